This is an optimization exercise on Yosys and OpenROAD, whose aim is small area, a short achievable clock period and few clock cycles per item, not a production implementation.
RTL that was checked went through simulation tests only; none was proved equivalent to the original.
Runs are listed by start time; runs that overlapped did not see each other's results, and the first one shown may already differ from the original design.
Not every run is shown, and edits may drop behaviour that the tests do not exercise.
The RTL of runs 2, 3, 5, 6, 8 to 12, 14, 15 and 22 was laid out without a check of its function.
No activity file was given, so power comes from the tool's default toggle rates.

==> flow/config.mk <==
export PLATFORM = sky130hd
export DESIGN_NAME = systolic_array_top
export DESIGN_NICKNAME = systolic_array_top
export VERILOG_FILES = /design/flow/design.v
export SDC_FILE = /design/flow/constraint.sdc
export NUM_CORES = 4
export LEC_CHECK = 0
export CAP_MARGIN = 20
export CORE_MARGIN = 2
export CORE_UTILIZATION = 40
export SLEW_MARGIN = 20
==> flow/constraint.sdc <==
create_clock -name core_clock -period 10.0 [get_ports {clk}]
set_input_delay 2.0000 -clock core_clock [delete_from_list [all_inputs] [get_ports {clk}]]
set_output_delay 2.0000 -clock core_clock [all_outputs]
set_load 0.01 [all_outputs]
==> flow/run.sh <==
#!/bin/bash
# synth_recipe.tcl (not shown) runs the flow's synth.tcl, then flattens the netlist and writes it again
# the make line also repeats each setting of config.mk as NAME=value (left out here)
make -C /OpenROAD-flow-scripts/flow DESIGN_CONFIG=/design/flow/config.mk WORK_HOME=/design/flow/orfs CLKGATE_MAP_FILE= SYNTH_SCRIPT=/design/flow/synth_recipe.tcl finish
==> flow/design.v <==
module PE (
    input  logic [15:0] a,
    input  logic [15:0] b,
    input  logic [31:0] s_in,
    input  logic [31:0] c_in,
    output logic [31:0] s_out,
    output logic [31:0] c_out
);
    logic [255:0] pp;
    genvar gi, gj;
    generate
        for (gi = 0; gi < 16; gi++) begin : g_row
            for (gj = 0; gj < 16; gj++) begin : g_col
                assign pp[gi*16+gj] = b[gi] & a[gj];
            end
        end
    endgenerate
    logic hs1, hc2, fs3, fc4, hs5, hc6, fs7, fc8, fs9, fc10, hs11, hc12, fs13, fc14, fs15, fc16, fs17, fc18, hs19, hc20, fs21, fc22, fs23, fc24, fs25, fc26, fs27, fc28, hs29, hc30, fs31, fc32, fs33, fc34, fs35, fc36, fs37, fc38, hs39, hc40, fs41, fc42, fs43, fc44, fs45, fc46, fs47, fc48, fs49, fc50, fs51, fc52, fs53, fc54, fs55, fc56, fs57, fc58, fs59, fc60, hs61, hc62, fs63, fc64, hs65, hc66, fs67, fc68, fs69, fc70, hs71, hc72, fs73, fc74, fs75, fc76, fs77, fc78, hs79, hc80, fs81, fc82, fs83, fc84, fs85, fc86, fs87, fc88, fs89, fc90, fs91, fc92, fs93, fc94, fs95, fc96, fs97, fc98, fs99, fc100, fs101, fc102, fs103, fc104, fs105, fc106, fs107, fc108, fs109, fc110, fs111, fc112, fs113, fc114, fs115, fc116, fs117, fc118, fs119, fc120, fs121, fc122, fs123, fc124, fs125, fc126, fs127, fc128, fs129, fc130, fs131, fc132, fs133, fc134, fs135, fc136, fs137, fc138, fs139, fc140, fs141, fc142, fs143, fc144, fs145, fc146, fs147, fc148, fs149, fc150, fs151, fc152, fs153, fc154, fs155, fc156, fs157, fc158, fs159, fc160, fs161, fc162, fs163, fc164, fs165, fc166, fs167, fc168, fs169, fc170, fs171, fc172, fs173, fc174, fs175, fc176, fs177, fc178, fs179, fc180, hs181, hc182, fs183, fc184, hs185, hc186, fs187, fc188, fs189, fc190, hs191, hc192, fs193, fc194, fs195, fc196, fs197, fc198, fs199, fc200, fs201, fc202, fs203, fc204, fs205, fc206, fs207, fc208, fs209, fc210, fs211, fc212, fs213, fc214, fs215, fc216, fs217, fc218, fs219, fc220, fs221, fc222, fs223, fc224, fs225, fc226, fs227, fc228, fs229, fc230, fs231, fc232, fs233, fc234, fs235, fc236, fs237, fc238, fs239, fc240, fs241, fc242, fs243, fc244, fs245, fc246, fs247, fc248, fs249, fc250, fs251, fc252, fs253, fc254, fs255, fc256, fs257, fc258, fs259, fc260, fs261, fc262, fs263, fc264, fs265, fc266, fs267, fc268, fs269, fc270, fs271, fc272, fs273, fc274, fs275, fc276, fs277, fc278, fs279, fc280, fs281, fc282, fs283, fc284, fs285, fc286, fs287, fc288, fs289, fc290, fs291, fc292, fs293, fc294, fs295, fc296, fs297, fc298, fs299, fc300, fs301, fc302, fs303, fc304, fs305, fc306, fs307, fc308, fs309, fc310, fs311, fc312, hs313, hc314, fs315, fc316, hs317, hc318, fs319, fc320, fs321, fc322, fs323, fc324, fs325, fc326, fs327, fc328, fs329, fc330, fs331, fc332, fs333, fc334, fs335, fc336, fs337, fc338, fs339, fc340, fs341, fc342, fs343, fc344, fs345, fc346, fs347, fc348, fs349, fc350, fs351, fc352, fs353, fc354, fs355, fc356, fs357, fc358, fs359, fc360, fs361, fc362, fs363, fc364, fs365, fc366, fs367, fc368, fs369, fc370, fs371, fc372, fs373, fc374, fs375, fc376, fs377, fc378, fs379, fc380, fs381, fc382, fs383, fc384, fs385, fc386, fs387, fc388, fs389, fc390, fs391, fc392, fs393, fc394, fs395, fc396, fs397, fc398, fs399, fc400, fs401, fc402, fs403, fc404, fs405, fc406, fs407, fc408, fs409, fc410, fs411, fc412, fs413, fc414, fs415, fc416, fs417, fc418, fs419, fc420, hs421, hc422, fs423, fc424, fs425, fc426, fs427, fc428, fs429, fc430, fs431, fc432, fs433, fc434, fs435, fc436, fs437, fc438, fs439, fc440, fs441, fc442, fs443, fc444, fs445, fc446, fs447, fc448, fs449, fc450, fs451, fc452, fs453, fc454, fs455, fc456, fs457, fc458, fs459, fc460, fs461, fc462, fs463, fc464, fs465, fc466, fs467, fc468, fs469, fc470, fs471, fc472, fs473, fc474, fs475, fc476, fs477, fc478, fs479, fc480, hs481, hc482, fs483, fc484, fs485, fc486, fs487, fc488, fs489, fc490, fs491, fc492, fs493, fc494, fs495, fc496, fs497, fc498, fs499, fc500, fs501, fc502, fs503, fc504, fs505, fc506, fs507, fc508, fs509, fc510, fs511, fc512, fs513, fc514, fs515, fc516, fs517, fc518, fs519, fc520, fs521, fc522, fs523, fc524, fs525, fc526, fs527, fc528, fs529, fc530, fs531, fc532, fs533, fc534, fs535, fc536, fs537, fc538, fs539, fc540, fs541, fc542, fs543, fc544;
    assign hs1 = pp[11] ^ pp[26];
    assign hc2 = pp[11] & pp[26];
    assign fs3 = pp[12] ^ pp[27] ^ pp[42];
    assign fc4 = (pp[12] & pp[27]) | (pp[12] & pp[42]) | (pp[27] & pp[42]);
    assign hs5 = pp[57] ^ pp[72];
    assign hc6 = pp[57] & pp[72];
    assign fs7 = pp[13] ^ pp[28] ^ pp[43];
    assign fc8 = (pp[13] & pp[28]) | (pp[13] & pp[43]) | (pp[28] & pp[43]);
    assign fs9 = pp[58] ^ pp[73] ^ pp[88];
    assign fc10 = (pp[58] & pp[73]) | (pp[58] & pp[88]) | (pp[73] & pp[88]);
    assign hs11 = pp[103] ^ pp[118];
    assign hc12 = pp[103] & pp[118];
    assign fs13 = pp[14] ^ pp[29] ^ pp[44];
    assign fc14 = (pp[14] & pp[29]) | (pp[14] & pp[44]) | (pp[29] & pp[44]);
    assign fs15 = pp[59] ^ pp[74] ^ pp[89];
    assign fc16 = (pp[59] & pp[74]) | (pp[59] & pp[89]) | (pp[74] & pp[89]);
    assign fs17 = pp[104] ^ pp[119] ^ pp[134];
    assign fc18 = (pp[104] & pp[119]) | (pp[104] & pp[134]) | (pp[119] & pp[134]);
    assign hs19 = pp[149] ^ pp[164];
    assign hc20 = pp[149] & pp[164];
    assign fs21 = pp[15] ^ pp[30] ^ pp[45];
    assign fc22 = (pp[15] & pp[30]) | (pp[15] & pp[45]) | (pp[30] & pp[45]);
    assign fs23 = pp[60] ^ pp[75] ^ pp[90];
    assign fc24 = (pp[60] & pp[75]) | (pp[60] & pp[90]) | (pp[75] & pp[90]);
    assign fs25 = pp[105] ^ pp[120] ^ pp[135];
    assign fc26 = (pp[105] & pp[120]) | (pp[105] & pp[135]) | (pp[120] & pp[135]);
    assign fs27 = pp[150] ^ pp[165] ^ pp[180];
    assign fc28 = (pp[150] & pp[165]) | (pp[150] & pp[180]) | (pp[165] & pp[180]);
    assign hs29 = pp[195] ^ pp[210];
    assign hc30 = pp[195] & pp[210];
    assign fs31 = pp[31] ^ pp[46] ^ pp[61];
    assign fc32 = (pp[31] & pp[46]) | (pp[31] & pp[61]) | (pp[46] & pp[61]);
    assign fs33 = pp[76] ^ pp[91] ^ pp[106];
    assign fc34 = (pp[76] & pp[91]) | (pp[76] & pp[106]) | (pp[91] & pp[106]);
    assign fs35 = pp[121] ^ pp[136] ^ pp[151];
    assign fc36 = (pp[121] & pp[136]) | (pp[121] & pp[151]) | (pp[136] & pp[151]);
    assign fs37 = pp[166] ^ pp[181] ^ pp[196];
    assign fc38 = (pp[166] & pp[181]) | (pp[166] & pp[196]) | (pp[181] & pp[196]);
    assign hs39 = pp[211] ^ pp[226];
    assign hc40 = pp[211] & pp[226];
    assign fs41 = pp[47] ^ pp[62] ^ pp[77];
    assign fc42 = (pp[47] & pp[62]) | (pp[47] & pp[77]) | (pp[62] & pp[77]);
    assign fs43 = pp[92] ^ pp[107] ^ pp[122];
    assign fc44 = (pp[92] & pp[107]) | (pp[92] & pp[122]) | (pp[107] & pp[122]);
    assign fs45 = pp[137] ^ pp[152] ^ pp[167];
    assign fc46 = (pp[137] & pp[152]) | (pp[137] & pp[167]) | (pp[152] & pp[167]);
    assign fs47 = pp[182] ^ pp[197] ^ pp[212];
    assign fc48 = (pp[182] & pp[197]) | (pp[182] & pp[212]) | (pp[197] & pp[212]);
    assign fs49 = pp[63] ^ pp[78] ^ pp[93];
    assign fc50 = (pp[63] & pp[78]) | (pp[63] & pp[93]) | (pp[78] & pp[93]);
    assign fs51 = pp[108] ^ pp[123] ^ pp[138];
    assign fc52 = (pp[108] & pp[123]) | (pp[108] & pp[138]) | (pp[123] & pp[138]);
    assign fs53 = pp[153] ^ pp[168] ^ pp[183];
    assign fc54 = (pp[153] & pp[168]) | (pp[153] & pp[183]) | (pp[168] & pp[183]);
    assign fs55 = pp[79] ^ pp[94] ^ pp[109];
    assign fc56 = (pp[79] & pp[94]) | (pp[79] & pp[109]) | (pp[94] & pp[109]);
    assign fs57 = pp[124] ^ pp[139] ^ pp[154];
    assign fc58 = (pp[124] & pp[139]) | (pp[124] & pp[154]) | (pp[139] & pp[154]);
    assign fs59 = pp[95] ^ pp[110] ^ pp[125];
    assign fc60 = (pp[95] & pp[110]) | (pp[95] & pp[125]) | (pp[110] & pp[125]);
    assign hs61 = pp[7] ^ pp[22];
    assign hc62 = pp[7] & pp[22];
    assign fs63 = pp[8] ^ pp[23] ^ pp[38];
    assign fc64 = (pp[8] & pp[23]) | (pp[8] & pp[38]) | (pp[23] & pp[38]);
    assign hs65 = pp[53] ^ pp[68];
    assign hc66 = pp[53] & pp[68];
    assign fs67 = pp[9] ^ pp[24] ^ pp[39];
    assign fc68 = (pp[9] & pp[24]) | (pp[9] & pp[39]) | (pp[24] & pp[39]);
    assign fs69 = pp[54] ^ pp[69] ^ pp[84];
    assign fc70 = (pp[54] & pp[69]) | (pp[54] & pp[84]) | (pp[69] & pp[84]);
    assign hs71 = pp[99] ^ pp[114];
    assign hc72 = pp[99] & pp[114];
    assign fs73 = pp[10] ^ pp[25] ^ pp[40];
    assign fc74 = (pp[10] & pp[25]) | (pp[10] & pp[40]) | (pp[25] & pp[40]);
    assign fs75 = pp[55] ^ pp[70] ^ pp[85];
    assign fc76 = (pp[55] & pp[70]) | (pp[55] & pp[85]) | (pp[70] & pp[85]);
    assign fs77 = pp[100] ^ pp[115] ^ pp[130];
    assign fc78 = (pp[100] & pp[115]) | (pp[100] & pp[130]) | (pp[115] & pp[130]);
    assign hs79 = pp[145] ^ pp[160];
    assign hc80 = pp[145] & pp[160];
    assign fs81 = hs1 ^ pp[41] ^ pp[56];
    assign fc82 = (hs1 & pp[41]) | (hs1 & pp[56]) | (pp[41] & pp[56]);
    assign fs83 = pp[71] ^ pp[86] ^ pp[101];
    assign fc84 = (pp[71] & pp[86]) | (pp[71] & pp[101]) | (pp[86] & pp[101]);
    assign fs85 = pp[116] ^ pp[131] ^ pp[146];
    assign fc86 = (pp[116] & pp[131]) | (pp[116] & pp[146]) | (pp[131] & pp[146]);
    assign fs87 = pp[161] ^ pp[176] ^ s_in[11];
    assign fc88 = (pp[161] & pp[176]) | (pp[161] & s_in[11]) | (pp[176] & s_in[11]);
    assign fs89 = fs3 ^ hs5 ^ pp[87];
    assign fc90 = (fs3 & hs5) | (fs3 & pp[87]) | (hs5 & pp[87]);
    assign fs91 = pp[102] ^ pp[117] ^ pp[132];
    assign fc92 = (pp[102] & pp[117]) | (pp[102] & pp[132]) | (pp[117] & pp[132]);
    assign fs93 = pp[147] ^ pp[162] ^ pp[177];
    assign fc94 = (pp[147] & pp[162]) | (pp[147] & pp[177]) | (pp[162] & pp[177]);
    assign fs95 = pp[192] ^ s_in[12] ^ c_in[12];
    assign fc96 = (pp[192] & s_in[12]) | (pp[192] & c_in[12]) | (s_in[12] & c_in[12]);
    assign fs97 = fs7 ^ fs9 ^ hs11;
    assign fc98 = (fs7 & fs9) | (fs7 & hs11) | (fs9 & hs11);
    assign fs99 = pp[133] ^ pp[148] ^ pp[163];
    assign fc100 = (pp[133] & pp[148]) | (pp[133] & pp[163]) | (pp[148] & pp[163]);
    assign fs101 = pp[178] ^ pp[193] ^ pp[208];
    assign fc102 = (pp[178] & pp[193]) | (pp[178] & pp[208]) | (pp[193] & pp[208]);
    assign fs103 = s_in[13] ^ c_in[13] ^ fc4;
    assign fc104 = (s_in[13] & c_in[13]) | (s_in[13] & fc4) | (c_in[13] & fc4);
    assign fs105 = fs13 ^ fs15 ^ fs17;
    assign fc106 = (fs13 & fs15) | (fs13 & fs17) | (fs15 & fs17);
    assign fs107 = hs19 ^ pp[179] ^ pp[194];
    assign fc108 = (hs19 & pp[179]) | (hs19 & pp[194]) | (pp[179] & pp[194]);
    assign fs109 = pp[209] ^ pp[224] ^ s_in[14];
    assign fc110 = (pp[209] & pp[224]) | (pp[209] & s_in[14]) | (pp[224] & s_in[14]);
    assign fs111 = c_in[14] ^ fc8 ^ fc10;
    assign fc112 = (c_in[14] & fc8) | (c_in[14] & fc10) | (fc8 & fc10);
    assign fs113 = fs21 ^ fs23 ^ fs25;
    assign fc114 = (fs21 & fs23) | (fs21 & fs25) | (fs23 & fs25);
    assign fs115 = fs27 ^ hs29 ^ pp[225];
    assign fc116 = (fs27 & hs29) | (fs27 & pp[225]) | (hs29 & pp[225]);
    assign fs117 = pp[240] ^ s_in[15] ^ c_in[15];
    assign fc118 = (pp[240] & s_in[15]) | (pp[240] & c_in[15]) | (s_in[15] & c_in[15]);
    assign fs119 = fc14 ^ fc16 ^ fc18;
    assign fc120 = (fc14 & fc16) | (fc14 & fc18) | (fc16 & fc18);
    assign fs121 = fs31 ^ fs33 ^ fs35;
    assign fc122 = (fs31 & fs33) | (fs31 & fs35) | (fs33 & fs35);
    assign fs123 = fs37 ^ hs39 ^ pp[241];
    assign fc124 = (fs37 & hs39) | (fs37 & pp[241]) | (hs39 & pp[241]);
    assign fs125 = s_in[16] ^ c_in[16] ^ fc22;
    assign fc126 = (s_in[16] & c_in[16]) | (s_in[16] & fc22) | (c_in[16] & fc22);
    assign fs127 = fc24 ^ fc26 ^ fc28;
    assign fc128 = (fc24 & fc26) | (fc24 & fc28) | (fc26 & fc28);
    assign fs129 = fs41 ^ fs43 ^ fs45;
    assign fc130 = (fs41 & fs43) | (fs41 & fs45) | (fs43 & fs45);
    assign fs131 = fs47 ^ pp[227] ^ pp[242];
    assign fc132 = (fs47 & pp[227]) | (fs47 & pp[242]) | (pp[227] & pp[242]);
    assign fs133 = s_in[17] ^ c_in[17] ^ fc32;
    assign fc134 = (s_in[17] & c_in[17]) | (s_in[17] & fc32) | (c_in[17] & fc32);
    assign fs135 = fc34 ^ fc36 ^ fc38;
    assign fc136 = (fc34 & fc36) | (fc34 & fc38) | (fc36 & fc38);
    assign fs137 = fs49 ^ fs51 ^ fs53;
    assign fc138 = (fs49 & fs51) | (fs49 & fs53) | (fs51 & fs53);
    assign fs139 = pp[198] ^ pp[213] ^ pp[228];
    assign fc140 = (pp[198] & pp[213]) | (pp[198] & pp[228]) | (pp[213] & pp[228]);
    assign fs141 = pp[243] ^ s_in[18] ^ c_in[18];
    assign fc142 = (pp[243] & s_in[18]) | (pp[243] & c_in[18]) | (s_in[18] & c_in[18]);
    assign fs143 = fc42 ^ fc44 ^ fc46;
    assign fc144 = (fc42 & fc44) | (fc42 & fc46) | (fc44 & fc46);
    assign fs145 = fs55 ^ fs57 ^ pp[169];
    assign fc146 = (fs55 & fs57) | (fs55 & pp[169]) | (fs57 & pp[169]);
    assign fs147 = pp[184] ^ pp[199] ^ pp[214];
    assign fc148 = (pp[184] & pp[199]) | (pp[184] & pp[214]) | (pp[199] & pp[214]);
    assign fs149 = pp[229] ^ pp[244] ^ s_in[19];
    assign fc150 = (pp[229] & pp[244]) | (pp[229] & s_in[19]) | (pp[244] & s_in[19]);
    assign fs151 = c_in[19] ^ fc50 ^ fc52;
    assign fc152 = (c_in[19] & fc50) | (c_in[19] & fc52) | (fc50 & fc52);
    assign fs153 = fs59 ^ pp[140] ^ pp[155];
    assign fc154 = (fs59 & pp[140]) | (fs59 & pp[155]) | (pp[140] & pp[155]);
    assign fs155 = pp[170] ^ pp[185] ^ pp[200];
    assign fc156 = (pp[170] & pp[185]) | (pp[170] & pp[200]) | (pp[185] & pp[200]);
    assign fs157 = pp[215] ^ pp[230] ^ pp[245];
    assign fc158 = (pp[215] & pp[230]) | (pp[215] & pp[245]) | (pp[230] & pp[245]);
    assign fs159 = s_in[20] ^ c_in[20] ^ fc56;
    assign fc160 = (s_in[20] & c_in[20]) | (s_in[20] & fc56) | (c_in[20] & fc56);
    assign fs161 = pp[111] ^ pp[126] ^ pp[141];
    assign fc162 = (pp[111] & pp[126]) | (pp[111] & pp[141]) | (pp[126] & pp[141]);
    assign fs163 = pp[156] ^ pp[171] ^ pp[186];
    assign fc164 = (pp[156] & pp[171]) | (pp[156] & pp[186]) | (pp[171] & pp[186]);
    assign fs165 = pp[201] ^ pp[216] ^ pp[231];
    assign fc166 = (pp[201] & pp[216]) | (pp[201] & pp[231]) | (pp[216] & pp[231]);
    assign fs167 = pp[246] ^ s_in[21] ^ c_in[21];
    assign fc168 = (pp[246] & s_in[21]) | (pp[246] & c_in[21]) | (s_in[21] & c_in[21]);
    assign fs169 = pp[127] ^ pp[142] ^ pp[157];
    assign fc170 = (pp[127] & pp[142]) | (pp[127] & pp[157]) | (pp[142] & pp[157]);
    assign fs171 = pp[172] ^ pp[187] ^ pp[202];
    assign fc172 = (pp[172] & pp[187]) | (pp[172] & pp[202]) | (pp[187] & pp[202]);
    assign fs173 = pp[217] ^ pp[232] ^ pp[247];
    assign fc174 = (pp[217] & pp[232]) | (pp[217] & pp[247]) | (pp[232] & pp[247]);
    assign fs175 = pp[143] ^ pp[158] ^ pp[173];
    assign fc176 = (pp[143] & pp[158]) | (pp[143] & pp[173]) | (pp[158] & pp[173]);
    assign fs177 = pp[188] ^ pp[203] ^ pp[218];
    assign fc178 = (pp[188] & pp[203]) | (pp[188] & pp[218]) | (pp[203] & pp[218]);
    assign fs179 = pp[159] ^ pp[174] ^ pp[189];
    assign fc180 = (pp[159] & pp[174]) | (pp[159] & pp[189]) | (pp[174] & pp[189]);
    assign hs181 = pp[4] ^ pp[19];
    assign hc182 = pp[4] & pp[19];
    assign fs183 = pp[5] ^ pp[20] ^ pp[35];
    assign fc184 = (pp[5] & pp[20]) | (pp[5] & pp[35]) | (pp[20] & pp[35]);
    assign hs185 = pp[50] ^ pp[65];
    assign hc186 = pp[50] & pp[65];
    assign fs187 = pp[6] ^ pp[21] ^ pp[36];
    assign fc188 = (pp[6] & pp[21]) | (pp[6] & pp[36]) | (pp[21] & pp[36]);
    assign fs189 = pp[51] ^ pp[66] ^ pp[81];
    assign fc190 = (pp[51] & pp[66]) | (pp[51] & pp[81]) | (pp[66] & pp[81]);
    assign hs191 = pp[96] ^ s_in[6];
    assign hc192 = pp[96] & s_in[6];
    assign fs193 = hs61 ^ pp[37] ^ pp[52];
    assign fc194 = (hs61 & pp[37]) | (hs61 & pp[52]) | (pp[37] & pp[52]);
    assign fs195 = pp[67] ^ pp[82] ^ pp[97];
    assign fc196 = (pp[67] & pp[82]) | (pp[67] & pp[97]) | (pp[82] & pp[97]);
    assign fs197 = pp[112] ^ s_in[7] ^ c_in[7];
    assign fc198 = (pp[112] & s_in[7]) | (pp[112] & c_in[7]) | (s_in[7] & c_in[7]);
    assign fs199 = fs63 ^ hs65 ^ pp[83];
    assign fc200 = (fs63 & hs65) | (fs63 & pp[83]) | (hs65 & pp[83]);
    assign fs201 = pp[98] ^ pp[113] ^ pp[128];
    assign fc202 = (pp[98] & pp[113]) | (pp[98] & pp[128]) | (pp[113] & pp[128]);
    assign fs203 = s_in[8] ^ c_in[8] ^ hc62;
    assign fc204 = (s_in[8] & c_in[8]) | (s_in[8] & hc62) | (c_in[8] & hc62);
    assign fs205 = fs67 ^ fs69 ^ hs71;
    assign fc206 = (fs67 & fs69) | (fs67 & hs71) | (fs69 & hs71);
    assign fs207 = pp[129] ^ pp[144] ^ s_in[9];
    assign fc208 = (pp[129] & pp[144]) | (pp[129] & s_in[9]) | (pp[144] & s_in[9]);
    assign fs209 = c_in[9] ^ fc64 ^ hc66;
    assign fc210 = (c_in[9] & fc64) | (c_in[9] & hc66) | (fc64 & hc66);
    assign fs211 = fs73 ^ fs75 ^ fs77;
    assign fc212 = (fs73 & fs75) | (fs73 & fs77) | (fs75 & fs77);
    assign fs213 = hs79 ^ s_in[10] ^ c_in[10];
    assign fc214 = (hs79 & s_in[10]) | (hs79 & c_in[10]) | (s_in[10] & c_in[10]);
    assign fs215 = fc68 ^ fc70 ^ hc72;
    assign fc216 = (fc68 & fc70) | (fc68 & hc72) | (fc70 & hc72);
    assign fs217 = fs81 ^ fs83 ^ fs85;
    assign fc218 = (fs81 & fs83) | (fs81 & fs85) | (fs83 & fs85);
    assign fs219 = fs87 ^ c_in[11] ^ fc74;
    assign fc220 = (fs87 & c_in[11]) | (fs87 & fc74) | (c_in[11] & fc74);
    assign fs221 = fc76 ^ fc78 ^ hc80;
    assign fc222 = (fc76 & fc78) | (fc76 & hc80) | (fc78 & hc80);
    assign fs223 = fs89 ^ fs91 ^ fs93;
    assign fc224 = (fs89 & fs91) | (fs89 & fs93) | (fs91 & fs93);
    assign fs225 = fs95 ^ hc2 ^ fc82;
    assign fc226 = (fs95 & hc2) | (fs95 & fc82) | (hc2 & fc82);
    assign fs227 = fc84 ^ fc86 ^ fc88;
    assign fc228 = (fc84 & fc86) | (fc84 & fc88) | (fc86 & fc88);
    assign fs229 = fs97 ^ fs99 ^ fs101;
    assign fc230 = (fs97 & fs99) | (fs97 & fs101) | (fs99 & fs101);
    assign fs231 = fs103 ^ hc6 ^ fc90;
    assign fc232 = (fs103 & hc6) | (fs103 & fc90) | (hc6 & fc90);
    assign fs233 = fc92 ^ fc94 ^ fc96;
    assign fc234 = (fc92 & fc94) | (fc92 & fc96) | (fc94 & fc96);
    assign fs235 = fs105 ^ fs107 ^ fs109;
    assign fc236 = (fs105 & fs107) | (fs105 & fs109) | (fs107 & fs109);
    assign fs237 = fs111 ^ hc12 ^ fc98;
    assign fc238 = (fs111 & hc12) | (fs111 & fc98) | (hc12 & fc98);
    assign fs239 = fc100 ^ fc102 ^ fc104;
    assign fc240 = (fc100 & fc102) | (fc100 & fc104) | (fc102 & fc104);
    assign fs241 = fs113 ^ fs115 ^ fs117;
    assign fc242 = (fs113 & fs115) | (fs113 & fs117) | (fs115 & fs117);
    assign fs243 = fs119 ^ hc20 ^ fc106;
    assign fc244 = (fs119 & hc20) | (fs119 & fc106) | (hc20 & fc106);
    assign fs245 = fc108 ^ fc110 ^ fc112;
    assign fc246 = (fc108 & fc110) | (fc108 & fc112) | (fc110 & fc112);
    assign fs247 = fs121 ^ fs123 ^ fs125;
    assign fc248 = (fs121 & fs123) | (fs121 & fs125) | (fs123 & fs125);
    assign fs249 = fs127 ^ hc30 ^ fc114;
    assign fc250 = (fs127 & hc30) | (fs127 & fc114) | (hc30 & fc114);
    assign fs251 = fc116 ^ fc118 ^ fc120;
    assign fc252 = (fc116 & fc118) | (fc116 & fc120) | (fc118 & fc120);
    assign fs253 = fs129 ^ fs131 ^ fs133;
    assign fc254 = (fs129 & fs131) | (fs129 & fs133) | (fs131 & fs133);
    assign fs255 = fs135 ^ hc40 ^ fc122;
    assign fc256 = (fs135 & hc40) | (fs135 & fc122) | (hc40 & fc122);
    assign fs257 = fc124 ^ fc126 ^ fc128;
    assign fc258 = (fc124 & fc126) | (fc124 & fc128) | (fc126 & fc128);
    assign fs259 = fs137 ^ fs139 ^ fs141;
    assign fc260 = (fs137 & fs139) | (fs137 & fs141) | (fs139 & fs141);
    assign fs261 = fs143 ^ fc48 ^ fc130;
    assign fc262 = (fs143 & fc48) | (fs143 & fc130) | (fc48 & fc130);
    assign fs263 = fc132 ^ fc134 ^ fc136;
    assign fc264 = (fc132 & fc134) | (fc132 & fc136) | (fc134 & fc136);
    assign fs265 = fs145 ^ fs147 ^ fs149;
    assign fc266 = (fs145 & fs147) | (fs145 & fs149) | (fs147 & fs149);
    assign fs267 = fs151 ^ fc54 ^ fc138;
    assign fc268 = (fs151 & fc54) | (fs151 & fc138) | (fc54 & fc138);
    assign fs269 = fc140 ^ fc142 ^ fc144;
    assign fc270 = (fc140 & fc142) | (fc140 & fc144) | (fc142 & fc144);
    assign fs271 = fs153 ^ fs155 ^ fs157;
    assign fc272 = (fs153 & fs155) | (fs153 & fs157) | (fs155 & fs157);
    assign fs273 = fs159 ^ fc58 ^ fc146;
    assign fc274 = (fs159 & fc58) | (fs159 & fc146) | (fc58 & fc146);
    assign fs275 = fc148 ^ fc150 ^ fc152;
    assign fc276 = (fc148 & fc150) | (fc148 & fc152) | (fc150 & fc152);
    assign fs277 = fs161 ^ fs163 ^ fs165;
    assign fc278 = (fs161 & fs163) | (fs161 & fs165) | (fs163 & fs165);
    assign fs279 = fs167 ^ fc60 ^ fc154;
    assign fc280 = (fs167 & fc60) | (fs167 & fc154) | (fc60 & fc154);
    assign fs281 = fc156 ^ fc158 ^ fc160;
    assign fc282 = (fc156 & fc158) | (fc156 & fc160) | (fc158 & fc160);
    assign fs283 = fs169 ^ fs171 ^ fs173;
    assign fc284 = (fs169 & fs171) | (fs169 & fs173) | (fs171 & fs173);
    assign fs285 = s_in[22] ^ c_in[22] ^ fc162;
    assign fc286 = (s_in[22] & c_in[22]) | (s_in[22] & fc162) | (c_in[22] & fc162);
    assign fs287 = fc164 ^ fc166 ^ fc168;
    assign fc288 = (fc164 & fc166) | (fc164 & fc168) | (fc166 & fc168);
    assign fs289 = fs175 ^ fs177 ^ pp[233];
    assign fc290 = (fs175 & fs177) | (fs175 & pp[233]) | (fs177 & pp[233]);
    assign fs291 = pp[248] ^ s_in[23] ^ c_in[23];
    assign fc292 = (pp[248] & s_in[23]) | (pp[248] & c_in[23]) | (s_in[23] & c_in[23]);
    assign fs293 = fc170 ^ fc172 ^ fc174;
    assign fc294 = (fc170 & fc172) | (fc170 & fc174) | (fc172 & fc174);
    assign fs295 = fs179 ^ pp[204] ^ pp[219];
    assign fc296 = (fs179 & pp[204]) | (fs179 & pp[219]) | (pp[204] & pp[219]);
    assign fs297 = pp[234] ^ pp[249] ^ s_in[24];
    assign fc298 = (pp[234] & pp[249]) | (pp[234] & s_in[24]) | (pp[249] & s_in[24]);
    assign fs299 = c_in[24] ^ fc176 ^ fc178;
    assign fc300 = (c_in[24] & fc176) | (c_in[24] & fc178) | (fc176 & fc178);
    assign fs301 = pp[175] ^ pp[190] ^ pp[205];
    assign fc302 = (pp[175] & pp[190]) | (pp[175] & pp[205]) | (pp[190] & pp[205]);
    assign fs303 = pp[220] ^ pp[235] ^ pp[250];
    assign fc304 = (pp[220] & pp[235]) | (pp[220] & pp[250]) | (pp[235] & pp[250]);
    assign fs305 = s_in[25] ^ c_in[25] ^ fc180;
    assign fc306 = (s_in[25] & c_in[25]) | (s_in[25] & fc180) | (c_in[25] & fc180);
    assign fs307 = pp[191] ^ pp[206] ^ pp[221];
    assign fc308 = (pp[191] & pp[206]) | (pp[191] & pp[221]) | (pp[206] & pp[221]);
    assign fs309 = pp[236] ^ pp[251] ^ s_in[26];
    assign fc310 = (pp[236] & pp[251]) | (pp[236] & s_in[26]) | (pp[251] & s_in[26]);
    assign fs311 = pp[207] ^ pp[222] ^ pp[237];
    assign fc312 = (pp[207] & pp[222]) | (pp[207] & pp[237]) | (pp[222] & pp[237]);
    assign hs313 = pp[2] ^ pp[17];
    assign hc314 = pp[2] & pp[17];
    assign fs315 = pp[3] ^ pp[18] ^ pp[33];
    assign fc316 = (pp[3] & pp[18]) | (pp[3] & pp[33]) | (pp[18] & pp[33]);
    assign hs317 = pp[48] ^ s_in[3];
    assign hc318 = pp[48] & s_in[3];
    assign fs319 = hs181 ^ pp[34] ^ pp[49];
    assign fc320 = (hs181 & pp[34]) | (hs181 & pp[49]) | (pp[34] & pp[49]);
    assign fs321 = pp[64] ^ s_in[4] ^ c_in[4];
    assign fc322 = (pp[64] & s_in[4]) | (pp[64] & c_in[4]) | (s_in[4] & c_in[4]);
    assign fs323 = fs183 ^ hs185 ^ pp[80];
    assign fc324 = (fs183 & hs185) | (fs183 & pp[80]) | (hs185 & pp[80]);
    assign fs325 = s_in[5] ^ c_in[5] ^ hc182;
    assign fc326 = (s_in[5] & c_in[5]) | (s_in[5] & hc182) | (c_in[5] & hc182);
    assign fs327 = fs187 ^ fs189 ^ hs191;
    assign fc328 = (fs187 & fs189) | (fs187 & hs191) | (fs189 & hs191);
    assign fs329 = c_in[6] ^ fc184 ^ hc186;
    assign fc330 = (c_in[6] & fc184) | (c_in[6] & hc186) | (fc184 & hc186);
    assign fs331 = fs193 ^ fs195 ^ fs197;
    assign fc332 = (fs193 & fs195) | (fs193 & fs197) | (fs195 & fs197);
    assign fs333 = fc188 ^ fc190 ^ hc192;
    assign fc334 = (fc188 & fc190) | (fc188 & hc192) | (fc190 & hc192);
    assign fs335 = fs199 ^ fs201 ^ fs203;
    assign fc336 = (fs199 & fs201) | (fs199 & fs203) | (fs201 & fs203);
    assign fs337 = fc194 ^ fc196 ^ fc198;
    assign fc338 = (fc194 & fc196) | (fc194 & fc198) | (fc196 & fc198);
    assign fs339 = fs205 ^ fs207 ^ fs209;
    assign fc340 = (fs205 & fs207) | (fs205 & fs209) | (fs207 & fs209);
    assign fs341 = fc200 ^ fc202 ^ fc204;
    assign fc342 = (fc200 & fc202) | (fc200 & fc204) | (fc202 & fc204);
    assign fs343 = fs211 ^ fs213 ^ fs215;
    assign fc344 = (fs211 & fs213) | (fs211 & fs215) | (fs213 & fs215);
    assign fs345 = fc206 ^ fc208 ^ fc210;
    assign fc346 = (fc206 & fc208) | (fc206 & fc210) | (fc208 & fc210);
    assign fs347 = fs217 ^ fs219 ^ fs221;
    assign fc348 = (fs217 & fs219) | (fs217 & fs221) | (fs219 & fs221);
    assign fs349 = fc212 ^ fc214 ^ fc216;
    assign fc350 = (fc212 & fc214) | (fc212 & fc216) | (fc214 & fc216);
    assign fs351 = fs223 ^ fs225 ^ fs227;
    assign fc352 = (fs223 & fs225) | (fs223 & fs227) | (fs225 & fs227);
    assign fs353 = fc218 ^ fc220 ^ fc222;
    assign fc354 = (fc218 & fc220) | (fc218 & fc222) | (fc220 & fc222);
    assign fs355 = fs229 ^ fs231 ^ fs233;
    assign fc356 = (fs229 & fs231) | (fs229 & fs233) | (fs231 & fs233);
    assign fs357 = fc224 ^ fc226 ^ fc228;
    assign fc358 = (fc224 & fc226) | (fc224 & fc228) | (fc226 & fc228);
    assign fs359 = fs235 ^ fs237 ^ fs239;
    assign fc360 = (fs235 & fs237) | (fs235 & fs239) | (fs237 & fs239);
    assign fs361 = fc230 ^ fc232 ^ fc234;
    assign fc362 = (fc230 & fc232) | (fc230 & fc234) | (fc232 & fc234);
    assign fs363 = fs241 ^ fs243 ^ fs245;
    assign fc364 = (fs241 & fs243) | (fs241 & fs245) | (fs243 & fs245);
    assign fs365 = fc236 ^ fc238 ^ fc240;
    assign fc366 = (fc236 & fc238) | (fc236 & fc240) | (fc238 & fc240);
    assign fs367 = fs247 ^ fs249 ^ fs251;
    assign fc368 = (fs247 & fs249) | (fs247 & fs251) | (fs249 & fs251);
    assign fs369 = fc242 ^ fc244 ^ fc246;
    assign fc370 = (fc242 & fc244) | (fc242 & fc246) | (fc244 & fc246);
    assign fs371 = fs253 ^ fs255 ^ fs257;
    assign fc372 = (fs253 & fs255) | (fs253 & fs257) | (fs255 & fs257);
    assign fs373 = fc248 ^ fc250 ^ fc252;
    assign fc374 = (fc248 & fc250) | (fc248 & fc252) | (fc250 & fc252);
    assign fs375 = fs259 ^ fs261 ^ fs263;
    assign fc376 = (fs259 & fs261) | (fs259 & fs263) | (fs261 & fs263);
    assign fs377 = fc254 ^ fc256 ^ fc258;
    assign fc378 = (fc254 & fc256) | (fc254 & fc258) | (fc256 & fc258);
    assign fs379 = fs265 ^ fs267 ^ fs269;
    assign fc380 = (fs265 & fs267) | (fs265 & fs269) | (fs267 & fs269);
    assign fs381 = fc260 ^ fc262 ^ fc264;
    assign fc382 = (fc260 & fc262) | (fc260 & fc264) | (fc262 & fc264);
    assign fs383 = fs271 ^ fs273 ^ fs275;
    assign fc384 = (fs271 & fs273) | (fs271 & fs275) | (fs273 & fs275);
    assign fs385 = fc266 ^ fc268 ^ fc270;
    assign fc386 = (fc266 & fc268) | (fc266 & fc270) | (fc268 & fc270);
    assign fs387 = fs277 ^ fs279 ^ fs281;
    assign fc388 = (fs277 & fs279) | (fs277 & fs281) | (fs279 & fs281);
    assign fs389 = fc272 ^ fc274 ^ fc276;
    assign fc390 = (fc272 & fc274) | (fc272 & fc276) | (fc274 & fc276);
    assign fs391 = fs283 ^ fs285 ^ fs287;
    assign fc392 = (fs283 & fs285) | (fs283 & fs287) | (fs285 & fs287);
    assign fs393 = fc278 ^ fc280 ^ fc282;
    assign fc394 = (fc278 & fc280) | (fc278 & fc282) | (fc280 & fc282);
    assign fs395 = fs289 ^ fs291 ^ fs293;
    assign fc396 = (fs289 & fs291) | (fs289 & fs293) | (fs291 & fs293);
    assign fs397 = fc284 ^ fc286 ^ fc288;
    assign fc398 = (fc284 & fc286) | (fc284 & fc288) | (fc286 & fc288);
    assign fs399 = fs295 ^ fs297 ^ fs299;
    assign fc400 = (fs295 & fs297) | (fs295 & fs299) | (fs297 & fs299);
    assign fs401 = fc290 ^ fc292 ^ fc294;
    assign fc402 = (fc290 & fc292) | (fc290 & fc294) | (fc292 & fc294);
    assign fs403 = fs301 ^ fs303 ^ fs305;
    assign fc404 = (fs301 & fs303) | (fs301 & fs305) | (fs303 & fs305);
    assign fs405 = fc296 ^ fc298 ^ fc300;
    assign fc406 = (fc296 & fc298) | (fc296 & fc300) | (fc298 & fc300);
    assign fs407 = fs307 ^ fs309 ^ c_in[26];
    assign fc408 = (fs307 & fs309) | (fs307 & c_in[26]) | (fs309 & c_in[26]);
    assign fs409 = fc302 ^ fc304 ^ fc306;
    assign fc410 = (fc302 & fc304) | (fc302 & fc306) | (fc304 & fc306);
    assign fs411 = fs311 ^ pp[252] ^ s_in[27];
    assign fc412 = (fs311 & pp[252]) | (fs311 & s_in[27]) | (pp[252] & s_in[27]);
    assign fs413 = c_in[27] ^ fc308 ^ fc310;
    assign fc414 = (c_in[27] & fc308) | (c_in[27] & fc310) | (fc308 & fc310);
    assign fs415 = pp[223] ^ pp[238] ^ pp[253];
    assign fc416 = (pp[223] & pp[238]) | (pp[223] & pp[253]) | (pp[238] & pp[253]);
    assign fs417 = s_in[28] ^ c_in[28] ^ fc312;
    assign fc418 = (s_in[28] & c_in[28]) | (s_in[28] & fc312) | (c_in[28] & fc312);
    assign fs419 = pp[239] ^ pp[254] ^ s_in[29];
    assign fc420 = (pp[239] & pp[254]) | (pp[239] & s_in[29]) | (pp[254] & s_in[29]);
    assign hs421 = pp[1] ^ pp[16];
    assign hc422 = pp[1] & pp[16];
    assign fs423 = hs313 ^ pp[32] ^ s_in[2];
    assign fc424 = (hs313 & pp[32]) | (hs313 & s_in[2]) | (pp[32] & s_in[2]);
    assign fs425 = fs315 ^ hs317 ^ c_in[3];
    assign fc426 = (fs315 & hs317) | (fs315 & c_in[3]) | (hs317 & c_in[3]);
    assign fs427 = fs319 ^ fs321 ^ fc316;
    assign fc428 = (fs319 & fs321) | (fs319 & fc316) | (fs321 & fc316);
    assign fs429 = fs323 ^ fs325 ^ fc320;
    assign fc430 = (fs323 & fs325) | (fs323 & fc320) | (fs325 & fc320);
    assign fs431 = fs327 ^ fs329 ^ fc324;
    assign fc432 = (fs327 & fs329) | (fs327 & fc324) | (fs329 & fc324);
    assign fs433 = fs331 ^ fs333 ^ fc328;
    assign fc434 = (fs331 & fs333) | (fs331 & fc328) | (fs333 & fc328);
    assign fs435 = fs335 ^ fs337 ^ fc332;
    assign fc436 = (fs335 & fs337) | (fs335 & fc332) | (fs337 & fc332);
    assign fs437 = fs339 ^ fs341 ^ fc336;
    assign fc438 = (fs339 & fs341) | (fs339 & fc336) | (fs341 & fc336);
    assign fs439 = fs343 ^ fs345 ^ fc340;
    assign fc440 = (fs343 & fs345) | (fs343 & fc340) | (fs345 & fc340);
    assign fs441 = fs347 ^ fs349 ^ fc344;
    assign fc442 = (fs347 & fs349) | (fs347 & fc344) | (fs349 & fc344);
    assign fs443 = fs351 ^ fs353 ^ fc348;
    assign fc444 = (fs351 & fs353) | (fs351 & fc348) | (fs353 & fc348);
    assign fs445 = fs355 ^ fs357 ^ fc352;
    assign fc446 = (fs355 & fs357) | (fs355 & fc352) | (fs357 & fc352);
    assign fs447 = fs359 ^ fs361 ^ fc356;
    assign fc448 = (fs359 & fs361) | (fs359 & fc356) | (fs361 & fc356);
    assign fs449 = fs363 ^ fs365 ^ fc360;
    assign fc450 = (fs363 & fs365) | (fs363 & fc360) | (fs365 & fc360);
    assign fs451 = fs367 ^ fs369 ^ fc364;
    assign fc452 = (fs367 & fs369) | (fs367 & fc364) | (fs369 & fc364);
    assign fs453 = fs371 ^ fs373 ^ fc368;
    assign fc454 = (fs371 & fs373) | (fs371 & fc368) | (fs373 & fc368);
    assign fs455 = fs375 ^ fs377 ^ fc372;
    assign fc456 = (fs375 & fs377) | (fs375 & fc372) | (fs377 & fc372);
    assign fs457 = fs379 ^ fs381 ^ fc376;
    assign fc458 = (fs379 & fs381) | (fs379 & fc376) | (fs381 & fc376);
    assign fs459 = fs383 ^ fs385 ^ fc380;
    assign fc460 = (fs383 & fs385) | (fs383 & fc380) | (fs385 & fc380);
    assign fs461 = fs387 ^ fs389 ^ fc384;
    assign fc462 = (fs387 & fs389) | (fs387 & fc384) | (fs389 & fc384);
    assign fs463 = fs391 ^ fs393 ^ fc388;
    assign fc464 = (fs391 & fs393) | (fs391 & fc388) | (fs393 & fc388);
    assign fs465 = fs395 ^ fs397 ^ fc392;
    assign fc466 = (fs395 & fs397) | (fs395 & fc392) | (fs397 & fc392);
    assign fs467 = fs399 ^ fs401 ^ fc396;
    assign fc468 = (fs399 & fs401) | (fs399 & fc396) | (fs401 & fc396);
    assign fs469 = fs403 ^ fs405 ^ fc400;
    assign fc470 = (fs403 & fs405) | (fs403 & fc400) | (fs405 & fc400);
    assign fs471 = fs407 ^ fs409 ^ fc404;
    assign fc472 = (fs407 & fs409) | (fs407 & fc404) | (fs409 & fc404);
    assign fs473 = fs411 ^ fs413 ^ fc408;
    assign fc474 = (fs411 & fs413) | (fs411 & fc408) | (fs413 & fc408);
    assign fs475 = fs415 ^ fs417 ^ fc412;
    assign fc476 = (fs415 & fs417) | (fs415 & fc412) | (fs417 & fc412);
    assign fs477 = fs419 ^ c_in[29] ^ fc416;
    assign fc478 = (fs419 & c_in[29]) | (fs419 & fc416) | (c_in[29] & fc416);
    assign fs479 = pp[255] ^ s_in[30] ^ c_in[30];
    assign fc480 = (pp[255] & s_in[30]) | (pp[255] & c_in[30]) | (s_in[30] & c_in[30]);
    assign hs481 = pp[0] ^ s_in[0];
    assign hc482 = pp[0] & s_in[0];
    assign fs483 = hs421 ^ s_in[1] ^ c_in[1];
    assign fc484 = (hs421 & s_in[1]) | (hs421 & c_in[1]) | (s_in[1] & c_in[1]);
    assign fs485 = fs423 ^ c_in[2] ^ hc422;
    assign fc486 = (fs423 & c_in[2]) | (fs423 & hc422) | (c_in[2] & hc422);
    assign fs487 = fs425 ^ hc314 ^ fc424;
    assign fc488 = (fs425 & hc314) | (fs425 & fc424) | (hc314 & fc424);
    assign fs489 = fs427 ^ hc318 ^ fc426;
    assign fc490 = (fs427 & hc318) | (fs427 & fc426) | (hc318 & fc426);
    assign fs491 = fs429 ^ fc322 ^ fc428;
    assign fc492 = (fs429 & fc322) | (fs429 & fc428) | (fc322 & fc428);
    assign fs493 = fs431 ^ fc326 ^ fc430;
    assign fc494 = (fs431 & fc326) | (fs431 & fc430) | (fc326 & fc430);
    assign fs495 = fs433 ^ fc330 ^ fc432;
    assign fc496 = (fs433 & fc330) | (fs433 & fc432) | (fc330 & fc432);
    assign fs497 = fs435 ^ fc334 ^ fc434;
    assign fc498 = (fs435 & fc334) | (fs435 & fc434) | (fc334 & fc434);
    assign fs499 = fs437 ^ fc338 ^ fc436;
    assign fc500 = (fs437 & fc338) | (fs437 & fc436) | (fc338 & fc436);
    assign fs501 = fs439 ^ fc342 ^ fc438;
    assign fc502 = (fs439 & fc342) | (fs439 & fc438) | (fc342 & fc438);
    assign fs503 = fs441 ^ fc346 ^ fc440;
    assign fc504 = (fs441 & fc346) | (fs441 & fc440) | (fc346 & fc440);
    assign fs505 = fs443 ^ fc350 ^ fc442;
    assign fc506 = (fs443 & fc350) | (fs443 & fc442) | (fc350 & fc442);
    assign fs507 = fs445 ^ fc354 ^ fc444;
    assign fc508 = (fs445 & fc354) | (fs445 & fc444) | (fc354 & fc444);
    assign fs509 = fs447 ^ fc358 ^ fc446;
    assign fc510 = (fs447 & fc358) | (fs447 & fc446) | (fc358 & fc446);
    assign fs511 = fs449 ^ fc362 ^ fc448;
    assign fc512 = (fs449 & fc362) | (fs449 & fc448) | (fc362 & fc448);
    assign fs513 = fs451 ^ fc366 ^ fc450;
    assign fc514 = (fs451 & fc366) | (fs451 & fc450) | (fc366 & fc450);
    assign fs515 = fs453 ^ fc370 ^ fc452;
    assign fc516 = (fs453 & fc370) | (fs453 & fc452) | (fc370 & fc452);
    assign fs517 = fs455 ^ fc374 ^ fc454;
    assign fc518 = (fs455 & fc374) | (fs455 & fc454) | (fc374 & fc454);
    assign fs519 = fs457 ^ fc378 ^ fc456;
    assign fc520 = (fs457 & fc378) | (fs457 & fc456) | (fc378 & fc456);
    assign fs521 = fs459 ^ fc382 ^ fc458;
    assign fc522 = (fs459 & fc382) | (fs459 & fc458) | (fc382 & fc458);
    assign fs523 = fs461 ^ fc386 ^ fc460;
    assign fc524 = (fs461 & fc386) | (fs461 & fc460) | (fc386 & fc460);
    assign fs525 = fs463 ^ fc390 ^ fc462;
    assign fc526 = (fs463 & fc390) | (fs463 & fc462) | (fc390 & fc462);
    assign fs527 = fs465 ^ fc394 ^ fc464;
    assign fc528 = (fs465 & fc394) | (fs465 & fc464) | (fc394 & fc464);
    assign fs529 = fs467 ^ fc398 ^ fc466;
    assign fc530 = (fs467 & fc398) | (fs467 & fc466) | (fc398 & fc466);
    assign fs531 = fs469 ^ fc402 ^ fc468;
    assign fc532 = (fs469 & fc402) | (fs469 & fc468) | (fc402 & fc468);
    assign fs533 = fs471 ^ fc406 ^ fc470;
    assign fc534 = (fs471 & fc406) | (fs471 & fc470) | (fc406 & fc470);
    assign fs535 = fs473 ^ fc410 ^ fc472;
    assign fc536 = (fs473 & fc410) | (fs473 & fc472) | (fc410 & fc472);
    assign fs537 = fs475 ^ fc414 ^ fc474;
    assign fc538 = (fs475 & fc414) | (fs475 & fc474) | (fc414 & fc474);
    assign fs539 = fs477 ^ fc418 ^ fc476;
    assign fc540 = (fs477 & fc418) | (fs477 & fc476) | (fc418 & fc476);
    assign fs541 = fs479 ^ fc420 ^ fc478;
    assign fc542 = (fs479 & fc420) | (fs479 & fc478) | (fc420 & fc478);
    assign fs543 = s_in[31] ^ c_in[31] ^ fc480;
    assign fc544 = (s_in[31] & c_in[31]) | (s_in[31] & fc480) | (c_in[31] & fc480);
    assign s_out = {fs543, fs541, fs539, fs537, fs535, fs533, fs531, fs529, fs527, fs525, fs523, fs521, fs519, fs517, fs515, fs513, fs511, fs509, fs507, fs505, fs503, fs501, fs499, fs497, fs495, fs493, fs491, fs489, fs487, fs485, fs483, hs481};
    assign c_out = {fc542, fc540, fc538, fc536, fc534, fc532, fc530, fc528, fc526, fc524, fc522, fc520, fc518, fc516, fc514, fc512, fc510, fc508, fc506, fc504, fc502, fc500, fc498, fc496, fc494, fc492, fc490, fc488, fc486, fc484, hc482, c_in[0]};
endmodule
module systolic_array (
    input  logic        clk,
    input  logic        first,
    input  logic [15:0] a,
    input  logic [47:0] b,
    output logic [95:0] sum
);
    logic [2:0][31:0] s_q, c_q, s_d, c_d;
    genvar j;
    generate
        for (j = 0; j < 3; j++) begin : g_col
            PE pe (
                .a    (a),
                .b    (b[16*j +: 16]),
                .s_in (first ? 32'd0 : s_q[j]),
                .c_in (first ? 32'd0 : c_q[j]),
                .s_out(s_d[j]),
                .c_out(c_d[j])
            );
            assign sum[32*j +: 32] = s_q[j] + c_q[j];
        end
    endgenerate
    always_ff @(posedge clk) begin
        s_q <= s_d;
        c_q <= c_d;
    end
endmodule
module systolic_array_top #(
    parameter DATAWIDTH = 16,
    parameter N_SIZE = 3
) (
    input  logic clk,
    input  logic rst_n,
    input  logic valid_in,
    input  logic [N_SIZE*DATAWIDTH-1:0] matrix_a_in,    
    input  logic [N_SIZE*DATAWIDTH-1:0] matrix_b_in,    
    output logic valid_out,
    output logic [N_SIZE*DATAWIDTH*2-1:0] matrix_c_out
);
    logic [3:0] cnt;
    logic       first;      
    always_ff @(posedge clk, negedge rst_n) begin
        if (!rst_n) begin
            cnt       <= 4'd0;
            first     <= 1'b0;
            valid_out <= 1'b0;
        end else begin
            if (cnt == 4'd0) begin
                if (valid_in) cnt <= 4'd1;
            end else if (cnt != 4'd11) begin
                cnt <= cnt + 4'd1;
            end
            first     <= (cnt == 4'd0 && valid_in) || cnt == 4'd3 || cnt == 4'd6;
            valid_out <= cnt == 4'd3 || cnt == 4'd6 || cnt == 4'd9;
        end
    end
    logic [15:0]      a_op;
    logic [2:0][15:0] a1, a2;
    logic [2:0][47:0] b;
    always_ff @(posedge clk) begin
        a_op  <= valid_in ? matrix_a_in[15:0] : a1[2];
        a1[0] <= valid_in ? matrix_a_in[31:16] : a2[2];
        a1[1] <= a1[0];
        a1[2] <= a1[1];
        a2[0] <= matrix_a_in[47:32];
        a2[1] <= a2[0];
        a2[2] <= a2[1];
        b[0]  <= valid_in ? matrix_b_in : b[2];
        b[1]  <= b[0];
        b[2]  <= b[1];
    end
    systolic_array u_array (
        .clk  (clk),
        .first(first),
        .a    (a_op),
        .b    (b[0]),
        .sum  (matrix_c_out)
    );
endmodule
==> flow_summary.ini, run 1 <==
[outcome]
outcome = timing/DRC/antenna clean

[timing]
worst_pin_slew_ns = 1.044
fin_tns_setup_ns = 0
slew_viol_final = 0
slew_headroom_pct = 30.30
fin_crit_sh_pct = 62.41
max_freq_mhz = 160.2
fin_skew_ns = 0.06081
period_minus_slack_ns = 6.241
hold_viol_final = 0
setup_violations = 0
rsz0062_at_grt = no

[clocking]
numCtsBuffers = 54
htree_num_levels = 2
clk_pin_slew_worst_paths_ns = 0.07
cts_buffer_depth = 3
cts_hold_buf = 0
insertion_delay_ns = 0.69
cts_tree = built
cts_sinks = 451
cts_resized = 0
clock-root-buffer = clkbuf_16
postCtsSetupRepairBufs = 0

[global_route]
antenna_found_initial = 4
grt_pass1_vias = 28284
grt_max_degree = 90
track_usage_pct = 21.17
grt_overflow = 0
grt_pass1_wl_mm = 162.4

[finish]
nFillCells = 9122
antennaDiodeCount = 0
fin_nets = 4939
finish.utilization_pct = 45.75
areaGrowthSynthToFinish_pct = 13.52
drive_above_1_share_pct = 6.591

[die]
initial_core_util_pct = 40.30
die_y_um = 315.9
core-area_mm2 = 0.09657
pin_count = 196
rows = 114
dieArea_mm2 = 0.09980
die_w_um = 315.9

[routing]
routed_wl_mm = 100.9
dr.pass1.iters = 5
drc_errors = 0
dr.first_iter.drc_count = 1362
postRouteAntennaNets = 0
via_count = 25766
detail_route.wl_per_cell_um = 19.22
avgViaCountPerCell = 4.907

[place]
port-buffer-count = 195
post-dp-hpwl_mm = 69.65
place.gp.congestion = 0.8337

[synthesis]
synth_fp_nets = 4825
ys_seq_area_share_pct = 23.28
synth.distinct_cells = 68
synthAdderAreaFrac_pct = 44.02
synthCells = 3816
synth_xor_area_share_pct = 1.981
muxShareOfSynthArea_pct = 2.370
synth-compound-area-share_pct = 4.923
async_flop_share_pct = 1.330
synth_edf_count = 0
synth_warnings = 2
synth_top_family_by_area = adder cells
ys.flop_type = dfxtp_1
yosys_register_bits = 451
synth-simple-area-share_pct = 15.21
netlist_area_mm2 = 0.03891
synth.avg_cell_area_um2 = 10.20

[worst_setup_path]
cp-end-kind = primary output
criticalPathCategory = reg -> out
critPathArrivalTime_ns = 4.24
path_max_fanout = 5
cp.required_ns = 8.00
cp-start-kind = flop

[worst_hold_path]
min_path_type = reg -> reg

[run]
cap_violations = 0
-- layout make-up --
cell class	instances	area, µm²	share of cell area (%)
inverters	662	2485	5.625
flip-flops and latches	451	9085	20.57
well taps	1276	1597	3.614
repair buffers	245	2325	5.262
multi-input cells	2516	26660	60.34
clock buffers	68	1505	3.407
clock inverters	33	523.0	1.184
-- critical path: stages, from the launching register on --
cell and delay (ns):
dfxtp_1 0.33, ha_1 0.19, inv_1 0.07, fa_1 0.46, nand2b_1 0.18, a21oi_1 0.24, o221a_2 0.31, a21o_1 0.15
nand3_1 0.13, o31ai_1 0.50, a211oi_1 0.17, a311oi_2 0.27, clkdlybuf4s50_1 0.57
-- path summary, 6_finish.rpt --
check	from	slack (ns)	cells after the start	endpoint
min in group asynchronous	rst_n	1.58	1	valid_out
max in group asynchronous	rst_n	8.16	1	first
min reg2reg	b[89]	0.30	0	b[137]
max	u_array.c_q[1]	3.76	12	matrix_c_out[31]
min	b[89]	0.30	0	b[137]
max reg2reg	a_op[8]	5.22	12	u_array.s_q[13]
-- cell usage after synthesis, drive strengths merged (4+ instances only) --
cell type / number / area share, %
fa: 765 / 39
inv: 662 / 6.4
dfxtp: 445 / 23
nand2: 424 / 4.1
and2: 393 / 6.3
clkbuf: 183 / 1.8
ha: 145 / 4.7
nand2b: 110 / 1.8
nor2b: 92 / 1.5
a21oi: 84 / 1.1
mux2: 81 / 2.3
nor2: 65 / 0.63
xnor2: 64 / 1.4
o21ai: 52 / 0.67
a21o: 48 / 0.93
nand3: 27 / 0.35
xor2: 24 / 0.54
o21a: 16 / 0.31
a31oi: 11 / 0.18
o211ai: 11 / 0.21
o21bai: 11 / 0.21
a211oi: 9 / 0.17
nand4: 7 / 0.11
nor3: 7 / 0.090
dfrtp: 6 / 0.39
o31ai: 5 / 0.12
or3: 5 / 0.080
a211o: 4 / 0.090
a311oi: 4 / 0.11
a41oi: 4 / 0.11
buf: 4 / 0.071
o2111ai: 4 / 0.090
o22ai: 4 / 0.064
or2: 4 / 0.064
-- state kept, by name (all words and copies together), names as in the netlist, 4 cells and up --
register	cells
u_array.c_q	93
u_array.s_q	96
a_op	16
b	144
cnt	4
a2	48
a1	48
-- layer usage --
layer	up-vias	global-route usage, %	routed length [µm]
met2	790	34.52	47490
met4	2	4.998	2248
met5	-	0	13
li1	11633	-	-
met1	13177	29.22	44660
met3	164	4.021	6526
-- layout by cell type, fill, tap and decap left out, types with 8 or more instances in the layout --
master	count
xor2_1	24
dfxtp_2	15
a31oi_1	11
o21a_1	16
o21ai_0	50
fa_1	765
ha_1	145
nand3_1	27
clkbuf_8	8
clkinv_2	11
xnor2_1	64
a21oi_1	83
clkdlybuf4s50_1	194
nand2_1	424
inv_1	662
a211oi_1	9
mux2_2	81
bufinv_16	10
o211ai_1	11
o21bai_1	11
nand2b_1	110
dfxtp_1	429
buf_4	51
nor2_1	65
and2_1	392
clkbuf_16	55
a21o_1	48
nor2b_1	92
-- kinds of logic (layout without fill, tap and decap cells) --
kind of cell / count (synthesis) / count (layout)
flip-flops: 451 / 451
buffers and inverters: 849 / 1008
XOR/XNOR: 88 / 88
AND/OR/NAND/NOR: 1146 / 1146
AO/OA/AOI/OAI: 290 / 290
multiplexers: 82 / 82
adder cells (fa/ha/maj): 910 / 910
-- metrics by stage --
| stage | worst slack, ns | hold WS [ns] | area (µm²) | instances |
|---|---|---|---|---|
| global placement | 4.446 | 0.3096 | 42150 | 5150 |
| global route | 3.462 | 0.3134 | 44180 | 5251 |
| detailed placement | 4.382 | 0.3121 | 42150 | 5150 |
| finish | 3.759 | 0.3046 | 44180 | 5251 |
| floorplan | 5.399 | 0.3096 | 38910 | 3816 |
| CTS | 3.632 | 0.3070 | 44180 | 5251 |
Testbench counts, summed over its fixed seeds: cycles 3,520, items 320.
Power of run 1 is not shown: the default activity estimate is doubtful for this run.
==> run 2: changes to the inputs <==
==> flow/design.v (replaced) <==
module PE (
    input  logic [8:0]  one,
    input  logic [7:0]  two,
    input  logic [7:0]  neg,
    input  logic [15:0] b,
    input  logic        first,
    input  logic [31:0] s_q,
    input  logic [31:0] c_q,
    output logic [31:0] s_out,
    output logic [31:0] c_out
);
    localparam logic [31:0] START = 32'h00020000;
    logic [31:0] s_in, c_in;
    assign s_in = first ? START : s_q;
    assign c_in = first ? 32'd0 : c_q;
    logic y1, y2, y3, y4, y5, y6, y7, y8, y9, y10, y11, y12, y13, y14, y15, y16, y17, nn18, y19, y20, y21, y22, y23, y24, y25, y26, y27, y28, y29, y30, y31, y32, y33, y34, y35, nn36, y37, y38, y39, y40, y41, y42, y43, y44, y45, y46, y47, y48, y49, y50, y51, y52, y53, nn54, y55, y56, y57, y58, y59, y60, y61, y62, y63, y64, y65, y66, y67, y68, y69, y70, y71, nn72, y73, y74, y75, y76, y77, y78, y79, y80, y81, y82, y83, y84, y85, y86, y87, y88, y89, nn90, y91, y92, y93, y94, y95, y96, y97, y98, y99, y100, y101, y102, y103, y104, y105, y106, y107, nn108, y109, y110, y111, y112, y113, y114, y115, y116, y117, y118, y119, y120, y121, y122, y123, y124, y125, nn126, y127, y128, y129, y130, y131, y132, y133, y134, y135, y136, y137, y138, y139, y140, y141, y142, y143, nn144, y145, y146, y147, y148, y149, y150, y151, y152, y153, y154, y155, y156, y157, y158, y159, y160, hs161, hc162, hs163, hc164, fs165, fc166, hs167, hc168, fs169, fc170, hs171, hc172, fs173, fc174, fs175, fc176, fs177, fc178, fs179, fc180, fs181, fc182, hs183, hc184, fs185, fc186, hs187, hc188, fs189, fc190, hs191, hc192, hs193, hc194, hs195, hc196, fs197, fc198, hs199, hc200, fs201, fc202, hs203, hc204, fs205, fc206, fs207, fc208, hs209, hc210, fs211, fc212, fs213, fc214, hs215, hc216, fs217, fc218, fs219, fc220, fs221, fc222, fs223, fc224, fs225, fc226, fs227, fc228, fs229, fc230, fs231, fc232, fs233, fc234, fs235, fc236, fs237, fc238, fs239, fc240, fs241, fc242, fs243, fc244, fs245, fc246, fs247, fc248, fs249, fc250, fs251, fc252, fs253, fc254, fs255, fc256, fs257, fc258, fs259, fc260, fs261, fc262, fs263, fc264, fs265, fc266, fs267, fc268, fs269, fc270, fs271, fc272, fs273, fc274, fs275, fc276, fs277, fc278, fs279, fc280, fs281, fc282, fs283, fc284, fs285, fc286, hs287, hc288, fs289, fc290, fs291, fc292, fs293, fc294, hs295, hc296, fs297, fc298, hs299, hc300, hs301, hc302, hs303, hc304, fs305, fc306, hs307, hc308, fs309, fc310, hs311, hc312, fs313, fc314, fs315, fc316, fs317, fc318, fs319, fc320, fs321, fc322, fs323, fc324, fs325, fc326, fs327, fc328, fs329, fc330, fs331, fc332, fs333, fc334, fs335, fc336, fs337, fc338, fs339, fc340, fs341, fc342, fs343, fc344, fs345, fc346, fs347, fc348, fs349, fc350, fs351, fc352, fs353, fc354, fs355, fc356, fs357, fc358, fs359, fc360, fs361, fc362, fs363, fc364, fs365, fc366, fs367, fc368, fs369, fc370, fs371, fc372, fs373, fc374, fs375, fc376, fs377, fc378, fs379, fc380, fs381, fc382, fs383, fc384, fs385, fc386, fs387, fc388, fs389, fc390, fs391, fc392, fs393, fc394, fs395, fc396, fs397, fc398, fs399, fc400, fs401, fc402, fs403, fc404, fs405, fc406, hs407, hc408, fs409, fc410, hs411, hc412, hs413, hc414, hs415, hc416, fs417, fc418, fs419, fc420, fs421, fc422, fs423, fc424, fs425, fc426, fs427, fc428, fs429, fc430, fs431, fc432, fs433, fc434, fs435, fc436, fs437, fc438, fs439, fc440, fs441, fc442, fs443, fc444, fs445, fc446, fs447, fc448, fs449, fc450, fs451, fc452, fs453, fc454, fs455, fc456, fs457, fc458, fs459, fc460, fs461, fc462, fs463, fc464, fs465, fc466, fs467, fc468, fs469, fc470, fs471, fc472, fs473, fc474, fs475, fc476, hs477, hc478, fs479, fc480, fs481, fc482, fs483, fc484, fs485, fc486, fs487, fc488, fs489, fc490, fs491, fc492, fs493, fc494, fs495, fc496, fs497, fc498, fs499, fc500, fs501, fc502, fs503, fc504, fs505, fc506, fs507, fc508, fs509, fc510, fs511, fc512, fs513, fc514, fs515, fc516, fs517, fc518, fs519, fc520, fs521, fc522, fs523, fc524, fs525, fc526, fs527, fc528, fs529, fc530, fs531, fc532, fs533, fc534, fs535, fc536, fs537, fc538, fs539, fc540;
    assign y1 = (one[0] & b[0]) ^ neg[0];
    assign y2 = ((one[0] & b[1]) | (two[0] & b[0])) ^ neg[0];
    assign y3 = ((one[0] & b[2]) | (two[0] & b[1])) ^ neg[0];
    assign y4 = ((one[0] & b[3]) | (two[0] & b[2])) ^ neg[0];
    assign y5 = ((one[0] & b[4]) | (two[0] & b[3])) ^ neg[0];
    assign y6 = ((one[0] & b[5]) | (two[0] & b[4])) ^ neg[0];
    assign y7 = ((one[0] & b[6]) | (two[0] & b[5])) ^ neg[0];
    assign y8 = ((one[0] & b[7]) | (two[0] & b[6])) ^ neg[0];
    assign y9 = ((one[0] & b[8]) | (two[0] & b[7])) ^ neg[0];
    assign y10 = ((one[0] & b[9]) | (two[0] & b[8])) ^ neg[0];
    assign y11 = ((one[0] & b[10]) | (two[0] & b[9])) ^ neg[0];
    assign y12 = ((one[0] & b[11]) | (two[0] & b[10])) ^ neg[0];
    assign y13 = ((one[0] & b[12]) | (two[0] & b[11])) ^ neg[0];
    assign y14 = ((one[0] & b[13]) | (two[0] & b[12])) ^ neg[0];
    assign y15 = ((one[0] & b[14]) | (two[0] & b[13])) ^ neg[0];
    assign y16 = ((one[0] & b[15]) | (two[0] & b[14])) ^ neg[0];
    assign y17 = (two[0] & b[15]) ^ neg[0];
    assign nn18 = ~neg[0];
    assign y19 = (one[1] & b[0]) ^ neg[1];
    assign y20 = ((one[1] & b[1]) | (two[1] & b[0])) ^ neg[1];
    assign y21 = ((one[1] & b[2]) | (two[1] & b[1])) ^ neg[1];
    assign y22 = ((one[1] & b[3]) | (two[1] & b[2])) ^ neg[1];
    assign y23 = ((one[1] & b[4]) | (two[1] & b[3])) ^ neg[1];
    assign y24 = ((one[1] & b[5]) | (two[1] & b[4])) ^ neg[1];
    assign y25 = ((one[1] & b[6]) | (two[1] & b[5])) ^ neg[1];
    assign y26 = ((one[1] & b[7]) | (two[1] & b[6])) ^ neg[1];
    assign y27 = ((one[1] & b[8]) | (two[1] & b[7])) ^ neg[1];
    assign y28 = ((one[1] & b[9]) | (two[1] & b[8])) ^ neg[1];
    assign y29 = ((one[1] & b[10]) | (two[1] & b[9])) ^ neg[1];
    assign y30 = ((one[1] & b[11]) | (two[1] & b[10])) ^ neg[1];
    assign y31 = ((one[1] & b[12]) | (two[1] & b[11])) ^ neg[1];
    assign y32 = ((one[1] & b[13]) | (two[1] & b[12])) ^ neg[1];
    assign y33 = ((one[1] & b[14]) | (two[1] & b[13])) ^ neg[1];
    assign y34 = ((one[1] & b[15]) | (two[1] & b[14])) ^ neg[1];
    assign y35 = (two[1] & b[15]) ^ neg[1];
    assign nn36 = ~neg[1];
    assign y37 = (one[2] & b[0]) ^ neg[2];
    assign y38 = ((one[2] & b[1]) | (two[2] & b[0])) ^ neg[2];
    assign y39 = ((one[2] & b[2]) | (two[2] & b[1])) ^ neg[2];
    assign y40 = ((one[2] & b[3]) | (two[2] & b[2])) ^ neg[2];
    assign y41 = ((one[2] & b[4]) | (two[2] & b[3])) ^ neg[2];
    assign y42 = ((one[2] & b[5]) | (two[2] & b[4])) ^ neg[2];
    assign y43 = ((one[2] & b[6]) | (two[2] & b[5])) ^ neg[2];
    assign y44 = ((one[2] & b[7]) | (two[2] & b[6])) ^ neg[2];
    assign y45 = ((one[2] & b[8]) | (two[2] & b[7])) ^ neg[2];
    assign y46 = ((one[2] & b[9]) | (two[2] & b[8])) ^ neg[2];
    assign y47 = ((one[2] & b[10]) | (two[2] & b[9])) ^ neg[2];
    assign y48 = ((one[2] & b[11]) | (two[2] & b[10])) ^ neg[2];
    assign y49 = ((one[2] & b[12]) | (two[2] & b[11])) ^ neg[2];
    assign y50 = ((one[2] & b[13]) | (two[2] & b[12])) ^ neg[2];
    assign y51 = ((one[2] & b[14]) | (two[2] & b[13])) ^ neg[2];
    assign y52 = ((one[2] & b[15]) | (two[2] & b[14])) ^ neg[2];
    assign y53 = (two[2] & b[15]) ^ neg[2];
    assign nn54 = ~neg[2];
    assign y55 = (one[3] & b[0]) ^ neg[3];
    assign y56 = ((one[3] & b[1]) | (two[3] & b[0])) ^ neg[3];
    assign y57 = ((one[3] & b[2]) | (two[3] & b[1])) ^ neg[3];
    assign y58 = ((one[3] & b[3]) | (two[3] & b[2])) ^ neg[3];
    assign y59 = ((one[3] & b[4]) | (two[3] & b[3])) ^ neg[3];
    assign y60 = ((one[3] & b[5]) | (two[3] & b[4])) ^ neg[3];
    assign y61 = ((one[3] & b[6]) | (two[3] & b[5])) ^ neg[3];
    assign y62 = ((one[3] & b[7]) | (two[3] & b[6])) ^ neg[3];
    assign y63 = ((one[3] & b[8]) | (two[3] & b[7])) ^ neg[3];
    assign y64 = ((one[3] & b[9]) | (two[3] & b[8])) ^ neg[3];
    assign y65 = ((one[3] & b[10]) | (two[3] & b[9])) ^ neg[3];
    assign y66 = ((one[3] & b[11]) | (two[3] & b[10])) ^ neg[3];
    assign y67 = ((one[3] & b[12]) | (two[3] & b[11])) ^ neg[3];
    assign y68 = ((one[3] & b[13]) | (two[3] & b[12])) ^ neg[3];
    assign y69 = ((one[3] & b[14]) | (two[3] & b[13])) ^ neg[3];
    assign y70 = ((one[3] & b[15]) | (two[3] & b[14])) ^ neg[3];
    assign y71 = (two[3] & b[15]) ^ neg[3];
    assign nn72 = ~neg[3];
    assign y73 = (one[4] & b[0]) ^ neg[4];
    assign y74 = ((one[4] & b[1]) | (two[4] & b[0])) ^ neg[4];
    assign y75 = ((one[4] & b[2]) | (two[4] & b[1])) ^ neg[4];
    assign y76 = ((one[4] & b[3]) | (two[4] & b[2])) ^ neg[4];
    assign y77 = ((one[4] & b[4]) | (two[4] & b[3])) ^ neg[4];
    assign y78 = ((one[4] & b[5]) | (two[4] & b[4])) ^ neg[4];
    assign y79 = ((one[4] & b[6]) | (two[4] & b[5])) ^ neg[4];
    assign y80 = ((one[4] & b[7]) | (two[4] & b[6])) ^ neg[4];
    assign y81 = ((one[4] & b[8]) | (two[4] & b[7])) ^ neg[4];
    assign y82 = ((one[4] & b[9]) | (two[4] & b[8])) ^ neg[4];
    assign y83 = ((one[4] & b[10]) | (two[4] & b[9])) ^ neg[4];
    assign y84 = ((one[4] & b[11]) | (two[4] & b[10])) ^ neg[4];
    assign y85 = ((one[4] & b[12]) | (two[4] & b[11])) ^ neg[4];
    assign y86 = ((one[4] & b[13]) | (two[4] & b[12])) ^ neg[4];
    assign y87 = ((one[4] & b[14]) | (two[4] & b[13])) ^ neg[4];
    assign y88 = ((one[4] & b[15]) | (two[4] & b[14])) ^ neg[4];
    assign y89 = (two[4] & b[15]) ^ neg[4];
    assign nn90 = ~neg[4];
    assign y91 = (one[5] & b[0]) ^ neg[5];
    assign y92 = ((one[5] & b[1]) | (two[5] & b[0])) ^ neg[5];
    assign y93 = ((one[5] & b[2]) | (two[5] & b[1])) ^ neg[5];
    assign y94 = ((one[5] & b[3]) | (two[5] & b[2])) ^ neg[5];
    assign y95 = ((one[5] & b[4]) | (two[5] & b[3])) ^ neg[5];
    assign y96 = ((one[5] & b[5]) | (two[5] & b[4])) ^ neg[5];
    assign y97 = ((one[5] & b[6]) | (two[5] & b[5])) ^ neg[5];
    assign y98 = ((one[5] & b[7]) | (two[5] & b[6])) ^ neg[5];
    assign y99 = ((one[5] & b[8]) | (two[5] & b[7])) ^ neg[5];
    assign y100 = ((one[5] & b[9]) | (two[5] & b[8])) ^ neg[5];
    assign y101 = ((one[5] & b[10]) | (two[5] & b[9])) ^ neg[5];
    assign y102 = ((one[5] & b[11]) | (two[5] & b[10])) ^ neg[5];
    assign y103 = ((one[5] & b[12]) | (two[5] & b[11])) ^ neg[5];
    assign y104 = ((one[5] & b[13]) | (two[5] & b[12])) ^ neg[5];
    assign y105 = ((one[5] & b[14]) | (two[5] & b[13])) ^ neg[5];
    assign y106 = ((one[5] & b[15]) | (two[5] & b[14])) ^ neg[5];
    assign y107 = (two[5] & b[15]) ^ neg[5];
    assign nn108 = ~neg[5];
    assign y109 = (one[6] & b[0]) ^ neg[6];
    assign y110 = ((one[6] & b[1]) | (two[6] & b[0])) ^ neg[6];
    assign y111 = ((one[6] & b[2]) | (two[6] & b[1])) ^ neg[6];
    assign y112 = ((one[6] & b[3]) | (two[6] & b[2])) ^ neg[6];
    assign y113 = ((one[6] & b[4]) | (two[6] & b[3])) ^ neg[6];
    assign y114 = ((one[6] & b[5]) | (two[6] & b[4])) ^ neg[6];
    assign y115 = ((one[6] & b[6]) | (two[6] & b[5])) ^ neg[6];
    assign y116 = ((one[6] & b[7]) | (two[6] & b[6])) ^ neg[6];
    assign y117 = ((one[6] & b[8]) | (two[6] & b[7])) ^ neg[6];
    assign y118 = ((one[6] & b[9]) | (two[6] & b[8])) ^ neg[6];
    assign y119 = ((one[6] & b[10]) | (two[6] & b[9])) ^ neg[6];
    assign y120 = ((one[6] & b[11]) | (two[6] & b[10])) ^ neg[6];
    assign y121 = ((one[6] & b[12]) | (two[6] & b[11])) ^ neg[6];
    assign y122 = ((one[6] & b[13]) | (two[6] & b[12])) ^ neg[6];
    assign y123 = ((one[6] & b[14]) | (two[6] & b[13])) ^ neg[6];
    assign y124 = ((one[6] & b[15]) | (two[6] & b[14])) ^ neg[6];
    assign y125 = (two[6] & b[15]) ^ neg[6];
    assign nn126 = ~neg[6];
    assign y127 = (one[7] & b[0]) ^ neg[7];
    assign y128 = ((one[7] & b[1]) | (two[7] & b[0])) ^ neg[7];
    assign y129 = ((one[7] & b[2]) | (two[7] & b[1])) ^ neg[7];
    assign y130 = ((one[7] & b[3]) | (two[7] & b[2])) ^ neg[7];
    assign y131 = ((one[7] & b[4]) | (two[7] & b[3])) ^ neg[7];
    assign y132 = ((one[7] & b[5]) | (two[7] & b[4])) ^ neg[7];
    assign y133 = ((one[7] & b[6]) | (two[7] & b[5])) ^ neg[7];
    assign y134 = ((one[7] & b[7]) | (two[7] & b[6])) ^ neg[7];
    assign y135 = ((one[7] & b[8]) | (two[7] & b[7])) ^ neg[7];
    assign y136 = ((one[7] & b[9]) | (two[7] & b[8])) ^ neg[7];
    assign y137 = ((one[7] & b[10]) | (two[7] & b[9])) ^ neg[7];
    assign y138 = ((one[7] & b[11]) | (two[7] & b[10])) ^ neg[7];
    assign y139 = ((one[7] & b[12]) | (two[7] & b[11])) ^ neg[7];
    assign y140 = ((one[7] & b[13]) | (two[7] & b[12])) ^ neg[7];
    assign y141 = ((one[7] & b[14]) | (two[7] & b[13])) ^ neg[7];
    assign y142 = ((one[7] & b[15]) | (two[7] & b[14])) ^ neg[7];
    assign y143 = (two[7] & b[15]) ^ neg[7];
    assign nn144 = ~neg[7];
    assign y145 = one[8] & b[0];
    assign y146 = one[8] & b[1];
    assign y147 = one[8] & b[2];
    assign y148 = one[8] & b[3];
    assign y149 = one[8] & b[4];
    assign y150 = one[8] & b[5];
    assign y151 = one[8] & b[6];
    assign y152 = one[8] & b[7];
    assign y153 = one[8] & b[8];
    assign y154 = one[8] & b[9];
    assign y155 = one[8] & b[10];
    assign y156 = one[8] & b[11];
    assign y157 = one[8] & b[12];
    assign y158 = one[8] & b[13];
    assign y159 = one[8] & b[14];
    assign y160 = one[8] & b[15];
    assign hs161 = y13 ^ y29;
    assign hc162 = y13 & y29;
    assign hs163 = y14 ^ y30;
    assign hc164 = y14 & y30;
    assign fs165 = y15 ^ y31 ^ y47;
    assign fc166 = (y15 & y31) | (y15 & y47) | (y31 & y47);
    assign hs167 = y63 ^ y79;
    assign hc168 = y63 & y79;
    assign fs169 = y16 ^ y32 ^ y48;
    assign fc170 = (y16 & y32) | (y16 & y48) | (y32 & y48);
    assign hs171 = y64 ^ y80;
    assign hc172 = y64 & y80;
    assign fs173 = y17 ^ y33 ^ y49;
    assign fc174 = (y17 & y33) | (y17 & y49) | (y33 & y49);
    assign fs175 = y65 ^ y81 ^ y97;
    assign fc176 = (y65 & y81) | (y65 & y97) | (y81 & y97);
    assign fs177 = nn18 ^ y34 ^ y50;
    assign fc178 = (nn18 & y34) | (nn18 & y50) | (y34 & y50);
    assign fs179 = y66 ^ y82 ^ y98;
    assign fc180 = (y66 & y82) | (y66 & y98) | (y82 & y98);
    assign fs181 = y35 ^ y51 ^ y67;
    assign fc182 = (y35 & y51) | (y35 & y67) | (y51 & y67);
    assign hs183 = y83 ^ y99;
    assign hc184 = y83 & y99;
    assign fs185 = nn36 ^ y52 ^ y68;
    assign fc186 = (nn36 & y52) | (nn36 & y68) | (y52 & y68);
    assign hs187 = y84 ^ y100;
    assign hc188 = y84 & y100;
    assign fs189 = y53 ^ y69 ^ y85;
    assign fc190 = (y53 & y69) | (y53 & y85) | (y69 & y85);
    assign hs191 = nn54 ^ y70;
    assign hc192 = nn54 & y70;
    assign hs193 = y7 ^ y23;
    assign hc194 = y7 & y23;
    assign hs195 = y8 ^ y24;
    assign hc196 = y8 & y24;
    assign fs197 = y9 ^ y25 ^ y41;
    assign fc198 = (y9 & y25) | (y9 & y41) | (y25 & y41);
    assign hs199 = y57 ^ y73;
    assign hc200 = y57 & y73;
    assign fs201 = y10 ^ y26 ^ y42;
    assign fc202 = (y10 & y26) | (y10 & y42) | (y26 & y42);
    assign hs203 = y58 ^ y74;
    assign hc204 = y58 & y74;
    assign fs205 = y11 ^ y27 ^ y43;
    assign fc206 = (y11 & y27) | (y11 & y43) | (y27 & y43);
    assign fs207 = y59 ^ y75 ^ y91;
    assign fc208 = (y59 & y75) | (y59 & y91) | (y75 & y91);
    assign hs209 = neg[5] ^ s_in[10];
    assign hc210 = neg[5] & s_in[10];
    assign fs211 = y12 ^ y28 ^ y44;
    assign fc212 = (y12 & y28) | (y12 & y44) | (y28 & y44);
    assign fs213 = y60 ^ y76 ^ y92;
    assign fc214 = (y60 & y76) | (y60 & y92) | (y76 & y92);
    assign hs215 = s_in[11] ^ c_in[11];
    assign hc216 = s_in[11] & c_in[11];
    assign fs217 = hs161 ^ y45 ^ y61;
    assign fc218 = (hs161 & y45) | (hs161 & y61) | (y45 & y61);
    assign fs219 = y77 ^ y93 ^ y109;
    assign fc220 = (y77 & y93) | (y77 & y109) | (y93 & y109);
    assign fs221 = neg[6] ^ s_in[12] ^ c_in[12];
    assign fc222 = (neg[6] & s_in[12]) | (neg[6] & c_in[12]) | (s_in[12] & c_in[12]);
    assign fs223 = hs163 ^ y46 ^ y62;
    assign fc224 = (hs163 & y46) | (hs163 & y62) | (y46 & y62);
    assign fs225 = y78 ^ y94 ^ y110;
    assign fc226 = (y78 & y94) | (y78 & y110) | (y94 & y110);
    assign fs227 = s_in[13] ^ c_in[13] ^ hc162;
    assign fc228 = (s_in[13] & c_in[13]) | (s_in[13] & hc162) | (c_in[13] & hc162);
    assign fs229 = fs165 ^ hs167 ^ y95;
    assign fc230 = (fs165 & hs167) | (fs165 & y95) | (hs167 & y95);
    assign fs231 = y111 ^ y127 ^ neg[7];
    assign fc232 = (y111 & y127) | (y111 & neg[7]) | (y127 & neg[7]);
    assign fs233 = s_in[14] ^ c_in[14] ^ hc164;
    assign fc234 = (s_in[14] & c_in[14]) | (s_in[14] & hc164) | (c_in[14] & hc164);
    assign fs235 = fs169 ^ hs171 ^ y96;
    assign fc236 = (fs169 & hs171) | (fs169 & y96) | (hs171 & y96);
    assign fs237 = y112 ^ y128 ^ s_in[15];
    assign fc238 = (y112 & y128) | (y112 & s_in[15]) | (y128 & s_in[15]);
    assign fs239 = c_in[15] ^ fc166 ^ hc168;
    assign fc240 = (c_in[15] & fc166) | (c_in[15] & hc168) | (fc166 & hc168);
    assign fs241 = fs173 ^ fs175 ^ y113;
    assign fc242 = (fs173 & fs175) | (fs173 & y113) | (fs175 & y113);
    assign fs243 = y129 ^ y145 ^ s_in[16];
    assign fc244 = (y129 & y145) | (y129 & s_in[16]) | (y145 & s_in[16]);
    assign fs245 = c_in[16] ^ fc170 ^ hc172;
    assign fc246 = (c_in[16] & fc170) | (c_in[16] & hc172) | (fc170 & hc172);
    assign fs247 = fs177 ^ fs179 ^ y114;
    assign fc248 = (fs177 & fs179) | (fs177 & y114) | (fs179 & y114);
    assign fs249 = y130 ^ y146 ^ s_in[17];
    assign fc250 = (y130 & y146) | (y130 & s_in[17]) | (y146 & s_in[17]);
    assign fs251 = c_in[17] ^ fc174 ^ fc176;
    assign fc252 = (c_in[17] & fc174) | (c_in[17] & fc176) | (fc174 & fc176);
    assign fs253 = fs181 ^ hs183 ^ y115;
    assign fc254 = (fs181 & hs183) | (fs181 & y115) | (hs183 & y115);
    assign fs255 = y131 ^ y147 ^ s_in[18];
    assign fc256 = (y131 & y147) | (y131 & s_in[18]) | (y147 & s_in[18]);
    assign fs257 = c_in[18] ^ fc178 ^ fc180;
    assign fc258 = (c_in[18] & fc178) | (c_in[18] & fc180) | (fc178 & fc180);
    assign fs259 = fs185 ^ hs187 ^ y116;
    assign fc260 = (fs185 & hs187) | (fs185 & y116) | (hs187 & y116);
    assign fs261 = y132 ^ y148 ^ s_in[19];
    assign fc262 = (y132 & y148) | (y132 & s_in[19]) | (y148 & s_in[19]);
    assign fs263 = c_in[19] ^ fc182 ^ hc184;
    assign fc264 = (c_in[19] & fc182) | (c_in[19] & hc184) | (fc182 & hc184);
    assign fs265 = fs189 ^ y101 ^ y117;
    assign fc266 = (fs189 & y101) | (fs189 & y117) | (y101 & y117);
    assign fs267 = y133 ^ y149 ^ s_in[20];
    assign fc268 = (y133 & y149) | (y133 & s_in[20]) | (y149 & s_in[20]);
    assign fs269 = c_in[20] ^ fc186 ^ hc188;
    assign fc270 = (c_in[20] & fc186) | (c_in[20] & hc188) | (fc186 & hc188);
    assign fs271 = hs191 ^ y86 ^ y102;
    assign fc272 = (hs191 & y86) | (hs191 & y102) | (y86 & y102);
    assign fs273 = y118 ^ y134 ^ y150;
    assign fc274 = (y118 & y134) | (y118 & y150) | (y134 & y150);
    assign fs275 = s_in[21] ^ c_in[21] ^ fc190;
    assign fc276 = (s_in[21] & c_in[21]) | (s_in[21] & fc190) | (c_in[21] & fc190);
    assign fs277 = y71 ^ y87 ^ y103;
    assign fc278 = (y71 & y87) | (y71 & y103) | (y87 & y103);
    assign fs279 = y119 ^ y135 ^ y151;
    assign fc280 = (y119 & y135) | (y119 & y151) | (y135 & y151);
    assign fs281 = s_in[22] ^ c_in[22] ^ hc192;
    assign fc282 = (s_in[22] & c_in[22]) | (s_in[22] & hc192) | (c_in[22] & hc192);
    assign fs283 = nn72 ^ y88 ^ y104;
    assign fc284 = (nn72 & y88) | (nn72 & y104) | (y88 & y104);
    assign fs285 = y120 ^ y136 ^ y152;
    assign fc286 = (y120 & y136) | (y120 & y152) | (y136 & y152);
    assign hs287 = s_in[23] ^ c_in[23];
    assign hc288 = s_in[23] & c_in[23];
    assign fs289 = y89 ^ y105 ^ y121;
    assign fc290 = (y89 & y105) | (y89 & y121) | (y105 & y121);
    assign fs291 = y137 ^ y153 ^ s_in[24];
    assign fc292 = (y137 & y153) | (y137 & s_in[24]) | (y153 & s_in[24]);
    assign fs293 = nn90 ^ y106 ^ y122;
    assign fc294 = (nn90 & y106) | (nn90 & y122) | (y106 & y122);
    assign hs295 = y138 ^ y154;
    assign hc296 = y138 & y154;
    assign fs297 = y107 ^ y123 ^ y139;
    assign fc298 = (y107 & y123) | (y107 & y139) | (y123 & y139);
    assign hs299 = nn108 ^ y124;
    assign hc300 = nn108 & y124;
    assign hs301 = y3 ^ y19;
    assign hc302 = y3 & y19;
    assign hs303 = y4 ^ y20;
    assign hc304 = y4 & y20;
    assign fs305 = y5 ^ y21 ^ y37;
    assign fc306 = (y5 & y21) | (y5 & y37) | (y21 & y37);
    assign hs307 = neg[2] ^ s_in[4];
    assign hc308 = neg[2] & s_in[4];
    assign fs309 = y6 ^ y22 ^ y38;
    assign fc310 = (y6 & y22) | (y6 & y38) | (y22 & y38);
    assign hs311 = s_in[5] ^ c_in[5];
    assign hc312 = s_in[5] & c_in[5];
    assign fs313 = hs193 ^ y39 ^ y55;
    assign fc314 = (hs193 & y39) | (hs193 & y55) | (y39 & y55);
    assign fs315 = neg[3] ^ s_in[6] ^ c_in[6];
    assign fc316 = (neg[3] & s_in[6]) | (neg[3] & c_in[6]) | (s_in[6] & c_in[6]);
    assign fs317 = hs195 ^ y40 ^ y56;
    assign fc318 = (hs195 & y40) | (hs195 & y56) | (y40 & y56);
    assign fs319 = s_in[7] ^ c_in[7] ^ hc194;
    assign fc320 = (s_in[7] & c_in[7]) | (s_in[7] & hc194) | (c_in[7] & hc194);
    assign fs321 = fs197 ^ hs199 ^ neg[4];
    assign fc322 = (fs197 & hs199) | (fs197 & neg[4]) | (hs199 & neg[4]);
    assign fs323 = s_in[8] ^ c_in[8] ^ hc196;
    assign fc324 = (s_in[8] & c_in[8]) | (s_in[8] & hc196) | (c_in[8] & hc196);
    assign fs325 = fs201 ^ hs203 ^ s_in[9];
    assign fc326 = (fs201 & hs203) | (fs201 & s_in[9]) | (hs203 & s_in[9]);
    assign fs327 = c_in[9] ^ fc198 ^ hc200;
    assign fc328 = (c_in[9] & fc198) | (c_in[9] & hc200) | (fc198 & hc200);
    assign fs329 = fs205 ^ fs207 ^ hs209;
    assign fc330 = (fs205 & fs207) | (fs205 & hs209) | (fs207 & hs209);
    assign fs331 = c_in[10] ^ fc202 ^ hc204;
    assign fc332 = (c_in[10] & fc202) | (c_in[10] & hc204) | (fc202 & hc204);
    assign fs333 = fs211 ^ fs213 ^ hs215;
    assign fc334 = (fs211 & fs213) | (fs211 & hs215) | (fs213 & hs215);
    assign fs335 = fc206 ^ fc208 ^ hc210;
    assign fc336 = (fc206 & fc208) | (fc206 & hc210) | (fc208 & hc210);
    assign fs337 = fs217 ^ fs219 ^ fs221;
    assign fc338 = (fs217 & fs219) | (fs217 & fs221) | (fs219 & fs221);
    assign fs339 = fc212 ^ fc214 ^ hc216;
    assign fc340 = (fc212 & fc214) | (fc212 & hc216) | (fc214 & hc216);
    assign fs341 = fs223 ^ fs225 ^ fs227;
    assign fc342 = (fs223 & fs225) | (fs223 & fs227) | (fs225 & fs227);
    assign fs343 = fc218 ^ fc220 ^ fc222;
    assign fc344 = (fc218 & fc220) | (fc218 & fc222) | (fc220 & fc222);
    assign fs345 = fs229 ^ fs231 ^ fs233;
    assign fc346 = (fs229 & fs231) | (fs229 & fs233) | (fs231 & fs233);
    assign fs347 = fc224 ^ fc226 ^ fc228;
    assign fc348 = (fc224 & fc226) | (fc224 & fc228) | (fc226 & fc228);
    assign fs349 = fs235 ^ fs237 ^ fs239;
    assign fc350 = (fs235 & fs237) | (fs235 & fs239) | (fs237 & fs239);
    assign fs351 = fc230 ^ fc232 ^ fc234;
    assign fc352 = (fc230 & fc232) | (fc230 & fc234) | (fc232 & fc234);
    assign fs353 = fs241 ^ fs243 ^ fs245;
    assign fc354 = (fs241 & fs243) | (fs241 & fs245) | (fs243 & fs245);
    assign fs355 = fc236 ^ fc238 ^ fc240;
    assign fc356 = (fc236 & fc238) | (fc236 & fc240) | (fc238 & fc240);
    assign fs357 = fs247 ^ fs249 ^ fs251;
    assign fc358 = (fs247 & fs249) | (fs247 & fs251) | (fs249 & fs251);
    assign fs359 = fc242 ^ fc244 ^ fc246;
    assign fc360 = (fc242 & fc244) | (fc242 & fc246) | (fc244 & fc246);
    assign fs361 = fs253 ^ fs255 ^ fs257;
    assign fc362 = (fs253 & fs255) | (fs253 & fs257) | (fs255 & fs257);
    assign fs363 = fc248 ^ fc250 ^ fc252;
    assign fc364 = (fc248 & fc250) | (fc248 & fc252) | (fc250 & fc252);
    assign fs365 = fs259 ^ fs261 ^ fs263;
    assign fc366 = (fs259 & fs261) | (fs259 & fs263) | (fs261 & fs263);
    assign fs367 = fc254 ^ fc256 ^ fc258;
    assign fc368 = (fc254 & fc256) | (fc254 & fc258) | (fc256 & fc258);
    assign fs369 = fs265 ^ fs267 ^ fs269;
    assign fc370 = (fs265 & fs267) | (fs265 & fs269) | (fs267 & fs269);
    assign fs371 = fc260 ^ fc262 ^ fc264;
    assign fc372 = (fc260 & fc262) | (fc260 & fc264) | (fc262 & fc264);
    assign fs373 = fs271 ^ fs273 ^ fs275;
    assign fc374 = (fs271 & fs273) | (fs271 & fs275) | (fs273 & fs275);
    assign fs375 = fc266 ^ fc268 ^ fc270;
    assign fc376 = (fc266 & fc268) | (fc266 & fc270) | (fc268 & fc270);
    assign fs377 = fs277 ^ fs279 ^ fs281;
    assign fc378 = (fs277 & fs279) | (fs277 & fs281) | (fs279 & fs281);
    assign fs379 = fc272 ^ fc274 ^ fc276;
    assign fc380 = (fc272 & fc274) | (fc272 & fc276) | (fc274 & fc276);
    assign fs381 = fs283 ^ fs285 ^ hs287;
    assign fc382 = (fs283 & fs285) | (fs283 & hs287) | (fs285 & hs287);
    assign fs383 = fc278 ^ fc280 ^ fc282;
    assign fc384 = (fc278 & fc280) | (fc278 & fc282) | (fc280 & fc282);
    assign fs385 = fs289 ^ fs291 ^ c_in[24];
    assign fc386 = (fs289 & fs291) | (fs289 & c_in[24]) | (fs291 & c_in[24]);
    assign fs387 = fc284 ^ fc286 ^ hc288;
    assign fc388 = (fc284 & fc286) | (fc284 & hc288) | (fc286 & hc288);
    assign fs389 = fs293 ^ hs295 ^ s_in[25];
    assign fc390 = (fs293 & hs295) | (fs293 & s_in[25]) | (hs295 & s_in[25]);
    assign fs391 = c_in[25] ^ fc290 ^ fc292;
    assign fc392 = (c_in[25] & fc290) | (c_in[25] & fc292) | (fc290 & fc292);
    assign fs393 = fs297 ^ y155 ^ s_in[26];
    assign fc394 = (fs297 & y155) | (fs297 & s_in[26]) | (y155 & s_in[26]);
    assign fs395 = c_in[26] ^ fc294 ^ hc296;
    assign fc396 = (c_in[26] & fc294) | (c_in[26] & hc296) | (fc294 & hc296);
    assign fs397 = hs299 ^ y140 ^ y156;
    assign fc398 = (hs299 & y140) | (hs299 & y156) | (y140 & y156);
    assign fs399 = s_in[27] ^ c_in[27] ^ fc298;
    assign fc400 = (s_in[27] & c_in[27]) | (s_in[27] & fc298) | (c_in[27] & fc298);
    assign fs401 = y125 ^ y141 ^ y157;
    assign fc402 = (y125 & y141) | (y125 & y157) | (y141 & y157);
    assign fs403 = s_in[28] ^ c_in[28] ^ hc300;
    assign fc404 = (s_in[28] & c_in[28]) | (s_in[28] & hc300) | (c_in[28] & hc300);
    assign fs405 = nn126 ^ y142 ^ y158;
    assign fc406 = (nn126 & y142) | (nn126 & y158) | (y142 & y158);
    assign hs407 = s_in[29] ^ c_in[29];
    assign hc408 = s_in[29] & c_in[29];
    assign fs409 = y143 ^ y159 ^ s_in[30];
    assign fc410 = (y143 & y159) | (y143 & s_in[30]) | (y159 & s_in[30]);
    assign hs411 = nn144 ^ y160;
    assign hc412 = nn144 & y160;
    assign hs413 = y1 ^ neg[0];
    assign hc414 = y1 & neg[0];
    assign hs415 = y2 ^ s_in[1];
    assign hc416 = y2 & s_in[1];
    assign fs417 = hs301 ^ neg[1] ^ s_in[2];
    assign fc418 = (hs301 & neg[1]) | (hs301 & s_in[2]) | (neg[1] & s_in[2]);
    assign fs419 = hs303 ^ s_in[3] ^ c_in[3];
    assign fc420 = (hs303 & s_in[3]) | (hs303 & c_in[3]) | (s_in[3] & c_in[3]);
    assign fs421 = fs305 ^ hs307 ^ c_in[4];
    assign fc422 = (fs305 & hs307) | (fs305 & c_in[4]) | (hs307 & c_in[4]);
    assign fs423 = fs309 ^ hs311 ^ fc306;
    assign fc424 = (fs309 & hs311) | (fs309 & fc306) | (hs311 & fc306);
    assign fs425 = fs313 ^ fs315 ^ fc310;
    assign fc426 = (fs313 & fs315) | (fs313 & fc310) | (fs315 & fc310);
    assign fs427 = fs317 ^ fs319 ^ fc314;
    assign fc428 = (fs317 & fs319) | (fs317 & fc314) | (fs319 & fc314);
    assign fs429 = fs321 ^ fs323 ^ fc318;
    assign fc430 = (fs321 & fs323) | (fs321 & fc318) | (fs323 & fc318);
    assign fs431 = fs325 ^ fs327 ^ fc322;
    assign fc432 = (fs325 & fs327) | (fs325 & fc322) | (fs327 & fc322);
    assign fs433 = fs329 ^ fs331 ^ fc326;
    assign fc434 = (fs329 & fs331) | (fs329 & fc326) | (fs331 & fc326);
    assign fs435 = fs333 ^ fs335 ^ fc330;
    assign fc436 = (fs333 & fs335) | (fs333 & fc330) | (fs335 & fc330);
    assign fs437 = fs337 ^ fs339 ^ fc334;
    assign fc438 = (fs337 & fs339) | (fs337 & fc334) | (fs339 & fc334);
    assign fs439 = fs341 ^ fs343 ^ fc338;
    assign fc440 = (fs341 & fs343) | (fs341 & fc338) | (fs343 & fc338);
    assign fs441 = fs345 ^ fs347 ^ fc342;
    assign fc442 = (fs345 & fs347) | (fs345 & fc342) | (fs347 & fc342);
    assign fs443 = fs349 ^ fs351 ^ fc346;
    assign fc444 = (fs349 & fs351) | (fs349 & fc346) | (fs351 & fc346);
    assign fs445 = fs353 ^ fs355 ^ fc350;
    assign fc446 = (fs353 & fs355) | (fs353 & fc350) | (fs355 & fc350);
    assign fs447 = fs357 ^ fs359 ^ fc354;
    assign fc448 = (fs357 & fs359) | (fs357 & fc354) | (fs359 & fc354);
    assign fs449 = fs361 ^ fs363 ^ fc358;
    assign fc450 = (fs361 & fs363) | (fs361 & fc358) | (fs363 & fc358);
    assign fs451 = fs365 ^ fs367 ^ fc362;
    assign fc452 = (fs365 & fs367) | (fs365 & fc362) | (fs367 & fc362);
    assign fs453 = fs369 ^ fs371 ^ fc366;
    assign fc454 = (fs369 & fs371) | (fs369 & fc366) | (fs371 & fc366);
    assign fs455 = fs373 ^ fs375 ^ fc370;
    assign fc456 = (fs373 & fs375) | (fs373 & fc370) | (fs375 & fc370);
    assign fs457 = fs377 ^ fs379 ^ fc374;
    assign fc458 = (fs377 & fs379) | (fs377 & fc374) | (fs379 & fc374);
    assign fs459 = fs381 ^ fs383 ^ fc378;
    assign fc460 = (fs381 & fs383) | (fs381 & fc378) | (fs383 & fc378);
    assign fs461 = fs385 ^ fs387 ^ fc382;
    assign fc462 = (fs385 & fs387) | (fs385 & fc382) | (fs387 & fc382);
    assign fs463 = fs389 ^ fs391 ^ fc386;
    assign fc464 = (fs389 & fs391) | (fs389 & fc386) | (fs391 & fc386);
    assign fs465 = fs393 ^ fs395 ^ fc390;
    assign fc466 = (fs393 & fs395) | (fs393 & fc390) | (fs395 & fc390);
    assign fs467 = fs397 ^ fs399 ^ fc394;
    assign fc468 = (fs397 & fs399) | (fs397 & fc394) | (fs399 & fc394);
    assign fs469 = fs401 ^ fs403 ^ fc398;
    assign fc470 = (fs401 & fs403) | (fs401 & fc398) | (fs403 & fc398);
    assign fs471 = fs405 ^ hs407 ^ fc402;
    assign fc472 = (fs405 & hs407) | (fs405 & fc402) | (hs407 & fc402);
    assign fs473 = fs409 ^ c_in[30] ^ fc406;
    assign fc474 = (fs409 & c_in[30]) | (fs409 & fc406) | (c_in[30] & fc406);
    assign fs475 = hs411 ^ s_in[31] ^ c_in[31];
    assign fc476 = (hs411 & s_in[31]) | (hs411 & c_in[31]) | (s_in[31] & c_in[31]);
    assign hs477 = hs413 ^ s_in[0];
    assign hc478 = hs413 & s_in[0];
    assign fs479 = hs415 ^ c_in[1] ^ hc414;
    assign fc480 = (hs415 & c_in[1]) | (hs415 & hc414) | (c_in[1] & hc414);
    assign fs481 = fs417 ^ c_in[2] ^ hc416;
    assign fc482 = (fs417 & c_in[2]) | (fs417 & hc416) | (c_in[2] & hc416);
    assign fs483 = fs419 ^ hc302 ^ fc418;
    assign fc484 = (fs419 & hc302) | (fs419 & fc418) | (hc302 & fc418);
    assign fs485 = fs421 ^ hc304 ^ fc420;
    assign fc486 = (fs421 & hc304) | (fs421 & fc420) | (hc304 & fc420);
    assign fs487 = fs423 ^ hc308 ^ fc422;
    assign fc488 = (fs423 & hc308) | (fs423 & fc422) | (hc308 & fc422);
    assign fs489 = fs425 ^ hc312 ^ fc424;
    assign fc490 = (fs425 & hc312) | (fs425 & fc424) | (hc312 & fc424);
    assign fs491 = fs427 ^ fc316 ^ fc426;
    assign fc492 = (fs427 & fc316) | (fs427 & fc426) | (fc316 & fc426);
    assign fs493 = fs429 ^ fc320 ^ fc428;
    assign fc494 = (fs429 & fc320) | (fs429 & fc428) | (fc320 & fc428);
    assign fs495 = fs431 ^ fc324 ^ fc430;
    assign fc496 = (fs431 & fc324) | (fs431 & fc430) | (fc324 & fc430);
    assign fs497 = fs433 ^ fc328 ^ fc432;
    assign fc498 = (fs433 & fc328) | (fs433 & fc432) | (fc328 & fc432);
    assign fs499 = fs435 ^ fc332 ^ fc434;
    assign fc500 = (fs435 & fc332) | (fs435 & fc434) | (fc332 & fc434);
    assign fs501 = fs437 ^ fc336 ^ fc436;
    assign fc502 = (fs437 & fc336) | (fs437 & fc436) | (fc336 & fc436);
    assign fs503 = fs439 ^ fc340 ^ fc438;
    assign fc504 = (fs439 & fc340) | (fs439 & fc438) | (fc340 & fc438);
    assign fs505 = fs441 ^ fc344 ^ fc440;
    assign fc506 = (fs441 & fc344) | (fs441 & fc440) | (fc344 & fc440);
    assign fs507 = fs443 ^ fc348 ^ fc442;
    assign fc508 = (fs443 & fc348) | (fs443 & fc442) | (fc348 & fc442);
    assign fs509 = fs445 ^ fc352 ^ fc444;
    assign fc510 = (fs445 & fc352) | (fs445 & fc444) | (fc352 & fc444);
    assign fs511 = fs447 ^ fc356 ^ fc446;
    assign fc512 = (fs447 & fc356) | (fs447 & fc446) | (fc356 & fc446);
    assign fs513 = fs449 ^ fc360 ^ fc448;
    assign fc514 = (fs449 & fc360) | (fs449 & fc448) | (fc360 & fc448);
    assign fs515 = fs451 ^ fc364 ^ fc450;
    assign fc516 = (fs451 & fc364) | (fs451 & fc450) | (fc364 & fc450);
    assign fs517 = fs453 ^ fc368 ^ fc452;
    assign fc518 = (fs453 & fc368) | (fs453 & fc452) | (fc368 & fc452);
    assign fs519 = fs455 ^ fc372 ^ fc454;
    assign fc520 = (fs455 & fc372) | (fs455 & fc454) | (fc372 & fc454);
    assign fs521 = fs457 ^ fc376 ^ fc456;
    assign fc522 = (fs457 & fc376) | (fs457 & fc456) | (fc376 & fc456);
    assign fs523 = fs459 ^ fc380 ^ fc458;
    assign fc524 = (fs459 & fc380) | (fs459 & fc458) | (fc380 & fc458);
    assign fs525 = fs461 ^ fc384 ^ fc460;
    assign fc526 = (fs461 & fc384) | (fs461 & fc460) | (fc384 & fc460);
    assign fs527 = fs463 ^ fc388 ^ fc462;
    assign fc528 = (fs463 & fc388) | (fs463 & fc462) | (fc388 & fc462);
    assign fs529 = fs465 ^ fc392 ^ fc464;
    assign fc530 = (fs465 & fc392) | (fs465 & fc464) | (fc392 & fc464);
    assign fs531 = fs467 ^ fc396 ^ fc466;
    assign fc532 = (fs467 & fc396) | (fs467 & fc466) | (fc396 & fc466);
    assign fs533 = fs469 ^ fc400 ^ fc468;
    assign fc534 = (fs469 & fc400) | (fs469 & fc468) | (fc400 & fc468);
    assign fs535 = fs471 ^ fc404 ^ fc470;
    assign fc536 = (fs471 & fc404) | (fs471 & fc470) | (fc404 & fc470);
    assign fs537 = fs473 ^ hc408 ^ fc472;
    assign fc538 = (fs473 & hc408) | (fs473 & fc472) | (hc408 & fc472);
    assign fs539 = fs475 ^ fc410 ^ fc474;
    assign fc540 = (fs475 & fc410) | (fs475 & fc474) | (fc410 & fc474);
    assign s_out = {fs539, fs537, fs535, fs533, fs531, fs529, fs527, fs525, fs523, fs521, fs519, fs517, fs515, fs513, fs511, fs509, fs507, fs505, fs503, fs501, fs499, fs497, fs495, fs493, fs491, fs489, fs487, fs485, fs483, fs481, fs479, hs477};
    assign c_out = {fc538, fc536, fc534, fc532, fc530, fc528, fc526, fc524, fc522, fc520, fc518, fc516, fc514, fc512, fc510, fc508, fc506, fc504, fc502, fc500, fc498, fc496, fc494, fc492, fc490, fc488, fc486, fc484, fc482, fc480, hc478, c_in[0]};
endmodule
module systolic_array (
    input  logic        clk,
    input  logic        first,
    input  logic [8:0]  one,
    input  logic [7:0]  two,
    input  logic [7:0]  neg,
    input  logic [47:0] b,
    output logic [95:0] sum
);
    logic [2:0][31:0] s_q, c_q, s_d, c_d;
    genvar j;
    generate
        for (j = 0; j < 3; j++) begin : g_col
            PE pe (
                .one  (one),
                .two  (two),
                .neg  (neg),
                .b    (b[16*j +: 16]),
                .first(first),
                .s_q  (s_q[j]),
                .c_q  (c_q[j]),
                .s_out(s_d[j]),
                .c_out(c_d[j])
            );
            assign sum[32*j +: 32] = s_q[j] + c_q[j];
        end
    endgenerate
    always_ff @(posedge clk) begin
        s_q <= s_d;
        c_q <= c_d;
    end
endmodule
module systolic_array_top #(
    parameter DATAWIDTH = 16,
    parameter N_SIZE = 3
) (
    input  logic clk,
    input  logic rst_n,
    input  logic valid_in,
    input  logic [N_SIZE*DATAWIDTH-1:0] matrix_a_in,    
    input  logic [N_SIZE*DATAWIDTH-1:0] matrix_b_in,    
    output logic valid_out,
    output logic [N_SIZE*DATAWIDTH*2-1:0] matrix_c_out
);
    logic [3:0] cnt;
    logic       first;      
    always_ff @(posedge clk, negedge rst_n) begin
        if (!rst_n) begin
            cnt       <= 4'd0;
            first     <= 1'b0;
            valid_out <= 1'b0;
        end else begin
            if (cnt == 4'd0) begin
                if (valid_in) cnt <= 4'd1;
            end else if (cnt != 4'd11) begin
                cnt <= cnt + 4'd1;
            end
            first     <= (cnt == 4'd0 && valid_in) || cnt == 4'd3 || cnt == 4'd6;
            valid_out <= cnt == 4'd3 || cnt == 4'd6 || cnt == 4'd9;
        end
    end
    logic [15:0]      a_next;
    logic [16:0]      a_pad;
    logic [2:0][15:0] a1, a2;
    logic [2:0][47:0] b;
    logic [8:0]       one;
    logic [7:0]       two, neg;
    assign a_next = valid_in ? matrix_a_in[15:0] : a1[2];
    assign a_pad  = {a_next, 1'b0};
    always_ff @(posedge clk) begin
        for (int i = 0; i < 8; i++) begin
            one[i] <= a_pad[2*i+1] ^ a_pad[2*i];
            two[i] <= (a_pad[2*i+2] & ~a_pad[2*i+1] & ~a_pad[2*i])
                    | (~a_pad[2*i+2] & a_pad[2*i+1] & a_pad[2*i]);
            neg[i] <= a_pad[2*i+2];
        end
        one[8] <= a_next[15];
        a1[0] <= valid_in ? matrix_a_in[31:16] : a2[2];
        a1[1] <= a1[0];
        a1[2] <= a1[1];
        a2[0] <= matrix_a_in[47:32];
        a2[1] <= a2[0];
        a2[2] <= a2[1];
        b[0]  <= valid_in ? matrix_b_in : b[2];
        b[1]  <= b[0];
        b[2]  <= b[1];
    end
    systolic_array u_array (
        .clk  (clk),
        .first(first),
        .one  (one),
        .two  (two),
        .neg  (neg),
        .b    (b[0]),
        .sum  (matrix_c_out)
    );
endmodule
--- a/flow/config.mk
+++ b/flow/config.mk
@@ -7,2 +7,3 @@
 export LEC_CHECK = 0
+export ABC_CLOCK_PERIOD_IN_PS = 4000
 export CAP_MARGIN = 20
@@ -10,2 +11,3 @@
 export CORE_UTILIZATION = 40
+export SETUP_SLACK_MARGIN = 5
 export SLEW_MARGIN = 20
==> flow_summary.ini, run 2 <==
[die]
rows = 110
dieArea_mm2 = 0.09343
initial_core_util_pct = 40.38
die_y_um = 305.7
core-area_mm2 = 0.09015
pin_count = 196
die_w_um = 305.7

[synthesis]
netlist_area_mm2 = 0.03640
synth_fp_nets = 4353
synth_warnings = 2
ys.flop_type = dfxtp_1
synthCells = 3600
synth_edf_count = 0
synth_commonest_cells = fa_1 (489), inv_1 (474), dfxtp_1 (453), xnor2_1 (443), a22oi_1 (361)
synth_top_area_cell = fa_1
yosys_register_bits = 459
ys_seq_area_share_pct = 25.33
async_flop_share_pct = 1.307
synth_top_area_share_pct = 26.89
synth.avg_cell_area_um2 = 10.11
yosysMostFrequentCell = fa_1
synth.distinct_cells = 69
synth_area_leaders = fa_1 (27%), dfxtp_1 (25%), xnor2_1 (11%)

[global_route]
track_usage_pct = 21.65
grt_pass1_vias = 27411
grt_overflow = 0
grt_max_degree = 86
antenna_found_initial = 13
grt_pass1_wl_mm = 158.3

[finish]
fin_nets = 4420
regMostFlops = b
nFillCells = 8401
drive_above_1_share_pct = 13.18
top_regs = b (144), u_array.s_q (96), u_array.c_q (93)
finish.utilization_pct = 46.87
largest_reg_flops = 144
layout_common_cells = fa_1 (486), inv_1 (471), xnor2_1 (438)
finalInstanceArea_mm2 = 0.04225
areaGrowthSynthToFinish_pct = 16.09
mostFrequentLayoutCell = fa_1

[timing]
rsz0062_at_grt = yes
fin_skew_ns = 0.04007
slew_headroom_pct = 30.52
period_minus_slack_ns = 5.146
slew_viol_final = 0
fin_tns_setup_ns = 0
fin_crit_sh_pct = 51.46
max_freq_mhz = 194.3
setup_violations = 0
worst_pin_slew_ns = 1.041
hold_viol_final = 0

[routing]
dr.pass1.iters = 6
avgViaCountPerCell = 5.275
routed_wl_mm = 100.2
dr.first_iter.drc_count = 1761
detail_route.wl_per_cell_um = 20.50
drc_errors = 0
via_count = 25790
postRouteAntennaNets = 0

[clocking]
htree_num_levels = 2
clk_pin_slew_worst_paths_ns = 0.06
cts_hold_buf = 0
cts_buffer_depth = 3
clock-root-buffer = clkbuf_16
cts_sinks = 459
numCtsBuffers = 54
insertion_delay_ns = 0.64
cts_tree = built

[worst_setup_path]
reg2regPathDepth = 8
criticalPathCategory = reg -> out
critPathArrivalTime_ns = 3.15
cp-start-kind = flop
cp.required_ns = 8.00
cp-end-kind = primary output
path_max_fanout = 3

[outcome]
outcome = timing/DRC/antenna clean

[place]
place.gp.congestion = 0.8402
post-dp-hpwl_mm = 66.82
place_area_mm2 = 0.03917
port-buffer-count = 195

[worst_hold_path]
hold_depth = 0
min_path_type = reg -> reg

[run]
cap_violations = 0
==> run 2: worst max-delay path, stage by stage, from the launching register on <==
cell,delay (ns)
dfxtp_2,0.33
ha_4,0.16
inv_2,0.05
fa_2,0.20
nor2b_2,0.05
o21ai_2,0.19
a21boi_4,0.11
buf_4,0.14
o31a_1,0.28
buf_4,0.15
o21ai_4,0.21
o31ai_2,0.08
buf_4,0.16
a31oi_2,0.15
xnor2_1,0.13
buf_2,0.15
==> run 2: kinds of logic after synthesis <==
logic type,count (synthesis),share of synthesized area [%]
compound gates,649,12.47
fa+ha+maj,654,32.57
buf+inv,759,7.896
simple gates,484,6.878
mux,88,2.664
xor+xnor,507,12.20
flops,459,25.33
==> run 2: final timing paths <==
path / slack, ns / from / endpoint
max: 4.85 / u_array.s_q[65] / matrix_c_out[89]
min reg2reg: 0.32 / b[67] / b[115]
max reg2reg: 5.35 / neg[0] / u_array.s_q[17]
min: 0.32 / b[67] / b[115]
min in group asynchronous: 1.61 / rst_n / valid_out
max in group asynchronous: 8.13 / rst_n / first
==> run 2: cell type report <==
type | count | area [µm²] | share of cell area (%)
repair buffers | 290 | 2489 | 5.890
clock buffers | 71 | 1536 | 3.636
flip-flops and latches | 459 | 9280 | 21.96
clock inverters | 28 | 440.4 | 1.042
well taps | 1176 | 1471 | 3.482
diodes | 3 | 7.507 | 0.01777
inverters | 480 | 1802 | 4.264
multi-input cells | 2382 | 25230 | 59.70
==> run 2: through the flow <==
stage | worst slack, ns | hold WS, ns | instances
floorplan | 5.578 | 0.3096 | 3600
finish | 4.854 | 0.3179 | 4889
global route | 4.681 | 0.3269 | 4886
detailed placement | 4.539 | 0.3121 | 4743
CTS | 4.721 | 0.3218 | 4874
global placement | 4.573 | 0.3095 | 4743
==> run 2: repair_timing <==
item | in CTS | in global routing
pin swaps | 73 | 50
setup endpoints to repair | 71 | 56
setup buffers | 32 | 12
gates resized for setup | 266 | 99
==> run 2: layer usage <==
layer	global-route usage (%)	wire (µm)	vias to the layer above
li1	-	-	11694
met1	28.02	42020	12963
met2	35.79	47460	926
met3	5.297	7938	185
met4	6.392	2675	22
met5	0	131	-
Power of run 2 is not shown: default switching activity piles up to over one toggle a cycle in this logic, so the estimate is an artifact.
==> run 3: changes to the inputs <==
--- a/flow/config.mk
+++ b/flow/config.mk
@@ -7,3 +7,2 @@
 export LEC_CHECK = 0
-export ABC_CLOCK_PERIOD_IN_PS = 4000
 export CAP_MARGIN = 20
==> flow_summary.ini, run 3 <==
[timing]
rsz0062_at_grt = yes
max_freq_mhz = 194.3
hold_viol_final = 0
fin_crit_sh_pct = 51.46
fin_skew_ns = 0.04007
fin_tns_setup_ns = 0
setup_violations = 0
slew_viol_final = 0
worst_pin_slew_ns = 1.041
period_minus_slack_ns = 5.146
slew_headroom_pct = 30.52

[die]
die_y_um = 305.7
die_w_um = 305.7
dieArea_mm2 = 0.09343
pin_count = 196
core-area_mm2 = 0.09015
initial_core_util_pct = 40.38
rows = 110

[finish]
fin_cells = 4889
seq_area_mm2 = 0.009280
mostFrequentLayoutCell = fa_1
multi_input_area_mm2 = 0.02523
areaGrowthSynthToFinish_pct = 16.09
largest_reg_flops = 144
drive_above_1_share_pct = 13.18
finish.utilization_pct = 46.87
layout_common_cells = fa_1 (486), inv_1 (471), xnor2_1 (438)
top_regs = b (144), u_array.s_q (96), u_array.c_q (93)
nFillCells = 8401
fin_nets = 4420
regMostFlops = b

[place]
port-buffer-count = 195
post-dp-hpwl_mm = 66.82
place.gp.congestion = 0.8402
placed_cells = 4743

[clocking]
clk_pin_slew_worst_paths_ns = 0.06
clock-root-buffer = clkbuf_16
cts_buffer_depth = 3
cts_tree = built
numCtsBuffers = 54
cts_sinks = 459
htree_num_levels = 2
insertion_delay_ns = 0.64

[synthesis]
async_flop_share_pct = 1.307
synth.avg_cell_area_um2 = 10.11
synth_area_leaders = fa_1 (27%), dfxtp_1 (25%), xnor2_1 (11%)
synthCells = 3600
synth_top_area_share_pct = 26.89
ys_seq_area_share_pct = 25.33
yosysMostFrequentCell = fa_1
netlist_area_mm2 = 0.03640
synth_edf_count = 0
yosys_register_bits = 459
synth_top_area_cell = fa_1
synth_commonest_cells = fa_1 (489), inv_1 (474), dfxtp_1 (453), xnor2_1 (443), a22oi_1 (361)
synth.distinct_cells = 69
ys.flop_type = dfxtp_1
synth_warnings = 2
synth_fp_nets = 4353

[worst_setup_path]
cp-end-kind = primary output
criticalPathCategory = reg -> out
path_max_fanout = 3
r2r_end = u_array.s_q[17]
reg2regPathDepth = 8
rrSetupSlack_ns = 5.35
cp.required_ns = 8.00
reg2reg_from = neg[0]
cp-start-kind = flop
critPathArrivalTime_ns = 3.15

[routing]
drc_errors = 0
postRouteAntennaNets = 0
detail_route.wl_per_cell_um = 20.50
via_count = 25790
routed_wl_mm = 100.2
dr.first_iter.drc_count = 1761
dr.pass1.iters = 6
avgViaCountPerCell = 5.275

[global_route]
grt_pass1_wl_mm = 158.3
grt_pass1_vias = 27411
grt_max_degree = 86
antenna_found_initial = 13
grt_overflow = 0
track_usage_pct = 21.65

[worst_hold_path]
min-delay-start = b[67]
min_path_type = reg -> reg
hold_depth = 0
holdPathEnd = b[115]

[run]
cap_violations = 0

[outcome]
outcome = timing/DRC/antenna clean
run 3: how the worst max path moves through the flow:
stage                     from          endpoint  slack [ns]  cells after the start
6_report       u_array.s_q[65]  matrix_c_out[89]        4.85                     15
5_1_grt        u_array.s_q[65]  matrix_c_out[93]        4.68                     13
4_1_cts        u_array.c_q[65]  matrix_c_out[93]        4.72                     13
3_5_place_dp   u_array.s_q[65]  matrix_c_out[93]        4.54                     12
3_3_place_gp   u_array.s_q[65]  matrix_c_out[93]        4.57                     12
2_1_floorplan  u_array.s_q[33]  matrix_c_out[61]        5.58                     11
run 3: logic make-up (layout without fill, tap and decap cells):
| logic type | Yosys count | count (layout) | synth area share (%) |
|---|---|---|---|
| buffers and inverters | 759 | 869 | 7.896 |
| other | 0 | 3 | 0 |
| AO/OA/AOI/OAI | 649 | 649 | 12.47 |
| multiplexers | 88 | 88 | 2.664 |
| adder cells (fa/ha/maj) | 654 | 654 | 32.57 |
| flip-flops | 459 | 459 | 25.33 |
| XOR/XNOR | 507 | 507 | 12.20 |
| AND/OR/NAND/NOR | 484 | 484 | 6.878 |
run 3: metrics by stage:
step / hold WS [ns] / instance area [µm²] / setup slack (ns)
floorplan: 0.3096 / 36400 / 5.578
global placement: 0.3095 / 39170 / 4.573
detailed placement: 0.3121 / 39170 / 4.539
CTS: 0.3218 / 41930 / 4.721
global route: 0.3269 / 42250 / 4.681
finish: 0.3179 / 42250 / 4.854
run 3: per-layer routing:
layer	vias up	share of wire, %	track usage, %
met5	-	0.13	0
met2	926	47	35.79
met4	22	2.7	6.392
met3	185	7.9	5.297
li1	11694	-	-
met1	12963	42	28.02
run 3: critical path, stage by stage (launching register included):
cell and delay (ns):
dfxtp_2 0.33, ha_4 0.16, inv_2 0.05, fa_2 0.20
nor2b_2 0.05, o21ai_2 0.19, a21boi_4 0.11, buf_4 0.14
o31a_1 0.28, buf_4 0.15, o21ai_4 0.21, o31ai_2 0.08
buf_4 0.16, a31oi_2 0.15, xnor2_1 0.13, buf_2 0.15
run 3: area by class of cell:
type                    instances  area share (%)
well taps                    1176           3.482
clock inverters                28           1.042
clock buffers                  71           3.636
diodes                          3         0.01777
inverters                     480           4.264
flip-flops and latches        459           21.96
multi-input cells            2382           59.70
repair buffers                290           5.890
run 3: timing repair:
item	in CTS	in global routing
hold buffers	0	0
gates resized for setup	266	99
endpoints found under the setup margin	71	56
pin swaps	73	50
setup buffers	32	12
Power of run 3 is left out for the same reason.
==> run 4: changes to the inputs <==
--- a/flow/design.v
+++ b/flow/design.v
@@ -1,5 +1,7 @@
-module PE (
-    input  logic [8:0]  one,
-    input  logic [7:0]  two,
-    input  logic [7:0]  neg,
+module PE #(
+    parameter logic [8:0] INV = 9'd0
+) (
+    input  logic [8:0]  one_in,
+    input  logic [7:0]  two_in,
+    input  logic [7:0]  neg_in,
     input  logic [15:0] b,
@@ -12,2 +14,7 @@
     localparam logic [31:0] START = 32'h00020000;
+    logic [8:0]  one;
+    logic [7:0]  two, neg;
+    assign one = one_in ^ INV;
+    assign two = two_in ^ INV[7:0];
+    assign neg = neg_in ^ INV[7:0];
     logic [31:0] s_in, c_in;
@@ -562,5 +569,5 @@
     input  logic        first,
-    input  logic [8:0]  one,
-    input  logic [7:0]  two,
-    input  logic [7:0]  neg,
+    input  logic [8:0]  one_p, one_n,
+    input  logic [7:0]  two_p, two_n,
+    input  logic [7:0]  neg_p, neg_n,
     input  logic [47:0] b,
@@ -569,19 +576,17 @@
     logic [2:0][31:0] s_q, c_q, s_d, c_d;
-    genvar j;
-    generate
-        for (j = 0; j < 3; j++) begin : g_col
-            PE pe (
-                .one  (one),
-                .two  (two),
-                .neg  (neg),
-                .b    (b[16*j +: 16]),
-                .first(first),
-                .s_q  (s_q[j]),
-                .c_q  (c_q[j]),
-                .s_out(s_d[j]),
-                .c_out(c_d[j])
-            );
-            assign sum[32*j +: 32] = s_q[j] + c_q[j];
-        end
-    endgenerate
+    PE #(.INV(9'b000000000)) pe0 (
+        .one_in(one_p), .two_in(two_p), .neg_in(neg_p), .b(b[15:0]),
+        .first(first), .s_q(s_q[0]), .c_q(c_q[0]), .s_out(s_d[0]), .c_out(c_d[0])
+    );
+    PE #(.INV(9'b111111111)) pe1 (
+        .one_in(one_n), .two_in(two_n), .neg_in(neg_n), .b(b[31:16]),
+        .first(first), .s_q(s_q[1]), .c_q(c_q[1]), .s_out(s_d[1]), .c_out(c_d[1])
+    );
+    PE #(.INV(9'b010101010)) pe2 (
+        .one_in((one_p & 9'b101010101) | (one_n & 9'b010101010)),
+        .two_in((two_p & 8'b01010101) | (two_n & 8'b10101010)),
+        .neg_in((neg_p & 8'b01010101) | (neg_n & 8'b10101010)),
+        .b(b[47:32]),
+        .first(first), .s_q(s_q[2]), .c_q(c_q[2]), .s_out(s_d[2]), .c_out(c_d[2])
+    );
     always_ff @(posedge clk) begin
@@ -589,2 +594,3 @@
         c_q <= c_d;
+        for (int j = 0; j < 3; j++) sum[32*j +: 32] <= s_q[j] + c_q[j];
     end
@@ -617,3 +623,3 @@
             first     <= (cnt == 4'd0 && valid_in) || cnt == 4'd3 || cnt == 4'd6;
-            valid_out <= cnt == 4'd3 || cnt == 4'd6 || cnt == 4'd9;
+            valid_out <= cnt == 4'd4 || cnt == 4'd7 || cnt == 4'd10;
         end
@@ -624,4 +630,4 @@
     logic [2:0][47:0] b;
-    logic [8:0]       one;
-    logic [7:0]       two, neg;
+    logic [8:0]       one, one_n;
+    logic [7:0]       two, neg, two_n, neg_n;
     assign a_next = valid_in ? matrix_a_in[15:0] : a1[2];
@@ -636,2 +642,9 @@
         one[8] <= a_next[15];
+        for (int i = 0; i < 8; i++) begin
+            one_n[i] <= ~(a_pad[2*i+1] ^ a_pad[2*i]);
+            two_n[i] <= ~((a_pad[2*i+2] & ~a_pad[2*i+1] & ~a_pad[2*i])
+                        | (~a_pad[2*i+2] & a_pad[2*i+1] & a_pad[2*i]));
+            neg_n[i] <= ~a_pad[2*i+2];
+        end
+        one_n[8] <= ~a_next[15];
         a1[0] <= valid_in ? matrix_a_in[31:16] : a2[2];
@@ -649,5 +662,8 @@
         .first(first),
-        .one  (one),
-        .two  (two),
-        .neg  (neg),
+        .one_p(one),
+        .one_n(one_n),
+        .two_p(two),
+        .two_n(two_n),
+        .neg_p(neg),
+        .neg_n(neg_n),
         .b    (b[0]),
==> flow_summary.ini, run 4 <==
[worst_setup_path]
cp.required_ns = 10.53
critPathArrivalTime_ns = 5.07
path_max_fanout = 91
crit_start = first
reg2reg_from = first
endpoint = u_array.s_q[12]
cp-start-kind = flop
cp-end-kind = flop
r2r_end = u_array.s_q[12]
reg2regPathDepth = 9
criticalPathCategory = reg -> reg
rrSetupSlack_ns = 5.46

[synthesis]
synth_warnings = 2
yosysMostFrequentCell = dfxtp_1
synth.avg_cell_area_um2 = 10.34
synth.distinct_cells = 70
synth_commonest_cells = dfxtp_1 (573), inv_1 (526), fa_1 (489), xnor2_1 (435), clkbuf_1 (209)
synth_top_area_share_pct = 29.66
synth_area_leaders = dfxtp_1 (30%), fa_1 (25%), xnor2_1 (9.9%)
yosys_register_bits = 579
synth_top_area_cell = dfxtp_1
synth_edf_count = 0
synth_fp_nets = 4494
netlist_area_mm2 = 0.03868
async_flop_share_pct = 1.036
ys_seq_area_share_pct = 30.05
synthCells = 3742
ys.flop_type = dfxtp_1

[finish]
drive_above_1_share_pct = 6.501
largest_reg_flops = 144
areaGrowthSynthToFinish_pct = 13.60
regMostFlops = b
antennaDiodeCount = 0
top_regs = b (144), u_array.s_q (96), u_array.sum (96)
mostFrequentLayoutCell = dfxtp_1
nFillCells = 9054
fin_nets = 4556
seq_area_mm2 = 0.01164
layout_common_cells = dfxtp_1 (562), inv_1 (526), fa_1 (489)
multi_input_area_mm2 = 0.02411
finish.utilization_pct = 45.63

[die]
die_y_um = 315.0
dieArea_mm2 = 0.09920
initial_core_util_pct = 40.17
pin_count = 196
core-area_mm2 = 0.09628
die_w_um = 315.0
rows = 114

[timing]
period_minus_slack_ns = 4.544
max_freq_mhz = 220.1
fin_hold_ws_ns = 0.3024
slew_headroom_pct = 27.10
slew_viol_final = 0
fin_skew_ns = 0.03987
fin_crit_sh_pct = 45.44
worst_pin_slew_ns = 1.093
hold_viol_final = 0
fin_tns_setup_ns = 0
rsz0062_at_grt = no
setup_violations = 0

[place]
port-buffer-count = 195
place.gp.congestion = 0.8775
post-dp-hpwl_mm = 76.72

[routing]
avgViaCountPerCell = 5.142
via_count = 26413
routed_wl_mm = 104.3
dr.pass1.iters = 6
dr.first_iter.drc_count = 1901
postRouteAntennaNets = 0
detail_route.wl_per_cell_um = 20.31
drc_errors = 0

[clocking]
clk_pin_slew_worst_paths_ns = 0.06
cts_hold_buf = 0
cts_tree = built
postCtsSetupRepairBufs = 0
htree_num_levels = 3
cts_resized = 0
insertion_delay_ns = 0.65
clock-root-buffer = clkbuf_16
numCtsBuffers = 70
cts_sinks = 579
cts_buffer_depth = 3

[global_route]
grt_pass1_wl_mm = 163.8
track_usage_pct = 21.42
grt_max_degree = 92
grt_overflow = 0
antenna_found_initial = 2
grt_pass1_vias = 27913

[outcome]
outcome = timing/DRC/antenna clean

[run]
cap_violations = 0

[worst_hold_path]
min_path_type = reg -> reg
==> run 4: cell types whose count changed after synthesis, sizes merged, moves of 8 or more <==
| cell | delta |
|---|---|
| a22oi | -178 |
| buf | -29 |
| clkbuf | -12 |
| dfxtp | +120 |
| inv | +59 |
| nand2 | -34 |
| nand2b | +18 |
| nand3 | +14 |
| nor2 | +28 |
| nor2b | -15 |
| o21ai | -14 |
| o22ai | +176 |
| xnor2 | -8 |
==> run 4: worst max-delay path, stage by stage, from the launching register on <==
cell	delay, ns
dfrtp_4	1.03
buf_4	0.54
buf_4	0.54
nor2b_1	0.13
fa_1	0.49
fa_1	0.49
inv_1	0.06
fa_1	0.53
inv_1	0.05
fa_1	0.45
==> run 4: logic make-up after synthesis <==
| logic type | Yosys count | synth area share, % |
|---|---|---|
| compound gates | 640 | 11.12 |
| fa+ha+maj | 653 | 30.62 |
| mux | 85 | 2.429 |
| flops | 579 | 30.05 |
| simple gates | 503 | 6.780 |
| xor+xnor | 503 | 11.39 |
| buf+inv | 779 | 7.618 |
==> run 4: layout make-up <==
type / instances / share of cell area, %
multi-input combinational: 2384 / 54.87
sequential: 579 / 26.49
timing repair buffer: 228 / 5.001
inverter: 541 / 4.622
clock buffer: 93 / 4.437
tap: 1276 / 3.634
clock inverter: 36 / 0.9426
==> run 4: worst min path at each step <==
stage            from  endpoint  slack (ns)  cells past startpoint
2_1_floorplan   a1[0]    a1[16]        0.31                      0
3_3_place_gp    b[60]    b[108]        0.31                      0
3_5_place_dp    b[68]    b[116]        0.31                      0
4_1_cts        a1[20]    a1[36]        0.31                      0
5_1_grt         b[57]    b[105]        0.32                      0
6_report       a1[20]    a1[36]        0.30                      0
==> run 4: per-layer routing <==
layer	vias to the layer above	GRT usage (%)	routed length (µm)
li1	12149	-	-
met1	13140	28.39	44460
met2	926	35.40	49500
met3	198	3.999	7228
met4	0	6.710	3129
met5	-	0	0
==> run 4: metrics by stage <==
| stage | setup WS, ns | cell area (µm²) | std cells |
|---|---|---|---|
| 2_1_floorplan | 5.864 | 38680 | 3742 |
| 3_3_place_gp | 5.422 | 41570 | 5008 |
| 3_5_place_dp | 5.384 | 41570 | 5008 |
| 4_1_cts | 5.418 | 43940 | 5137 |
| 5_1_grt | 5.180 | 43940 | 5137 |
| 6_report | 5.456 | 43940 | 5137 |
Testbench counts for the RTL of run 4, summed over its fixed seeds: cycles 3,840, items 320.
Power of run 4 is not shown: the default activity estimate is doubtful for this run.
--- run 5: outline of the changes from run 4 ---
flow/design.v: 672 -> 680 lines; modules unchanged: 0
  PE: edited, 566 -> 569 lines, shown in part
  systolic_array: edited, 31 -> 31 lines
  systolic_array_top: edited, 75 -> 80 lines
==> module PE, changes in run 5, first 53 of 647 lines <==
@@ -1,3 +1,4 @@
 module PE #(
-    parameter logic [8:0] INV = 9'd0
+    parameter logic [8:0] INV = 9'd0,
+    parameter logic       FIRST_INV = 1'b0
 ) (
@@ -7,3 +8,3 @@
     input  logic [15:0] b,
-    input  logic        first,
+    input  logic        first_in,
     input  logic [31:0] s_q,
@@ -19,2 +20,4 @@
     assign neg = neg_in ^ INV[7:0];
+    logic        first;
+    assign first = first_in ^ FIRST_INV;
     logic [31:0] s_in, c_in;
@@ -183,10 +186,10 @@
     assign y160 = one[8] & b[15];
-    assign hs161 = y13 ^ y29;
-    assign hc162 = y13 & y29;
+    assign hs161 = neg[6] ^ y13;
+    assign hc162 = neg[6] & y13;
     assign hs163 = y14 ^ y30;
     assign hc164 = y14 & y30;
-    assign fs165 = y15 ^ y31 ^ y47;
-    assign fc166 = (y15 & y31) | (y15 & y47) | (y31 & y47);
-    assign hs167 = y63 ^ y79;
-    assign hc168 = y63 & y79;
+    assign fs165 = neg[7] ^ y15 ^ y31;
+    assign fc166 = (neg[7] & y15) | (neg[7] & y31) | (y15 & y31);
+    assign hs167 = y47 ^ y63;
+    assign hc168 = y47 & y63;
     assign fs169 = y16 ^ y32 ^ y48;
@@ -215,10 +218,10 @@
     assign hc192 = nn54 & y70;
-    assign hs193 = y7 ^ y23;
-    assign hc194 = y7 & y23;
+    assign hs193 = neg[3] ^ y7;
+    assign hc194 = neg[3] & y7;
     assign hs195 = y8 ^ y24;
     assign hc196 = y8 & y24;
-    assign fs197 = y9 ^ y25 ^ y41;
-    assign fc198 = (y9 & y25) | (y9 & y41) | (y25 & y41);
-    assign hs199 = y57 ^ y73;
-    assign hc200 = y57 & y73;
+    assign fs197 = neg[4] ^ y9 ^ y25;
+    assign fc198 = (neg[4] & y9) | (neg[4] & y25) | (y9 & y25);
+    assign hs199 = y41 ^ y57;
+    assign hc200 = y41 & y57;
     assign fs201 = y10 ^ y26 ^ y42;
@@ -227,8 +230,8 @@
     assign hc204 = y58 & y74;
-    assign fs205 = y11 ^ y27 ^ y43;
==> module systolic_array as of run 5 <==
module systolic_array (
    input  logic        clk,
    input  logic [2:0]  first,     
    input  logic [8:0]  one_p, one_n,
    input  logic [7:0]  two_p, two_n,
    input  logic [7:0]  neg_p, neg_n,
    input  logic [47:0] b,
    output logic [95:0] sum
);
    logic [2:0][31:0] s_q, c_q, s_d, c_d;
    PE #(.INV(9'b000000000), .FIRST_INV(1'b0)) pe0 (
        .one_in(one_p), .two_in(two_p), .neg_in(neg_p), .b(b[15:0]),
        .first_in(first[0]), .s_q(s_q[0]), .c_q(c_q[0]), .s_out(s_d[0]), .c_out(c_d[0])
    );
    PE #(.INV(9'b111111111), .FIRST_INV(1'b1)) pe1 (
        .one_in(one_n), .two_in(two_n), .neg_in(neg_n), .b(b[31:16]),
        .first_in(first[1]), .s_q(s_q[1]), .c_q(c_q[1]), .s_out(s_d[1]), .c_out(c_d[1])
    );
    PE #(.INV(9'b010101010), .FIRST_INV(1'b0)) pe2 (
        .one_in((one_p & 9'b101010101) | (one_n & 9'b010101010)),
        .two_in((two_p & 8'b01010101) | (two_n & 8'b10101010)),
        .neg_in((neg_p & 8'b01010101) | (neg_n & 8'b10101010)),
        .b(b[47:32]),
        .first_in(first[2]), .s_q(s_q[2]), .c_q(c_q[2]), .s_out(s_d[2]), .c_out(c_d[2])
    );
    always_ff @(posedge clk) begin
        s_q <= s_d;
        c_q <= c_d;
        for (int j = 0; j < 3; j++) sum[32*j +: 32] <= s_q[j] + c_q[j];
    end
endmodule
==> module systolic_array_top, changes in run 5 <==
@@ -13,3 +13,10 @@
     logic [3:0] cnt;
-    logic       first;      
+    logic       first_c, first_n, first_k;
+    logic [2:0] k;
+    always_ff @(posedge clk) begin
+        first_c <= (cnt == 4'd0 && valid_in) || cnt == 4'd3 || cnt == 4'd6;
+        first_n <= !((cnt == 4'd0 && valid_in) || cnt == 4'd3 || cnt == 4'd6);
+        k       <= cnt == 4'd0 ? 3'b001 : {k[1:0], k[2]};
+    end
+    assign first_k = k[0];
     always_ff @(posedge clk, negedge rst_n) begin
@@ -17,3 +24,2 @@
             cnt       <= 4'd0;
-            first     <= 1'b0;
             valid_out <= 1'b0;
@@ -25,3 +31,2 @@
             end
-            first     <= (cnt == 4'd0 && valid_in) || cnt == 4'd3 || cnt == 4'd6;
             valid_out <= cnt == 4'd4 || cnt == 4'd7 || cnt == 4'd10;
@@ -64,3 +69,3 @@
         .clk  (clk),
-        .first(first),
+        .first({first_k, first_n, first_c}),
         .one_p(one),
==> flow_summary.ini, run 5 <==
[worst_setup_path]
slowest_delay_ns = 0.60
cp-start-kind = flop
r2r_end = u_array.s_q[19]
crit_slowest_cell = clkinv_1
path_max_fanout = 22
crit_path_cell_trace = buf_4 > clkinv_1 > buf_4 > xnor2_1 > fa_1 > inv_1 > fa_1 > inv_1 > fa_1 > fa_1 > inv_1 > fa_1
rrSetupSlack_ns = 5.41
cp-end-kind = flop
cp.required_ns = 10.51
reg2regPathDepth = 12
reg2reg_from = neg[2]
critPathArrivalTime_ns = 5.10
crit_path_frequent_cell = fa_1
criticalPathCategory = reg -> reg

[timing]
worst_pin_slew_ns = 0.9911
fin_skew_ns = 0.02946
fin_crit_sh_pct = 45.88
slew_headroom_pct = 33.86
hold_viol_final = 0
worst_slack_ns = 5.412
period_minus_slack_ns = 4.588
max_freq_mhz = 218.0
rsz0062_at_grt = no
fin_tns_setup_ns = 0
slew_viol_final = 0
setup_violations = 0

[clocking]
cts_buffer_depth = 3
insertion_delay_ns = 0.65
cts_resized = 0
postCtsSetupRepairBufs = 0
cts_sinks = 583
numCtsBuffers = 68
cts_tree = built
cts_hold_buf = 0
htree_num_levels = 3
clock-root-buffer = clkbuf_16
clk_pin_slew_worst_paths_ns = 0.06

[die]
core-area_mm2 = 0.09828
initial_core_util_pct = 40.29
die_w_um = 318.6
die_y_um = 318.6
pin_count = 196
rows = 115
dieArea_mm2 = 0.1015

[global_route]
antenna_found_initial = 1
grt_max_degree = 63
grt_pass1_wl_mm = 167.3
track_usage_pct = 20.98
grt_overflow = 0
grt_pass1_vias = 29331

[synthesis]
yosys_register_bits = 583
netlist_area_mm2 = 0.03959
synth_fp_nets = 4691
ys.flop_type = dfxtp_1
synth_area_leaders = dfxtp_1 (29%), fa_1 (25%), xnor2_1 (9.7%)
synth_commonest_cells = inv_1 (642), dfxtp_1 (578), fa_1 (492), xnor2_1 (440), clkbuf_1 (224)
synth.avg_cell_area_um2 = 10.06
synth_edf_count = 0
synth_warnings = 2
synthCells = 3936
yosysMostFrequentCell = inv_1
synth_top_area_cell = dfxtp_1
synth.distinct_cells = 69
synth_top_area_share_pct = 29.23
async_flop_share_pct = 0.8576
ys_seq_area_share_pct = 29.54

[worst_hold_path]
hold_depth = 0
min-delay-start = b[49]
holdPathEnd = b[97]
min_path_type = reg -> reg

[place]
place.gp.congestion = 0.9033
post-dp-hpwl_mm = 78.56
port-buffer-count = 195
post-place-ws_ns = 5.490

[outcome]
outcome = timing/DRC/antenna clean

[routing]
drc_errors = 0
postRouteAntennaNets = 0
dr.pass1.iters = 6
avgViaCountPerCell = 5.169
dr.first_iter.drc_count = 2024
detail_route.wl_per_cell_um = 19.65
routed_wl_mm = 104.6
via_count = 27521

[finish]
top_regs = b (144), u_array.s_q (96), u_array.sum (96)
fin_nets = 4740
layout_common_cells = inv_1 (642), dfxtp_1 (571), fa_1 (492)
drive_above_1_share_pct = 6.095
regMostFlops = b
mostFrequentLayoutCell = inv_1
areaGrowthSynthToFinish_pct = 13.05
largest_reg_flops = 144
nFillCells = 9258

[run]
cap_violations = 0
## run 5: changes by cell type in the layout (fill, tap and decap cells not counted), moves of 19 or more
cell,previous run,this run
and2_1,15,59
inv_1,526,642
nor2b_1,113,82
nand2b_1,94,69
o21ai_1,26,7
a21oi_1,95,72
nand2_1,110,129
## run 5: worst max-delay path by stage
stage	slack, ns	endpoint	cells after the start	startpoint
global placement	5.57	u_array.s_q[19]	12	neg[2]
detailed placement	5.49	u_array.s_q[19]	12	neg[2]
floorplan	6.16	u_array.s_q[19]	12	neg[2]
global route	5.26	u_array.s_q[19]	12	neg[2]
CTS	5.48	u_array.s_q[19]	12	neg[2]
finish	5.41	u_array.s_q[19]	12	neg[2]
## run 5: logic make-up after synthesis
kind of cell	after synthesis	synth area share, %
adders and majority gates	656	30.06
xor gates and xnor gates	503	11.13
AOI/OAI and AO/OA	658	11.32
and+or+nand+nor	537	6.918
DFF	583	29.54
muxes	83	2.310
buffers and inverters	916	8.723
## run 5: cell type report
type | instances | area (µm²) | area share, %
timing repair buffer | 236 | 2257 | 5.043
multi-input combinational | 2437 | 24440 | 54.61
clock buffer | 84 | 1883 | 4.207
sequential | 583 | 11710 | 26.16
tap | 1287 | 1610 | 3.598
inverter | 659 | 2474 | 5.527
clock inverter | 37 | 382.9 | 0.8554
antenna | 1 | 2.502 | 0.005591
## run 5: layer usage
metal	GRT usage, %	wire length, µm
met4	8.552	4086
met2	35.15	50640
met1	26.65	42850
met5	0	0
met3	3.905	7057
## run 5: worst max-delay path, delay by kind of cell, from the launching register on
family / cells / cell delay (ns)
DFF: 1 / 0.31
buffers and inverters: 6 / 1.57
adders and majority gates: 5 / 2.39
xor gates and xnor gates: 1 / 0.18
## run 5: through the flow
stage	util (%)	cell area, µm²	hold slack (ns)	instances
floorplan	-	39590	0.3096	3936
global placement	43.23	42490	0.3096	5202
detailed placement	43.23	42490	0.3121	5202
CTS	45.54	44750	0.3227	5323
global route	45.54	44760	0.3283	5324
finish	45.54	44760	0.3184	5324
Power of run 5 is not shown: the default activity estimate is doubtful for this run.
==> run 6: changes to the inputs <==
==> flow/flow/run.sh (new file) <==
#!/bin/bash
# The standard layout, with timing repair aiming at a 3.5 ns period (setup
# margin 6.5 ns on the 10 ns clock) instead of the 10 ns period itself.
set -euo pipefail
bash standard.sh finish SETUP_SLACK_MARGIN=6.5 > flow.log 2>&1
==> flow/standard.sh (new file) <==
#!/bin/bash
# synth_recipe.tcl (not shown) runs the flow's synth.tcl, then flattens the netlist and writes it again
# the make line also repeats each setting of config.mk as NAME=value (left out here)
make -C /OpenROAD-flow-scripts/flow DESIGN_CONFIG=/design/flow/config.mk WORK_HOME=/design/flow/orfs CLKGATE_MAP_FILE= SYNTH_SCRIPT=/design/flow/synth_recipe.tcl "${@:-finish}"
--- a/flow/config.mk
+++ b/flow/config.mk
@@ -10,3 +10,2 @@
 export CORE_UTILIZATION = 40
-export SETUP_SLACK_MARGIN = 5
 export SLEW_MARGIN = 20
removed: flow/run.sh
==> flow_summary.ini, run 6 <==
[worst_setup_path]
crit_path_frequent_cell = fa_1
cp-end-kind = flop
cp-start-kind = flop
crit_slowest_cell = fa_1
path_max_fanout = 5
path_buf_inv = 6
cp.required_ns = 10.52
slowest_delay_ns = 0.58
crit_family = adder cells
critPathArrivalTime_ns = 4.13
criticalPathCategory = reg -> reg
crit_path_cell_trace = buf_6 > clkinvlp_4 > o22ai_2 > xnor2_2 > fa_1 > inv_2 > fa_1 > inv_1 > fa_2 > inv_2 > fa_1 > inv_1 > fa_1

[die]
core-area_mm2 = 0.09828
rows = 115
initial_core_util_pct = 40.29
die_y_um = 318.6
die_w_um = 318.6
pin_count = 196
dieArea_mm2 = 0.1015

[clocking]
insertion_delay_ns = 0.66
clock-root-buffer = clkbuf_16
numCtsBuffers = 69
clk_pin_slew_worst_paths_ns = 0.06
htree_num_levels = 3
cts_buffer_depth = 3
cts_hold_buf = 0
cts_sinks = 583
cts_tree = built

[timing]
fin_skew_ns = 0.03460
max_freq_mhz = 276.3
hold_viol_final = 0
period_minus_slack_ns = 3.619
worst_slack_ns = 6.381
worst_pin_slew_ns = 0.7329
slew_headroom_pct = 49.74
fin_hold_ws_ns = 0.3079
fin_tns_setup_ns = 0
slew_viol_final = 0
fin_crit_sh_pct = 36.19
rsz0062_at_grt = yes
setup_violations = 0

[synthesis]
yosys_register_bits = 583
synth_fp_nets = 4691
synth_edf_count = 0
async_flop_share_pct = 0.8576
netlist_area_mm2 = 0.03959
synth_warnings = 2
synth_area_leaders = dfxtp_1 (29%), fa_1 (25%), xnor2_1 (9.7%)
yosysMostFrequentCell = inv_1
synth_commonest_cells = inv_1 (642), dfxtp_1 (578), fa_1 (492), xnor2_1 (440), clkbuf_1 (224)
synth.distinct_cells = 69
synth_top_area_cell = dfxtp_1
synth.avg_cell_area_um2 = 10.06
ys.flop_type = dfxtp_1
ys_seq_area_share_pct = 29.54
synth_top_area_share_pct = 29.23
synthCells = 3936

[global_route]
grt.busiest_layer = met2
track_usage_pct = 22.09
met2_usage_pct = 36.63
grt_overflow = 0
grt_use_met3_pct = 5.062
grt_max_degree = 63
grt_util_met1_pct = 27.71
grt_pass1_wl_mm = 174.4
antenna_found_initial = 0
grt_pass1_vias = 30170

[finish]
finalInstanceArea_mm2 = 0.04851
largest_reg_flops = 144
antennaDiodeCount = 0
fin_nets = 4945
nFillCells = 8910
layout_common_cells = inv_1 (590), dfxtp_1 (493), fa_1 (448)
regMostFlops = b
areaGrowthSynthToFinish_pct = 22.52
mostFrequentLayoutCell = inv_1
top_regs = b (144), u_array.s_q (96), u_array.sum (96)
drive_above_1_share_pct = 17.42

[place]
post-place-ws_ns = 5.654
place_area_mm2 = 0.04247
post-dp-hpwl_mm = 77.90
place.gp.congestion = 0.8953
port-buffer-count = 195

[routing]
dr.first_iter.drc_count = 2649
routed_wl_mm = 114.1
dr.pass1.iters = 6
via_count = 29241
postRouteAntennaNets = 0
avgViaCountPerCell = 5.289
drc_errors = 0
detail_route.wl_per_cell_um = 20.64

[run]
cap_violations = 0

[outcome]
outcome = timing/DRC/antenna clean

[worst_hold_path]
min_path_type = reg -> reg
## run 6: logic make-up after synthesis
kind of cell	Yosys count	share of synthesized area, %
buf+inv	916	8.723
fa+ha+maj	656	30.06
simple gates	537	6.918
flops	583	29.54
xor+xnor	503	11.13
mux	83	2.310
compound gates	658	11.32
## run 6: final cells by class
class                           instances  area (µm²)  area share (%)
Tap cell                             1287        1610           3.320
Multi-Input combinational cell       2437       25340           52.25
Sequential cell                       583       11920           24.56
Timing Repair inverter                  1       7.507         0.01548
Clock buffer                           88        1908           3.934
Timing Repair Buffer                  439        4597           9.477
Inverter                              659        2661           5.486
Clock inverter                         35       464.2          0.9569
## run 6: worst reg2reg max path, delay by kind of cell (launching register included)
kind            cells  cell delay [ns]
buf+inv             6             0.61
flops               1             0.32
compound gates      1             0.22
fa+ha+maj           5             2.24
xor+xnor            1             0.12
## run 6: repair_timing
action	4_1_cts	5_1_grt
cloned	14	7
setup buffers	89	97
pin swaps	33	81
setup endpoints to repair	216	66
resized for setup	373	188
## run 6: through the flow
stage | instances | util (%)
after floorplan | 3936 | -
after global placement | 5199 | 43.21
after detailed placement | 5199 | 43.21
after CTS | 5425 | 47.66
after global routing | 5529 | 49.36
final | 5529 | 49.36
## run 6: path summary, 6_finish.rpt
path	startpoint	to	slack, ns	cells past startpoint
setup / recovery	b[43]	u_array.s_q[82]	6.38	13
hold / removal	a1[18]	a1[34]	0.31	0
setup reg to reg	b[43]	u_array.s_q[82]	6.38	13
hold reg to reg	a1[18]	a1[34]	0.31	0
max in group asynchronous	rst_n	cnt[2]	8.19	1
min in group asynchronous	rst_n	valid_out	1.58	1
## run 6: layer usage
layer  vias up  routed length [µm]
met2      1316               54280
met5         -                   0
met4         0                5316
met3       328                9213
met1     14534               45310
li1      13063                   -
Power of run 6 is not shown: the default activity estimate is doubtful for this run.
==> run 7: changes to the inputs <==
==> flow/design.v: back to that of run 4 <==
==> flow_summary.ini, run 7 <==
[synthesis]
synth_top_area_share_pct = 29.66
netlist_area_mm2 = 0.03868
synthCells = 3742
ys.flop_type = dfxtp_1
synth_top_area_cell = dfxtp_1
synth_warnings = 2
synth_commonest_cells = dfxtp_1 (573), inv_1 (526), fa_1 (489), xnor2_1 (435), clkbuf_1 (209)
ys_seq_area_share_pct = 30.05
synth.distinct_cells = 70
synth_edf_count = 0
async_flop_share_pct = 1.036
synth.avg_cell_area_um2 = 10.34
yosysMostFrequentCell = dfxtp_1
synth_area_leaders = dfxtp_1 (30%), fa_1 (25%), xnor2_1 (9.9%)
yosys_register_bits = 579
synth_fp_nets = 4494

[routing]
avgViaCountPerCell = 5.318
detail_route.wl_per_cell_um = 22.46
drc_errors = 0
dr.first_iter.drc_count = 2485
routed_wl_mm = 120.5
dr.pass1.iters = 7
postRouteAntennaNets = 0
via_count = 28544

[outcome]
outcome = timing/DRC/antenna clean

[worst_hold_path]
min_path_type = reg -> reg

[global_route]
track_usage_pct = 23.50
grt_pass1_wl_mm = 177.4
grt_overflow = 0
grt_max_degree = 52
antenna_found_initial = 4
grt_pass1_vias = 29233

[die]
dieArea_mm2 = 0.09920
initial_core_util_pct = 40.17
die_y_um = 315.0
pin_count = 196
die_w_um = 315.0
rows = 114
core-area_mm2 = 0.09628

[clocking]
clk_pin_slew_worst_paths_ns = 0.07
htree_num_levels = 3
cts_hold_buf = 0
numCtsBuffers = 69
insertion_delay_ns = 0.66
clock-root-buffer = clkbuf_16
cts_tree = built
cts_buffer_depth = 3
cts_sinks = 579

[timing]
slew_headroom_pct = 56.85
fin_skew_ns = 0.03505
max_freq_mhz = 265.0
slew_viol_final = 0
fin_tns_setup_ns = 0
setup_violations = 0
worst_pin_slew_ns = 0.6292
rsz0062_at_grt = yes
hold_viol_final = 0
fin_crit_sh_pct = 37.74
period_minus_slack_ns = 3.774

[finish]
layout_common_cells = dfxtp_1 (485), inv_1 (464), fa_1 (430)
areaGrowthSynthToFinish_pct = 25.73
finish.utilization_pct = 50.51
regMostFlops = b
top_regs = b (144), u_array.s_q (96), u_array.sum (96)
mostFrequentLayoutCell = dfxtp_1
drive_above_1_share_pct = 20.47
largest_reg_flops = 144
fin_cells = 5367
fin_nets = 4786
finalInstanceArea_mm2 = 0.04863

[run]
cap_violations = 0

[worst_setup_path]
crit_slowest_cell = fa_2
path_buf_inv = 3
cp-start-kind = flop
crit_path_frequent_cell = fa_2
crit_path_cell_trace = buf_12 > buf_16 > buf_6 > a22oi_2 > xnor2_2 > fa_2 > fa_2 > fa_1 > fa_2 > fa_2
path_max_fanout = 6
slowest_delay_ns = 0.56
critPathArrivalTime_ns = 4.31
cp-end-kind = flop
crit_family = adder cells
criticalPathCategory = reg -> reg
cp.required_ns = 10.54

[place]
placed_cells = 5009
place.gp.congestion = 0.8697
post-dp-hpwl_mm = 76.17
port-buffer-count = 195
place_area_mm2 = 0.04163
==> run 7: cell count changes after synthesis, sizes merged, moves of 15 or more <==
| cell | change |
|---|---|
| a21oi | +23 |
| and2 | -44 |
| clkbuf | -16 |
| inv | -110 |
| nand2 | -19 |
| nand2b | +25 |
| nor2 | -15 |
| nor2b | +31 |
==> run 7: kinds of logic (layout without fill, tap and decap cells) <==
kind of cell | after synthesis | in the layout | synth area share, %
buffers and inverters | 779 | 1126 | 7.618
and+or+nand+nor | 503 | 503 | 6.780
AOI/OAI and AO/OA | 640 | 640 | 11.12
muxes | 85 | 85 | 2.429
other | 0 | 2 | 0
adders and majority gates | 653 | 653 | 30.62
xor gates and xnor gates | 503 | 503 | 11.39
DFF | 579 | 579 | 30.05
==> run 7: metrics by stage <==
stage          hold slack (ns)  setup WS [ns]
2_1_floorplan           0.3096          6.451
3_3_place_gp            0.3096          5.471
3_5_place_dp            0.3121          5.359
4_1_cts                 0.3178          6.356
5_1_grt                 0.3167          6.181
6_report                0.3137          6.226
==> run 7: layer usage <==
metal  up-vias  GRT usage, %  routed length, µm
met5         -             0                 23
met4         4         8.939               5322
met3       374         5.618              12090
met2      1445         37.47              54600
met1     14075         30.87              48490
li1      12646             -                  -
==> run 7: worst paths after layout <==
kind | cells after the start | start | endpoint | slack (ns)
max | 10 | two[2] | u_array.s_q[17] | 6.23
min | 0 | a1[21] | a1[37] | 0.31
max reg2reg | 10 | two[2] | u_array.s_q[17] | 6.23
min reg2reg | 0 | a1[21] | a1[37] | 0.31
max in group asynchronous | 1 | rst_n | first | 8.09
min in group asynchronous | 1 | rst_n | cnt[3] | 1.63
==> run 7: area by class of cell <==
type,instances,area [µm²]
inverter,541,2165
sequential,579,11880
multi-input combinational,2384,25340
clock buffer,86,1903
timing repair inverter,3,21.27
fill,8503,47650
antenna,2,5.005
clock inverter,40,586.8
timing repair buffer,456,5136
tap,1276,1597
==> run 7: timing repair <==
action                     4_1_cts  5_1_grt
resized for setup              396      261
setup endpoints to repair      263      117
setup buffers                  137       68
pin swaps                      140      213
gates cloned                    19        6
==> run 7: worst reg2reg max path: cells and delay by family, from the launching register on <==
family                     cells  cell delay, ns
buffers and inverters          3            0.38
xor gates and xnor gates       1            0.18
AOI/OAI and AO/OA              1            0.24
adders and majority gates      5            2.49
DFF                            1            0.37
Testbench counts for the RTL of run 7, summed over its fixed seeds: cycles 3,840, items 320.
Power of run 7 is not shown: the default activity estimate is doubtful for this run.
==> run 8: changes to the inputs <==
==> flow/design.v (replaced) <==
module PE (
    input  logic [8:0]  one,
    input  logic [7:0]  two,
    input  logic [7:0]  neg,
    input  logic [15:0] b,
    input  logic        first_s,    
    input  logic        first_c,    
    input  logic [31:0] s_q,
    input  logic [31:0] c_q,
    output logic [31:0] s_out,
    output logic [31:0] c_out
);
    localparam logic [31:0] START = 32'h00020000;
    logic [31:0] s_in, c_in;
    assign s_in = first_s ? START : s_q;
    assign c_in = first_c ? 32'd0 : c_q;
    logic y1, y2, y3, y4, y5, y6, y7, y8, y9, y10, y11, y12, y13, y14, y15, y16, y17, nn18, y19, y20, y21, y22, y23, y24, y25, y26, y27, y28, y29, y30, y31, y32, y33, y34, y35, nn36, y37, y38, y39, y40, y41, y42, y43, y44, y45, y46, y47, y48, y49, y50, y51, y52, y53, nn54, y55, y56, y57, y58, y59, y60, y61, y62, y63, y64, y65, y66, y67, y68, y69, y70, y71, nn72, y73, y74, y75, y76, y77, y78, y79, y80, y81, y82, y83, y84, y85, y86, y87, y88, y89, nn90, y91, y92, y93, y94, y95, y96, y97, y98, y99, y100, y101, y102, y103, y104, y105, y106, y107, nn108, y109, y110, y111, y112, y113, y114, y115, y116, y117, y118, y119, y120, y121, y122, y123, y124, y125, nn126, y127, y128, y129, y130, y131, y132, y133, y134, y135, y136, y137, y138, y139, y140, y141, y142, y143, nn144, y145, y146, y147, y148, y149, y150, y151, y152, y153, y154, y155, y156, y157, y158, y159, y160, hs161, hc162, hs163, hc164, fs165, fc166, hs167, hc168, fs169, fc170, hs171, hc172, fs173, fc174, fs175, fc176, fs177, fc178, fs179, fc180, fs181, fc182, hs183, hc184, fs185, fc186, hs187, hc188, fs189, fc190, hs191, hc192, hs193, hc194, hs195, hc196, fs197, fc198, hs199, hc200, fs201, fc202, hs203, hc204, fs205, fc206, fs207, fc208, hs209, hc210, fs211, fc212, fs213, fc214, hs215, hc216, fs217, fc218, fs219, fc220, fs221, fc222, fs223, fc224, fs225, fc226, fs227, fc228, fs229, fc230, fs231, fc232, fs233, fc234, fs235, fc236, fs237, fc238, fs239, fc240, fs241, fc242, fs243, fc244, fs245, fc246, fs247, fc248, fs249, fc250, fs251, fc252, fs253, fc254, fs255, fc256, fs257, fc258, fs259, fc260, fs261, fc262, fs263, fc264, fs265, fc266, fs267, fc268, fs269, fc270, fs271, fc272, fs273, fc274, fs275, fc276, fs277, fc278, fs279, fc280, fs281, fc282, fs283, fc284, fs285, fc286, hs287, hc288, fs289, fc290, fs291, fc292, fs293, fc294, hs295, hc296, fs297, fc298, hs299, hc300, hs301, hc302, hs303, hc304, fs305, fc306, hs307, hc308, fs309, fc310, hs311, hc312, fs313, fc314, fs315, fc316, fs317, fc318, fs319, fc320, fs321, fc322, fs323, fc324, fs325, fc326, fs327, fc328, fs329, fc330, fs331, fc332, fs333, fc334, fs335, fc336, fs337, fc338, fs339, fc340, fs341, fc342, fs343, fc344, fs345, fc346, fs347, fc348, fs349, fc350, fs351, fc352, fs353, fc354, fs355, fc356, fs357, fc358, fs359, fc360, fs361, fc362, fs363, fc364, fs365, fc366, fs367, fc368, fs369, fc370, fs371, fc372, fs373, fc374, fs375, fc376, fs377, fc378, fs379, fc380, fs381, fc382, fs383, fc384, fs385, fc386, fs387, fc388, fs389, fc390, fs391, fc392, fs393, fc394, fs395, fc396, fs397, fc398, fs399, fc400, fs401, fc402, fs403, fc404, fs405, fc406, hs407, hc408, fs409, fc410, hs411, hc412, hs413, hc414, hs415, hc416, fs417, fc418, fs419, fc420, fs421, fc422, fs423, fc424, fs425, fc426, fs427, fc428, fs429, fc430, fs431, fc432, fs433, fc434, fs435, fc436, fs437, fc438, fs439, fc440, fs441, fc442, fs443, fc444, fs445, fc446, fs447, fc448, fs449, fc450, fs451, fc452, fs453, fc454, fs455, fc456, fs457, fc458, fs459, fc460, fs461, fc462, fs463, fc464, fs465, fc466, fs467, fc468, fs469, fc470, fs471, fc472, fs473, fc474, fs475, fc476, hs477, hc478, fs479, fc480, fs481, fc482, fs483, fc484, fs485, fc486, fs487, fc488, fs489, fc490, fs491, fc492, fs493, fc494, fs495, fc496, fs497, fc498, fs499, fc500, fs501, fc502, fs503, fc504, fs505, fc506, fs507, fc508, fs509, fc510, fs511, fc512, fs513, fc514, fs515, fc516, fs517, fc518, fs519, fc520, fs521, fc522, fs523, fc524, fs525, fc526, fs527, fc528, fs529, fc530, fs531, fc532, fs533, fc534, fs535, fc536, fs537, fc538, fs539, fc540;
    assign y1 = (one[0] & b[0]) ^ neg[0];
    assign y2 = ((one[0] & b[1]) | (two[0] & b[0])) ^ neg[0];
    assign y3 = ((one[0] & b[2]) | (two[0] & b[1])) ^ neg[0];
    assign y4 = ((one[0] & b[3]) | (two[0] & b[2])) ^ neg[0];
    assign y5 = ((one[0] & b[4]) | (two[0] & b[3])) ^ neg[0];
    assign y6 = ((one[0] & b[5]) | (two[0] & b[4])) ^ neg[0];
    assign y7 = ((one[0] & b[6]) | (two[0] & b[5])) ^ neg[0];
    assign y8 = ((one[0] & b[7]) | (two[0] & b[6])) ^ neg[0];
    assign y9 = ((one[0] & b[8]) | (two[0] & b[7])) ^ neg[0];
    assign y10 = ((one[0] & b[9]) | (two[0] & b[8])) ^ neg[0];
    assign y11 = ((one[0] & b[10]) | (two[0] & b[9])) ^ neg[0];
    assign y12 = ((one[0] & b[11]) | (two[0] & b[10])) ^ neg[0];
    assign y13 = ((one[0] & b[12]) | (two[0] & b[11])) ^ neg[0];
    assign y14 = ((one[0] & b[13]) | (two[0] & b[12])) ^ neg[0];
    assign y15 = ((one[0] & b[14]) | (two[0] & b[13])) ^ neg[0];
    assign y16 = ((one[0] & b[15]) | (two[0] & b[14])) ^ neg[0];
    assign y17 = (two[0] & b[15]) ^ neg[0];
    assign nn18 = ~neg[0];
    assign y19 = (one[1] & b[0]) ^ neg[1];
    assign y20 = ((one[1] & b[1]) | (two[1] & b[0])) ^ neg[1];
    assign y21 = ((one[1] & b[2]) | (two[1] & b[1])) ^ neg[1];
    assign y22 = ((one[1] & b[3]) | (two[1] & b[2])) ^ neg[1];
    assign y23 = ((one[1] & b[4]) | (two[1] & b[3])) ^ neg[1];
    assign y24 = ((one[1] & b[5]) | (two[1] & b[4])) ^ neg[1];
    assign y25 = ((one[1] & b[6]) | (two[1] & b[5])) ^ neg[1];
    assign y26 = ((one[1] & b[7]) | (two[1] & b[6])) ^ neg[1];
    assign y27 = ((one[1] & b[8]) | (two[1] & b[7])) ^ neg[1];
    assign y28 = ((one[1] & b[9]) | (two[1] & b[8])) ^ neg[1];
    assign y29 = ((one[1] & b[10]) | (two[1] & b[9])) ^ neg[1];
    assign y30 = ((one[1] & b[11]) | (two[1] & b[10])) ^ neg[1];
    assign y31 = ((one[1] & b[12]) | (two[1] & b[11])) ^ neg[1];
    assign y32 = ((one[1] & b[13]) | (two[1] & b[12])) ^ neg[1];
    assign y33 = ((one[1] & b[14]) | (two[1] & b[13])) ^ neg[1];
    assign y34 = ((one[1] & b[15]) | (two[1] & b[14])) ^ neg[1];
    assign y35 = (two[1] & b[15]) ^ neg[1];
    assign nn36 = ~neg[1];
    assign y37 = (one[2] & b[0]) ^ neg[2];
    assign y38 = ((one[2] & b[1]) | (two[2] & b[0])) ^ neg[2];
    assign y39 = ((one[2] & b[2]) | (two[2] & b[1])) ^ neg[2];
    assign y40 = ((one[2] & b[3]) | (two[2] & b[2])) ^ neg[2];
    assign y41 = ((one[2] & b[4]) | (two[2] & b[3])) ^ neg[2];
    assign y42 = ((one[2] & b[5]) | (two[2] & b[4])) ^ neg[2];
    assign y43 = ((one[2] & b[6]) | (two[2] & b[5])) ^ neg[2];
    assign y44 = ((one[2] & b[7]) | (two[2] & b[6])) ^ neg[2];
    assign y45 = ((one[2] & b[8]) | (two[2] & b[7])) ^ neg[2];
    assign y46 = ((one[2] & b[9]) | (two[2] & b[8])) ^ neg[2];
    assign y47 = ((one[2] & b[10]) | (two[2] & b[9])) ^ neg[2];
    assign y48 = ((one[2] & b[11]) | (two[2] & b[10])) ^ neg[2];
    assign y49 = ((one[2] & b[12]) | (two[2] & b[11])) ^ neg[2];
    assign y50 = ((one[2] & b[13]) | (two[2] & b[12])) ^ neg[2];
    assign y51 = ((one[2] & b[14]) | (two[2] & b[13])) ^ neg[2];
    assign y52 = ((one[2] & b[15]) | (two[2] & b[14])) ^ neg[2];
    assign y53 = (two[2] & b[15]) ^ neg[2];
    assign nn54 = ~neg[2];
    assign y55 = (one[3] & b[0]) ^ neg[3];
    assign y56 = ((one[3] & b[1]) | (two[3] & b[0])) ^ neg[3];
    assign y57 = ((one[3] & b[2]) | (two[3] & b[1])) ^ neg[3];
    assign y58 = ((one[3] & b[3]) | (two[3] & b[2])) ^ neg[3];
    assign y59 = ((one[3] & b[4]) | (two[3] & b[3])) ^ neg[3];
    assign y60 = ((one[3] & b[5]) | (two[3] & b[4])) ^ neg[3];
    assign y61 = ((one[3] & b[6]) | (two[3] & b[5])) ^ neg[3];
    assign y62 = ((one[3] & b[7]) | (two[3] & b[6])) ^ neg[3];
    assign y63 = ((one[3] & b[8]) | (two[3] & b[7])) ^ neg[3];
    assign y64 = ((one[3] & b[9]) | (two[3] & b[8])) ^ neg[3];
    assign y65 = ((one[3] & b[10]) | (two[3] & b[9])) ^ neg[3];
    assign y66 = ((one[3] & b[11]) | (two[3] & b[10])) ^ neg[3];
    assign y67 = ((one[3] & b[12]) | (two[3] & b[11])) ^ neg[3];
    assign y68 = ((one[3] & b[13]) | (two[3] & b[12])) ^ neg[3];
    assign y69 = ((one[3] & b[14]) | (two[3] & b[13])) ^ neg[3];
    assign y70 = ((one[3] & b[15]) | (two[3] & b[14])) ^ neg[3];
    assign y71 = (two[3] & b[15]) ^ neg[3];
    assign nn72 = ~neg[3];
    assign y73 = (one[4] & b[0]) ^ neg[4];
    assign y74 = ((one[4] & b[1]) | (two[4] & b[0])) ^ neg[4];
    assign y75 = ((one[4] & b[2]) | (two[4] & b[1])) ^ neg[4];
    assign y76 = ((one[4] & b[3]) | (two[4] & b[2])) ^ neg[4];
    assign y77 = ((one[4] & b[4]) | (two[4] & b[3])) ^ neg[4];
    assign y78 = ((one[4] & b[5]) | (two[4] & b[4])) ^ neg[4];
    assign y79 = ((one[4] & b[6]) | (two[4] & b[5])) ^ neg[4];
    assign y80 = ((one[4] & b[7]) | (two[4] & b[6])) ^ neg[4];
    assign y81 = ((one[4] & b[8]) | (two[4] & b[7])) ^ neg[4];
    assign y82 = ((one[4] & b[9]) | (two[4] & b[8])) ^ neg[4];
    assign y83 = ((one[4] & b[10]) | (two[4] & b[9])) ^ neg[4];
    assign y84 = ((one[4] & b[11]) | (two[4] & b[10])) ^ neg[4];
    assign y85 = ((one[4] & b[12]) | (two[4] & b[11])) ^ neg[4];
    assign y86 = ((one[4] & b[13]) | (two[4] & b[12])) ^ neg[4];
    assign y87 = ((one[4] & b[14]) | (two[4] & b[13])) ^ neg[4];
    assign y88 = ((one[4] & b[15]) | (two[4] & b[14])) ^ neg[4];
    assign y89 = (two[4] & b[15]) ^ neg[4];
    assign nn90 = ~neg[4];
    assign y91 = (one[5] & b[0]) ^ neg[5];
    assign y92 = ((one[5] & b[1]) | (two[5] & b[0])) ^ neg[5];
    assign y93 = ((one[5] & b[2]) | (two[5] & b[1])) ^ neg[5];
    assign y94 = ((one[5] & b[3]) | (two[5] & b[2])) ^ neg[5];
    assign y95 = ((one[5] & b[4]) | (two[5] & b[3])) ^ neg[5];
    assign y96 = ((one[5] & b[5]) | (two[5] & b[4])) ^ neg[5];
    assign y97 = ((one[5] & b[6]) | (two[5] & b[5])) ^ neg[5];
    assign y98 = ((one[5] & b[7]) | (two[5] & b[6])) ^ neg[5];
    assign y99 = ((one[5] & b[8]) | (two[5] & b[7])) ^ neg[5];
    assign y100 = ((one[5] & b[9]) | (two[5] & b[8])) ^ neg[5];
    assign y101 = ((one[5] & b[10]) | (two[5] & b[9])) ^ neg[5];
    assign y102 = ((one[5] & b[11]) | (two[5] & b[10])) ^ neg[5];
    assign y103 = ((one[5] & b[12]) | (two[5] & b[11])) ^ neg[5];
    assign y104 = ((one[5] & b[13]) | (two[5] & b[12])) ^ neg[5];
    assign y105 = ((one[5] & b[14]) | (two[5] & b[13])) ^ neg[5];
    assign y106 = ((one[5] & b[15]) | (two[5] & b[14])) ^ neg[5];
    assign y107 = (two[5] & b[15]) ^ neg[5];
    assign nn108 = ~neg[5];
    assign y109 = (one[6] & b[0]) ^ neg[6];
    assign y110 = ((one[6] & b[1]) | (two[6] & b[0])) ^ neg[6];
    assign y111 = ((one[6] & b[2]) | (two[6] & b[1])) ^ neg[6];
    assign y112 = ((one[6] & b[3]) | (two[6] & b[2])) ^ neg[6];
    assign y113 = ((one[6] & b[4]) | (two[6] & b[3])) ^ neg[6];
    assign y114 = ((one[6] & b[5]) | (two[6] & b[4])) ^ neg[6];
    assign y115 = ((one[6] & b[6]) | (two[6] & b[5])) ^ neg[6];
    assign y116 = ((one[6] & b[7]) | (two[6] & b[6])) ^ neg[6];
    assign y117 = ((one[6] & b[8]) | (two[6] & b[7])) ^ neg[6];
    assign y118 = ((one[6] & b[9]) | (two[6] & b[8])) ^ neg[6];
    assign y119 = ((one[6] & b[10]) | (two[6] & b[9])) ^ neg[6];
    assign y120 = ((one[6] & b[11]) | (two[6] & b[10])) ^ neg[6];
    assign y121 = ((one[6] & b[12]) | (two[6] & b[11])) ^ neg[6];
    assign y122 = ((one[6] & b[13]) | (two[6] & b[12])) ^ neg[6];
    assign y123 = ((one[6] & b[14]) | (two[6] & b[13])) ^ neg[6];
    assign y124 = ((one[6] & b[15]) | (two[6] & b[14])) ^ neg[6];
    assign y125 = (two[6] & b[15]) ^ neg[6];
    assign nn126 = ~neg[6];
    assign y127 = (one[7] & b[0]) ^ neg[7];
    assign y128 = ((one[7] & b[1]) | (two[7] & b[0])) ^ neg[7];
    assign y129 = ((one[7] & b[2]) | (two[7] & b[1])) ^ neg[7];
    assign y130 = ((one[7] & b[3]) | (two[7] & b[2])) ^ neg[7];
    assign y131 = ((one[7] & b[4]) | (two[7] & b[3])) ^ neg[7];
    assign y132 = ((one[7] & b[5]) | (two[7] & b[4])) ^ neg[7];
    assign y133 = ((one[7] & b[6]) | (two[7] & b[5])) ^ neg[7];
    assign y134 = ((one[7] & b[7]) | (two[7] & b[6])) ^ neg[7];
    assign y135 = ((one[7] & b[8]) | (two[7] & b[7])) ^ neg[7];
    assign y136 = ((one[7] & b[9]) | (two[7] & b[8])) ^ neg[7];
    assign y137 = ((one[7] & b[10]) | (two[7] & b[9])) ^ neg[7];
    assign y138 = ((one[7] & b[11]) | (two[7] & b[10])) ^ neg[7];
    assign y139 = ((one[7] & b[12]) | (two[7] & b[11])) ^ neg[7];
    assign y140 = ((one[7] & b[13]) | (two[7] & b[12])) ^ neg[7];
    assign y141 = ((one[7] & b[14]) | (two[7] & b[13])) ^ neg[7];
    assign y142 = ((one[7] & b[15]) | (two[7] & b[14])) ^ neg[7];
    assign y143 = (two[7] & b[15]) ^ neg[7];
    assign nn144 = ~neg[7];
    assign y145 = one[8] & b[0];
    assign y146 = one[8] & b[1];
    assign y147 = one[8] & b[2];
    assign y148 = one[8] & b[3];
    assign y149 = one[8] & b[4];
    assign y150 = one[8] & b[5];
    assign y151 = one[8] & b[6];
    assign y152 = one[8] & b[7];
    assign y153 = one[8] & b[8];
    assign y154 = one[8] & b[9];
    assign y155 = one[8] & b[10];
    assign y156 = one[8] & b[11];
    assign y157 = one[8] & b[12];
    assign y158 = one[8] & b[13];
    assign y159 = one[8] & b[14];
    assign y160 = one[8] & b[15];
    assign hs161 = neg[6] ^ y13;
    assign hc162 = neg[6] & y13;
    assign hs163 = y14 ^ y30;
    assign hc164 = y14 & y30;
    assign fs165 = neg[7] ^ y15 ^ y31;
    assign fc166 = (neg[7] & y15) | (neg[7] & y31) | (y15 & y31);
    assign hs167 = y47 ^ y63;
    assign hc168 = y47 & y63;
    assign fs169 = y16 ^ y32 ^ y48;
    assign fc170 = (y16 & y32) | (y16 & y48) | (y32 & y48);
    assign hs171 = y64 ^ y80;
    assign hc172 = y64 & y80;
    assign fs173 = y17 ^ y33 ^ y49;
    assign fc174 = (y17 & y33) | (y17 & y49) | (y33 & y49);
    assign fs175 = y65 ^ y81 ^ y97;
    assign fc176 = (y65 & y81) | (y65 & y97) | (y81 & y97);
    assign fs177 = nn18 ^ y34 ^ y50;
    assign fc178 = (nn18 & y34) | (nn18 & y50) | (y34 & y50);
    assign fs179 = y66 ^ y82 ^ y98;
    assign fc180 = (y66 & y82) | (y66 & y98) | (y82 & y98);
    assign fs181 = y35 ^ y51 ^ y67;
    assign fc182 = (y35 & y51) | (y35 & y67) | (y51 & y67);
    assign hs183 = y83 ^ y99;
    assign hc184 = y83 & y99;
    assign fs185 = nn36 ^ y52 ^ y68;
    assign fc186 = (nn36 & y52) | (nn36 & y68) | (y52 & y68);
    assign hs187 = y84 ^ y100;
    assign hc188 = y84 & y100;
    assign fs189 = y53 ^ y69 ^ y85;
    assign fc190 = (y53 & y69) | (y53 & y85) | (y69 & y85);
    assign hs191 = nn54 ^ y70;
    assign hc192 = nn54 & y70;
    assign hs193 = neg[3] ^ y7;
    assign hc194 = neg[3] & y7;
    assign hs195 = y8 ^ y24;
    assign hc196 = y8 & y24;
    assign fs197 = neg[4] ^ y9 ^ y25;
    assign fc198 = (neg[4] & y9) | (neg[4] & y25) | (y9 & y25);
    assign hs199 = y41 ^ y57;
    assign hc200 = y41 & y57;
    assign fs201 = y10 ^ y26 ^ y42;
    assign fc202 = (y10 & y26) | (y10 & y42) | (y26 & y42);
    assign hs203 = y58 ^ y74;
    assign hc204 = y58 & y74;
    assign fs205 = neg[5] ^ y11 ^ y27;
    assign fc206 = (neg[5] & y11) | (neg[5] & y27) | (y11 & y27);
    assign fs207 = y43 ^ y59 ^ y75;
    assign fc208 = (y43 & y59) | (y43 & y75) | (y59 & y75);
    assign hs209 = y91 ^ s_in[10];
    assign hc210 = y91 & s_in[10];
    assign fs211 = y12 ^ y28 ^ y44;
    assign fc212 = (y12 & y28) | (y12 & y44) | (y28 & y44);
    assign fs213 = y60 ^ y76 ^ y92;
    assign fc214 = (y60 & y76) | (y60 & y92) | (y76 & y92);
    assign hs215 = s_in[11] ^ c_in[11];
    assign hc216 = s_in[11] & c_in[11];
    assign fs217 = y29 ^ y45 ^ y61;
    assign fc218 = (y29 & y45) | (y29 & y61) | (y45 & y61);
    assign fs219 = y77 ^ y93 ^ y109;
    assign fc220 = (y77 & y93) | (y77 & y109) | (y93 & y109);
    assign fs221 = hs161 ^ s_in[12] ^ c_in[12];
    assign fc222 = (hs161 & s_in[12]) | (hs161 & c_in[12]) | (s_in[12] & c_in[12]);
    assign fs223 = y46 ^ y62 ^ y78;
    assign fc224 = (y46 & y62) | (y46 & y78) | (y62 & y78);
    assign fs225 = y94 ^ y110 ^ hc162;
    assign fc226 = (y94 & y110) | (y94 & hc162) | (y110 & hc162);
    assign fs227 = hs163 ^ s_in[13] ^ c_in[13];
    assign fc228 = (hs163 & s_in[13]) | (hs163 & c_in[13]) | (s_in[13] & c_in[13]);
    assign fs229 = y79 ^ y95 ^ y111;
    assign fc230 = (y79 & y95) | (y79 & y111) | (y95 & y111);
    assign fs231 = y127 ^ hc164 ^ hs167;
    assign fc232 = (y127 & hc164) | (y127 & hs167) | (hc164 & hs167);
    assign fs233 = fs165 ^ s_in[14] ^ c_in[14];
    assign fc234 = (fs165 & s_in[14]) | (fs165 & c_in[14]) | (s_in[14] & c_in[14]);
    assign fs235 = y96 ^ y112 ^ y128;
    assign fc236 = (y96 & y112) | (y96 & y128) | (y112 & y128);
    assign fs237 = hc168 ^ hs171 ^ fc166;
    assign fc238 = (hc168 & hs171) | (hc168 & fc166) | (hs171 & fc166);
    assign fs239 = fs169 ^ s_in[15] ^ c_in[15];
    assign fc240 = (fs169 & s_in[15]) | (fs169 & c_in[15]) | (s_in[15] & c_in[15]);
    assign fs241 = y113 ^ y129 ^ y145;
    assign fc242 = (y113 & y129) | (y113 & y145) | (y129 & y145);
    assign fs243 = hc172 ^ fc170 ^ fs173;
    assign fc244 = (hc172 & fc170) | (hc172 & fs173) | (fc170 & fs173);
    assign fs245 = fs175 ^ s_in[16] ^ c_in[16];
    assign fc246 = (fs175 & s_in[16]) | (fs175 & c_in[16]) | (s_in[16] & c_in[16]);
    assign fs247 = y114 ^ y130 ^ y146;
    assign fc248 = (y114 & y130) | (y114 & y146) | (y130 & y146);
    assign fs249 = fc174 ^ fc176 ^ fs177;
    assign fc250 = (fc174 & fc176) | (fc174 & fs177) | (fc176 & fs177);
    assign fs251 = fs179 ^ s_in[17] ^ c_in[17];
    assign fc252 = (fs179 & s_in[17]) | (fs179 & c_in[17]) | (s_in[17] & c_in[17]);
    assign fs253 = y115 ^ y131 ^ y147;
    assign fc254 = (y115 & y131) | (y115 & y147) | (y131 & y147);
    assign fs255 = hs183 ^ fc178 ^ fc180;
    assign fc256 = (hs183 & fc178) | (hs183 & fc180) | (fc178 & fc180);
    assign fs257 = fs181 ^ s_in[18] ^ c_in[18];
    assign fc258 = (fs181 & s_in[18]) | (fs181 & c_in[18]) | (s_in[18] & c_in[18]);
    assign fs259 = y116 ^ y132 ^ y148;
    assign fc260 = (y116 & y132) | (y116 & y148) | (y132 & y148);
    assign fs261 = hc184 ^ hs187 ^ fc182;
    assign fc262 = (hc184 & hs187) | (hc184 & fc182) | (hs187 & fc182);
    assign fs263 = fs185 ^ s_in[19] ^ c_in[19];
    assign fc264 = (fs185 & s_in[19]) | (fs185 & c_in[19]) | (s_in[19] & c_in[19]);
    assign fs265 = y101 ^ y117 ^ y133;
    assign fc266 = (y101 & y117) | (y101 & y133) | (y117 & y133);
    assign fs267 = y149 ^ hc188 ^ fc186;
    assign fc268 = (y149 & hc188) | (y149 & fc186) | (hc188 & fc186);
    assign fs269 = fs189 ^ s_in[20] ^ c_in[20];
    assign fc270 = (fs189 & s_in[20]) | (fs189 & c_in[20]) | (s_in[20] & c_in[20]);
    assign fs271 = y86 ^ y102 ^ y118;
    assign fc272 = (y86 & y102) | (y86 & y118) | (y102 & y118);
    assign fs273 = y134 ^ y150 ^ hs191;
    assign fc274 = (y134 & y150) | (y134 & hs191) | (y150 & hs191);
    assign fs275 = fc190 ^ s_in[21] ^ c_in[21];
    assign fc276 = (fc190 & s_in[21]) | (fc190 & c_in[21]) | (s_in[21] & c_in[21]);
    assign fs277 = y71 ^ y87 ^ y103;
    assign fc278 = (y71 & y87) | (y71 & y103) | (y87 & y103);
    assign fs279 = y119 ^ y135 ^ y151;
    assign fc280 = (y119 & y135) | (y119 & y151) | (y135 & y151);
    assign fs281 = hc192 ^ s_in[22] ^ c_in[22];
    assign fc282 = (hc192 & s_in[22]) | (hc192 & c_in[22]) | (s_in[22] & c_in[22]);
    assign fs283 = nn72 ^ y88 ^ y104;
    assign fc284 = (nn72 & y88) | (nn72 & y104) | (y88 & y104);
    assign fs285 = y120 ^ y136 ^ y152;
    assign fc286 = (y120 & y136) | (y120 & y152) | (y136 & y152);
    assign hs287 = s_in[23] ^ c_in[23];
    assign hc288 = s_in[23] & c_in[23];
    assign fs289 = y89 ^ y105 ^ y121;
    assign fc290 = (y89 & y105) | (y89 & y121) | (y105 & y121);
    assign fs291 = y137 ^ y153 ^ s_in[24];
    assign fc292 = (y137 & y153) | (y137 & s_in[24]) | (y153 & s_in[24]);
    assign fs293 = nn90 ^ y106 ^ y122;
    assign fc294 = (nn90 & y106) | (nn90 & y122) | (y106 & y122);
    assign hs295 = y138 ^ y154;
    assign hc296 = y138 & y154;
    assign fs297 = y107 ^ y123 ^ y139;
    assign fc298 = (y107 & y123) | (y107 & y139) | (y123 & y139);
    assign hs299 = nn108 ^ y124;
    assign hc300 = nn108 & y124;
    assign hs301 = neg[1] ^ y3;
    assign hc302 = neg[1] & y3;
    assign hs303 = y4 ^ y20;
    assign hc304 = y4 & y20;
    assign fs305 = neg[2] ^ y5 ^ y21;
    assign fc306 = (neg[2] & y5) | (neg[2] & y21) | (y5 & y21);
    assign hs307 = y37 ^ s_in[4];
    assign hc308 = y37 & s_in[4];
    assign fs309 = y6 ^ y22 ^ y38;
    assign fc310 = (y6 & y22) | (y6 & y38) | (y22 & y38);
    assign hs311 = s_in[5] ^ c_in[5];
    assign hc312 = s_in[5] & c_in[5];
    assign fs313 = y23 ^ y39 ^ y55;
    assign fc314 = (y23 & y39) | (y23 & y55) | (y39 & y55);
    assign fs315 = hs193 ^ s_in[6] ^ c_in[6];
    assign fc316 = (hs193 & s_in[6]) | (hs193 & c_in[6]) | (s_in[6] & c_in[6]);
    assign fs317 = y40 ^ y56 ^ hc194;
    assign fc318 = (y40 & y56) | (y40 & hc194) | (y56 & hc194);
    assign fs319 = hs195 ^ s_in[7] ^ c_in[7];
    assign fc320 = (hs195 & s_in[7]) | (hs195 & c_in[7]) | (s_in[7] & c_in[7]);
    assign fs321 = y73 ^ hc196 ^ hs199;
    assign fc322 = (y73 & hc196) | (y73 & hs199) | (hc196 & hs199);
    assign fs323 = fs197 ^ s_in[8] ^ c_in[8];
    assign fc324 = (fs197 & s_in[8]) | (fs197 & c_in[8]) | (s_in[8] & c_in[8]);
    assign fs325 = hc200 ^ hs203 ^ fc198;
    assign fc326 = (hc200 & hs203) | (hc200 & fc198) | (hs203 & fc198);
    assign fs327 = fs201 ^ s_in[9] ^ c_in[9];
    assign fc328 = (fs201 & s_in[9]) | (fs201 & c_in[9]) | (s_in[9] & c_in[9]);
    assign fs329 = hc204 ^ fc202 ^ fs205;
    assign fc330 = (hc204 & fc202) | (hc204 & fs205) | (fc202 & fs205);
    assign fs331 = fs207 ^ c_in[10] ^ hs209;
    assign fc332 = (fs207 & c_in[10]) | (fs207 & hs209) | (c_in[10] & hs209);
    assign fs333 = fc206 ^ fc208 ^ fs211;
    assign fc334 = (fc206 & fc208) | (fc206 & fs211) | (fc208 & fs211);
    assign fs335 = fs213 ^ hc210 ^ hs215;
    assign fc336 = (fs213 & hc210) | (fs213 & hs215) | (hc210 & hs215);
    assign fs337 = fc212 ^ fc214 ^ fs217;
    assign fc338 = (fc212 & fc214) | (fc212 & fs217) | (fc214 & fs217);
    assign fs339 = fs219 ^ hc216 ^ fs221;
    assign fc340 = (fs219 & hc216) | (fs219 & fs221) | (hc216 & fs221);
    assign fs341 = fc218 ^ fc220 ^ fs223;
    assign fc342 = (fc218 & fc220) | (fc218 & fs223) | (fc220 & fs223);
    assign fs343 = fs225 ^ fc222 ^ fs227;
    assign fc344 = (fs225 & fc222) | (fs225 & fs227) | (fc222 & fs227);
    assign fs345 = fc224 ^ fs229 ^ fc226;
    assign fc346 = (fc224 & fs229) | (fc224 & fc226) | (fs229 & fc226);
    assign fs347 = fs231 ^ fc228 ^ fs233;
    assign fc348 = (fs231 & fc228) | (fs231 & fs233) | (fc228 & fs233);
    assign fs349 = fc230 ^ fs235 ^ fc232;
    assign fc350 = (fc230 & fs235) | (fc230 & fc232) | (fs235 & fc232);
    assign fs351 = fs237 ^ fc234 ^ fs239;
    assign fc352 = (fs237 & fc234) | (fs237 & fs239) | (fc234 & fs239);
    assign fs353 = fc236 ^ fs241 ^ fc238;
    assign fc354 = (fc236 & fs241) | (fc236 & fc238) | (fs241 & fc238);
    assign fs355 = fs243 ^ fc240 ^ fs245;
    assign fc356 = (fs243 & fc240) | (fs243 & fs245) | (fc240 & fs245);
    assign fs357 = fc242 ^ fs247 ^ fc244;
    assign fc358 = (fc242 & fs247) | (fc242 & fc244) | (fs247 & fc244);
    assign fs359 = fs249 ^ fc246 ^ fs251;
    assign fc360 = (fs249 & fc246) | (fs249 & fs251) | (fc246 & fs251);
    assign fs361 = fc248 ^ fs253 ^ fs255;
    assign fc362 = (fc248 & fs253) | (fc248 & fs255) | (fs253 & fs255);
    assign fs363 = fc250 ^ fc252 ^ fs257;
    assign fc364 = (fc250 & fc252) | (fc250 & fs257) | (fc252 & fs257);
    assign fs365 = fc254 ^ fs259 ^ fc256;
    assign fc366 = (fc254 & fs259) | (fc254 & fc256) | (fs259 & fc256);
    assign fs367 = fs261 ^ fc258 ^ fs263;
    assign fc368 = (fs261 & fc258) | (fs261 & fs263) | (fc258 & fs263);
    assign fs369 = fc260 ^ fs265 ^ fc262;
    assign fc370 = (fc260 & fs265) | (fc260 & fc262) | (fs265 & fc262);
    assign fs371 = fs267 ^ fc264 ^ fs269;
    assign fc372 = (fs267 & fc264) | (fs267 & fs269) | (fc264 & fs269);
    assign fs373 = fc266 ^ fs271 ^ fs273;
    assign fc374 = (fc266 & fs271) | (fc266 & fs273) | (fs271 & fs273);
    assign fs375 = fc268 ^ fc270 ^ fs275;
    assign fc376 = (fc268 & fc270) | (fc268 & fs275) | (fc270 & fs275);
    assign fs377 = fc272 ^ fs277 ^ fs279;
    assign fc378 = (fc272 & fs277) | (fc272 & fs279) | (fs277 & fs279);
    assign fs379 = fc274 ^ fc276 ^ fs281;
    assign fc380 = (fc274 & fc276) | (fc274 & fs281) | (fc276 & fs281);
    assign fs381 = fc278 ^ fc280 ^ fs283;
    assign fc382 = (fc278 & fc280) | (fc278 & fs283) | (fc280 & fs283);
    assign fs383 = fs285 ^ hs287 ^ fc282;
    assign fc384 = (fs285 & hs287) | (fs285 & fc282) | (hs287 & fc282);
    assign fs385 = fc284 ^ fc286 ^ fs289;
    assign fc386 = (fc284 & fc286) | (fc284 & fs289) | (fc286 & fs289);
    assign fs387 = c_in[24] ^ hc288 ^ fs291;
    assign fc388 = (c_in[24] & hc288) | (c_in[24] & fs291) | (hc288 & fs291);
    assign fs389 = hs295 ^ fc290 ^ fs293;
    assign fc390 = (hs295 & fc290) | (hs295 & fs293) | (fc290 & fs293);
    assign fs391 = s_in[25] ^ c_in[25] ^ fc292;
    assign fc392 = (s_in[25] & c_in[25]) | (s_in[25] & fc292) | (c_in[25] & fc292);
    assign fs393 = y155 ^ hc296 ^ fc294;
    assign fc394 = (y155 & hc296) | (y155 & fc294) | (hc296 & fc294);
    assign fs395 = fs297 ^ s_in[26] ^ c_in[26];
    assign fc396 = (fs297 & s_in[26]) | (fs297 & c_in[26]) | (s_in[26] & c_in[26]);
    assign fs397 = y140 ^ y156 ^ hs299;
    assign fc398 = (y140 & y156) | (y140 & hs299) | (y156 & hs299);
    assign fs399 = fc298 ^ s_in[27] ^ c_in[27];
    assign fc400 = (fc298 & s_in[27]) | (fc298 & c_in[27]) | (s_in[27] & c_in[27]);
    assign fs401 = y125 ^ y141 ^ y157;
    assign fc402 = (y125 & y141) | (y125 & y157) | (y141 & y157);
    assign fs403 = hc300 ^ s_in[28] ^ c_in[28];
    assign fc404 = (hc300 & s_in[28]) | (hc300 & c_in[28]) | (s_in[28] & c_in[28]);
    assign fs405 = nn126 ^ y142 ^ y158;
    assign fc406 = (nn126 & y142) | (nn126 & y158) | (y142 & y158);
    assign hs407 = s_in[29] ^ c_in[29];
    assign hc408 = s_in[29] & c_in[29];
    assign fs409 = y143 ^ y159 ^ s_in[30];
    assign fc410 = (y143 & y159) | (y143 & s_in[30]) | (y159 & s_in[30]);
    assign hs411 = nn144 ^ y160;
    assign hc412 = nn144 & y160;
    assign hs413 = neg[0] ^ y1;
    assign hc414 = neg[0] & y1;
    assign hs415 = y2 ^ s_in[1];
    assign hc416 = y2 & s_in[1];
    assign fs417 = y19 ^ hs301 ^ s_in[2];
    assign fc418 = (y19 & hs301) | (y19 & s_in[2]) | (hs301 & s_in[2]);
    assign fs419 = hc302 ^ hs303 ^ s_in[3];
    assign fc420 = (hc302 & hs303) | (hc302 & s_in[3]) | (hs303 & s_in[3]);
    assign fs421 = hc304 ^ fs305 ^ c_in[4];
    assign fc422 = (hc304 & fs305) | (hc304 & c_in[4]) | (fs305 & c_in[4]);
    assign fs423 = fc306 ^ fs309 ^ hc308;
    assign fc424 = (fc306 & fs309) | (fc306 & hc308) | (fs309 & hc308);
    assign fs425 = fc310 ^ fs313 ^ hc312;
    assign fc426 = (fc310 & fs313) | (fc310 & hc312) | (fs313 & hc312);
    assign fs427 = fc314 ^ fs317 ^ fc316;
    assign fc428 = (fc314 & fs317) | (fc314 & fc316) | (fs317 & fc316);
    assign fs429 = fc318 ^ fs321 ^ fc320;
    assign fc430 = (fc318 & fs321) | (fc318 & fc320) | (fs321 & fc320);
    assign fs431 = fc322 ^ fs325 ^ fc324;
    assign fc432 = (fc322 & fs325) | (fc322 & fc324) | (fs325 & fc324);
    assign fs433 = fc326 ^ fs329 ^ fc328;
    assign fc434 = (fc326 & fs329) | (fc326 & fc328) | (fs329 & fc328);
    assign fs435 = fc330 ^ fs333 ^ fc332;
    assign fc436 = (fc330 & fs333) | (fc330 & fc332) | (fs333 & fc332);
    assign fs437 = fc334 ^ fs337 ^ fc336;
    assign fc438 = (fc334 & fs337) | (fc334 & fc336) | (fs337 & fc336);
    assign fs439 = fc338 ^ fs341 ^ fc340;
    assign fc440 = (fc338 & fs341) | (fc338 & fc340) | (fs341 & fc340);
    assign fs441 = fc342 ^ fs345 ^ fc344;
    assign fc442 = (fc342 & fs345) | (fc342 & fc344) | (fs345 & fc344);
    assign fs443 = fc346 ^ fs349 ^ fc348;
    assign fc444 = (fc346 & fs349) | (fc346 & fc348) | (fs349 & fc348);
    assign fs445 = fc350 ^ fs353 ^ fc352;
    assign fc446 = (fc350 & fs353) | (fc350 & fc352) | (fs353 & fc352);
    assign fs447 = fc354 ^ fs357 ^ fc356;
    assign fc448 = (fc354 & fs357) | (fc354 & fc356) | (fs357 & fc356);
    assign fs449 = fc358 ^ fs361 ^ fc360;
    assign fc450 = (fc358 & fs361) | (fc358 & fc360) | (fs361 & fc360);
    assign fs451 = fs365 ^ fc362 ^ fc364;
    assign fc452 = (fs365 & fc362) | (fs365 & fc364) | (fc362 & fc364);
    assign fs453 = fc366 ^ fs369 ^ fc368;
    assign fc454 = (fc366 & fs369) | (fc366 & fc368) | (fs369 & fc368);
    assign fs455 = fc370 ^ fs373 ^ fc372;
    assign fc456 = (fc370 & fs373) | (fc370 & fc372) | (fs373 & fc372);
    assign fs457 = fs377 ^ fc374 ^ fc376;
    assign fc458 = (fs377 & fc374) | (fs377 & fc376) | (fc374 & fc376);
    assign fs459 = fc378 ^ fs381 ^ fs383;
    assign fc460 = (fc378 & fs381) | (fc378 & fs383) | (fs381 & fs383);
    assign fs461 = fc382 ^ fs385 ^ fc384;
    assign fc462 = (fc382 & fs385) | (fc382 & fc384) | (fs385 & fc384);
    assign fs463 = fc386 ^ fs389 ^ fs391;
    assign fc464 = (fc386 & fs389) | (fc386 & fs391) | (fs389 & fs391);
    assign fs465 = fs393 ^ fc390 ^ fs395;
    assign fc466 = (fs393 & fc390) | (fs393 & fs395) | (fc390 & fs395);
    assign fs467 = fs397 ^ fc394 ^ fc396;
    assign fc468 = (fs397 & fc394) | (fs397 & fc396) | (fc394 & fc396);
    assign fs469 = fs401 ^ fc398 ^ fc400;
    assign fc470 = (fs401 & fc398) | (fs401 & fc400) | (fc398 & fc400);
    assign fs471 = fc402 ^ fs405 ^ hs407;
    assign fc472 = (fc402 & fs405) | (fc402 & hs407) | (fs405 & hs407);
    assign fs473 = fc406 ^ c_in[30] ^ hc408;
    assign fc474 = (fc406 & c_in[30]) | (fc406 & hc408) | (c_in[30] & hc408);
    assign fs475 = hs411 ^ s_in[31] ^ c_in[31];
    assign fc476 = (hs411 & s_in[31]) | (hs411 & c_in[31]) | (s_in[31] & c_in[31]);
    assign hs477 = hs413 ^ s_in[0];
    assign hc478 = hs413 & s_in[0];
    assign fs479 = hc414 ^ c_in[1] ^ hs415;
    assign fc480 = (hc414 & c_in[1]) | (hc414 & hs415) | (c_in[1] & hs415);
    assign fs481 = c_in[2] ^ hc416 ^ fs417;
    assign fc482 = (c_in[2] & hc416) | (c_in[2] & fs417) | (hc416 & fs417);
    assign fs483 = c_in[3] ^ fc418 ^ fs419;
    assign fc484 = (c_in[3] & fc418) | (c_in[3] & fs419) | (fc418 & fs419);
    assign fs485 = hs307 ^ fc420 ^ fs421;
    assign fc486 = (hs307 & fc420) | (hs307 & fs421) | (fc420 & fs421);
    assign fs487 = hs311 ^ fc422 ^ fs423;
    assign fc488 = (hs311 & fc422) | (hs311 & fs423) | (fc422 & fs423);
    assign fs489 = fs315 ^ fc424 ^ fs425;
    assign fc490 = (fs315 & fc424) | (fs315 & fs425) | (fc424 & fs425);
    assign fs491 = fs319 ^ fc426 ^ fs427;
    assign fc492 = (fs319 & fc426) | (fs319 & fs427) | (fc426 & fs427);
    assign fs493 = fs323 ^ fc428 ^ fs429;
    assign fc494 = (fs323 & fc428) | (fs323 & fs429) | (fc428 & fs429);
    assign fs495 = fs327 ^ fc430 ^ fs431;
    assign fc496 = (fs327 & fc430) | (fs327 & fs431) | (fc430 & fs431);
    assign fs497 = fs331 ^ fc432 ^ fs433;
    assign fc498 = (fs331 & fc432) | (fs331 & fs433) | (fc432 & fs433);
    assign fs499 = fs335 ^ fc434 ^ fs435;
    assign fc500 = (fs335 & fc434) | (fs335 & fs435) | (fc434 & fs435);
    assign fs501 = fs339 ^ fc436 ^ fs437;
    assign fc502 = (fs339 & fc436) | (fs339 & fs437) | (fc436 & fs437);
    assign fs503 = fs343 ^ fc438 ^ fs439;
    assign fc504 = (fs343 & fc438) | (fs343 & fs439) | (fc438 & fs439);
    assign fs505 = fs347 ^ fc440 ^ fs441;
    assign fc506 = (fs347 & fc440) | (fs347 & fs441) | (fc440 & fs441);
    assign fs507 = fs351 ^ fc442 ^ fs443;
    assign fc508 = (fs351 & fc442) | (fs351 & fs443) | (fc442 & fs443);
    assign fs509 = fs355 ^ fc444 ^ fs445;
    assign fc510 = (fs355 & fc444) | (fs355 & fs445) | (fc444 & fs445);
    assign fs511 = fs359 ^ fc446 ^ fs447;
    assign fc512 = (fs359 & fc446) | (fs359 & fs447) | (fc446 & fs447);
    assign fs513 = fs363 ^ fc448 ^ fs449;
    assign fc514 = (fs363 & fc448) | (fs363 & fs449) | (fc448 & fs449);
    assign fs515 = fs367 ^ fc450 ^ fs451;
    assign fc516 = (fs367 & fc450) | (fs367 & fs451) | (fc450 & fs451);
    assign fs517 = fs371 ^ fc452 ^ fs453;
    assign fc518 = (fs371 & fc452) | (fs371 & fs453) | (fc452 & fs453);
    assign fs519 = fs375 ^ fc454 ^ fs455;
    assign fc520 = (fs375 & fc454) | (fs375 & fs455) | (fc454 & fs455);
    assign fs521 = fs379 ^ fc456 ^ fs457;
    assign fc522 = (fs379 & fc456) | (fs379 & fs457) | (fc456 & fs457);
    assign fs523 = fc380 ^ fc458 ^ fs459;
    assign fc524 = (fc380 & fc458) | (fc380 & fs459) | (fc458 & fs459);
    assign fs525 = fs387 ^ fs461 ^ fc460;
    assign fc526 = (fs387 & fs461) | (fs387 & fc460) | (fs461 & fc460);
    assign fs527 = fc388 ^ fc462 ^ fs463;
    assign fc528 = (fc388 & fc462) | (fc388 & fs463) | (fc462 & fs463);
    assign fs529 = fc392 ^ fs465 ^ fc464;
    assign fc530 = (fc392 & fs465) | (fc392 & fc464) | (fs465 & fc464);
    assign fs531 = fs399 ^ fs467 ^ fc466;
    assign fc532 = (fs399 & fs467) | (fs399 & fc466) | (fs467 & fc466);
    assign fs533 = fs403 ^ fc468 ^ fs469;
    assign fc534 = (fs403 & fc468) | (fs403 & fs469) | (fc468 & fs469);
    assign fs535 = fc404 ^ fs471 ^ fc470;
    assign fc536 = (fc404 & fs471) | (fc404 & fc470) | (fs471 & fc470);
    assign fs537 = fs409 ^ fs473 ^ fc472;
    assign fc538 = (fs409 & fs473) | (fs409 & fc472) | (fs473 & fc472);
    assign fs539 = fc410 ^ fs475 ^ fc474;
    assign fc540 = (fc410 & fs475) | (fc410 & fc474) | (fs475 & fc474);
    assign s_out = {fs539, fs537, fs535, fs533, fs531, fs529, fs527, fs525, fs523, fs521, fs519, fs517, fs515, fs513, fs511, fs509, fs507, fs505, fs503, fs501, fs499, fs497, fs495, fs493, fs491, fs489, fs487, fs485, fs483, fs481, fs479, hs477};
    assign c_out = {fc538, fc536, fc534, fc532, fc530, fc528, fc526, fc524, fc522, fc520, fc518, fc516, fc514, fc512, fc510, fc508, fc506, fc504, fc502, fc500, fc498, fc496, fc494, fc492, fc490, fc488, fc486, fc484, fc482, fc480, hc478, c_in[0]};
endmodule
module systolic_array (
    input  logic        clk,
    input  logic [1:0]  first,     
    input  logic [8:0]  one,
    input  logic [7:0]  two,
    input  logic [7:0]  neg,
    input  logic [47:0] b,
    output logic [95:0] sum
);
    logic [2:0][31:0] s_q, c_q, s_d, c_d;
    PE pe0 (
        .one(one), .two(two), .neg(neg), .b(b[15:0]),
        .first_s(first[0]), .first_c(first[0]),
        .s_q(s_q[0]), .c_q(c_q[0]), .s_out(s_d[0]), .c_out(c_d[0])
    );
    PE pe1 (
        .one(one), .two(two), .neg(neg), .b(b[31:16]),
        .first_s(first[1]), .first_c(first[1]),
        .s_q(s_q[1]), .c_q(c_q[1]), .s_out(s_d[1]), .c_out(c_d[1])
    );
    PE pe2 (
        .one(one), .two(two), .neg(neg), .b(b[47:32]),
        .first_s(first[0]), .first_c(first[1]),
        .s_q(s_q[2]), .c_q(c_q[2]), .s_out(s_d[2]), .c_out(c_d[2])
    );
    always_ff @(posedge clk) begin
        s_q <= s_d;
        c_q <= c_d;
        for (int j = 0; j < 3; j++) sum[32*j +: 32] <= s_q[j] + c_q[j];
    end
endmodule
module systolic_array_top #(
    parameter DATAWIDTH = 16,
    parameter N_SIZE = 3
) (
    input  logic clk,
    input  logic rst_n,
    input  logic valid_in,
    input  logic [N_SIZE*DATAWIDTH-1:0] matrix_a_in,    
    input  logic [N_SIZE*DATAWIDTH-1:0] matrix_b_in,    
    output logic valid_out,
    output logic [N_SIZE*DATAWIDTH*2-1:0] matrix_c_out
);
    logic [3:0] cnt;
    logic       first_c, first_k;
    logic [2:0] k;
    always_ff @(posedge clk) begin
        first_c <= (cnt == 4'd0 && valid_in) || cnt == 4'd3 || cnt == 4'd6;
        k       <= cnt == 4'd0 ? 3'b001 : {k[1:0], k[2]};
    end
    assign first_k = k[0];
    always_ff @(posedge clk, negedge rst_n) begin
        if (!rst_n) begin
            cnt       <= 4'd0;
            valid_out <= 1'b0;
        end else begin
            if (cnt == 4'd0) begin
                if (valid_in) cnt <= 4'd1;
            end else if (cnt != 4'd11) begin
                cnt <= cnt + 4'd1;
            end
            valid_out <= cnt == 4'd4 || cnt == 4'd7 || cnt == 4'd10;
        end
    end
    logic [15:0]      a_next;
    logic [16:0]      a_pad;
    logic [2:0][15:0] a1, a2;
    logic [2:0][47:0] b;
    logic [8:0]       one;
    logic [7:0]       two, neg;
    assign a_next = valid_in ? matrix_a_in[15:0] : a1[2];
    assign a_pad  = {a_next, 1'b0};
    always_ff @(posedge clk) begin
        for (int i = 0; i < 8; i++) begin
            one[i] <= a_pad[2*i+1] ^ a_pad[2*i];
            two[i] <= (a_pad[2*i+2] & ~a_pad[2*i+1] & ~a_pad[2*i])
                    | (~a_pad[2*i+2] & a_pad[2*i+1] & a_pad[2*i]);
            neg[i] <= a_pad[2*i+2];
        end
        one[8] <= a_next[15];
        a1[0] <= valid_in ? matrix_a_in[31:16] : a2[2];
        a1[1] <= a1[0];
        a1[2] <= a1[1];
        a2[0] <= matrix_a_in[47:32];
        a2[1] <= a2[0];
        a2[2] <= a2[1];
        b[0]  <= valid_in ? matrix_b_in : b[2];
        b[1]  <= b[0];
        b[2]  <= b[1];
    end
    systolic_array u_array (
        .clk  (clk),
        .first({first_k, first_c}),
        .one  (one),
        .two  (two),
        .neg  (neg),
        .b    (b[0]),
        .sum  (matrix_c_out)
    );
endmodule
==> flow_summary.ini, run 8 <==
[global_route]
antenna_found_initial = 7
grt_overflow = 0
grt_max_degree = 91
grt_pass1_wl_mm = 173.9
grt_pass1_vias = 29069
track_usage_pct = 23.13

[clocking]
cts_tree = built
clock-root-buffer = clkbuf_16
clk_pin_slew_worst_paths_ns = 0.07
htree_num_levels = 3
cts_hold_buf = 0
numCtsBuffers = 69
cts_buffer_depth = 3
cts_sinks = 558
insertion_delay_ns = 0.66

[routing]
wl_met1_mm = 46.13
detail_route.wl_per_cell_um = 22.05
via_count = 27801
dr.pass1.iters = 6
drc_errors = 0
top_layer_used = met5
postRouteAntennaNets = 0
dr.first_iter.drc_count = 2391
dr_wl_met3_mm = 12.46
routed_wl_mm = 116.1
avgViaCountPerCell = 5.280
wl_met2_mm = 50.91

[outcome]
outcome = timing/DRC/antenna clean

[place]
place.gp.congestion = 0.8110
port-buffer-count = 195
post-dp-hpwl_mm = 66.74
place_area_mm2 = 0.04140

[synthesis]
synth_warnings = 2
synth_top_area_share_pct = 28.77
yosysMostFrequentCell = inv_1
ys_seq_area_share_pct = 29.10
netlist_area_mm2 = 0.03848
async_flop_share_pct = 0.8961
synthCells = 3734
synth_edf_count = 0
synth_top_area_cell = dfxtp_1
ys.flop_type = dfxtp_1
synth_commonest_cells = inv_1 (603), dfxtp_1 (553), fa_1 (492), xnor2_1 (435), a22oi_1 (360)
synth.avg_cell_area_um2 = 10.30
synth.distinct_cells = 67
yosys_register_bits = 558
synth_fp_nets = 4489
synth_area_leaders = dfxtp_1 (29%), fa_1 (26%), xnor2_1 (9.9%)

[finish]
top_regs = b (144), u_array.s_q (96), u_array.sum (96)
largest_reg_flops = 144
drive_above_1_share_pct = 15.73
layout_common_cells = inv_1 (578), dfxtp_1 (499), fa_1 (456)
fin_nets = 4702
mostFrequentLayoutCell = inv_1
finalInstanceArea_mm2 = 0.04720
regMostFlops = b
areaGrowthSynthToFinish_pct = 22.67

[die]
die_y_um = 314.2
die_w_um = 314.2
rows = 113
dieArea_mm2 = 0.09869
core-area_mm2 = 0.09515
initial_core_util_pct = 40.44
pin_count = 196

[timing]
max_freq_mhz = 270.0
slew_viol_final = 0
period_minus_slack_ns = 3.704
setup_violations = 0
fin_crit_sh_pct = 37.04
hold_viol_final = 0
worst_pin_slew_ns = 0.7924
fin_skew_ns = 0.04034
fin_tns_setup_ns = 0
rsz0062_at_grt = yes
slew_headroom_pct = 47.18

[worst_hold_path]
min_path_type = reg -> reg

[worst_setup_path]
cp-end-kind = flop
critPathArrivalTime_ns = 4.23
path_max_fanout = 13
criticalPathCategory = reg -> reg
cp-start-kind = flop
cp.required_ns = 10.53

[run]
cap_violations = 0
## run 8: repair_timing
item,4_1_cts,5_1_grt
cloned,31,7
hold endpoints to repair,0,0
buffers inserted,61,62
resized for setup,291,159
endpoints found under the setup margin,234,58
pin swaps,15,90
## run 8: critical path, stage by stage, from the launching register on
cell	delay (ns)
dfxtp_4	0.42
buf_4	0.17
a22oi_1	0.28
xor2_1	0.17
fa_1	0.54
inv_1	0.06
fa_1	0.50
fa_1	0.40
inv_1	0.08
fa_1	0.42
inv_1	0.09
fa_1	0.44
## run 8: kinds of logic (layout without fill, tap and decap cells)
family                     after synthesis  count (layout)  synth area share [%]
other                                    0               1                     0
DFF                                    558             558                 29.10
AOI/OAI and AO/OA                      599             599                 11.15
muxes                                   83              83                 2.380
xor gates and xnor gates               508             508                 11.56
buffers and inverters                  868            1133                 8.477
adders and majority gates              656             656                 30.93
and+or+nand+nor                        462             462                 6.400
## run 8: final timing paths
| kind | startpoint | end | slack (ns) | cells past startpoint |
|---|---|---|---|---|
| worst max register to register | b[29] | u_array.s_q[48] | 6.30 | 11 |
| min in group asynchronous | rst_n | cnt[1] | 1.59 | 1 |
| worst min-delay path | b[67] | b[115] | 0.31 | 0 |
| worst min register to register | b[67] | b[115] | 0.31 | 0 |
| max in group asynchronous | rst_n | cnt[2] | 8.21 | 1 |
| worst max-delay path | b[29] | u_array.s_q[48] | 6.30 | 11 |
## run 8: area by class of cell
type	count	area (µm²)
antenna	1	2.502
clock buffer	94	2003
clock inverter	29	412.9
fill	8584	47950
inverter	608	2352
multi-input combinational	2308	24650
sequential	558	11360
tap	1265	1583
timing repair buffer	401	4827
timing repair inverter	1	11.26
## run 8: layer usage
layer / GRT usage [%] / up-vias
met5: 0.04836 / -
li1: - / 12289
met3: 7.154 / 410
met4: 11.44 / 10
met2: 35.82 / 1357
met1: 29.23 / 13735
## run 8: through the flow
stage          hold WS (ns)  std cells  setup WS [ns]  utilization (%)
2_1_floorplan        0.3096       3734          6.423                -
3_3_place_gp         0.3096       4980          4.945            43.51
3_5_place_dp         0.3121       4980          4.836            43.51
4_1_cts              0.3150       5195          6.440            48.31
5_1_grt              0.3203       5264          6.242            49.60
6_report             0.3133       5265          6.296            49.60
Power of run 8 is not shown: the default activity estimate is doubtful for this run.
==> run 9: changes to the inputs <==
==> flow/flow/run.sh (replaced) <==
#!/bin/bash
# The standard layout, with timing repair aiming at a 3.5 ns period (setup
# margin 6.5 ns on the 10 ns clock) and denser placement.
set -euo pipefail
bash standard.sh finish SETUP_SLACK_MARGIN=6.5 PLACE_DENSITY=0.75 CORE_UTILIZATION=55 > flow.log 2>&1
==> flow_summary.ini, run 9 <==
[synthesis]
synth.distinct_cells = 67
synthCells = 3734
synth.avg_cell_area_um2 = 10.30
yosys_register_bits = 558
synth_top_area_share_pct = 28.77
synth_warnings = 2
synth_edf_count = 0
synth_fp_nets = 4489
async_flop_share_pct = 0.8961
ys.flop_type = dfxtp_1
synth_commonest_cells = inv_1 (603), dfxtp_1 (553), fa_1 (492), xnor2_1 (435), a22oi_1 (360)
netlist_area_mm2 = 0.03848
yosysMostFrequentCell = inv_1
ys_seq_area_share_pct = 29.10
synth_top_area_cell = dfxtp_1
synth_area_leaders = dfxtp_1 (29%), fa_1 (26%), xnor2_1 (9.9%)

[die]
pin_count = 196
die_w_um = 268.5
rows = 96
initial_core_util_pct = 55.81
core-area_mm2 = 0.06895
die_y_um = 268.5
dieArea_mm2 = 0.07209

[routing]
dr.pass1.iters = 14
dr.first_iter.drc_count = 3669
postRouteAntennaNets = 0
routed_wl_mm = 114.8
detail_route.wl_per_cell_um = 23.50
avgViaCountPerCell = 5.894
via_count = 28786
drc_errors = 0

[finish]
antennaDiodeCount = 0
largest_reg_flops = 144
layout_common_cells = inv_1 (569), dfxtp_1 (493), fa_1 (434)
nFillCells = 4949
areaGrowthSynthToFinish_pct = 20.62
drive_above_1_share_pct = 16.04
fin_nets = 4658
top_regs = b (144), u_array.s_q (96), u_array.sum (96)
regMostFlops = b
mostFrequentLayoutCell = inv_1

[worst_hold_path]
min_path_type = reg -> reg
min-delay-start = a1[8]

[clocking]
cts_hold_buf = 0
clk_pin_slew_worst_paths_ns = 0.06
clock-root-buffer = clkbuf_16
cts_tree = built
cts_buffer_depth = 3
htree_num_levels = 2
numCtsBuffers = 58
cts_sinks = 558
insertion_delay_ns = 0.69

[worst_setup_path]
cp-end-kind = flop
path_max_fanout = 12
crit_start = one[5]
cp-start-kind = flop
cp.required_ns = 10.52
reg2reg_from = one[5]
criticalPathCategory = reg -> reg
critPathArrivalTime_ns = 4.49

[global_route]
grt_pass1_vias = 29649
antenna_found_initial = 8
grt_max_degree = 64
track_usage_pct = 30.37
grt_overflow = 0
grt_pass1_wl_mm = 167.1

[timing]
period_minus_slack_ns = 3.970
worst_pin_slew_ns = 0.8457
max_freq_mhz = 251.9
rsz0062_at_grt = yes
fin_skew_ns = 0.05030
setup_violations = 0
fin_crit_sh_pct = 39.70
slew_headroom_pct = 43.22
fin_tns_setup_ns = 0
hold_viol_final = 0
slew_viol_final = 0

[place]
port-buffer-count = 195
post-dp-hpwl_mm = 63.21
place.gp.congestion = 0.8441

[outcome]
outcome = timing/DRC/antenna clean

[run]
cap_violations = 0
[run 9: final cells by class]
type	instances	area, µm²	share of cell area [%]
Multi-Input combinational cell	2308	24770	53.37
Timing Repair Buffer	369	4674	10.07
Tap cell	931	1165	2.510
Clock buffer	69	1583	3.410
Inverter	608	2347	5.058
Clock inverter	41	493.0	1.062
Sequential cell	558	11380	24.52
[run 9: cell families (layout without fill, tap and decap cells)]
group           Yosys count  in the layout  share of synthesized area (%)
flops                   558            558                          29.10
compound gates          599            599                          11.15
mux                      83             83                          2.380
xor+xnor                508            508                          11.56
fa+ha+maj               656            656                          30.93
simple gates            462            462                          6.400
buf+inv                 868           1087                          8.477
[run 9: per-stage QoR]
step / cell area [µm²] / setup slack [ns] / utilization [%] / hold slack [ns] / instances
finish: 46410 / 6.030 / 67.31 / 0.3243 / 4884
global placement: 40930 / 5.373 / 59.37 / 0.3097 / 4640
global route: 46410 / 6.007 / 67.31 / 0.3268 / 4884
detailed placement: 40930 / 5.252 / 59.37 / 0.3121 / 4640
CTS: 44910 / 6.420 / 65.14 / 0.3226 / 4808
floorplan: 38670 / 6.423 / - / 0.3096 / 3734
[run 9: per-layer routing]
metal | part of all wire, % | track usage (%)
met1 | 36 | 37.14
met2 | 42 | 46.38
met3 | 14 | 11.50
met4 | 8.1 | 16.43
met5 | 0.26 | 1.419
[run 9: final timing paths]
kind	to	slack [ns]	depth (start not counted)
max in group asynchronous	cnt[2]	8.27	1
max reg2reg	u_array.s_q[47]	6.03	9
min in group asynchronous	cnt[3]	1.54	1
max	u_array.s_q[47]	6.03	9
min	a1[24]	0.32	0
min reg2reg	a1[24]	0.32	0
[run 9: what timing repair did]
action                     CTS  global route
resized for setup          268           234
cloned                      33             4
pin swaps                   15            84
setup buffers               25            72
setup endpoints to repair  198            99
[run 9: worst max-delay path: stages, from the launching register on]
cell and delay (ns):
dfxtp_4 0.45, bufbuf_16 0.36, a22oi_1 0.12, xnor2_1 0.72, fa_1 0.59, fa_1 0.52
inv_1 0.05, fa_1 0.41, inv_1 0.14, fa_2 0.46
Power of run 9 is not shown: the default activity estimate is doubtful for this run.
==> run 10: changes to the inputs <==
==> flow/flow/run.sh (replaced) <==
#!/bin/bash
# The standard layout, with timing repair aiming at a 3.0 ns period (setup
# margin 7 ns on the 10 ns clock) instead of the 10 ns period itself.
set -euo pipefail
bash standard.sh finish SETUP_SLACK_MARGIN=7 > flow.log 2>&1
==> flow_summary.ini, run 10 <==
[synthesis]
synth_warnings = 2
netlist_area_mm2 = 0.03848
ys.flop_type = dfxtp_1
synth_commonest_cells = inv_1 (603), dfxtp_1 (553), fa_1 (492), xnor2_1 (435), a22oi_1 (360)
async_flop_share_pct = 0.8961
ys_seq_area_share_pct = 29.10
synth_top_area_cell = dfxtp_1
synth.distinct_cells = 67
yosys_register_bits = 558
synth_fp_nets = 4489
synth_edf_count = 0
synth_top_area_share_pct = 28.77
synthCells = 3734
synth.avg_cell_area_um2 = 10.30
synth_area_leaders = dfxtp_1 (29%), fa_1 (26%), xnor2_1 (9.9%)
yosysMostFrequentCell = inv_1

[clocking]
cts_sinks = 558
cts_tree = built
numCtsBuffers = 67
insertion_delay_ns = 0.64
cts_hold_buf = 0
htree_num_levels = 3
clk_pin_slew_worst_paths_ns = 0.06
cts_buffer_depth = 3
clock-root-buffer = clkbuf_16

[routing]
detail_route.wl_per_cell_um = 23.99
postRouteAntennaNets = 0
dr.pass1.iters = 8
avgViaCountPerCell = 5.431
routed_wl_mm = 127.6
drc_errors = 0
dr.first_iter.drc_count = 2809
via_count = 28885

[timing]
setup_violations = 0
slew_headroom_pct = 54.49
rsz0062_at_grt = yes
fin_crit_sh_pct = 38.89
slew_viol_final = 0
fin_tns_setup_ns = 0
fin_skew_ns = 0.03109
max_freq_mhz = 257.2
hold_viol_final = 0
worst_pin_slew_ns = 0.6826
period_minus_slack_ns = 3.889

[finish]
largest_reg_flops = 144
fin_cells = 5319
layout_common_cells = inv_1 (498), dfxtp_1 (436), xnor2_1 (373)
regMostFlops = b
finish.utilization_pct = 52.40
fin_nets = 4751
drive_above_1_share_pct = 30.38
top_regs = b (144), u_array.s_q (96), u_array.sum (96)
mostFrequentLayoutCell = inv_1
nFillCells = 8209
seq_area_mm2 = 0.01143
multi_input_area_mm2 = 0.02608
areaGrowthSynthToFinish_pct = 29.58

[outcome]
outcome = timing/DRC/antenna clean

[worst_setup_path]
cp-start-kind = flop
path_max_fanout = 12
cp.required_ns = 10.50
critPathArrivalTime_ns = 4.39
criticalPathCategory = reg -> reg
cp-end-kind = flop

[die]
core-area_mm2 = 0.09515
die_w_um = 314.2
die_y_um = 314.2
initial_core_util_pct = 40.44
rows = 113
dieArea_mm2 = 0.09869
pin_count = 196

[worst_hold_path]
min_path_type = reg -> reg

[global_route]
grt_pass1_wl_mm = 185.7
grt_max_degree = 63
grt_pass1_vias = 29694
antenna_found_initial = 13
track_usage_pct = 25.11
grt_overflow = 0

[place]
place.gp.congestion = 0.7901
post-dp-hpwl_mm = 67.15
placed_cells = 4984
port-buffer-count = 195

[run]
cap_violations = 0
## run 10: cell counts after synthesis
No cell type changed its count.
## run 10: cells by family after synthesis
family                   count (synthesis)  share of synthesized area [%]
adder cells (fa/ha/maj)                656                          30.93
multiplexers                            83                          2.380
XOR/XNOR                               508                          11.56
buffers and inverters                  868                          8.477
AND/OR/NAND/NOR                        462                          6.400
AO/OA/AOI/OAI                          599                          11.15
flip-flops                             558                          29.10
## run 10: timing repair
| item | 4_1_cts | 5_1_grt |
|---|---|---|
| gates cloned | 59 | 9 |
| buffers inserted | 88 | 52 |
| pin swaps | 158 | 251 |
| endpoints found under the hold margin | 0 | 0 |
| gates resized for setup | 888 | 357 |
| setup endpoints to repair | 330 | 257 |
## run 10: stage by stage
step | setup slack, ns | cell area [µm²] | hold slack [ns]
2_1_floorplan | 6.621 | 40420 | 0.3096
3_3_place_gp | 5.656 | 41980 | 0.3099
3_5_place_dp | 5.594 | 41980 | 0.3121
4_1_cts | 6.508 | 48140 | 0.3225
5_1_grt | 6.080 | 49840 | 0.3238
6_report | 6.111 | 49860 | 0.3204
## run 10: worst paths after layout
path	from	end	slack, ns	depth (start not counted)
worst min-delay path	a1[3]	a1[19]	0.32	0
worst max-delay path	two[0]	u_array.s_q[48]	6.11	11
max in group asynchronous	rst_n	cnt[0]	8.22	1
worst min register to register	a1[3]	a1[19]	0.32	0
min in group asynchronous	rst_n	cnt[2]	1.58	1
worst max register to register	two[0]	u_array.s_q[48]	6.11	11
## run 10: per-layer routing
layer	global-route usage, %	wire length, µm	up-vias
li1	-	-	12396
met1	31.43	48470	14168
met2	37.40	53650	1663
met3	10.26	16590	646
met4	12.24	8761	12
met5	0.5319	152	-
## run 10: cell type report
class / count / area share, %
Clock inverter: 30 / 0.9085
Tap cell: 1265 / 3.175
Timing Repair inverter: 2 / 0.09285
Multi-Input combinational cell: 2308 / 52.32
Antenna cell: 8 / 0.04015
Sequential cell: 558 / 22.93
Inverter: 608 / 4.723
Clock buffer: 89 / 3.769
Timing Repair Buffer: 451 / 12.04
## run 10: worst max-delay path, stage by stage, from the launching register on
cell and delay [ns]:
dfxtp_4 0.36, buf_12 0.16, a22oi_2 0.26, xor2_2 0.43
fa_2 0.56, inv_1 0.12, fa_1 0.45, fa_2 0.35
inv_2 0.07, fa_1 0.42, inv_2 0.10, fa_2 0.46
Power of run 10 is not shown: the default activity estimate is doubtful for this run.
==> run 11: changes to the inputs <==
==> flow/flow/run.sh (replaced) <==
#!/bin/bash
# The standard layout, with timing repair aiming at a 3.5 ns period (setup
# margin 6.5 ns on the 10 ns clock) instead of the 10 ns period itself, and
# the port buffers made with buf_2 cells.
set -euo pipefail
bash standard.sh finish SETUP_SLACK_MARGIN=6.5 "BUFFER_PORTS_ARGS=-buffer_cell sky130_fd_sc_hd__buf_2" > flow.log 2>&1
==> flow_summary.ini, run 11 <==
[worst_setup_path]
crit_family = adder cells
crit_slowest_cell = fa_2
crit_start = two[0]
critPathArrivalTime_ns = 4.29
crit_path_frequent_cell = fa_2
slowest_delay_ns = 0.56
reg2reg_from = two[0]
cp-end-kind = flop
r2r_end = u_array.s_q[48]
cp-start-kind = flop
path_buf_inv = 4
cp.required_ns = 10.55
crit_path_cell_trace = buf_12 > a22oi_2 > xor2_2 > fa_2 > inv_2 > fa_2 > fa_2 > inv_2 > fa_1 > inv_1 > fa_1
reg2regPathDepth = 11
path_max_fanout = 12
rrSetupSlack_ns = 6.26
criticalPathCategory = reg -> reg

[die]
core-area_mm2 = 0.09515
initial_core_util_pct = 40.44
die_w_um = 314.2
die_y_um = 314.2
rows = 113
dieArea_mm2 = 0.09869
pin_count = 196

[clocking]
cts_tree = built
cts_sinks = 558
cts_buffer_depth = 3
clock-root-buffer = clkbuf_16
numCtsBuffers = 61
insertion_delay_ns = 0.68
cts_hold_buf = 0
clk_pin_slew_worst_paths_ns = 0.06
htree_num_levels = 2

[synthesis]
synth_area_leaders = dfxtp_1 (29%), fa_1 (26%), xnor2_1 (9.9%)
synth_xor_area_share_pct = 11.56
synth_commonest_cells = inv_1 (603), dfxtp_1 (553), fa_1 (492), xnor2_1 (435), a22oi_1 (360)
synth_top_family_by_area = adder cells
synthCells = 3734
synth_warnings = 2
synthAdderAreaFrac_pct = 30.93
ys.flop_type = dfxtp_1
async_flop_share_pct = 0.8961
synth_top_area_share_pct = 28.77
synth.distinct_cells = 67
muxShareOfSynthArea_pct = 2.380
synth-compound-area-share_pct = 11.15
ys_seq_area_share_pct = 29.10
synth-simple-area-share_pct = 6.400
netlist_area_mm2 = 0.03848
synth.avg_cell_area_um2 = 10.30
synth_top_area_cell = dfxtp_1
synth_fp_nets = 4489
yosysMostFrequentCell = inv_1
synth_edf_count = 0
yosys_register_bits = 558

[finish]
fin_nets = 4648
regMostFlops = b
largest_reg_flops = 144
top_regs = b (144), u_array.s_q (96), u_array.sum (96)
drive_above_1_share_pct = 19.88
layout_common_cells = inv_1 (582), dfxtp_1 (499), fa_1 (441)
mostFrequentLayoutCell = inv_1
areaGrowthSynthToFinish_pct = 19.17

[routing]
via_count = 27542
postRouteAntennaNets = 0
detail_route.wl_per_cell_um = 21.94
routed_wl_mm = 114.4
dr.pass1.iters = 6
drc_errors = 0
avgViaCountPerCell = 5.283
dr.first_iter.drc_count = 2201

[global_route]
grt_max_degree = 63
track_usage_pct = 23.06
grt_pass1_wl_mm = 173.6
antenna_found_initial = 9
grt_overflow = 0
grt_pass1_vias = 29019

[timing]
rsz0062_at_grt = yes
fin_tns_setup_ns = 0
slew_headroom_pct = 49.69
period_minus_slack_ns = 3.738
worst_pin_slew_ns = 0.7453
fin_crit_sh_pct = 37.38
fin_skew_ns = 0.02314
max_freq_mhz = 267.5
slew_viol_final = 0
hold_viol_final = 0
setup_violations = 0

[worst_hold_path]
holdPathEnd = b[106]
hold_depth = 0
min_path_type = reg -> reg
min-delay-start = b[58]

[place]
place.gp.congestion = 0.8047
port-buffer-count = 195
post-dp-hpwl_mm = 67.50

[outcome]
outcome = timing/DRC/antenna clean

[run]
cap_violations = 0
## run 11: cell counts after synthesis
Identical to the previous run, type by type.
## run 11: cell type report
class	instances	area (µm²)
fillers	8685	49300
multi-input cells	2308	24720
flip-flops and latches	558	11360
repair buffers	355	3575
inverters	608	2345
clock buffers	83	1739
well taps	1265	1583
clock inverters	30	504.2
diodes	5	12.51
repair inverters	1	11.26
## run 11: cell families after synthesis
logic type / Yosys count
flip-flops: 558
multiplexers: 83
XOR/XNOR: 508
buffers and inverters: 868
adder cells (fa/ha/maj): 656
AND/OR/NAND/NOR: 462
AO/OA/AOI/OAI: 599
## run 11: how the worst max path moves through the flow
stage,endpoint,cells past startpoint
2_1_floorplan,a1[0],4
3_3_place_gp,u_array.s_q[19],12
3_5_place_dp,u_array.s_q[19],12
4_1_cts,u_array.s_q[17],11
5_1_grt,u_array.s_q[48],11
6_report,u_array.s_q[48],11
## run 11: stage by stage
| step | util [%] | worst slack, ns | hold slack [ns] | cells | instance area (µm²) |
|---|---|---|---|---|---|
| after floorplan | - | 6.423 | 0.3096 | 3734 | 38670 |
| after global placement | 42.50 | 5.141 | 0.3098 | 4981 | 40440 |
| after detailed placement | 42.50 | 5.103 | 0.3121 | 4981 | 40440 |
| after CTS | 47.19 | 6.460 | 0.3199 | 5180 | 44900 |
| after global routing | 48.18 | 6.205 | 0.3309 | 5209 | 45840 |
| final | 48.19 | 6.262 | 0.3191 | 5213 | 45850 |
## run 11: routing by layer
metal / up-vias / routed length [µm] / global-route usage, %
met4: 10 / 7321 / 12.57
met1: 13596 / 46000 / 29.65
met5: - / 56 / 0
met3: 448 / 11560 / 6.495
li1: 12168 / - / -
met2: 1320 / 49450 / 35.08
## run 11: worst register-to-register path: cells and delay by family (launching register included)
kind	cells	cell delay, ns
fa+ha+maj	5	2.14
flops	1	0.35
xor+xnor	1	0.45
compound gates	1	0.28
buf+inv	4	0.39
## run 11: repair_timing
item                                    CTS  global route
endpoints found under the setup margin  139            74
pin swaps                                20            93
setup buffers                            52            23
gates resized for setup                 198           180
gates cloned                             34             5
Power of run 11 is not shown: the default activity estimate is doubtful for this run.
==> run 12: changes to the inputs <==
--- a/flow/design.v
+++ b/flow/design.v
@@ -16,3 +16,3 @@
     assign c_in = first_c ? 32'd0 : c_q;
-    logic y1, y2, y3, y4, y5, y6, y7, y8, y9, y10, y11, y12, y13, y14, y15, y16, y17, nn18, y19, y20, y21, y22, y23, y24, y25, y26, y27, y28, y29, y30, y31, y32, y33, y34, y35, nn36, y37, y38, y39, y40, y41, y42, y43, y44, y45, y46, y47, y48, y49, y50, y51, y52, y53, nn54, y55, y56, y57, y58, y59, y60, y61, y62, y63, y64, y65, y66, y67, y68, y69, y70, y71, nn72, y73, y74, y75, y76, y77, y78, y79, y80, y81, y82, y83, y84, y85, y86, y87, y88, y89, nn90, y91, y92, y93, y94, y95, y96, y97, y98, y99, y100, y101, y102, y103, y104, y105, y106, y107, nn108, y109, y110, y111, y112, y113, y114, y115, y116, y117, y118, y119, y120, y121, y122, y123, y124, y125, nn126, y127, y128, y129, y130, y131, y132, y133, y134, y135, y136, y137, y138, y139, y140, y141, y142, y143, nn144, y145, y146, y147, y148, y149, y150, y151, y152, y153, y154, y155, y156, y157, y158, y159, y160, hs161, hc162, hs163, hc164, fs165, fc166, hs167, hc168, fs169, fc170, hs171, hc172, fs173, fc174, fs175, fc176, fs177, fc178, fs179, fc180, fs181, fc182, hs183, hc184, fs185, fc186, hs187, hc188, fs189, fc190, hs191, hc192, hs193, hc194, hs195, hc196, fs197, fc198, hs199, hc200, fs201, fc202, hs203, hc204, fs205, fc206, fs207, fc208, hs209, hc210, fs211, fc212, fs213, fc214, hs215, hc216, fs217, fc218, fs219, fc220, fs221, fc222, fs223, fc224, fs225, fc226, fs227, fc228, fs229, fc230, fs231, fc232, fs233, fc234, fs235, fc236, fs237, fc238, fs239, fc240, fs241, fc242, fs243, fc244, fs245, fc246, fs247, fc248, fs249, fc250, fs251, fc252, fs253, fc254, fs255, fc256, fs257, fc258, fs259, fc260, fs261, fc262, fs263, fc264, fs265, fc266, fs267, fc268, fs269, fc270, fs271, fc272, fs273, fc274, fs275, fc276, fs277, fc278, fs279, fc280, fs281, fc282, fs283, fc284, fs285, fc286, hs287, hc288, fs289, fc290, fs291, fc292, fs293, fc294, hs295, hc296, fs297, fc298, hs299, hc300, hs301, hc302, hs303, hc304, fs305, fc306, hs307, hc308, fs309, fc310, hs311, hc312, fs313, fc314, fs315, fc316, fs317, fc318, fs319, fc320, fs321, fc322, fs323, fc324, fs325, fc326, fs327, fc328, fs329, fc330, fs331, fc332, fs333, fc334, fs335, fc336, fs337, fc338, fs339, fc340, fs341, fc342, fs343, fc344, fs345, fc346, fs347, fc348, fs349, fc350, fs351, fc352, fs353, fc354, fs355, fc356, fs357, fc358, fs359, fc360, fs361, fc362, fs363, fc364, fs365, fc366, fs367, fc368, fs369, fc370, fs371, fc372, fs373, fc374, fs375, fc376, fs377, fc378, fs379, fc380, fs381, fc382, fs383, fc384, fs385, fc386, fs387, fc388, fs389, fc390, fs391, fc392, fs393, fc394, fs395, fc396, fs397, fc398, fs399, fc400, fs401, fc402, fs403, fc404, fs405, fc406, hs407, hc408, fs409, fc410, hs411, hc412, hs413, hc414, hs415, hc416, fs417, fc418, fs419, fc420, fs421, fc422, fs423, fc424, fs425, fc426, fs427, fc428, fs429, fc430, fs431, fc432, fs433, fc434, fs435, fc436, fs437, fc438, fs439, fc440, fs441, fc442, fs443, fc444, fs445, fc446, fs447, fc448, fs449, fc450, fs451, fc452, fs453, fc454, fs455, fc456, fs457, fc458, fs459, fc460, fs461, fc462, fs463, fc464, fs465, fc466, fs467, fc468, fs469, fc470, fs471, fc472, fs473, fc474, fs475, fc476, hs477, hc478, fs479, fc480, fs481, fc482, fs483, fc484, fs485, fc486, fs487, fc488, fs489, fc490, fs491, fc492, fs493, fc494, fs495, fc496, fs497, fc498, fs499, fc500, fs501, fc502, fs503, fc504, fs505, fc506, fs507, fc508, fs509, fc510, fs511, fc512, fs513, fc514, fs515, fc516, fs517, fc518, fs519, fc520, fs521, fc522, fs523, fc524, fs525, fc526, fs527, fc528, fs529, fc530, fs531, fc532, fs533, fc534, fs535, fc536, fs537, fc538, fs539, fc540;
+    logic y1, y2, y3, y4, y5, y6, y7, y8, y9, y10, y11, y12, y13, y14, y15, y16, y17, nn18, y19, y20, y21, y22, y23, y24, y25, y26, y27, y28, y29, y30, y31, y32, y33, y34, y35, nn36, y37, y38, y39, y40, y41, y42, y43, y44, y45, y46, y47, y48, y49, y50, y51, y52, y53, nn54, y55, y56, y57, y58, y59, y60, y61, y62, y63, y64, y65, y66, y67, y68, y69, y70, y71, nn72, y73, y74, y75, y76, y77, y78, y79, y80, y81, y82, y83, y84, y85, y86, y87, y88, y89, nn90, y91, y92, y93, y94, y95, y96, y97, y98, y99, y100, y101, y102, y103, y104, y105, y106, y107, nn108, y109, y110, y111, y112, y113, y114, y115, y116, y117, y118, y119, y120, y121, y122, y123, y124, y125, nn126, y127, y128, y129, y130, y131, y132, y133, y134, y135, y136, y137, y138, y139, y140, y141, y142, y143, nn144, y145, y146, y147, y148, y149, y150, y151, y152, y153, y154, y155, y156, y157, y158, y159, y160, hs161, hc162, hs163, hc164, fs165, fc166, hs167, hc168, fs169, fc170, hs171, hc172, fs173, fc174, fs175, fc176, fs177, fc178, fs179, fc180, fs181, fc182, hs183, hc184, fs185, fc186, hs187, hc188, fs189, fc190, hs191, hc192, hs193, hc194, hs195, hc196, fs197, fc198, hs199, hc200, fs201, fc202, hs203, hc204, fs205, fc206, fs207, fc208, hs209, hc210, fs211, fc212, fs213, fc214, hs215, hc216, fs217, fc218, fs219, fc220, fs221, fc222, fs223, fc224, fs225, fc226, fs227, fc228, fs229, fc230, fs231, fc232, fs233, fc234, fs235, fc236, fs237, fc238, fs239, fc240, fs241, fc242, fs243, fc244, fs245, fc246, fs247, fc248, fs249, fc250, fs251, fc252, fs253, fc254, fs255, fc256, fs257, fc258, fs259, fc260, fs261, fc262, fs263, fc264, fs265, fc266, fs267, fc268, fs269, fc270, fs271, fc272, fs273, fc274, fs275, fc276, fs277, fc278, fs279, fc280, fs281, fc282, fs283, fc284, fs285, fc286, hs287, hc288, fs289, fc290, fs291, fc292, fs293, fc294, hs295, hc296, fs297, fc298, hs299, hc300, hs301, hc302, hs303, hc304, fs305, fc306, fx307, hs308, hc309, fs310, fc311, fx312, hs313, hc314, fs315, fc316, fx317, fs318, fc319, fx320, fs321, fc322, fx323, fs324, fc325, fx326, fs327, fc328, fx329, fs330, fc331, fx332, fs333, fc334, fx335, fs336, fc337, fx338, fs339, fc340, fx341, fs342, fc343, fx344, fs345, fc346, fx347, fs348, fc349, fx350, fs351, fc352, fx353, fs354, fc355, fx356, fs357, fc358, fx359, fs360, fc361, fx362, fs363, fc364, fx365, fs366, fc367, fx368, fs369, fc370, fx371, fs372, fc373, fx374, fs375, fc376, fx377, fs378, fc379, fx380, fs381, fc382, fx383, fs384, fc385, fx386, fs387, fc388, fx389, fs390, fc391, fx392, fs393, fc394, fx395, fs396, fc397, fx398, fs399, fc400, fx401, fs402, fc403, fx404, fs405, fc406, fx407, fs408, fc409, fx410, fs411, fc412, fx413, fs414, fc415, fx416, fs417, fc418, fx419, fs420, fc421, fx422, fs423, fc424, fx425, fs426, fc427, fx428, fs429, fc430, fx431, fs432, fc433, fx434, fs435, fc436, fx437, fs438, fc439, fx440, fs441, fc442, fx443, fs444, fc445, fx446, fs447, fc448, fx449, fs450, fc451, fx452, fs453, fc454, fx455, hs456, hc457, fs458, fc459, fx460, hs461, hc462, hs463, hc464, hs465, hc466, fs467, fc468, fx469, fs470, fc471, fx472, fs473, fc474, fx475, fs476, fc477, fx478, fs479, fc480, fx481, fs482, fc483, fx484, fs485, fc486, fx487, fs488, fc489, fx490, fs491, fc492, fx493, fs494, fc495, fx496, fs497, fc498, fx499, fs500, fc501, fx502, fs503, fc504, fx505, fs506, fc507, fx508, fs509, fc510, fx511, fs512, fc513, fx514, fs515, fc516, fx517, fs518, fc519, fx520, fs521, fc522, fx523, fs524, fc525, fx526, fs527, fc528, fx529, fs530, fc531, fx532, fs533, fc534, fx535, fs536, fc537, fx538, fs539, fc540, fx541, fs542, fc543, fx544, fs545, fc546, fx547, fs548, fc549, fx550, fs551, fc552, fx553, fs554, fc555, fx556, hs557, hc558, fs559, fc560, fx561, fs562, fc563, fx564, fs565, fc566, fx567, fs568, fc569, fx570, fs571, fc572, fx573, fs574, fc575, fx576, fs577, fc578, fx579, fs580, fc581, fx582, fs583, fc584, fx585, fs586, fc587, fx588, fs589, fc590, fx591, fs592, fc593, fx594, fs595, fc596, fx597, fs598, fc599, fx600, fs601, fc602, fx603, fs604, fc605, fx606, fs607, fc608, fx609, fs610, fc611, fx612, fs613, fc614, fx615, fs616, fc617, fx618, fs619, fc620, fx621, fs622, fc623, fx624, fs625, fc626, fx627, fs628, fc629, fx630, fs631, fc632, fx633, fs634, fc635, fx636, fs637, fc638, fx639, fs640, fc641, fx642, fs643, fc644, fx645, fs646, fc647, fx648, fs649, fc650, fx651;
     assign y1 = (one[0] & b[0]) ^ neg[0];
@@ -321,240 +321,351 @@
     assign hc304 = y4 & y20;
-    assign fs305 = neg[2] ^ y5 ^ y21;
-    assign fc306 = (neg[2] & y5) | (neg[2] & y21) | (y5 & y21);
-    assign hs307 = y37 ^ s_in[4];
-    assign hc308 = y37 & s_in[4];
-    assign fs309 = y6 ^ y22 ^ y38;
-    assign fc310 = (y6 & y22) | (y6 & y38) | (y22 & y38);
-    assign hs311 = s_in[5] ^ c_in[5];
-    assign hc312 = s_in[5] & c_in[5];
-    assign fs313 = y23 ^ y39 ^ y55;
-    assign fc314 = (y23 & y39) | (y23 & y55) | (y39 & y55);
-    assign fs315 = hs193 ^ s_in[6] ^ c_in[6];
-    assign fc316 = (hs193 & s_in[6]) | (hs193 & c_in[6]) | (s_in[6] & c_in[6]);
-    assign fs317 = y40 ^ y56 ^ hc194;
-    assign fc318 = (y40 & y56) | (y40 & hc194) | (y56 & hc194);
-    assign fs319 = hs195 ^ s_in[7] ^ c_in[7];
-    assign fc320 = (hs195 & s_in[7]) | (hs195 & c_in[7]) | (s_in[7] & c_in[7]);
-    assign fs321 = y73 ^ hc196 ^ hs199;
-    assign fc322 = (y73 & hc196) | (y73 & hs199) | (hc196 & hs199);
-    assign fs323 = fs197 ^ s_in[8] ^ c_in[8];
-    assign fc324 = (fs197 & s_in[8]) | (fs197 & c_in[8]) | (s_in[8] & c_in[8]);
-    assign fs325 = hc200 ^ hs203 ^ fc198;
-    assign fc326 = (hc200 & hs203) | (hc200 & fc198) | (hs203 & fc198);
-    assign fs327 = fs201 ^ s_in[9] ^ c_in[9];
-    assign fc328 = (fs201 & s_in[9]) | (fs201 & c_in[9]) | (s_in[9] & c_in[9]);
-    assign fs329 = hc204 ^ fc202 ^ fs205;
-    assign fc330 = (hc204 & fc202) | (hc204 & fs205) | (fc202 & fs205);
-    assign fs331 = fs207 ^ c_in[10] ^ hs209;
-    assign fc332 = (fs207 & c_in[10]) | (fs207 & hs209) | (c_in[10] & hs209);
-    assign fs333 = fc206 ^ fc208 ^ fs211;
-    assign fc334 = (fc206 & fc208) | (fc206 & fs211) | (fc208 & fs211);
-    assign fs335 = fs213 ^ hc210 ^ hs215;
-    assign fc336 = (fs213 & hc210) | (fs213 & hs215) | (hc210 & hs215);
-    assign fs337 = fc212 ^ fc214 ^ fs217;
-    assign fc338 = (fc212 & fc214) | (fc212 & fs217) | (fc214 & fs217);
-    assign fs339 = fs219 ^ hc216 ^ fs221;
-    assign fc340 = (fs219 & hc216) | (fs219 & fs221) | (hc216 & fs221);
-    assign fs341 = fc218 ^ fc220 ^ fs223;
-    assign fc342 = (fc218 & fc220) | (fc218 & fs223) | (fc220 & fs223);
-    assign fs343 = fs225 ^ fc222 ^ fs227;
-    assign fc344 = (fs225 & fc222) | (fs225 & fs227) | (fc222 & fs227);
-    assign fs345 = fc224 ^ fs229 ^ fc226;
-    assign fc346 = (fc224 & fs229) | (fc224 & fc226) | (fs229 & fc226);
-    assign fs347 = fs231 ^ fc228 ^ fs233;
-    assign fc348 = (fs231 & fc228) | (fs231 & fs233) | (fc228 & fs233);
-    assign fs349 = fc230 ^ fs235 ^ fc232;
-    assign fc350 = (fc230 & fs235) | (fc230 & fc232) | (fs235 & fc232);
-    assign fs351 = fs237 ^ fc234 ^ fs239;
-    assign fc352 = (fs237 & fc234) | (fs237 & fs239) | (fc234 & fs239);
-    assign fs353 = fc236 ^ fs241 ^ fc238;
-    assign fc354 = (fc236 & fs241) | (fc236 & fc238) | (fs241 & fc238);
-    assign fs355 = fs243 ^ fc240 ^ fs245;
-    assign fc356 = (fs243 & fc240) | (fs243 & fs245) | (fc240 & fs245);
-    assign fs357 = fc242 ^ fs247 ^ fc244;
-    assign fc358 = (fc242 & fs247) | (fc242 & fc244) | (fs247 & fc244);
-    assign fs359 = fs249 ^ fc246 ^ fs251;
-    assign fc360 = (fs249 & fc246) | (fs249 & fs251) | (fc246 & fs251);
-    assign fs361 = fc248 ^ fs253 ^ fs255;
-    assign fc362 = (fc248 & fs253) | (fc248 & fs255) | (fs253 & fs255);
-    assign fs363 = fc250 ^ fc252 ^ fs257;
-    assign fc364 = (fc250 & fc252) | (fc250 & fs257) | (fc252 & fs257);
-    assign fs365 = fc254 ^ fs259 ^ fc256;
-    assign fc366 = (fc254 & fs259) | (fc254 & fc256) | (fs259 & fc256);
-    assign fs367 = fs261 ^ fc258 ^ fs263;
-    assign fc368 = (fs261 & fc258) | (fs261 & fs263) | (fc258 & fs263);
-    assign fs369 = fc260 ^ fs265 ^ fc262;
-    assign fc370 = (fc260 & fs265) | (fc260 & fc262) | (fs265 & fc262);
-    assign fs371 = fs267 ^ fc264 ^ fs269;
-    assign fc372 = (fs267 & fc264) | (fs267 & fs269) | (fc264 & fs269);
-    assign fs373 = fc266 ^ fs271 ^ fs273;
-    assign fc374 = (fc266 & fs271) | (fc266 & fs273) | (fs271 & fs273);
-    assign fs375 = fc268 ^ fc270 ^ fs275;
-    assign fc376 = (fc268 & fc270) | (fc268 & fs275) | (fc270 & fs275);
-    assign fs377 = fc272 ^ fs277 ^ fs279;
-    assign fc378 = (fc272 & fs277) | (fc272 & fs279) | (fs277 & fs279);
-    assign fs379 = fc274 ^ fc276 ^ fs281;
-    assign fc380 = (fc274 & fc276) | (fc274 & fs281) | (fc276 & fs281);
-    assign fs381 = fc278 ^ fc280 ^ fs283;
-    assign fc382 = (fc278 & fc280) | (fc278 & fs283) | (fc280 & fs283);
-    assign fs383 = fs285 ^ hs287 ^ fc282;
-    assign fc384 = (fs285 & hs287) | (fs285 & fc282) | (hs287 & fc282);
-    assign fs385 = fc284 ^ fc286 ^ fs289;
-    assign fc386 = (fc284 & fc286) | (fc284 & fs289) | (fc286 & fs289);
-    assign fs387 = c_in[24] ^ hc288 ^ fs291;
-    assign fc388 = (c_in[24] & hc288) | (c_in[24] & fs291) | (hc288 & fs291);
-    assign fs389 = hs295 ^ fc290 ^ fs293;
-    assign fc390 = (hs295 & fc290) | (hs295 & fs293) | (fc290 & fs293);
-    assign fs391 = s_in[25] ^ c_in[25] ^ fc292;
-    assign fc392 = (s_in[25] & c_in[25]) | (s_in[25] & fc292) | (c_in[25] & fc292);
-    assign fs393 = y155 ^ hc296 ^ fc294;
-    assign fc394 = (y155 & hc296) | (y155 & fc294) | (hc296 & fc294);
-    assign fs395 = fs297 ^ s_in[26] ^ c_in[26];
-    assign fc396 = (fs297 & s_in[26]) | (fs297 & c_in[26]) | (s_in[26] & c_in[26]);
-    assign fs397 = y140 ^ y156 ^ hs299;
-    assign fc398 = (y140 & y156) | (y140 & hs299) | (y156 & hs299);
-    assign fs399 = fc298 ^ s_in[27] ^ c_in[27];
-    assign fc400 = (fc298 & s_in[27]) | (fc298 & c_in[27]) | (s_in[27] & c_in[27]);
-    assign fs401 = y125 ^ y141 ^ y157;
-    assign fc402 = (y125 & y141) | (y125 & y157) | (y141 & y157);
-    assign fs403 = hc300 ^ s_in[28] ^ c_in[28];
-    assign fc404 = (hc300 & s_in[28]) | (hc300 & c_in[28]) | (s_in[28] & c_in[28]);
-    assign fs405 = nn126 ^ y142 ^ y158;
-    assign fc406 = (nn126 & y142) | (nn126 & y158) | (y142 & y158);
-    assign hs407 = s_in[29] ^ c_in[29];
-    assign hc408 = s_in[29] & c_in[29];
-    assign fs409 = y143 ^ y159 ^ s_in[30];
-    assign fc410 = (y143 & y159) | (y143 & s_in[30]) | (y159 & s_in[30]);
-    assign hs411 = nn144 ^ y160;
-    assign hc412 = nn144 & y160;
-    assign hs413 = neg[0] ^ y1;
-    assign hc414 = neg[0] & y1;
-    assign hs415 = y2 ^ s_in[1];
-    assign hc416 = y2 & s_in[1];
-    assign fs417 = y19 ^ hs301 ^ s_in[2];
-    assign fc418 = (y19 & hs301) | (y19 & s_in[2]) | (hs301 & s_in[2]);
-    assign fs419 = hc302 ^ hs303 ^ s_in[3];
-    assign fc420 = (hc302 & hs303) | (hc302 & s_in[3]) | (hs303 & s_in[3]);
-    assign fs421 = hc304 ^ fs305 ^ c_in[4];
-    assign fc422 = (hc304 & fs305) | (hc304 & c_in[4]) | (fs305 & c_in[4]);
-    assign fs423 = fc306 ^ fs309 ^ hc308;
-    assign fc424 = (fc306 & fs309) | (fc306 & hc308) | (fs309 & hc308);
-    assign fs425 = fc310 ^ fs313 ^ hc312;
-    assign fc426 = (fc310 & fs313) | (fc310 & hc312) | (fs313 & hc312);
-    assign fs427 = fc314 ^ fs317 ^ fc316;
-    assign fc428 = (fc314 & fs317) | (fc314 & fc316) | (fs317 & fc316);
-    assign fs429 = fc318 ^ fs321 ^ fc320;
-    assign fc430 = (fc318 & fs321) | (fc318 & fc320) | (fs321 & fc320);
-    assign fs431 = fc322 ^ fs325 ^ fc324;
-    assign fc432 = (fc322 & fs325) | (fc322 & fc324) | (fs325 & fc324);
-    assign fs433 = fc326 ^ fs329 ^ fc328;
-    assign fc434 = (fc326 & fs329) | (fc326 & fc328) | (fs329 & fc328);
-    assign fs435 = fc330 ^ fs333 ^ fc332;
-    assign fc436 = (fc330 & fs333) | (fc330 & fc332) | (fs333 & fc332);
-    assign fs437 = fc334 ^ fs337 ^ fc336;
-    assign fc438 = (fc334 & fs337) | (fc334 & fc336) | (fs337 & fc336);
-    assign fs439 = fc338 ^ fs341 ^ fc340;
-    assign fc440 = (fc338 & fs341) | (fc338 & fc340) | (fs341 & fc340);
-    assign fs441 = fc342 ^ fs345 ^ fc344;
-    assign fc442 = (fc342 & fs345) | (fc342 & fc344) | (fs345 & fc344);
-    assign fs443 = fc346 ^ fs349 ^ fc348;
-    assign fc444 = (fc346 & fs349) | (fc346 & fc348) | (fs349 & fc348);
-    assign fs445 = fc350 ^ fs353 ^ fc352;
-    assign fc446 = (fc350 & fs353) | (fc350 & fc352) | (fs353 & fc352);
-    assign fs447 = fc354 ^ fs357 ^ fc356;
-    assign fc448 = (fc354 & fs357) | (fc354 & fc356) | (fs357 & fc356);
-    assign fs449 = fc358 ^ fs361 ^ fc360;
-    assign fc450 = (fc358 & fs361) | (fc358 & fc360) | (fs361 & fc360);
-    assign fs451 = fs365 ^ fc362 ^ fc364;
-    assign fc452 = (fs365 & fc362) | (fs365 & fc364) | (fc362 & fc364);
-    assign fs453 = fc366 ^ fs369 ^ fc368;
-    assign fc454 = (fc366 & fs369) | (fc366 & fc368) | (fs369 & fc368);
-    assign fs455 = fc370 ^ fs373 ^ fc372;
-    assign fc456 = (fc370 & fs373) | (fc370 & fc372) | (fs373 & fc372);
-    assign fs457 = fs377 ^ fc374 ^ fc376;
-    assign fc458 = (fs377 & fc374) | (fs377 & fc376) | (fc374 & fc376);
-    assign fs459 = fc378 ^ fs381 ^ fs383;
-    assign fc460 = (fc378 & fs381) | (fc378 & fs383) | (fs381 & fs383);
-    assign fs461 = fc382 ^ fs385 ^ fc384;
-    assign fc462 = (fc382 & fs385) | (fc382 & fc384) | (fs385 & fc384);
-    assign fs463 = fc386 ^ fs389 ^ fs391;
-    assign fc464 = (fc386 & fs389) | (fc386 & fs391) | (fs389 & fs391);
-    assign fs465 = fs393 ^ fc390 ^ fs395;
-    assign fc466 = (fs393 & fc390) | (fs393 & fs395) | (fc390 & fs395);
-    assign fs467 = fs397 ^ fc394 ^ fc396;
-    assign fc468 = (fs397 & fc394) | (fs397 & fc396) | (fc394 & fc396);
-    assign fs469 = fs401 ^ fc398 ^ fc400;
-    assign fc470 = (fs401 & fc398) | (fs401 & fc400) | (fc398 & fc400);
-    assign fs471 = fc402 ^ fs405 ^ hs407;
-    assign fc472 = (fc402 & fs405) | (fc402 & hs407) | (fs405 & hs407);
-    assign fs473 = fc406 ^ c_in[30] ^ hc408;
-    assign fc474 = (fc406 & c_in[30]) | (fc406 & hc408) | (c_in[30] & hc408);
-    assign fs475 = hs411 ^ s_in[31] ^ c_in[31];
-    assign fc476 = (hs411 & s_in[31]) | (hs411 & c_in[31]) | (s_in[31] & c_in[31]);
-    assign hs477 = hs413 ^ s_in[0];
-    assign hc478 = hs413 & s_in[0];
-    assign fs479 = hc414 ^ c_in[1] ^ hs415;
-    assign fc480 = (hc414 & c_in[1]) | (hc414 & hs415) | (c_in[1] & hs415);
-    assign fs481 = c_in[2] ^ hc416 ^ fs417;
-    assign fc482 = (c_in[2] & hc416) | (c_in[2] & fs417) | (hc416 & fs417);
-    assign fs483 = c_in[3] ^ fc418 ^ fs419;
-    assign fc484 = (c_in[3] & fc418) | (c_in[3] & fs419) | (fc418 & fs419);
-    assign fs485 = hs307 ^ fc420 ^ fs421;
-    assign fc486 = (hs307 & fc420) | (hs307 & fs421) | (fc420 & fs421);
-    assign fs487 = hs311 ^ fc422 ^ fs423;
-    assign fc488 = (hs311 & fc422) | (hs311 & fs423) | (fc422 & fs423);
-    assign fs489 = fs315 ^ fc424 ^ fs425;
-    assign fc490 = (fs315 & fc424) | (fs315 & fs425) | (fc424 & fs425);
-    assign fs491 = fs319 ^ fc426 ^ fs427;
-    assign fc492 = (fs319 & fc426) | (fs319 & fs427) | (fc426 & fs427);
-    assign fs493 = fs323 ^ fc428 ^ fs429;
-    assign fc494 = (fs323 & fc428) | (fs323 & fs429) | (fc428 & fs429);
-    assign fs495 = fs327 ^ fc430 ^ fs431;
-    assign fc496 = (fs327 & fc430) | (fs327 & fs431) | (fc430 & fs431);
-    assign fs497 = fs331 ^ fc432 ^ fs433;
-    assign fc498 = (fs331 & fc432) | (fs331 & fs433) | (fc432 & fs433);
-    assign fs499 = fs335 ^ fc434 ^ fs435;
-    assign fc500 = (fs335 & fc434) | (fs335 & fs435) | (fc434 & fs435);
-    assign fs501 = fs339 ^ fc436 ^ fs437;
-    assign fc502 = (fs339 & fc436) | (fs339 & fs437) | (fc436 & fs437);
-    assign fs503 = fs343 ^ fc438 ^ fs439;
-    assign fc504 = (fs343 & fc438) | (fs343 & fs439) | (fc438 & fs439);
-    assign fs505 = fs347 ^ fc440 ^ fs441;
-    assign fc506 = (fs347 & fc440) | (fs347 & fs441) | (fc440 & fs441);
-    assign fs507 = fs351 ^ fc442 ^ fs443;
-    assign fc508 = (fs351 & fc442) | (fs351 & fs443) | (fc442 & fs443);
-    assign fs509 = fs355 ^ fc444 ^ fs445;
-    assign fc510 = (fs355 & fc444) | (fs355 & fs445) | (fc444 & fs445);
-    assign fs511 = fs359 ^ fc446 ^ fs447;
-    assign fc512 = (fs359 & fc446) | (fs359 & fs447) | (fc446 & fs447);
-    assign fs513 = fs363 ^ fc448 ^ fs449;
-    assign fc514 = (fs363 & fc448) | (fs363 & fs449) | (fc448 & fs449);
-    assign fs515 = fs367 ^ fc450 ^ fs451;
-    assign fc516 = (fs367 & fc450) | (fs367 & fs451) | (fc450 & fs451);
-    assign fs517 = fs371 ^ fc452 ^ fs453;
-    assign fc518 = (fs371 & fc452) | (fs371 & fs453) | (fc452 & fs453);
-    assign fs519 = fs375 ^ fc454 ^ fs455;
-    assign fc520 = (fs375 & fc454) | (fs375 & fs455) | (fc454 & fs455);
-    assign fs521 = fs379 ^ fc456 ^ fs457;
-    assign fc522 = (fs379 & fc456) | (fs379 & fs457) | (fc456 & fs457);
-    assign fs523 = fc380 ^ fc458 ^ fs459;
-    assign fc524 = (fc380 & fc458) | (fc380 & fs459) | (fc458 & fs459);
-    assign fs525 = fs387 ^ fs461 ^ fc460;
-    assign fc526 = (fs387 & fs461) | (fs387 & fc460) | (fs461 & fc460);
-    assign fs527 = fc388 ^ fc462 ^ fs463;
-    assign fc528 = (fc388 & fc462) | (fc388 & fs463) | (fc462 & fs463);
-    assign fs529 = fc392 ^ fs465 ^ fc464;
-    assign fc530 = (fc392 & fs465) | (fc392 & fc464) | (fs465 & fc464);
-    assign fs531 = fs399 ^ fs467 ^ fc466;
-    assign fc532 = (fs399 & fs467) | (fs399 & fc466) | (fs467 & fc466);
-    assign fs533 = fs403 ^ fc468 ^ fs469;
-    assign fc534 = (fs403 & fc468) | (fs403 & fs469) | (fc468 & fs469);
-    assign fs535 = fc404 ^ fs471 ^ fc470;
-    assign fc536 = (fc404 & fs471) | (fc404 & fc470) | (fs471 & fc470);
-    assign fs537 = fs409 ^ fs473 ^ fc472;
-    assign fc538 = (fs409 & fs473) | (fs409 & fc472) | (fs473 & fc472);
-    assign fs539 = fc410 ^ fs475 ^ fc474;
-    assign fc540 = (fc410 & fs475) | (fc410 & fc474) | (fs475 & fc474);
-    assign s_out = {fs539, fs537, fs535, fs533, fs531, fs529, fs527, fs525, fs523, fs521, fs519, fs517, fs515, fs513, fs511, fs509, fs507, fs505, fs503, fs501, fs499, fs497, fs495, fs493, fs491, fs489, fs487, fs485, fs483, fs481, fs479, hs477};
-    assign c_out = {fc538, fc536, fc534, fc532, fc530, fc528, fc526, fc524, fc522, fc520, fc518, fc516, fc514, fc512, fc510, fc508, fc506, fc504, fc502, fc500, fc498, fc496, fc494, fc492, fc490, fc488, fc486, fc484, fc482, fc480, hc478, c_in[0]};
+    assign fx307 = neg[2] ^ y5;
+    assign fs305 = fx307 ^ y21;
+    assign fc306 = fx307 ? y21 : neg[2];
+    assign hs308 = y37 ^ s_in[4];
+    assign hc309 = y37 & s_in[4];
+    assign fx312 = y6 ^ y22;
+    assign fs310 = fx312 ^ y38;
+    assign fc311 = fx312 ? y38 : y6;
+    assign hs313 = s_in[5] ^ c_in[5];
+    assign hc314 = s_in[5] & c_in[5];
+    assign fx317 = y23 ^ y39;
+    assign fs315 = fx317 ^ y55;
+    assign fc316 = fx317 ? y55 : y23;
+    assign fx320 = hs193 ^ s_in[6];
+    assign fs318 = fx320 ^ c_in[6];
+    assign fc319 = fx320 ? c_in[6] : hs193;
+    assign fx323 = y40 ^ y56;
+    assign fs321 = fx323 ^ hc194;
+    assign fc322 = fx323 ? hc194 : y40;
+    assign fx326 = hs195 ^ s_in[7];
+    assign fs324 = fx326 ^ c_in[7];
+    assign fc325 = fx326 ? c_in[7] : hs195;
+    assign fx329 = y73 ^ hc196;
+    assign fs327 = fx329 ^ hs199;
+    assign fc328 = fx329 ? hs199 : y73;
+    assign fx332 = fs197 ^ s_in[8];
+    assign fs330 = fx332 ^ c_in[8];
+    assign fc331 = fx332 ? c_in[8] : fs197;
+    assign fx335 = hc200 ^ hs203;
+    assign fs333 = fx335 ^ fc198;
+    assign fc334 = fx335 ? fc198 : hc200;
+    assign fx338 = fs201 ^ s_in[9];
+    assign fs336 = fx338 ^ c_in[9];
+    assign fc337 = fx338 ? c_in[9] : fs201;
+    assign fx341 = hc204 ^ fc202;
+    assign fs339 = fx341 ^ fs205;
+    assign fc340 = fx341 ? fs205 : hc204;
+    assign fx344 = fs207 ^ c_in[10];
+    assign fs342 = fx344 ^ hs209;
+    assign fc343 = fx344 ? hs209 : fs207;
+    assign fx347 = fc206 ^ fc208;
+    assign fs345 = fx347 ^ fs211;
+    assign fc346 = fx347 ? fs211 : fc206;
+    assign fx350 = fs213 ^ hc210;
+    assign fs348 = fx350 ^ hs215;
+    assign fc349 = fx350 ? hs215 : fs213;
+    assign fx353 = fc212 ^ fc214;
+    assign fs351 = fx353 ^ fs217;
+    assign fc352 = fx353 ? fs217 : fc212;
+    assign fx356 = fs219 ^ hc216;
+    assign fs354 = fx356 ^ fs221;
+    assign fc355 = fx356 ? fs221 : fs219;
+    assign fx359 = fc218 ^ fc220;
+    assign fs357 = fx359 ^ fs223;
+    assign fc358 = fx359 ? fs223 : fc218;
+    assign fx362 = fs225 ^ fc222;
+    assign fs360 = fx362 ^ fs227;
+    assign fc361 = fx362 ? fs227 : fs225;
+    assign fx365 = fc224 ^ fs229;
+    assign fs363 = fx365 ^ fc226;
+    assign fc364 = fx365 ? fc226 : fc224;
+    assign fx368 = fs231 ^ fc228;
+    assign fs366 = fx368 ^ fs233;
+    assign fc367 = fx368 ? fs233 : fs231;
+    assign fx371 = fc230 ^ fs235;
+    assign fs369 = fx371 ^ fc232;
+    assign fc370 = fx371 ? fc232 : fc230;
+    assign fx374 = fs237 ^ fc234;
+    assign fs372 = fx374 ^ fs239;
+    assign fc373 = fx374 ? fs239 : fs237;
+    assign fx377 = fc236 ^ fs241;
+    assign fs375 = fx377 ^ fc238;
+    assign fc376 = fx377 ? fc238 : fc236;
+    assign fx380 = fs243 ^ fc240;
+    assign fs378 = fx380 ^ fs245;
+    assign fc379 = fx380 ? fs245 : fs243;
+    assign fx383 = fc242 ^ fs247;
+    assign fs381 = fx383 ^ fc244;
+    assign fc382 = fx383 ? fc244 : fc242;
+    assign fx386 = fs249 ^ fc246;
+    assign fs384 = fx386 ^ fs251;
+    assign fc385 = fx386 ? fs251 : fs249;
+    assign fx389 = fc248 ^ fs253;
+    assign fs387 = fx389 ^ fs255;
+    assign fc388 = fx389 ? fs255 : fc248;
+    assign fx392 = fc250 ^ fc252;
+    assign fs390 = fx392 ^ fs257;
+    assign fc391 = fx392 ? fs257 : fc250;
+    assign fx395 = fc254 ^ fs259;
+    assign fs393 = fx395 ^ fc256;
+    assign fc394 = fx395 ? fc256 : fc254;
+    assign fx398 = fs261 ^ fc258;
+    assign fs396 = fx398 ^ fs263;
+    assign fc397 = fx398 ? fs263 : fs261;
+    assign fx401 = fc260 ^ fs265;
+    assign fs399 = fx401 ^ fc262;
+    assign fc400 = fx401 ? fc262 : fc260;
+    assign fx404 = fs267 ^ fc264;
+    assign fs402 = fx404 ^ fs269;
+    assign fc403 = fx404 ? fs269 : fs267;
+    assign fx407 = fc266 ^ fs271;
+    assign fs405 = fx407 ^ fs273;
+    assign fc406 = fx407 ? fs273 : fc266;
+    assign fx410 = fc268 ^ fc270;
+    assign fs408 = fx410 ^ fs275;
+    assign fc409 = fx410 ? fs275 : fc268;
+    assign fx413 = fc272 ^ fs277;
+    assign fs411 = fx413 ^ fs279;
+    assign fc412 = fx413 ? fs279 : fc272;
+    assign fx416 = fc274 ^ fc276;
+    assign fs414 = fx416 ^ fs281;
+    assign fc415 = fx416 ? fs281 : fc274;
+    assign fx419 = fc278 ^ fc280;
+    assign fs417 = fx419 ^ fs283;
+    assign fc418 = fx419 ? fs283 : fc278;
+    assign fx422 = fs285 ^ hs287;
+    assign fs420 = fx422 ^ fc282;
+    assign fc421 = fx422 ? fc282 : fs285;
+    assign fx425 = fc284 ^ fc286;
+    assign fs423 = fx425 ^ fs289;
+    assign fc424 = fx425 ? fs289 : fc284;
+    assign fx428 = c_in[24] ^ hc288;
+    assign fs426 = fx428 ^ fs291;
+    assign fc427 = fx428 ? fs291 : c_in[24];
+    assign fx431 = hs295 ^ fc290;
+    assign fs429 = fx431 ^ fs293;
+    assign fc430 = fx431 ? fs293 : hs295;
+    assign fx434 = s_in[25] ^ c_in[25];
+    assign fs432 = fx434 ^ fc292;
+    assign fc433 = fx434 ? fc292 : s_in[25];
+    assign fx437 = y155 ^ hc296;
+    assign fs435 = fx437 ^ fc294;
+    assign fc436 = fx437 ? fc294 : y155;
+    assign fx440 = fs297 ^ s_in[26];
+    assign fs438 = fx440 ^ c_in[26];
+    assign fc439 = fx440 ? c_in[26] : fs297;
+    assign fx443 = y140 ^ y156;
+    assign fs441 = fx443 ^ hs299;
+    assign fc442 = fx443 ? hs299 : y140;
+    assign fx446 = fc298 ^ s_in[27];
+    assign fs444 = fx446 ^ c_in[27];
+    assign fc445 = fx446 ? c_in[27] : fc298;
+    assign fx449 = y125 ^ y141;
+    assign fs447 = fx449 ^ y157;
+    assign fc448 = fx449 ? y157 : y125;
+    assign fx452 = hc300 ^ s_in[28];
+    assign fs450 = fx452 ^ c_in[28];
+    assign fc451 = fx452 ? c_in[28] : hc300;
+    assign fx455 = nn126 ^ y142;
+    assign fs453 = fx455 ^ y158;
+    assign fc454 = fx455 ? y158 : nn126;
+    assign hs456 = s_in[29] ^ c_in[29];
+    assign hc457 = s_in[29] & c_in[29];
+    assign fx460 = y143 ^ y159;
+    assign fs458 = fx460 ^ s_in[30];
+    assign fc459 = fx460 ? s_in[30] : y143;
+    assign hs461 = nn144 ^ y160;
+    assign hc462 = nn144 & y160;
+    assign hs463 = neg[0] ^ y1;
+    assign hc464 = neg[0] & y1;
+    assign hs465 = y2 ^ s_in[1];
+    assign hc466 = y2 & s_in[1];
+    assign fx469 = y19 ^ hs301;
+    assign fs467 = fx469 ^ s_in[2];
+    assign fc468 = fx469 ? s_in[2] : y19;
+    assign fx472 = hc302 ^ hs303;
+    assign fs470 = fx472 ^ s_in[3];
+    assign fc471 = fx472 ? s_in[3] : hc302;
+    assign fx475 = hc304 ^ fs305;
+    assign fs473 = fx475 ^ c_in[4];
+    assign fc474 = fx475 ? c_in[4] : hc304;
+    assign fx478 = fc306 ^ fs310;
+    assign fs476 = fx478 ^ hc309;
+    assign fc477 = fx478 ? hc309 : fc306;
+    assign fx481 = fc311 ^ fs315;
+    assign fs479 = fx481 ^ hc314;
+    assign fc480 = fx481 ? hc314 : fc311;
+    assign fx484 = fc316 ^ fs321;
+    assign fs482 = fx484 ^ fc319;
+    assign fc483 = fx484 ? fc319 : fc316;
+    assign fx487 = fc322 ^ fs327;
+    assign fs485 = fx487 ^ fc325;
+    assign fc486 = fx487 ? fc325 : fc322;
+    assign fx490 = fc328 ^ fs333;
+    assign fs488 = fx490 ^ fc331;
+    assign fc489 = fx490 ? fc331 : fc328;
+    assign fx493 = fc334 ^ fs339;
+    assign fs491 = fx493 ^ fc337;
+    assign fc492 = fx493 ? fc337 : fc334;
+    assign fx496 = fc340 ^ fs345;
+    assign fs494 = fx496 ^ fc343;
+    assign fc495 = fx496 ? fc343 : fc340;
+    assign fx499 = fc346 ^ fs351;
+    assign fs497 = fx499 ^ fc349;
+    assign fc498 = fx499 ? fc349 : fc346;
+    assign fx502 = fc352 ^ fs357;
+    assign fs500 = fx502 ^ fc355;
+    assign fc501 = fx502 ? fc355 : fc352;
+    assign fx505 = fc358 ^ fs363;
+    assign fs503 = fx505 ^ fc361;
+    assign fc504 = fx505 ? fc361 : fc358;
+    assign fx508 = fc364 ^ fs369;
+    assign fs506 = fx508 ^ fc367;
+    assign fc507 = fx508 ? fc367 : fc364;
+    assign fx511 = fc370 ^ fs375;
+    assign fs509 = fx511 ^ fc373;
+    assign fc510 = fx511 ? fc373 : fc370;
+    assign fx514 = fc376 ^ fs381;
+    assign fs512 = fx514 ^ fc379;
+    assign fc513 = fx514 ? fc379 : fc376;
+    assign fx517 = fc382 ^ fs387;
+    assign fs515 = fx517 ^ fc385;
+    assign fc516 = fx517 ? fc385 : fc382;
+    assign fx520 = fs393 ^ fc388;
+    assign fs518 = fx520 ^ fc391;
+    assign fc519 = fx520 ? fc391 : fs393;
+    assign fx523 = fc394 ^ fs399;
+    assign fs521 = fx523 ^ fc397;
+    assign fc522 = fx523 ? fc397 : fc394;
+    assign fx526 = fc400 ^ fs405;
+    assign fs524 = fx526 ^ fc403;
+    assign fc525 = fx526 ? fc403 : fc400;
+    assign fx529 = fs411 ^ fc406;
+    assign fs527 = fx529 ^ fc409;
+    assign fc528 = fx529 ? fc409 : fs411;
+    assign fx532 = fc412 ^ fs417;
+    assign fs530 = fx532 ^ fs420;
+    assign fc531 = fx532 ? fs420 : fc412;
+    assign fx535 = fc418 ^ fs423;
+    assign fs533 = fx535 ^ fc421;
+    assign fc534 = fx535 ? fc421 : fc418;
+    assign fx538 = fc424 ^ fs429;
+    assign fs536 = fx538 ^ fs432;
+    assign fc537 = fx538 ? fs432 : fc424;
+    assign fx541 = fs435 ^ fc430;
+    assign fs539 = fx541 ^ fs438;
+    assign fc540 = fx541 ? fs438 : fs435;
+    assign fx544 = fs441 ^ fc436;
+    assign fs542 = fx544 ^ fc439;
+    assign fc543 = fx544 ? fc439 : fs441;
+    assign fx547 = fs447 ^ fc442;
+    assign fs545 = fx547 ^ fc445;
+    assign fc546 = fx547 ? fc445 : fs447;
+    assign fx550 = fc448 ^ fs453;
+    assign fs548 = fx550 ^ hs456;
+    assign fc549 = fx550 ? hs456 : fc448;
+    assign fx553 = fc454 ^ c_in[30];
+    assign fs551 = fx553 ^ hc457;
+    assign fc552 = fx553 ? hc457 : fc454;
+    assign fx556 = hs461 ^ s_in[31];
+    assign fs554 = fx556 ^ c_in[31];
+    assign fc555 = fx556 ? c_in[31] : hs461;
+    assign hs557 = hs463 ^ s_in[0];
+    assign hc558 = hs463 & s_in[0];
+    assign fx561 = hc464 ^ c_in[1];
+    assign fs559 = fx561 ^ hs465;
+    assign fc560 = fx561 ? hs465 : hc464;
+    assign fx564 = c_in[2] ^ hc466;
+    assign fs562 = fx564 ^ fs467;
+    assign fc563 = fx564 ? fs467 : c_in[2];
+    assign fx567 = c_in[3] ^ fc468;
+    assign fs565 = fx567 ^ fs470;
+    assign fc566 = fx567 ? fs470 : c_in[3];
+    assign fx570 = hs308 ^ fc471;
+    assign fs568 = fx570 ^ fs473;
+    assign fc569 = fx570 ? fs473 : hs308;
+    assign fx573 = hs313 ^ fc474;
+    assign fs571 = fx573 ^ fs476;
+    assign fc572 = fx573 ? fs476 : hs313;
+    assign fx576 = fs318 ^ fc477;
+    assign fs574 = fx576 ^ fs479;
+    assign fc575 = fx576 ? fs479 : fs318;
+    assign fx579 = fs324 ^ fc480;
+    assign fs577 = fx579 ^ fs482;
+    assign fc578 = fx579 ? fs482 : fs324;
+    assign fx582 = fs330 ^ fc483;
+    assign fs580 = fx582 ^ fs485;
+    assign fc581 = fx582 ? fs485 : fs330;
+    assign fx585 = fs336 ^ fc486;
+    assign fs583 = fx585 ^ fs488;
+    assign fc584 = fx585 ? fs488 : fs336;
+    assign fx588 = fs342 ^ fc489;
+    assign fs586 = fx588 ^ fs491;
+    assign fc587 = fx588 ? fs491 : fs342;
+    assign fx591 = fs348 ^ fc492;
+    assign fs589 = fx591 ^ fs494;
+    assign fc590 = fx591 ? fs494 : fs348;
+    assign fx594 = fs354 ^ fc495;
+    assign fs592 = fx594 ^ fs497;
+    assign fc593 = fx594 ? fs497 : fs354;
+    assign fx597 = fs360 ^ fc498;
+    assign fs595 = fx597 ^ fs500;
+    assign fc596 = fx597 ? fs500 : fs360;
+    assign fx600 = fs366 ^ fc501;
+    assign fs598 = fx600 ^ fs503;
+    assign fc599 = fx600 ? fs503 : fs366;
+    assign fx603 = fs372 ^ fc504;
+    assign fs601 = fx603 ^ fs506;
+    assign fc602 = fx603 ? fs506 : fs372;
+    assign fx606 = fs378 ^ fc507;
+    assign fs604 = fx606 ^ fs509;
+    assign fc605 = fx606 ? fs509 : fs378;
+    assign fx609 = fs384 ^ fc510;
+    assign fs607 = fx609 ^ fs512;
+    assign fc608 = fx609 ? fs512 : fs384;
+    assign fx612 = fs390 ^ fc513;
+    assign fs610 = fx612 ^ fs515;
+    assign fc611 = fx612 ? fs515 : fs390;
+    assign fx615 = fs396 ^ fc516;
+    assign fs613 = fx615 ^ fs518;
+    assign fc614 = fx615 ? fs518 : fs396;
+    assign fx618 = fs402 ^ fc519;
+    assign fs616 = fx618 ^ fs521;
+    assign fc617 = fx618 ? fs521 : fs402;
+    assign fx621 = fs408 ^ fc522;
+    assign fs619 = fx621 ^ fs524;
+    assign fc620 = fx621 ? fs524 : fs408;
+    assign fx624 = fs414 ^ fc525;
+    assign fs622 = fx624 ^ fs527;
+    assign fc623 = fx624 ? fs527 : fs414;
+    assign fx627 = fc415 ^ fc528;
+    assign fs625 = fx627 ^ fs530;
+    assign fc626 = fx627 ? fs530 : fc415;
+    assign fx630 = fs426 ^ fs533;
+    assign fs628 = fx630 ^ fc531;
+    assign fc629 = fx630 ? fc531 : fs426;
+    assign fx633 = fc427 ^ fc534;
+    assign fs631 = fx633 ^ fs536;
+    assign fc632 = fx633 ? fs536 : fc427;
+    assign fx636 = fc433 ^ fs539;
+    assign fs634 = fx636 ^ fc537;
+    assign fc635 = fx636 ? fc537 : fc433;
+    assign fx639 = fs444 ^ fs542;
+    assign fs637 = fx639 ^ fc540;
+    assign fc638 = fx639 ? fc540 : fs444;
+    assign fx642 = fs450 ^ fc543;
+    assign fs640 = fx642 ^ fs545;
+    assign fc641 = fx642 ? fs545 : fs450;
+    assign fx645 = fc451 ^ fs548;
+    assign fs643 = fx645 ^ fc546;
+    assign fc644 = fx645 ? fc546 : fc451;
+    assign fx648 = fs458 ^ fs551;
+    assign fs646 = fx648 ^ fc549;
+    assign fc647 = fx648 ? fc549 : fs458;
+    assign fx651 = fc459 ^ fs554;
+    assign fs649 = fx651 ^ fc552;
+    assign fc650 = fx651 ? fc552 : fc459;
+    assign s_out = {fs649, fs646, fs643, fs640, fs637, fs634, fs631, fs628, fs625, fs622, fs619, fs616, fs613, fs610, fs607, fs604, fs601, fs598, fs595, fs592, fs589, fs586, fs583, fs580, fs577, fs574, fs571, fs568, fs565, fs562, fs559, hs557};
+    assign c_out = {fc647, fc644, fc641, fc638, fc635, fc632, fc629, fc626, fc623, fc620, fc617, fc614, fc611, fc608, fc605, fc602, fc599, fc596, fc593, fc590, fc587, fc584, fc581, fc578, fc575, fc572, fc569, fc566, fc563, fc560, hc558, c_in[0]};
 endmodule
==> flow/flow/run.sh (replaced) <==
#!/bin/bash
# The standard layout, with timing repair aiming at a 3.5 ns period (setup
# margin 6.5 ns on the 10 ns clock) instead of the 10 ns period itself.
set -euo pipefail
bash standard.sh finish SETUP_SLACK_MARGIN=6.5 > flow.log 2>&1
==> flow_summary.ini, run 12 <==
[synthesis]
synth.avg_cell_area_um2 = 9.562
synth.distinct_cells = 78
synth_top_area_cell = dfxtp_1
synth_fp_nets = 4591
synth_area_leaders = dfxtp_1 (28%), xnor2_1 (19%), fa_1 (8.9%)
ys_seq_area_share_pct = 28.21
async_flop_share_pct = 0.8961
synth_warnings = 2
ys.flop_type = dfxtp_1
netlist_area_mm2 = 0.03969
synth_top_area_share_pct = 27.89
synthCells = 4151
yosysMostFrequentCell = xnor2_1
synth_edf_count = 0
synth_commonest_cells = xnor2_1 (869), dfxtp_1 (553), a22oi_1 (359), xor2_1 (236), nand2_1 (219)
yosys_register_bits = 558

[run]
cap_violations = 0

[worst_setup_path]
path_max_fanout = 14
crit_slowest_cell = fa_1
crit_path_cell_trace = buf_12 > inv_2 > buf_12 > xnor2_1 > fa_1 > inv_1 > fa_1 > maj3_1 > xor2_2 > xnor2_1 > maj3_1
crit_family = adder cells
slowest_delay_ns = 0.52
cp.required_ns = 10.54
cp-start-kind = flop
path_buf_inv = 4
cp-end-kind = flop
critPathArrivalTime_ns = 3.94
criticalPathCategory = reg -> reg

[clocking]
numCtsBuffers = 60
clk_pin_slew_worst_paths_ns = 0.06
cts_buffer_depth = 3
insertion_delay_ns = 0.67
cts_tree = built
cts_sinks = 558
cts_hold_buf = 0
clock-root-buffer = clkbuf_16
htree_num_levels = 2

[global_route]
grt_overflow = 0
grt_pass1_wl_mm = 166.0
antenna_found_initial = 16
track_usage_pct = 20.45
grt_use_met3_pct = 4.947
grt_util_met1_pct = 27.76
grt_pass1_vias = 29459
grt.busiest_layer = met2
grt_max_degree = 66
met2_usage_pct = 32.23

[routing]
postRouteAntennaNets = 0
detail_route.wl_per_cell_um = 19.50
dr.first_iter.drc_count = 2153
routed_wl_mm = 108.3
via_count = 29717
drc_errors = 0
avgViaCountPerCell = 5.350
dr.pass1.iters = 5

[place]
port-buffer-count = 195
post-dp-hpwl_mm = 72.00
place.gp.congestion = 0.8245

[finish]
nFillCells = 9481
regMostFlops = b
areaGrowthSynthToFinish_pct = 14.21
fin_nets = 4657
layout_common_cells = xnor2_1 (865), dfxtp_1 (511), a22oi_1 (358)
mostFrequentLayoutCell = xnor2_1
top_regs = b (144), u_array.s_q (96), u_array.sum (96)
drive_above_1_share_pct = 8.015
largest_reg_flops = 144

[die]
die_y_um = 319.0
pin_count = 196
dieArea_mm2 = 0.1018
core-area_mm2 = 0.09842
initial_core_util_pct = 40.33
rows = 115
die_w_um = 319.0

[timing]
hold_viol_final = 0
slew_headroom_pct = 37.05
fin_tns_setup_ns = 0
slew_viol_final = 0
rsz0062_at_grt = no
fin_crit_sh_pct = 34.00
setup_violations = 0
worst_pin_slew_ns = 0.9429
fin_skew_ns = 0.03143
period_minus_slack_ns = 3.399
max_freq_mhz = 294.2

[worst_hold_path]
min_path_type = reg -> reg

[outcome]
outcome = timing/DRC/antenna clean
run 12: changes by cell type after synthesis, moves of 105 or more:
cell     before  now
xor2_1       73  236
nand2_1     114  219
inv_1       603  144
maj3_1        0  197
xnor2_1     435  869
fa_1        492  177
run 12: through the flow:
| stage | util, % | cell area, µm² | worst slack [ns] | hold WS, ns | std cells |
|---|---|---|---|---|---|
| 2_1_floorplan | - | 39780 | 6.495 | 0.3096 | 4151 |
| 3_3_place_gp | 43.23 | 42550 | 5.904 | 0.3101 | 5406 |
| 3_5_place_dp | 43.23 | 42550 | 5.900 | 0.3121 | 5406 |
| 4_1_cts | 45.51 | 44790 | 6.499 | 0.3202 | 5526 |
| 5_1_grt | 46.06 | 45330 | 6.495 | 0.3260 | 5555 |
| 6_report | 46.06 | 45330 | 6.601 | 0.3152 | 5555 |
run 12: worst paths after layout:
kind / from / cells after the start / to / slack, ns
setup / recovery: neg[5] / 11 / u_array.c_q[18] / 6.60
hold / removal: b[60] / 0 / b[108] / 0.32
setup reg to reg: neg[5] / 11 / u_array.c_q[18] / 6.60
hold reg to reg: b[60] / 0 / b[108] / 0.32
max in group asynchronous: rst_n / 1 / cnt[3] / 8.23
min in group asynchronous: rst_n / 1 / valid_out / 1.58
run 12: per-layer routing:
| metal | routed length [µm] | share of wire, % |
|---|---|---|
| met3 | 9449 | 8.7 |
| met1 | 47940 | 44 |
| met2 | 47740 | 44 |
| met4 | 3037 | 2.8 |
| met5 | 161 | 0.15 |
run 12: what timing repair did:
action / in CTS / in global routing
pin swaps: 0 / 2
setup buffers: 8 / 21
setup endpoints to repair: 178 / 63
gates cloned: 0 / 7
resized for setup: 157 / 64
run 12: cells by family (layout without fill, tap and decap cells):
group	after synthesis	count (layout)	share of synthesized area [%]
xor+xnor	1107	1107	24.50
compound gates	792	792	13.72
simple gates	646	646	7.849
flops	558	558	28.21
fa+ha+maj	546	546	19.29
buf+inv	418	534	4.101
mux	84	84	2.333
other cells	0	1	0
run 12: area by class of cell:
| class | count | area [µm²] | area share [%] |
|---|---|---|---|
| Multi-Input combinational cell | 3175 | 26910 | 59.37 |
| Sequential cell | 558 | 11310 | 24.95 |
| Timing Repair Buffer | 276 | 2849 | 6.285 |
| Clock buffer | 83 | 1750 | 3.861 |
| Tap cell | 1287 | 1610 | 3.552 |
| Inverter | 146 | 554.3 | 1.223 |
| Clock inverter | 29 | 339.1 | 0.7480 |
| Antenna cell | 1 | 2.502 | 0.005520 |
Power of run 12 is not shown: the default activity estimate is doubtful for this run.
==> run 13: changes to the inputs <==
--- a/flow/design.v
+++ b/flow/design.v
@@ -16,3 +16,3 @@
     assign c_in = first_c ? 32'd0 : c_q;
-    logic y1, y2, y3, y4, y5, y6, y7, y8, y9, y10, y11, y12, y13, y14, y15, y16, y17, nn18, y19, y20, y21, y22, y23, y24, y25, y26, y27, y28, y29, y30, y31, y32, y33, y34, y35, nn36, y37, y38, y39, y40, y41, y42, y43, y44, y45, y46, y47, y48, y49, y50, y51, y52, y53, nn54, y55, y56, y57, y58, y59, y60, y61, y62, y63, y64, y65, y66, y67, y68, y69, y70, y71, nn72, y73, y74, y75, y76, y77, y78, y79, y80, y81, y82, y83, y84, y85, y86, y87, y88, y89, nn90, y91, y92, y93, y94, y95, y96, y97, y98, y99, y100, y101, y102, y103, y104, y105, y106, y107, nn108, y109, y110, y111, y112, y113, y114, y115, y116, y117, y118, y119, y120, y121, y122, y123, y124, y125, nn126, y127, y128, y129, y130, y131, y132, y133, y134, y135, y136, y137, y138, y139, y140, y141, y142, y143, nn144, y145, y146, y147, y148, y149, y150, y151, y152, y153, y154, y155, y156, y157, y158, y159, y160, hs161, hc162, hs163, hc164, fs165, fc166, hs167, hc168, fs169, fc170, hs171, hc172, fs173, fc174, fs175, fc176, fs177, fc178, fs179, fc180, fs181, fc182, hs183, hc184, fs185, fc186, hs187, hc188, fs189, fc190, hs191, hc192, hs193, hc194, hs195, hc196, fs197, fc198, hs199, hc200, fs201, fc202, hs203, hc204, fs205, fc206, fs207, fc208, hs209, hc210, fs211, fc212, fs213, fc214, hs215, hc216, fs217, fc218, fs219, fc220, fs221, fc222, fs223, fc224, fs225, fc226, fs227, fc228, fs229, fc230, fs231, fc232, fs233, fc234, fs235, fc236, fs237, fc238, fs239, fc240, fs241, fc242, fs243, fc244, fs245, fc246, fs247, fc248, fs249, fc250, fs251, fc252, fs253, fc254, fs255, fc256, fs257, fc258, fs259, fc260, fs261, fc262, fs263, fc264, fs265, fc266, fs267, fc268, fs269, fc270, fs271, fc272, fs273, fc274, fs275, fc276, fs277, fc278, fs279, fc280, fs281, fc282, fs283, fc284, fs285, fc286, hs287, hc288, fs289, fc290, fs291, fc292, fs293, fc294, hs295, hc296, fs297, fc298, hs299, hc300, hs301, hc302, hs303, hc304, fs305, fc306, fx307, hs308, hc309, fs310, fc311, fx312, hs313, hc314, fs315, fc316, fx317, fs318, fc319, fx320, fs321, fc322, fx323, fs324, fc325, fx326, fs327, fc328, fx329, fs330, fc331, fx332, fs333, fc334, fx335, fs336, fc337, fx338, fs339, fc340, fx341, fs342, fc343, fx344, fs345, fc346, fx347, fs348, fc349, fx350, fs351, fc352, fx353, fs354, fc355, fx356, fs357, fc358, fx359, fs360, fc361, fx362, fs363, fc364, fx365, fs366, fc367, fx368, fs369, fc370, fx371, fs372, fc373, fx374, fs375, fc376, fx377, fs378, fc379, fx380, fs381, fc382, fx383, fs384, fc385, fx386, fs387, fc388, fx389, fs390, fc391, fx392, fs393, fc394, fx395, fs396, fc397, fx398, fs399, fc400, fx401, fs402, fc403, fx404, fs405, fc406, fx407, fs408, fc409, fx410, fs411, fc412, fx413, fs414, fc415, fx416, fs417, fc418, fx419, fs420, fc421, fx422, fs423, fc424, fx425, fs426, fc427, fx428, fs429, fc430, fx431, fs432, fc433, fx434, fs435, fc436, fx437, fs438, fc439, fx440, fs441, fc442, fx443, fs444, fc445, fx446, fs447, fc448, fx449, fs450, fc451, fx452, fs453, fc454, fx455, hs456, hc457, fs458, fc459, fx460, hs461, hc462, hs463, hc464, hs465, hc466, fs467, fc468, fx469, fs470, fc471, fx472, fs473, fc474, fx475, fs476, fc477, fx478, fs479, fc480, fx481, fs482, fc483, fx484, fs485, fc486, fx487, fs488, fc489, fx490, fs491, fc492, fx493, fs494, fc495, fx496, fs497, fc498, fx499, fs500, fc501, fx502, fs503, fc504, fx505, fs506, fc507, fx508, fs509, fc510, fx511, fs512, fc513, fx514, fs515, fc516, fx517, fs518, fc519, fx520, fs521, fc522, fx523, fs524, fc525, fx526, fs527, fc528, fx529, fs530, fc531, fx532, fs533, fc534, fx535, fs536, fc537, fx538, fs539, fc540, fx541, fs542, fc543, fx544, fs545, fc546, fx547, fs548, fc549, fx550, fs551, fc552, fx553, fs554, fc555, fx556, hs557, hc558, fs559, fc560, fx561, fs562, fc563, fx564, fs565, fc566, fx567, fs568, fc569, fx570, fs571, fc572, fx573, fs574, fc575, fx576, fs577, fc578, fx579, fs580, fc581, fx582, fs583, fc584, fx585, fs586, fc587, fx588, fs589, fc590, fx591, fs592, fc593, fx594, fs595, fc596, fx597, fs598, fc599, fx600, fs601, fc602, fx603, fs604, fc605, fx606, fs607, fc608, fx609, fs610, fc611, fx612, fs613, fc614, fx615, fs616, fc617, fx618, fs619, fc620, fx621, fs622, fc623, fx624, fs625, fc626, fx627, fs628, fc629, fx630, fs631, fc632, fx633, fs634, fc635, fx636, fs637, fc638, fx639, fs640, fc641, fx642, fs643, fc644, fx645, fs646, fc647, fx648, fs649, fc650, fx651;
+    logic y1, y2, y3, y4, y5, y6, y7, y8, y9, y10, y11, y12, y13, y14, y15, y16, y17, nn18, y19, y20, y21, y22, y23, y24, y25, y26, y27, y28, y29, y30, y31, y32, y33, y34, y35, nn36, y37, y38, y39, y40, y41, y42, y43, y44, y45, y46, y47, y48, y49, y50, y51, y52, y53, nn54, y55, y56, y57, y58, y59, y60, y61, y62, y63, y64, y65, y66, y67, y68, y69, y70, y71, nn72, y73, y74, y75, y76, y77, y78, y79, y80, y81, y82, y83, y84, y85, y86, y87, y88, y89, nn90, y91, y92, y93, y94, y95, y96, y97, y98, y99, y100, y101, y102, y103, y104, y105, y106, y107, nn108, y109, y110, y111, y112, y113, y114, y115, y116, y117, y118, y119, y120, y121, y122, y123, y124, y125, nn126, y127, y128, y129, y130, y131, y132, y133, y134, y135, y136, y137, y138, y139, y140, y141, y142, y143, nn144, y145, y146, y147, y148, y149, y150, y151, y152, y153, y154, y155, y156, y157, y158, y159, y160, hs161, hc162, hs163, hc164, fs165, fc166, hs167, hc168, fs169, fc170, hs171, hc172, fs173, fc174, fs175, fc176, fs177, fc178, fs179, fc180, fs181, fc182, hs183, hc184, fs185, fc186, hs187, hc188, fs189, fc190, hs191, hc192, hs193, hc194, hs195, hc196, fs197, fc198, hs199, hc200, fs201, fc202, hs203, hc204, fs205, fc206, fs207, fc208, hs209, hc210, fs211, fc212, fs213, fc214, hs215, hc216, fs217, fc218, fs219, fc220, fs221, fc222, fs223, fc224, fs225, fc226, fs227, fc228, fs229, fc230, fs231, fc232, fs233, fc234, fs235, fc236, fs237, fc238, fs239, fc240, fs241, fc242, fs243, fc244, fs245, fc246, fs247, fc248, fs249, fc250, fs251, fc252, fs253, fc254, fs255, fc256, fs257, fc258, fs259, fc260, fs261, fc262, fs263, fc264, fs265, fc266, fs267, fc268, fs269, fc270, fs271, fc272, fs273, fc274, fs275, fc276, fs277, fc278, fs279, fc280, fs281, fc282, fs283, fc284, fs285, fc286, hs287, hc288, fs289, fc290, fs291, fc292, fs293, fc294, hs295, hc296, fs297, fc298, hs299, hc300, hs301, hc302, hs303, hc304, fs305, fc306, hs307, hc308, fs309, fc310, hs311, hc312, fs313, fc314, fs315, fc316, fs317, fc318, fs319, fc320, fs321, fc322, fs323, fc324, fs325, fc326, fs327, fc328, fs329, fc330, fs331, fc332, fs333, fc334, fs335, fc336, fs337, fc338, fs339, fc340, fs341, fc342, fs343, fc344, fs345, fc346, fs347, fc348, fs349, fc350, fs351, fc352, fs353, fc354, fs355, fc356, fs357, fc358, fs359, fc360, fs361, fc362, fs363, fc364, fs365, fc366, fs367, fc368, fs369, fc370, fs371, fc372, fs373, fc374, fs375, fc376, fs377, fc378, fs379, fc380, fs381, fc382, fs383, fc384, fs385, fc386, fs387, fc388, fs389, fc390, fs391, fc392, fs393, fc394, fs395, fc396, fs397, fc398, fs399, fc400, fs401, fc402, fs403, fc404, fs405, fc406, hs407, hc408, fs409, fc410, hs411, hc412, hs413, hc414, hs415, hc416, fs417, fc418, fx419, fs420, fc421, fx422, fs423, fc424, fx425, fs426, fc427, fx428, fs429, fc430, fx431, fs432, fc433, fx434, fs435, fc436, fx437, fs438, fc439, fx440, fs441, fc442, fx443, fs444, fc445, fx446, fs447, fc448, fx449, fs450, fc451, fx452, fs453, fc454, fx455, fs456, fc457, fx458, fs459, fc460, fx461, fs462, fc463, fx464, fs465, fc466, fx467, fs468, fc469, fx470, fs471, fc472, fx473, fs474, fc475, fx476, fs477, fc478, fx479, fs480, fc481, fx482, fs483, fc484, fx485, fs486, fc487, fx488, fs489, fc490, fx491, fs492, fc493, fx494, fs495, fc496, fx497, fs498, fc499, fx500, fs501, fc502, fx503, fs504, fc505, fx506, hs507, hc508, fs509, fc510, fx511, fs512, fc513, fx514, fs515, fc516, fx517, fs518, fc519, fx520, fs521, fc522, fx523, fs524, fc525, fx526, fs527, fc528, fx529, fs530, fc531, fx532, fs533, fc534, fx535, fs536, fc537, fx538, fs539, fc540, fx541, fs542, fc543, fx544, fs545, fc546, fx547, fs548, fc549, fx550, fs551, fc552, fx553, fs554, fc555, fx556, fs557, fc558, fx559, fs560, fc561, fx562, fs563, fc564, fx565, fs566, fc567, fx568, fs569, fc570, fx571, fs572, fc573, fx574, fs575, fc576, fx577, fs578, fc579, fx580, fs581, fc582, fx583, fs584, fc585, fx586, fs587, fc588, fx589, fs590, fc591, fx592, fs593, fc594, fx595, fs596, fc597, fx598, fs599, fc600, fx601;
     assign y1 = (one[0] & b[0]) ^ neg[0];
@@ -321,351 +321,301 @@
     assign hc304 = y4 & y20;
-    assign fx307 = neg[2] ^ y5;
-    assign fs305 = fx307 ^ y21;
-    assign fc306 = fx307 ? y21 : neg[2];
-    assign hs308 = y37 ^ s_in[4];
-    assign hc309 = y37 & s_in[4];
-    assign fx312 = y6 ^ y22;
-    assign fs310 = fx312 ^ y38;
-    assign fc311 = fx312 ? y38 : y6;
-    assign hs313 = s_in[5] ^ c_in[5];
-    assign hc314 = s_in[5] & c_in[5];
-    assign fx317 = y23 ^ y39;
-    assign fs315 = fx317 ^ y55;
-    assign fc316 = fx317 ? y55 : y23;
-    assign fx320 = hs193 ^ s_in[6];
-    assign fs318 = fx320 ^ c_in[6];
-    assign fc319 = fx320 ? c_in[6] : hs193;
-    assign fx323 = y40 ^ y56;
-    assign fs321 = fx323 ^ hc194;
-    assign fc322 = fx323 ? hc194 : y40;
-    assign fx326 = hs195 ^ s_in[7];
-    assign fs324 = fx326 ^ c_in[7];
-    assign fc325 = fx326 ? c_in[7] : hs195;
-    assign fx329 = y73 ^ hc196;
-    assign fs327 = fx329 ^ hs199;
-    assign fc328 = fx329 ? hs199 : y73;
-    assign fx332 = fs197 ^ s_in[8];
-    assign fs330 = fx332 ^ c_in[8];
-    assign fc331 = fx332 ? c_in[8] : fs197;
-    assign fx335 = hc200 ^ hs203;
-    assign fs333 = fx335 ^ fc198;
-    assign fc334 = fx335 ? fc198 : hc200;
-    assign fx338 = fs201 ^ s_in[9];
-    assign fs336 = fx338 ^ c_in[9];
-    assign fc337 = fx338 ? c_in[9] : fs201;
-    assign fx341 = hc204 ^ fc202;
-    assign fs339 = fx341 ^ fs205;
-    assign fc340 = fx341 ? fs205 : hc204;
-    assign fx344 = fs207 ^ c_in[10];
-    assign fs342 = fx344 ^ hs209;
-    assign fc343 = fx344 ? hs209 : fs207;
-    assign fx347 = fc206 ^ fc208;
-    assign fs345 = fx347 ^ fs211;
-    assign fc346 = fx347 ? fs211 : fc206;
-    assign fx350 = fs213 ^ hc210;
-    assign fs348 = fx350 ^ hs215;
-    assign fc349 = fx350 ? hs215 : fs213;
-    assign fx353 = fc212 ^ fc214;
-    assign fs351 = fx353 ^ fs217;
-    assign fc352 = fx353 ? fs217 : fc212;
-    assign fx356 = fs219 ^ hc216;
-    assign fs354 = fx356 ^ fs221;
-    assign fc355 = fx356 ? fs221 : fs219;
-    assign fx359 = fc218 ^ fc220;
-    assign fs357 = fx359 ^ fs223;
-    assign fc358 = fx359 ? fs223 : fc218;
-    assign fx362 = fs225 ^ fc222;
-    assign fs360 = fx362 ^ fs227;
-    assign fc361 = fx362 ? fs227 : fs225;
-    assign fx365 = fc224 ^ fs229;
-    assign fs363 = fx365 ^ fc226;
-    assign fc364 = fx365 ? fc226 : fc224;
-    assign fx368 = fs231 ^ fc228;
-    assign fs366 = fx368 ^ fs233;
-    assign fc367 = fx368 ? fs233 : fs231;
-    assign fx371 = fc230 ^ fs235;
-    assign fs369 = fx371 ^ fc232;
-    assign fc370 = fx371 ? fc232 : fc230;
-    assign fx374 = fs237 ^ fc234;
-    assign fs372 = fx374 ^ fs239;
-    assign fc373 = fx374 ? fs239 : fs237;
-    assign fx377 = fc236 ^ fs241;
-    assign fs375 = fx377 ^ fc238;
-    assign fc376 = fx377 ? fc238 : fc236;
-    assign fx380 = fs243 ^ fc240;
-    assign fs378 = fx380 ^ fs245;
-    assign fc379 = fx380 ? fs245 : fs243;
-    assign fx383 = fc242 ^ fs247;
-    assign fs381 = fx383 ^ fc244;
-    assign fc382 = fx383 ? fc244 : fc242;
-    assign fx386 = fs249 ^ fc246;
-    assign fs384 = fx386 ^ fs251;
-    assign fc385 = fx386 ? fs251 : fs249;
-    assign fx389 = fc248 ^ fs253;
-    assign fs387 = fx389 ^ fs255;
-    assign fc388 = fx389 ? fs255 : fc248;
-    assign fx392 = fc250 ^ fc252;
-    assign fs390 = fx392 ^ fs257;
-    assign fc391 = fx392 ? fs257 : fc250;
-    assign fx395 = fc254 ^ fs259;
-    assign fs393 = fx395 ^ fc256;
-    assign fc394 = fx395 ? fc256 : fc254;
-    assign fx398 = fs261 ^ fc258;
-    assign fs396 = fx398 ^ fs263;
-    assign fc397 = fx398 ? fs263 : fs261;
-    assign fx401 = fc260 ^ fs265;
-    assign fs399 = fx401 ^ fc262;
-    assign fc400 = fx401 ? fc262 : fc260;
-    assign fx404 = fs267 ^ fc264;
-    assign fs402 = fx404 ^ fs269;
-    assign fc403 = fx404 ? fs269 : fs267;
-    assign fx407 = fc266 ^ fs271;
-    assign fs405 = fx407 ^ fs273;
-    assign fc406 = fx407 ? fs273 : fc266;
-    assign fx410 = fc268 ^ fc270;
-    assign fs408 = fx410 ^ fs275;
-    assign fc409 = fx410 ? fs275 : fc268;
-    assign fx413 = fc272 ^ fs277;
-    assign fs411 = fx413 ^ fs279;
-    assign fc412 = fx413 ? fs279 : fc272;
-    assign fx416 = fc274 ^ fc276;
-    assign fs414 = fx416 ^ fs281;
-    assign fc415 = fx416 ? fs281 : fc274;
-    assign fx419 = fc278 ^ fc280;
-    assign fs417 = fx419 ^ fs283;
-    assign fc418 = fx419 ? fs283 : fc278;
-    assign fx422 = fs285 ^ hs287;
-    assign fs420 = fx422 ^ fc282;
-    assign fc421 = fx422 ? fc282 : fs285;
-    assign fx425 = fc284 ^ fc286;
-    assign fs423 = fx425 ^ fs289;
-    assign fc424 = fx425 ? fs289 : fc284;
-    assign fx428 = c_in[24] ^ hc288;
-    assign fs426 = fx428 ^ fs291;
-    assign fc427 = fx428 ? fs291 : c_in[24];
-    assign fx431 = hs295 ^ fc290;
-    assign fs429 = fx431 ^ fs293;
-    assign fc430 = fx431 ? fs293 : hs295;
-    assign fx434 = s_in[25] ^ c_in[25];
-    assign fs432 = fx434 ^ fc292;
-    assign fc433 = fx434 ? fc292 : s_in[25];
-    assign fx437 = y155 ^ hc296;
-    assign fs435 = fx437 ^ fc294;
-    assign fc436 = fx437 ? fc294 : y155;
-    assign fx440 = fs297 ^ s_in[26];
-    assign fs438 = fx440 ^ c_in[26];
-    assign fc439 = fx440 ? c_in[26] : fs297;
-    assign fx443 = y140 ^ y156;
-    assign fs441 = fx443 ^ hs299;
-    assign fc442 = fx443 ? hs299 : y140;
-    assign fx446 = fc298 ^ s_in[27];
-    assign fs444 = fx446 ^ c_in[27];
-    assign fc445 = fx446 ? c_in[27] : fc298;
-    assign fx449 = y125 ^ y141;
-    assign fs447 = fx449 ^ y157;
-    assign fc448 = fx449 ? y157 : y125;
-    assign fx452 = hc300 ^ s_in[28];
-    assign fs450 = fx452 ^ c_in[28];
-    assign fc451 = fx452 ? c_in[28] : hc300;
-    assign fx455 = nn126 ^ y142;
-    assign fs453 = fx455 ^ y158;
-    assign fc454 = fx455 ? y158 : nn126;
-    assign hs456 = s_in[29] ^ c_in[29];
-    assign hc457 = s_in[29] & c_in[29];
-    assign fx460 = y143 ^ y159;
-    assign fs458 = fx460 ^ s_in[30];
-    assign fc459 = fx460 ? s_in[30] : y143;
-    assign hs461 = nn144 ^ y160;
-    assign hc462 = nn144 & y160;
-    assign hs463 = neg[0] ^ y1;
-    assign hc464 = neg[0] & y1;
-    assign hs465 = y2 ^ s_in[1];
-    assign hc466 = y2 & s_in[1];
-    assign fx469 = y19 ^ hs301;
-    assign fs467 = fx469 ^ s_in[2];
-    assign fc468 = fx469 ? s_in[2] : y19;
-    assign fx472 = hc302 ^ hs303;
-    assign fs470 = fx472 ^ s_in[3];
-    assign fc471 = fx472 ? s_in[3] : hc302;
-    assign fx475 = hc304 ^ fs305;
-    assign fs473 = fx475 ^ c_in[4];
-    assign fc474 = fx475 ? c_in[4] : hc304;
-    assign fx478 = fc306 ^ fs310;
-    assign fs476 = fx478 ^ hc309;
-    assign fc477 = fx478 ? hc309 : fc306;
-    assign fx481 = fc311 ^ fs315;
-    assign fs479 = fx481 ^ hc314;
-    assign fc480 = fx481 ? hc314 : fc311;
-    assign fx484 = fc316 ^ fs321;
-    assign fs482 = fx484 ^ fc319;
-    assign fc483 = fx484 ? fc319 : fc316;
-    assign fx487 = fc322 ^ fs327;
-    assign fs485 = fx487 ^ fc325;
-    assign fc486 = fx487 ? fc325 : fc322;
-    assign fx490 = fc328 ^ fs333;
-    assign fs488 = fx490 ^ fc331;
-    assign fc489 = fx490 ? fc331 : fc328;
-    assign fx493 = fc334 ^ fs339;
-    assign fs491 = fx493 ^ fc337;
-    assign fc492 = fx493 ? fc337 : fc334;
-    assign fx496 = fc340 ^ fs345;
-    assign fs494 = fx496 ^ fc343;
-    assign fc495 = fx496 ? fc343 : fc340;
-    assign fx499 = fc346 ^ fs351;
-    assign fs497 = fx499 ^ fc349;
-    assign fc498 = fx499 ? fc349 : fc346;
-    assign fx502 = fc352 ^ fs357;
-    assign fs500 = fx502 ^ fc355;
-    assign fc501 = fx502 ? fc355 : fc352;
-    assign fx505 = fc358 ^ fs363;
-    assign fs503 = fx505 ^ fc361;
-    assign fc504 = fx505 ? fc361 : fc358;
-    assign fx508 = fc364 ^ fs369;
-    assign fs506 = fx508 ^ fc367;
-    assign fc507 = fx508 ? fc367 : fc364;
-    assign fx511 = fc370 ^ fs375;
-    assign fs509 = fx511 ^ fc373;
-    assign fc510 = fx511 ? fc373 : fc370;
-    assign fx514 = fc376 ^ fs381;
-    assign fs512 = fx514 ^ fc379;
-    assign fc513 = fx514 ? fc379 : fc376;
-    assign fx517 = fc382 ^ fs387;
-    assign fs515 = fx517 ^ fc385;
-    assign fc516 = fx517 ? fc385 : fc382;
-    assign fx520 = fs393 ^ fc388;
-    assign fs518 = fx520 ^ fc391;
-    assign fc519 = fx520 ? fc391 : fs393;
-    assign fx523 = fc394 ^ fs399;
-    assign fs521 = fx523 ^ fc397;
-    assign fc522 = fx523 ? fc397 : fc394;
-    assign fx526 = fc400 ^ fs405;
-    assign fs524 = fx526 ^ fc403;
-    assign fc525 = fx526 ? fc403 : fc400;
-    assign fx529 = fs411 ^ fc406;
-    assign fs527 = fx529 ^ fc409;
-    assign fc528 = fx529 ? fc409 : fs411;
-    assign fx532 = fc412 ^ fs417;
-    assign fs530 = fx532 ^ fs420;
-    assign fc531 = fx532 ? fs420 : fc412;
-    assign fx535 = fc418 ^ fs423;
-    assign fs533 = fx535 ^ fc421;
-    assign fc534 = fx535 ? fc421 : fc418;
-    assign fx538 = fc424 ^ fs429;
-    assign fs536 = fx538 ^ fs432;
-    assign fc537 = fx538 ? fs432 : fc424;
-    assign fx541 = fs435 ^ fc430;
-    assign fs539 = fx541 ^ fs438;
-    assign fc540 = fx541 ? fs438 : fs435;
-    assign fx544 = fs441 ^ fc436;
-    assign fs542 = fx544 ^ fc439;
-    assign fc543 = fx544 ? fc439 : fs441;
-    assign fx547 = fs447 ^ fc442;
-    assign fs545 = fx547 ^ fc445;
-    assign fc546 = fx547 ? fc445 : fs447;
-    assign fx550 = fc448 ^ fs453;
-    assign fs548 = fx550 ^ hs456;
-    assign fc549 = fx550 ? hs456 : fc448;
-    assign fx553 = fc454 ^ c_in[30];
-    assign fs551 = fx553 ^ hc457;
-    assign fc552 = fx553 ? hc457 : fc454;
-    assign fx556 = hs461 ^ s_in[31];
-    assign fs554 = fx556 ^ c_in[31];
-    assign fc555 = fx556 ? c_in[31] : hs461;
-    assign hs557 = hs463 ^ s_in[0];
-    assign hc558 = hs463 & s_in[0];
-    assign fx561 = hc464 ^ c_in[1];
-    assign fs559 = fx561 ^ hs465;
-    assign fc560 = fx561 ? hs465 : hc464;
-    assign fx564 = c_in[2] ^ hc466;
-    assign fs562 = fx564 ^ fs467;
-    assign fc563 = fx564 ? fs467 : c_in[2];
-    assign fx567 = c_in[3] ^ fc468;
-    assign fs565 = fx567 ^ fs470;
-    assign fc566 = fx567 ? fs470 : c_in[3];
-    assign fx570 = hs308 ^ fc471;
-    assign fs568 = fx570 ^ fs473;
-    assign fc569 = fx570 ? fs473 : hs308;
-    assign fx573 = hs313 ^ fc474;
-    assign fs571 = fx573 ^ fs476;
-    assign fc572 = fx573 ? fs476 : hs313;
-    assign fx576 = fs318 ^ fc477;
-    assign fs574 = fx576 ^ fs479;
-    assign fc575 = fx576 ? fs479 : fs318;
-    assign fx579 = fs324 ^ fc480;
-    assign fs577 = fx579 ^ fs482;
-    assign fc578 = fx579 ? fs482 : fs324;
-    assign fx582 = fs330 ^ fc483;
-    assign fs580 = fx582 ^ fs485;
-    assign fc581 = fx582 ? fs485 : fs330;
-    assign fx585 = fs336 ^ fc486;
-    assign fs583 = fx585 ^ fs488;
-    assign fc584 = fx585 ? fs488 : fs336;
-    assign fx588 = fs342 ^ fc489;
-    assign fs586 = fx588 ^ fs491;
-    assign fc587 = fx588 ? fs491 : fs342;
-    assign fx591 = fs348 ^ fc492;
-    assign fs589 = fx591 ^ fs494;
-    assign fc590 = fx591 ? fs494 : fs348;
-    assign fx594 = fs354 ^ fc495;
-    assign fs592 = fx594 ^ fs497;
-    assign fc593 = fx594 ? fs497 : fs354;
-    assign fx597 = fs360 ^ fc498;
-    assign fs595 = fx597 ^ fs500;
-    assign fc596 = fx597 ? fs500 : fs360;
-    assign fx600 = fs366 ^ fc501;
-    assign fs598 = fx600 ^ fs503;
-    assign fc599 = fx600 ? fs503 : fs366;
-    assign fx603 = fs372 ^ fc504;
-    assign fs601 = fx603 ^ fs506;
-    assign fc602 = fx603 ? fs506 : fs372;
-    assign fx606 = fs378 ^ fc507;
-    assign fs604 = fx606 ^ fs509;
-    assign fc605 = fx606 ? fs509 : fs378;
-    assign fx609 = fs384 ^ fc510;
-    assign fs607 = fx609 ^ fs512;
-    assign fc608 = fx609 ? fs512 : fs384;
-    assign fx612 = fs390 ^ fc513;
-    assign fs610 = fx612 ^ fs515;
-    assign fc611 = fx612 ? fs515 : fs390;
-    assign fx615 = fs396 ^ fc516;
-    assign fs613 = fx615 ^ fs518;
-    assign fc614 = fx615 ? fs518 : fs396;
-    assign fx618 = fs402 ^ fc519;
-    assign fs616 = fx618 ^ fs521;
-    assign fc617 = fx618 ? fs521 : fs402;
-    assign fx621 = fs408 ^ fc522;
-    assign fs619 = fx621 ^ fs524;
-    assign fc620 = fx621 ? fs524 : fs408;
-    assign fx624 = fs414 ^ fc525;
-    assign fs622 = fx624 ^ fs527;
-    assign fc623 = fx624 ? fs527 : fs414;
-    assign fx627 = fc415 ^ fc528;
-    assign fs625 = fx627 ^ fs530;
-    assign fc626 = fx627 ? fs530 : fc415;
-    assign fx630 = fs426 ^ fs533;
-    assign fs628 = fx630 ^ fc531;
-    assign fc629 = fx630 ? fc531 : fs426;
-    assign fx633 = fc427 ^ fc534;
-    assign fs631 = fx633 ^ fs536;
-    assign fc632 = fx633 ? fs536 : fc427;
-    assign fx636 = fc433 ^ fs539;
-    assign fs634 = fx636 ^ fc537;
-    assign fc635 = fx636 ? fc537 : fc433;
-    assign fx639 = fs444 ^ fs542;
-    assign fs637 = fx639 ^ fc540;
-    assign fc638 = fx639 ? fc540 : fs444;
-    assign fx642 = fs450 ^ fc543;
-    assign fs640 = fx642 ^ fs545;
-    assign fc641 = fx642 ? fs545 : fs450;
-    assign fx645 = fc451 ^ fs548;
-    assign fs643 = fx645 ^ fc546;
-    assign fc644 = fx645 ? fc546 : fc451;
-    assign fx648 = fs458 ^ fs551;
-    assign fs646 = fx648 ^ fc549;
-    assign fc647 = fx648 ? fc549 : fs458;
-    assign fx651 = fc459 ^ fs554;
-    assign fs649 = fx651 ^ fc552;
-    assign fc650 = fx651 ? fc552 : fc459;
-    assign s_out = {fs649, fs646, fs643, fs640, fs637, fs634, fs631, fs628, fs625, fs622, fs619, fs616, fs613, fs610, fs607, fs604, fs601, fs598, fs595, fs592, fs589, fs586, fs583, fs580, fs577, fs574, fs571, fs568, fs565, fs562, fs559, hs557};
-    assign c_out = {fc647, fc644, fc641, fc638, fc635, fc632, fc629, fc626, fc623, fc620, fc617, fc614, fc611, fc608, fc605, fc602, fc599, fc596, fc593, fc590, fc587, fc584, fc581, fc578, fc575, fc572, fc569, fc566, fc563, fc560, hc558, c_in[0]};
+    assign fs305 = neg[2] ^ y5 ^ y21;
+    assign fc306 = (neg[2] & y5) | (neg[2] & y21) | (y5 & y21);
+    assign hs307 = y37 ^ s_in[4];
+    assign hc308 = y37 & s_in[4];
+    assign fs309 = y6 ^ y22 ^ y38;
+    assign fc310 = (y6 & y22) | (y6 & y38) | (y22 & y38);
+    assign hs311 = s_in[5] ^ c_in[5];
+    assign hc312 = s_in[5] & c_in[5];
+    assign fs313 = y23 ^ y39 ^ y55;
+    assign fc314 = (y23 & y39) | (y23 & y55) | (y39 & y55);
+    assign fs315 = hs193 ^ s_in[6] ^ c_in[6];
+    assign fc316 = (hs193 & s_in[6]) | (hs193 & c_in[6]) | (s_in[6] & c_in[6]);
+    assign fs317 = y40 ^ y56 ^ hc194;
+    assign fc318 = (y40 & y56) | (y40 & hc194) | (y56 & hc194);
+    assign fs319 = hs195 ^ s_in[7] ^ c_in[7];
+    assign fc320 = (hs195 & s_in[7]) | (hs195 & c_in[7]) | (s_in[7] & c_in[7]);
+    assign fs321 = y73 ^ hc196 ^ hs199;
+    assign fc322 = (y73 & hc196) | (y73 & hs199) | (hc196 & hs199);
+    assign fs323 = fs197 ^ s_in[8] ^ c_in[8];
+    assign fc324 = (fs197 & s_in[8]) | (fs197 & c_in[8]) | (s_in[8] & c_in[8]);
+    assign fs325 = hc200 ^ hs203 ^ fc198;
+    assign fc326 = (hc200 & hs203) | (hc200 & fc198) | (hs203 & fc198);
+    assign fs327 = fs201 ^ s_in[9] ^ c_in[9];
+    assign fc328 = (fs201 & s_in[9]) | (fs201 & c_in[9]) | (s_in[9] & c_in[9]);
+    assign fs329 = hc204 ^ fc202 ^ fs205;
+    assign fc330 = (hc204 & fc202) | (hc204 & fs205) | (fc202 & fs205);
+    assign fs331 = fs207 ^ c_in[10] ^ hs209;
+    assign fc332 = (fs207 & c_in[10]) | (fs207 & hs209) | (c_in[10] & hs209);
+    assign fs333 = fc206 ^ fc208 ^ fs211;
+    assign fc334 = (fc206 & fc208) | (fc206 & fs211) | (fc208 & fs211);
+    assign fs335 = fs213 ^ hc210 ^ hs215;
+    assign fc336 = (fs213 & hc210) | (fs213 & hs215) | (hc210 & hs215);
+    assign fs337 = fc212 ^ fc214 ^ fs217;
+    assign fc338 = (fc212 & fc214) | (fc212 & fs217) | (fc214 & fs217);
+    assign fs339 = fs219 ^ hc216 ^ fs221;
+    assign fc340 = (fs219 & hc216) | (fs219 & fs221) | (hc216 & fs221);
+    assign fs341 = fc218 ^ fc220 ^ fs223;
+    assign fc342 = (fc218 & fc220) | (fc218 & fs223) | (fc220 & fs223);
+    assign fs343 = fs225 ^ fc222 ^ fs227;
+    assign fc344 = (fs225 & fc222) | (fs225 & fs227) | (fc222 & fs227);
+    assign fs345 = fc224 ^ fs229 ^ fc226;
+    assign fc346 = (fc224 & fs229) | (fc224 & fc226) | (fs229 & fc226);
+    assign fs347 = fs231 ^ fc228 ^ fs233;
+    assign fc348 = (fs231 & fc228) | (fs231 & fs233) | (fc228 & fs233);
+    assign fs349 = fc230 ^ fs235 ^ fc232;
+    assign fc350 = (fc230 & fs235) | (fc230 & fc232) | (fs235 & fc232);
+    assign fs351 = fs237 ^ fc234 ^ fs239;
+    assign fc352 = (fs237 & fc234) | (fs237 & fs239) | (fc234 & fs239);
+    assign fs353 = fc236 ^ fs241 ^ fc238;
+    assign fc354 = (fc236 & fs241) | (fc236 & fc238) | (fs241 & fc238);
+    assign fs355 = fs243 ^ fc240 ^ fs245;
+    assign fc356 = (fs243 & fc240) | (fs243 & fs245) | (fc240 & fs245);
+    assign fs357 = fc242 ^ fs247 ^ fc244;
+    assign fc358 = (fc242 & fs247) | (fc242 & fc244) | (fs247 & fc244);
+    assign fs359 = fs249 ^ fc246 ^ fs251;
+    assign fc360 = (fs249 & fc246) | (fs249 & fs251) | (fc246 & fs251);
+    assign fs361 = fc248 ^ fs253 ^ fs255;
+    assign fc362 = (fc248 & fs253) | (fc248 & fs255) | (fs253 & fs255);
+    assign fs363 = fc250 ^ fc252 ^ fs257;
+    assign fc364 = (fc250 & fc252) | (fc250 & fs257) | (fc252 & fs257);
+    assign fs365 = fc254 ^ fs259 ^ fc256;
+    assign fc366 = (fc254 & fs259) | (fc254 & fc256) | (fs259 & fc256);
+    assign fs367 = fs261 ^ fc258 ^ fs263;
+    assign fc368 = (fs261 & fc258) | (fs261 & fs263) | (fc258 & fs263);
+    assign fs369 = fc260 ^ fs265 ^ fc262;
+    assign fc370 = (fc260 & fs265) | (fc260 & fc262) | (fs265 & fc262);
+    assign fs371 = fs267 ^ fc264 ^ fs269;
+    assign fc372 = (fs267 & fc264) | (fs267 & fs269) | (fc264 & fs269);
+    assign fs373 = fc266 ^ fs271 ^ fs273;
+    assign fc374 = (fc266 & fs271) | (fc266 & fs273) | (fs271 & fs273);
+    assign fs375 = fc268 ^ fc270 ^ fs275;
+    assign fc376 = (fc268 & fc270) | (fc268 & fs275) | (fc270 & fs275);
+    assign fs377 = fc272 ^ fs277 ^ fs279;
+    assign fc378 = (fc272 & fs277) | (fc272 & fs279) | (fs277 & fs279);
+    assign fs379 = fc274 ^ fc276 ^ fs281;
+    assign fc380 = (fc274 & fc276) | (fc274 & fs281) | (fc276 & fs281);
+    assign fs381 = fc278 ^ fc280 ^ fs283;
+    assign fc382 = (fc278 & fc280) | (fc278 & fs283) | (fc280 & fs283);
+    assign fs383 = fs285 ^ hs287 ^ fc282;
+    assign fc384 = (fs285 & hs287) | (fs285 & fc282) | (hs287 & fc282);
+    assign fs385 = fc284 ^ fc286 ^ fs289;
+    assign fc386 = (fc284 & fc286) | (fc284 & fs289) | (fc286 & fs289);
+    assign fs387 = c_in[24] ^ hc288 ^ fs291;
+    assign fc388 = (c_in[24] & hc288) | (c_in[24] & fs291) | (hc288 & fs291);
+    assign fs389 = hs295 ^ fc290 ^ fs293;
+    assign fc390 = (hs295 & fc290) | (hs295 & fs293) | (fc290 & fs293);
+    assign fs391 = s_in[25] ^ c_in[25] ^ fc292;
+    assign fc392 = (s_in[25] & c_in[25]) | (s_in[25] & fc292) | (c_in[25] & fc292);
+    assign fs393 = y155 ^ hc296 ^ fc294;
+    assign fc394 = (y155 & hc296) | (y155 & fc294) | (hc296 & fc294);
+    assign fs395 = fs297 ^ s_in[26] ^ c_in[26];
+    assign fc396 = (fs297 & s_in[26]) | (fs297 & c_in[26]) | (s_in[26] & c_in[26]);
+    assign fs397 = y140 ^ y156 ^ hs299;
+    assign fc398 = (y140 & y156) | (y140 & hs299) | (y156 & hs299);
+    assign fs399 = fc298 ^ s_in[27] ^ c_in[27];
+    assign fc400 = (fc298 & s_in[27]) | (fc298 & c_in[27]) | (s_in[27] & c_in[27]);
+    assign fs401 = y125 ^ y141 ^ y157;
+    assign fc402 = (y125 & y141) | (y125 & y157) | (y141 & y157);
+    assign fs403 = hc300 ^ s_in[28] ^ c_in[28];
+    assign fc404 = (hc300 & s_in[28]) | (hc300 & c_in[28]) | (s_in[28] & c_in[28]);
+    assign fs405 = nn126 ^ y142 ^ y158;
+    assign fc406 = (nn126 & y142) | (nn126 & y158) | (y142 & y158);
+    assign hs407 = s_in[29] ^ c_in[29];
+    assign hc408 = s_in[29] & c_in[29];
+    assign fs409 = y143 ^ y159 ^ s_in[30];
+    assign fc410 = (y143 & y159) | (y143 & s_in[30]) | (y159 & s_in[30]);
+    assign hs411 = nn144 ^ y160;
+    assign hc412 = nn144 & y160;
+    assign hs413 = neg[0] ^ y1;
+    assign hc414 = neg[0] & y1;
+    assign hs415 = y2 ^ s_in[1];
+    assign hc416 = y2 & s_in[1];
+    assign fx419 = y19 ^ hs301;
+    assign fs417 = fx419 ^ s_in[2];
+    assign fc418 = fx419 ? s_in[2] : y19;
+    assign fx422 = hc302 ^ hs303;
+    assign fs420 = fx422 ^ s_in[3];
+    assign fc421 = fx422 ? s_in[3] : hc302;
+    assign fx425 = hc304 ^ fs305;
+    assign fs423 = fx425 ^ c_in[4];
+    assign fc424 = fx425 ? c_in[4] : hc304;
+    assign fx428 = fc306 ^ fs309;
+    assign fs426 = fx428 ^ hc308;
+    assign fc427 = fx428 ? hc308 : fc306;
+    assign fx431 = fc310 ^ fs313;
+    assign fs429 = fx431 ^ hc312;
+    assign fc430 = fx431 ? hc312 : fc310;
+    assign fx434 = fc314 ^ fs317;
+    assign fs432 = fx434 ^ fc316;
+    assign fc433 = fx434 ? fc316 : fc314;
+    assign fx437 = fc318 ^ fs321;
+    assign fs435 = fx437 ^ fc320;
+    assign fc436 = fx437 ? fc320 : fc318;
+    assign fx440 = fc322 ^ fs325;
+    assign fs438 = fx440 ^ fc324;
+    assign fc439 = fx440 ? fc324 : fc322;
+    assign fx443 = fc326 ^ fs329;
+    assign fs441 = fx443 ^ fc328;
+    assign fc442 = fx443 ? fc328 : fc326;
+    assign fx446 = fc330 ^ fs333;
+    assign fs444 = fx446 ^ fc332;
+    assign fc445 = fx446 ? fc332 : fc330;
+    assign fx449 = fc334 ^ fs337;
+    assign fs447 = fx449 ^ fc336;
+    assign fc448 = fx449 ? fc336 : fc334;
+    assign fx452 = fc338 ^ fs341;
+    assign fs450 = fx452 ^ fc340;
+    assign fc451 = fx452 ? fc340 : fc338;
+    assign fx455 = fc342 ^ fs345;
+    assign fs453 = fx455 ^ fc344;
+    assign fc454 = fx455 ? fc344 : fc342;
+    assign fx458 = fc346 ^ fs349;
+    assign fs456 = fx458 ^ fc348;
+    assign fc457 = fx458 ? fc348 : fc346;
+    assign fx461 = fc350 ^ fs353;
+    assign fs459 = fx461 ^ fc352;
+    assign fc460 = fx461 ? fc352 : fc350;
+    assign fx464 = fc354 ^ fs357;
+    assign fs462 = fx464 ^ fc356;
+    assign fc463 = fx464 ? fc356 : fc354;
+    assign fx467 = fc358 ^ fs361;
+    assign fs465 = fx467 ^ fc360;
+    assign fc466 = fx467 ? fc360 : fc358;
+    assign fx470 = fs365 ^ fc362;
+    assign fs468 = fx470 ^ fc364;
+    assign fc469 = fx470 ? fc364 : fs365;
+    assign fx473 = fc366 ^ fs369;
+    assign fs471 = fx473 ^ fc368;
+    assign fc472 = fx473 ? fc368 : fc366;
+    assign fx476 = fc370 ^ fs373;
+    assign fs474 = fx476 ^ fc372;
+    assign fc475 = fx476 ? fc372 : fc370;
+    assign fx479 = fs377 ^ fc374;
+    assign fs477 = fx479 ^ fc376;
+    assign fc478 = fx479 ? fc376 : fs377;
+    assign fx482 = fc378 ^ fs381;
+    assign fs480 = fx482 ^ fs383;
+    assign fc481 = fx482 ? fs383 : fc378;
+    assign fx485 = fc382 ^ fs385;
+    assign fs483 = fx485 ^ fc384;
+    assign fc484 = fx485 ? fc384 : fc382;
+    assign fx488 = fc386 ^ fs389;
+    assign fs486 = fx488 ^ fs391;
+    assign fc487 = fx488 ? fs391 : fc386;
+    assign fx491 = fs393 ^ fc390;
+    assign fs489 = fx491 ^ fs395;
+    assign fc490 = fx491 ? fs395 : fs393;
+    assign fx494 = fs397 ^ fc394;
+    assign fs492 = fx494 ^ fc396;
+    assign fc493 = fx494 ? fc396 : fs397;
+    assign fx497 = fs401 ^ fc398;
+    assign fs495 = fx497 ^ fc400;
+    assign fc496 = fx497 ? fc400 : fs401;
+    assign fx500 = fc402 ^ fs405;
+    assign fs498 = fx500 ^ hs407;
+    assign fc499 = fx500 ? hs407 : fc402;
+    assign fx503 = fc406 ^ c_in[30];
+    assign fs501 = fx503 ^ hc408;
+    assign fc502 = fx503 ? hc408 : fc406;
+    assign fx506 = hs411 ^ s_in[31];
+    assign fs504 = fx506 ^ c_in[31];
+    assign fc505 = fx506 ? c_in[31] : hs411;
+    assign hs507 = hs413 ^ s_in[0];
+    assign hc508 = hs413 & s_in[0];
+    assign fx511 = hc414 ^ c_in[1];
+    assign fs509 = fx511 ^ hs415;
+    assign fc510 = fx511 ? hs415 : hc414;
+    assign fx514 = c_in[2] ^ hc416;
+    assign fs512 = fx514 ^ fs417;
+    assign fc513 = fx514 ? fs417 : c_in[2];
+    assign fx517 = c_in[3] ^ fc418;
+    assign fs515 = fx517 ^ fs420;
+    assign fc516 = fx517 ? fs420 : c_in[3];
+    assign fx520 = hs307 ^ fc421;
+    assign fs518 = fx520 ^ fs423;
+    assign fc519 = fx520 ? fs423 : hs307;
+    assign fx523 = hs311 ^ fc424;
+    assign fs521 = fx523 ^ fs426;
+    assign fc522 = fx523 ? fs426 : hs311;
+    assign fx526 = fs315 ^ fc427;
+    assign fs524 = fx526 ^ fs429;
+    assign fc525 = fx526 ? fs429 : fs315;
+    assign fx529 = fs319 ^ fc430;
+    assign fs527 = fx529 ^ fs432;
+    assign fc528 = fx529 ? fs432 : fs319;
+    assign fx532 = fs323 ^ fc433;
+    assign fs530 = fx532 ^ fs435;
+    assign fc531 = fx532 ? fs435 : fs323;
+    assign fx535 = fs327 ^ fc436;
+    assign fs533 = fx535 ^ fs438;
+    assign fc534 = fx535 ? fs438 : fs327;
+    assign fx538 = fs331 ^ fc439;
+    assign fs536 = fx538 ^ fs441;
+    assign fc537 = fx538 ? fs441 : fs331;
+    assign fx541 = fs335 ^ fc442;
+    assign fs539 = fx541 ^ fs444;
+    assign fc540 = fx541 ? fs444 : fs335;
+    assign fx544 = fs339 ^ fc445;
+    assign fs542 = fx544 ^ fs447;
+    assign fc543 = fx544 ? fs447 : fs339;
+    assign fx547 = fs343 ^ fc448;
+    assign fs545 = fx547 ^ fs450;
+    assign fc546 = fx547 ? fs450 : fs343;
+    assign fx550 = fs347 ^ fc451;
+    assign fs548 = fx550 ^ fs453;
+    assign fc549 = fx550 ? fs453 : fs347;
+    assign fx553 = fs351 ^ fc454;
+    assign fs551 = fx553 ^ fs456;
+    assign fc552 = fx553 ? fs456 : fs351;
+    assign fx556 = fs355 ^ fc457;
+    assign fs554 = fx556 ^ fs459;
+    assign fc555 = fx556 ? fs459 : fs355;
+    assign fx559 = fs359 ^ fc460;
+    assign fs557 = fx559 ^ fs462;
+    assign fc558 = fx559 ? fs462 : fs359;
+    assign fx562 = fs363 ^ fc463;
+    assign fs560 = fx562 ^ fs465;
+    assign fc561 = fx562 ? fs465 : fs363;
+    assign fx565 = fs367 ^ fc466;
+    assign fs563 = fx565 ^ fs468;
+    assign fc564 = fx565 ? fs468 : fs367;
+    assign fx568 = fs371 ^ fc469;
+    assign fs566 = fx568 ^ fs471;
+    assign fc567 = fx568 ? fs471 : fs371;
+    assign fx571 = fs375 ^ fc472;
+    assign fs569 = fx571 ^ fs474;
+    assign fc570 = fx571 ? fs474 : fs375;
+    assign fx574 = fs379 ^ fc475;
+    assign fs572 = fx574 ^ fs477;
+    assign fc573 = fx574 ? fs477 : fs379;
+    assign fx577 = fc380 ^ fc478;
+    assign fs575 = fx577 ^ fs480;
+    assign fc576 = fx577 ? fs480 : fc380;
+    assign fx580 = fs387 ^ fs483;
+    assign fs578 = fx580 ^ fc481;
+    assign fc579 = fx580 ? fc481 : fs387;
+    assign fx583 = fc388 ^ fc484;
+    assign fs581 = fx583 ^ fs486;
+    assign fc582 = fx583 ? fs486 : fc388;
+    assign fx586 = fc392 ^ fs489;
+    assign fs584 = fx586 ^ fc487;
+    assign fc585 = fx586 ? fc487 : fc392;
+    assign fx589 = fs399 ^ fs492;
+    assign fs587 = fx589 ^ fc490;
+    assign fc588 = fx589 ? fc490 : fs399;
+    assign fx592 = fs403 ^ fc493;
+    assign fs590 = fx592 ^ fs495;
+    assign fc591 = fx592 ? fs495 : fs403;
+    assign fx595 = fc404 ^ fs498;
+    assign fs593 = fx595 ^ fc496;
+    assign fc594 = fx595 ? fc496 : fc404;
+    assign fx598 = fs409 ^ fs501;
+    assign fs596 = fx598 ^ fc499;
+    assign fc597 = fx598 ? fc499 : fs409;
+    assign fx601 = fc410 ^ fs504;
+    assign fs599 = fx601 ^ fc502;
+    assign fc600 = fx601 ? fc502 : fc410;
+    assign s_out = {fs599, fs596, fs593, fs590, fs587, fs584, fs581, fs578, fs575, fs572, fs569, fs566, fs563, fs560, fs557, fs554, fs551, fs548, fs545, fs542, fs539, fs536, fs533, fs530, fs527, fs524, fs521, fs518, fs515, fs512, fs509, hs507};
+    assign c_out = {fc597, fc594, fc591, fc588, fc585, fc582, fc579, fc576, fc573, fc570, fc567, fc564, fc561, fc558, fc555, fc552, fc549, fc546, fc543, fc540, fc537, fc534, fc531, fc528, fc525, fc522, fc519, fc516, fc513, fc510, hc508, c_in[0]};
 endmodule
==> flow_summary.ini, run 13 <==
[outcome]
outcome = timing/DRC/antenna clean

[timing]
max_freq_mhz = 288.6
fin_tns_setup_ns = 0
hold_viol_final = 0
fin_crit_sh_pct = 34.65
slew_viol_final = 0
setup_violations = 0
slew_headroom_pct = 30.14
period_minus_slack_ns = 3.465
fin_skew_ns = 0.06863
worst_pin_slew_ns = 1.046
rsz0062_at_grt = yes

[worst_setup_path]
criticalPathCategory = reg -> reg
slowest_delay_ns = 0.51
crit_path_cell_trace = clkbuf_8 > xnor2_1 > fa_1 > inv_1 > fa_1 > fa_1 > maj3_1 > maj3_1 > inv_1
cp.required_ns = 10.59
path_max_fanout = 30
crit_path_frequent_cell = fa_1
crit_slowest_cell = fa_1
cp-end-kind = flop
critPathArrivalTime_ns = 4.06
cp-start-kind = flop

[finish]
regMostFlops = b
mostFrequentLayoutCell = xnor2_1
areaGrowthSynthToFinish_pct = 15.41
fin_nets = 4571
largest_reg_flops = 144
drive_above_1_share_pct = 7.862
nFillCells = 9078
layout_common_cells = xnor2_1 (674), dfxtp_1 (519), a22oi_1 (360)
top_regs = b (144), u_array.s_q (96), u_array.sum (96)

[clocking]
clock-root-buffer = clkbuf_16
cts_tree = built
cts_sinks = 558
htree_num_levels = 3
cts_buffer_depth = 3
clk_pin_slew_worst_paths_ns = 0.07
insertion_delay_ns = 0.68
numCtsBuffers = 66

[synthesis]
synth_commonest_cells = xnor2_1 (675), dfxtp_1 (553), a22oi_1 (361), fa_1 (315), inv_1 (253)
yosys_register_bits = 558
synth_fp_nets = 4498
synth_warnings = 2
synth_edf_count = 0
yosysMostFrequentCell = xnor2_1
synth.avg_cell_area_um2 = 9.945
ys.flop_type = dfxtp_1
netlist_area_mm2 = 0.03899
ys_seq_area_share_pct = 28.72
synthCells = 3920
synth_area_leaders = dfxtp_1 (28%), fa_1 (16%), xnor2_1 (15%)
synth_top_area_share_pct = 28.40
synth.distinct_cells = 74
async_flop_share_pct = 0.8961
synth_top_area_cell = dfxtp_1

[global_route]
grt_overflow = 0
track_usage_pct = 20.87
antenna_found_initial = 4
grt_pass1_wl_mm = 163.6
grt_pass1_vias = 28652
grt_max_degree = 67

[routing]
dr.pass1.iters = 8
avgViaCountPerCell = 5.193
routed_wl_mm = 104.0
dr_wl_met3_mm = 6.447
detail_route.wl_per_cell_um = 19.53
wl_met2_mm = 49.67
via_count = 27641
wl_met1_mm = 44.44
dr.first_iter.drc_count = 1879
postRouteAntennaNets = 0
drc_errors = 0
top_layer_used = met4

[run]
cap_violations = 0

[die]
rows = 114
die_y_um = 316.2
core-area_mm2 = 0.09671
initial_core_util_pct = 40.31
die_w_um = 316.2
dieArea_mm2 = 0.09998
pin_count = 196

[worst_hold_path]
min_path_type = reg -> reg

[place]
port-buffer-count = 195
place.gp.congestion = 0.8114
post-dp-hpwl_mm = 69.38
[run 13: cell types whose count changed after synthesis, sizes merged, moves of 35 or more]
cell,change
nor2,-40
maj3,-93
clkbuf,+79
xor2,-55
nand2,-35
inv,+110
nand2b,+56
xnor2,-194
a21oi,-51
fa,+138
buf,-77
[run 13: cells by family (layout without fill, tap and decap cells)]
kind of cell               after synthesis  in the layout  share of synthesized area (%)
muxes                                   82             82                          2.320
buffers and inverters                  530            655                          5.112
and+or+nand+nor                        579            579                          7.436
other                                    0              2                              0
DFF                                    558            558                          28.72
adders and majority gates              591            591                          24.31
xor gates and xnor gates               856            856                          19.23
AOI/OAI and AO/OA                      724            724                          12.87
[run 13: path summary, 6_finish.rpt]
path | slack [ns] | start | endpoint | depth (start not counted)
min reg2reg | 0.31 | b[73] | b[121] | 0
max in group asynchronous | 8.24 | rst_n | cnt[2] | 1
max reg2reg | 6.53 | neg[5] | u_array.c_q[84] | 9
max | 6.53 | neg[5] | u_array.c_q[84] | 9
min | 0.31 | b[73] | b[121] | 0
min in group asynchronous | 1.57 | rst_n | cnt[0] | 1
[run 13: area by class of cell]
type / instances / area, µm² / area share, %
Antenna cell: 2 / 5.005 / 0.01112
Inverter: 256 / 978.4 / 2.175
Multi-Input combinational cell: 2832 / 25810 / 57.37
Tap cell: 1276 / 1597 / 3.548
Sequential cell: 558 / 11280 / 25.06
Clock inverter: 29 / 467.9 / 1.040
Timing Repair Buffer: 279 / 2999 / 6.666
Clock buffer: 91 / 1856 / 4.124
[run 13: routing by layer]
layer	global-route usage, %	up-vias
met4	8.158	0
met2	35.49	884
met1	26.58	13403
li1	-	13147
met3	3.257	207
met5	0	-
[run 13: through the flow]
step	setup slack [ns]	utilization [%]	area [µm²]	instances	hold WS [ns]
floorplan	6.484	-	39030	3920	0.3096
global placement	5.475	43.35	41920	5169	0.3098
detailed placement	5.499	43.35	41920	5169	0.3121
CTS	6.451	46.17	44650	5305	0.3156
global route	6.433	46.52	44990	5322	0.3205
finish	6.535	46.52	44990	5323	0.3141
[run 13: repair_timing]
item / CTS / global route
pin swaps: 0 / 1
endpoints found under the setup margin: 198 / 63
hold buffers: 0 / 0
setup buffers: 12 / 11
cloned: 4 / 5
gates resized for setup: 166 / 41
[run 13: critical path, delay by kind of cell, from the launching register on]
kind	cells	cell delay, ns
xor+xnor	1	0.16
flops	1	0.41
buf+inv	3	0.58
fa+ha+maj	5	2.20
Testbench counts for the RTL of run 13, summed over its fixed seeds: cycles 3,840, items 320.
Power of run 13 is not shown: the default activity estimate is doubtful for this run.
==> run 14: changes to the inputs <==
--- a/flow/design.v
+++ b/flow/design.v
@@ -631,2 +631,9 @@
     logic [2:0][31:0] s_q, c_q, s_d, c_d;
+    logic [95:0]      sum_d;
+    genvar j;
+    generate
+        for (j = 0; j < 3; j++) begin : g_add
+            adder32 add (.a(s_q[j]), .b(c_q[j]), .y(sum_d[32*j +: 32]));
+        end
+    endgenerate
     PE pe0 (
@@ -649,5 +656,217 @@
         c_q <= c_d;
-        for (int j = 0; j < 3; j++) sum[32*j +: 32] <= s_q[j] + c_q[j];
+        sum <= sum_d;
     end
 endmodule
+module adder32 (
+    input  logic [31:0] a,
+    input  logic [31:0] b,
+    output logic [31:0] y
+);
+    logic [31:0] g0, p0;
+    assign g0 = a & b;
+    assign p0 = a ^ b;
+    logic g1, p1;
+    assign g1 = g0[1] | (p0[1] & g0[0]);
+    assign p1 = p0[1] & p0[0];
+    logic g2, p2;
+    assign g2 = g0[3] | (p0[3] & g0[2]);
+    assign p2 = p0[3] & p0[2];
+    logic g3, p3;
+    assign g3 = g0[5] | (p0[5] & g0[4]);
+    assign p3 = p0[5] & p0[4];
+    logic g4, p4;
+    assign g4 = g0[7] | (p0[7] & g0[6]);
+    assign p4 = p0[7] & p0[6];
+    logic g5, p5;
+    assign g5 = g0[9] | (p0[9] & g0[8]);
+    assign p5 = p0[9] & p0[8];
+    logic g6, p6;
+    assign g6 = g0[11] | (p0[11] & g0[10]);
+    assign p6 = p0[11] & p0[10];
+    logic g7, p7;
+    assign g7 = g0[13] | (p0[13] & g0[12]);
+    assign p7 = p0[13] & p0[12];
+    logic g8, p8;
+    assign g8 = g0[15] | (p0[15] & g0[14]);
+    assign p8 = p0[15] & p0[14];
+    logic g9, p9;
+    assign g9 = g0[17] | (p0[17] & g0[16]);
+    assign p9 = p0[17] & p0[16];
+    logic g10, p10;
+    assign g10 = g0[19] | (p0[19] & g0[18]);
+    assign p10 = p0[19] & p0[18];
+    logic g11, p11;
+    assign g11 = g0[21] | (p0[21] & g0[20]);
+    assign p11 = p0[21] & p0[20];
+    logic g12, p12;
+    assign g12 = g0[23] | (p0[23] & g0[22]);
+    assign p12 = p0[23] & p0[22];
+    logic g13, p13;
+    assign g13 = g0[25] | (p0[25] & g0[24]);
+    assign p13 = p0[25] & p0[24];
+    logic g14, p14;
+    assign g14 = g0[27] | (p0[27] & g0[26]);
+    assign p14 = p0[27] & p0[26];
+    logic g15, p15;
+    assign g15 = g0[29] | (p0[29] & g0[28]);
+    assign p15 = p0[29] & p0[28];
+    logic g16, p16;
+    assign g16 = g0[31] | (p0[31] & g0[30]);
+    assign p16 = p0[31] & p0[30];
+    logic g17, p17;
+    assign g17 = g2 | (p2 & g1);
+    assign p17 = p2 & p1;
+    logic g18, p18;
+    assign g18 = g4 | (p4 & g3);
+    assign p18 = p4 & p3;
+    logic g19, p19;
+    assign g19 = g6 | (p6 & g5);
+    assign p19 = p6 & p5;
+    logic g20, p20;
+    assign g20 = g8 | (p8 & g7);
+    assign p20 = p8 & p7;
+    logic g21, p21;
+    assign g21 = g10 | (p10 & g9);
+    assign p21 = p10 & p9;
+    logic g22, p22;
+    assign g22 = g12 | (p12 & g11);
+    assign p22 = p12 & p11;
+    logic g23, p23;
+    assign g23 = g14 | (p14 & g13);
+    assign p23 = p14 & p13;
+    logic g24, p24;
+    assign g24 = g16 | (p16 & g15);
+    assign p24 = p16 & p15;
+    logic g25, p25;
+    assign g25 = g18 | (p18 & g17);
+    assign p25 = p18 & p17;
+    logic g26, p26;
+    assign g26 = g20 | (p20 & g19);
+    assign p26 = p20 & p19;
+    logic g27, p27;
+    assign g27 = g22 | (p22 & g21);
+    assign p27 = p22 & p21;
+    logic g28, p28;
+    assign g28 = g24 | (p24 & g23);
+    assign p28 = p24 & p23;
+    logic g29, p29;
+    assign g29 = g26 | (p26 & g25);
+    assign p29 = p26 & p25;
+    logic g30, p30;
+    assign g30 = g28 | (p28 & g27);
+    assign p30 = p28 & p27;
+    logic g31, p31;
+    assign g31 = g30 | (p30 & g29);
+    assign p31 = p30 & p29;
+    logic g32, p32;
+    assign g32 = g27 | (p27 & g29);
+    assign p32 = p27 & p29;
+    logic g33, p33;
+    assign g33 = g19 | (p19 & g25);
+    assign p33 = p19 & p25;
+    logic g34, p34;
+    assign g34 = g21 | (p21 & g29);
+    assign p34 = p21 & p29;
+    logic g35, p35;
+    assign g35 = g23 | (p23 & g32);
+    assign p35 = p23 & p32;
+    logic g36, p36;
+    assign g36 = g3 | (p3 & g17);
+    assign p36 = p3 & p17;
+    logic g37, p37;
+    assign g37 = g5 | (p5 & g25);
+    assign p37 = p5 & p25;
+    logic g38, p38;
+    assign g38 = g7 | (p7 & g33);
+    assign p38 = p7 & p33;
+    logic g39, p39;
+    assign g39 = g9 | (p9 & g29);
+    assign p39 = p9 & p29;
+    logic g40, p40;
+    assign g40 = g11 | (p11 & g34);
+    assign p40 = p11 & p34;
+    logic g41, p41;
+    assign g41 = g13 | (p13 & g32);
+    assign p41 = p13 & p32;
+    logic g42, p42;
+    assign g42 = g15 | (p15 & g35);
+    assign p42 = p15 & p35;
+    logic g43, p43;
+    assign g43 = g0[2] | (p0[2] & g1);
+    assign p43 = p0[2] & p1;
+    logic g44, p44;
+    assign g44 = g0[4] | (p0[4] & g17);
+    assign p44 = p0[4] & p17;
+    logic g45, p45;
+    assign g45 = g0[6] | (p0[6] & g36);
+    assign p45 = p0[6] & p36;
+    logic g46, p46;
+    assign g46 = g0[8] | (p0[8] & g25);
+    assign p46 = p0[8] & p25;
+    logic g47, p47;
+    assign g47 = g0[10] | (p0[10] & g37);
+    assign p47 = p0[10] & p37;
+    logic g48, p48;
+    assign g48 = g0[12] | (p0[12] & g33);
+    assign p48 = p0[12] & p33;
+    logic g49, p49;
+    assign g49 = g0[14] | (p0[14] & g38);
+    assign p49 = p0[14] & p38;
+    logic g50, p50;
+    assign g50 = g0[16] | (p0[16] & g29);
+    assign p50 = p0[16] & p29;
+    logic g51, p51;
+    assign g51 = g0[18] | (p0[18] & g39);
+    assign p51 = p0[18] & p39;
+    logic g52, p52;
+    assign g52 = g0[20] | (p0[20] & g34);
+    assign p52 = p0[20] & p34;
+    logic g53, p53;
+    assign g53 = g0[22] | (p0[22] & g40);
+    assign p53 = p0[22] & p40;
+    logic g54, p54;
+    assign g54 = g0[24] | (p0[24] & g32);
+    assign p54 = p0[24] & p32;
+    logic g55, p55;
+    assign g55 = g0[26] | (p0[26] & g41);
+    assign p55 = p0[26] & p41;
+    logic g56, p56;
+    assign g56 = g0[28] | (p0[28] & g35);
+    assign p56 = p0[28] & p35;
+    logic g57, p57;
+    assign g57 = g0[30] | (p0[30] & g42);
+    assign p57 = p0[30] & p42;
+    assign y[0] = p0[0];
+    assign y[1] = p0[1] ^ g0[0];
+    assign y[2] = p0[2] ^ g1;
+    assign y[3] = p0[3] ^ g43;
+    assign y[4] = p0[4] ^ g17;
+    assign y[5] = p0[5] ^ g44;
+    assign y[6] = p0[6] ^ g36;
+    assign y[7] = p0[7] ^ g45;
+    assign y[8] = p0[8] ^ g25;
+    assign y[9] = p0[9] ^ g46;
+    assign y[10] = p0[10] ^ g37;
+    assign y[11] = p0[11] ^ g47;
+    assign y[12] = p0[12] ^ g33;
+    assign y[13] = p0[13] ^ g48;
+    assign y[14] = p0[14] ^ g38;
+    assign y[15] = p0[15] ^ g49;
+    assign y[16] = p0[16] ^ g29;
+    assign y[17] = p0[17] ^ g50;
+    assign y[18] = p0[18] ^ g39;
+    assign y[19] = p0[19] ^ g51;
+    assign y[20] = p0[20] ^ g34;
+    assign y[21] = p0[21] ^ g52;
+    assign y[22] = p0[22] ^ g40;
+    assign y[23] = p0[23] ^ g53;
+    assign y[24] = p0[24] ^ g32;
+    assign y[25] = p0[25] ^ g54;
+    assign y[26] = p0[26] ^ g41;
+    assign y[27] = p0[27] ^ g55;
+    assign y[28] = p0[28] ^ g35;
+    assign y[29] = p0[29] ^ g56;
+    assign y[30] = p0[30] ^ g42;
+    assign y[31] = p0[31] ^ g57;
+endmodule
 module systolic_array_top #(
==> flow/flow/run.sh (replaced) <==
#!/bin/bash
# The standard layout, with timing repair aiming at a 3.5 ns period (setup
# margin 6.5 ns on the 10 ns clock) instead of the 10 ns period itself, and
# the port buffers made with buf_2 cells.
set -euo pipefail
bash standard.sh finish SETUP_SLACK_MARGIN=6.5 "BUFFER_PORTS_ARGS=-buffer_cell sky130_fd_sc_hd__buf_2" > flow.log 2>&1
==> flow_summary.ini, run 14 <==
[synthesis]
synth_top_area_cell = dfxtp_1
ys.flop_type = dfxtp_1
netlist_area_mm2 = 0.03822
yosys_register_bits = 558
synth_warnings = 2
synth.avg_cell_area_um2 = 10.28
synth_fp_nets = 4334
synth_edf_count = 0
synthCells = 3717
synth_area_leaders = dfxtp_1 (29%), fa_1 (19%), xnor2_1 (15%)
synth_top_area_share_pct = 28.97
yosysMostFrequentCell = xnor2_1
ys_seq_area_share_pct = 29.30
synth_commonest_cells = xnor2_1 (640), dfxtp_1 (553), a22oi_1 (361), fa_1 (357), inv_1 (300)
synth.distinct_cells = 60
async_flop_share_pct = 0.8961

[finish]
areaGrowthSynthToFinish_pct = 13.53
drive_above_1_share_pct = 13.62
mostFrequentLayoutCell = xnor2_1
top_regs = b (144), u_array.s_q (96), u_array.sum (96)
layout_common_cells = xnor2_1 (636), dfxtp_1 (505), a22oi_1 (361)
regMostFlops = b
fin_nets = 4422
largest_reg_flops = 144
finish.utilization_pct = 45.73

[worst_setup_path]
path_max_fanout = 18
path_buf_inv = 2
r2r_end = u_array.c_q[20]
crit_path_frequent_cell = fa_1
slowest_delay_ns = 0.65
cp-end-kind = flop
cp.required_ns = 10.58
cp-start-kind = flop
crit_family = adder cells
critPathArrivalTime_ns = 4.02
reg2reg_from = b[9]
crit_slowest_cell = dfxtp_2
crit_path_cell_trace = a22oi_1 > xnor2_1 > fa_1 > inv_1 > fa_1 > fa_1 > maj3_1 > maj3_1 > inv_1
rrSetupSlack_ns = 6.56
reg2regPathDepth = 9
criticalPathCategory = reg -> reg

[timing]
worst_pin_slew_ns = 1.028
fin_tns_setup_ns = 0
setup_violations = 0
slew_headroom_pct = 31.50
rsz0062_at_grt = yes
fin_hold_ws_ns = 0.3170
hold_viol_final = 0
period_minus_slack_ns = 3.441
fin_crit_sh_pct = 34.41
max_freq_mhz = 290.6
slew_viol_final = 0
worst_slack_ns = 6.559
fin_skew_ns = 0.02695

[global_route]
grt_pass1_wl_mm = 154.0
grt_util_met1_pct = 25.47
grt_max_degree = 95
grt_use_met3_pct = 2.971
antenna_found_initial = 1
grt_pass1_vias = 27333
track_usage_pct = 20.01
grt.busiest_layer = met2
grt_overflow = 0
met2_usage_pct = 34.60

[clocking]
numCtsBuffers = 66
insertion_delay_ns = 0.64
cts_tree = built
cts_buffer_depth = 3
clock-root-buffer = clkbuf_16
cts_sinks = 558
htree_num_levels = 3
clk_pin_slew_worst_paths_ns = 0.06

[routing]
routed_wl_mm = 98.89
dr.first_iter.drc_count = 1791
avgViaCountPerCell = 5.132
dr.pass1.iters = 6
drc_errors = 0
via_count = 26274
postRouteAntennaNets = 0
detail_route.wl_per_cell_um = 19.32

[worst_hold_path]
min-delay-start = a1[18]
holdPathEnd = a1[34]
hold_depth = 0
min_path_type = reg -> reg

[die]
die_w_um = 313.1
rows = 113
initial_core_util_pct = 40.28
pin_count = 196
dieArea_mm2 = 0.09803
core-area_mm2 = 0.09487
die_y_um = 313.1

[run]
cap_violations = 0

[outcome]
outcome = timing/DRC/antenna clean

[place]
place.gp.congestion = 0.8023
port-buffer-count = 195
post-dp-hpwl_mm = 67.17
post-place-ws_ns = 5.924
[run 14: cell count changes in the layout (fill, tap and decap cells not counted), sizes merged, moves of 41 or more]
cell / before / now
dlygate4sd2: 95 / 0
o21ai: 112 / 71
fa: 315 / 357
buf: 74 / 272
clkdlybuf4s50: 98 / 0
inv: 260 / 308
[run 14: what timing repair did]
item                       CTS  global route
hold buffers                 0             0
buffers inserted             2            30
cloned                       0             6
setup endpoints to repair   94            61
resized for setup           69            50
[run 14: kinds of logic after synthesis]
logic type | synth area share, %
xor+xnor | 18.93
fa+ha+maj | 27.01
compound gates | 10.68
buf+inv | 5.563
flops | 29.30
simple gates | 6.185
mux | 2.338
[run 14: area by class of cell]
class	count	area [µm²]
Multi-Input combinational cell	2598	24930
Inverter	303	1144
Fill cell	8959	51480
Clock buffer	77	1753
Clock inverter	40	584.3
Sequential cell	558	11300
Timing Repair Buffer	278	2085
Tap cell	1265	1583
Antenna cell	1	2.502
[run 14: metrics by stage]
stage	cell area, µm²	std cells
6_report	43390	5120
2_1_floorplan	38260	3717
4_1_cts	42750	5083
3_5_place_dp	40170	4964
3_3_place_gp	40170	4964
5_1_grt	43380	5119
[run 14: how the worst max path moves through the flow]
stage / endpoint / depth (start not counted) / slack (ns) / startpoint
floorplan: u_array.c_q[52] / 12 / 6.49 / one[1]
global route: u_array.s_q[23] / 10 / 6.46 / one[4]
finish: u_array.c_q[20] / 9 / 6.56 / b[9]
CTS: u_array.c_q[52] / 10 / 6.48 / two[3]
detailed placement: two[6] / 6 / 5.92 / valid_in
global placement: two[5] / 6 / 5.95 / valid_in
[run 14: per-layer routing]
metal,part of all wire [%],wire length [µm]
met4,3.4,3402
met3,5.7,5643
met1,42,41740
met5,0.013,13
met2,49,48090
Power of run 14 is not shown: the default activity estimate is doubtful for this run.
## Run 15: large edit since run 14, in outline
flow/design.v: 940 -> 1050 lines; modules unchanged: 3
  PE: edited, 621 -> 731 lines, shown in part
==> module PE as of run 15, first 16 of 731 lines <==
module PE (
    input  logic [8:0]  one,
    input  logic [7:0]  two,
    input  logic [7:0]  neg,
    input  logic [15:0] b,
    input  logic        first_s,    
    input  logic        first_c,    
    input  logic [31:0] s_q,
    input  logic [31:0] c_q,
    output logic [31:0] s_out,
    output logic [31:0] c_out
);
    localparam logic [31:0] START = 32'h00020000;
    logic [31:0] s_in, c_in;
    assign s_in = first_s ? START : s_q;
    assign c_in = first_c ? 32'd0 : c_q;
==> flow_summary.ini, run 15 <==
[synthesis]
yosysMostFrequentCell = xnor2_1
synth_warnings = 2
synth.avg_cell_area_um2 = 9.205
synth_commonest_cells = xnor2_1 (1059), dfxtp_1 (553), a22oi_1 (358), nand2_1 (289), nor2_1 (264)
ys_seq_area_share_pct = 26.27
ys.flop_type = dfxtp_1
synth.distinct_cells = 86
synth_top_area_cell = dfxtp_1
synth_area_leaders = dfxtp_1 (26%), xnor2_1 (22%), a22oi_1 (6.3%)
yosys_register_bits = 558
synth_edf_count = 0
synth_top_area_share_pct = 25.97
netlist_area_mm2 = 0.04262
async_flop_share_pct = 0.8961
synth_fp_nets = 4900
synthCells = 4630

[finish]
drive_above_1_share_pct = 14.16
largest_reg_flops = 144
layout_common_cells = xnor2_1 (1047), dfxtp_1 (505), a22oi_1 (357)
top_regs = b (144), u_array.s_q (96), u_array.sum (96)
areaGrowthSynthToFinish_pct = 12.33
mostFrequentLayoutCell = xnor2_1
fin_nets = 4976
regMostFlops = b

[timing]
slew_headroom_pct = 38.57
slew_viol_final = 0
hold_viol_final = 0
setup_violations = 0
worst_pin_slew_ns = 0.9214
fin_tns_setup_ns = 0
fin_skew_ns = 0.04068
rsz0062_at_grt = yes
period_minus_slack_ns = 3.450
max_freq_mhz = 289.8
fin_crit_sh_pct = 34.50

[worst_hold_path]
min_path_type = reg -> reg
min-delay-start = b[84]

[routing]
routed_wl_mm = 125.2
detail_route.wl_per_cell_um = 20.36
drc_errors = 0
avgViaCountPerCell = 5.452
via_count = 33534
dr.pass1.iters = 6
postRouteAntennaNets = 0
dr.first_iter.drc_count = 2944

[worst_setup_path]
cp.required_ns = 10.51
cp-end-kind = flop
rrSetupSlack_ns = 6.55
critPathArrivalTime_ns = 3.96
crit_path_cell_trace = buf_12 > buf_8 > xnor2_1 > xnor3_1 > xnor3_1 > xnor2_1 > and2_1 > nor2_1 > xor2_1 > maj3_1 > maj3_1
crit_slowest_cell = dfxtp_4
slowest_delay_ns = 0.43
reg2reg_from = neg[3]
criticalPathCategory = reg -> reg
cp-start-kind = flop
crit_start = neg[3]
path_max_fanout = 26

[clocking]
cts_tree = built
insertion_delay_ns = 0.65
htree_num_levels = 3
cts_hold_buf = 0
clk_pin_slew_worst_paths_ns = 0.06
cts_buffer_depth = 3
clock-root-buffer = clkbuf_16
numCtsBuffers = 69
cts_sinks = 558

[outcome]
outcome = timing/DRC/antenna clean

[place]
post-dp-hpwl_mm = 82.43
place.gp.congestion = 0.8478
port-buffer-count = 195

[die]
rows = 119
die_w_um = 330.4
dieArea_mm2 = 0.1092
initial_core_util_pct = 40.43
pin_count = 196
core-area_mm2 = 0.1054
die_y_um = 330.4

[global_route]
grt_overflow = 0
track_usage_pct = 22.24
grt_max_degree = 65
grt_use_met3_pct = 4.354
grt.busiest_layer = met2
grt_util_met1_pct = 31.52
grt_pass1_wl_mm = 190.1
grt_pass1_vias = 32711
met2_usage_pct = 33.73
antenna_found_initial = 5

[run]
cap_violations = 0
[run 15: cell count changes after synthesis, moves of 39 or more]
| cell | delta |
|---|---|
| a21o_1 | +39 |
| a21oi_1 | +96 |
| buf_2 | +80 |
| clkbuf_1 | -114 |
| fa_1 | -312 |
| inv_1 | -162 |
| maj3_1 | +144 |
| nand2_1 | +141 |
| nand2b_1 | -68 |
| nor2_1 | +181 |
| o21ai_0 | +66 |
| xnor2_1 | +419 |
| xor2_1 | +62 |
[run 15: what timing repair did]
| action | CTS | global route |
|---|---|---|
| pin swaps | 1 | 8 |
| endpoints found under the setup margin | 101 | 69 |
| buffers inserted | 9 | 11 |
| gates cloned | 0 | 7 |
| gates resized for setup | 82 | 78 |
[run 15: worst max-delay path, delay by kind of cell (launching register included)]
family | cells | cell delay (ns)
xor+xnor | 5 | 1.39
fa+ha+maj | 2 | 0.72
buf+inv | 2 | 0.55
flops | 1 | 0.43
simple gates | 2 | 0.22
[run 15: final timing paths]
kind                                        end  cells after the start
max in group asynchronous                cnt[3]                      1
worst max register to register  u_array.s_q[85]                     11
worst min register to register           b[132]                      0
min in group asynchronous             valid_out                      1
worst max-delay path            u_array.s_q[85]                     11
worst min-delay path                     b[132]                      0
[run 15: per-stage QoR]
step	cells	hold slack [ns]	worst slack, ns	area [µm²]	util [%]
after floorplan	4630	0.3096	6.414	42700	-
after global placement	5999	0.3096	5.823	44360	42.08
after detailed placement	5999	0.3121	5.797	44360	42.08
after CTS	6132	0.3183	6.490	47250	44.82
after global routing	6150	0.3240	6.405	47870	45.41
final	6151	0.3159	6.550	47870	45.41
[run 15: layer usage]
| metal | vias to the layer above | wire length [µm] | part of all wire [%] |
|---|---|---|---|
| met2 | 1351 | 52600 | 42 |
| li1 | 15942 | - | - |
| met5 | - | 63 | 0.050 |
| met1 | 15984 | 57650 | 46 |
| met4 | 10 | 4023 | 3.2 |
| met3 | 247 | 10870 | 8.7 |
[run 15: kinds of logic after synthesis]
kind of cell	Yosys count	synth area share [%]
fa+ha+maj	459	12.66
simple gates	798	8.372
xor+xnor	1386	30.56
compound gates	897	14.46
buf+inv	416	4.732
mux	116	2.953
flops	558	26.27
[run 15: cell type report]
class | count | area, µm²
clock buffers | 100 | 2122
well taps | 1391 | 1740
clock inverters | 24 | 322.8
flip-flops and latches | 558 | 11310
repair buffers | 282 | 2173
fillers | 10223 | 57540
inverters | 139 | 521.8
multi-input cells | 3656 | 29690
diodes | 1 | 2.502
Power of run 15 is not shown: the default activity estimate is doubtful for this run.
--- run 16: outline of the changes from run 15 ---
flow/design.v: 1050 -> 942 lines; modules unchanged: 2
  PE: edited, 731 -> 621 lines, shown in part
  systolic_array_top: edited, 69 -> 71 lines
==> module PE as of run 16, first 16 of 621 lines <==
module PE (
    input  logic [8:0]  one,
    input  logic [7:0]  two,
    input  logic [7:0]  neg,
    input  logic [15:0] b,
    input  logic        first_s,    
    input  logic        first_c,    
    input  logic [31:0] s_q,
    input  logic [31:0] c_q,
    output logic [31:0] s_out,
    output logic [31:0] c_out
);
    localparam logic [31:0] START = 32'h00020000;
    logic [31:0] s_in, c_in;
    assign s_in = first_s ? START : s_q;
    assign c_in = first_c ? 32'd0 : c_q;
==> module systolic_array_top, changes in run 16 <==
@@ -15,3 +15,5 @@
     logic [2:0] k;
+    logic       rot;
     always_ff @(posedge clk) begin
+        rot     <= cnt >= 4'd2 && cnt <= 4'd9;
         first_c <= (cnt == 4'd0 && valid_in) || cnt == 4'd3 || cnt == 4'd6;
@@ -39,3 +41,3 @@
     logic [7:0]       two, neg;
-    assign a_next = valid_in ? matrix_a_in[15:0] : a1[2];
+    assign a_next = rot ? a1[2] : matrix_a_in[15:0];
     assign a_pad  = {a_next, 1'b0};
@@ -49,3 +51,3 @@
         one[8] <= a_next[15];
-        a1[0] <= valid_in ? matrix_a_in[31:16] : a2[2];
+        a1[0] <= rot ? a2[2] : matrix_a_in[31:16];
         a1[1] <= a1[0];
@@ -55,3 +57,3 @@
         a2[2] <= a2[1];
-        b[0]  <= valid_in ? matrix_b_in : b[2];
+        b[0]  <= rot ? b[2] : matrix_b_in;
         b[1]  <= b[0];
==> flow_summary.ini, run 16 <==
[timing]
slew_viol_final = 0
worst_pin_slew_ns = 0.9423
fin_skew_ns = 0.05500
period_minus_slack_ns = 3.462
fin_crit_sh_pct = 34.62
slew_headroom_pct = 37.18
rsz0062_at_grt = yes
hold_viol_final = 0
setup_violations = 0
fin_tns_setup_ns = 0
max_freq_mhz = 288.8

[worst_setup_path]
r2r_end = u_array.c_q[82]
cp-end-kind = flop
slowest_delay_ns = 0.52
cp.required_ns = 10.65
crit_cells = 11
reg2reg_from = neg[2]
crit_start = neg[2]
crit_slowest_cell = fa_1
crit_family = adder cells
critPathArrivalTime_ns = 4.12
reg2regPathDepth = 11
crit_path_cell_trace = buf_12 > inv_2 > buf_12 > buf_12 > xnor2_1 > fa_1 > fa_1 > fa_1 > maj3_1 > maj3_1 > inv_1
criticalPathCategory = reg -> reg
path_buf_inv = 5
path_max_fanout = 10
cp-start-kind = flop
endpoint = u_array.c_q[82]
rrSetupSlack_ns = 6.54

[finish]
top_regs = b (144), u_array.s_q (96), u_array.sum (96)
fin_cells = 5158
fin_nets = 4461
areaGrowthSynthToFinish_pct = 14.74
antennaDiodeCount = 0
largest_reg_flops = 144
layout_common_cells = xnor2_1 (634), dfxtp_1 (511), a22oi_1 (357)
mostFrequentLayoutCell = xnor2_1
regMostFlops = b
nFillCells = 8875
drive_above_1_share_pct = 14.08

[synthesis]
yosysMostFrequentCell = xnor2_1
yosys_register_bits = 559
ys_seq_area_share_pct = 29.30
synth_warnings = 2
synthCells = 3729
synth_top_area_share_pct = 28.97
synth.avg_cell_area_um2 = 10.27
async_flop_share_pct = 0.8945
netlist_area_mm2 = 0.03829
synth_top_area_cell = dfxtp_1
synth_commonest_cells = xnor2_1 (640), dfxtp_1 (554), a22oi_1 (360), fa_1 (357), inv_1 (299)
ys.flop_type = dfxtp_1
synth.distinct_cells = 55
synth_area_leaders = dfxtp_1 (29%), fa_1 (19%), xnor2_1 (15%)
synth_edf_count = 0
synth_fp_nets = 4347

[clocking]
clock-root-buffer = clkbuf_16
clk_pin_slew_worst_paths_ns = 0.06
insertion_delay_ns = 0.71
cts_hold_buf = 0
numCtsBuffers = 61
htree_num_levels = 2
cts_sinks = 559
cts_buffer_depth = 3
cts_tree = built

[routing]
postRouteAntennaNets = 0
avgViaCountPerCell = 5.234
routed_wl_mm = 108.1
via_count = 26996
dr.pass1.iters = 6
drc_errors = 0
dr.first_iter.drc_count = 2282
detail_route.wl_per_cell_um = 20.96

[place]
placed_cells = 4985
place.gp.congestion = 0.8131
post-dp-hpwl_mm = 68.44
port-buffer-count = 195

[die]
pin_count = 196
die_y_um = 313.4
dieArea_mm2 = 0.09820
initial_core_util_pct = 40.36
die_w_um = 313.4
rows = 113
core-area_mm2 = 0.09487

[global_route]
track_usage_pct = 20.83
grt_max_degree = 72
grt_overflow = 0
grt_pass1_wl_mm = 160.2
antenna_found_initial = 1
grt_pass1_vias = 27859

[outcome]
outcome = timing/DRC/antenna clean

[worst_hold_path]
min_path_type = reg -> reg

[run]
cap_violations = 0
-- run 16: cell types whose count changed after synthesis, sizes merged, moves of 106 or more --
cell / before / now
nor2: 264 / 84
nand2: 289 / 143
inv: 139 / 301
maj3: 288 / 116
xnor2: 1090 / 640
fa: 45 / 357
clkbuf: 88 / 194
buf: 189 / 64
-- run 16: per-stage QoR --
stage / setup slack, ns / hold WS [ns] / cell area (µm²) / util, %
finish: 6.538 / 0.2980 / 43930 / 46.30
CTS: 6.460 / 0.3112 / 42880 / 45.20
global route: 6.459 / 0.3040 / 43930 / 46.30
detailed placement: 6.068 / 0.3121 / 40310 / 42.49
floorplan: 6.502 / 0.3096 / 38330 / -
global placement: 6.097 / 0.3099 / 40310 / 42.49
-- run 16: worst reg2reg max path, cell delays in order (launching register included) --
cell	delay, ns
dfxtp_4	0.40
buf_12	0.13
inv_2	0.07
buf_12	0.16
buf_12	0.16
xnor2_1	0.24
fa_1	0.50
fa_1	0.52
fa_1	0.42
maj3_1	0.40
maj3_1	0.35
inv_1	0.06
-- run 16: how the worst min path moves through the flow --
stage | from | end | slack [ns] | cells after the start
finish | b[55] | b[103] | 0.30 | 0
global route | b[55] | b[103] | 0.30 | 0
CTS | b[55] | b[103] | 0.31 | 0
detailed placement | a2[13] | a2[29] | 0.31 | 0
global placement | b[79] | b[127] | 0.31 | 0
floorplan | a1[0] | a1[16] | 0.31 | 0
-- run 16: cell type report --
cell class / count / area [µm²] / share of cell area [%]
Timing Repair Buffer: 309 / 2658 / 6.050
Clock inverter: 39 / 579.3 / 1.319
Multi-Input combinational cell: 2610 / 25020 / 56.96
Tap cell: 1265 / 1583 / 3.603
Sequential cell: 559 / 11340 / 25.81
Inverter: 302 / 1136 / 2.586
Clock buffer: 74 / 1615 / 3.677
-- run 16: kinds of logic after synthesis --
group | Yosys count | synth area share, %
AO/OA/AOI/OAI | 590 | 10.67
XOR/XNOR | 826 | 18.90
adder cells (fa/ha/maj) | 635 | 26.99
buffers and inverters | 560 | 5.543
flip-flops | 559 | 29.30
multiplexers | 81 | 2.337
AND/OR/NAND/NOR | 478 | 6.265
-- run 16: metal layers --
metal	global-route usage, %	part of all wire [%]
met1	27.73	43
met5	0	0.012
met4	7.025	3.7
met2	33.85	45
met3	4.163	8.7
-- run 16: timing repair --
action,in CTS,in global routing
gates cloned,3,22
setup endpoints to repair,92,84
pin swaps,0,2
setup buffers,2,33
gates resized for setup,70,64
Testbench counts for the RTL of run 16, summed over its fixed seeds: cycles 3,840, items 320.
Power of run 16 is not shown: the default activity estimate is doubtful for this run.
==> run 17: changes to the inputs <==
==> flow/flow/run.sh (replaced) <==
#!/bin/bash
# The standard layout, with timing repair aiming at a 3.2 ns period (setup
# margin 6.8 ns on the 10 ns clock) instead of the 10 ns period itself, the
# port buffers made with buf_2 cells and the clock tree with clkbuf_8 cells.
set -euo pipefail
bash standard.sh finish SETUP_SLACK_MARGIN=6.8 "BUFFER_PORTS_ARGS=-buffer_cell sky130_fd_sc_hd__buf_2" CTS_BUF_LIST=sky130_fd_sc_hd__clkbuf_8 > flow.log 2>&1
==> flow_summary.ini, run 17 <==
[outcome]
outcome = timing/DRC/antenna clean

[worst_setup_path]
criticalPathCategory = reg -> out
crit_path_cell_trace = buf_2
path_buf_inv = 1
cp-end-kind = primary output
critPathArrivalTime_ns = 1.29
slowest_delay_ns = 0.35
crit_family = flip-flops
cp-start-kind = flop
crit_slowest_cell = dfrtp_1
cp.required_ns = 8.00
path_max_fanout = 1

[synthesis]
synth_top_area_cell = dfxtp_1
ys_seq_area_share_pct = 29.30
async_flop_share_pct = 0.8945
synth_warnings = 2
synth.distinct_cells = 55
synth_commonest_cells = xnor2_1 (640), dfxtp_1 (554), a22oi_1 (360), fa_1 (357), inv_1 (299)
ys.flop_type = dfxtp_1
synthCells = 3729
synth_fp_nets = 4347
synth_area_leaders = dfxtp_1 (29%), fa_1 (19%), xnor2_1 (15%)
yosysMostFrequentCell = xnor2_1
synth_edf_count = 0
synth.avg_cell_area_um2 = 10.27
yosys_register_bits = 559
netlist_area_mm2 = 0.03829
synth_top_area_share_pct = 28.97

[finish]
areaGrowthSynthToFinish_pct = 20.97
regMostFlops = b
top_regs = b (144), u_array.s_q (96), u_array.sum (96)
mostFrequentLayoutCell = xnor2_1
drive_above_1_share_pct = 23.04
layout_common_cells = xnor2_1 (585), dfxtp_1 (437), inv_1 (317)
fin_nets = 4536
largest_reg_flops = 144

[die]
dieArea_mm2 = 0.09820
pin_count = 196
die_w_um = 313.4
core-area_mm2 = 0.09487
rows = 113
die_y_um = 313.4
initial_core_util_pct = 40.36

[global_route]
grt_max_degree = 72
antenna_found_initial = 5
grt_overflow = 0
grt_pass1_wl_mm = 169.3
track_usage_pct = 22.52
grt_pass1_vias = 28186

[routing]
routed_wl_mm = 113.6
via_count = 27749
postRouteAntennaNets = 0
drc_errors = 0
dr.pass1.iters = 6
avgViaCountPerCell = 5.276
detail_route.wl_per_cell_um = 21.61
dr.first_iter.drc_count = 2376

[clocking]
numCtsBuffers = 96
cts_buffer_depth = 3
htree_num_levels = 3
clk_pin_slew_worst_paths_ns = 0.06
cts_tree = built
cts_sinks = 559
clock-root-buffer = clkbuf_8
insertion_delay_ns = 0.81

[timing]
slew_viol_final = 0
period_minus_slack_ns = 3.290
fin_tns_setup_ns = 0
worst_pin_slew_ns = 0.8183
fin_crit_sh_pct = 32.90
hold_viol_final = 0
rsz0062_at_grt = yes
slew_headroom_pct = 45.45
setup_violations = 0
fin_skew_ns = 0.03917
max_freq_mhz = 303.9

[place]
place.gp.congestion = 0.7952
post-dp-hpwl_mm = 67.19
port-buffer-count = 195

[run]
cap_violations = 0

[worst_hold_path]
min_path_type = reg -> reg
## run 17: cell counts after synthesis
No cell type changed its count.
## run 17: timing repair
| action | in CTS | in global routing |
|---|---|---|
| buffers inserted | 34 | 27 |
| hold buffers | 0 | 0 |
| cloned | 28 | 11 |
| pin swaps | 36 | 142 |
| setup endpoints to repair | 223 | 188 |
| gates resized for setup | 293 | 254 |
## run 17: path summary, 6_finish.rpt
check | from | end | slack (ns) | cells past startpoint
max reg2reg | two[1] | u_array.c_q[50] | 6.77 | 12
min reg2reg | a1[7] | a1[23] | 0.32 | 0
min in group asynchronous | rst_n | cnt[0] | 1.00 | 1
min | a1[7] | a1[23] | 0.32 | 0
max in group asynchronous | rst_n | cnt[2] | 8.85 | 1
max | valid_out | valid_out | 6.71 | 1
## run 17: per-layer routing
layer / track usage, % / share of wire (%)
met1: 29.86 / 42
met2: 34.80 / 44
met3: 5.053 / 8.8
met4: 10.86 / 5.3
met5: 0 / 0.011
## run 17: metrics by stage
| stage | area (µm²) | setup slack, ns | cells | util [%] | hold slack (ns) |
|---|---|---|---|---|---|
| after floorplan | 38650 | 6.743 | 3729 | - | 0.3096 |
| after global placement | 40340 | 6.058 | 4985 | 42.53 | 0.3096 |
| after detailed placement | 40340 | 6.067 | 4985 | 42.53 | 0.3121 |
| after CTS | 44670 | 6.644 | 5216 | 47.09 | 0.3121 |
| after global routing | 46310 | 6.627 | 5255 | 48.81 | 0.3251 |
| final | 46320 | 6.710 | 5259 | 48.82 | 0.3207 |
## run 17: kinds of logic (layout without fill, tap and decap cells)
| logic type | count (synthesis) | after routing | share of synthesized area (%) |
|---|---|---|---|
| flip-flops | 559 | 559 | 29.30 |
| XOR/XNOR | 826 | 826 | 18.90 |
| adder cells (fa/ha/maj) | 635 | 635 | 26.99 |
| multiplexers | 81 | 81 | 2.337 |
| AO/OA/AOI/OAI | 590 | 590 | 10.67 |
| other | 0 | 5 | 0 |
| AND/OR/NAND/NOR | 478 | 478 | 6.265 |
| buffers and inverters | 560 | 820 | 5.543 |
## run 17: layout make-up
cell class / instances / area, µm²
clock inverter: 54 / 574.3
tap: 1265 / 1583
inverter: 302 / 1156
sequential: 559 / 11450
clock buffer: 115 / 1583
timing repair inverter: 1 / 8.758
fill: 8614 / 48550
timing repair buffer: 348 / 3914
multi-input combinational: 2610 / 26030
antenna: 5 / 12.51
Power of run 17 is not shown: the default activity estimate is doubtful for this run.
--- run 18: outline of the changes from run 17 ---
flow/design.v: 942 -> 1037 lines; modules unchanged: 3
  PE: edited, 621 -> 716 lines, shown in part
==> module PE as of run 18, first 16 of 716 lines <==
module PE (
    input  logic [8:0]  one,
    input  logic [7:0]  two,
    input  logic [7:0]  neg,
    input  logic [15:0] b,
    input  logic        first_s,    
    input  logic        first_c,    
    input  logic [31:0] s_q,
    input  logic [31:0] c_q,
    output logic [31:0] s_out,
    output logic [31:0] c_out
);
    localparam logic [31:0] START = 32'h00020000;
    logic [31:0] s_in, c_in;
    assign s_in = first_s ? START : s_q;
    assign c_in = first_c ? 32'd0 : c_q;
==> flow/flow/run.sh (replaced) <==
#!/bin/bash
# The standard layout, with timing repair aiming at a 3.2 ns period (setup
# margin 6.8 ns on the 10 ns clock) instead of the 10 ns period itself, and
# the port buffers made with buf_2 cells.
set -euo pipefail
bash standard.sh finish SETUP_SLACK_MARGIN=6.8 "BUFFER_PORTS_ARGS=-buffer_cell sky130_fd_sc_hd__buf_2" > flow.log 2>&1
==> flow_summary.ini, run 18 <==
[finish]
drive_above_1_share_pct = 19.12
fin_cells = 5681
regMostFlops = b
mostFrequentLayoutCell = xnor2_1
largest_reg_flops = 144
nFillCells = 9619
areaGrowthSynthToFinish_pct = 14.26
top_regs = b (144), u_array.s_q (96), u_array.sum (96)
fin_nets = 4594
layout_common_cells = xnor2_1 (1046), dfxtp_1 (490), a22oi_1 (303)

[synthesis]
yosysMostFrequentCell = xnor2_1
synth_warnings = 2
yosys_register_bits = 559
synthCells = 4153
synth_fp_nets = 4486
synth.avg_cell_area_um2 = 9.913
synth_top_area_cell = dfxtp_1
synth_commonest_cells = xnor2_1 (1053), dfxtp_1 (554), a22oi_1 (312), maj3_1 (203), nand2_1 (180)
async_flop_share_pct = 0.8945
ys.flop_type = dfxtp_1
synth.distinct_cells = 62
synth_area_leaders = dfxtp_1 (27%), xnor2_1 (22%), a22oi_1 (5.7%)
synth_edf_count = 0
synth_top_area_share_pct = 26.94
ys_seq_area_share_pct = 27.24
netlist_area_mm2 = 0.04117

[global_route]
grt_overflow = 0
antenna_found_initial = 11
grt_pass1_wl_mm = 176.6
track_usage_pct = 21.44
grt_max_degree = 65
grt_pass1_vias = 29414

[worst_setup_path]
crit_family = flip-flops
crit_slowest_cell = dfxtp_2
path_max_fanout = 1
slowest_delay_ns = 0.36
cp.required_ns = 8.00
path_buf_inv = 1
critPathArrivalTime_ns = 1.17
cp-start-kind = flop
crit_path_cell_trace = buf_6
cp-end-kind = primary output
criticalPathCategory = reg -> out

[routing]
dr.first_iter.drc_count = 2513
detail_route.wl_per_cell_um = 21.82
via_count = 30563
routed_wl_mm = 123.9
drc_errors = 0
postRouteAntennaNets = 0
dr.pass1.iters = 7
avgViaCountPerCell = 5.380

[timing]
slew_viol_final = 0
setup_violations = 0
worst_pin_slew_ns = 1.041
fin_tns_setup_ns = 0
max_freq_mhz = 315.6
fin_crit_sh_pct = 31.68
hold_viol_final = 0
fin_skew_ns = 0.04152
rsz0062_at_grt = yes
slew_headroom_pct = 30.49
period_minus_slack_ns = 3.168

[place]
place.gp.congestion = 0.8458
port-buffer-count = 195
post-dp-hpwl_mm = 77.08
placed_cells = 5505

[clocking]
htree_num_levels = 3
cts_buffer_depth = 3
cts_sinks = 559
clock-root-buffer = clkbuf_16
numCtsBuffers = 68
cts_tree = built
clk_pin_slew_worst_paths_ns = 0.07
cts_hold_buf = 0
insertion_delay_ns = 0.67

[worst_hold_path]
min_path_type = reg -> reg

[die]
pin_count = 196
die_y_um = 324.8
rows = 117
dieArea_mm2 = 0.1055
initial_core_util_pct = 40.40
die_w_um = 324.8
core-area_mm2 = 0.1019

[outcome]
outcome = timing/DRC/antenna clean

[run]
cap_violations = 0
## run 18: worst paths after layout
path	startpoint	endpoint	slack, ns	cells after the start
setup / recovery	u_array.sum[95]	matrix_c_out[95]	6.83	1
hold / removal	b[75]	b[123]	0.32	0
setup reg to reg	b[25]	u_array.c_q[53]	6.84	10
hold reg to reg	b[75]	b[123]	0.32	0
max in group asynchronous	rst_n	cnt[2]	8.72	1
min in group asynchronous	rst_n	cnt[3]	1.15	1
## run 18: logic make-up (layout without fill, tap and decap cells)
group / Yosys count / in the layout / share of synthesized area [%]
other: 0 / 4 / 0
adder cells (fa/ha/maj): 565 / 565 / 16.86
buffers and inverters: 389 / 545 / 4.799
flip-flops: 559 / 559 / 27.24
XOR/XNOR: 1314 / 1314 / 30.58
AND/OR/NAND/NOR: 551 / 551 / 6.209
AO/OA/AOI/OAI: 689 / 689 / 12.00
multiplexers: 86 / 86 / 2.298
## run 18: repair_timing
action / in CTS / in global routing
endpoints found under the setup margin: 142 / 95
gates resized for setup: 126 / 94
pin swaps: 6 / 19
endpoints found under the hold margin: 0 / 0
cloned: 9 / 19
setup buffers: 12 / 14
## run 18: routing by layer
metal  vias to the layer above  track usage, %  wire length [µm]
met1                     14688           29.90             55000
met5                         -               0                76
met3                       311           4.043             10950
met4                        12           8.545              5782
met2                      1286           32.52             52120
li1                      14266               -                 -
## run 18: final cells by class
class                   instances  area [µm²]  share of cell area, %
clock inverters                32       471.7                  1.003
flip-flops and latches        559       11410                  24.25
multi-input cells            3205       28270                  60.11
inverters                     127       505.5                  1.075
diodes                          4       10.01                0.02128
well taps                    1368        1712                  3.639
clock buffers                  86        1901                  4.041
repair buffers                300        2755                  5.857
## run 18: per-stage QoR
stage | hold slack [ns] | area, µm² | setup WS, ns | utilization, %
after global placement | 0.3097 | 42840 | 5.974 | 42.05
after CTS | 0.3128 | 46050 | 6.782 | 45.20
final | 0.3173 | 47040 | 6.832 | 46.16
after detailed placement | 0.3121 | 42840 | 5.884 | 42.05
after floorplan | 0.3096 | 41410 | 6.786 | -
after global routing | 0.3284 | 47030 | 6.777 | 46.16
Testbench counts for the RTL of run 18, summed over its fixed seeds: cycles 3,840, items 320.
Power of run 18 is not shown: the default activity estimate is doubtful for this run.
==> run 19: changes to the inputs <==
==> flow/design.v: back to that of run 16 <==
==> flow_summary.ini, run 19 <==
[synthesis]
synth-compound-area-share_pct = 10.67
yosys_register_bits = 559
synthCells = 3729
muxShareOfSynthArea_pct = 2.337
synth_top_family_by_area = adder cells
async_flop_share_pct = 0.8945
synth.avg_cell_area_um2 = 10.27
synth.distinct_cells = 55
synth_top_area_cell = dfxtp_1
synth-simple-area-share_pct = 6.265
synth_xor_area_share_pct = 18.90
ys_seq_area_share_pct = 29.30
yosysMostFrequentCell = xnor2_1
synth_warnings = 2
synth_top_area_share_pct = 28.97
synth_area_leaders = dfxtp_1 (29%), fa_1 (19%), xnor2_1 (15%)
ys.flop_type = dfxtp_1
synthAdderAreaFrac_pct = 26.99
synth_commonest_cells = xnor2_1 (640), dfxtp_1 (554), a22oi_1 (360), fa_1 (357), inv_1 (299)
synth_edf_count = 0
netlist_area_mm2 = 0.03829
synth_fp_nets = 4347

[routing]
via_count = 27418
dr.first_iter.drc_count = 2153
avgViaCountPerCell = 5.262
routed_wl_mm = 111.5
detail_route.wl_per_cell_um = 21.40
drc_errors = 0
postRouteAntennaNets = 0
dr.pass1.iters = 7

[global_route]
grt_pass1_vias = 28070
grt_overflow = 0
grt_pass1_wl_mm = 169.8
track_usage_pct = 22.65
grt_max_degree = 72
antenna_found_initial = 2

[timing]
period_minus_slack_ns = 3.248
max_freq_mhz = 307.9
slew_viol_final = 0
fin_hold_ws_ns = 0.3234
fin_crit_sh_pct = 32.48
setup_violations = 0
hold_viol_final = 0
worst_pin_slew_ns = 0.8422
fin_skew_ns = 0.05079
slew_headroom_pct = 43.85
fin_tns_setup_ns = 0
rsz0062_at_grt = yes

[finish]
areaGrowthSynthToFinish_pct = 20.61
largest_reg_flops = 144
drive_above_1_share_pct = 21.84
nFillCells = 8567
layout_common_cells = xnor2_1 (580), dfxtp_1 (500), fa_1 (297)
fin_nets = 4509
top_regs = b (144), u_array.s_q (96), u_array.sum (96)
regMostFlops = b
mostFrequentLayoutCell = xnor2_1

[clocking]
clk_pin_slew_worst_paths_ns = 0.06
cts_hold_buf = 0
cts_buffer_depth = 3
numCtsBuffers = 66
cts_tree = built
insertion_delay_ns = 0.68
cts_sinks = 559
clock-root-buffer = clkbuf_16
htree_num_levels = 3

[worst_hold_path]
min-delay-start = a2[24]
min_path_type = reg -> reg

[die]
die_y_um = 313.4
pin_count = 196
rows = 113
core-area_mm2 = 0.09487
dieArea_mm2 = 0.09820
initial_core_util_pct = 40.36
die_w_um = 313.4

[place]
place.gp.congestion = 0.7952
post-dp-hpwl_mm = 67.19
port-buffer-count = 195

[worst_setup_path]
cp.required_ns = 10.59
crit_start = one[4]
path_max_fanout = 6
cp-start-kind = flop
critPathArrivalTime_ns = 3.84
reg2reg_from = one[4]
criticalPathCategory = reg -> reg
cp-end-kind = flop

[run]
cap_violations = 0

[outcome]
outcome = timing/DRC/antenna clean
[run 19: area by class of cell]
type	count	area [µm²]	area share, %
multi-input cells	2610	26180	56.68
inverters	302	1151	2.493
repair inverters	1	8.758	0.01897
diodes	3	7.507	0.01626
well taps	1265	1583	3.428
flip-flops and latches	559	11370	24.62
clock buffers	83	1868	4.045
repair buffers	351	3418	7.403
clock inverters	37	594.3	1.287
[run 19: worst max-delay path: stages (launching register included)]
cell and delay (ns):
dfxtp_4 0.40, buf_12 0.17, a22oi_2 0.23, xnor2_2 0.11
fa_1 0.53, inv_1 0.05, fa_1 0.48, fa_2 0.42
maj3_2 0.33, maj3_1 0.36, inv_1 0.06
[run 19: kinds of logic after synthesis]
family | Yosys count
fa+ha+maj | 635
mux | 81
flops | 559
compound gates | 590
simple gates | 478
buf+inv | 560
xor+xnor | 826
[run 19: through the flow]
stage | util [%] | cell area (µm²) | worst slack, ns | cells
after global routing | 48.67 | 46170 | 6.668 | 5209
after CTS | 47.18 | 44760 | 6.719 | 5170
after detailed placement | 42.53 | 40340 | 6.067 | 4985
final | 48.67 | 46180 | 6.752 | 5211
after floorplan | - | 38650 | 6.743 | 3729
after global placement | 42.53 | 40340 | 6.058 | 4985
[run 19: worst paths after layout]
kind	to	slack [ns]	depth (start not counted)
max in group asynchronous	cnt[2]	8.72	1
setup / recovery	u_array.c_q[20]	6.75	10
hold reg to reg	a2[40]	0.32	0
min in group asynchronous	valid_out	1.13	1
hold / removal	a2[40]	0.32	0
setup reg to reg	u_array.c_q[20]	6.75	10
[run 19: what timing repair did]
item | in CTS | in global routing
endpoints found under the hold margin | 0 | 0
pin swaps | 55 | 161
endpoints found under the setup margin | 128 | 95
buffers inserted | 35 | 36
resized for setup | 215 | 223
gates cloned | 30 | 2
[run 19: layer usage]
metal	vias to the layer above	track usage, %	share of wire, %
met3	277	5.614	8.4
li1	12471	-	-
met4	2	10.90	5.0
met5	-	0	0.012
met2	1138	35.11	45
met1	13530	29.62	42
Testbench counts for the RTL of run 19, summed over its fixed seeds: cycles 3,840, items 320.
Power of run 19 is not shown: the default activity estimate is doubtful for this run.
==> run 20: changes to the inputs <==
==> flow/design.v: back to that of run 18 <==
==> flow/flow/run.sh (replaced) <==
#!/bin/bash
# The standard layout, with timing repair aiming at a 3.2 ns period (setup
# margin 6.8 ns on the 10 ns clock) instead of the 10 ns period itself, the
# port buffers made with buf_2 cells, and repair_design aiming at the
# library's own slew and capacitance limits (no extra margin).
set -euo pipefail
bash standard.sh finish SETUP_SLACK_MARGIN=6.8 "BUFFER_PORTS_ARGS=-buffer_cell sky130_fd_sc_hd__buf_2" CAP_MARGIN=0 SLEW_MARGIN=0 > flow.log 2>&1
==> flow_summary.ini, run 20 <==
[worst_setup_path]
criticalPathCategory = reg -> out
cp-end-kind = primary output
slowest_delay_ns = 0.36
crit_path_cell_trace = buf_6
path_buf_inv = 1
path_max_fanout = 1
critPathArrivalTime_ns = 1.17
crit_family = flip-flops
cp-start-kind = flop
cp.required_ns = 8.00
crit_slowest_cell = dfxtp_2

[die]
core-area_mm2 = 0.1019
die_y_um = 324.8
pin_count = 196
initial_core_util_pct = 40.40
die_w_um = 324.8
rows = 117
dieArea_mm2 = 0.1055

[finish]
largest_reg_flops = 144
areaGrowthSynthToFinish_pct = 14.26
drive_above_1_share_pct = 19.12
seq_area_mm2 = 0.01141
mostFrequentLayoutCell = xnor2_1
multi_input_area_mm2 = 0.02827
fin_nets = 4594
regMostFlops = b
nFillCells = 9619
top_regs = b (144), u_array.s_q (96), u_array.sum (96)
layout_common_cells = xnor2_1 (1046), dfxtp_1 (490), a22oi_1 (303)

[clocking]
htree_num_levels = 3
insertion_delay_ns = 0.67
clk_pin_slew_worst_paths_ns = 0.07
cts_sinks = 559
cts_buffer_depth = 3
clock-root-buffer = clkbuf_16
numCtsBuffers = 68
cts_tree = built

[timing]
fin_tns_setup_ns = 0
fin_crit_sh_pct = 31.68
worst_pin_slew_ns = 1.041
setup_violations = 0
rsz0062_at_grt = yes
slew_headroom_pct = 30.49
hold_viol_final = 0
period_minus_slack_ns = 3.168
fin_skew_ns = 0.04152
max_freq_mhz = 315.6
slew_viol_final = 0

[synthesis]
ys.flop_type = dfxtp_1
synth_edf_count = 0
async_flop_share_pct = 0.8945
synth_warnings = 2
yosys_register_bits = 559
synth_fp_nets = 4486
synth_commonest_cells = xnor2_1 (1053), dfxtp_1 (554), a22oi_1 (312), maj3_1 (203), nand2_1 (180)
synth_top_area_share_pct = 26.94
yosysMostFrequentCell = xnor2_1
synth_top_area_cell = dfxtp_1
synth.distinct_cells = 62
synth.avg_cell_area_um2 = 9.913
synth_area_leaders = dfxtp_1 (27%), xnor2_1 (22%), a22oi_1 (5.7%)
synthCells = 4153
ys_seq_area_share_pct = 27.24
netlist_area_mm2 = 0.04117

[place]
place.gp.congestion = 0.8458
port-buffer-count = 195
post-dp-hpwl_mm = 77.08

[routing]
dr.first_iter.drc_count = 2513
drc_errors = 0
postRouteAntennaNets = 0
detail_route.wl_per_cell_um = 21.82
via_count = 30563
routed_wl_mm = 123.9
dr.pass1.iters = 7
avgViaCountPerCell = 5.380

[global_route]
grt_pass1_vias = 29414
grt_pass1_wl_mm = 176.6
grt_overflow = 0
grt_max_degree = 65
antenna_found_initial = 11
track_usage_pct = 21.44

[worst_hold_path]
min_path_type = reg -> reg

[outcome]
outcome = timing/DRC/antenna clean

[run]
cap_violations = 0
==> run 20: changes by cell type after synthesis, sizes merged, moves of 30 or more <==
cell | before | now
clkbuf | 194 | 46
a21oi | 80 | 124
nand2b | 92 | 46
nand2 | 143 | 180
inv | 301 | 127
nor2 | 84 | 168
maj3 | 116 | 331
xnor2 | 640 | 1082
fa | 357 | 72
a21o | 20 | 50
buf | 64 | 216
xnor3 | 0 | 33
==> run 20: metrics by stage <==
stage / setup slack (ns) / hold WS, ns / instances / util (%) / instance area (µm²)
after CTS: 6.782 / 0.3128 / 5644 / 45.20 / 46050
final: 6.832 / 0.3173 / 5681 / 46.16 / 47040
after floorplan: 6.786 / 0.3096 / 4153 / - / 41410
after detailed placement: 5.884 / 0.3121 / 5505 / 42.05 / 42840
after global routing: 6.777 / 0.3284 / 5680 / 46.16 / 47030
after global placement: 5.974 / 0.3097 / 5505 / 42.05 / 42840
==> run 20: kinds of logic (layout without fill, tap and decap cells) <==
logic type / after synthesis / in the layout / synth area share [%]
buf+inv: 389 / 545 / 4.799
compound gates: 689 / 689 / 12.00
other cells: 0 / 4 / 0
mux: 86 / 86 / 2.298
flops: 559 / 559 / 27.24
fa+ha+maj: 565 / 565 / 16.86
simple gates: 551 / 551 / 6.209
xor+xnor: 1314 / 1314 / 30.58
==> run 20: cell type report <==
cell class / count / share of cell area (%)
Antenna cell: 4 / 0.02128
Clock buffer: 86 / 4.041
Clock inverter: 32 / 1.003
Inverter: 127 / 1.075
Multi-Input combinational cell: 3205 / 60.11
Sequential cell: 559 / 24.25
Tap cell: 1368 / 3.639
Timing Repair Buffer: 300 / 5.857
==> run 20: routing by layer <==
metal  wire length [µm]  up-vias  global-route usage [%]
li1                   -    14266                       -
met1              55000    14688                   29.90
met2              52120     1286                   32.52
met3              10950      311                   4.043
met4               5782       12                   8.545
met5                 76        -                       0
==> run 20: path summary, 6_finish.rpt <==
kind / from / to / slack [ns] / depth (start not counted)
worst max-delay path: u_array.sum[95] / matrix_c_out[95] / 6.83 / 1
worst min-delay path: b[75] / b[123] / 0.32 / 0
worst max register to register: b[25] / u_array.c_q[53] / 6.84 / 10
worst min register to register: b[75] / b[123] / 0.32 / 0
max in group asynchronous: rst_n / cnt[2] / 8.72 / 1
min in group asynchronous: rst_n / cnt[3] / 1.15 / 1
==> run 20: timing repair <==
item,in CTS,in global routing
setup buffers,12,14
setup endpoints to repair,142,95
hold buffers,0,0
pin swaps,6,19
gates resized for setup,126,94
cloned,9,19
Testbench counts for the RTL of run 20, summed over its fixed seeds: cycles 3,840, items 320.
Power of run 20 is not shown: the default activity estimate is doubtful for this run.
==> run 21: changes to the inputs <==
==> flow/flow/run.sh (replaced) <==
#!/bin/bash
# The standard layout, with timing repair aiming at a 3.2 ns period (setup
# margin 6.8 ns on the 10 ns clock) instead of the 10 ns period itself, the
# port buffers made with buf_2 cells, and Yosys's area-oriented ABC script.
set -euo pipefail
bash standard.sh finish SETUP_SLACK_MARGIN=6.8 "BUFFER_PORTS_ARGS=-buffer_cell sky130_fd_sc_hd__buf_2" ABC_AREA=1 > flow.log 2>&1
==> flow_summary.ini, run 21 <==
[routing]
detail_route.wl_per_cell_um = 17.95
dr.pass1.iters = 6
dr.first_iter.drc_count = 4820
avgViaCountPerCell = 5.298
drc_errors = 0
routed_wl_mm = 172.1
via_count = 50780
postRouteAntennaNets = 0

[die]
die_y_um = 348.1
core-area_mm2 = 0.1178
pin_count = 196
rows = 126
die_w_um = 348.1
dieArea_mm2 = 0.1212
initial_core_util_pct = 40.22

[synthesis]
synth_top_area_share_pct = 26.64
async_flop_share_pct = 0.8945
synth_edf_count = 0
synth_warnings = 2
synth.distinct_cells = 50
synthCells = 7755
synth.avg_cell_area_um2 = 6.108
synth_area_leaders = nand2_1 (27%), dfxtp_1 (23%), nand3_1 (10%)
netlist_area_mm2 = 0.04737
synth_top_area_cell = nand2_1
yosysMostFrequentCell = nand2_1
yosys_register_bits = 559
ys.flop_type = dfxtp_1
synth_commonest_cells = nand2_1 (3362), nand3_1 (951), inv_1 (747), dfxtp_1 (554), xor2_1 (350)
ys_seq_area_share_pct = 23.68
synth_fp_nets = 8088

[finish]
layout_common_cells = nand2_1 (3332), nand3_1 (942), inv_1 (716)
mostFrequentLayoutCell = nand2_1
drive_above_1_share_pct = 11.31
largest_reg_flops = 144
finish.utilization_pct = 46.70
regMostFlops = b
top_regs = b (144), u_array.s_q (96), u_array.sum (96)
fin_nets = 8321
nFillCells = 12050
areaGrowthSynthToFinish_pct = 16.12

[outcome]
outcome = timing/DRC/antenna clean

[worst_setup_path]
crit_path_cell_trace = buf_8 > clkinvlp_4 > buf_4 > o22ai_1 > xor2_1 > fa_2 > xor2_1 > o21ai_1 > inv_1 > nor2_1 > or2_2 > or2_2 > nand2_1 > inv_1 > nand2_1 > nand2_1 > nand2_1 > nand2_1
crit_slowest_cell = fa_2
cp-end-kind = flop
criticalPathCategory = reg -> reg
path_max_fanout = 8
crit_path_frequent_cell = nand2_1
slowest_delay_ns = 0.39
cp.required_ns = 10.58
critPathArrivalTime_ns = 3.83
cp-start-kind = flop

[timing]
hold_viol_final = 0
slew_headroom_pct = 45.05
rsz0062_at_grt = yes
slew_viol_final = 0
setup_violations = 0
fin_skew_ns = 0.04218
fin_tns_setup_ns = 0
fin_crit_sh_pct = 32.53
max_freq_mhz = 307.4
period_minus_slack_ns = 3.253
worst_pin_slew_ns = 0.8157

[global_route]
track_usage_pct = 27.00
grt_overflow = 0
grt_pass1_wl_mm = 255.0
antenna_found_initial = 10
grt_pass1_vias = 45739
grt_max_degree = 63

[place]
place.gp.congestion = 0.9335
post-dp-hpwl_mm = 117.6
port-buffer-count = 195

[run]
cap_violations = 0

[worst_hold_path]
min_path_type = reg -> reg

[clocking]
cts_tree = built
numCtsBuffers = 70
cts_buffer_depth = 3
insertion_delay_ns = 0.69
htree_num_levels = 3
cts_sinks = 559
clock-root-buffer = clkbuf_16
clk_pin_slew_worst_paths_ns = 0.06
run 21: cells by family after synthesis:
group	synth area share (%)
AO/OA/AOI/OAI	9.467
XOR/XNOR	7.906
adder cells (fa/ha/maj)	7.322
buffers and inverters	9.346
flip-flops	23.68
multiplexers	1.693
AND/OR/NAND/NOR	40.59
run 21: critical path: cells and delay by family, from the launching register on:
| kind | cells | cell delay (ns) |
|---|---|---|
| flip-flops | 1 | 0.33 |
| XOR/XNOR | 2 | 0.44 |
| AND/OR/NAND/NOR | 8 | 0.98 |
| buffers and inverters | 5 | 0.76 |
| adder cells (fa/ha/maj) | 1 | 0.39 |
| AO/OA/AOI/OAI | 2 | 0.24 |
run 21: worst paths after layout:
path | endpoint | slack (ns) | startpoint | depth (start not counted)
min in group asynchronous | cnt[0] | 1.13 | rst_n | 1
max in group asynchronous | cnt[3] | 8.74 | rst_n | 1
worst max-delay path | u_array.s_q[18] | 6.75 | b[11] | 18
worst min-delay path | a1[37] | 0.31 | a1[21] | 0
worst max register to register | u_array.s_q[18] | 6.75 | b[11] | 18
worst min register to register | a1[37] | 0.31 | a1[21] | 0
run 21: final cells by class:
class | instances | area, µm² | area share, %
tap | 1536 | 1922 | 3.494
sequential | 559 | 11330 | 20.59
clock inverter | 38 | 551.8 | 1.003
antenna | 4 | 10.01 | 0.01820
clock buffer | 90 | 1947 | 3.540
timing repair inverter | 1 | 5.005 | 0.009099
timing repair buffer | 419 | 3578 | 6.506
inverter | 772 | 3089 | 5.617
multi-input combinational | 6165 | 32570 | 59.22
run 21: what timing repair did:
item / in CTS / in global routing
buffers inserted: 39 / 90
setup endpoints to repair: 189 / 108
endpoints found under the hold margin: 0 / 0
pin swaps: 4 / 64
gates cloned: 8 / 7
hold buffers: 0 / 0
gates resized for setup: 146 / 297
run 21: per-layer routing:
| metal | vias up | GRT usage (%) | part of all wire, % |
|---|---|---|---|
| met1 | 22906 | 34.91 | 42 |
| met2 | 2166 | 42.82 | 43 |
| met4 | 10 | 13.09 | 5.3 |
| met3 | 512 | 5.489 | 9.9 |
| met5 | - | 0 | 0.033 |
| li1 | 25186 | - | - |
run 21: through the flow:
stage | hold WS [ns] | instances | instance area [µm²] | worst slack (ns)
after floorplan | 0.3096 | 7755 | 47380 | 6.807
after global placement | 0.3097 | 9307 | 49360 | 5.723
after detailed placement | 0.3121 | 9308 | 49390 | 5.556
after CTS | 0.3070 | 9483 | 52970 | 6.757
after global routing | 0.3152 | 9581 | 54990 | 6.677
final | 0.3119 | 9584 | 55000 | 6.747
Power of run 21 is left out: the tool's default activity adds up to more than one toggle a clock period on the data nets, which glitch-free logic cannot reach.
==> run 22: too many edits to list; what changed since run 21 <==
flow/design.v: 1037 -> 1046 lines; modules unchanged: 3
  PE: edited, 716 -> 725 lines, shown in part
==> module PE as of run 22, first 16 of 725 lines <==
module PE (
    input  logic [8:0]  one,
    input  logic [7:0]  two,
    input  logic [7:0]  neg,
    input  logic [15:0] b,
    input  logic        first_s,    
    input  logic        first_c,    
    input  logic [31:0] s_q,
    input  logic [31:0] c_q,
    output logic [31:0] s_out,
    output logic [31:0] c_out
);
    localparam logic [31:0] START = 32'h00020000;
    logic [31:0] s_in, c_in;
    assign s_in = first_s ? START : s_q;
    assign c_in = first_c ? 32'd0 : c_q;
==> flow/flow/run.sh (replaced) <==
#!/bin/bash
# The standard layout, with timing repair aiming at a 3.2 ns period (setup
# margin 6.8 ns on the 10 ns clock) instead of the 10 ns period itself, and
# the port buffers made with buf_2 cells.
set -euo pipefail
bash standard.sh finish SETUP_SLACK_MARGIN=6.8 "BUFFER_PORTS_ARGS=-buffer_cell sky130_fd_sc_hd__buf_2" > flow.log 2>&1
==> flow_summary.ini, run 22 <==
[clocking]
htree_num_levels = 3
clk_pin_slew_worst_paths_ns = 0.06
cts_tree = built
cts_buffer_depth = 3
insertion_delay_ns = 0.66
clock-root-buffer = clkbuf_16
cts_sinks = 559
numCtsBuffers = 71

[timing]
rsz0062_at_grt = yes
fin_skew_ns = 0.03654
hold_viol_final = 0
period_minus_slack_ns = 3.204
worst_pin_slew_ns = 0.6634
fin_crit_sh_pct = 32.04
max_freq_mhz = 312.1
slew_viol_final = 0
fin_tns_setup_ns = 0
setup_violations = 0
slew_headroom_pct = 55.31

[finish]
regMostFlops = b
layout_common_cells = xnor2_1 (1091), dfxtp_1 (473), a22oi_1 (353)
multi_input_area_mm2 = 0.02788
areaGrowthSynthToFinish_pct = 14.50
fin_nets = 4619
mostFrequentLayoutCell = xnor2_1
drive_above_1_share_pct = 15.75
largest_reg_flops = 144
top_regs = b (144), u_array.s_q (96), u_array.sum (96)
nFillCells = 9442
seq_area_mm2 = 0.01143

[routing]
drc_errors = 0
postRouteAntennaNets = 0
avgViaCountPerCell = 5.347
routed_wl_mm = 121.3
dr.first_iter.drc_count = 2637
via_count = 30620
detail_route.wl_per_cell_um = 21.18
dr.pass1.iters = 6

[power]
power_w = 0.01888
p_per_area_mw_per_mm2 = 406.0
p_leak_nw = 18.15
peakVddDrop_mv = 0.1955

[die]
core-area_mm2 = 0.1003
pin_count = 196
die_y_um = 322.6
dieArea_mm2 = 0.1041
die_w_um = 322.6
initial_core_util_pct = 40.49
rows = 116

[synthesis]
yosys_register_bits = 559
netlist_area_mm2 = 0.04061
synthCells = 4209
synth_fp_nets = 4515
async_flop_share_pct = 0.8945
synth_top_area_cell = dfxtp_1
synth.distinct_cells = 65
synth_warnings = 2
synth_commonest_cells = xnor2_1 (1106), dfxtp_1 (554), a22oi_1 (354), maj3_1 (312), nand2_1 (237)
synth.avg_cell_area_um2 = 9.648
synth_top_area_share_pct = 27.31
synth_area_leaders = dfxtp_1 (27%), xnor2_1 (24%), maj3_1 (7.7%)
ys.flop_type = dfxtp_1
yosysMostFrequentCell = xnor2_1
synth_edf_count = 0
ys_seq_area_share_pct = 27.62

[worst_setup_path]
path_max_fanout = 3
cp-end-kind = flop
criticalPathCategory = reg -> reg
critPathArrivalTime_ns = 3.71
cp.required_ns = 10.50
cp-start-kind = flop

[global_route]
grt_pass1_vias = 29678
grt_pass1_wl_mm = 175.8
track_usage_pct = 21.90
grt_overflow = 0
antenna_found_initial = 13
grt_max_degree = 62

[worst_hold_path]
min_path_type = reg -> reg

[outcome]
outcome = timing/DRC/antenna clean

[place]
place.gp.congestion = 0.8556
post-dp-hpwl_mm = 75.54
port-buffer-count = 195

[run]
cap_violations = 0
-- run 22: cell families after synthesis --
group / after synthesis / synth area share [%]
AOI/OAI and AO/OA: 678 / 11.45
and+or+nand+nor: 569 / 6.295
xor gates and xnor gates: 1359 / 31.55
muxes: 85 / 2.302
DFF: 559 / 27.62
adders and majority gates: 566 / 16.20
buffers and inverters: 393 / 4.585
-- run 22: timing repair --
| action | CTS | global route |
|---|---|---|
| endpoints found under the setup margin | 144 | 94 |
| pin swaps | 14 | 29 |
| resized for setup | 130 | 112 |
| setup buffers | 19 | 26 |
| hold buffers | 0 | 0 |
| gates cloned | 2 | 19 |
-- run 22: final cells by class --
type / count / share of cell area [%]
inverters: 129 / 1.076
repair buffers: 295 / 5.261
multi-input cells: 3257 / 59.95
clock inverters: 36 / 1.128
well taps: 1357 / 3.652
flip-flops and latches: 559 / 24.58
clock buffers: 92 / 4.341
diodes: 2 / 0.01076
-- run 22: power by group --
group          total, W  internal (W)  switching [W]  leakage [nW]
clock network   0.00273       0.00164        0.00110          1.24
registers       0.00379       0.00317       0.000625          4.75
logic            0.0124       0.00643        0.00592          12.2
-- run 22: critical path, stage by stage (launching register included) --
cell and delay (ns):
dfxtp_1 0.31, ha_1 0.27, a21o_1 0.15, a21oi_4 0.07
o21bai_1 0.14, a21o_1 0.22, a21oi_4 0.09, o31a_1 0.39
nor3_2 0.34, a21oi_2 0.16, o41ai_4 0.44, fa_1 0.50
-- run 22: worst paths after layout --
kind,from,to,slack (ns),cells past startpoint
setup / recovery,u_array.s_q[66],u_array.sum[94],6.80,11
hold / removal,b[86],b[134],0.31,0
setup reg to reg,u_array.s_q[66],u_array.sum[94],6.80,11
hold reg to reg,b[86],b[134],0.31,0
max in group asynchronous,rst_n,cnt[2],8.70,1
min in group asynchronous,rst_n,cnt[1],1.15,1
-- run 22: layer usage --
layer	wire length, µm	part of all wire, %	GRT usage (%)
met5	161	0.13	0
met4	4592	3.8	8.134
met3	11770	9.7	5.764
met2	50800	42	32.77
met1	53990	45	30.08
-- run 22: stage by stage --
step                      std cells  utilization, %  setup WS (ns)  instance area (µm²)  hold slack, ns
final                          5727           46.36          6.796                46490          0.3107
after global routing           5727           46.36          6.669                46490          0.3237
after CTS                      5680           45.31          6.779                45440          0.3150
after detailed placement       5531           42.10          5.733                42220          0.3121
after global placement         5531           42.10          5.785                42220          0.3098
after floorplan                4209               -          6.788                40710          0.3096
==> run 23: changes to the inputs <==
==> flow/design.v: back to that of run 18 <==
==> flow/flow/run.sh (replaced) <==
#!/bin/bash
# The standard layout, with timing repair aiming at a 3.2 ns period (setup
# margin 6.8 ns on the 10 ns clock) instead of the 10 ns period itself, the
# port buffers made with buf_2 cells, and larger clock-sink clusters.
set -euo pipefail
bash standard.sh finish SETUP_SLACK_MARGIN=6.8 "BUFFER_PORTS_ARGS=-buffer_cell sky130_fd_sc_hd__buf_2" CTS_CLUSTER_SIZE=20 CTS_CLUSTER_DIAMETER=100 > flow.log 2>&1
==> flow_summary.ini, run 23 <==
[synthesis]
ys.flop_type = dfxtp_1
synth_fp_nets = 4486
yosysMostFrequentCell = xnor2_1
async_flop_share_pct = 0.8945
synth.distinct_cells = 62
synthCells = 4153
synth_top_area_cell = dfxtp_1
synth_area_leaders = dfxtp_1 (27%), xnor2_1 (22%), a22oi_1 (5.7%)
synth_top_area_share_pct = 26.94
netlist_area_mm2 = 0.04117
yosys_register_bits = 559
synth_edf_count = 0
synth_warnings = 2
synth_commonest_cells = xnor2_1 (1053), dfxtp_1 (554), a22oi_1 (312), maj3_1 (203), nand2_1 (180)
ys_seq_area_share_pct = 27.24
synth.avg_cell_area_um2 = 9.913

[global_route]
grt_max_degree = 65
grt_pass1_wl_mm = 176.0
track_usage_pct = 21.32
grt_overflow = 0
grt_pass1_vias = 29111
antenna_found_initial = 9

[die]
die_y_um = 324.8
initial_core_util_pct = 40.40
die_w_um = 324.8
rows = 117
pin_count = 196
dieArea_mm2 = 0.1055
core-area_mm2 = 0.1019

[timing]
max_freq_mhz = 316.1
slew_headroom_pct = 30.53
fin_tns_setup_ns = 0
fin_crit_sh_pct = 31.64
setup_violations = 0
slew_viol_final = 0
rsz0062_at_grt = yes
period_minus_slack_ns = 3.164
worst_pin_slew_ns = 1.041
hold_viol_final = 0
fin_skew_ns = 0.03234

[worst_setup_path]
crit_slowest_cell = dfxtp_1
crit_path_cell_trace = buf_2
path_buf_inv = 1
cp.required_ns = 8.00
crit_family = flip-flops
cp-start-kind = flop
path_max_fanout = 1
critPathArrivalTime_ns = 1.16
cp-end-kind = primary output
criticalPathCategory = reg -> out
slowest_delay_ns = 0.33

[clocking]
clock-root-buffer = clkbuf_16
numCtsBuffers = 39
cts_buffer_depth = 3
cts_tree = built
htree_num_levels = 2
clk_pin_slew_worst_paths_ns = 0.08
cts_sinks = 559
cts_hold_buf = 0
insertion_delay_ns = 0.65

[routing]
via_count = 30443
detail_route.wl_per_cell_um = 21.75
avgViaCountPerCell = 5.396
routed_wl_mm = 122.7
dr.pass1.iters = 5
postRouteAntennaNets = 0
dr.first_iter.drc_count = 2588
drc_errors = 0

[finish]
nFillCells = 9669
seq_area_mm2 = 0.01141
drive_above_1_share_pct = 18.67
layout_common_cells = xnor2_1 (1043), dfxtp_1 (486), a22oi_1 (303)
areaGrowthSynthToFinish_pct = 12.11
regMostFlops = b
top_regs = b (144), u_array.s_q (96), u_array.sum (96)
multi_input_area_mm2 = 0.02833
largest_reg_flops = 144
mostFrequentLayoutCell = xnor2_1
fin_nets = 4580

[place]
post-dp-hpwl_mm = 77.08
port-buffer-count = 195
place.gp.congestion = 0.8458

[run]
cap_violations = 0

[worst_hold_path]
min_path_type = reg -> reg

[outcome]
outcome = timing/DRC/antenna clean
==> run 23: changes by cell type in the layout (fill, tap and decap cells not counted), sizes merged, moves of 9 or more <==
cell    previous run  this run
o21ai             83       100
fa                45        72
clkinv            17         7
xor2             189       174
maj3             359       331
clkbuf           111        60
nor2             152       168
nand2            237       180
xnor2           1107      1082
buf              274       287
bufbuf             2        11
nand2b            18        46
==> run 23: worst paths after layout <==
path	from	endpoint	slack [ns]	cells after the start
max	u_array.sum[93]	matrix_c_out[93]	6.84	1
min	b[84]	b[132]	0.32	0
max reg2reg	b[1]	u_array.c_q[16]	6.87	7
min reg2reg	b[84]	b[132]	0.32	0
max in group asynchronous	rst_n	cnt[3]	8.70	1
min in group asynchronous	rst_n	valid_out	1.16	1
==> run 23: cell families after synthesis <==
kind of cell	after synthesis	synth area share (%)
simple gates	551	6.209
compound gates	689	12.00
fa+ha+maj	565	16.86
xor+xnor	1314	30.58
flops	559	27.24
mux	86	2.298
buf+inv	389	4.799
==> run 23: cell type report <==
class / instances / area share (%)
diodes: 4 / 0.02169
multi-input cells: 3205 / 61.38
flip-flops and latches: 559 / 24.73
inverters: 127 / 1.095
clock buffers: 43 / 2.147
well taps: 1368 / 3.709
clock inverters: 21 / 0.6560
repair buffers: 315 / 6.265
==> run 23: what timing repair did <==
action,CTS,global route
resized for setup,126,101
pin swaps,7,21
setup buffers,13,28
endpoints found under the hold margin,0,0
endpoints found under the setup margin,138,98
cloned,11,17
==> run 23: metal layers <==
metal / vias to the layer above / wire [µm] / track usage [%]
met1: 14717 / 54520 / 29.89
met4: 10 / 5352 / 7.880
met2: 1242 / 51640 / 32.51
li1: 14211 / - / -
met5: - / 57 / 0
met3: 263 / 11170 / 3.890
==> run 23: stage by stage <==
step                      instance area, µm²  hold slack (ns)  instances  utilization, %  setup slack [ns]
after floorplan                        41410           0.3096       4153               -             6.786
final                                  46150           0.3205       5642           45.30             6.836
after CTS                              45040           0.3201       5593           44.21             6.777
after global routing                   46150           0.3266       5641           45.30             6.784
after detailed placement               42840           0.3121       5505           42.05             5.884
after global placement                 42840           0.3097       5505           42.05             5.974
Testbench counts for the RTL of run 23, summed over its fixed seeds: cycles 3,840, items 320.
Power of run 23 is not shown: the default activity estimate is doubtful for this run.
==> run 24: changes to the inputs <==
--- a/flow/flow/run.sh
+++ b/flow/flow/run.sh
@@ -5,2 +5,2 @@
 set -euo pipefail
-bash standard.sh finish SETUP_SLACK_MARGIN=6.8 "BUFFER_PORTS_ARGS=-buffer_cell sky130_fd_sc_hd__buf_2" CTS_CLUSTER_SIZE=20 CTS_CLUSTER_DIAMETER=100 > flow.log 2>&1
+bash standard.sh finish SETUP_SLACK_MARGIN=6.8 "BUFFER_PORTS_ARGS=-buffer_cell sky130_fd_sc_hd__buf_2" CTS_CLUSTER_SIZE=24 CTS_CLUSTER_DIAMETER=80 > flow.log 2>&1
==> flow_summary.ini, run 24 <==
[outcome]
outcome = timing/DRC/antenna clean

[worst_setup_path]
r2r_end = u_array.c_q[55]
cp-start-kind = flop
cp-end-kind = primary output
path_buf_inv = 1
path_max_fanout = 1
crit_start = valid_out
crit_slowest_cell = dfrtp_1
cp.required_ns = 8.00
crit_path_cell_trace = buf_2
criticalPathCategory = reg -> out
reg2reg_from = two[3]
rrSetupSlack_ns = 6.85
slowest_delay_ns = 0.37
crit_family = flip-flops
reg2regPathDepth = 10
critPathArrivalTime_ns = 1.15

[synthesis]
synth_edf_count = 0
yosys_register_bits = 559
synth_fp_nets = 4486
yosysMostFrequentCell = xnor2_1
synth_area_leaders = dfxtp_1 (27%), xnor2_1 (22%), a22oi_1 (5.7%)
netlist_area_mm2 = 0.04117
ys.flop_type = dfxtp_1
synth_warnings = 2
async_flop_share_pct = 0.8945
synth.avg_cell_area_um2 = 9.913
ys_seq_area_share_pct = 27.24
synth_top_area_share_pct = 26.94
synth.distinct_cells = 62
synthCells = 4153
synth_commonest_cells = xnor2_1 (1053), dfxtp_1 (554), a22oi_1 (312), maj3_1 (203), nand2_1 (180)
synth_top_area_cell = dfxtp_1

[timing]
fin_crit_sh_pct = 31.54
rsz0062_at_grt = yes
hold_viol_final = 0
worst_pin_slew_ns = 1.011
fin_skew_ns = 0.05194
fin_tns_setup_ns = 0
period_minus_slack_ns = 3.154
slew_headroom_pct = 32.50
slew_viol_final = 0
max_freq_mhz = 317.1
setup_violations = 0

[routing]
dr.first_iter.drc_count = 2666
wl_met2_mm = 52.08
detail_route.wl_per_cell_um = 21.83
avgViaCountPerCell = 5.374
via_count = 30386
dr.pass1.iters = 7
wl_met1_mm = 55.02
top_layer_used = met5
postRouteAntennaNets = 0
routed_wl_mm = 123.4
drc_errors = 0
dr_wl_met3_mm = 11.20

[clocking]
cts_tree = built
numCtsBuffers = 43
clk_pin_slew_worst_paths_ns = 0.09
insertion_delay_ns = 0.67
cts_sinks = 559
cts_hold_buf = 0
htree_num_levels = 2
clock-root-buffer = clkbuf_16
cts_buffer_depth = 3

[run]
cap_violations = 0

[die]
rows = 117
die_y_um = 324.8
pin_count = 196
dieArea_mm2 = 0.1055
initial_core_util_pct = 40.40
die_w_um = 324.8
core-area_mm2 = 0.1019

[worst_hold_path]
min-delay-start = b[52]
holdPathEnd = b[100]
hold_depth = 0
min_path_type = reg -> reg

[finish]
nFillCells = 9683
mostFrequentLayoutCell = xnor2_1
fin_nets = 4585
drive_above_1_share_pct = 18.71
top_regs = b (144), u_array.s_q (96), u_array.sum (96)
regMostFlops = b
largest_reg_flops = 144
layout_common_cells = xnor2_1 (1044), dfxtp_1 (488), a22oi_1 (303)
areaGrowthSynthToFinish_pct = 12.65

[global_route]
grt_overflow = 0
antenna_found_initial = 10
grt_pass1_wl_mm = 176.9
grt_pass1_vias = 29130
grt_max_degree = 65
track_usage_pct = 21.47

[place]
place.gp.congestion = 0.8458
post-dp-hpwl_mm = 77.08
port-buffer-count = 195
[run 24: cell counts after synthesis]
Identical to the previous run, type by type.
[run 24: per-layer routing]
metal / vias up / GRT usage [%]
met3: 273 / 3.872
met2: 1297 / 32.91
met4: 10 / 7.709
met1: 14572 / 30.09
met5: - / 0
li1: 14234 / -
[run 24: kinds of logic after synthesis]
group           Yosys count  synth area share [%]
buf+inv                 389                 4.799
flops                   559                 27.24
simple gates            551                 6.209
fa+ha+maj               565                 16.86
compound gates          689                 12.00
mux                      86                 2.298
xor+xnor               1314                 30.58
[run 24: area by class of cell]
type                       instances  area, µm²  share of cell area (%)
clock inverter                    24      349.1                  0.7528
clock buffer                      51       1147                   2.474
timing repair buffer             316       2940                   6.341
multi-input combinational       3205      28290                   61.01
sequential                       559      11410                   24.61
inverter                         127      510.5                   1.101
tap                             1368       1712                   3.691
antenna                            4      10.01                 0.02158
[run 24: through the flow]
step	hold WS [ns]	setup slack [ns]	area [µm²]	instances	util (%)
2_1_floorplan	0.3096	6.786	41410	4153	-
3_3_place_gp	0.3097	5.974	42840	5505	42.05
3_5_place_dp	0.3121	5.884	42840	5505	42.05
4_1_cts	0.3222	6.785	45340	5606	44.50
5_1_grt	0.3223	6.764	46370	5653	45.51
6_report	0.3199	6.846	46370	5654	45.51
[run 24: worst max-delay path by stage]
stage	cells past startpoint	end	slack, ns
after floorplan	14	u_array.c_q[21]	6.79
after global placement	10	u_array.c_q[51]	5.97
after detailed placement	10	u_array.c_q[51]	5.88
after CTS	10	u_array.c_q[51]	6.79
after global routing	11	u_array.s_q[85]	6.76
final	1	valid_out	6.85
[run 24: repair_timing]
item / 4_1_cts / 5_1_grt
gates cloned: 13 / 15
gates resized for setup: 132 / 93
endpoints found under the hold margin: 0 / 0
setup buffers: 13 / 29
endpoints found under the setup margin: 144 / 91
pin swaps: 7 / 21
Power of run 24 is not shown: the default activity estimate is doubtful for this run.
==> run 25: changes to the inputs <==
==> flow/design.v: back to that of run 16 <==
==> flow_summary.ini, run 25 <==
[place]
place.gp.congestion = 0.7952
place_area_mm2 = 0.04034
port-buffer-count = 195
post-dp-hpwl_mm = 67.19
placed_cells = 4985

[timing]
worst_pin_slew_ns = 0.8290
period_minus_slack_ns = 3.248
fin_skew_ns = 0.04502
slew_viol_final = 0
fin_crit_sh_pct = 32.48
setup_violations = 0
max_freq_mhz = 307.9
slew_headroom_pct = 44.73
hold_viol_final = 0
rsz0062_at_grt = yes
fin_tns_setup_ns = 0

[synthesis]
synth.distinct_cells = 55
synth_commonest_cells = xnor2_1 (640), dfxtp_1 (554), a22oi_1 (360), fa_1 (357), inv_1 (299)
synth.avg_cell_area_um2 = 10.27
synth_warnings = 2
synth_edf_count = 0
yosys_register_bits = 559
ys_seq_area_share_pct = 29.30
synth_top_area_cell = dfxtp_1
synth_fp_nets = 4347
netlist_area_mm2 = 0.03829
ys.flop_type = dfxtp_1
yosysMostFrequentCell = xnor2_1
async_flop_share_pct = 0.8945
synth_area_leaders = dfxtp_1 (29%), fa_1 (19%), xnor2_1 (15%)
synth_top_area_share_pct = 28.97
synthCells = 3729

[routing]
dr.first_iter.drc_count = 2418
postRouteAntennaNets = 0
detail_route.wl_per_cell_um = 21.77
dr.pass1.iters = 6
via_count = 27309
drc_errors = 0
avgViaCountPerCell = 5.291
routed_wl_mm = 112.3

[global_route]
antenna_found_initial = 4
grt_pass1_vias = 27401
grt_max_degree = 72
grt_overflow = 0
track_usage_pct = 22.01
grt_pass1_wl_mm = 166.5

[die]
die_y_um = 313.4
rows = 113
dieArea_mm2 = 0.09820
pin_count = 196
core-area_mm2 = 0.09487
die_w_um = 313.4
initial_core_util_pct = 40.36

[worst_setup_path]
crit_slowest_cell = fa_1
criticalPathCategory = reg -> reg
path_max_fanout = 6
r2r_end = u_array.s_q[15]
cp.required_ns = 10.51
crit_path_cell_trace = buf_12 > a22oi_2 > xnor2_2 > fa_1 > inv_1 > fa_1 > inv_2 > fa_2 > xor2_2 > xnor2_2 > xnor2_1 > xnor2_1
reg2regPathDepth = 12
critPathArrivalTime_ns = 3.76
cp-end-kind = flop
reg2reg_from = one[1]
cp-start-kind = flop
path_buf_inv = 3
crit_family = adder cells
rrSetupSlack_ns = 6.75
slowest_delay_ns = 0.51

[run]
cap_violations = 0

[worst_hold_path]
holdPathEnd = a2[42]
min-delay-start = a2[26]
hold_depth = 0
min_path_type = reg -> reg

[finish]
mostFrequentLayoutCell = xnor2_1
largest_reg_flops = 144
finish.utilization_pct = 47.57
areaGrowthSynthToFinish_pct = 17.88
regMostFlops = b
fin_nets = 4480
nFillCells = 8660
fin_cells = 5161
layout_common_cells = xnor2_1 (595), dfxtp_1 (502), fa_1 (312)
drive_above_1_share_pct = 19.41
top_regs = b (144), u_array.s_q (96), u_array.sum (96)
finalInstanceArea_mm2 = 0.04513

[clocking]
clk_pin_slew_worst_paths_ns = 0.09
cts_tree = built
cts_sinks = 559
insertion_delay_ns = 0.65
numCtsBuffers = 43
cts_buffer_depth = 3
clock-root-buffer = clkbuf_16
cts_hold_buf = 0
htree_num_levels = 2

[outcome]
outcome = timing/DRC/antenna clean
## run 25: changes by cell type after synthesis, moves of 87 or more
cell | before | now
xnor2_1 | 1053 | 640
fa_1 | 72 | 357
clkbuf_1 | 45 | 194
maj3_1 | 203 | 116
inv_1 | 123 | 299
maj3_2 | 128 | 0
## run 25: layout make-up
type                            instances  area, µm²  area share, %
Timing Repair Buffer                  345       3468          7.685
Clock buffer                           47       1132          2.509
Timing Repair inverter                  1      8.758        0.01941
Sequential cell                       559      11370          25.20
Tap cell                             1265       1583          3.507
Antenna cell                            2      5.005        0.01109
Multi-Input combinational cell       2610      25910          57.41
Inverter                              302       1154          2.556
Clock inverter                         30      496.7          1.101
## run 25: per-stage QoR
stage / setup WS [ns] / hold WS (ns)
after detailed placement: 6.067 / 0.3121
after CTS: 6.646 / 0.3240
after global routing: 6.660 / 0.3245
final: 6.752 / 0.3208
after global placement: 6.058 / 0.3096
after floorplan: 6.743 / 0.3096
## run 25: worst max-delay path by stage
stage | from | to | slack (ns) | cells after the start
6_report | one[1] | u_array.s_q[15] | 6.75 | 12
5_1_grt | one[3] | u_array.c_q[20] | 6.66 | 11
4_1_cts | two[1] | u_array.c_q[52] | 6.65 | 11
3_5_place_dp | neg[1] | u_array.c_q[52] | 6.07 | 10
3_3_place_gp | neg[1] | u_array.c_q[52] | 6.06 | 10
2_1_floorplan | one[1] | u_array.c_q[52] | 6.74 | 12
## run 25: what timing repair did
| item | 4_1_cts | 5_1_grt |
|---|---|---|
| cloned | 27 | 13 |
| hold endpoints to repair | 0 | 0 |
| pin swaps | 42 | 131 |
| resized for setup | 192 | 194 |
| setup endpoints to repair | 123 | 95 |
| setup buffers | 19 | 38 |
## run 25: cells by family after synthesis
| family | after synthesis | share of synthesized area [%] |
|---|---|---|
| compound gates | 590 | 10.67 |
| xor+xnor | 826 | 18.90 |
| fa+ha+maj | 635 | 26.99 |
| buf+inv | 560 | 5.543 |
| flops | 559 | 29.30 |
| mux | 81 | 2.337 |
| simple gates | 478 | 6.265 |
## run 25: routing by layer
metal / global-route usage (%) / part of all wire (%)
met5: 0 / 0.012
met4: 9.645 / 4.8
met3: 4.169 / 8.7
met2: 34.38 / 44
met1: 29.74 / 42
Testbench counts for the RTL of run 25, summed over its fixed seeds: cycles 3,840, items 320.
Power of run 25 is not shown: the default activity estimate is doubtful for this run.
==> run 26: changes to the inputs <==
==> flow/design.v: back to that of run 18 <==
==> flow/flow/run.sh (replaced) <==
#!/bin/bash
# The standard layout, with timing repair aiming at a 3.1 ns period (setup
# margin 6.9 ns on the 10 ns clock) instead of the 10 ns period itself, the
# port buffers made with buf_2 cells, and larger clock-sink clusters.
set -euo pipefail
bash standard.sh finish SETUP_SLACK_MARGIN=6.9 "BUFFER_PORTS_ARGS=-buffer_cell sky130_fd_sc_hd__buf_2" CTS_CLUSTER_SIZE=24 CTS_CLUSTER_DIAMETER=80 > flow.log 2>&1
==> flow_summary.ini, run 26 <==
[worst_setup_path]
criticalPathCategory = reg -> out
crit_path_cell_trace = buf_2
slowest_delay_ns = 0.37
reg2reg_from = neg[5]
r2r_end = u_array.c_q[51]
reg2regPathDepth = 9
path_max_fanout = 1
cp-start-kind = flop
path_buf_inv = 1
cp.required_ns = 8.00
cp-end-kind = primary output
crit_family = flip-flops
critPathArrivalTime_ns = 1.15
rrSetupSlack_ns = 6.91
crit_slowest_cell = dfrtp_1

[synthesis]
synth_top_area_cell = dfxtp_1
netlist_area_mm2 = 0.04117
synth.distinct_cells = 62
synth_area_leaders = dfxtp_1 (27%), xnor2_1 (22%), a22oi_1 (5.7%)
yosysMostFrequentCell = xnor2_1
synth_edf_count = 0
synth_fp_nets = 4486
ys.flop_type = dfxtp_1
synth_commonest_cells = xnor2_1 (1053), dfxtp_1 (554), a22oi_1 (312), maj3_1 (203), nand2_1 (180)
yosys_register_bits = 559
synth_top_area_share_pct = 26.94
synthCells = 4153
async_flop_share_pct = 0.8945
synth.avg_cell_area_um2 = 9.913
ys_seq_area_share_pct = 27.24
synth_warnings = 2

[finish]
mostFrequentLayoutCell = xnor2_1
multi_input_area_mm2 = 0.02866
top_regs = b (144), u_array.s_q (96), u_array.sum (96)
areaGrowthSynthToFinish_pct = 14.74
nFillCells = 9709
regMostFlops = b
largest_reg_flops = 144
seq_area_mm2 = 0.01147
layout_common_cells = xnor2_1 (1027), dfxtp_1 (447), a22oi_1 (287)
drive_above_1_share_pct = 21.41
fin_nets = 4582

[clocking]
insertion_delay_ns = 0.66
clock-root-buffer = clkbuf_16
cts_tree = built
clk_pin_slew_worst_paths_ns = 0.10
cts_buffer_depth = 3
numCtsBuffers = 43
htree_num_levels = 2
cts_sinks = 559

[routing]
via_count = 30461
avgViaCountPerCell = 5.391
dr.pass1.iters = 6
detail_route.wl_per_cell_um = 21.97
drc_errors = 0
routed_wl_mm = 124.1
dr.first_iter.drc_count = 2759
postRouteAntennaNets = 0

[die]
core-area_mm2 = 0.1019
pin_count = 196
initial_core_util_pct = 40.40
dieArea_mm2 = 0.1055
die_w_um = 324.8
rows = 117
die_y_um = 324.8

[place]
place.gp.congestion = 0.8293
port-buffer-count = 195
post-dp-hpwl_mm = 75.99
post-place-ws_ns = 5.852

[global_route]
grt_pass1_wl_mm = 183.8
antenna_found_initial = 13
grt_max_degree = 75
track_usage_pct = 22.57
grt_pass1_vias = 29775
grt_overflow = 0

[timing]
hold_viol_final = 0
fin_crit_sh_pct = 31.47
worst_slack_ns = 6.853
fin_tns_setup_ns = 0
worst_pin_slew_ns = 0.7021
slew_headroom_pct = 53.20
fin_skew_ns = 0.05451
rsz0062_at_grt = yes
period_minus_slack_ns = 3.147
max_freq_mhz = 317.7
slew_viol_final = 0
setup_violations = 0

[worst_hold_path]
min-delay-start = b[79]
holdPathEnd = b[127]
min_path_type = reg -> reg
hold_depth = 0

[run]
cap_violations = 0

[outcome]
outcome = timing/DRC/antenna clean
run 26: timing repair:
item | CTS | global route
cloned | 25 | 4
gates resized for setup | 229 | 171
pin swaps | 11 | 62
setup buffers | 13 | 27
endpoints found under the setup margin | 231 | 143
hold buffers | 0 | 0
run 26: final cells by class:
class	instances	area share, %
clock buffers	49	2.437
repair buffers	313	7.149
clock inverters	26	0.7364
inverters	127	1.075
multi-input cells	3205	60.68
well taps	1368	3.624
diodes	3	0.01589
flip-flops and latches	559	24.28
run 26: kinds of logic (layout without fill, tap and decap cells):
logic type / count (synthesis) / after routing / synth area share (%)
xor gates and xnor gates: 1314 / 1314 / 30.58
AOI/OAI and AO/OA: 689 / 689 / 12.00
adders and majority gates: 565 / 565 / 16.86
DFF: 559 / 559 / 27.24
and+or+nand+nor: 551 / 551 / 6.209
buffers and inverters: 389 / 515 / 4.799
muxes: 86 / 86 / 2.298
other: 0 / 3 / 0
run 26: how the worst max path moves through the flow:
stage               slack, ns  depth (start not counted)  startpoint              end
detailed placement       5.85                         11      neg[4]  u_array.s_q[50]
finish                   6.85                          1   valid_out        valid_out
global route             6.80                          1   valid_out        valid_out
CTS                      6.80                          1   valid_out        valid_out
global placement         5.88                         11      neg[4]  u_array.s_q[50]
floorplan                6.87                         12      two[2]  u_array.c_q[21]
run 26: metrics by stage:
stage | utilization, % | hold WS [ns] | std cells | cell area [µm²]
finish | 46.36 | 0.3141 | 5650 | 47230
global route | 46.35 | 0.3312 | 5648 | 47230
CTS | 45.34 | 0.3238 | 5616 | 46190
detailed placement | 42.07 | 0.3121 | 5503 | 42860
global placement | 42.07 | 0.3097 | 5503 | 42860
floorplan | - | 0.3096 | 4153 | 41520
run 26: routing by layer:
layer,GRT usage [%],vias to the layer above,share of wire [%]
li1,-,14204,-
met1,31.04,14720,45
met2,34.40,1232,42
met3,5.264,287,9.3
met4,8.092,18,4.0
met5,0,-,0.091
Testbench counts for the RTL of run 26, summed over its fixed seeds: cycles 3,840, items 320.
Power of run 26 is not shown: the default activity estimate is doubtful for this run.
==> run 27: changes to the inputs <==
==> flow/flow/run.sh (replaced) <==
#!/bin/bash
# The standard layout, with timing repair aiming at a 3.2 ns period (setup
# margin 6.8 ns on the 10 ns clock) instead of the 10 ns period itself, the
# port buffers made with buf_2 cells, and larger clock-sink clusters.
set -euo pipefail
bash standard.sh finish SETUP_SLACK_MARGIN=6.8 "BUFFER_PORTS_ARGS=-buffer_cell sky130_fd_sc_hd__buf_2" CTS_CLUSTER_SIZE=20 CTS_CLUSTER_DIAMETER=60 > flow.log 2>&1
==> flow_summary.ini, run 27 <==
[die]
initial_core_util_pct = 40.40
dieArea_mm2 = 0.1055
rows = 117
die_w_um = 324.8
core-area_mm2 = 0.1019
pin_count = 196
die_y_um = 324.8

[place]
port-buffer-count = 195
place.gp.congestion = 0.8458
post-dp-hpwl_mm = 77.08

[worst_hold_path]
min_path_type = reg -> reg
hold_depth = 0

[synthesis]
synth.avg_cell_area_um2 = 9.913
yosys_register_bits = 559
synth_area_leaders = dfxtp_1 (27%), xnor2_1 (22%), a22oi_1 (5.7%)
ys.flop_type = dfxtp_1
synth_edf_count = 0
yosysMostFrequentCell = xnor2_1
synth_top_family_by_area = XOR/XNOR gates
synth_fp_nets = 4486
synth_top_area_share_pct = 26.94
synth-simple-area-share_pct = 6.209
synthAdderAreaFrac_pct = 16.86
synth_commonest_cells = xnor2_1 (1053), dfxtp_1 (554), a22oi_1 (312), maj3_1 (203), nand2_1 (180)
synthCells = 4153
synth_xor_area_share_pct = 30.58
synth.distinct_cells = 62
async_flop_share_pct = 0.8945
ys_seq_area_share_pct = 27.24
synth_warnings = 2
synth_top_area_cell = dfxtp_1
synth-compound-area-share_pct = 12.00
netlist_area_mm2 = 0.04117
muxShareOfSynthArea_pct = 2.298

[timing]
slew_viol_final = 0
period_minus_slack_ns = 3.166
fin_crit_sh_pct = 31.66
hold_viol_final = 0
setup_violations = 0
rsz0062_at_grt = yes
fin_skew_ns = 0.05097
fin_tns_setup_ns = 0
max_freq_mhz = 315.9
slew_headroom_pct = 32.22
worst_pin_slew_ns = 1.015

[finish]
seq_area_mm2 = 0.01141
layout_common_cells = xnor2_1 (1047), dfxtp_1 (489), a22oi_1 (304)
largest_reg_flops = 144
multi_input_area_mm2 = 0.02826
regMostFlops = b
mostFrequentLayoutCell = xnor2_1
nFillCells = 9624
top_regs = b (144), u_array.s_q (96), u_array.sum (96)
areaGrowthSynthToFinish_pct = 14.28
fin_nets = 4605
drive_above_1_share_pct = 19.48

[clocking]
cts_tree = built
clk_pin_slew_worst_paths_ns = 0.08
cts_buffer_depth = 3
htree_num_levels = 3
cts_sinks = 559
insertion_delay_ns = 0.67
numCtsBuffers = 67
clock-root-buffer = clkbuf_16

[routing]
dr.pass1.iters = 5
postRouteAntennaNets = 0
drc_errors = 0
avgViaCountPerCell = 5.363
dr.first_iter.drc_count = 2369
routed_wl_mm = 123.7
via_count = 30540
detail_route.wl_per_cell_um = 21.72

[worst_setup_path]
criticalPathCategory = reg -> reg
crit_path_frequent_cell = maj3_1
slowest_delay_ns = 0.51
reg2regPathDepth = 10
cp-start-kind = flop
crit_family = adder cells
path_max_fanout = 12
path_buf_inv = 2
critPathArrivalTime_ns = 3.70
crit_path_cell_trace = buf_12 > clkbuf_16 > a22oi_1 > xnor2_1 > fa_1 > o21ai_0 > a21oi_1 > maj3_1 > maj3_2 > maj3_1
cp-end-kind = flop
crit_slowest_cell = fa_1
crit_cells = 10
cp.required_ns = 10.54

[run]
cap_violations = 0

[global_route]
grt_max_degree = 65
grt_pass1_wl_mm = 176.5
grt_pass1_vias = 29341
grt_overflow = 0
track_usage_pct = 21.42
antenna_found_initial = 8

[outcome]
outcome = timing/DRC/antenna clean
## run 27: cell counts after synthesis
No cell type changed its count.
## run 27: per-layer routing
| metal | wire length, µm | global-route usage [%] |
|---|---|---|
| met1 | 54760 | 29.69 |
| met2 | 52080 | 32.42 |
| met3 | 11080 | 4.543 |
| met4 | 5737 | 8.353 |
| met5 | 56 | 0 |
## run 27: timing repair
item / CTS / global route
setup endpoints to repair: 142 / 94
gates cloned: 11 / 18
setup buffers: 15 / 22
hold buffers: 0 / 0
pin swaps: 6 / 20
gates resized for setup: 126 / 92
## run 27: cells by family after synthesis
family                   Yosys count
AO/OA/AOI/OAI                    689
XOR/XNOR                        1314
adder cells (fa/ha/maj)          565
buffers and inverters            389
flip-flops                       559
multiplexers                      86
AND/OR/NAND/NOR                  551
## run 27: area by class of cell
class	count	share of cell area [%]
inverter	127	1.058
tap	1368	3.638
timing repair buffer	312	6.181
multi-input combinational	3205	60.06
sequential	559	24.25
clock inverter	48	1.096
antenna	4	0.02128
clock buffer	72	3.689
## run 27: through the flow
step                cell area, µm²  std cells  util [%]  hold WS [ns]  worst slack (ns)
finish                       47050       5695     46.17        0.3195             6.834
global route                 47040       5694     46.17        0.3182             6.754
CTS                          46020       5651     45.16        0.3187             6.788
detailed placement           42840       5505     42.05        0.3121             5.884
global placement             42840       5505     42.05        0.3097             5.974
floorplan                    41410       4153         -        0.3096             6.786
## run 27: worst paths after layout
path,start,endpoint,slack (ns)
min in group asynchronous,rst_n,valid_out,1.15
setup reg to reg,two[1],u_array.c_q[50],6.83
hold reg to reg,a1[12],a1[28],0.32
hold / removal,a1[12],a1[28],0.32
max in group asynchronous,rst_n,cnt[3],8.72
setup / recovery,two[1],u_array.c_q[50],6.83
Power of run 27 is not shown: the default activity estimate is doubtful for this run.

## static timing again, ports no longer ideal
Ports are ideal in the flow. The routed layouts listed here were re-timed in OpenROAD. Step 1: set_driving_cell puts a clkbuf_16 on clk and a buf_2 on each other input, an assumption about the parent block. Step 2 adds t to the input delays and takes it off the output delays; t is the mean of the earliest and latest rising clock arrival at the registers after step 1. Input paths then give back, and output paths get back, about the clock's delay inside the block. Three values: ideal ports, drivers, drivers and shift; two values: the first two.
run	shift t [ns]	slack for setup (ns)	hold slack, ns	latest minus earliest clock arrival (ns)	pins driven straight from the clock port
run 1	0.724	3.759 / 3.692 / 4.416	0.305 / 0.305 / 0.305	0.064 / 0.063	1
run 2	0.695	4.854 / 4.783 / 5.354	0.318 / 0.318 / 0.318	0.045 / 0.045	1
run 3	0.695	4.854 / 4.783 / 5.354	0.318 / 0.318 / 0.318	0.045 / 0.045	1
run 4	0.697	5.456 / 5.456 / 5.456	0.302 / 0.302 / 0.302	0.041 / 0.040	1
run 5	0.707	5.412 / 5.412 / 5.412	0.318 / 0.318 / 0.318	0.029 / 0.030	1
run 6	0.715	6.381 / 6.381 / 5.989	0.308 / 0.308 / 0.308	0.035 / 0.036	1
run 7	0.707	6.226 / 6.226 / 5.914	0.314 / 0.314 / 0.314	0.036 / 0.036	1
run 8	0.701	6.296 / 6.296 / 6.056	0.313 / 0.313 / 0.313	0.045 / 0.045	1
run 9	0.730	6.030 / 6.030 / 6.030	0.324 / 0.324 / 0.324	0.052 / 0.051	1
run 10	0.700	6.111 / 6.111 / 6.111	0.320 / 0.320 / 0.320	0.032 / 0.031	1
run 11	0.741	6.262 / 6.262 / 6.075	0.319 / 0.319 / 0.319	0.026 / 0.026	1
run 12	0.728	6.601 / 6.601 / 6.088	0.315 / 0.315 / 0.315	0.033 / 0.033	1
run 13	0.716	6.535 / 6.486 / 6.159	0.314 / 0.314 / 0.314	0.070 / 0.070	1
run 14	0.698	6.559 / 6.559 / 6.103	0.317 / 0.317 / 0.317	0.029 / 0.029	1
run 15	0.700	6.550 / 6.550 / 6.029	0.316 / 0.316 / 0.316	0.049 / 0.049	1
run 16	0.749	6.538 / 6.538 / 6.538	0.298 / 0.298 / 0.298	0.055 / 0.056	1
run 17	0.855	6.710 / 6.642 / 6.767	0.321 / 0.321 / 0.321	0.041 / 0.041	1
run 18	0.725	6.832 / 6.755 / 6.842	0.317 / 0.317 / 0.317	0.042 / 0.042	1
run 19	0.720	6.752 / 6.752 / 6.752	0.323 / 0.323 / 0.323	0.055 / 0.054	1
run 20	0.725	6.832 / 6.755 / 6.842	0.317 / 0.317 / 0.317	0.042 / 0.042	1
run 21	0.746	6.747 / 6.747 / 6.617	0.312 / 0.312 / 0.312	0.046 / 0.045	1
run 22	0.717	6.796 / 6.751 / 6.796	0.311 / 0.311 / 0.311	0.037 / 0.038	1
run 23	0.706	6.836 / 6.763 / 6.870	0.320 / 0.320 / 0.320	0.033 / 0.033	1
run 24	0.714	6.846 / 6.775 / 6.853	0.320 / 0.320 / 0.320	0.054 / 0.054	1
run 25	0.689	6.752 / 6.752 / 6.752	0.321 / 0.321 / 0.321	0.047 / 0.047	1
run 26	0.706	6.853 / 6.782 / 6.909	0.314 / 0.314 / 0.314	0.058 / 0.059	1
run 27	0.720	6.834 / 6.764 / 6.834	0.319 / 0.319 / 0.319	0.051 / 0.051	1
After both steps setup and hold are still met in every run listed. The setup slack of run 15, which loses most, moves by 0.000 ns with the drivers and by -0.521 ns with both steps.
